Source: an optimization exercise on an open RTL-to-GDS flow (aim: small area and a short achievable clock period). Production flows keep margins and buffers that such runs may drop. Where RTL was checked, it was by simulation tests only, not by an equivalence proof against the original. Order is by start time. A run may have started before the one above it ended, and the first run may already hold edits. The series may have gaps, and a smaller design here may also do less where the tests do not look. Only the layout flow was run in runs 6, 7, 12, 13, 16 to 18, 23, 25 to 28, 30, 31, 33, 45 and 46; the RTL was not checked for function there.

File: design/flow/run.sh
#!/bin/bash
# synth_recipe.tcl (not shown) runs the flow's synth.tcl, then flattens the netlist and writes it again
# the make line also repeats each setting of config.mk as NAME=value (left out here)
make -C /OpenROAD-flow-scripts/flow DESIGN_CONFIG=/design/flow/config.mk WORK_HOME=/design/flow/orfs CLKGATE_MAP_FILE= SYNTH_SCRIPT=/design/flow/synth_recipe.tcl finish
File: design/flow/constraint.sdc
create_clock -name core_clock -period 15.0 [get_ports {clk}]
set_input_delay 3.0000 -clock core_clock [delete_from_list [all_inputs] [get_ports {clk}]]
set_output_delay 3.0000 -clock core_clock [all_outputs]
set_load 0.01 [all_outputs]
File: design/flow/design.v
module lab2_pipe (
    input clk,
    input rst,
    input start,
    input [31:0] x,
    output reg rdy,
    output reg [31:0] y
);
reg [31:0] pow2, pow3, pow4, pow5, temp_pow2;
reg [31:0] x1, x2, x3, x4;
reg rdy1, rdy2;
always @(posedge clk) begin
    if (rst) begin
        y    <= 0;
        rdy  <= 1;
        pow2 <= 0;
        pow3 <= 0;
        pow4 <= 0;
        pow5 <= 0;
        x1   <= 0;
        x2   <= 0;
        x3   <= 0;
        x4   <= 0;
        rdy1 <= 0;
        rdy2 <= 0;
        temp_pow2 <= 0;
    end else begin
        if (start) begin
            rdy  <= 0;
            rdy1 <= 1;
        end
        rdy2 <= rdy1;
        rdy  <= rdy2;
        x1   <= x;
        x2   <= x1;
        x3   <= x2;
        x4   <= x3;
        pow2      <= x * x;
        pow3      <= pow2 * x1;  
        pow4      <= pow3 * x2;  
        pow5      <= pow4 * x3;  
        temp_pow2  = x4 * x4;    
        y         <= pow5 + temp_pow2;  
    end
end
endmodule
File: design/flow/config.mk
export PLATFORM = sky130hd
export DESIGN_NAME = lab2_pipe
export DESIGN_NICKNAME = lab2_pipe
export VERILOG_FILES = /design/flow/design.v
export SDC_FILE = /design/flow/constraint.sdc
export NUM_CORES = 4
export LEC_CHECK = 0
export CAP_MARGIN = 20
export CORE_MARGIN = 2
export CORE_UTILIZATION = 40
export PLACE_DENSITY = 0.6
export SLEW_MARGIN = 20
==> reports/qor.yml, run 1 <==
die_area_um2: 207000
htreeDepth: 2
avgRoutedWirePerCell_um: 18.4
rsz0062_at_grt: "false"
route.final.wire_length_mm: 207
hp-class: "register to register"
post-place-ws_ns: 3.28
antenna_left: 0
avgViaCountPerCell: 4.91
sequential_cell_area_um2: 5700
netlist-cell-type-count: 68
clkTransAtPathRegs_ns: 0.06
initial_utilization: 0.402
area_growth_syn_to_fin_pct: 6.04
global_route.overflow_total: 0
postCtsSetupBuffers: 0
syn-mean-instance-area_um2: 9.34
multi_input_comb_area_um2: 66200
min_period_ns: 11.13
ys_ff_latch: 284
largest_net_degree_at_the_start_of_global_routing: 152
timing_hold_violations_final: 0
setup_violations: 0
synth_edf_count: 0
max-clock-path-buffers: 3
synthArstFlopShare: 0
timing.reg2reg.worst_path_depth: 27
final_critical_path_setup_slack_ns: 3.87
worstReg2RegStart: "x4[7]$_SDFF_PP0_"
dr_total_vias: 55347
reg2reg_slack_ns: 6.46
maxClockFrequency_ghz: 0.0899
cts-hold-fix-buffers: 0
std_cell_rows: 165
detail_route.drc_violations: 0
share_of_the_yosys_chip_area_belonging_to_registers: 0.0699
synthesis.area_um2: 81300
critical_path.startpoint: "x[6]"
globalRouteTotalUtil: 0.212
endpoint_kind: "register"
post_route_cells_drive_above_1_share: 0.0236
grt_pass1_wl_mm: 346
critPathRequiredTime_ns: 15.57
number_of_antenna_violations_at_the_first_check_in_global_routing: 7
io_pins: 68
filler_cell_count: 19855
port_buffers: 66
clock_buffer_count_from_cts: 42
slew_viol_final: 0
run_status: "finished clean"
clkSinkCount: 284
worst_setup_path_category: "primary input to register"
critical_path.startpoint_type: "primary input"
design.core.area_um2: 202000
final.setup.tns_ns: 0
clk_root_buffer_cell: "sky130_fd_sc_hd__clkbuf_16"
synth_warnings: 1
detail_route.iter0.violations: 2507
worst_skew_pair.late_latency_ns: 0.67
critical_path_peak_fanout: 22
max_cap_viol_count: 0
finalInstanceArea_um2: 86200
postSynthCellCount: 8706
final.setup_skew_ns: 0.0584
dpl_wire_length_mm: 167
dominantRegCellSynth: "sky130_fd_sc_hd__dfxtp_1"
gpl.final_weighted_congestion: 0.873
tritoncts: "yes"
die_x_extent_um: 455
tightestPinTransition_ns: 1.17
cts.repair.resized: 0
drt-pass1-iter-count: 5
cp.arrival_ns: 11.70
postPlaceCellArea_um2: 84700
chipHeight_um: 455
ratio_of_final_minimum_period_to_clock_period: 0.742
worst_r2r_endpoint: "y[31]$_SDFF_PP0_"
finish.net_count: 11199
worstSetupEndpoint: "pow2[30]$_SDFF_PP0_"
relSlewSlack: 0.216
first_global_vias: 63010
-- metal layers --
| metal | up-vias | GRT usage | share of wire |
|---|---|---|---|
| li1 | 24723 | - | - |
| met4 | 0 | 0.0512 | 0.027 |
| met3 | 277 | 0.0233 | 0.045 |
| met2 | 1208 | 0.377 | 0.50 |
| met5 | - | 0 | 0 |
| met1 | 29139 | 0.277 | 0.42 |
-- cell families (layout without fill, tap and decap cells) --
logic type               Yosys count  after routing  synth area share
adder cells (fa/ha/maj)         2610           2610             0.584
AND/OR/NAND/NOR                 2541           2541             0.160
buffers and inverters           2533           2398             0.117
AO/OA/AOI/OAI                    377            377            0.0306
XOR/XNOR                         354            354            0.0381
flip-flops                       284            284            0.0699
multiplexers                       5              5          0.000662
other                              2             23         0.0000924
-- worst min path at each step --
stage,startpoint,endpoint,slack [ns],depth (start not counted)
floorplan,rdy2$_SDFF_PP0_,rdy$_SDFF_PP1_,0.39,1
global placement,rdy2$_SDFF_PP0_,rdy$_SDFF_PP1_,0.39,1
detailed placement,rdy2$_SDFF_PP0_,rdy$_SDFF_PP1_,0.40,1
CTS,rdy2$_SDFF_PP0_,rdy$_SDFF_PP1_,0.42,1
global route,rdy2$_SDFF_PP0_,rdy$_SDFF_PP1_,0.45,1
finish,rdy2$_SDFF_PP0_,rdy$_SDFF_PP1_,0.42,1
-- through the flow --
step	util	instances	hold WS, ns
final	0.427	11264	0.417
after global routing	0.427	11258	0.450
after CTS	0.426	11257	0.422
after detailed placement	0.419	11181	0.404
after global placement	0.419	11181	0.393
after floorplan	-	8721	0.389
-- area by class of cell --
class | instances | share of cell area
multi-input cells | 5904 | 0.767
flip-flops and latches | 284 | 0.0661
diodes | 6 | 0.000174
clock inverters | 19 | 0.00274
clock buffers | 57 | 0.0140
inverters | 2151 | 0.0936
well taps | 2672 | 0.0388
repair buffers | 171 | 0.0171
-- cell usage after synthesis, types with 4 or more instances --
cell                        instances  share of area
sky130_fd_sc_hd__dfxtp_1          284          0.070
sky130_fd_sc_hd__a221oi_1           4        0.00043
sky130_fd_sc_hd__nor2_1           203         0.0094
sky130_fd_sc_hd__clkbuf_1         375          0.017
sky130_fd_sc_hd__ha_1             638          0.098
sky130_fd_sc_hd__o2111ai_1          4        0.00043
sky130_fd_sc_hd__o21a_1            19         0.0018
sky130_fd_sc_hd__a31oi_1           14         0.0011
sky130_fd_sc_hd__inv_1           2151          0.099
sky130_fd_sc_hd__a211oi_1          21         0.0019
sky130_fd_sc_hd__o211ai_1           9        0.00083
sky130_fd_sc_hd__nor3_1            29         0.0018
sky130_fd_sc_hd__nand2_1          944          0.044
sky130_fd_sc_hd__a41oi_1            5        0.00054
sky130_fd_sc_hd__o21ai_1           18         0.0011
sky130_fd_sc_hd__nand2b_1          15         0.0012
sky130_fd_sc_hd__a2111oi_0          4        0.00043
sky130_fd_sc_hd__xnor2_1          243          0.026
sky130_fd_sc_hd__nor2b_1          159          0.012
sky130_fd_sc_hd__o22ai_1            7        0.00054
sky130_fd_sc_hd__a221o_1            4        0.00049
sky130_fd_sc_hd__fa_1            1972           0.49
sky130_fd_sc_hd__xor2_1           111          0.012
sky130_fd_sc_hd__buf_1              6        0.00028
sky130_fd_sc_hd__or2_2              6        0.00046
sky130_fd_sc_hd__a21oi_1          109         0.0067
sky130_fd_sc_hd__o21ai_0           35         0.0022
sky130_fd_sc_hd__a31o_2             4        0.00043
sky130_fd_sc_hd__o31ai_1            8        0.00074
sky130_fd_sc_hd__nor4_1             5        0.00038
sky130_fd_sc_hd__nand3_1           26         0.0016
sky130_fd_sc_hd__o311a_1            4        0.00049
sky130_fd_sc_hd__and2_1          1105          0.085
sky130_fd_sc_hd__a211o_1            5        0.00054
sky130_fd_sc_hd__nand4_1           10        0.00077
sky130_fd_sc_hd__o21bai_1          20         0.0018
sky130_fd_sc_hd__and3_1            19         0.0015
sky130_fd_sc_hd__or3_1              6        0.00046
sky130_fd_sc_hd__a21o_1            60         0.0055
-- worst max-delay path, cell delays in order --
cell	delay, ns
sky130_fd_sc_hd__clkdlybuf4s50_1	1.24
sky130_fd_sc_hd__inv_1	0.41
sky130_fd_sc_hd__nor2_1	0.37
sky130_fd_sc_hd__fa_1	0.51
sky130_fd_sc_hd__fa_1	0.50
sky130_fd_sc_hd__fa_1	0.52
sky130_fd_sc_hd__inv_1	0.05
sky130_fd_sc_hd__fa_1	0.48
sky130_fd_sc_hd__inv_1	0.05
sky130_fd_sc_hd__fa_1	0.48
sky130_fd_sc_hd__fa_1	0.57
sky130_fd_sc_hd__fa_1	0.43
sky130_fd_sc_hd__fa_1	0.46
sky130_fd_sc_hd__ha_1	0.35
sky130_fd_sc_hd__and3_1	0.19
sky130_fd_sc_hd__a221o_1	0.36
sky130_fd_sc_hd__a21o_1	0.23
sky130_fd_sc_hd__o311a_1	0.41
sky130_fd_sc_hd__a311o_1	0.44
sky130_fd_sc_hd__o311a_1	0.33
sky130_fd_sc_hd__o21a_1	0.17
sky130_fd_sc_hd__nor3_1	0.14
-- sequential cells by signal (all words and copies together) (netlist names) --
name  flops
y        31
rdy2      1
pow4     32
x4       30
x1       31
rdy       1
pow5     32
rdy1      1
pow2     31
pow3     32
x3       31
x2       31
-- cells in the final DEF (no fill, tap or decap), drive strengths merged, types with 8 or more instances in the layout --
cell type,count
a211oi,21
a21o,60
a21oi,110
a31oi,14
and2,1105
and3,19
buf,106
clkbuf,57
clkdlybuf4s50,65
clkinv,9
conb,17
dfxtp,284
fa,1972
ha,638
inv,2155
nand2,944
nand2b,15
nand3,26
nand4,10
nor2,203
nor2b,159
nor3,29
o211ai,9
o21a,19
o21ai,53
o21bai,20
o31ai,8
xnor2,243
xor2,111
Power of run 1 is not shown: the default activity estimate is doubtful for this run.
## Run 2: large edit since run 1, in outline
design/flow/design.v: 46 -> 2450 lines; modules unchanged: 0
  lab2_pipe: edited, 46 -> 2450 lines, shown in part
==> module lab2_pipe, changes in run 2, first 72 of 2476 lines <==
@@ -6,6 +6,4 @@
     output reg rdy,
-    output reg [31:0] y
+    output [31:0] y
 );
-reg [31:0] pow2, pow3, pow4, pow5, temp_pow2;
-reg [31:0] x1, x2, x3, x4;
 reg rdy1, rdy2;
@@ -13,34 +11,2440 @@
     if (rst) begin
-        y    <= 0;
-        rdy  <= 1;
-        pow2 <= 0;
-        pow3 <= 0;
-        pow4 <= 0;
-        pow5 <= 0;
-        x1   <= 0;
-        x2   <= 0;
-        x3   <= 0;
-        x4   <= 0;
-        rdy1 <= 0;
-        rdy2 <= 0;
-        temp_pow2 <= 0;
+        rdy1 <= 1'b0;
+        rdy2 <= 1'b0;
+        rdy  <= 1'b1;
     end else begin
-        if (start) begin
-            rdy  <= 0;
-            rdy1 <= 1;
-        end
+        if (start) rdy1 <= 1'b1;
         rdy2 <= rdy1;
         rdy  <= rdy2;
-        x1   <= x;
-        x2   <= x1;
-        x3   <= x2;
-        x4   <= x3;
-        pow2      <= x * x;
-        pow3      <= pow2 * x1;  
-        pow4      <= pow3 * x2;  
-        pow5      <= pow4 * x3;  
-        temp_pow2  = x4 * x4;    
-        y         <= pow5 + temp_pow2;  
     end
 end
+reg [3:0] v;
+always @(posedge clk) v <= rst ? 4'b0 : {v[2:0], 1'b1};
+reg [31:0] r1_x;
+reg [30:0] r2_x2;
+reg [31:0] r2_x;
+reg [28:0] r3_x4;
+reg [31:0] r3_x;
+reg [30:0] r3_x2;
+reg [61:0] r4_cs;
+wire p1 = r1_x[1] & ~r1_x[0];
+wire p2 = r1_x[1] & r1_x[0];
+wire p3 = r1_x[2] & ~r1_x[1];
+wire p4 = r1_x[2] & r1_x[1];
+wire p5 = r1_x[3] & ~r1_x[2];
+wire p6 = r1_x[3] & r1_x[2];
+wire p7 = r1_x[4] & ~r1_x[3];
+wire p8 = r1_x[4] & r1_x[3];
+wire p9 = r1_x[5] & ~r1_x[4];
+wire p10 = r1_x[5] & r1_x[4];
+wire p11 = r1_x[6] & ~r1_x[5];
+wire p12 = r1_x[6] & r1_x[5];
+wire p13 = r1_x[7] & ~r1_x[6];
+wire p14 = r1_x[7] & r1_x[6];
+wire p15 = r1_x[8] & ~r1_x[7];
+wire p16 = r1_x[8] & r1_x[7];
+wire p17 = r1_x[9] & ~r1_x[8];
==> reports/qor.yml, run 2 <==
commonest_cells_after_routing_fill_and_taps_aside: "sky130_fd_sc_hd__fa_1 (665), sky130_fd_sc_hd__inv_1 (557), sky130_fd_sc_hd__and2_1 (505)"
clock_buffer_count_from_cts: 36  # -14%
syn-mean-instance-area_um2: 9.78  # +4.7%
endpoint_kind: "register"
synth.top_cells.by_area: "sky130_fd_sc_hd__fa_1 (42%), sky130_fd_sc_hd__dfxtp_1 (18%), sky130_fd_sc_hd__and2_1 (9.9%), sky130_fd_sc_hd__inv_1 (6.5%), sky130_fd_sc_hd__ha_1 (5.4%)"
synthesis.area_um2: 32000  # -61%
cts-hold-fix-buffers: 0  # unchanged
synth_most_common_cell: "sky130_fd_sc_hd__fa_1"
design.core.area_um2: 79000  # -61%
rsz0062_at_grt: "false"
ys_ff_latch: 283  # -0.35%
dr_total_vias: 21257  # -62%
tightestPinTransition_ns: 0.974  # -0.200 ns
setup_violations: 0  # unchanged
port_buffers: 66  # unchanged
slew_viol_final: 0  # unchanged
hp-class: "register to register"
largest_register: "r4_cs"
min_period_ns: 5.71  # -5.42 ns
synth_edf_count: 0  # unchanged
synthDominantAreaCellType: "sky130_fd_sc_hd__fa_1"
dominantRegCellSynth: "sky130_fd_sc_hd__dfxtp_1"
clkTransAtPathRegs_ns: 0.06  # about the same
std_cell_rows: 103  # -38%
clkSinkCount: 283  # -0.35%
largest_register_ffs: 61
dpl_wire_length_mm: 60.8  # -64%
die_x_extent_um: 287  # -37%
postSynthCellCount: 3269  # -62%
largest_net_degree_at_the_start_of_global_routing: 61  # -60%
top_regs: "r4_cs (61), r1_x (32), r2_x (32)"
detail_route.iter0.violations: 1148  # -54%
postCtsSetupBuffers: 0  # unchanged
globalRouteTotalUtil: 0.210  # -0.00266
io_pins: 68  # unchanged
route.final.wire_length_mm: 82.3  # -60%
critical_path.startpoint_type: "register"
first_global_vias: 23340  # -63%
ratio_of_final_minimum_period_to_clock_period: 0.381  # -0.361
detail_route.drc_violations: 0  # unchanged
relSlewSlack: 0.350  # +0.134
number_of_antenna_violations_at_the_first_check_in_global_routing: 4  # -3
global_route.overflow_total: 0  # unchanged
synth_top_cell_area_share: 0.416  # -0.0692
drt-pass1-iter-count: 5  # unchanged
finish.net_count: 4106  # -63%
timing_hold_violations_final: 0  # unchanged
worst_skew_pair.late_latency_ns: 0.55  # -0.12 ns
layout.cells.most_common: "sky130_fd_sc_hd__fa_1"
antenna_left: 0  # unchanged
synth_warnings: 1  # unchanged
synthArstFlopShare: 0  # unchanged
final.setup.tns_ns: 0  # unchanged
share_of_the_yosys_chip_area_belonging_to_registers: 0.177  # +0.107
post_route_cells_drive_above_1_share: 0.0346  # +0.0110
cp.arrival_ns: 6.12  # -5.58 ns
die_area_um2: 82200  # -60%
chipHeight_um: 287  # -37%
gpl.final_weighted_congestion: 0.883  # +1.1%
area_growth_syn_to_fin_pct: 9.05
netlist-cell-type-count: 62  # -8.8%
htreeDepth: 2  # unchanged
run_status: "finished clean"
grt_pass1_wl_mm: 133  # -62%
critPathRequiredTime_ns: 15.41  # -0.16 ns
worst_setup_path_category: "register to register"
maxClockFrequency_ghz: 0.175  # +95%
initial_utilization: 0.405  # +0.00245
tritoncts: "yes"
max_cap_viol_count: 0  # unchanged
cts.repair.resized: 0  # unchanged
max-clock-path-buffers: 3  # unchanged
avgViaCountPerCell: 4.89  # -0.43%
avgRoutedWirePerCell_um: 18.9  # +3.1%
critical_path_peak_fanout: 23  # +4.5%
synth.top_cells.by_count: "sky130_fd_sc_hd__fa_1 (665), sky130_fd_sc_hd__inv_1 (557), sky130_fd_sc_hd__and2_1 (505)"
clk_root_buffer_cell: "sky130_fd_sc_hd__clkbuf_16"
final.setup_skew_ns: 0.0257  # -0.0326 ns
run 2: final timing paths:
check,from,end,slack (ns),depth (start not counted)
setup / recovery,r3_x[6]$_DFF_P_,r4_cs[61]$_DFF_P_,9.29,16
hold / removal,r2_x[18]$_DFF_P_,r3_x[18]$_DFF_P_,0.33,0
setup reg to reg,r3_x[6]$_DFF_P_,r4_cs[61]$_DFF_P_,9.29,16
hold reg to reg,r2_x[18]$_DFF_P_,r3_x[18]$_DFF_P_,0.33,0
run 2: layout make-up:
class | instances | area (um^2)
timing repair buffer | 107 | 968
clock buffer | 49 | 1030
antenna | 1 | 2.50
tap | 1050 | 1310
sequential | 283 | 5670
inverter | 557 | 2090
fill | 7608 | 44100
clock inverter | 14 | 123
multi-input combinational | 2284 | 23700
run 2: routing by layer:
metal / vias up / wire length [um] / GRT usage
li1: 9645 / - / -
met1: 10919 / 36200 / 0.280
met2: 569 / 39900 / 0.359
met3: 124 / 4200 / 0.0296
met4: 0 / 1990 / 0.0530
met5: - / 0 / 0
run 2: cells by family after synthesis:
kind of cell / synth area share
buffers and inverters: 0.0826
other: 0.000117
DFF: 0.177
and+or+nand+nor: 0.175
AOI/OAI and AO/OA: 0.0451
xor gates and xnor gates: 0.0501
adders and majority gates: 0.470
run 2: per-stage QoR:
step           cells  utilization  worst slack, ns  hold WS [ns]  cell area, um^2
3_3_place_gp    4281        0.427             9.39         0.311            33700
2_1_floorplan   3269            -             9.81         0.310            32000
4_1_cts         4344        0.441             9.31         0.324            34900
6_report        4345        0.441             9.29         0.325            34900
3_5_place_dp    4281        0.427             9.36         0.312            33700
5_1_grt         4344        0.441             9.02         0.334            34900
run 2: worst max-delay path: stages, from the launching register on:
cell and delay (ns):
sky130_fd_sc_hd__dfxtp_1 0.93, sky130_fd_sc_hd__nand2_1 0.18, sky130_fd_sc_hd__fa_1 0.54, sky130_fd_sc_hd__fa_1 0.44, sky130_fd_sc_hd__fa_1 0.47, sky130_fd_sc_hd__fa_1 0.46, sky130_fd_sc_hd__fa_1 0.44, sky130_fd_sc_hd__fa_1 0.46
sky130_fd_sc_hd__fa_1 0.49, sky130_fd_sc_hd__inv_1 0.04, sky130_fd_sc_hd__ha_1 0.18, sky130_fd_sc_hd__xor2_1 0.15, sky130_fd_sc_hd__xnor2_1 0.20, sky130_fd_sc_hd__xnor2_1 0.11, sky130_fd_sc_hd__xnor2_1 0.23, sky130_fd_sc_hd__xnor2_1 0.16
sky130_fd_sc_hd__xnor2_1 0.09
Power of run 2 is left out: the tool's default activity adds up to more than one toggle a clock period on the data nets, which glitch-free logic cannot reach.
--- run 3: outline of the changes from run 2 ---
design/flow/design.v: 2450 -> 2558 lines; modules unchanged: 0
  lab2_pipe: edited, 2450 -> 2548 lines, shown in part
  lab2_fa: new, 4 lines
  lab2_x3: new, 3 lines
  lab2_nor: new, 3 lines
==> module lab2_pipe as of run 3, first 65 of 2548 lines <==
module lab2_pipe (
    input clk,
    input rst,
    input start,
    input [31:0] x,
    output reg rdy,
    output [31:0] y
);
reg rdy1, rdy2;
always @(posedge clk) begin
    if (rst) begin
        rdy1 <= 1'b0;
        rdy2 <= 1'b0;
        rdy  <= 1'b1;
    end else begin
        if (start) rdy1 <= 1'b1;
        rdy2 <= rdy1;
        rdy  <= rdy2;
    end
end
reg [3:0] v;
always @(posedge clk) v <= rst ? 4'b0 : {v[2:0], 1'b1};
reg [31:0] r1_x;
reg [30:0] r2_x2;
reg [31:0] r2_x;
reg [28:0] r3_x4;
reg [31:0] r3_x;
reg [30:0] r3_x2;
reg [61:0] r4_cs;
wire p1 = ~(r1_x[1] & ~r1_x[0]);
wire p2 = ~(r1_x[1] & r1_x[0]);
wire p3 = ~(r1_x[2] & ~r1_x[1]);
wire p4 = ~(r1_x[2] & r1_x[1]);
wire p5 = ~(r1_x[3] & ~r1_x[2]);
wire p6 = ~(r1_x[3] & r1_x[2]);
wire p7 = ~(r1_x[4] & ~r1_x[3]);
wire p8 = ~(r1_x[4] & r1_x[3]);
wire p9 = ~(r1_x[5] & ~r1_x[4]);
wire p10 = ~(r1_x[5] & r1_x[4]);
wire p11 = ~(r1_x[6] & ~r1_x[5]);
wire p12 = ~(r1_x[6] & r1_x[5]);
wire p13 = ~(r1_x[7] & ~r1_x[6]);
wire p14 = ~(r1_x[7] & r1_x[6]);
wire p15 = ~(r1_x[8] & ~r1_x[7]);
wire p16 = ~(r1_x[8] & r1_x[7]);
wire p17 = ~(r1_x[9] & ~r1_x[8]);
wire p18 = ~(r1_x[9] & r1_x[8]);
wire p19 = ~(r1_x[10] & ~r1_x[9]);
wire p20 = ~(r1_x[10] & r1_x[9]);
wire p21 = ~(r1_x[11] & ~r1_x[10]);
wire p22 = ~(r1_x[11] & r1_x[10]);
wire p23 = ~(r1_x[12] & ~r1_x[11]);
wire p24 = ~(r1_x[12] & r1_x[11]);
wire p25 = ~(r1_x[13] & ~r1_x[12]);
wire p26 = ~(r1_x[13] & r1_x[12]);
wire p27 = ~(r1_x[14] & ~r1_x[13]);
wire p28 = ~(r1_x[14] & r1_x[13]);
wire p29 = ~(r1_x[15] & ~r1_x[14]);
wire p30 = ~(r1_x[15] & r1_x[14]);
wire p31 = ~(r1_x[0] & r1_x[2]);
wire p32 = ~(r1_x[0] & r1_x[3]);
wire p33 = ~(r1_x[0] & r1_x[4]);
wire p34 = ~(r1_x[0] & r1_x[5]);
wire p35 = ~(r1_x[0] & r1_x[6]);
wire p36 = ~(r1_x[0] & r1_x[7]);
==> module lab2_fa as of run 3 <==
module lab2_fa (input a, input b, input c, output s, output co);
assign s = a ^ b ^ c;
assign co = (a & b) | (c & (a ^ b));
endmodule
==> module lab2_x3 as of run 3 <==
module lab2_x3 (input a, input b, input c, output y);
assign y = a ^ b ^ c;
endmodule
==> module lab2_nor as of run 3 <==
module lab2_nor (input a, input b, output y);
assign y = ~(a | b);
endmodule
--- a/design/flow/config.mk
+++ b/design/flow/config.mk
@@ -12 +12,2 @@
 export SLEW_MARGIN = 20
+export SYNTH_HIERARCHICAL = 1
==> reports/qor.yml, run 3 <==
run_status: "finished clean"
route.final.wire_length_mm: 77.7  # -5.6%
min_period_ns: 5.53  # -0.183 ns
synthDominantAreaCellType: "sky130_fd_sc_hd__fa_1"
reg2reg_slack_ns: 9.47  # +0.18 ns
critical_path.startpoint_type: "register"
clkTransAtPathRegs_ns: 0.06  # about the same
cp_cell_sequence: "nand2_1, fa_1, fa_1, fa_1, fa_1, fa_1, inv_1, ha_1, a21oi_1, o21ai_0, a221o_1, a31oi_1, o21ai_1, nor4bb_1, nor3_1"
final_critical_path_setup_slack_ns: 9.47  # +0.183 ns
worstReg2RegStart: "r1_x[11]$_DFF_P_"
std_cell_rows: 100  # -2.9%
largest_net_degree_at_the_start_of_global_routing: 61  # unchanged
ys_ff_latch: 285  # +0.71%
endpoint_kind: "register"
dr_total_vias: 20620  # -3.0%
layout.cells.most_common: "sky130_fd_sc_hd__nand2_1"
synthArstFlopShare: 0  # unchanged
clkSinkCount: 285  # +0.71%
cts-hold-fix-buffers: 0  # unchanged
finalNonFillerCells: 3893  # -10%
htreeDepth: 2  # unchanged
largest_register_ffs: 62  # +1.6%
tritoncts: "yes"
max_cap_viol_count: 0  # unchanged
grt_pass1_wl_mm: 126  # -4.9%
commonest_cells_after_routing_fill_and_taps_aside: "sky130_fd_sc_hd__nand2_1 (922), sky130_fd_sc_hd__fa_1 (665), sky130_fd_sc_hd__dfxtp_1 (284)"
largest_register: "r4_cs"
worstHoldEndpoint: "r3_x[1]$_DFF_P_"
worstHoldStart: "r2_x[1]$_DFF_P_"
yosys.area_share.xor_xnor: 0.0754  # +0.0252
synthesis.area_um2: 29900  # -6.5%
worst_skew_pair.late_latency_ns: 0.55  # about the same
crit_slowest_cell: "sky130_fd_sc_hd__dfxtp_1"
cts.repair.resized: 0  # unchanged
place.detailed.instances: 3831  # -11%
share_of_the_yosys_chip_area_belonging_to_registers: 0.191  # +0.0136
filler_cell_count: 7065  # -7.1%
port_buffers: 66  # unchanged
synth.top_cells.by_area: "sky130_fd_sc_hd__fa_1 (45%), sky130_fd_sc_hd__dfxtp_1 (19%), sky130_fd_sc_hd__nand2_1 (12%), sky130_fd_sc_hd__xor3_1 (4.4%), sky130_fd_sc_hd__ha_1 (4.0%)"
gpl.final_weighted_congestion: 0.842  # -4.6%
clk_root_buffer_cell: "sky130_fd_sc_hd__clkbuf_16"
syn-mean-instance-area_um2: 10.2  # +4.4%
critPathMaxStageDelay_ns: 1.01  # +0.08 ns
maxClockFrequency_ghz: 0.181  # +3.3%
cpLargestDelayFamily: "adder cells"
sequential_cell_area_um2: 5710  # +0.71%
tightestPinTransition_ns: 1.16  # +0.189 ns
synth_most_common_cell: "sky130_fd_sc_hd__nand2_1"
synth.top_cells.by_count: "sky130_fd_sc_hd__nand2_1 (922), sky130_fd_sc_hd__fa_1 (665), sky130_fd_sc_hd__dfxtp_1 (285)"
chipHeight_um: 277  # -3.2%
postCtsSetupBuffers: 0  # unchanged
drt-pass1-iter-count: 6  # +1
clock_buffer_count_from_cts: 35  # -2.8%
max-clock-path-buffers: 3  # unchanged
critPathRequiredTime_ns: 15.42  # about the same
cp.arrival_ns: 5.94  # -0.18 ns
netlist-cell-type-count: 68  # +9.7%
area_growth_syn_to_fin_pct: 9.12  # about the same
final.setup_skew_ns: 0.0249  # -0.000784 ns
first_global_vias: 23013  # -1.4%
setup_violations: 0  # unchanged
final.setup.tns_ns: 0  # unchanged
postSynthCellCount: 2929  # -10%
avgRoutedWirePerCell_um: 20.0  # +5.4%
design.core.area_um2: 74200  # -6.1%
slew_viol_final: 0  # unchanged
worstHoldPathCells: 0  # unchanged
die_area_um2: 77000  # -6.4%
timing_hold_violations_final: 0  # unchanged
initial_utilization: 0.403  # -0.00169
worst_r2r_endpoint: "r2_x2[30]$_DFF_P_"
yosys.area_share.adder: 0.485  # +0.0150
finalCoreUtilization: 0.440  # -0.00156
dpl_wire_length_mm: 56.7  # -6.8%
worst_setup_path_category: "register to register"
detail_route.iter0.violations: 1432  # +25%
timing.reg2reg.worst_path_depth: 15  # -1
multi_input_comb_area_um2: 22900  # -3.1%
synth_simple_gate_area_share: 0.154  # -0.0211
synth_warnings: 7  # +6
synth_top_family_by_area: "adder cells"
synth_edf_count: 0  # unchanged
number_of_antenna_violations_at_the_first_check_in_global_routing: 0  # -4
rsz0062_at_grt: "false"
dominantRegCellSynth: "sky130_fd_sc_hd__dfxtp_1"
post_route_cells_drive_above_1_share: 0.0424  # +0.00780
critical_path.most_common_cell: "sky130_fd_sc_hd__fa_1"
hp-class: "register to register"
global_route.overflow_total: 0  # unchanged
antenna_left: 0  # unchanged
critical_path_buf_inv_count: 1  # unchanged
globalRouteTotalUtil: 0.209  # -0.000251
synth_mux_area_frac: 0.00100  # +0.00100
synth_compound_area_frac: 0.0515  # +0.00643
io_pins: 68  # unchanged
finish.net_count: 3694  # -10%
diodes: 0  # -1
critical_path_peak_fanout: 22  # -4.3%
detail_route.drc_violations: 0  # unchanged
relSlewSlack: 0.224  # -0.126
post-place-ws_ns: 9.47  # +0.104 ns
avgViaCountPerCell: 5.30  # +8.3%
die_x_extent_um: 277  # -3.2%
synth_top_cell_area_share: 0.445  # +0.0288
ratio_of_final_minimum_period_to_clock_period: 0.368  # -0.0122
[run 3: how the worst max path moves through the flow]
stage,startpoint,end,slack (ns),cells after the start
final,r1_x[11]$_DFF_P_,r2_x2[30]$_DFF_P_,9.47,15
after floorplan,r1_x[1]$_DFF_P_,r2_x2[30]$_DFF_P_,10.02,17
after global placement,r1_x[11]$_DFF_P_,r2_x2[30]$_DFF_P_,9.59,15
after global routing,r1_x[11]$_DFF_P_,r2_x2[30]$_DFF_P_,9.08,15
after detailed placement,r1_x[11]$_DFF_P_,r2_x2[30]$_DFF_P_,9.47,15
after CTS,r1_x[11]$_DFF_P_,r2_x2[30]$_DFF_P_,9.47,15
[run 3: final cells by class]
| class | count | share of cell area |
|---|---|---|
| Clock buffer | 44 | 0.0294 |
| Sequential cell | 285 | 0.175 |
| Tap cell | 969 | 0.0372 |
| Inverter | 155 | 0.0178 |
| Clock inverter | 18 | 0.00667 |
| Multi-Input combinational cell | 2308 | 0.703 |
| Timing Repair Buffer | 114 | 0.0313 |
[run 3: per-module statistics from Yosys (local to each module, per instance)]
module	area (um^2)	cells	flip-flops and latches
lab2_x3	23.8	1	0
lab2_fa	20.0	1	0
lab2_pipe	15100	2168	285
lab2_nor	3.75	1	0
[run 3: metrics by stage]
stage                     cell area, um^2  hold slack, ns
after detailed placement            31500           0.312
after global routing                32600           0.330
final                               32600           0.323
after CTS                           32600           0.320
after global placement              31500           0.310
after floorplan                     29900           0.310
[run 3: kinds of logic (layout without fill, tap and decap cells)]
family / after synthesis / after routing
simple gates: 1149 / 1149
fa+ha+maj: 760 / 760
buf+inv: 336 / 331
flops: 285 / 285
compound gates: 232 / 232
xor+xnor: 163 / 163
mux: 3 / 3
other cells: 1 / 1
[run 3: metal layers]
layer | wire [um] | part of all wire | track usage
met1 | 31700 | 0.41 | 0.271
met2 | 37500 | 0.48 | 0.358
met3 | 5720 | 0.074 | 0.0305
met4 | 2810 | 0.036 | 0.0747
met5 | 0 | 0 | 0
Power of run 3 is left out for the same reason.
==> inputs of run 4 (changes only) <==
--- a/design/flow/config.mk
+++ b/design/flow/config.mk
@@ -7,3 +7,3 @@
 export LEC_CHECK = 0
-export CAP_MARGIN = 20
+export CAP_MARGIN = 50
 export CORE_MARGIN = 2
@@ -11,3 +11,3 @@
 export PLACE_DENSITY = 0.6
-export SLEW_MARGIN = 20
+export SLEW_MARGIN = 75
 export SYNTH_HIERARCHICAL = 1
==> reports/qor.yml, run 4 <==
dpl_wire_length_mm: 56.8  # +0.15%
critical_path_peak_fanout: 18  # -18%
maxClockFrequency_ghz: 0.195  # +7.5%
critical_path.startpoint_type: "register"
layout.cells.most_common: "sky130_fd_sc_hd__nand2_1"
synth_warnings: 7  # unchanged
place.detailed.instances: 3835  # +0.10%
finish.net_count: 3701  # +0.19%
timing.reg2reg.worst_path_depth: 15  # unchanged
port_buffers: 66  # unchanged
synthesis.area_um2: 29900  # unchanged
multi_input_comb_area_um2: 23000  # +0.51%
detail_route.drc_violations: 0  # unchanged
cp.arrival_ns: 5.55  # -0.39 ns
ratio_of_final_minimum_period_to_clock_period: 0.343  # -0.0256
dr_total_vias: 20677  # +0.28%
worstHoldPathCells: 0  # unchanged
setup_violations: 0  # unchanged
postCtsSetupBuffers: 0  # unchanged
io_pins: 68  # unchanged
postSynthCellCount: 2929  # unchanged
area_growth_syn_to_fin_pct: 10.5
synth.top_cells.by_count: "sky130_fd_sc_hd__nand2_1 (922), sky130_fd_sc_hd__fa_1 (665), sky130_fd_sc_hd__dfxtp_1 (285)"
worst_skew_pair.late_latency_ns: 0.54  # about the same
synthArstFlopShare: 0  # unchanged
synthDominantAreaCellType: "sky130_fd_sc_hd__fa_1"
netlist-cell-type-count: 68  # unchanged
clkTransAtPathRegs_ns: 0.06  # about the same
rsz0062_at_grt: "false"
die_area_um2: 77000  # unchanged
run_status: "finished clean"
finalInstanceArea_um2: 33100  # +1.3%
max-clock-path-buffers: 3  # unchanged
grt_pass1_wl_mm: 126  # -0.35%
route.final.wire_length_mm: 77.7  # about the same
ys_ff_latch: 285  # unchanged
std_cell_rows: 100  # unchanged
avgRoutedWirePerCell_um: 19.9  # -0.27%
clk_root_buffer_cell: "sky130_fd_sc_hd__clkbuf_16"
timing_hold_violations_final: 0  # unchanged
first_global_vias: 23042  # +0.13%
sequential_cell_area_um2: 5830  # +2.1%
initial_utilization: 0.403  # unchanged
synth_edf_count: 0  # unchanged
dominantRegCellSynth: "sky130_fd_sc_hd__dfxtp_1"
endpoint_kind: "register"
globalRouteTotalUtil: 0.208  # -0.00112
avgViaCountPerCell: 5.30  # about the same
worst_setup_path_category: "register to register"
die_x_extent_um: 277  # unchanged
clkSinkCount: 285  # unchanged
drt-pass1-iter-count: 5  # -1
commonest_cells_after_routing_fill_and_taps_aside: "sky130_fd_sc_hd__nand2_1 (921), sky130_fd_sc_hd__fa_1 (665), sky130_fd_sc_hd__dfxtp_1 (238)"
post_route_cells_drive_above_1_share: 0.0668  # +0.0244
slew_viol_final: 0  # unchanged
global_route.overflow_total: 0  # unchanged
chipHeight_um: 277  # unchanged
antenna_left: 0  # unchanged
filler_cell_count: 7003  # -0.88%
detail_route.iter0.violations: 1624  # +13%
design.core.area_um2: 74200  # unchanged
max_cap_viol_count: 0  # unchanged
cts-hold-fix-buffers: 0  # unchanged
hp-class: "register to register"
final.setup_skew_ns: 0.0268  # +0.00186 ns
syn-mean-instance-area_um2: 10.2  # unchanged
gpl.final_weighted_congestion: 0.842  # unchanged
min_period_ns: 5.14  # -0.384 ns
finalNonFillerCells: 3902  # +0.23%
tritoncts: "yes"
finalCoreUtilization: 0.445  # +0.00565
htreeDepth: 2  # unchanged
cts.repair.resized: 0  # unchanged
largest_register_ffs: 62  # unchanged
synth_top_cell_area_share: 0.445  # unchanged
diodes: 0  # unchanged
largest_register: "r4_cs"
number_of_antenna_violations_at_the_first_check_in_global_routing: 0  # unchanged
clock_buffer_count_from_cts: 36  # +2.9%
synth_most_common_cell: "sky130_fd_sc_hd__nand2_1"
synth.top_cells.by_area: "sky130_fd_sc_hd__fa_1 (45%), sky130_fd_sc_hd__dfxtp_1 (19%), sky130_fd_sc_hd__nand2_1 (12%), sky130_fd_sc_hd__xor3_1 (4.4%), sky130_fd_sc_hd__ha_1 (4.0%)"
share_of_the_yosys_chip_area_belonging_to_registers: 0.191  # unchanged
postPlaceCellArea_um2: 31800  # +1.0%
critPathRequiredTime_ns: 15.41  # about the same
largest_net_degree_at_the_start_of_global_routing: 35  # -43%
final.setup.tns_ns: 0  # unchanged
-- run 4: cell counts after synthesis --
Identical to the previous run, type by type.
-- run 4: per-module statistics from Yosys (local to each module, per instance) --
module / cells / cell area [um^2]
lab2_fa: 1 / 20.0
lab2_nor: 1 / 3.75
lab2_pipe: 2168 / 15100
lab2_x3: 1 / 23.8
-- run 4: cell type report --
class	count	share of cell area
Sequential cell	285	0.176
Inverter	155	0.0178
Tap cell	969	0.0367
Clock inverter	18	0.00553
Clock buffer	47	0.0310
Timing Repair Buffer	120	0.0354
Multi-Input combinational cell	2308	0.697
-- run 4: per-stage QoR --
stage	setup WS, ns	hold slack [ns]
global route	9.59	0.324
global placement	9.59	0.310
floorplan	10.02	0.310
finish	9.86	0.319
CTS	9.83	0.321
detailed placement	9.85	0.312
-- run 4: kinds of logic (layout without fill, tap and decap cells) --
kind of cell | Yosys count | in the layout | synth area share
simple gates | 1149 | 1149 | 0.154
xor+xnor | 163 | 163 | 0.0754
compound gates | 232 | 232 | 0.0515
mux | 3 | 3 | 0.00100
fa+ha+maj | 760 | 760 | 0.485
flops | 285 | 285 | 0.191
other cells | 1 | 1 | 0.000125
buf+inv | 336 | 340 | 0.0424
-- run 4: worst paths after layout --
kind	endpoint	slack [ns]	startpoint
setup / recovery	r2_x2[27]$_DFF_P_	9.86	r1_x[4]$_DFF_P_
hold / removal	r3_x[17]$_DFF_P_	0.32	r2_x[17]$_DFF_P_
setup reg to reg	r2_x2[27]$_DFF_P_	9.86	r1_x[4]$_DFF_P_
hold reg to reg	r3_x[17]$_DFF_P_	0.32	r2_x[17]$_DFF_P_
-- run 4: layer usage --
| metal | GRT usage | part of all wire |
|---|---|---|
| met5 | 0 | 0 |
| met1 | 0.270 | 0.41 |
| met2 | 0.356 | 0.48 |
| met3 | 0.0304 | 0.070 |
| met4 | 0.0727 | 0.035 |
-- run 4: worst max-delay path, cell delays in order (launching register included) --
cell	delay, ns
sky130_fd_sc_hd__dfxtp_2	0.47
sky130_fd_sc_hd__buf_4	0.29
sky130_fd_sc_hd__nand2_1	0.10
sky130_fd_sc_hd__fa_1	0.47
sky130_fd_sc_hd__fa_1	0.40
sky130_fd_sc_hd__fa_1	0.46
sky130_fd_sc_hd__fa_1	0.43
sky130_fd_sc_hd__fa_1	0.49
sky130_fd_sc_hd__inv_1	0.04
sky130_fd_sc_hd__ha_1	0.37
sky130_fd_sc_hd__or2_2	0.30
sky130_fd_sc_hd__a21oi_1	0.30
sky130_fd_sc_hd__o32ai_4	0.14
sky130_fd_sc_hd__a221oi_4	0.32
sky130_fd_sc_hd__nor4b_1	0.09
sky130_fd_sc_hd__a311o_1	0.32
Power of run 4 is left out for the same reason.
==> inputs of run 5 (changes only) <==
--- a/design/flow/config.mk
+++ b/design/flow/config.mk
@@ -7,3 +7,3 @@
 export LEC_CHECK = 0
-export CAP_MARGIN = 50
+export CAP_MARGIN = 20
 export CORE_MARGIN = 2
@@ -11,3 +11,3 @@
 export PLACE_DENSITY = 0.6
-export SLEW_MARGIN = 75
+export SLEW_MARGIN = 90
 export SYNTH_HIERARCHICAL = 1
==> reports/qor.yml, run 5 <==
run_status: "finished clean"
share_of_the_yosys_chip_area_belonging_to_registers: 0.191  # unchanged
final.setup.tns_ns: 0  # unchanged
clock_buffer_count_from_cts: 37  # +2.8%
global_route.overflow_total: 0  # unchanged
yosys.area_share.adder: 0.485  # unchanged
dominantRegCellSynth: "sky130_fd_sc_hd__dfxtp_1"
maxClockFrequency_ghz: 0.0694  # -64%
io_pins: 68  # unchanged
cpLargestDelayFamily: "buffers and inverters"
ys_ff_latch: 285  # unchanged
worst_setup_path_category: "register to register"
avgRoutedWirePerCell_um: 23.0  # +16%
timing_hold_violations_final: 0  # unchanged
critical_path_buf_inv_count: 32  # +30
largest_net_degree_at_the_start_of_global_routing: 21  # -40%
min_period_ns: 14.41  # +9.27 ns
finish.net_count: 4343  # +17%
globalRouteTotalUtil: 0.245  # +0.0367
antenna_left: 0  # unchanged
critPathRequiredTime_ns: 15.45  # +0.04 ns
layout.cells.most_common: "sky130_fd_sc_hd__nand2_1"
initial_utilization: 0.403  # unchanged
die_area_um2: 77000  # unchanged
synth_most_common_cell: "sky130_fd_sc_hd__nand2_1"
postSynthCellCount: 2929  # unchanged
grt_pass1_wl_mm: 148  # +18%
design.core.area_um2: 74200  # unchanged
synthArstFlopShare: 0  # unchanged
synth.top_cells.by_count: "sky130_fd_sc_hd__nand2_1 (922), sky130_fd_sc_hd__fa_1 (665), sky130_fd_sc_hd__dfxtp_1 (285)"
critical_path.startpoint_type: "register"
die_x_extent_um: 277  # unchanged
cts-hold-fix-buffers: 0  # unchanged
synth_simple_gate_area_share: 0.154  # unchanged
dr_total_vias: 24998  # +21%
avgViaCountPerCell: 5.50  # +3.8%
std_cell_rows: 100  # unchanged
clkTransAtPathRegs_ns: 0.06  # about the same
synth_top_cell_area_share: 0.445  # unchanged
area_growth_syn_to_fin_pct: 52.8
hp-class: "register to register"
cp.arrival_ns: 14.86  # +9.31 ns
synth_edf_count: 0  # unchanged
critical_path.most_common_cell: "sky130_fd_sc_hd__clkdlybuf4s50_1"
endpoint_kind: "register"
dpl_wire_length_mm: 77.0  # +36%
htreeDepth: 2  # unchanged
netlist-cell-type-count: 68  # unchanged
drt-pass1-iter-count: 5  # unchanged
critical_path_peak_fanout: 3  # -15
synth_mux_area_frac: 0.00100  # unchanged
route.final.wire_length_mm: 105  # +35%
number_of_antenna_violations_at_the_first_check_in_global_routing: 2  # +2
worst_skew_pair.late_latency_ns: 0.56  # +0.02 ns
clk_root_buffer_cell: "sky130_fd_sc_hd__clkbuf_16"
setup_violations: 0  # unchanged
synthDominantAreaCellType: "sky130_fd_sc_hd__fa_1"
detail_route.drc_violations: 0  # unchanged
yosys.area_share.xor_xnor: 0.0754  # unchanged
tritoncts: "yes"
syn-mean-instance-area_um2: 10.2  # unchanged
largest_register: "r4_cs"
final.setup_skew_ns: 0.0174  # -0.00939 ns
crit_slowest_cell: "sky130_fd_sc_hd__clkdlybuf4s50_1"
first_global_vias: 27061  # +17%
commonest_cells_after_routing_fill_and_taps_aside: "sky130_fd_sc_hd__nand2_1 (587), sky130_fd_sc_hd__fa_1 (553), sky130_fd_sc_hd__clkdlybuf4s50_1 (306)"
synth_compound_area_frac: 0.0515  # unchanged
synthesis.area_um2: 29900  # unchanged
critPathMaxStageDelay_ns: 0.52  # +0.03 ns
ratio_of_final_minimum_period_to_clock_period: 0.960  # +0.618
detail_route.iter0.violations: 1903  # +17%
largest_register_ffs: 62  # unchanged
rsz0062_at_grt: "false"
port_buffers: 66  # unchanged
synth_warnings: 7  # unchanged
max_cap_viol_count: 0  # unchanged
max-clock-path-buffers: 3  # unchanged
clkSinkCount: 285  # unchanged
synth_top_family_by_area: "adder cells"
gpl.final_weighted_congestion: 0.842  # unchanged
chipHeight_um: 277  # unchanged
slew_viol_final: 0  # unchanged
synth.top_cells.by_area: "sky130_fd_sc_hd__fa_1 (45%), sky130_fd_sc_hd__dfxtp_1 (19%), sky130_fd_sc_hd__nand2_1 (12%), sky130_fd_sc_hd__xor3_1 (4.4%), sky130_fd_sc_hd__ha_1 (4.0%)"
post_route_cells_drive_above_1_share: 0.413  # +0.346
==> run 5: cell count changes in the layout (fill, tap and decap cells not counted), moves of 72 or more <==
| cell | previous run | this run |
|---|---|---|
| sky130_fd_sc_hd__buf_4 | 31 | 150 |
| sky130_fd_sc_hd__clkdlybuf4s50_1 | 66 | 306 |
| sky130_fd_sc_hd__fa_1 | 665 | 553 |
| sky130_fd_sc_hd__fa_2 | 0 | 74 |
| sky130_fd_sc_hd__ha_1 | 95 | 11 |
| sky130_fd_sc_hd__nand2_1 | 921 | 587 |
| sky130_fd_sc_hd__nand2_2 | 0 | 126 |
| sky130_fd_sc_hd__nand2_4 | 1 | 209 |
| sky130_fd_sc_hd__nor2_1 | 110 | 38 |
==> run 5: logic make-up after synthesis <==
| kind of cell | count (synthesis) |
|---|---|
| AND/OR/NAND/NOR | 1149 |
| adder cells (fa/ha/maj) | 760 |
| buffers and inverters | 336 |
| flip-flops | 285 |
| AO/OA/AOI/OAI | 232 |
| XOR/XNOR | 163 |
| multiplexers | 3 |
| other | 1 |
==> run 5: final timing paths <==
check,start,to,slack [ns],cells after the start
min reg2reg,r2_x[17]$_DFF_P_,r3_x[17]$_DFF_P_,0.32,0
min,r2_x[17]$_DFF_P_,r3_x[17]$_DFF_P_,0.32,0
max,r4_cs[27]$_DFF_P_,y_r[31]$_SDFF_PP0_,0.59,41
max reg2reg,r4_cs[27]$_DFF_P_,y_r[31]$_SDFF_PP0_,0.59,41
==> run 5: stage by stage <==
| step | hold slack [ns] | setup slack (ns) | instances | utilization | area [um^2] |
|---|---|---|---|---|---|
| floorplan | 0.310 | 10.02 | 2929 | - | 29900 |
| global placement | 0.310 | 9.59 | 3831 | 0.424 | 31500 |
| global route | 0.321 | 0.167 | 4542 | 0.616 | 45700 |
| CTS | 0.323 | 0.00867 | 4433 | 0.576 | 42800 |
| detailed placement | 0.312 | -15.03 | 4438 | 0.569 | 42200 |
| finish | 0.319 | 0.594 | 4544 | 0.616 | 45700 |
==> run 5: per-layer routing <==
| layer | global-route usage | up-vias | wire length [um] |
|---|---|---|---|
| met5 | 0 | - | 0 |
| met4 | 0.0928 | 0 | 5860 |
| met3 | 0.0420 | 450 | 6950 |
| met2 | 0.438 | 1320 | 53500 |
| met1 | 0.294 | 12903 | 38200 |
| li1 | - | 10325 | - |
==> run 5: area by class of cell <==
cell class              instances  area (um^2)
inverters                     155          619
repair buffers                761         7200
flip-flops and latches        285         5950
clock inverters                20          243
well taps                     969         1210
clock buffers                  44          962
diodes                          2         5.00
multi-input cells            2308        29500
fillers                      5165        28500
==> run 5: repair_timing <==
action | in CTS | in global routing
buffers inserted | 5 | 12
endpoints found under the setup margin | 21 | 30
resized for setup | 22 | 23
pin swaps | 4 | 11
endpoints found under the hold margin | 0 | 0
==> run 5: modules after synthesis, one instance, submodules excluded <==
module | times used | cells inside | cell area (um^2)
lab2_pipe | 1 | 2168 | 15100
lab2_x3 | 55 | 1 | 23.8
lab2_fa | 664 | 1 | 20.0
lab2_nor | 42 | 1 | 3.75
Power of run 5 is left out for the same reason.
## Run 6: large edit since run 5, in outline
design/flow/design.v: 2558 -> 2687 lines; modules unchanged: 3
  lab2_pipe: edited, 2548 -> 2671 lines, shown in part
  lab2_x2: new, 3 lines
  lab2_bsel: new, 3 lines
==> module lab2_pipe, changes in run 6, first 47 of 3462 lines <==
@@ -28,3 +28,3 @@
 reg [30:0] r3_x2;
-reg [61:0] r4_cs;
+reg [62:0] r4_cs;
 wire p1 = ~(r1_x[1] & ~r1_x[0]);
@@ -662,566 +662,567 @@
 wire s451;
-lab2_x3 u451 (.a(p30), .b(p59), .c(p86), .y(s451));
+lab2_x2 u451 (.a(p30), .b(p59), .y(s451));
 wire s452;
-lab2_x3 u452 (.a(p111), .b(p134), .c(p155), .y(s452));
+lab2_x2 u452 (.a(p86), .b(p111), .y(s452));
 wire s453;
-lab2_x3 u453 (.a(p174), .b(p191), .c(p206), .y(s453));
+lab2_x2 u453 (.a(p134), .b(p155), .y(s453));
 wire s454;
-lab2_x3 u454 (.a(p219), .b(p230), .c(p239), .y(s454));
+lab2_x2 u454 (.a(p174), .b(p191), .y(s454));
 wire s455;
-lab2_x3 u455 (.a(p246), .b(p251), .c(p254), .y(s455));
+lab2_x2 u455 (.a(p206), .b(p219), .y(s455));
 wire s456;
-lab2_x3 u456 (.a(p255), .b(c438), .c(c439), .y(s456));
+lab2_x2 u456 (.a(p230), .b(p239), .y(s456));
 wire s457;
-lab2_x3 u457 (.a(c440), .b(c441), .c(c442), .y(s457));
+lab2_x2 u457 (.a(p246), .b(p251), .y(s457));
 wire s458;
-lab2_x3 u458 (.a(s451), .b(s452), .c(s453), .y(s458));
+lab2_x2 u458 (.a(p254), .b(p255), .y(s458));
 wire s459;
-lab2_x3 u459 (.a(s454), .b(s455), .c(c443), .y(s459));
+lab2_x2 u459 (.a(s451), .b(s452), .y(s459));
 wire s460;
-lab2_x3 u460 (.a(c444), .b(c445), .c(s456), .y(s460));
+lab2_x2 u460 (.a(s453), .b(s454), .y(s460));
 wire s461;
-lab2_x3 u461 (.a(s457), .b(s458), .c(c446), .y(s461));
+lab2_x2 u461 (.a(s455), .b(s456), .y(s461));
 wire s462;
-lab2_x3 u462 (.a(s459), .b(c447), .c(s460), .y(s462));
+lab2_x2 u462 (.a(s457), .b(s458), .y(s462));
 wire s463;
-lab2_x3 u463 (.a(c448), .b(s461), .c(s462), .y(s463));
+lab2_x2 u463 (.a(c438), .b(c439), .y(s463));
 wire s464;
-lab2_x3 u464 (.a(c449), .b(s463), .c(c450), .y(s464));
==> module lab2_x2 as of run 6 <==
module lab2_x2 (input a, input b, output y);
assign y = a ^ b;
endmodule
==> module lab2_bsel as of run 6 <==
module lab2_bsel (input one, input two, input neg, input m0, input m1, output y);
assign y = ~(((one & m0) | (two & m1)) ^ neg);
endmodule
--- a/design/flow/config.mk
+++ b/design/flow/config.mk
@@ -11,3 +11,3 @@
 export PLACE_DENSITY = 0.6
-export SLEW_MARGIN = 90
+export SLEW_MARGIN = 82
 export SYNTH_HIERARCHICAL = 1
==> reports/qor.yml, run 6 <==
worstReg2RegStart: "r2_x2[6]$_DFF_P_"
synthesis.area_um2: 29400  # -1.6%
drt-pass1-iter-count: 5  # unchanged
final.setup.tns_ns: 0  # unchanged
ys_ff_latch: 286  # +0.35%
initial_utilization: 0.404  # +0.000799
worst_setup_path_category: "register to register"
std_cell_rows: 99  # -1.0%
detail_route.iter0.violations: 1260  # -34%
timing.reg2reg.worst_path_depth: 22  # -46%
dpl_wire_length_mm: 57.3  # -26%
area_growth_syn_to_fin_pct: 14.2
port_buffers: 66  # unchanged
min_period_ns: 6.38  # -8.02 ns
share_of_the_yosys_chip_area_belonging_to_registers: 0.195  # +0.00386
synthDominantAreaCellType: "sky130_fd_sc_hd__fa_1"
synth_warnings: 7  # unchanged
worst_skew_pair.late_latency_ns: 0.57  # about the same
route.final.wire_length_mm: 77.8  # -26%
crit_slowest_cell: "sky130_fd_sc_hd__clkdlybuf4s50_1"
dominantRegCellSynth: "sky130_fd_sc_hd__dfxtp_1"
die_area_um2: 75700  # -1.6%
ratio_of_final_minimum_period_to_clock_period: 0.425  # -0.535
cts.repair.resized: 0  # -100%
maxClockFrequency_ghz: 0.157  # +130%
setup_violations: 0  # unchanged
use_met3: 0.0395  # -0.00258
finish.net_count: 3743  # -14%
post_route_cells_drive_above_1_share: 0.0982  # -0.315
clkSinkCount: 286  # +0.35%
critical_path_peak_fanout: 24  # +21
synthArstFlopShare: 0  # unchanged
worst_r2r_endpoint: "r3_x4[25]$_DFF_P_"
die_x_extent_um: 275  # -0.81%
netlist-cell-type-count: 70  # +2.9%
clock_buffer_count_from_cts: 36  # -2.7%
busiest_layer: "met2"
chipHeight_um: 275  # -0.81%
synth.top_cells.by_count: "sky130_fd_sc_hd__nand2_1 (920), sky130_fd_sc_hd__fa_1 (665), sky130_fd_sc_hd__dfxtp_1 (286)"
globalRouteTotalUtil: 0.214  # -0.0312
worstHoldPathCells: 0  # unchanged
gpl.final_weighted_congestion: 0.850  # +0.94%
avgViaCountPerCell: 5.24  # -4.8%
postCtsSetupBuffers: 0  # -5
global_route.overflow_total: 0  # unchanged
run_status: "finished clean"
clkTransAtPathRegs_ns: 0.06  # about the same
critical_path.most_common_cell: "sky130_fd_sc_hd__fa_1"
cts-hold-fix-buffers: 0  # unchanged
antenna_left: 0  # unchanged
critical_path_buf_inv_count: 7  # -78%
layout.cells.most_common: "sky130_fd_sc_hd__nand2_1"
tritoncts: "yes"
rsz0062_at_grt: "false"
hp-class: "register to register"
max_cap_viol_count: 0  # unchanged
io_pins: 68  # unchanged
syn-mean-instance-area_um2: 9.99  # -2.1%
detail_route.drc_violations: 0  # unchanged
number_of_antenna_violations_at_the_first_check_in_global_routing: 1  # -1
grtUsageMet2: 0.362  # -0.0764
timing_hold_violations_final: 0  # unchanged
first_global_vias: 22776  # -16%
filler_cell_count: 6814  # +32%
cp_cell_sequence: "buf_6, nand2_1, fa_1, fa_1, fa_1, fa_1, inv_1, ha_1, nand3_1, nand2b_1, o221ai_2, nor4_2, clkdlybuf4s50_1, clkdlybuf4s50_1, o22ai_2, nor4_4, buf_1, o41ai_4, clkdlybuf4s50_1, buf_1, a31oi_1, xnor2_1"
finalInstanceArea_um2: 33600  # -26%
dr_total_vias: 20649  # -17%
multi_input_comb_area_um2: 23100  # -22%
critPathRequiredTime_ns: 15.45  # about the same
worstHoldEndpoint: "r4_cs[5]$_DFF_P_"
cp.arrival_ns: 6.83  # -8.03 ns
postSynthCellCount: 2943  # +0.48%
postPlaceCellArea_um2: 32000  # -24%
sequential_cell_area_um2: 5900  # -0.90%
synth_edf_count: 0  # unchanged
largest_register: "r4_cs"
largest_register_ffs: 63  # +1.6%
reg2reg_slack_ns: 8.62  # +8.02 ns
holdWs_ns: 0.318  # -0.000968 ns
grt_pass1_wl_mm: 125  # -15%
max-clock-path-buffers: 3  # unchanged
design.core.area_um2: 72800  # -1.8%
critPathMaxStageDelay_ns: 0.56  # +0.04 ns
htreeDepth: 2  # unchanged
synth_most_common_cell: "sky130_fd_sc_hd__nand2_1"
grtUsageMet1: 0.272  # -0.0228
final.setup_skew_ns: 0.0370  # +0.0196 ns
synth.top_cells.by_area: "sky130_fd_sc_hd__fa_1 (45%), sky130_fd_sc_hd__dfxtp_1 (19%), sky130_fd_sc_hd__nand2_1 (12%), sky130_fd_sc_hd__xor2_1 (5.6%), sky130_fd_sc_hd__ha_1 (3.6%)"
critical_path.startpoint_type: "register"
cpLargestDelayFamily: "adder cells"
slew_viol_final: 0  # unchanged
commonest_cells_after_routing_fill_and_taps_aside: "sky130_fd_sc_hd__nand2_1 (920), sky130_fd_sc_hd__fa_1 (665), sky130_fd_sc_hd__dfxtp_1 (229)"
endpoint_kind: "register"
synth_top_cell_area_share: 0.453  # +0.00742
clk_root_buffer_cell: "sky130_fd_sc_hd__clkbuf_16"
largest_net_degree_at_the_start_of_global_routing: 33  # +57%
worstHoldStart: "r3_x2[2]$_DFF_P_"
avgRoutedWirePerCell_um: 19.7  # -14%
## run 6: cell count changes in the layout (fill, tap and decap cells not counted), moves of 62 or more
| cell | change |
|---|---|
| sky130_fd_sc_hd__clkdlybuf4s50_1 | -232 |
| sky130_fd_sc_hd__xor2_1 | +152 |
| sky130_fd_sc_hd__ha_1 | +62 |
| sky130_fd_sc_hd__nand2_4 | -209 |
| sky130_fd_sc_hd__nor2_1 | +71 |
| sky130_fd_sc_hd__ha_4 | -68 |
| sky130_fd_sc_hd__nand2_2 | -126 |
| sky130_fd_sc_hd__nand2_1 | +333 |
| sky130_fd_sc_hd__fa_2 | -74 |
| sky130_fd_sc_hd__buf_4 | -148 |
| sky130_fd_sc_hd__fa_1 | +112 |
## run 6: worst max-delay path by stage
| stage | from | endpoint | slack, ns | depth (start not counted) |
|---|---|---|---|---|
| 6_report | r2_x2[6]$_DFF_P_ | r3_x4[25]$_DFF_P_ | 8.62 | 22 |
| 5_1_grt | r2_x2[1]$_DFF_P_ | r3_x4[25]$_DFF_P_ | 8.25 | 22 |
| 4_1_cts | r2_x2[6]$_DFF_P_ | r3_x4[27]$_DFF_P_ | 8.61 | 22 |
| 3_5_place_dp | r2_x2[6]$_DFF_P_ | r3_x4[25]$_DFF_P_ | 8.65 | 22 |
| 3_3_place_gp | r1_x[12]$_DFF_P_ | r2_x2[30]$_DFF_P_ | 9.27 | 17 |
| 2_1_floorplan | r1_x[1]$_DFF_P_ | r2_x2[30]$_DFF_P_ | 9.58 | 20 |
## run 6: cell families (layout without fill, tap and decap cells)
group | Yosys count | in the layout | synth area share
xor gates and xnor gates | 232 | 232 | 0.0691
buffers and inverters | 313 | 354 | 0.0404
AOI/OAI and AO/OA | 222 | 222 | 0.0523
other | 1 | 2 | 0.000127
adders and majority gates | 750 | 750 | 0.489
muxes | 1 | 1 | 0.000340
and+or+nand+nor | 1138 | 1138 | 0.154
DFF | 286 | 286 | 0.195
## run 6: Yosys stat by module (local to each module, per instance)
module	flops+latches	cell area (um^2)	copies in the design	cells inside
lab2_fa	0	20.0	664	1
lab2_nor	0	3.75	52	1
lab2_pipe	286	15000	1	2120
lab2_x2	0	8.76	107	1
## run 6: layer usage
metal,share of wire,vias up,wire (um)
li1,-,9077,-
met1,0.40,10561,31300
met2,0.49,818,37900
met3,0.074,193,5730
met4,0.038,0,2970
met5,0,-,0
## run 6: worst register-to-register path: cells and delay by family, from the launching register on
kind                       cells  cell delay [ns]
DFF                            1             0.33
and+or+nand+nor                5             0.68
adders and majority gates      5             2.27
buffers and inverters          7             2.05
AOI/OAI and AO/OA              4             0.81
xor gates and xnor gates       1             0.14
## run 6: cell type report
| type | instances | area share |
|---|---|---|
| antenna | 1 | 0.0000745 |
| clock buffer | 49 | 0.0292 |
| clock inverter | 15 | 0.00588 |
| inverter | 131 | 0.0148 |
| multi-input combinational | 2344 | 0.688 |
| sequential | 286 | 0.176 |
| tap | 959 | 0.0357 |
| timing repair buffer | 159 | 0.0511 |
## run 6: per-stage QoR
step / util / setup slack [ns] / instances
final: 0.461 / 8.62 / 3944
after global routing: 0.461 / 8.25 / 3943
after CTS: 0.456 / 8.61 / 3928
after detailed placement: 0.440 / 8.65 / 3864
after global placement: 0.425 / 9.27 / 3833
after floorplan: - / 9.58 / 2943
Power of run 6 is left out for the same reason.
==> inputs of run 7 (changes only) <==
--- a/design/flow/config.mk
+++ b/design/flow/config.mk
@@ -11,3 +11,3 @@
 export PLACE_DENSITY = 0.6
-export SLEW_MARGIN = 82
+export SLEW_MARGIN = 75
 export SYNTH_HIERARCHICAL = 1
==> reports/qor.yml, run 7 <==
finish.net_count: 3704  # -1.0%
hp-class: "register to register"
max_cap_viol_count: 0  # unchanged
slew_viol_final: 0  # unchanged
postSynthCellCount: 2943  # unchanged
area_growth_syn_to_fin_pct: 10.6
drt-pass1-iter-count: 5  # unchanged
ratio_of_final_minimum_period_to_clock_period: 0.360  # -0.0654
largest_net_degree_at_the_start_of_global_routing: 33  # unchanged
postCtsSetupBuffers: 0  # unchanged
cp_cell_sequence: "buf_4, nand2b_1, fa_1, fa_1, fa_1, fa_1, fa_1, fa_1, inv_1, ha_1, and3_1, nor2b_1, a2111oi_2, o21ai_0, o21ai_1, o31ai_1, a21o_1, a21oi_1, xnor2_1"
final.setup.tns_ns: 0  # unchanged
clkSinkCount: 286  # unchanged
critical_path.startpoint: "r1_x[10]$_DFF_P_"
crit_slowest_cell: "sky130_fd_sc_hd__fa_1"
clk_root_buffer_cell: "sky130_fd_sc_hd__clkbuf_16"
io_pins: 68  # unchanged
htreeDepth: 2  # unchanged
syn-mean-instance-area_um2: 9.99  # unchanged
critPathRequiredTime_ns: 15.47  # +0.02 ns
critical_path.most_common_cell: "sky130_fd_sc_hd__fa_1"
post_route_cells_drive_above_1_share: 0.0655  # -0.0327
tritoncts: "yes"
min_period_ns: 5.40  # -0.981 ns
cts-hold-fix-buffers: 0  # unchanged
port_buffers: 66  # unchanged
share_of_the_yosys_chip_area_belonging_to_registers: 0.195  # unchanged
design.core.area_um2: 72800  # unchanged
synth_most_common_cell: "sky130_fd_sc_hd__nand2_1"
critPathMaxStageDelay_ns: 0.49  # -0.07 ns
run_status: "finished clean"
detail_route.drc_violations: 0  # unchanged
avgViaCountPerCell: 5.25  # +0.30%
antenna_left: 0  # unchanged
worstReg2RegStart: "r1_x[10]$_DFF_P_"
first_global_vias: 22625  # -0.66%
critical_path_peak_fanout: 23  # -4.2%
initial_utilization: 0.404  # unchanged
grt_pass1_wl_mm: 124  # -0.67%
std_cell_rows: 99  # unchanged
final.setup_skew_ns: 0.0301  # -0.00693 ns
dr_total_vias: 20501  # -0.72%
worst_skew_pair.late_latency_ns: 0.56  # about the same
maxClockFrequency_ghz: 0.185  # +18%
setup_violations: 0  # unchanged
avgRoutedWirePerCell_um: 19.7  # -0.28%
globalRouteTotalUtil: 0.213  # -0.00123
dominantRegCellSynth: "sky130_fd_sc_hd__dfxtp_1"
chipHeight_um: 275  # unchanged
cts.repair.resized: 0  # unchanged
gpl.final_weighted_congestion: 0.850  # unchanged
layout.cells.most_common: "sky130_fd_sc_hd__nand2_1"
diodes: 0  # -1
die_x_extent_um: 275  # unchanged
ys_ff_latch: 286  # unchanged
synth_edf_count: 0  # unchanged
detail_route.iter0.violations: 1461  # +16%
worst_setup_path_category: "register to register"
cp.arrival_ns: 5.88  # -0.95 ns
dpl_wire_length_mm: 56.5  # -1.4%
route.final.wire_length_mm: 76.8  # -1.3%
clkTransAtPathRegs_ns: 0.06  # about the same
rsz0062_at_grt: "false"
commonest_cells_after_routing_fill_and_taps_aside: "sky130_fd_sc_hd__nand2_1 (920), sky130_fd_sc_hd__fa_1 (665), sky130_fd_sc_hd__dfxtp_1 (237)"
endpoint_kind: "register"
worstHoldStart: "r2_x[16]$_DFF_P_"
timing_hold_violations_final: 0  # unchanged
global_route.overflow_total: 0  # unchanged
synth.top_cells.by_area: "sky130_fd_sc_hd__fa_1 (45%), sky130_fd_sc_hd__dfxtp_1 (19%), sky130_fd_sc_hd__nand2_1 (12%), sky130_fd_sc_hd__xor2_1 (5.6%), sky130_fd_sc_hd__ha_1 (3.6%)"
synthDominantAreaCellType: "sky130_fd_sc_hd__fa_1"
synth_top_cell_area_share: 0.453  # unchanged
max-clock-path-buffers: 3  # unchanged
critical_path.startpoint_type: "register"
synthArstFlopShare: 0  # unchanged
synthesis.area_um2: 29400  # unchanged
netlist-cell-type-count: 70  # unchanged
number_of_antenna_violations_at_the_first_check_in_global_routing: 0  # -1
largest_register: "r4_cs"
synth.top_cells.by_count: "sky130_fd_sc_hd__nand2_1 (920), sky130_fd_sc_hd__fa_1 (665), sky130_fd_sc_hd__dfxtp_1 (286)"
synth_warnings: 7  # unchanged
largest_register_ffs: 63  # unchanged
die_area_um2: 75700  # unchanged
clock_buffer_count_from_cts: 34  # -5.6%
cpLargestDelayFamily: "adder cells"
filler_cell_count: 6911  # +1.4%
critical_path_buf_inv_count: 2  # -5
[run 7: metal layers]
metal | vias to the layer above | GRT usage | share of wire
met5 | - | 0 | 0
met4 | 0 | 0.0869 | 0.039
met3 | 204 | 0.0361 | 0.070
met2 | 823 | 0.357 | 0.48
met1 | 10475 | 0.273 | 0.41
li1 | 8999 | - | -
[run 7: layout make-up]
class	instances	area, um^2	share of cell area
sequential	286	5850	0.180
clock buffer	47	941	0.0289
timing repair buffer	122	1200	0.0371
clock inverter	15	184	0.00566
inverter	131	497	0.0153
tap	959	1200	0.0369
multi-input combinational	2344	22600	0.696
[run 7: metrics by stage]
step	setup WS (ns)	area, um^2	utilization	hold slack, ns	cells
6_report	9.60	32500	0.446	0.318	3904
5_1_grt	9.29	32500	0.446	0.317	3904
4_1_cts	9.58	32400	0.445	0.317	3901
3_5_place_dp	9.60	31300	0.430	0.312	3839
3_3_place_gp	9.27	30900	0.425	0.311	3833
2_1_floorplan	9.58	29400	-	0.310	2943
[run 7: logic make-up (layout without fill, tap and decap cells)]
family          count (synthesis)  in the layout  share of synthesized area
xor+xnor                      232            232                     0.0691
compound gates                222            222                     0.0523
other cells                     1              1                   0.000127
buf+inv                       313            315                     0.0404
flops                         286            286                      0.195
mux                             1              1                   0.000340
fa+ha+maj                     750            750                      0.489
simple gates                 1138           1138                      0.154
[run 7: path summary, 6_finish.rpt]
kind                                          end  slack (ns)  depth (start not counted)
worst max-delay path            r2_x2[30]$_DFF_P_        9.60                         19
worst min-delay path             r3_x[16]$_DFF_P_        0.32                          0
worst max register to register  r2_x2[30]$_DFF_P_        9.60                         19
worst min register to register   r3_x[16]$_DFF_P_        0.32                          0
[run 7: per-module statistics from Yosys (local to each module, per instance)]
| module | cells inside | copies in the design | flip-flops and latches |
|---|---|---|---|
| lab2_nor | 1 | 52 | 0 |
| lab2_pipe | 2120 | 1 | 286 |
| lab2_x2 | 1 | 107 | 0 |
| lab2_fa | 1 | 664 | 0 |
Power of run 7 is left out for the same reason.
==> inputs of run 8 (changes only) <==
==> design/flow/design.v: back to that of run 3 <==
==> reports/qor.yml, run 8 <==
run_status: "finished clean"
drt-pass1-iter-count: 5  # unchanged
synthesis.area_um2: 29900  # +1.7%
clk_root_buffer_cell: "sky130_fd_sc_hd__clkbuf_16"
cts-hold-fix-buffers: 0  # unchanged
synth_simple_gate_area_share: 0.154  # -0.000481
number_of_antenna_violations_at_the_first_check_in_global_routing: 0  # unchanged
critical_path_peak_fanout: 18  # -22%
die_x_extent_um: 277  # +0.82%
timing_hold_violations_final: 0  # unchanged
globalRouteTotalUtil: 0.208  # -0.00433
worst_setup_path_category: "register to register"
chipHeight_um: 277  # +0.82%
dominantRegCellSynth: "sky130_fd_sc_hd__dfxtp_1"
htreeDepth: 2  # unchanged
largest_register_ffs: 62  # -1.6%
hp-class: "register to register"
ys_ff_latch: 285  # -0.35%
io_pins: 68  # unchanged
detail_route.drc_violations: 0  # unchanged
slew_viol_final: 0  # unchanged
tritoncts: "yes"
layout.cells.most_common: "sky130_fd_sc_hd__nand2_1"
final_critical_path_setup_slack_ns: 9.86  # +0.260 ns
cp_cell_sequence: "buf_4, nand2_1, fa_1, fa_1, fa_1, fa_1, fa_1, inv_1, ha_1, or2_2, a21oi_1, o32ai_4, a221oi_4, nor4b_1, a311o_1"
max_cap_viol_count: 0  # unchanged
synth_mux_area_frac: 0.00100  # +0.000664
share_of_the_yosys_chip_area_belonging_to_registers: 0.191  # -0.00386
route.final.wire_length_mm: 77.7  # +1.1%
critical_path_buf_inv_count: 2  # unchanged
largest_net_degree_at_the_start_of_global_routing: 35  # +6.1%
first_global_vias: 23042  # +1.8%
synth_most_common_cell: "sky130_fd_sc_hd__nand2_1"
post_route_cells_drive_above_1_share: 0.0668  # +0.00129
avgViaCountPerCell: 5.30  # +0.91%
design.core.area_um2: 74200  # +1.9%
dr_total_vias: 20677  # +0.86%
synth_warnings: 7  # unchanged
critPathRequiredTime_ns: 15.41  # -0.06 ns
clkSinkCount: 285  # -0.35%
diodes: 0  # unchanged
finish.net_count: 3701  # -0.081%
grt_pass1_wl_mm: 126  # +1.3%
synth.top_cells.by_area: "sky130_fd_sc_hd__fa_1 (45%), sky130_fd_sc_hd__dfxtp_1 (19%), sky130_fd_sc_hd__nand2_1 (12%), sky130_fd_sc_hd__xor3_1 (4.4%), sky130_fd_sc_hd__ha_1 (4.0%)"
finalInstanceArea_um2: 33100  # +1.6%
cp.arrival_ns: 5.55  # -0.33 ns
antenna_left: 0  # unchanged
final.setup_skew_ns: 0.0268  # -0.00329 ns
synthArstFlopShare: 0  # unchanged
netlist-cell-type-count: 68  # -2.9%
postPlaceCellArea_um2: 31800  # +1.5%
detail_route.iter0.violations: 1624  # +11%
crit_slowest_cell: "sky130_fd_sc_hd__fa_1"
clkTransAtPathRegs_ns: 0.06  # about the same
largest_register: "r4_cs"
rsz0062_at_grt: "false"
initial_utilization: 0.403  # -0.000799
finalCoreUtilization: 0.445  # -0.00104
port_buffers: 66  # unchanged
cts.repair.resized: 0  # unchanged
commonest_cells_after_routing_fill_and_taps_aside: "sky130_fd_sc_hd__nand2_1 (921), sky130_fd_sc_hd__fa_1 (665), sky130_fd_sc_hd__dfxtp_1 (238)"
syn-mean-instance-area_um2: 10.2  # +2.2%
die_area_um2: 77000  # +1.6%
post-place-ws_ns: 9.85  # +0.251 ns
area_growth_syn_to_fin_pct: 10.5  # about the same
critPathMaxStageDelay_ns: 0.49  # about the same
std_cell_rows: 100  # +1.0%
max-clock-path-buffers: 3  # unchanged
yosys.area_share.adder: 0.485  # -0.00383
yosys.area_share.xor_xnor: 0.0754  # +0.00627
endpoint_kind: "register"
dpl_wire_length_mm: 56.8  # +0.47%
worst_skew_pair.late_latency_ns: 0.54  # -0.02 ns
postSynthCellCount: 2929  # -0.48%
synth_edf_count: 0  # unchanged
synth.top_cells.by_count: "sky130_fd_sc_hd__nand2_1 (922), sky130_fd_sc_hd__fa_1 (665), sky130_fd_sc_hd__dfxtp_1 (285)"
synth_top_cell_area_share: 0.445  # -0.00742
cpLargestDelayFamily: "adder cells"
setup_violations: 0  # unchanged
synth_compound_area_frac: 0.0515  # -0.000774
synthDominantAreaCellType: "sky130_fd_sc_hd__fa_1"
avgRoutedWirePerCell_um: 19.9  # +1.2%
critical_path.startpoint_type: "register"
critical_path.most_common_cell: "sky130_fd_sc_hd__fa_1"
clock_buffer_count_from_cts: 36  # +5.9%
global_route.overflow_total: 0  # unchanged
postCtsSetupBuffers: 0  # unchanged
min_period_ns: 5.14  # -0.260 ns
maxClockFrequency_ghz: 0.195  # +5.1%
gpl.final_weighted_congestion: 0.842  # -0.93%
synth_top_family_by_area: "adder cells"
final.setup.tns_ns: 0  # unchanged
ratio_of_final_minimum_period_to_clock_period: 0.343  # -0.0173
-- run 8: kinds of logic (layout without fill, tap and decap cells) --
logic type,after synthesis,count (layout)
fa+ha+maj,760,760
flops,285,285
other cells,1,1
xor+xnor,163,163
simple gates,1149,1149
compound gates,232,232
mux,3,3
buf+inv,336,340
-- run 8: worst paths after layout --
| check | slack (ns) | cells after the start | endpoint | from |
|---|---|---|---|---|
| setup / recovery | 9.86 | 15 | r2_x2[27]$_DFF_P_ | r1_x[4]$_DFF_P_ |
| hold / removal | 0.32 | 0 | r3_x[17]$_DFF_P_ | r2_x[17]$_DFF_P_ |
| setup reg to reg | 9.86 | 15 | r2_x2[27]$_DFF_P_ | r1_x[4]$_DFF_P_ |
| hold reg to reg | 0.32 | 0 | r3_x[17]$_DFF_P_ | r2_x[17]$_DFF_P_ |
-- run 8: through the flow --
step	instances	hold WS (ns)
2_1_floorplan	2929	0.310
3_3_place_gp	3831	0.310
3_5_place_dp	3835	0.312
4_1_cts	3900	0.321
5_1_grt	3902	0.324
6_report	3902	0.319
-- run 8: layout make-up --
type	count	area, um^2
sequential	285	5830
inverter	155	587
multi-input combinational	2308	23000
tap	969	1210
fill	7003	41100
clock inverter	18	183
clock buffer	47	1020
timing repair buffer	120	1170
-- run 8: per-module statistics from Yosys, one instance, submodules excluded --
| module | times used | cell area (um^2) |
|---|---|---|
| lab2_fa | 664 | 20.0 |
| lab2_nor | 42 | 3.75 |
| lab2_pipe | 1 | 15100 |
| lab2_x3 | 55 | 23.8 |
-- run 8: per-layer routing --
layer / up-vias / global-route usage / part of all wire
met2: 848 / 0.356 / 0.48
met4: 0 / 0.0727 / 0.035
li1: 9036 / - / -
met5: - / 0 / 0
met3: 190 / 0.0304 / 0.070
met1: 10603 / 0.270 / 0.41
Power of run 8 is left out for the same reason.
==> run 9: too many edits to list; what changed since run 8 <==
design/flow/design.v: 2558 -> 2762 lines; modules unchanged: 3
  lab2_pipe: edited, 2548 -> 2746 lines, shown in part
  lab2_x2: new, 3 lines
  lab2_bsel: new, 3 lines
==> module lab2_pipe, changes in run 9, first 55 of 3580 lines <==
@@ -23,8 +23,10 @@
 reg [31:0] r1_x;
-reg [30:0] r2_x2;
 reg [31:0] r2_x;
-reg [28:0] r3_x4;
+reg [21:0] r2_x2l;
+reg [19:0] r2_x2h;
 reg [31:0] r3_x;
 reg [30:0] r3_x2;
-reg [61:0] r4_cs;
+reg [21:0] r3_x4l;
+reg [15:0] r3_x4h;
+reg [76:0] r4_cs;
 wire p1 = ~(r1_x[1] & ~r1_x[0]);
@@ -662,1882 +664,2078 @@
 wire s451;
-lab2_x3 u451 (.a(p30), .b(p59), .c(p86), .y(s451));
+lab2_x2 u451 (.a(p30), .b(p59), .y(s451));
 wire s452;
-lab2_x3 u452 (.a(p111), .b(p134), .c(p155), .y(s452));
+lab2_x2 u452 (.a(p86), .b(p111), .y(s452));
 wire s453;
-lab2_x3 u453 (.a(p174), .b(p191), .c(p206), .y(s453));
+lab2_x2 u453 (.a(p134), .b(p155), .y(s453));
 wire s454;
-lab2_x3 u454 (.a(p219), .b(p230), .c(p239), .y(s454));
+lab2_x2 u454 (.a(p174), .b(p191), .y(s454));
 wire s455;
-lab2_x3 u455 (.a(p246), .b(p251), .c(p254), .y(s455));
+lab2_x2 u455 (.a(p206), .b(p219), .y(s455));
 wire s456;
-lab2_x3 u456 (.a(p255), .b(c438), .c(c439), .y(s456));
+lab2_x2 u456 (.a(p230), .b(p239), .y(s456));
 wire s457;
-lab2_x3 u457 (.a(c440), .b(c441), .c(c442), .y(s457));
+lab2_x2 u457 (.a(p246), .b(p251), .y(s457));
 wire s458;
-lab2_x3 u458 (.a(s451), .b(s452), .c(s453), .y(s458));
+lab2_x2 u458 (.a(p254), .b(p255), .y(s458));
 wire s459;
-lab2_x3 u459 (.a(s454), .b(s455), .c(c443), .y(s459));
+lab2_x2 u459 (.a(s451), .b(s452), .y(s459));
 wire s460;
-lab2_x3 u460 (.a(c444), .b(c445), .c(s456), .y(s460));
+lab2_x2 u460 (.a(s453), .b(s454), .y(s460));
 wire s461;
-lab2_x3 u461 (.a(s457), .b(s458), .c(c446), .y(s461));
+lab2_x2 u461 (.a(s455), .b(s456), .y(s461));
 wire s462;
-lab2_x3 u462 (.a(s459), .b(c447), .c(s460), .y(s462));
+lab2_x2 u462 (.a(s457), .b(s458), .y(s462));
 wire s463;
-lab2_x3 u463 (.a(c448), .b(s461), .c(s462), .y(s463));
+lab2_x2 u463 (.a(c438), .b(c439), .y(s463));
 wire s464;
==> module lab2_x2 as of run 9 <==
module lab2_x2 (input a, input b, output y);
assign y = a ^ b;
endmodule
==> module lab2_bsel as of run 9 <==
module lab2_bsel (input one, input two, input neg, input m0, input m1, output y);
assign y = ~(((one & m0) | (two & m1)) ^ neg);
endmodule
--- a/design/flow/config.mk
+++ b/design/flow/config.mk
@@ -11,3 +11,3 @@
 export PLACE_DENSITY = 0.6
-export SLEW_MARGIN = 75
+export SLEW_MARGIN = 20
 export SYNTH_HIERARCHICAL = 1
==> reports/qor.yml, run 9 <==
worst_skew_pair.late_latency_ns: 0.58  # +0.04 ns
critPathRequiredTime_ns: 15.51  # +0.10 ns
top_regs: "r4_cs (77), r1_x (32)"
port_buffers: 66  # unchanged
initial_utilization: 0.404  # +0.000550
final.setup.tns_ns: 0  # unchanged
max_cap_viol_count: 0  # unchanged
syn-mean-instance-area_um2: 10.2  # -0.51%
antenna_left: 0  # unchanged
htreeDepth: 2  # unchanged
area_growth_syn_to_fin_pct: 9.36
dpl_wire_length_mm: 55.5  # -2.3%
run_status: "finished clean"
die_x_extent_um: 278  # +0.15%
dominantRegCellSynth: "sky130_fd_sc_hd__dfxtp_1"
synthArstFlopShare: 0  # unchanged
synth.top_cells.by_area: "sky130_fd_sc_hd__fa_1 (45%), sky130_fd_sc_hd__dfxtp_1 (21%), sky130_fd_sc_hd__nand2_1 (11%), sky130_fd_sc_hd__xor2_1 (4.8%), sky130_fd_sc_hd__ha_1 (3.5%)"
chipHeight_um: 278  # +0.15%
clkSinkCount: 320  # +12%
diodes: 0  # unchanged
highest_layer_used_for_signal_routing: "met4"
hp-class: "register to register"
postSynthCellCount: 2953  # +0.82%
max-clock-path-buffers: 3  # unchanged
cts.repair.resized: 0  # unchanged
wl_met2_mm: 37.4  # -0.29%
tightestPinTransition_ns: 1.20
synth_top_cell_area_share: 0.446  # +0.00131
met1_length_mm: 31.9  # -0.24%
post_route_cells_drive_above_1_share: 0.0451  # -0.0218
commonest_cells_after_routing_fill_and_taps_aside: "sky130_fd_sc_hd__nand2_1 (907), sky130_fd_sc_hd__fa_1 (669), sky130_fd_sc_hd__dfxtp_1 (318)"
grt_pass1_wl_mm: 125  # -0.71%
synth_most_common_cell: "sky130_fd_sc_hd__nand2_1"
largest_register: "r4_cs"
holdWs_ns: 0.310  # -0.00962 ns
netlist-cell-type-count: 64  # -5.9%
worst_setup_path_category: "register to register"
clk_root_buffer_cell: "sky130_fd_sc_hd__clkbuf_16"
share_of_the_yosys_chip_area_belonging_to_registers: 0.214  # +0.0228
finalInstanceArea_um2: 32800  # -0.75%
filler_cell_count: 7157  # +2.2%
dr_wl_met3_mm: 6.30  # +15%
reg2reg_slack_ns: 10.24  # +0.38 ns
slew_viol_final: 0  # unchanged
drt-pass1-iter-count: 5  # unchanged
std_cell_rows: 100  # unchanged
multi_input_comb_area_um2: 22500  # -2.5%
clkTransAtPathRegs_ns: 0.07  # about the same
largest_net_degree_at_the_start_of_global_routing: 61  # +74%
synthesis.area_um2: 30000  # +0.31%
synth_edf_count: 0  # unchanged
final.setup_skew_ns: 0.0334  # +0.00665 ns
critical_path.startpoint_type: "register"
rsz0062_at_grt: "false"
sequential_cell_area_um2: 6410  # +10%
io_pins: 68  # unchanged
critical_path_peak_fanout: 23  # +5
dr_total_vias: 20603  # -0.36%
ratio_of_final_minimum_period_to_clock_period: 0.317  # -0.0256
avgViaCountPerCell: 5.25  # -0.84%
finish.net_count: 3710  # +0.24%
avgRoutedWirePerCell_um: 19.8  # -0.63%
postCtsSetupBuffers: 0  # unchanged
number_of_antenna_violations_at_the_first_check_in_global_routing: 0  # unchanged
design.core.area_um2: 74300  # +0.17%
cts-hold-fix-buffers: 0  # unchanged
tritoncts: "yes"
clock_buffer_count_from_cts: 38  # +5.6%
layout.cells.most_common: "sky130_fd_sc_hd__nand2_1"
relSlewSlack: 0.197
global_route.overflow_total: 0  # unchanged
largest_register_ffs: 77  # +24%
timing_hold_violations_final: 0  # unchanged
synth_warnings: 7  # unchanged
die_area_um2: 77200  # +0.30%
endpoint_kind: "register"
setup_violations: 0  # unchanged
route.final.wire_length_mm: 77.6  # -0.15%
first_global_vias: 22597  # -1.9%
globalRouteTotalUtil: 0.208  # -0.000272
min_period_ns: 4.76  # -0.385 ns
maxClockFrequency_ghz: 0.210  # +8.1%
detail_route.iter0.violations: 1563  # -3.8%
gpl.final_weighted_congestion: 0.869  # +3.1%
cp.arrival_ns: 5.27  # -0.28 ns
synthDominantAreaCellType: "sky130_fd_sc_hd__fa_1"
detail_route.drc_violations: 0  # unchanged
ys_ff_latch: 320  # +12%
synth.top_cells.by_count: "sky130_fd_sc_hd__nand2_1 (907), sky130_fd_sc_hd__fa_1 (669), sky130_fd_sc_hd__dfxtp_1 (320)"
postPlaceCellArea_um2: 31500  # -0.87%
==> run 9: worst paths after layout <==
check / end / cells after the start / startpoint
max reg2reg: r3_x4l[21]$_DFF_P_ / 13 / r2_x2l[7]$_DFF_P_
min reg2reg: r3_x[2]$_DFF_P_ / 0 / r2_x[2]$_DFF_P_
min: r3_x[2]$_DFF_P_ / 0 / r2_x[2]$_DFF_P_
max: r3_x4l[21]$_DFF_P_ / 13 / r2_x2l[7]$_DFF_P_
==> run 9: cells by family (layout without fill, tap and decap cells) <==
logic type,after synthesis,after routing,synth area share
compound gates,205,205,0.0446
xor+xnor,228,228,0.0666
fa+ha+maj,752,752,0.481
buf+inv,294,293,0.0373
flops,320,320,0.214
mux,3,3,0.00100
other cells,1,1,0.000125
simple gates,1150,1150,0.156
==> run 9: area by class of cell <==
cell class,instances,share of cell area
clock buffer,47,0.0312
clock inverter,22,0.00843
inverter,116,0.0133
multi-input combinational,2339,0.685
sequential,320,0.195
tap,969,0.0370
timing repair buffer,108,0.0298
==> run 9: routing by layer <==
metal  up-vias  GRT usage
met2       896      0.352
met3       160     0.0404
met4         0     0.0607
li1       8988          -
met5         -          0
met1     10559      0.271
==> run 9: Yosys stat by module (local to each module, per instance) <==
| module | copies in the design | cells | flops+latches | area [um^2] |
|---|---|---|---|---|
| lab2_x2 | 107 | 1 | 0 | 8.76 |
| lab2_fa | 664 | 1 | 0 | 20.0 |
| lab2_pipe | 1 | 2130 | 320 | 15600 |
| lab2_nor | 52 | 1 | 0 | 3.75 |
==> run 9: through the flow <==
step | std cells | util | setup WS [ns]
6_report | 3921 | 0.441 | 10.24
5_1_grt | 3921 | 0.441 | 10.03
4_1_cts | 3921 | 0.441 | 10.30
3_5_place_dp | 3852 | 0.424 | 9.70
3_3_place_gp | 3852 | 0.424 | 9.70
2_1_floorplan | 2953 | - | 10.81
==> run 9: critical path: stages (launching register included) <==
cell                       delay (ns)
sky130_fd_sc_hd__dfxtp_1         1.09
sky130_fd_sc_hd__nand2_1         0.20
sky130_fd_sc_hd__fa_1            0.46
sky130_fd_sc_hd__fa_1            0.41
sky130_fd_sc_hd__fa_1            0.41
sky130_fd_sc_hd__fa_1            0.47
sky130_fd_sc_hd__ha_1            0.35
sky130_fd_sc_hd__a41oi_1         0.17
sky130_fd_sc_hd__o21ai_0         0.14
sky130_fd_sc_hd__a21o_1          0.22
sky130_fd_sc_hd__nor3_1          0.22
sky130_fd_sc_hd__a21boi_0        0.23
sky130_fd_sc_hd__o21bai_1        0.12
sky130_fd_sc_hd__a31oi_1         0.18
Power of run 9 is left out for the same reason.
==> inputs of run 10 (changes only) <==
--- a/design/flow/config.mk
+++ b/design/flow/config.mk
@@ -11,3 +11,3 @@
 export PLACE_DENSITY = 0.6
-export SLEW_MARGIN = 20
+export SLEW_MARGIN = 75
 export SYNTH_HIERARCHICAL = 1
==> reports/qor.yml, run 10 <==
detail_route.drc_violations: 0  # unchanged
clkSinkCount: 320  # unchanged
synthDominantAreaCellType: "sky130_fd_sc_hd__fa_1"
worst_skew_pair.late_latency_ns: 0.58  # about the same
grtUsageMet1: 0.278  # +0.00673
timing_hold_violations_final: 0  # unchanged
final.setup_skew_ns: 0.0420  # +0.00854 ns
setup_violations: 0  # unchanged
maxClockFrequency_ghz: 0.225  # +6.8%
hp-class: "register to register"
detail_route.iter0.violations: 1567  # +0.26%
syn-mean-instance-area_um2: 10.2  # unchanged
clock_buffer_count_from_cts: 39  # +2.6%
cpLargestDelayFamily: "buffers and inverters"
critPathMaxStageDelay_ns: 0.55  # -0.54 ns
run_status: "finished clean"
post_route_cells_drive_above_1_share: 0.0747  # +0.0297
finalNonFillerCells: 3927  # +0.15%
worstSetupEndpoint: "y[4]"
critical_path.startpoint_type: "register"
diodes: 0  # unchanged
synth.top_cells.by_area: "sky130_fd_sc_hd__fa_1 (45%), sky130_fd_sc_hd__dfxtp_1 (21%), sky130_fd_sc_hd__nand2_1 (11%), sky130_fd_sc_hd__xor2_1 (4.8%), sky130_fd_sc_hd__ha_1 (3.5%)"
largest_register_ffs: 77  # unchanged
first_global_vias: 22693  # +0.42%
top_regs: "r4_cs (77), r1_x (32)"
worstReg2RegStart: "r2_x2l[21]$_DFF_P_"
cts.repair.resized: 0  # unchanged
synth_edf_count: 0  # unchanged
synthArstFlopShare: 0  # unchanged
largest_net_degree_at_the_start_of_global_routing: 37  # -39%
yosys.area_share.adder: 0.481  # unchanged
drt-pass1-iter-count: 7  # +2
crit_slowest_cell: "sky130_fd_sc_hd__clkdlybuf4s50_1"
slew_viol_final: 0  # unchanged
place.detailed.instances: 3858  # +0.16%
avgRoutedWirePerCell_um: 19.8  # +0.32%
yosys.area_share.xor_xnor: 0.0666  # unchanged
chipHeight_um: 278  # unchanged
critPathRequiredTime_ns: 12.00  # -3.51 ns
finalCoreUtilization: 0.449  # +0.00729
postCtsSetupBuffers: 0  # unchanged
dr_total_vias: 20602  # -0.0049%
max-clock-path-buffers: 3  # unchanged
largest_register: "r4_cs"
dominantRegCellSynth: "sky130_fd_sc_hd__dfxtp_1"
synth_most_common_cell: "sky130_fd_sc_hd__nand2_1"
design.core.area_um2: 74300  # unchanged
worst_setup_path_category: "register to output pin"
port_buffers: 66  # unchanged
cp_cell_sequence: "clkdlybuf4s50_1"
avgViaCountPerCell: 5.25  # -0.16%
filler_cell_count: 7049  # -1.5%
critical_path_buf_inv_count: 1  # +1
number_of_antenna_violations_at_the_first_check_in_global_routing: 1  # +1
cp.arrival_ns: 1.45  # -3.82 ns
std_cell_rows: 100  # unchanged
critical_path.startpoint: "y_r[4]$_SDFF_PP0_"
netlist-cell-type-count: 64  # unchanged
worst_r2r_endpoint: "r3_x4h[13]$_DFF_P_"
ratio_of_final_minimum_period_to_clock_period: 0.297  # -0.0202
tritoncts: "yes"
synth.top_cells.by_count: "sky130_fd_sc_hd__nand2_1 (907), sky130_fd_sc_hd__fa_1 (669), sky130_fd_sc_hd__dfxtp_1 (320)"
synth_simple_gate_area_share: 0.156  # unchanged
global_route.overflow_total: 0  # unchanged
max_cap_viol_count: 0  # unchanged
clkTransAtPathRegs_ns: 0.07  # about the same
antenna_left: 0  # unchanged
area_growth_syn_to_fin_pct: 11.2
final.setup.tns_ns: 0  # unchanged
gpl.final_weighted_congestion: 0.869  # unchanged
synthesis.area_um2: 30000  # unchanged
critical_path_peak_fanout: 1  # -96%
ys_ff_latch: 320  # unchanged
synth_warnings: 7  # unchanged
die_x_extent_um: 278  # unchanged
share_of_the_yosys_chip_area_belonging_to_registers: 0.214  # unchanged
min_period_ns: 4.45  # -0.302 ns
dpl_wire_length_mm: 55.8  # +0.71%
htreeDepth: 2  # unchanged
synth_mux_area_frac: 0.00100  # unchanged
clk_root_buffer_cell: "sky130_fd_sc_hd__clkbuf_16"
use_met3: 0.0355  # -0.00497
reg2reg_slack_ns: 10.61  # +0.37 ns
io_pins: 68  # unchanged
cts-hold-fix-buffers: 0  # unchanged
crit_cells: 1  # -12
finish.net_count: 3718  # +0.22%
grtUsageMet2: 0.353  # +0.000769
endpoint_kind: "output pin"
globalRouteTotalUtil: 0.209  # +0.00123
postSynthCellCount: 2953  # unchanged
synth_top_family_by_area: "adder cells"
route.final.wire_length_mm: 77.9  # +0.47%
grt_pass1_wl_mm: 126  # +0.94%
timing.reg2reg.worst_path_depth: 14  # +1
initial_utilization: 0.404  # unchanged
synth_compound_area_frac: 0.0446  # unchanged
rsz0062_at_grt: "false"
die_area_um2: 77200  # unchanged
busiest_layer: "met2"
synth_top_cell_area_share: 0.446  # unchanged
layout.cells.most_common: "sky130_fd_sc_hd__nand2_1"
commonest_cells_after_routing_fill_and_taps_aside: "sky130_fd_sc_hd__nand2_1 (906), sky130_fd_sc_hd__fa_1 (665), sky130_fd_sc_hd__dfxtp_1 (270)"
-- run 10: cell counts after synthesis --
No cell type changed its count.
-- run 10: cell type report --
cell class	count	area [um^2]	share of cell area
multi-input combinational	2339	22700	0.680
sequential	320	6550	0.196
clock buffer	55	1210	0.0364
tap	969	1210	0.0364
timing repair buffer	115	1150	0.0346
inverter	116	438	0.0131
clock inverter	13	113	0.00338
-- run 10: worst min-delay path by stage --
stage	from	endpoint	slack (ns)	depth (start not counted)
floorplan	r1_x[31]$_DFF_P_	r2_x[31]$_DFF_P_	0.31	0
global placement	r2_x[9]$_DFF_P_	r3_x[9]$_DFF_P_	0.31	0
finish	r2_x[29]$_DFF_P_	r3_x[29]$_DFF_P_	0.32	0
CTS	r2_x[22]$_DFF_P_	r3_x[22]$_DFF_P_	0.32	0
detailed placement	r2_x[16]$_DFF_P_	r3_x[16]$_DFF_P_	0.31	0
global route	r2_x[16]$_DFF_P_	r3_x[16]$_DFF_P_	0.33	0
-- run 10: kinds of logic after synthesis --
family | Yosys count
XOR/XNOR | 228
flip-flops | 320
AND/OR/NAND/NOR | 1150
other | 1
AO/OA/AOI/OAI | 205
adder cells (fa/ha/maj) | 752
buffers and inverters | 294
multiplexers | 3
-- run 10: Yosys stat by module, one instance, submodules excluded --
module / cells inside / copies in the design / cell area [um^2] / flops+latches
lab2_nor: 1 / 52 / 3.75 / 0
lab2_pipe: 2130 / 1 / 15600 / 320
lab2_fa: 1 / 664 / 20.0 / 0
lab2_x2: 1 / 107 / 8.76 / 0
-- run 10: layer usage --
layer / up-vias / share of wire
li1: 8994 / -
met1: 10566 / 0.41
met2: 904 / 0.48
met3: 138 / 0.081
met4: 0 / 0.023
met5: - / 0
-- run 10: per-stage QoR --
step	worst slack (ns)	area, um^2	hold slack (ns)
5_1_grt	10.33	33300	0.326
2_1_floorplan	10.81	30000	0.310
3_5_place_dp	10.21	31900	0.312
3_3_place_gp	9.70	31500	0.310
6_report	10.55	33300	0.324
4_1_cts	10.49	33200	0.323
Power of run 10 is left out for the same reason.
==> inputs of run 11 (changes only) <==
--- a/design/flow/config.mk
+++ b/design/flow/config.mk
@@ -10,2 +10,4 @@
 export CORE_UTILIZATION = 40
+export CTS_CLUSTER_DIAMETER = 80
+export CTS_CLUSTER_SIZE = 22
 export PLACE_DENSITY = 0.6
==> reports/qor.yml, run 11 <==
run_status: "finished clean"
grt_pass1_wl_mm: 125  # -1.0%
final.setup.tns_ns: 0  # unchanged
clk_root_buffer_cell: "sky130_fd_sc_hd__clkbuf_16"
cts.repair.resized: 0  # unchanged
detail_route.drc_violations: 0  # unchanged
dpl_wire_length_mm: 55.8  # unchanged
htreeDepth: 1  # -1
worst_skew_pair.late_latency_ns: 0.59  # about the same
cp_cell_sequence: "clkdlybuf4s50_1"
postSynthCellCount: 2953  # unchanged
final_critical_path_setup_slack_ns: 10.51  # -0.0410 ns
synthArstFlopShare: 0  # unchanged
synth_most_common_cell: "sky130_fd_sc_hd__nand2_1"
postCtsSetupBuffers: 0  # unchanged
max_cap_viol_count: 0  # unchanged
port_buffers: 66  # unchanged
commonest_cells_after_routing_fill_and_taps_aside: "sky130_fd_sc_hd__nand2_1 (906), sky130_fd_sc_hd__fa_1 (665), sky130_fd_sc_hd__dfxtp_1 (270)"
drt-pass1-iter-count: 5  # -2
share_of_the_yosys_chip_area_belonging_to_registers: 0.214  # unchanged
post_route_cells_drive_above_1_share: 0.0668  # -0.00786
initial_utilization: 0.404  # unchanged
setup_violations: 0  # unchanged
synth_top_cell_area_share: 0.446  # unchanged
layout.cells.most_common: "sky130_fd_sc_hd__nand2_1"
detail_route.iter0.violations: 1506  # -3.9%
largest_register_ffs: 77  # unchanged
finish.net_count: 3703  # -0.40%
synthDominantAreaCellType: "sky130_fd_sc_hd__fa_1"
clkSinkCount: 320  # unchanged
synth_warnings: 7  # unchanged
holdWs_ns: 0.324  # +0.000389 ns
die_area_um2: 77200  # unchanged
critPathRequiredTime_ns: 12.00  # about the same
avgRoutedWirePerCell_um: 19.7  # -0.57%
largest_register: "r4_cs"
max-clock-path-buffers: 3  # unchanged
timing_hold_violations_final: 0  # unchanged
gpl.final_weighted_congestion: 0.869  # unchanged
cts-hold-fix-buffers: 0  # unchanged
ys_ff_latch: 320  # unchanged
largest_net_degree_at_the_start_of_global_routing: 37  # unchanged
cpLargestDelayFamily: "buffers and inverters"
netlist-cell-type-count: 64  # unchanged
critical_path_buf_inv_count: 1  # unchanged
rsz0062_at_grt: "false"
first_global_vias: 22401  # -1.3%
synth_edf_count: 0  # unchanged
critical_path_peak_fanout: 1  # unchanged
route.final.wire_length_mm: 77.0  # -1.2%
final.setup_skew_ns: 0.0559  # +0.0140 ns
cp.arrival_ns: 1.49  # +0.04 ns
diodes: 0  # unchanged
maxClockFrequency_ghz: 0.222  # -0.91%
ratio_of_final_minimum_period_to_clock_period: 0.300  # +0.00273
hp-class: "register to register"
slew_viol_final: 0  # unchanged
critPathMaxStageDelay_ns: 0.55  # about the same
design.core.area_um2: 74300  # unchanged
io_pins: 68  # unchanged
synth.top_cells.by_count: "sky130_fd_sc_hd__nand2_1 (907), sky130_fd_sc_hd__fa_1 (669), sky130_fd_sc_hd__dfxtp_1 (320)"
avgViaCountPerCell: 5.25  # about the same
top_regs: "r4_cs (77), r1_x (32)"
endpoint_kind: "output pin"
dominantRegCellSynth: "sky130_fd_sc_hd__dfxtp_1"
worst_setup_path_category: "register to output pin"
antenna_left: 0  # unchanged
synth.top_cells.by_area: "sky130_fd_sc_hd__fa_1 (45%), sky130_fd_sc_hd__dfxtp_1 (21%), sky130_fd_sc_hd__nand2_1 (11%), sky130_fd_sc_hd__xor2_1 (4.8%), sky130_fd_sc_hd__ha_1 (3.5%)"
globalRouteTotalUtil: 0.206  # -0.00304
synthesis.area_um2: 30000  # unchanged
die_x_extent_um: 278  # unchanged
dr_total_vias: 20473  # -0.63%
global_route.overflow_total: 0  # unchanged
min_period_ns: 4.49  # +0.0410 ns
critical_path.startpoint_type: "register"
area_growth_syn_to_fin_pct: 9.49
crit_slowest_cell: "sky130_fd_sc_hd__clkdlybuf4s50_1"
chipHeight_um: 278  # unchanged
post-place-ws_ns: 10.21  # unchanged
number_of_antenna_violations_at_the_first_check_in_global_routing: 1  # unchanged
clock_buffer_count_from_cts: 24  # -38%
std_cell_rows: 100  # unchanged
tritoncts: "yes"
syn-mean-instance-area_um2: 10.2  # unchanged
clkTransAtPathRegs_ns: 0.08  # about the same
## run 11: final timing paths
check / start / endpoint / slack, ns / cells past startpoint
max: y_r[4]$_SDFF_PP0_ / y[4] / 10.51 / 1
min: r3_x2[1]$_DFF_P_ / r4_cs[3]$_DFF_P_ / 0.32 / 0
max reg2reg: r2_x2l[21]$_DFF_P_ / r3_x4h[13]$_DFF_P_ / 10.61 / 14
min reg2reg: r3_x2[1]$_DFF_P_ / r4_cs[3]$_DFF_P_ / 0.32 / 0
## run 11: logic make-up after synthesis
| logic type | share of synthesized area |
|---|---|
| AOI/OAI and AO/OA | 0.0446 |
| other | 0.000125 |
| buffers and inverters | 0.0373 |
| adders and majority gates | 0.481 |
| DFF | 0.214 |
| muxes | 0.00100 |
| and+or+nand+nor | 0.156 |
| xor gates and xnor gates | 0.0666 |
## run 11: area by class of cell
type / instances / area [um^2]
clock inverters: 14 / 185
inverters: 116 / 438
multi-input cells: 2339 / 22700
fillers: 7096 / 41500
flip-flops and latches: 320 / 6550
well taps: 969 / 1210
clock buffers: 28 / 637
repair buffers: 115 / 1150
## run 11: per-layer routing
layer / part of all wire / GRT usage / vias up
met3: 0.075 / 0.0302 / 129
met5: 0 / 0 / -
met2: 0.48 / 0.354 / 875
met1: 0.42 / 0.276 / 10520
li1: - / - / 8949
met4: 0.023 / 0.0480 / 0
## run 11: metrics by stage
step,std cells,instance area [um^2],util
2_1_floorplan,2953,30000,-
4_1_cts,3900,32700,0.441
6_report,3901,32800,0.442
3_5_place_dp,3858,31900,0.429
5_1_grt,3901,32800,0.442
3_3_place_gp,3852,31500,0.424
## run 11: Yosys stat by module, one instance, submodules excluded
module	copies in the design	cell area, um^2	cells	flip-flops and latches
lab2_pipe	1	15600	2130	320
lab2_nor	52	3.75	1	0
lab2_fa	664	20.0	1	0
lab2_x2	107	8.76	1	0
Power of run 11 is left out for the same reason.
--- run 12: outline of the changes from run 11 ---
design/flow/design.v: 2762 -> 2761 lines; modules unchanged: 5
  lab2_pipe: edited, 2746 -> 2745 lines, shown in part
==> module lab2_pipe as of run 12, first 66 of 2745 lines <==
module lab2_pipe (
    input clk,
    input rst,
    input start,
    input [31:0] x,
    output reg rdy,
    output [31:0] y
);
reg rdy1, rdy2;
always @(posedge clk) begin
    if (rst) begin
        rdy1 <= 1'b0;
        rdy2 <= 1'b0;
        rdy  <= 1'b1;
    end else begin
        if (start) rdy1 <= 1'b1;
        rdy2 <= rdy1;
        rdy  <= rdy2;
    end
end
reg [3:0] v;
always @(posedge clk) v <= rst ? 4'b0 : {v[2:0], 1'b1};
reg [31:0] r1_x;
reg [31:0] r2_x;
reg [21:0] r2_x2l;
reg [19:0] r2_x2h;
reg [31:0] r3_x;
reg [30:0] r3_x2;
reg [19:0] r3_x4l;
reg [19:0] r3_x4h;
reg [78:0] r4_cs;
wire p1 = ~(r1_x[1] & ~r1_x[0]);
wire p2 = ~(r1_x[1] & r1_x[0]);
wire p3 = ~(r1_x[2] & ~r1_x[1]);
wire p4 = ~(r1_x[2] & r1_x[1]);
wire p5 = ~(r1_x[3] & ~r1_x[2]);
wire p6 = ~(r1_x[3] & r1_x[2]);
wire p7 = ~(r1_x[4] & ~r1_x[3]);
wire p8 = ~(r1_x[4] & r1_x[3]);
wire p9 = ~(r1_x[5] & ~r1_x[4]);
wire p10 = ~(r1_x[5] & r1_x[4]);
wire p11 = ~(r1_x[6] & ~r1_x[5]);
wire p12 = ~(r1_x[6] & r1_x[5]);
wire p13 = ~(r1_x[7] & ~r1_x[6]);
wire p14 = ~(r1_x[7] & r1_x[6]);
wire p15 = ~(r1_x[8] & ~r1_x[7]);
wire p16 = ~(r1_x[8] & r1_x[7]);
wire p17 = ~(r1_x[9] & ~r1_x[8]);
wire p18 = ~(r1_x[9] & r1_x[8]);
wire p19 = ~(r1_x[10] & ~r1_x[9]);
wire p20 = ~(r1_x[10] & r1_x[9]);
wire p21 = ~(r1_x[11] & ~r1_x[10]);
wire p22 = ~(r1_x[11] & r1_x[10]);
wire p23 = ~(r1_x[12] & ~r1_x[11]);
wire p24 = ~(r1_x[12] & r1_x[11]);
wire p25 = ~(r1_x[13] & ~r1_x[12]);
wire p26 = ~(r1_x[13] & r1_x[12]);
wire p27 = ~(r1_x[14] & ~r1_x[13]);
wire p28 = ~(r1_x[14] & r1_x[13]);
wire p29 = ~(r1_x[15] & ~r1_x[14]);
wire p30 = ~(r1_x[15] & r1_x[14]);
wire p31 = ~(r1_x[0] & r1_x[2]);
wire p32 = ~(r1_x[0] & r1_x[3]);
wire p33 = ~(r1_x[0] & r1_x[4]);
wire p34 = ~(r1_x[0] & r1_x[5]);
wire p35 = ~(r1_x[0] & r1_x[6]);
removed: design/flow/run.sh
==> design/flow/flow/run.sh (new file) <==
#!/bin/bash
set -euo pipefail
export BUFFER_PORTS_ARGS="-buffer_cell sky130_fd_sc_hd__buf_2"
bash standard.sh > standard_flow.log 2>&1
==> design/flow/standard.sh (new file) <==
#!/bin/bash
# synth_recipe.tcl (not shown) runs the flow's synth.tcl, then flattens the netlist and writes it again
# the make line also repeats each setting of config.mk as NAME=value (left out here)
make -C /OpenROAD-flow-scripts/flow DESIGN_CONFIG=/design/flow/config.mk WORK_HOME=/design/flow/orfs CLKGATE_MAP_FILE= SYNTH_SCRIPT=/design/flow/synth_recipe.tcl "${@:-finish}"
==> reports/qor.yml, run 12 <==
std_cell_rows: 100  # unchanged
diodes: 0  # unchanged
port_buffers: 66  # unchanged
post-place-ws_ns: 10.49  # +0.275 ns
cp_cell_sequence: "buf_4, nand2_1, fa_1, fa_1, fa_1, fa_1, fa_1, ha_1, inv_1, or3_1, o21ai_0, o21ai_0, o2bb2ai_1"
globalRouteTotalUtil: 0.203  # -0.00310
synthDominantAreaCellType: "sky130_fd_sc_hd__fa_1"
rsz0062_at_grt: "false"
hp-class: "register to register"
maxClockFrequency_ghz: 0.225  # +0.99%
max_cap_viol_count: 0  # unchanged
synth_warnings: 7  # unchanged
synth_top_cell_area_share: 0.446  # -0.000874
die_x_extent_um: 278  # about the same
ratio_of_final_minimum_period_to_clock_period: 0.297  # -0.00294
largest_net_degree_at_the_start_of_global_routing: 37  # unchanged
dr_total_vias: 20360  # -0.55%
chipHeight_um: 278  # about the same
area_growth_syn_to_fin_pct: 9.31
filler_cell_count: 7017  # -1.1%
synthArstFlopShare: 0  # unchanged
critical_path.startpoint_type: "register"
critical_path.most_common_cell: "sky130_fd_sc_hd__fa_1"
synth.top_cells.by_count: "sky130_fd_sc_hd__nand2_1 (910), sky130_fd_sc_hd__fa_1 (669), sky130_fd_sc_hd__dfxtp_1 (324)"
clkTransAtPathRegs_ns: 0.09  # about the same
htreeDepth: 1  # unchanged
commonest_cells_after_routing_fill_and_taps_aside: "sky130_fd_sc_hd__nand2_1 (910), sky130_fd_sc_hd__fa_1 (665), sky130_fd_sc_hd__dfxtp_1 (268)"
worst_setup_path_category: "register to register"
reg2reg_slack_ns: 10.55  # -0.06 ns
detail_route.iter0.violations: 1231  # -18%
setup_violations: 0  # unchanged
layout.cells.most_common: "sky130_fd_sc_hd__nand2_1"
endpoint_kind: "register"
postCtsSetupBuffers: 0  # unchanged
gpl.final_weighted_congestion: 0.840  # -3.3%
syn-mean-instance-area_um2: 10.1  # -0.14%
crit_slowest_cell: "sky130_fd_sc_hd__fa_1"
cts.repair.resized: 0  # unchanged
synthesis.area_um2: 30100  # +0.20%
top_regs: "r4_cs (79), r1_x (32)"
antenna_left: 0  # unchanged
critPathRequiredTime_ns: 15.49  # +3.49 ns
avgRoutedWirePerCell_um: 19.6  # -0.83%
drt-pass1-iter-count: 5  # unchanged
min_period_ns: 4.45  # -0.0441 ns
tritoncts: "yes"
netlist-cell-type-count: 63  # -1.6%
design.core.area_um2: 74400  # +0.17%
avgViaCountPerCell: 5.18  # -1.3%
cp.arrival_ns: 4.94  # +3.45 ns
clkSinkCount: 324  # +1.3%
ys_ff_latch: 324  # +1.3%
largest_register: "r4_cs"
synth_edf_count: 0  # unchanged
io_pins: 68  # unchanged
clk_root_buffer_cell: "sky130_fd_sc_hd__clkbuf_16"
postSynthCellCount: 2963  # +0.34%
share_of_the_yosys_chip_area_belonging_to_registers: 0.216  # +0.00225
finish.net_count: 3725  # +0.59%
dpl_wire_length_mm: 56.4  # +0.98%
critPathMaxStageDelay_ns: 0.52  # -0.03 ns
die_area_um2: 77300  # +0.19%
synth.top_cells.by_area: "sky130_fd_sc_hd__fa_1 (45%), sky130_fd_sc_hd__dfxtp_1 (22%), sky130_fd_sc_hd__nand2_1 (11%), sky130_fd_sc_hd__xor2_1 (4.7%), sky130_fd_sc_hd__ha_1 (3.5%)"
dominantRegCellSynth: "sky130_fd_sc_hd__dfxtp_1"
synth_most_common_cell: "sky130_fd_sc_hd__nand2_1"
final_critical_path_setup_slack_ns: 10.55  # +0.0441 ns
clock_buffer_count_from_cts: 28  # +17%
run_status: "finished clean"
detail_route.drc_violations: 0  # unchanged
max-clock-path-buffers: 3  # unchanged
timing_hold_violations_final: 0  # unchanged
critical_path_peak_fanout: 26  # +25
final.setup_skew_ns: 0.0208  # -0.0351 ns
first_global_vias: 21644  # -3.4%
final.setup.tns_ns: 0  # unchanged
largest_register_ffs: 79  # +2.6%
cts-hold-fix-buffers: 0  # unchanged
route.final.wire_length_mm: 76.9  # -0.12%
worst_skew_pair.late_latency_ns: 0.61  # +0.02 ns
slew_viol_final: 0  # unchanged
number_of_antenna_violations_at_the_first_check_in_global_routing: 2  # +1
global_route.overflow_total: 0  # unchanged
initial_utilization: 0.404  # about the same
post_route_cells_drive_above_1_share: 0.0905  # +0.0237
grt_pass1_wl_mm: 122  # -2.0%
[run 12: cell types whose count changed after synthesis, sizes merged, moves of 5 or more]
| cell | previous run | this run |
|---|---|---|
| a31oi | 9 | 4 |
| nor2 | 103 | 108 |
| o211ai | 4 | 12 |
| xnor2 | 64 | 58 |
[run 12: cells by family after synthesis]
group	count (synthesis)	synth area share
simple gates	1155	0.155
fa+ha+maj	752	0.480
flops	324	0.216
buf+inv	295	0.0371
xor+xnor	220	0.0641
compound gates	210	0.0454
mux	6	0.00200
other cells	1	0.000125
[run 12: path summary, 6_finish.rpt]
path | from | endpoint | cells after the start
max | r1_x[7]$_DFF_P_ | r2_x2l[21]$_DFF_P_ | 13
min | r2_x[18]$_DFF_P_ | r3_x[18]$_DFF_P_ | 0
max reg2reg | r1_x[7]$_DFF_P_ | r2_x2l[21]$_DFF_P_ | 13
min reg2reg | r2_x[18]$_DFF_P_ | r3_x[18]$_DFF_P_ | 0
[run 12: stage by stage]
stage	area (um^2)	std cells	hold slack (ns)	utilization
2_1_floorplan	30100	2963	0.310	-
3_3_place_gp	31200	3864	0.310	0.420
3_5_place_dp	31700	3875	0.312	0.426
4_1_cts	32700	3927	0.330	0.440
5_1_grt	32900	3929	0.335	0.441
6_report	32900	3929	0.330	0.441
[run 12: layer usage]
| metal | share of wire | vias up | global-route usage | wire length (um) |
|---|---|---|---|---|
| met4 | 0.033 | 4 | 0.0657 | 2550 |
| li1 | - | 9022 | - | - |
| met2 | 0.48 | 772 | 0.338 | 37200 |
| met1 | 0.41 | 10407 | 0.266 | 31300 |
| met3 | 0.077 | 155 | 0.0408 | 5880 |
| met5 | 0.00035 | - | 0 | 27 |
[run 12: final cells by class]
type	instances	area (um^2)	area share
clock inverter	17	255	0.00777
clock buffer	35	768	0.0234
inverter	119	449	0.0137
sequential	324	6650	0.202
timing repair buffer	121	870	0.0265
multi-input combinational	2344	22700	0.689
tap	969	1210	0.0369
[run 12: per-module statistics from Yosys, one instance, submodules excluded]
| module | flops+latches | area, um^2 |
|---|---|---|
| lab2_fa | 0 | 20.0 |
| lab2_x2 | 0 | 8.76 |
| lab2_nor | 0 | 3.75 |
| lab2_pipe | 324 | 15600 |
[run 12: critical path: cells and delay by family (launching register included)]
family,cells,cell delay [ns]
adder cells (fa/ha/maj),6,2.56
AO/OA/AOI/OAI,3,0.55
AND/OR/NAND/NOR,2,0.54
buffers and inverters,2,0.39
flip-flops,1,0.31
Power of run 12 is left out for the same reason.
--- run 13: outline of the changes from run 12 ---
design/flow/design.v: 2761 -> 2758 lines; modules unchanged: 5
  lab2_pipe: edited, 2745 -> 2742 lines, shown in part
==> module lab2_pipe as of run 13, first 66 of 2742 lines <==
module lab2_pipe (
    input clk,
    input rst,
    input start,
    input [31:0] x,
    output reg rdy,
    output [31:0] y
);
reg rdy1, rdy2;
always @(posedge clk) begin
    if (rst) begin
        rdy1 <= 1'b0;
        rdy2 <= 1'b0;
        rdy  <= 1'b1;
    end else begin
        if (start) rdy1 <= 1'b1;
        rdy2 <= rdy1;
        rdy  <= rdy2;
    end
end
reg [3:0] v;
always @(posedge clk) v <= rst ? 4'b0 : {v[2:0], 1'b1};
reg [31:0] r1_x;
reg [31:0] r2_x;
reg [21:0] r2_x2l;
reg [19:0] r2_x2h;
reg [31:0] r3_x;
reg [30:0] r3_x2;
reg [18:0] r3_x4l;
reg [21:0] r3_x4h;
reg [85:0] r4_cs;
wire p1 = ~(r1_x[1] & ~r1_x[0]);
wire p2 = ~(r1_x[1] & r1_x[0]);
wire p3 = ~(r1_x[2] & ~r1_x[1]);
wire p4 = ~(r1_x[2] & r1_x[1]);
wire p5 = ~(r1_x[3] & ~r1_x[2]);
wire p6 = ~(r1_x[3] & r1_x[2]);
wire p7 = ~(r1_x[4] & ~r1_x[3]);
wire p8 = ~(r1_x[4] & r1_x[3]);
wire p9 = ~(r1_x[5] & ~r1_x[4]);
wire p10 = ~(r1_x[5] & r1_x[4]);
wire p11 = ~(r1_x[6] & ~r1_x[5]);
wire p12 = ~(r1_x[6] & r1_x[5]);
wire p13 = ~(r1_x[7] & ~r1_x[6]);
wire p14 = ~(r1_x[7] & r1_x[6]);
wire p15 = ~(r1_x[8] & ~r1_x[7]);
wire p16 = ~(r1_x[8] & r1_x[7]);
wire p17 = ~(r1_x[9] & ~r1_x[8]);
wire p18 = ~(r1_x[9] & r1_x[8]);
wire p19 = ~(r1_x[10] & ~r1_x[9]);
wire p20 = ~(r1_x[10] & r1_x[9]);
wire p21 = ~(r1_x[11] & ~r1_x[10]);
wire p22 = ~(r1_x[11] & r1_x[10]);
wire p23 = ~(r1_x[12] & ~r1_x[11]);
wire p24 = ~(r1_x[12] & r1_x[11]);
wire p25 = ~(r1_x[13] & ~r1_x[12]);
wire p26 = ~(r1_x[13] & r1_x[12]);
wire p27 = ~(r1_x[14] & ~r1_x[13]);
wire p28 = ~(r1_x[14] & r1_x[13]);
wire p29 = ~(r1_x[15] & ~r1_x[14]);
wire p30 = ~(r1_x[15] & r1_x[14]);
wire p31 = ~(r1_x[0] & r1_x[2]);
wire p32 = ~(r1_x[0] & r1_x[3]);
wire p33 = ~(r1_x[0] & r1_x[4]);
wire p34 = ~(r1_x[0] & r1_x[5]);
wire p35 = ~(r1_x[0] & r1_x[6]);
==> reports/qor.yml, run 13 <==
run_status: "finished clean"
layout.cells.most_common: "sky130_fd_sc_hd__nand2_1"
timing_hold_violations_final: 0  # unchanged
sequential_cell_area_um2: 6840  # +2.8%
cts-hold-fix-buffers: 0  # unchanged
dr_total_vias: 20942  # +2.9%
port_buffers: 66  # unchanged
detail_route.drc_violations: 0  # unchanged
htreeDepth: 1  # unchanged
syn-mean-instance-area_um2: 10.1  # -0.12%
postCtsSetupBuffers: 0  # unchanged
slew_viol_final: 0  # unchanged
clock_buffer_count_from_cts: 29  # +3.6%
setup_violations: 0  # unchanged
dominantRegCellSynth: "sky130_fd_sc_hd__dfxtp_1"
synth.top_cells.by_count: "sky130_fd_sc_hd__nand2_1 (905), sky130_fd_sc_hd__fa_1 (669), sky130_fd_sc_hd__dfxtp_1 (332)"
synth_edf_count: 0  # unchanged
ys_ff_latch: 332  # +2.5%
share_of_the_yosys_chip_area_belonging_to_registers: 0.218  # +0.00213
synth_most_common_cell: "sky130_fd_sc_hd__nand2_1"
maxClockFrequency_ghz: 0.225  # +0.25%
largest_net_degree_at_the_start_of_global_routing: 42  # +14%
clk_root_buffer_cell: "sky130_fd_sc_hd__clkbuf_16"
globalRouteTotalUtil: 0.205  # +0.00184
final.setup.tns_ns: 0  # unchanged
critPathRequiredTime_ns: 15.48  # about the same
die_area_um2: 78500  # +1.4%
ratio_of_final_minimum_period_to_clock_period: 0.296  # -0.000753
tritoncts: "yes"
clkTransAtPathRegs_ns: 0.09  # about the same
hp-class: "register to register"
multi_input_comb_area_um2: 22900  # +1.2%
synthesis.area_um2: 30500  # +1.5%
endpoint_kind: "register"
std_cell_rows: 101  # +1.0%
chipHeight_um: 280  # +0.72%
post_route_cells_drive_above_1_share: 0.0917  # +0.00119
finish.net_count: 3762  # +0.99%
synthDominantAreaCellType: "sky130_fd_sc_hd__fa_1"
synth_top_cell_area_share: 0.439  # -0.00644
synth.top_cells.by_area: "sky130_fd_sc_hd__fa_1 (44%), sky130_fd_sc_hd__dfxtp_1 (22%), sky130_fd_sc_hd__nand2_1 (11%), sky130_fd_sc_hd__xor2_1 (4.5%), sky130_fd_sc_hd__ha_1 (3.4%)"
avgViaCountPerCell: 5.27  # +1.6%
avgRoutedWirePerCell_um: 19.7  # +0.65%
cp.arrival_ns: 4.92  # -0.02 ns
clkSinkCount: 332  # +2.5%
first_global_vias: 22375  # +3.4%
grt_pass1_wl_mm: 125  # +2.2%
number_of_antenna_violations_at_the_first_check_in_global_routing: 1  # -1
die_x_extent_um: 280  # +0.72%
synth_warnings: 7  # unchanged
commonest_cells_after_routing_fill_and_taps_aside: "sky130_fd_sc_hd__nand2_1 (904), sky130_fd_sc_hd__fa_1 (665), sky130_fd_sc_hd__dfxtp_1 (272)"
drt-pass1-iter-count: 5  # unchanged
initial_utilization: 0.403  # -0.000848
largest_register_ffs: 86  # +8.9%
antenna_left: 0  # unchanged
postSynthCellCount: 3010  # +1.6%
dpl_wire_length_mm: 57.6  # +2.2%
max-clock-path-buffers: 3  # unchanged
largest_register: "r4_cs"
critical_path.startpoint_type: "register"
global_route.overflow_total: 0  # unchanged
max_cap_viol_count: 0  # unchanged
diodes: 0  # unchanged
worst_setup_path_category: "register to register"
cts.repair.resized: 0  # unchanged
final.setup_skew_ns: 0.0405  # +0.0197 ns
critical_path_peak_fanout: 3  # -88%
design.core.area_um2: 75700  # +1.7%
synthArstFlopShare: 0  # unchanged
min_period_ns: 4.44  # -0.0113 ns
route.final.wire_length_mm: 78.3  # +1.9%
filler_cell_count: 7182  # +2.4%
worst_skew_pair.late_latency_ns: 0.62  # about the same
netlist-cell-type-count: 63  # unchanged
area_growth_syn_to_fin_pct: 9.10
io_pins: 68  # unchanged
reg2reg_slack_ns: 10.56  # about the same
gpl.final_weighted_congestion: 0.856  # +1.9%
detail_route.iter0.violations: 1405  # +14%
rsz0062_at_grt: "false"
top_regs: "r4_cs (86), r1_x (32)"
run 13: logic make-up (layout without fill, tap and decap cells):
family,Yosys count,count (layout),share of synthesized area
adder cells (fa/ha/maj),752,752,0.473
AO/OA/AOI/OAI,211,211,0.0452
XOR/XNOR,219,219,0.0629
flip-flops,332,332,0.218
other,1,1,0.000123
AND/OR/NAND/NOR,1193,1193,0.162
buffers and inverters,295,283,0.0364
multiplexers,7,7,0.00230
run 13: layer usage:
metal	track usage	vias up	share of wire
li1	-	9178	-
met1	0.266	10774	0.40
met2	0.351	836	0.49
met3	0.0304	154	0.071
met4	0.0679	0	0.035
met5	0	-	0
run 13: path summary, 6_finish.rpt:
kind              cells after the start                  to                from
setup / recovery                     14  r3_x4h[19]$_DFF_P_  r2_x2l[21]$_DFF_P_
hold / removal                        0    r3_x[19]$_DFF_P_    r2_x[19]$_DFF_P_
setup reg to reg                     14  r3_x4h[19]$_DFF_P_  r2_x2l[21]$_DFF_P_
hold reg to reg                       0    r3_x[19]$_DFF_P_    r2_x[19]$_DFF_P_
run 13: layout make-up:
class | instances | area share
Multi-Input combinational cell | 2383 | 0.689
Clock inverter | 22 | 0.00997
Clock buffer | 32 | 0.0228
Tap cell | 978 | 0.0368
Inverter | 118 | 0.0134
Timing Repair Buffer | 111 | 0.0229
Sequential cell | 332 | 0.205
run 13: metrics by stage:
stage	hold slack [ns]	utilization	setup slack (ns)	instance area (um^2)	cells
global route	0.331	0.440	10.33	33300	3976
CTS	0.321	0.438	10.54	33100	3972
detailed placement	0.312	0.423	10.55	32000	3918
finish	0.313	0.440	10.56	33300	3976
global placement	0.311	0.418	10.10	31600	3911
floorplan	0.310	-	10.63	30500	3010
run 13: worst max-delay path: stages (launching register included):
cell and delay, ns:
sky130_fd_sc_hd__dfxtp_1 0.40, sky130_fd_sc_hd__inv_1 0.09, sky130_fd_sc_hd__fa_2 0.41, sky130_fd_sc_hd__fa_2 0.36, sky130_fd_sc_hd__nor2b_1 0.13, sky130_fd_sc_hd__o21ai_0 0.12
sky130_fd_sc_hd__a21boi_1 0.29, sky130_fd_sc_hd__o21ai_0 0.15, sky130_fd_sc_hd__nor2b_1 0.17, sky130_fd_sc_hd__xnor2_2 0.26, sky130_fd_sc_hd__nand2_1 0.12, sky130_fd_sc_hd__fa_1 0.48
sky130_fd_sc_hd__fa_1 0.45, sky130_fd_sc_hd__fa_1 0.51, sky130_fd_sc_hd__fa_1 0.40
run 13: per-module statistics from Yosys (local to each module, per instance):
module     flops+latches  area, um^2
lab2_fa                0        20.0
lab2_nor               0        3.75
lab2_x2                0        8.76
lab2_pipe            332       16100
Power of run 13 is left out for the same reason.
==> inputs of run 14 (changes only) <==
==> design/flow/design.v: back to that of run 9 <==
--- a/design/flow/config.mk
+++ b/design/flow/config.mk
@@ -10,4 +10,2 @@
 export CORE_UTILIZATION = 40
-export CTS_CLUSTER_DIAMETER = 80
-export CTS_CLUSTER_SIZE = 22
 export PLACE_DENSITY = 0.6
==> reports/qor.yml, run 14 <==
place.detailed.instances: 3855  # -1.6%
maxClockFrequency_ghz: 0.233  # +3.6%
postSynthCellCount: 2953  # -1.9%
antenna_left: 0  # unchanged
first_global_vias: 22113  # -1.2%
io_pins: 68  # unchanged
synth_top_cell_area_share: 0.446  # +0.00731
critical_path.startpoint_type: "register"
worstReg2RegStart: "r2_x2l[5]$_DFF_P_"
largest_register: "r4_cs"
ys_ff_latch: 320  # -3.6%
run_status: "finished clean"
global_route.overflow_total: 0  # unchanged
initial_utilization: 0.404  # +0.000737
use_met3: 0.0399  # +0.00953
largest_register_ffs: 77  # -10%
dominantRegCellSynth: "sky130_fd_sc_hd__dfxtp_1"
std_cell_rows: 100  # -0.99%
route.final.wire_length_mm: 77.8  # -0.63%
netlist-cell-type-count: 64  # +1.6%
cpLargestDelayFamily: "adder cells"
worstHoldPathCells: 0  # unchanged
drt-pass1-iter-count: 6  # +1
crit_slowest_cell: "sky130_fd_sc_hd__fa_1"
cts.repair.resized: 0  # unchanged
critical_path_peak_fanout: 25  # +22
port_buffers: 66  # unchanged
diodes: 0  # unchanged
area_growth_syn_to_fin_pct: 10.1
endpoint_kind: "register"
dr_total_vias: 20441  # -2.4%
finalNonFillerCells: 3927  # -1.2%
commonest_cells_after_routing_fill_and_taps_aside: "sky130_fd_sc_hd__nand2_1 (906), sky130_fd_sc_hd__fa_1 (665), sky130_fd_sc_hd__dfxtp_1 (265)"
slew_viol_final: 0  # unchanged
post_route_cells_drive_above_1_share: 0.0963  # +0.00462
cts-hold-fix-buffers: 0  # unchanged
synth_edf_count: 0  # unchanged
number_of_antenna_violations_at_the_first_check_in_global_routing: 1  # unchanged
synth_most_common_cell: "sky130_fd_sc_hd__nand2_1"
worstHoldStart: "r2_x[14]$_DFF_P_"
timing.reg2reg.worst_path_depth: 15  # +1
synth_warnings: 7  # unchanged
hp-class: "register to register"
cp.arrival_ns: 4.78  # -0.14 ns
cp_cell_sequence: "buf_6, inv_1, nand2_1, fa_1, fa_1, fa_1, fa_1, ha_1, a41oi_1, o21ai_0, a21o_1, nor3_1, o21ai_2, a221oi_2, xor2_1"
crit_cells: 15  # +1
htreeDepth: 2  # +1
detail_route.iter0.violations: 1487  # +5.8%
grtUsageMet2: 0.346  # -0.00514
critPathMaxStageDelay_ns: 0.50  # about the same
worst_skew_pair.late_latency_ns: 0.58  # -0.04 ns
setup_violations: 0  # unchanged
final.setup_skew_ns: 0.0386  # -0.00190 ns
finalInstanceArea_um2: 33000  # -0.71%
tritoncts: "yes"
worstHoldEndpoint: "r3_x[14]$_DFF_P_"
synth.top_cells.by_count: "sky130_fd_sc_hd__nand2_1 (907), sky130_fd_sc_hd__fa_1 (669), sky130_fd_sc_hd__dfxtp_1 (320)"
grt_pass1_wl_mm: 125  # about the same
avgRoutedWirePerCell_um: 19.8  # +0.61%
rsz0062_at_grt: "false"
gpl.final_weighted_congestion: 0.840  # -1.9%
die_area_um2: 77200  # -1.6%
largest_net_degree_at_the_start_of_global_routing: 49  # +17%
max_cap_viol_count: 0  # unchanged
max-clock-path-buffers: 3  # unchanged
ratio_of_final_minimum_period_to_clock_period: 0.286  # -0.0104
clock_buffer_count_from_cts: 40  # +38%
synthDominantAreaCellType: "sky130_fd_sc_hd__fa_1"
postPlaceCellArea_um2: 31500  # -1.6%
finalCoreUtilization: 0.444  # +0.00495
share_of_the_yosys_chip_area_belonging_to_registers: 0.214  # -0.00438
postCtsSetupBuffers: 0  # unchanged
chipHeight_um: 278  # -0.81%
layout.cells.most_common: "sky130_fd_sc_hd__nand2_1"
min_period_ns: 4.28  # -0.155 ns
avgViaCountPerCell: 5.21  # -1.2%
critPathRequiredTime_ns: 15.50  # +0.02 ns
dpl_wire_length_mm: 55.8  # -3.2%
worst_setup_path_category: "register to register"
detail_route.drc_violations: 0  # unchanged
grtUsageMet1: 0.276  # +0.00983
busiest_layer: "met2"
design.core.area_um2: 74300  # -1.8%
finish.net_count: 3717  # -1.2%
worst_r2r_endpoint: "r3_x4l[20]$_DFF_P_"
critical_path.most_common_cell: "sky130_fd_sc_hd__fa_1"
synthArstFlopShare: 0  # unchanged
syn-mean-instance-area_um2: 10.2  # +0.26%
top_regs: "r4_cs (77), r1_x (32)"
critical_path_buf_inv_count: 2  # +1
clk_root_buffer_cell: "sky130_fd_sc_hd__clkbuf_16"
die_x_extent_um: 278  # -0.81%
timing_hold_violations_final: 0  # unchanged
clkTransAtPathRegs_ns: 0.06  # -0.03 ns
globalRouteTotalUtil: 0.208  # +0.00317
reg2reg_slack_ns: 10.72  # +0.16 ns
final.setup.tns_ns: 0  # unchanged
filler_cell_count: 7015  # -2.3%
synth.top_cells.by_area: "sky130_fd_sc_hd__fa_1 (45%), sky130_fd_sc_hd__dfxtp_1 (21%), sky130_fd_sc_hd__nand2_1 (11%), sky130_fd_sc_hd__xor2_1 (4.8%), sky130_fd_sc_hd__ha_1 (3.5%)"
synthesis.area_um2: 30000  # -1.6%
clkSinkCount: 320  # -3.6%
## run 14: changes by cell type after synthesis, moves of 5 or more
cell and delta:
sky130_fd_sc_hd__nor3_1 -6, sky130_fd_sc_hd__nor2b_1 -10, sky130_fd_sc_hd__nor2_1 -11, sky130_fd_sc_hd__xor2_1 +7, sky130_fd_sc_hd__dfxtp_1 -12, sky130_fd_sc_hd__a211oi_1 +5
sky130_fd_sc_hd__nand2b_1 -10
## run 14: cell families after synthesis
logic type | count (synthesis) | synth area share
flops | 320 | 0.214
xor+xnor | 228 | 0.0666
mux | 3 | 0.00100
simple gates | 1150 | 0.156
fa+ha+maj | 752 | 0.481
compound gates | 205 | 0.0446
buf+inv | 294 | 0.0373
other cells | 1 | 0.000125
## run 14: worst max-delay path by stage
stage	startpoint	endpoint	slack [ns]
2_1_floorplan	r2_x2l[12]$_DFF_P_	r3_x4l[20]$_DFF_P_	10.81
3_3_place_gp	rst	y_r[26]$_SDFF_PP0_	10.22
3_5_place_dp	r2_x2l[5]$_DFF_P_	r3_x4l[20]$_DFF_P_	10.67
4_1_cts	r2_x2l[5]$_DFF_P_	r3_x4l[20]$_DFF_P_	10.64
5_1_grt	r2_x2l[5]$_DFF_P_	r3_x4l[21]$_DFF_P_	10.43
6_report	r2_x2l[5]$_DFF_P_	r3_x4l[20]$_DFF_P_	10.72
## run 14: routing by layer
layer / vias up / wire length [um]
met4: 0 / 2420
met1: 10445 / 32800
met2: 833 / 36800
met5: - / 0
met3: 172 / 5730
li1: 8991 / -
## run 14: final cells by class
class	count	area (um^2)	share of cell area
clock buffers	51	1140	0.0347
clock inverters	19	268	0.00811
inverters	116	440	0.0133
multi-input cells	2339	22600	0.685
flip-flops and latches	320	6570	0.199
well taps	969	1210	0.0367
repair buffers	113	786	0.0238
## run 14: Yosys stat by module, one instance, submodules excluded
module     cells  flip-flops and latches  area (um^2)
lab2_fa        1                       0         20.0
lab2_x2        1                       0         8.76
lab2_pipe   2130                     320        15600
lab2_nor       1                       0         3.75
## run 14: metrics by stage
| stage | hold WS [ns] | worst slack, ns |
|---|---|---|
| after floorplan | 0.310 | 10.81 |
| after global placement | 0.310 | 10.22 |
| after detailed placement | 0.312 | 10.67 |
| after CTS | 0.320 | 10.64 |
| after global routing | 0.329 | 10.43 |
| final | 0.320 | 10.72 |
Power of run 14 is left out for the same reason.
==> inputs of run 15 (changes only) <==
--- a/design/flow/config.mk
+++ b/design/flow/config.mk
@@ -9,4 +9,6 @@
 export CORE_MARGIN = 2
-export CORE_UTILIZATION = 40
-export PLACE_DENSITY = 0.6
+export CORE_UTILIZATION = 60
+export CTS_CLUSTER_DIAMETER = 80
+export CTS_CLUSTER_SIZE = 22
+export PLACE_DENSITY = 0.75
 export SLEW_MARGIN = 75
==> reports/qor.yml, run 15 <==
grtUsageMet1: 0.373  # +0.0971
clk_root_buffer_cell: "sky130_fd_sc_hd__clkbuf_16"
dr_total_vias: 21420  # +4.8%
area_growth_syn_to_fin_pct: 6.95
run_status: "finished clean"
timing_hold_violations_final: 0  # unchanged
busiest_layer: "met2"
std_cell_rows: 81  # -19%
clkTransAtPathRegs_ns: 0.09  # +0.03 ns
top_regs: "r4_cs (77), r1_x (32)"
rsz0062_at_grt: "false"
detail_route.drc_violations: 0  # unchanged
avgViaCountPerCell: 5.98  # +15%
worstReg2RegStart: "r2_x2l[0]$_DFF_P_"
hp-class: "register to register"
critical_path.startpoint_type: "register"
postSynthCellCount: 2953  # unchanged
timing.reg2reg.worst_path_depth: 14  # -1
share_of_the_yosys_chip_area_belonging_to_registers: 0.214  # unchanged
clkSinkCount: 320  # unchanged
max_cap_viol_count: 0  # unchanged
number_of_antenna_violations_at_the_first_check_in_global_routing: 0  # -1
cp_cell_sequence: "buf_4, nand2_1, fa_1, fa_1, fa_1, fa_1, ha_1, a41oi_1, o21ai_0, a21o_1, nor3_1, o21ai_2, a221oi_2, xor2_1"
commonest_cells_after_routing_fill_and_taps_aside: "sky130_fd_sc_hd__nand2_1 (906), sky130_fd_sc_hd__fa_1 (665), sky130_fd_sc_hd__dfxtp_1 (255)"
cts-hold-fix-buffers: 0  # unchanged
maxClockFrequency_ghz: 0.225  # -3.5%
worstHoldPathCells: 0  # unchanged
diodes: 0  # unchanged
synthArstFlopShare: 0  # unchanged
design.core.area_um2: 49200  # -34%
largest_register: "r4_cs"
postCtsSetupBuffers: 0  # unchanged
synth.top_cells.by_area: "sky130_fd_sc_hd__fa_1 (45%), sky130_fd_sc_hd__dfxtp_1 (21%), sky130_fd_sc_hd__nand2_1 (11%), sky130_fd_sc_hd__xor2_1 (4.8%), sky130_fd_sc_hd__ha_1 (3.5%)"
gpl.final_weighted_congestion: 0.916  # +9.0%
synth_simple_gate_area_share: 0.156  # unchanged
initial_utilization: 0.610  # +0.207
layout.cells.most_common: "sky130_fd_sc_hd__nand2_1"
largest_register_ffs: 77  # unchanged
detail_route.iter0.violations: 2030  # +37%
critPathRequiredTime_ns: 15.50  # about the same
port_buffers: 66  # unchanged
grt_pass1_wl_mm: 122  # -2.6%
max-clock-path-buffers: 3  # unchanged
setup_violations: 0  # unchanged
first_global_vias: 23423  # +5.9%
final_critical_path_setup_slack_ns: 10.56  # -0.156 ns
synth_mux_area_frac: 0.00100  # unchanged
dpl_wire_length_mm: 55.8  # about the same
post_route_cells_drive_above_1_share: 0.0885  # -0.00784
filler_cell_count: 3711  # -47%
slew_viol_final: 0  # unchanged
critical_path.most_common_cell: "sky130_fd_sc_hd__fa_1"
synth_top_cell_area_share: 0.446  # unchanged
route.final.wire_length_mm: 75.7  # -2.7%
synth_top_family_by_area: "adder cells"
synth_warnings: 7  # unchanged
cp.arrival_ns: 4.94  # +0.16 ns
htreeDepth: 1  # -1
ys_ff_latch: 320  # unchanged
chipHeight_um: 228  # -18%
final.setup.tns_ns: 0  # unchanged
io_pins: 68  # unchanged
avgRoutedWirePerCell_um: 21.2  # +6.8%
syn-mean-instance-area_um2: 10.2  # unchanged
critPathMaxStageDelay_ns: 0.47  # -0.03 ns
global_route.overflow_total: 0  # unchanged
clock_buffer_count_from_cts: 25  # -38%
use_met3: 0.0604  # +0.0205
netlist-cell-type-count: 64  # unchanged
finish.net_count: 3688  # -0.78%
synth_compound_area_frac: 0.0446  # unchanged
tritoncts: "yes"
antenna_left: 0  # unchanged
synth.top_cells.by_count: "sky130_fd_sc_hd__nand2_1 (907), sky130_fd_sc_hd__fa_1 (669), sky130_fd_sc_hd__dfxtp_1 (320)"
worst_r2r_endpoint: "r3_x4l[20]$_DFF_P_"
worst_skew_pair.late_latency_ns: 0.58  # about the same
synth_most_common_cell: "sky130_fd_sc_hd__nand2_1"
dominantRegCellSynth: "sky130_fd_sc_hd__dfxtp_1"
yosys.area_share.xor_xnor: 0.0666  # unchanged
yosys.area_share.adder: 0.481  # unchanged
post-place-ws_ns: 10.51  # -0.157 ns
worstHoldEndpoint: "r3_x[19]$_DFF_P_"
largest_net_degree_at_the_start_of_global_routing: 38  # -22%
grtUsageMet2: 0.520  # +0.174
synthesis.area_um2: 30000  # unchanged
globalRouteTotalUtil: 0.306  # +0.0981
crit_slowest_cell: "sky130_fd_sc_hd__fa_1"
drt-pass1-iter-count: 6  # unchanged
synthDominantAreaCellType: "sky130_fd_sc_hd__fa_1"
cts.repair.resized: 0  # unchanged
critical_path_peak_fanout: 27  # +8.0%
endpoint_kind: "register"
worst_setup_path_category: "register to register"
die_area_um2: 51800  # -33%
ratio_of_final_minimum_period_to_clock_period: 0.296  # +0.0104
min_period_ns: 4.44  # +0.156 ns
reg2reg_slack_ns: 10.56  # -0.16 ns
final.setup_skew_ns: 0.0383  # -0.000342 ns
die_x_extent_um: 228  # -18%
synth_edf_count: 0  # unchanged
worstHoldStart: "r2_x[19]$_DFF_P_"
run 15: cell counts after synthesis:
No cell type changed its count.
run 15: worst max path at each step:
stage / from / slack, ns / depth (start not counted) / endpoint
floorplan: r2_x2l[12]$_DFF_P_ / 10.81 / 15 / r3_x4l[20]$_DFF_P_
global placement: rst / 10.31 / 7 / y_r[26]$_SDFF_PP0_
detailed placement: r2_x2l[21]$_DFF_P_ / 10.51 / 14 / r3_x4h[13]$_DFF_P_
CTS: r2_x2l[21]$_DFF_P_ / 10.50 / 14 / r3_x4h[13]$_DFF_P_
global route: r2_x2l[0]$_DFF_P_ / 10.38 / 14 / r3_x4l[20]$_DFF_P_
finish: r2_x2l[0]$_DFF_P_ / 10.56 / 14 / r3_x4l[20]$_DFF_P_
run 15: cell families (layout without fill, tap and decap cells):
logic type,Yosys count,in the layout
XOR/XNOR,228,228
AND/OR/NAND/NOR,1150,1150
buffers and inverters,294,256
AO/OA/AOI/OAI,205,205
adder cells (fa/ha/maj),752,752
multiplexers,3,3
other,1,1
flip-flops,320,320
run 15: final cells by class:
class | count | area, um^2 | share of cell area
multi-input cells | 2339 | 22700 | 0.707
clock buffers | 27 | 633 | 0.0197
well taps | 664 | 831 | 0.0259
clock inverters | 14 | 200 | 0.00624
inverters | 116 | 438 | 0.0137
flip-flops and latches | 320 | 6600 | 0.206
repair buffers | 99 | 698 | 0.0218
run 15: Yosys stat by module (local to each module, per instance):
module / area, um^2 / times used / cells
lab2_pipe: 15600 / 1 / 2130
lab2_x2: 8.76 / 107 / 1
lab2_nor: 3.75 / 52 / 1
lab2_fa: 20.0 / 664 / 1
run 15: layer usage:
metal / routed length (um) / share of wire
met5: 0 / 0
met2: 36800 / 0.49
met3: 7870 / 0.10
met4: 4520 / 0.060
met1: 26600 / 0.35
run 15: per-stage QoR:
step                      instances  hold slack [ns]  instance area, um^2  utilization
after floorplan                2953            0.310                30000            -
after global placement         3528            0.311                30600        0.623
after detailed placement       3535            0.312                31100        0.632
after CTS                      3576            0.327                31900        0.649
after global routing           3579            0.335                32100        0.653
final                          3579            0.324                32100        0.653
run 15: worst max-delay path: cells and delay by family, from the launching register on:
family,cells,cell delay [ns]
fa+ha+maj,5,2.15
simple gates,2,0.40
compound gates,5,1.01
buf+inv,1,0.31
flops,1,0.31
xor+xnor,1,0.19
Power of run 15 is left out for the same reason.
==> run 16: too many edits to list; what changed since run 15 <==
design/flow/design.v: 2762 -> 2755 lines; modules unchanged: 5
  lab2_pipe: edited, 2746 -> 2739 lines, shown in part
==> module lab2_pipe, changes in run 16, first 42 of 3556 lines <==
@@ -24,9 +24,9 @@
 reg [31:0] r2_x;
-reg [21:0] r2_x2l;
-reg [19:0] r2_x2h;
+reg [18:0] r2_x2l;
+reg [25:0] r2_x2h;
 reg [31:0] r3_x;
 reg [30:0] r3_x2;
-reg [21:0] r3_x4l;
-reg [15:0] r3_x4h;
-reg [76:0] r4_cs;
+reg [17:0] r3_x4l;
+reg [23:0] r3_x4h;
+reg [94:0] r4_cs;
 wire p1 = ~(r1_x[1] & ~r1_x[0]);
@@ -732,1546 +732,1555 @@
 wire i492 = ~c311;
-wire i493 = ~s326;
-wire i494 = ~c327;
-wire i495 = ~s344;
-wire [22:0] x2_lo = ~({1'b1, i495, i494, i493, i492, s309, i490, i489, i488, c279, i486, i485, i484, s265, i482, s259, i480, p60, p3, p2, p1, 1'b1, i478} + {1'b1, c335, s335, c318, s318, i491, s303, c290, s290, i487, s279, c270, s270, i483, s263, i481, s258, i479, p32, p31, 1'b1, 1'b1, 1'b1} + 1'b1);
-wire [9:0] x2_hi = {r2_x2h[18], r2_x2h[16], r2_x2h[14], r2_x2h[12], ~r2_x2h[10], r2_x2h[8], r2_x2h[6], r2_x2h[4], ~r2_x2h[2], r2_x2h[0]} + {~r2_x2h[19], ~r2_x2h[17], ~r2_x2h[15], ~r2_x2h[13], r2_x2h[11], ~r2_x2h[9], ~r2_x2h[7], ~r2_x2h[5], r2_x2h[3], ~r2_x2h[1]} + r2_x2l[21];
-wire p496 = ~(r2_x2l[2] & r2_x2l[1]);
-wire p497 = ~(r2_x2l[2] & ~r2_x2l[1]);
-wire p498 = ~(r2_x2l[3] & ~r2_x2l[2]);
-wire p499 = ~(r2_x2l[3] & r2_x2l[2]);
-wire p500 = ~(r2_x2l[4] & ~r2_x2l[3]);
-wire p501 = ~(r2_x2l[4] & r2_x2l[3]);
-wire p502 = ~(r2_x2l[5] & ~r2_x2l[4]);
-wire p503 = ~(r2_x2l[5] & r2_x2l[4]);
-wire p504 = ~(r2_x2l[6] & ~r2_x2l[5]);
-wire p505 = ~(r2_x2l[6] & r2_x2l[5]);
-wire p506 = ~(r2_x2l[7] & ~r2_x2l[6]);
-wire p507 = ~(r2_x2l[7] & r2_x2l[6]);
-wire p508 = ~(r2_x2l[8] & ~r2_x2l[7]);
-wire p509 = ~(r2_x2l[8] & r2_x2l[7]);
-wire p510 = ~(r2_x2l[9] & ~r2_x2l[8]);
-wire p511 = ~(r2_x2l[9] & r2_x2l[8]);
-wire p512 = ~(r2_x2l[10] & ~r2_x2l[9]);
-wire p513 = ~(r2_x2l[10] & r2_x2l[9]);
-wire p514 = ~(r2_x2l[11] & ~r2_x2l[10]);
-wire p515 = ~(r2_x2l[11] & r2_x2l[10]);
--- a/design/flow/config.mk
+++ b/design/flow/config.mk
@@ -9,6 +9,6 @@
 export CORE_MARGIN = 2
-export CORE_UTILIZATION = 60
+export CORE_UTILIZATION = 40
 export CTS_CLUSTER_DIAMETER = 80
 export CTS_CLUSTER_SIZE = 22
-export PLACE_DENSITY = 0.75
+export PLACE_DENSITY = 0.6
 export SLEW_MARGIN = 75
==> reports/qor.yml, run 16 <==
run_status: "finished clean"
max_cap_viol_count: 0  # unchanged
synth.top_cells.by_count: "sky130_fd_sc_hd__nand2_1 (879), sky130_fd_sc_hd__fa_1 (669), sky130_fd_sc_hd__dfxtp_1 (345)"
hp-class: "register to register"
postSynthCellCount: 3016  # +2.1%
cp.arrival_ns: 5.11  # +0.17 ns
std_cell_rows: 101  # +25%
die_area_um2: 79200  # +53%
layout.cells.most_common: "sky130_fd_sc_hd__nand2_1"
postCtsSetupBuffers: 0  # unchanged
critical_path_peak_fanout: 6  # -78%
first_global_vias: 22635  # -3.4%
gpl.final_weighted_congestion: 0.835  # -8.9%
syn-mean-instance-area_um2: 10.2  # +0.50%
synth.top_cells.by_area: "sky130_fd_sc_hd__fa_1 (43%), sky130_fd_sc_hd__dfxtp_1 (22%), sky130_fd_sc_hd__nand2_1 (11%), sky130_fd_sc_hd__xor2_1 (4.6%), sky130_fd_sc_hd__ha_1 (3.4%)"
critical_path.startpoint_type: "register"
top_regs: "r4_cs (95), r1_x (32)"
globalRouteTotalUtil: 0.202  # -0.105
ys_ff_latch: 345  # +7.8%
antenna_left: 0  # unchanged
avgRoutedWirePerCell_um: 19.3  # -9.0%
synthArstFlopShare: 0  # unchanged
area_growth_syn_to_fin_pct: 9.42
chipHeight_um: 281  # +24%
clock_buffer_count_from_cts: 27  # +8.0%
clk_root_buffer_cell: "sky130_fd_sc_hd__clkbuf_16"
tritoncts: "yes"
cts-hold-fix-buffers: 0  # unchanged
rsz0062_at_grt: "false"
cts.repair.resized: 0  # unchanged
share_of_the_yosys_chip_area_belonging_to_registers: 0.224  # +0.0108
setup_violations: 0  # unchanged
maxClockFrequency_ghz: 0.214  # -4.9%
slew_viol_final: 0  # unchanged
largest_register_ffs: 95  # +23%
diodes: 0  # unchanged
synthDominantAreaCellType: "sky130_fd_sc_hd__fa_1"
synthesis.area_um2: 30800  # +2.6%
detail_route.drc_violations: 0  # unchanged
largest_register: "r4_cs"
htreeDepth: 1  # unchanged
synth_top_cell_area_share: 0.435  # -0.0115
synth_compound_area_frac: 0.0484  # +0.00381
timing_hold_violations_final: 0  # unchanged
synth_top_family_by_area: "adder cells"
avgViaCountPerCell: 5.17  # -14%
synth_mux_area_frac: 0.00236  # +0.00136
ratio_of_final_minimum_period_to_clock_period: 0.311  # +0.0152
final.setup_skew_ns: 0.0473  # +0.00899 ns
clkTransAtPathRegs_ns: 0.08  # about the same
port_buffers: 66  # unchanged
synth_warnings: 7  # unchanged
detail_route.iter0.violations: 1509  # -26%
dpl_wire_length_mm: 58.1  # +4.2%
clkSinkCount: 345  # +7.8%
design.core.area_um2: 76100  # +55%
worst_skew_pair.late_latency_ns: 0.60  # +0.02 ns
finalCoreUtilization: 0.443  # -0.210
largest_net_degree_at_the_start_of_global_routing: 33  # -13%
global_route.overflow_total: 0  # unchanged
drt-pass1-iter-count: 5  # -1
yosys.area_share.xor_xnor: 0.0614  # -0.00513
max-clock-path-buffers: 3  # unchanged
yosys.area_share.adder: 0.469  # -0.0120
netlist-cell-type-count: 70  # +9.4%
min_period_ns: 4.67  # +0.228 ns
route.final.wire_length_mm: 77.7  # +2.7%
number_of_antenna_violations_at_the_first_check_in_global_routing: 0  # unchanged
synth_edf_count: 0  # unchanged
filler_cell_count: 7275  # +96%
finish.net_count: 3777  # +2.4%
grt_pass1_wl_mm: 124  # +2.2%
synth_most_common_cell: "sky130_fd_sc_hd__nand2_1"
io_pins: 68  # unchanged
worst_setup_path_category: "register to register"
commonest_cells_after_routing_fill_and_taps_aside: "sky130_fd_sc_hd__nand2_1 (878), sky130_fd_sc_hd__fa_1 (665), sky130_fd_sc_hd__dfxtp_1 (302)"
endpoint_kind: "register"
synth_simple_gate_area_share: 0.157  # +0.00143
post_route_cells_drive_above_1_share: 0.0938  # +0.00524
dr_total_vias: 20893  # -2.5%
die_x_extent_um: 281  # +24%
dominantRegCellSynth: "sky130_fd_sc_hd__dfxtp_1"
final.setup.tns_ns: 0  # unchanged
critPathRequiredTime_ns: 15.44  # -0.06 ns
initial_utilization: 0.405  # -0.206
run 16: changes by cell type after synthesis, sizes merged, moves of 5 or more:
| cell | previous run | this run |
|---|---|---|
| nand2 | 908 | 879 |
| dfxtp | 320 | 345 |
| a21oi | 71 | 52 |
| nand3 | 6 | 22 |
| o21a | 7 | 23 |
| nand2b | 58 | 69 |
| nor2 | 103 | 112 |
| xnor2 | 64 | 56 |
| a21o | 24 | 30 |
| nor2b | 16 | 21 |
| o21ai | 46 | 41 |
run 16: modules after synthesis (local to each module, per instance):
module | copies in the design | cells inside
lab2_fa | 664 | 1
lab2_pipe | 1 | 2193
lab2_x2 | 107 | 1
lab2_nor | 52 | 1
run 16: worst paths after layout:
check	start	endpoint	slack, ns	cells past startpoint
worst max register to register	r2_x2l[18]$_DFF_P_	r3_x4h[21]$_DFF_P_	10.33	15
worst min-delay path	r2_x[1]$_DFF_P_	r3_x[1]$_DFF_P_	0.33	0
worst max-delay path	r2_x2l[18]$_DFF_P_	r3_x4h[21]$_DFF_P_	10.33	15
worst min register to register	r2_x[1]$_DFF_P_	r3_x[1]$_DFF_P_	0.33	0
run 16: cell type report:
type / count / area (um^2) / share of cell area
Sequential cell: 345 / 7010 / 0.208
Clock buffer: 30 / 687 / 0.0204
Inverter: 118 / 443 / 0.0131
Multi-Input combinational cell: 2370 / 23100 / 0.686
Timing Repair Buffer: 127 / 895 / 0.0266
Clock inverter: 18 / 256 / 0.00761
Tap cell: 1030 / 1290 / 0.0383
run 16: cell families after synthesis:
group,Yosys count
xor+xnor,216
mux,7
compound gates,221
simple gates,1172
flops,345
other cells,1
fa+ha+maj,753
buf+inv,301
run 16: worst max-delay path, stage by stage, from the launching register on:
cell and delay (ns):
sky130_fd_sc_hd__dfxtp_1 0.32, sky130_fd_sc_hd__inv_1 0.05, sky130_fd_sc_hd__fa_2 0.40, sky130_fd_sc_hd__fa_2 0.38, sky130_fd_sc_hd__nor2b_1 0.11, sky130_fd_sc_hd__o21ai_0 0.12
sky130_fd_sc_hd__a21boi_2 0.27, sky130_fd_sc_hd__o21a_1 0.14, sky130_fd_sc_hd__nor2_1 0.06, sky130_fd_sc_hd__xnor2_2 0.30, sky130_fd_sc_hd__nand2_1 0.14, sky130_fd_sc_hd__fa_1 0.44
sky130_fd_sc_hd__fa_1 0.51, sky130_fd_sc_hd__fa_1 0.43, sky130_fd_sc_hd__fa_1 0.40, sky130_fd_sc_hd__fa_1 0.46
run 16: stage by stage:
stage,worst slack (ns),hold slack (ns),area [um^2],std cells
after floorplan,10.49,0.310,30800,3016
after global placement,10.18,0.311,32100,3976
after detailed placement,10.25,0.312,32600,3989
after CTS,10.23,0.329,33600,4037
after global routing,10.08,0.337,33700,4038
final,10.33,0.326,33700,4038
run 16: layer usage:
| metal | vias to the layer above | part of all wire | wire length, um | global-route usage |
|---|---|---|---|---|
| met2 | 848 | 0.48 | 37600 | 0.343 |
| met5 | - | 0 | 0 | 0 |
| met3 | 132 | 0.072 | 5590 | 0.0376 |
| li1 | 9231 | - | - | - |
| met1 | 10682 | 0.42 | 32600 | 0.264 |
| met4 | 0 | 0.025 | 1960 | 0.0541 |
Power of run 16 is left out for the same reason.
## Run 17: large edit since run 16, in outline
design/flow/design.v: 2755 -> 2756 lines; modules unchanged: 5
  lab2_pipe: edited, 2739 -> 2740 lines, shown in part
==> module lab2_pipe, changes in run 17, first 39 of 3509 lines <==
@@ -24,9 +24,9 @@
 reg [31:0] r2_x;
-reg [18:0] r2_x2l;
-reg [25:0] r2_x2h;
+reg [19:0] r2_x2l;
+reg [23:0] r2_x2h;
 reg [31:0] r3_x;
 reg [30:0] r3_x2;
-reg [17:0] r3_x4l;
-reg [23:0] r3_x4h;
-reg [94:0] r4_cs;
+reg [18:0] r3_x4l;
+reg [21:0] r3_x4h;
+reg [85:0] r4_cs;
 wire p1 = ~(r1_x[1] & ~r1_x[0]);
@@ -732,590 +732,589 @@
 wire i492 = ~c311;
-wire [19:0] x2_lo = ~({1'b1, i492, s309, i490, i489, i488, c279, i486, i485, i484, s265, i482, s259, i480, p60, p3, p2, p1, 1'b1, i478} + {1'b1, s318, i491, s303, c290, s290, i487, s279, c270, s270, i483, s263, i481, s258, i479, p32, p31, 1'b1, 1'b1, 1'b1} + 1'b1);
-wire [12:0] x2_hi = {r2_x2h[24], r2_x2h[22], r2_x2h[20], r2_x2h[18], ~r2_x2h[16], r2_x2h[14], r2_x2h[12], r2_x2h[10], ~r2_x2h[8], r2_x2h[6], r2_x2h[4], r2_x2h[2], r2_x2h[0]} + {~r2_x2h[25], ~r2_x2h[23], ~r2_x2h[21], ~r2_x2h[19], r2_x2h[17], ~r2_x2h[15], ~r2_x2h[13], ~r2_x2h[11], r2_x2h[9], ~r2_x2h[7], ~r2_x2h[5], ~r2_x2h[3], ~r2_x2h[1]} + r2_x2l[18];
-wire p493 = ~(r2_x2l[2] & r2_x2l[1]);
-wire p494 = ~(r2_x2l[2] & ~r2_x2l[1]);
-wire p495 = ~(r2_x2l[3] & ~r2_x2l[2]);
-wire p496 = ~(r2_x2l[3] & r2_x2l[2]);
-wire p497 = ~(r2_x2l[4] & ~r2_x2l[3]);
-wire p498 = ~(r2_x2l[4] & r2_x2l[3]);
-wire p499 = ~(r2_x2l[5] & ~r2_x2l[4]);
-wire p500 = ~(r2_x2l[5] & r2_x2l[4]);
-wire p501 = ~(r2_x2l[6] & ~r2_x2l[5]);
-wire p502 = ~(r2_x2l[6] & r2_x2l[5]);
-wire p503 = ~(r2_x2l[7] & ~r2_x2l[6]);
-wire p504 = ~(r2_x2l[7] & r2_x2l[6]);
-wire p505 = ~(r2_x2l[8] & ~r2_x2l[7]);
-wire p506 = ~(r2_x2l[8] & r2_x2l[7]);
-wire p507 = ~(r2_x2l[9] & ~r2_x2l[8]);
-wire p508 = ~(r2_x2l[9] & r2_x2l[8]);
-wire p509 = ~(r2_x2l[10] & ~r2_x2l[9]);
-wire p510 = ~(r2_x2l[10] & r2_x2l[9]);
-wire p511 = ~(r2_x2l[11] & ~r2_x2l[10]);
-wire p512 = ~(r2_x2l[11] & r2_x2l[10]);
==> reports/qor.yml, run 17 <==
synth_edf_count: 0  # unchanged
std_cell_rows: 100  # -0.99%
chipHeight_um: 279  # -1.0%
rsz0062_at_grt: "false"
drt-pass1-iter-count: 8  # +3
diodes: 0  # unchanged
max-clock-path-buffers: 3  # unchanged
layout.cells.most_common: "sky130_fd_sc_hd__nand2_1"
die_x_extent_um: 279  # -1.0%
clkSinkCount: 334  # -3.2%
syn-mean-instance-area_um2: 10.2  # -0.30%
synthArstFlopShare: 0  # unchanged
route.final.wire_length_mm: 77.2  # -0.76%
clkTransAtPathRegs_ns: 0.08  # about the same
dpl_wire_length_mm: 56.5  # -2.8%
synthDominantAreaCellType: "sky130_fd_sc_hd__fa_1"
max_cap_viol_count: 0  # unchanged
tritoncts: "yes"
post_route_cells_drive_above_1_share: 0.0896  # -0.00419
htreeDepth: 1  # unchanged
clock_buffer_count_from_cts: 27  # unchanged
first_global_vias: 22150  # -2.1%
globalRouteTotalUtil: 0.203  # +0.00154
timing_hold_violations_final: 0  # unchanged
gpl.final_weighted_congestion: 0.864  # +3.5%
setup_violations: 0  # unchanged
design.core.area_um2: 74600  # -2.0%
dominantRegCellSynth: "sky130_fd_sc_hd__dfxtp_1"
netlist-cell-type-count: 57  # -19%
synth.top_cells.by_count: "sky130_fd_sc_hd__nand2_1 (898), sky130_fd_sc_hd__fa_1 (669), sky130_fd_sc_hd__dfxtp_1 (334)"
critPathRequiredTime_ns: 15.45  # about the same
io_pins: 68  # unchanged
final.setup.tns_ns: 0  # unchanged
detail_route.iter0.violations: 1375  # -8.9%
worst_setup_path_category: "register to register"
share_of_the_yosys_chip_area_belonging_to_registers: 0.222  # -0.00254
top_regs: "r4_cs (86), r1_x (32)"
final.setup_skew_ns: 0.0467  # -0.000533 ns
cts-hold-fix-buffers: 0  # unchanged
synth_top_cell_area_share: 0.444  # +0.00924
filler_cell_count: 7097  # -2.4%
ratio_of_final_minimum_period_to_clock_period: 0.301  # -0.0105
clk_root_buffer_cell: "sky130_fd_sc_hd__clkbuf_16"
port_buffers: 66  # unchanged
critical_path_peak_fanout: 3  # -3
avgViaCountPerCell: 5.21  # +0.66%
largest_register: "r4_cs"
cp.arrival_ns: 4.96  # -0.15 ns
area_growth_syn_to_fin_pct: 8.78
largest_net_degree_at_the_start_of_global_routing: 33  # unchanged
grt_pass1_wl_mm: 123  # -1.0%
ys_ff_latch: 334  # -3.2%
hp-class: "register to register"
largest_register_ffs: 86  # -9.5%
timing.reg2reg.worst_path_depth: 14  # -1
maxClockFrequency_ghz: 0.222  # +3.5%
commonest_cells_after_routing_fill_and_taps_aside: "sky130_fd_sc_hd__nand2_1 (897), sky130_fd_sc_hd__fa_1 (665), sky130_fd_sc_hd__dfxtp_1 (288)"
run_status: "finished clean"
postSynthCellCount: 2962  # -1.8%
cts.repair.resized: 0  # unchanged
die_area_um2: 77600  # -2.1%
endpoint_kind: "register"
antenna_left: 0  # unchanged
worst_skew_pair.late_latency_ns: 0.59  # about the same
dr_total_vias: 20457  # -2.1%
worstHoldPathCells: 0  # unchanged
synth.top_cells.by_area: "sky130_fd_sc_hd__fa_1 (44%), sky130_fd_sc_hd__dfxtp_1 (22%), sky130_fd_sc_hd__nand2_1 (11%), sky130_fd_sc_hd__xor2_1 (5.0%), sky130_fd_sc_hd__ha_1 (3.4%)"
synth_most_common_cell: "sky130_fd_sc_hd__nand2_1"
synthesis.area_um2: 30100  # -2.1%
number_of_antenna_violations_at_the_first_check_in_global_routing: 2  # +2
finish.net_count: 3727  # -1.3%
initial_utilization: 0.404  # -0.000428
synth_warnings: 7  # unchanged
global_route.overflow_total: 0  # unchanged
critical_path.startpoint_type: "register"
avgRoutedWirePerCell_um: 19.6  # +2.0%
postCtsSetupBuffers: 0  # unchanged
detail_route.drc_violations: 0  # unchanged
min_period_ns: 4.51  # -0.158 ns
slew_viol_final: 0  # unchanged
-- run 17: cell count changes after synthesis, sizes merged, moves of 7 or more --
cell    delta
nor2       +8
buf        -7
and2       -7
o21a       -7
nand2     +19
a21oi      +7
a21o      -10
xor2      +13
nand3      -9
nand2b     -8
dfxtp     -11
nor3       +9
-- run 17: path summary, 6_finish.rpt --
check	start	to	slack, ns
min reg2reg	r2_x[14]$_DFF_P_	r3_x[14]$_DFF_P_	0.33
min	r2_x[14]$_DFF_P_	r3_x[14]$_DFF_P_	0.33
max	r2_x2l[19]$_DFF_P_	r3_x4h[19]$_DFF_P_	10.49
max reg2reg	r2_x2l[19]$_DFF_P_	r3_x4h[19]$_DFF_P_	10.49
-- run 17: area by class of cell --
class / instances / area (um^2) / area share
tap: 969 / 1210 / 0.0370
inverter: 121 / 457 / 0.0139
clock buffer: 31 / 691 / 0.0211
multi-input combinational: 2337 / 22600 / 0.689
clock inverter: 17 / 225 / 0.00687
timing repair buffer: 119 / 787 / 0.0240
sequential: 334 / 6820 / 0.208
-- run 17: worst max-delay path: stages (launching register included) --
cell and delay [ns]:
sky130_fd_sc_hd__dfxtp_1 0.31, sky130_fd_sc_hd__inv_1 0.05, sky130_fd_sc_hd__fa_2 0.41, sky130_fd_sc_hd__fa_2 0.39, sky130_fd_sc_hd__nor2b_1 0.12, sky130_fd_sc_hd__o21ai_0 0.11
sky130_fd_sc_hd__a21boi_1 0.28, sky130_fd_sc_hd__o21ai_0 0.16, sky130_fd_sc_hd__a21oi_1 0.33, sky130_fd_sc_hd__xor2_2 0.28, sky130_fd_sc_hd__nand2_1 0.12, sky130_fd_sc_hd__fa_1 0.53
sky130_fd_sc_hd__fa_1 0.43, sky130_fd_sc_hd__fa_1 0.41, sky130_fd_sc_hd__fa_1 0.45
-- run 17: through the flow --
step	cell area [um^2]	utilization	hold WS, ns	instances	setup WS (ns)
after global placement	31400	0.421	0.311	3869	10.44
after global routing	32800	0.440	0.323	3928	10.25
after detailed placement	31800	0.426	0.312	3878	10.52
after CTS	32700	0.439	0.330	3926	10.49
after floorplan	30100	-	0.310	2962	10.79
final	32800	0.440	0.329	3928	10.49
-- run 17: per-module statistics from Yosys, one instance, submodules excluded --
module	area, um^2	times used	flip-flops and latches	cells
lab2_nor	3.75	52	0	1
lab2_x2	8.76	107	0	1
lab2_pipe	15700	1	334	2139
lab2_fa	20.0	664	0	1
-- run 17: logic make-up (layout without fill, tap and decap cells) --
family	Yosys count	after routing	synth area share
adder cells (fa/ha/maj)	752	752	0.479
AND/OR/NAND/NOR	1169	1169	0.157
buffers and inverters	291	288	0.0364
other	1	1	0.000124
flip-flops	334	334	0.222
multiplexers	2	2	0.000664
AO/OA/AOI/OAI	189	189	0.0404
XOR/XNOR	224	224	0.0651
-- run 17: per-layer routing --
layer  GRT usage  share of wire  vias to the layer above  wire length, um
met3      0.0292          0.071                      152             5490
met4      0.0576          0.032                        0             2480
li1            -              -                     8991                -
met2       0.347           0.48                      809            37200
met1       0.270           0.41                    10505            31900
met5           0              0                        -                0
Power of run 17 is left out for the same reason.
--- run 18: outline of the changes from run 17 ---
design/flow/design.v: 2756 -> 2784 lines; modules unchanged: 5
  lab2_pipe: edited, 2740 -> 2768 lines, shown in part
==> module lab2_pipe, changes in run 18, first 43 of 3923 lines <==
@@ -25,3 +25,3 @@
 reg [19:0] r2_x2l;
-reg [23:0] r2_x2h;
+reg [27:0] r2_x2h;
 reg [31:0] r3_x;
@@ -29,4 +29,4 @@
 reg [18:0] r3_x4l;
-reg [21:0] r3_x4h;
-reg [85:0] r4_cs;
+reg [31:0] r3_x4h;
+reg [87:0] r4_cs;
 wire p1 = ~(r1_x[1] & ~r1_x[0]);
@@ -515,2067 +515,2047 @@
 wire s375, c375;
-lab2_fa u375 (.a(c362), .b(s374), .c(c363), .s(s375), .co(c375));
+lab2_fa u375 (.a(p24), .b(p53), .c(p80), .s(s375), .co(c375));
 wire s376, c376;
-lab2_fa u376 (.a(p24), .b(p53), .c(p80), .s(s376), .co(c376));
+lab2_fa u376 (.a(p105), .b(p128), .c(p149), .s(s376), .co(c376));
 wire s377, c377;
-lab2_fa u377 (.a(p105), .b(p128), .c(p149), .s(s377), .co(c377));
+lab2_fa u377 (.a(p168), .b(p185), .c(p200), .s(s377), .co(c377));
 wire s378, c378;
-lab2_fa u378 (.a(p168), .b(p185), .c(p200), .s(s378), .co(c378));
+lab2_fa u378 (.a(p213), .b(p224), .c(p233), .s(s378), .co(c378));
 wire s379, c379;
-lab2_fa u379 (.a(p213), .b(p224), .c(p233), .s(s379), .co(c379));
+lab2_fa u379 (.a(p240), .b(c366), .c(c367), .s(s379), .co(c379));
 wire s380, c380;
-lab2_fa u380 (.a(p240), .b(c366), .c(c367), .s(s380), .co(c380));
+lab2_fa u380 (.a(c368), .b(c369), .c(s375), .s(s380), .co(c380));
 wire s381, c381;
-lab2_fa u381 (.a(c368), .b(c369), .c(s376), .s(s381), .co(c381));
+lab2_fa u381 (.a(s376), .b(s377), .c(s378), .s(s381), .co(c381));
 wire s382, c382;
-lab2_fa u382 (.a(s377), .b(s378), .c(s379), .s(s382), .co(c382));
+lab2_fa u382 (.a(c370), .b(c371), .c(s379), .s(s382), .co(c382));
 wire s383, c383;
-lab2_fa u383 (.a(c370), .b(c371), .c(s380), .s(s383), .co(c383));
+lab2_fa u383 (.a(s380), .b(s381), .c(c372), .s(s383), .co(c383));
 wire s384, c384;
-lab2_fa u384 (.a(s381), .b(s382), .c(c372), .s(s384), .co(c384));
+lab2_fa u384 (.a(c373), .b(s382), .c(s383), .s(s384), .co(c384));
==> reports/qor.yml, run 18 <==
critPathMaxStageDelay_ns: 0.52  # about the same
filler_cell_count: 7185  # +1.2%
max-clock-path-buffers: 3  # unchanged
min_period_ns: 4.18  # -0.335 ns
hp-class: "register to register"
setup_violations: 0  # unchanged
critical_path.startpoint_type: "register"
dr_total_vias: 20831  # +1.8%
layout.cells.most_common: "sky130_fd_sc_hd__nand2_1"
synthesis.area_um2: 30900  # +2.3%
chipHeight_um: 282  # +1.1%
clkSinkCount: 350  # +4.8%
finalCoreUtilization: 0.441  # +0.00167
clkTransAtPathRegs_ns: 0.08  # about the same
synth_warnings: 7  # unchanged
critical_path_peak_fanout: 26  # +23
worst_setup_path_category: "register to register"
maxClockFrequency_ghz: 0.239  # +8.0%
io_pins: 68  # unchanged
largest_register_ffs: 88  # +2.3%
synth.top_cells.by_count: "sky130_fd_sc_hd__nand2_1 (901), sky130_fd_sc_hd__fa_1 (668), sky130_fd_sc_hd__dfxtp_1 (350)"
first_global_vias: 23197  # +4.7%
avgRoutedWirePerCell_um: 19.5  # -0.70%
final.setup.tns_ns: 0  # unchanged
worst_skew_pair.late_latency_ns: 0.61  # +0.02 ns
commonest_cells_after_routing_fill_and_taps_aside: "sky130_fd_sc_hd__nand2_1 (900), sky130_fd_sc_hd__fa_1 (664), sky130_fd_sc_hd__dfxtp_1 (301)"
route.final.wire_length_mm: 78.8  # +2.2%
timing_hold_violations_final: 0  # unchanged
multi_input_comb_area_um2: 22900  # +1.5%
design.core.area_um2: 76200  # +2.2%
share_of_the_yosys_chip_area_belonging_to_registers: 0.227  # +0.00532
cts.repair.resized: 0  # unchanged
post-place-ws_ns: 10.76  # +0.246 ns
globalRouteTotalUtil: 0.208  # +0.00491
avgViaCountPerCell: 5.15  # -1.0%
gpl.final_weighted_congestion: 0.845  # -2.2%
synth_most_common_cell: "sky130_fd_sc_hd__nand2_1"
slew_viol_final: 0  # unchanged
rsz0062_at_grt: "false"
post_route_cells_drive_above_1_share: 0.0917  # +0.00211
detail_route.iter0.violations: 1369  # -0.44%
initial_utilization: 0.405  # +0.000594
largest_register: "r4_cs"
endpoint_kind: "register"
area_growth_syn_to_fin_pct: 9.03
netlist-cell-type-count: 71  # +25%
critical_path.most_common_cell: "sky130_fd_sc_hd__fa_1"
clk_root_buffer_cell: "sky130_fd_sc_hd__clkbuf_16"
tritoncts: "yes"
critPathRequiredTime_ns: 15.45  # about the same
postCtsSetupBuffers: 0  # unchanged
detail_route.drc_violations: 0  # unchanged
number_of_antenna_violations_at_the_first_check_in_global_routing: 1  # -1
synthDominantAreaCellType: "sky130_fd_sc_hd__fa_1"
postSynthCellCount: 3017  # +1.9%
dominantRegCellSynth: "sky130_fd_sc_hd__dfxtp_1"
cts-hold-fix-buffers: 0  # unchanged
synth.top_cells.by_area: "sky130_fd_sc_hd__fa_1 (43%), sky130_fd_sc_hd__dfxtp_1 (23%), sky130_fd_sc_hd__nand2_1 (11%), sky130_fd_sc_hd__xor2_1 (4.8%), sky130_fd_sc_hd__ha_1 (3.4%)"
synth_edf_count: 0  # unchanged
antenna_left: 0  # unchanged
sequential_cell_area_um2: 7150  # +4.9%
worstReg2RegStart: "r1_x[7]$_DFF_P_"
run_status: "finished clean"
top_regs: "r4_cs (88), r1_x (32), r3_x4h (32)"
critical_path.startpoint: "r1_x[7]$_DFF_P_"
drt-pass1-iter-count: 5  # -3
std_cell_rows: 101  # +1.0%
grt_pass1_wl_mm: 128  # +3.7%
die_x_extent_um: 282  # +1.1%
max_cap_viol_count: 0  # unchanged
finish.net_count: 3777  # +1.3%
synthArstFlopShare: 0  # unchanged
final.setup_skew_ns: 0.0518  # +0.00507 ns
synth_top_cell_area_share: 0.433  # -0.0108
largest_net_degree_at_the_start_of_global_routing: 33  # unchanged
global_route.overflow_total: 0  # unchanged
syn-mean-instance-area_um2: 10.2  # +0.47%
port_buffers: 66  # unchanged
crit_slowest_cell: "sky130_fd_sc_hd__or4_1"
clock_buffer_count_from_cts: 27  # unchanged
ys_ff_latch: 350  # +4.8%
cp.arrival_ns: 4.63  # -0.33 ns
final_critical_path_setup_slack_ns: 10.82  # +0.335 ns
cp_cell_sequence: "buf_4, nand2_1, fa_1, fa_1, fa_1, fa_1, fa_1, ha_1, inv_1, or4_1, and4_1"
dpl_wire_length_mm: 58.0  # +2.6%
ratio_of_final_minimum_period_to_clock_period: 0.278  # -0.0223
worstHoldStart: "r2_x[30]$_DFF_P_"
die_area_um2: 79400  # +2.3%
htreeDepth: 1  # unchanged
## run 18: changes by cell type in the layout (fill, tap and decap cells not counted), sizes merged, moves of 5 or more
| cell | before | now |
|---|---|---|
| a21o | 20 | 31 |
| a21oi | 59 | 66 |
| and2 | 4 | 9 |
| dfxtp | 334 | 350 |
| nand2b | 61 | 53 |
| nor2 | 120 | 111 |
| nor3 | 24 | 14 |
| or4 | 1 | 7 |
| xnor2 | 51 | 60 |
## run 18: worst paths after layout
path	depth (start not counted)	end	slack, ns
max	11	r2_x2l[17]$_DFF_P_	10.82
min	0	r3_x[30]$_DFF_P_	0.33
max reg2reg	11	r2_x2l[17]$_DFF_P_	10.82
min reg2reg	0	r3_x[30]$_DFF_P_	0.33
## run 18: layout make-up
class / count / share of cell area
clock buffer: 32 / 0.0219
tap: 1030 / 0.0383
clock inverter: 18 / 0.00625
timing repair buffer: 122 / 0.0260
antenna: 1 / 0.0000744
inverter: 115 / 0.0129
multi-input combinational: 2374 / 0.682
sequential: 350 / 0.212
## run 18: metrics by stage
step	cells	instance area (um^2)	hold slack, ns
floorplan	3017	30900	0.310
global placement	3979	32100	0.310
detailed placement	3991	32600	0.312
CTS	4041	33600	0.329
global route	4041	33600	0.332
finish	4042	33600	0.329
## run 18: worst max-delay path: cells and delay by family, from the launching register on
kind | cells | cell delay (ns)
adders and majority gates | 6 | 2.50
and+or+nand+nor | 3 | 0.83
buffers and inverters | 2 | 0.43
DFF | 1 | 0.31
## run 18: per-module statistics from Yosys (local to each module, per instance)
module / cells / times used / flops+latches / area, um^2
lab2_fa: 1 / 663 / 0 / 20.0
lab2_nor: 1 / 56 / 0 / 3.75
lab2_x2: 1 / 108 / 0 / 8.76
lab2_pipe: 2190 / 1 / 350 / 16400
## run 18: cell families after synthesis
group | share of synthesized area
simple gates | 0.156
fa+ha+maj | 0.467
flops | 0.227
buf+inv | 0.0365
xor+xnor | 0.0653
compound gates | 0.0468
mux | 0.000649
other cells | 0.000122
## run 18: routing by layer
metal  part of all wire  track usage  wire length [um]
met5                  0            0                 0
met3              0.070       0.0338              5530
met1               0.41        0.270             32500
met4              0.034       0.0693              2710
met2               0.48        0.355             38100
Power of run 18 is left out for the same reason.
==> inputs of run 19 (changes only) <==
==> design/flow/design.v: back to that of run 9 <==
--- a/design/flow/config.mk
+++ b/design/flow/config.mk
@@ -10,4 +10,4 @@
 export CORE_UTILIZATION = 40
-export CTS_CLUSTER_DIAMETER = 80
-export CTS_CLUSTER_SIZE = 22
+export CTS_CLUSTER_DIAMETER = 60
+export CTS_CLUSTER_SIZE = 30
 export PLACE_DENSITY = 0.6
==> reports/qor.yml, run 19 <==
setup_violations: 0  # unchanged
synth_top_family_by_area: "adder cells"
run_status: "finished clean"
min_period_ns: 4.30  # +0.120 ns
dpl_wire_length_mm: 55.8  # -3.8%
max-clock-path-buffers: 3  # unchanged
clkTransAtPathRegs_ns: 0.10  # +0.02 ns
largest_register: "r4_cs"
port_buffers: 66  # unchanged
yosys.area_share.adder: 0.481  # +0.0136
final.setup.tns_ns: 0  # unchanged
cts.repair.resized: 0  # unchanged
postSynthCellCount: 2953  # -2.1%
ratio_of_final_minimum_period_to_clock_period: 0.286  # +0.00802
post_route_cells_drive_above_1_share: 0.0946  # +0.00291
largest_register_ffs: 77  # -13%
final.setup_skew_ns: 0.0210  # -0.0308 ns
worst_skew_pair.late_latency_ns: 0.58  # -0.03 ns
synthDominantAreaCellType: "sky130_fd_sc_hd__fa_1"
netlist-cell-type-count: 64  # -9.9%
htreeDepth: 2  # +1
synthesis.area_um2: 30000  # -2.8%
chipHeight_um: 278  # -1.4%
layout.cells.most_common: "sky130_fd_sc_hd__nand2_1"
synth_compound_area_frac: 0.0446  # -0.00217
timing_hold_violations_final: 0  # unchanged
largest_net_degree_at_the_start_of_global_routing: 49  # +48%
design.core.area_um2: 74300  # -2.5%
worst_setup_path_category: "register to register"
dr_total_vias: 20425  # -1.9%
die_area_um2: 77200  # -2.7%
top_regs: "r4_cs (77), r1_x (32)"
syn-mean-instance-area_um2: 10.2  # -0.67%
slew_viol_final: 0  # unchanged
multi_input_comb_area_um2: 22600  # -1.5%
first_global_vias: 22126  # -4.6%
route.final.wire_length_mm: 77.8  # -1.4%
cp.arrival_ns: 4.75  # +0.12 ns
synth_simple_gate_area_share: 0.156  # -0.000338
avgRoutedWirePerCell_um: 19.8  # +1.7%
filler_cell_count: 7037  # -2.1%
die_x_extent_um: 278  # -1.4%
synth_top_cell_area_share: 0.446  # +0.0131
rsz0062_at_grt: "false"
endpoint_kind: "register"
std_cell_rows: 100  # -0.99%
gpl.final_weighted_congestion: 0.840  # -0.60%
synth_most_common_cell: "sky130_fd_sc_hd__nand2_1"
critical_path_peak_fanout: 3  # -88%
io_pins: 68  # unchanged
synth_edf_count: 0  # unchanged
synthArstFlopShare: 0  # unchanged
clock_buffer_count_from_cts: 34  # +26%
detail_route.iter0.violations: 1549  # +13%
antenna_left: 0  # unchanged
area_growth_syn_to_fin_pct: 9.57
number_of_antenna_violations_at_the_first_check_in_global_routing: 1  # unchanged
synth.top_cells.by_count: "sky130_fd_sc_hd__nand2_1 (907), sky130_fd_sc_hd__fa_1 (669), sky130_fd_sc_hd__dfxtp_1 (320)"
cts-hold-fix-buffers: 0  # unchanged
diodes: 0  # -1
ys_ff_latch: 320  # -8.6%
dominantRegCellSynth: "sky130_fd_sc_hd__dfxtp_1"
critical_path.startpoint_type: "register"
clk_root_buffer_cell: "sky130_fd_sc_hd__clkbuf_16"
postCtsSetupBuffers: 0  # unchanged
yosys.area_share.xor_xnor: 0.0666  # +0.00128
avgViaCountPerCell: 5.21  # +1.1%
global_route.overflow_total: 0  # unchanged
critPathRequiredTime_ns: 15.46  # about the same
drt-pass1-iter-count: 6  # +1
commonest_cells_after_routing_fill_and_taps_aside: "sky130_fd_sc_hd__nand2_1 (906), sky130_fd_sc_hd__fa_1 (665), sky130_fd_sc_hd__dfxtp_1 (265)"
synth_mux_area_frac: 0.00100  # +0.000352
grt_pass1_wl_mm: 125  # -2.2%
clkSinkCount: 320  # -8.6%
maxClockFrequency_ghz: 0.233  # -2.8%
tritoncts: "yes"
share_of_the_yosys_chip_area_belonging_to_registers: 0.214  # -0.0135
initial_utilization: 0.404  # -0.00129
finish.net_count: 3711  # -1.7%
detail_route.drc_violations: 0  # unchanged
max_cap_viol_count: 0  # unchanged
synth_warnings: 7  # unchanged
globalRouteTotalUtil: 0.208  # about the same
synth.top_cells.by_area: "sky130_fd_sc_hd__fa_1 (45%), sky130_fd_sc_hd__dfxtp_1 (21%), sky130_fd_sc_hd__nand2_1 (11%), sky130_fd_sc_hd__xor2_1 (4.8%), sky130_fd_sc_hd__ha_1 (3.5%)"
hp-class: "register to register"
sequential_cell_area_um2: 6570  # -8.1%
run 19: stage by stage:
step | area (um^2) | utilization | worst slack, ns | hold WS [ns] | instances
after floorplan | 30000 | - | 10.81 | 0.310 | 2953
after global placement | 31200 | 0.419 | 10.22 | 0.310 | 3850
after detailed placement | 31500 | 0.424 | 10.67 | 0.312 | 3855
after CTS | 32800 | 0.441 | 10.63 | 0.307 | 3917
after global routing | 32900 | 0.442 | 10.39 | 0.309 | 3919
final | 32900 | 0.442 | 10.70 | 0.303 | 3919
run 19: Yosys stat by module (local to each module, per instance):
module	cells	cell area (um^2)
lab2_fa	1	20.0
lab2_nor	1	3.75
lab2_pipe	2130	15600
lab2_x2	1	8.76
run 19: worst paths after layout:
kind                      startpoint                  to  slack (ns)  cells after the start
hold / removal      r2_x[14]$_DFF_P_    r3_x[14]$_DFF_P_        0.30                      0
setup reg to reg  r2_x2l[21]$_DFF_P_  r3_x4h[13]$_DFF_P_       10.70                     14
setup / recovery  r2_x2l[21]$_DFF_P_  r3_x4h[13]$_DFF_P_       10.70                     14
hold reg to reg     r2_x[14]$_DFF_P_    r3_x[14]$_DFF_P_        0.30                      0
run 19: worst max-delay path, cell delays in order, from the launching register on:
cell and delay (ns):
sky130_fd_sc_hd__dfxtp_1 0.33, sky130_fd_sc_hd__inv_1 0.06, sky130_fd_sc_hd__fa_2 0.41, sky130_fd_sc_hd__fa_2 0.36
sky130_fd_sc_hd__nor2b_1 0.10, sky130_fd_sc_hd__o21ai_0 0.10, sky130_fd_sc_hd__a21boi_1 0.30, sky130_fd_sc_hd__o21ai_0 0.16
sky130_fd_sc_hd__nor2b_1 0.18, sky130_fd_sc_hd__xnor2_2 0.22, sky130_fd_sc_hd__nand2_1 0.12, sky130_fd_sc_hd__fa_1 0.47
sky130_fd_sc_hd__fa_1 0.44, sky130_fd_sc_hd__fa_1 0.52, sky130_fd_sc_hd__fa_1 0.41
run 19: cells by family after synthesis:
| logic type | Yosys count |
|---|---|
| DFF | 320 |
| buffers and inverters | 294 |
| and+or+nand+nor | 1150 |
| xor gates and xnor gates | 228 |
| AOI/OAI and AO/OA | 205 |
| adders and majority gates | 752 |
| muxes | 3 |
| other | 1 |
run 19: area by class of cell:
type / count / share of cell area
Multi-Input combinational cell: 2339 / 0.688
Sequential cell: 320 / 0.200
Tap cell: 969 / 0.0369
Clock buffer: 39 / 0.0280
Timing Repair Buffer: 113 / 0.0239
Inverter: 116 / 0.0134
Clock inverter: 23 / 0.00994
run 19: layer usage:
layer	track usage	share of wire	up-vias
met5	0	0	-
met4	0.0640	0.029	0
met3	0.0379	0.074	158
met2	0.344	0.47	867
met1	0.279	0.42	10417
li1	-	-	8983
Power of run 19 is left out for the same reason.
==> inputs of run 20 (changes only) <==
--- a/design/flow/config.mk
+++ b/design/flow/config.mk
@@ -10,4 +10,4 @@
 export CORE_UTILIZATION = 40
-export CTS_CLUSTER_DIAMETER = 60
-export CTS_CLUSTER_SIZE = 30
+export CTS_CLUSTER_DIAMETER = 80
+export CTS_CLUSTER_SIZE = 22
 export PLACE_DENSITY = 0.6
==> reports/qor.yml, run 20 <==
cts.repair.resized: 0  # unchanged
tritoncts: "yes"
global_route.overflow_total: 0  # unchanged
slew_viol_final: 0  # unchanged
timing.reg2reg.worst_path_depth: 14  # unchanged
max_cap_viol_count: 0  # unchanged
largest_register_ffs: 77  # unchanged
gpl.final_weighted_congestion: 0.840  # unchanged
post_route_cells_drive_above_1_share: 0.0915  # -0.00311
cts-hold-fix-buffers: 0  # unchanged
netlist-cell-type-count: 64  # unchanged
finish.net_count: 3706  # -0.13%
timing_hold_violations_final: 0  # unchanged
largest_net_degree_at_the_start_of_global_routing: 49  # unchanged
endpoint_kind: "register"
top_regs: "r4_cs (77), r1_x (32)"
critical_path.startpoint_type: "register"
ys_ff_latch: 320  # unchanged
synthesis.area_um2: 30000  # unchanged
design.core.area_um2: 74300  # unchanged
critical_path_peak_fanout: 3  # unchanged
avgViaCountPerCell: 5.22  # +0.14%
antenna_left: 0  # unchanged
route.final.wire_length_mm: 77.5  # -0.33%
ratio_of_final_minimum_period_to_clock_period: 0.285  # -0.00175
share_of_the_yosys_chip_area_belonging_to_registers: 0.214  # unchanged
reg2reg_slack_ns: 10.73  # +0.03 ns
largest_register: "r4_cs"
drt-pass1-iter-count: 5  # -1
finalCoreUtilization: 0.439  # -0.00290
dpl_wire_length_mm: 55.8  # unchanged
synth_top_cell_area_share: 0.446  # unchanged
dr_total_vias: 20407  # -0.088%
holdWs_ns: 0.328  # +0.0249 ns
synthDominantAreaCellType: "sky130_fd_sc_hd__fa_1"
commonest_cells_after_routing_fill_and_taps_aside: "sky130_fd_sc_hd__nand2_1 (906), sky130_fd_sc_hd__fa_1 (665), sky130_fd_sc_hd__dfxtp_1 (265)"
syn-mean-instance-area_um2: 10.2  # unchanged
synth.top_cells.by_area: "sky130_fd_sc_hd__fa_1 (45%), sky130_fd_sc_hd__dfxtp_1 (21%), sky130_fd_sc_hd__nand2_1 (11%), sky130_fd_sc_hd__xor2_1 (4.8%), sky130_fd_sc_hd__ha_1 (3.5%)"
clkSinkCount: 320  # unchanged
min_period_ns: 4.27  # -0.0263 ns
synth_most_common_cell: "sky130_fd_sc_hd__nand2_1"
post-place-ws_ns: 10.67  # unchanged
io_pins: 68  # unchanged
number_of_antenna_violations_at_the_first_check_in_global_routing: 2  # +1
first_global_vias: 21950  # -0.80%
maxClockFrequency_ghz: 0.234  # +0.61%
max-clock-path-buffers: 3  # unchanged
synth_warnings: 7  # unchanged
hp-class: "register to register"
clkTransAtPathRegs_ns: 0.09  # about the same
die_area_um2: 77200  # unchanged
synth.top_cells.by_count: "sky130_fd_sc_hd__nand2_1 (907), sky130_fd_sc_hd__fa_1 (669), sky130_fd_sc_hd__dfxtp_1 (320)"
detail_route.iter0.violations: 1509  # -2.6%
postSynthCellCount: 2953  # unchanged
run_status: "finished clean"
final.setup.tns_ns: 0  # unchanged
cp.arrival_ns: 4.74  # about the same
final.setup_skew_ns: 0.0495  # +0.0285 ns
postCtsSetupBuffers: 0  # unchanged
globalRouteTotalUtil: 0.206  # -0.00208
die_x_extent_um: 278  # unchanged
diodes: 0  # unchanged
synthArstFlopShare: 0  # unchanged
initial_utilization: 0.404  # unchanged
dominantRegCellSynth: "sky130_fd_sc_hd__dfxtp_1"
worst_setup_path_category: "register to register"
grt_pass1_wl_mm: 124  # -0.51%
clk_root_buffer_cell: "sky130_fd_sc_hd__clkbuf_16"
setup_violations: 0  # unchanged
rsz0062_at_grt: "false"
synth_edf_count: 0  # unchanged
port_buffers: 66  # unchanged
htreeDepth: 1  # -1
detail_route.drc_violations: 0  # unchanged
area_growth_syn_to_fin_pct: 8.86
std_cell_rows: 100  # unchanged
layout.cells.most_common: "sky130_fd_sc_hd__nand2_1"
avgRoutedWirePerCell_um: 19.8  # -0.10%
chipHeight_um: 278  # unchanged
final_critical_path_setup_slack_ns: 10.73  # +0.0263 ns
critPathRequiredTime_ns: 15.47  # about the same
worst_skew_pair.late_latency_ns: 0.62  # +0.04 ns
clock_buffer_count_from_cts: 28  # -18%
worstHoldPathCells: 0  # unchanged
## run 20: logic make-up (layout without fill, tap and decap cells)
logic type,Yosys count,count (layout),share of synthesized area
compound gates,205,205,0.0446
xor+xnor,228,228,0.0666
mux,3,3,0.00100
buf+inv,294,282,0.0373
fa+ha+maj,752,752,0.481
other cells,1,1,0.000125
simple gates,1150,1150,0.156
flops,320,320,0.214
## run 20: final timing paths
check	start	endpoint
setup / recovery	r2_x2l[21]$_DFF_P_	r3_x4h[13]$_DFF_P_
hold / removal	r2_x[14]$_DFF_P_	r3_x[14]$_DFF_P_
setup reg to reg	r2_x2l[21]$_DFF_P_	r3_x4h[13]$_DFF_P_
hold reg to reg	r2_x[14]$_DFF_P_	r3_x[14]$_DFF_P_
## run 20: area by class of cell
| type | instances | area, um^2 |
|---|---|---|
| fillers | 7067 | 41700 |
| multi-input cells | 2339 | 22600 |
| flip-flops and latches | 320 | 6570 |
| well taps | 969 | 1210 |
| repair buffers | 114 | 793 |
| clock buffers | 32 | 747 |
| inverters | 116 | 440 |
| clock inverters | 20 | 280 |
## run 20: worst max-delay path, stage by stage (launching register included)
cell	delay, ns
sky130_fd_sc_hd__dfxtp_1	0.33
sky130_fd_sc_hd__inv_1	0.06
sky130_fd_sc_hd__fa_2	0.41
sky130_fd_sc_hd__fa_2	0.36
sky130_fd_sc_hd__nor2b_1	0.10
sky130_fd_sc_hd__o21ai_0	0.10
sky130_fd_sc_hd__a21boi_1	0.30
sky130_fd_sc_hd__o21ai_0	0.16
sky130_fd_sc_hd__nor2b_1	0.18
sky130_fd_sc_hd__xnor2_2	0.22
sky130_fd_sc_hd__nand2_1	0.11
sky130_fd_sc_hd__fa_1	0.47
sky130_fd_sc_hd__fa_1	0.44
sky130_fd_sc_hd__fa_1	0.51
sky130_fd_sc_hd__fa_1	0.41
## run 20: modules after synthesis, one instance, submodules excluded
module	copies in the design	cells	cell area (um^2)
lab2_nor	52	1	3.75
lab2_pipe	1	2130	15600
lab2_fa	664	1	20.0
lab2_x2	107	1	8.76
## run 20: stage by stage
stage                     area [um^2]  instances
after floorplan                 30000       2953
after global placement          31200       3850
after detailed placement        31500       3855
after CTS                       32600       3907
after global routing            32700       3910
final                           32700       3910
## run 20: per-layer routing
metal / track usage / wire, um
met1: 0.278 / 32800
met2: 0.343 / 36900
met3: 0.0333 / 5470
met4: 0.0578 / 2280
met5: 0 / 0
Power of run 20 is left out for the same reason.
==> inputs of run 21 (changes only) <==
--- a/design/flow/config.mk
+++ b/design/flow/config.mk
@@ -13,3 +13,3 @@
 export PLACE_DENSITY = 0.6
-export SLEW_MARGIN = 75
+export SLEW_MARGIN = 65
 export SYNTH_HIERARCHICAL = 1
==> reports/qor.yml, run 21 <==
post_route_cells_drive_above_1_share: 0.0825  # -0.00896
place.detailed.instances: 3851  # -0.10%
maxClockFrequency_ghz: 0.229  # -2.1%
reg2reg_slack_ns: 10.64  # -0.09 ns
design.core.area_um2: 74300  # unchanged
rsz0062_at_grt: "false"
synth_top_cell_area_share: 0.446  # unchanged
synth.top_cells.by_count: "sky130_fd_sc_hd__nand2_1 (907), sky130_fd_sc_hd__fa_1 (669), sky130_fd_sc_hd__dfxtp_1 (320)"
detail_route.iter0.violations: 1360  # -9.9%
gpl.final_weighted_congestion: 0.840  # unchanged
die_x_extent_um: 278  # unchanged
tightestPinTransition_ns: 0.559
min_period_ns: 4.36  # +0.0927 ns
dominantRegCellSynth: "sky130_fd_sc_hd__dfxtp_1"
finalNonFillerCells: 3902  # -0.20%
critical_path_peak_fanout: 3  # unchanged
drt-pass1-iter-count: 6  # +1
synthesis.area_um2: 30000  # unchanged
relSlewSlack: 0.627
postSynthCellCount: 2953  # unchanged
slew_viol_final: 0  # unchanged
synth_edf_count: 0  # unchanged
clk_root_buffer_cell: "sky130_fd_sc_hd__clkbuf_16"
sequential_cell_area_um2: 6510  # -0.88%
cts-hold-fix-buffers: 0  # unchanged
synth.top_cells.by_area: "sky130_fd_sc_hd__fa_1 (45%), sky130_fd_sc_hd__dfxtp_1 (21%), sky130_fd_sc_hd__nand2_1 (11%), sky130_fd_sc_hd__xor2_1 (4.8%), sky130_fd_sc_hd__ha_1 (3.5%)"
timing_hold_violations_final: 0  # unchanged
top_regs: "r4_cs (77), r1_x (32)"
dpl_wire_length_mm: 55.6  # -0.39%
critical_path.startpoint_type: "register"
io_pins: 68  # unchanged
ratio_of_final_minimum_period_to_clock_period: 0.291  # +0.00618
worst_skew_pair.late_latency_ns: 0.62  # about the same
route.final.wire_length_mm: 77.3  # -0.31%
dr_total_vias: 20235  # -0.84%
synth_top_family_by_area: "adder cells"
detail_route.drc_violations: 0  # unchanged
largest_register: "r4_cs"
worst_r2r_endpoint: "r3_x4h[13]$_DFF_P_"
max_cap_viol_count: 0  # unchanged
run_status: "finished clean"
commonest_cells_after_routing_fill_and_taps_aside: "sky130_fd_sc_hd__nand2_1 (906), sky130_fd_sc_hd__fa_1 (666), sky130_fd_sc_hd__dfxtp_1 (271)"
worst_setup_path_category: "register to register"
tritoncts: "yes"
synthDominantAreaCellType: "sky130_fd_sc_hd__fa_1"
number_of_antenna_violations_at_the_first_check_in_global_routing: 0  # -2
critical_path.startpoint: "r2_x2l[21]$_DFF_P_"
setup_violations: 0  # unchanged
postCtsSetupBuffers: 0  # unchanged
clkTransAtPathRegs_ns: 0.09  # about the same
cp.arrival_ns: 4.83  # +0.09 ns
syn-mean-instance-area_um2: 10.2  # unchanged
layout.cells.most_common: "sky130_fd_sc_hd__nand2_1"
synth_mux_area_frac: 0.00100  # unchanged
port_buffers: 66  # unchanged
avgRoutedWirePerCell_um: 19.8  # -0.11%
yosys.area_share.xor_xnor: 0.0666  # unchanged
finish.net_count: 3699  # -0.19%
grt_pass1_wl_mm: 124  # -0.26%
globalRouteTotalUtil: 0.206  # about the same
global_route.overflow_total: 0  # unchanged
chipHeight_um: 278  # unchanged
final.setup_skew_ns: 0.0514  # +0.00189 ns
final.setup.tns_ns: 0  # unchanged
worstReg2RegStart: "r2_x2l[21]$_DFF_P_"
max-clock-path-buffers: 3  # unchanged
timing.reg2reg.worst_path_depth: 14  # unchanged
netlist-cell-type-count: 64  # unchanged
holdWs_ns: 0.327  # -0.000838 ns
synth_compound_area_frac: 0.0446  # unchanged
postPlaceCellArea_um2: 31300  # -0.75%
area_growth_syn_to_fin_pct: 7.95
largest_register_ffs: 77  # unchanged
avgViaCountPerCell: 5.19  # -0.64%
antenna_left: 0  # unchanged
critPathRequiredTime_ns: 15.47  # about the same
die_area_um2: 77200  # unchanged
initial_utilization: 0.404  # unchanged
share_of_the_yosys_chip_area_belonging_to_registers: 0.214  # unchanged
clkSinkCount: 320  # unchanged
filler_cell_count: 7064  # -0.042%
worstSetupEndpoint: "r3_x4h[13]$_DFF_P_"
synth_most_common_cell: "sky130_fd_sc_hd__nand2_1"
synthArstFlopShare: 0  # unchanged
first_global_vias: 22050  # +0.46%
htreeDepth: 1  # unchanged
finalInstanceArea_um2: 32400  # -0.83%
yosys.area_share.adder: 0.481  # unchanged
ys_ff_latch: 320  # unchanged
synth_warnings: 7  # unchanged
largest_net_degree_at_the_start_of_global_routing: 49  # unchanged
endpoint_kind: "register"
clock_buffer_count_from_cts: 28  # unchanged
std_cell_rows: 100  # unchanged
multi_input_comb_area_um2: 22500  # -0.38%
diodes: 0  # unchanged
cts.repair.resized: 0  # unchanged
hp-class: "register to register"
synth_simple_gate_area_share: 0.156  # unchanged
[run 21: cell counts after synthesis]
Identical to the previous run, type by type.
[run 21: cell type report]
| cell class | instances | area share |
|---|---|---|
| Tap cell | 969 | 0.0374 |
| Multi-Input combinational cell | 2339 | 0.696 |
| Timing Repair Buffer | 107 | 0.0197 |
| Inverter | 116 | 0.0135 |
| Sequential cell | 320 | 0.201 |
| Clock inverter | 18 | 0.00842 |
| Clock buffer | 33 | 0.0242 |
[run 21: critical path: stages (launching register included)]
cell and delay [ns]:
sky130_fd_sc_hd__dfxtp_1 0.32, sky130_fd_sc_hd__inv_1 0.06, sky130_fd_sc_hd__fa_2 0.40, sky130_fd_sc_hd__fa_2 0.36
sky130_fd_sc_hd__nor2b_1 0.11, sky130_fd_sc_hd__o21ai_0 0.10, sky130_fd_sc_hd__a21boi_0 0.30, sky130_fd_sc_hd__o21ai_0 0.15
sky130_fd_sc_hd__nor2b_1 0.16, sky130_fd_sc_hd__xnor2_1 0.33, sky130_fd_sc_hd__nand2_1 0.12, sky130_fd_sc_hd__fa_1 0.47
sky130_fd_sc_hd__fa_1 0.44, sky130_fd_sc_hd__fa_1 0.51, sky130_fd_sc_hd__fa_1 0.40
[run 21: metal layers]
metal / vias to the layer above / global-route usage / share of wire / wire length, um
met2: 846 / 0.347 / 0.48 / 37100
li1: 8959 / - / - / -
met3: 148 / 0.0380 / 0.078 / 6010
met5: - / 0 / 0 / 0
met4: 0 / 0.0571 / 0.028 / 2190
met1: 10282 / 0.273 / 0.41 / 32000
[run 21: cells by family after synthesis]
family | count (synthesis)
adders and majority gates | 752
buffers and inverters | 294
and+or+nand+nor | 1150
DFF | 320
xor gates and xnor gates | 228
AOI/OAI and AO/OA | 205
muxes | 3
other | 1
[run 21: through the flow]
step | utilization | setup WS, ns
after floorplan | - | 10.81
after global placement | 0.419 | 10.22
after detailed placement | 0.421 | 10.59
after CTS | 0.435 | 10.58
after global routing | 0.436 | 10.29
final | 0.436 | 10.64
[run 21: worst min-delay path by stage]
stage | from | endpoint | slack (ns) | cells past startpoint
CTS | r2_x[28]$_DFF_P_ | r3_x[28]$_DFF_P_ | 0.32 | 0
global placement | r2_x[13]$_DFF_P_ | r3_x[13]$_DFF_P_ | 0.31 | 0
finish | r2_x[28]$_DFF_P_ | r3_x[28]$_DFF_P_ | 0.33 | 0
floorplan | r1_x[31]$_DFF_P_ | r2_x[31]$_DFF_P_ | 0.31 | 0
detailed placement | r2_x[11]$_DFF_P_ | r3_x[11]$_DFF_P_ | 0.31 | 0
global route | r2_x[24]$_DFF_P_ | r3_x[24]$_DFF_P_ | 0.33 | 0
[run 21: modules after synthesis (local to each module, per instance)]
module     area, um^2  cells  flip-flops and latches  copies in the design
lab2_fa          20.0      1                       0                   664
lab2_nor         3.75      1                       0                    52
lab2_pipe       15600   2130                     320                     1
lab2_x2          8.76      1                       0                   107
Power of run 21 is left out for the same reason.
==> inputs of run 22 (changes only) <==
--- a/design/flow/config.mk
+++ b/design/flow/config.mk
@@ -13,3 +13,3 @@
 export PLACE_DENSITY = 0.6
-export SLEW_MARGIN = 65
+export SLEW_MARGIN = 80
 export SYNTH_HIERARCHICAL = 1
==> reports/qor.yml, run 22 <==
run_status: "finished clean"
largest_net_degree_at_the_start_of_global_routing: 33  # -33%
clkSinkCount: 320  # unchanged
die_area_um2: 77200  # unchanged
die_x_extent_um: 278  # unchanged
synth.top_cells.by_count: "sky130_fd_sc_hd__nand2_1 (907), sky130_fd_sc_hd__fa_1 (669), sky130_fd_sc_hd__dfxtp_1 (320)"
worstReg2RegStart: "r2_x2l[21]$_DFF_P_"
number_of_antenna_violations_at_the_first_check_in_global_routing: 0  # unchanged
grt_pass1_wl_mm: 125  # +0.72%
dominantRegCellSynth: "sky130_fd_sc_hd__dfxtp_1"
ratio_of_final_minimum_period_to_clock_period: 0.291  # +0.000467
post_route_cells_drive_above_1_share: 0.109  # +0.0267
htreeDepth: 1  # unchanged
clkTransAtPathRegs_ns: 0.09  # about the same
cp_cell_sequence: "inv_1, fa_4, fa_4, nor2b_1, o21ai_1, a21boi_2, o21ai_0, nor2b_1, xnor2_2, nand2_1, fa_1, fa_1, fa_1, fa_1"
finish.net_count: 3731  # +0.87%
chipHeight_um: 278  # unchanged
worst_skew_pair.late_latency_ns: 0.60  # -0.02 ns
cts-hold-fix-buffers: 0  # unchanged
tritoncts: "yes"
worst_setup_path_category: "register to register"
postSynthCellCount: 2953  # unchanged
filler_cell_count: 7040  # -0.34%
syn-mean-instance-area_um2: 10.2  # unchanged
critPathRequiredTime_ns: 15.48  # about the same
max-clock-path-buffers: 3  # unchanged
clock_buffer_count_from_cts: 29  # +3.6%
postPlaceCellArea_um2: 32100  # +2.4%
rsz0062_at_grt: "false"
share_of_the_yosys_chip_area_belonging_to_registers: 0.214  # unchanged
initial_utilization: 0.404  # unchanged
top_regs: "r4_cs (77), r1_x (32)"
slew_viol_final: 0  # unchanged
antenna_left: 0  # unchanged
hp-class: "register to register"
globalRouteTotalUtil: 0.207  # +0.000445
gpl.final_weighted_congestion: 0.840  # unchanged
cts.repair.resized: 0  # unchanged
dpl_wire_length_mm: 56.8  # +2.2%
port_buffers: 66  # unchanged
synth_edf_count: 0  # unchanged
critPathMaxStageDelay_ns: 0.51  # about the same
critical_path_peak_fanout: 3  # unchanged
synth_warnings: 7  # unchanged
global_route.overflow_total: 0  # unchanged
critical_path_buf_inv_count: 1  # unchanged
cp.arrival_ns: 4.85  # +0.02 ns
endpoint_kind: "register"
postCtsSetupBuffers: 0  # unchanged
io_pins: 68  # unchanged
setup_violations: 0  # unchanged
route.final.wire_length_mm: 77.7  # +0.54%
timing_hold_violations_final: 0  # unchanged
synth.top_cells.by_area: "sky130_fd_sc_hd__fa_1 (45%), sky130_fd_sc_hd__dfxtp_1 (21%), sky130_fd_sc_hd__nand2_1 (11%), sky130_fd_sc_hd__xor2_1 (4.8%), sky130_fd_sc_hd__ha_1 (3.5%)"
worstHoldStart: "r2_x[3]$_DFF_P_"
drt-pass1-iter-count: 5  # -1
min_period_ns: 4.37  # +0.00700 ns
avgRoutedWirePerCell_um: 19.7  # -0.30%
detail_route.drc_violations: 0  # unchanged
critical_path.startpoint_type: "register"
largest_register: "r4_cs"
synth_most_common_cell: "sky130_fd_sc_hd__nand2_1"
max_cap_viol_count: 0  # unchanged
detail_route.iter0.violations: 1285  # -5.5%
maxClockFrequency_ghz: 0.229  # -0.16%
first_global_vias: 22140  # +0.41%
critical_path.startpoint: "r2_x2l[21]$_DFF_P_"
ys_ff_latch: 320  # unchanged
diodes: 0  # unchanged
synthDominantAreaCellType: "sky130_fd_sc_hd__fa_1"
clk_root_buffer_cell: "sky130_fd_sc_hd__clkbuf_16"
layout.cells.most_common: "sky130_fd_sc_hd__nand2_1"
finalInstanceArea_um2: 33400  # +3.1%
dr_total_vias: 20464  # +1.1%
area_growth_syn_to_fin_pct: 11.2
cpLargestDelayFamily: "adder cells"
netlist-cell-type-count: 64  # unchanged
commonest_cells_after_routing_fill_and_taps_aside: "sky130_fd_sc_hd__nand2_1 (905), sky130_fd_sc_hd__fa_1 (665), sky130_fd_sc_hd__dfxtp_1 (259)"
avgViaCountPerCell: 5.20  # +0.28%
crit_slowest_cell: "sky130_fd_sc_hd__fa_4"
synth_top_cell_area_share: 0.446  # unchanged
critical_path.most_common_cell: "sky130_fd_sc_hd__fa_1"
std_cell_rows: 100  # unchanged
final.setup_skew_ns: 0.0216  # -0.0299 ns
largest_register_ffs: 77  # unchanged
synthesis.area_um2: 30000  # unchanged
design.core.area_um2: 74300  # unchanged
final.setup.tns_ns: 0  # unchanged
synthArstFlopShare: 0  # unchanged
==> run 22: worst paths after layout <==
kind,cells after the start,to,slack [ns]
hold reg to reg,0,r3_x[3]$_DFF_P_,0.32
hold / removal,0,r3_x[3]$_DFF_P_,0.32
setup / recovery,14,r3_x4h[13]$_DFF_P_,10.63
setup reg to reg,14,r3_x4h[13]$_DFF_P_,10.63
==> run 22: routing by layer <==
layer / track usage / part of all wire / wire [um]
met5: 0.00313 / 0.00040 / 31
met1: 0.275 / 0.42 / 32500
met3: 0.0359 / 0.073 / 5670
met4: 0.0534 / 0.028 / 2170
met2: 0.349 / 0.48 / 37300
==> run 22: cells by family after synthesis <==
family / share of synthesized area
flops: 0.214
buf+inv: 0.0373
compound gates: 0.0446
simple gates: 0.156
xor+xnor: 0.0666
fa+ha+maj: 0.481
other cells: 0.000125
mux: 0.00100
==> run 22: through the flow <==
stage | instances | worst slack, ns | hold WS, ns | util
floorplan | 2953 | 10.81 | 0.310 | -
global placement | 3850 | 10.22 | 0.310 | 0.419
detailed placement | 3873 | 10.52 | 0.312 | 0.431
CTS | 3926 | 10.48 | 0.327 | 0.446
global route | 3935 | 10.40 | 0.328 | 0.449
finish | 3935 | 10.63 | 0.323 | 0.449
==> run 22: per-module statistics from Yosys (local to each module, per instance) <==
module | times used | cells inside | area (um^2) | flops+latches
lab2_fa | 664 | 1 | 20.0 | 0
lab2_nor | 52 | 1 | 3.75 | 0
lab2_pipe | 1 | 2130 | 15600 | 320
lab2_x2 | 107 | 1 | 8.76 | 0
==> run 22: layout make-up <==
class	instances	area [um^2]	area share
inverters	116	440	0.0132
repair buffers	138	1180	0.0355
well taps	969	1210	0.0363
flip-flops and latches	320	6600	0.198
clock inverters	20	297	0.00889
multi-input cells	2339	22900	0.686
clock buffers	33	762	0.0228
Power of run 22 is left out for the same reason.
==> run 23: too many edits to list; what changed since run 22 <==
design/flow/design.v: 2762 -> 2757 lines; modules unchanged: 5
  lab2_pipe: edited, 2746 -> 2741 lines, shown in part
==> module lab2_pipe, changes in run 23, first 41 of 3512 lines <==
@@ -24,9 +24,9 @@
 reg [31:0] r2_x;
-reg [21:0] r2_x2l;
-reg [19:0] r2_x2h;
+reg [20:0] r2_x2l;
+reg [21:0] r2_x2h;
 reg [31:0] r3_x;
 reg [30:0] r3_x2;
-reg [21:0] r3_x4l;
-reg [15:0] r3_x4h;
-reg [76:0] r4_cs;
+reg [18:0] r3_x4l;
+reg [21:0] r3_x4h;
+reg [85:0] r4_cs;
 wire p1 = ~(r1_x[1] & ~r1_x[0]);
@@ -734,591 +734,592 @@
 wire i494 = ~c327;
-wire i495 = ~s344;
-wire [22:0] x2_lo = ~({1'b1, i495, i494, i493, i492, s309, i490, i489, i488, c279, i486, i485, i484, s265, i482, s259, i480, p60, p3, p2, p1, 1'b1, i478} + {1'b1, c335, s335, c318, s318, i491, s303, c290, s290, i487, s279, c270, s270, i483, s263, i481, s258, i479, p32, p31, 1'b1, 1'b1, 1'b1} + 1'b1);
-wire [9:0] x2_hi = {r2_x2h[18], r2_x2h[16], r2_x2h[14], r2_x2h[12], ~r2_x2h[10], r2_x2h[8], r2_x2h[6], r2_x2h[4], ~r2_x2h[2], r2_x2h[0]} + {~r2_x2h[19], ~r2_x2h[17], ~r2_x2h[15], ~r2_x2h[13], r2_x2h[11], ~r2_x2h[9], ~r2_x2h[7], ~r2_x2h[5], r2_x2h[3], ~r2_x2h[1]} + r2_x2l[21];
-wire p496 = ~(r2_x2l[2] & r2_x2l[1]);
-wire p497 = ~(r2_x2l[2] & ~r2_x2l[1]);
-wire p498 = ~(r2_x2l[3] & ~r2_x2l[2]);
-wire p499 = ~(r2_x2l[3] & r2_x2l[2]);
-wire p500 = ~(r2_x2l[4] & ~r2_x2l[3]);
-wire p501 = ~(r2_x2l[4] & r2_x2l[3]);
-wire p502 = ~(r2_x2l[5] & ~r2_x2l[4]);
-wire p503 = ~(r2_x2l[5] & r2_x2l[4]);
-wire p504 = ~(r2_x2l[6] & ~r2_x2l[5]);
-wire p505 = ~(r2_x2l[6] & r2_x2l[5]);
-wire p506 = ~(r2_x2l[7] & ~r2_x2l[6]);
-wire p507 = ~(r2_x2l[7] & r2_x2l[6]);
-wire p508 = ~(r2_x2l[8] & ~r2_x2l[7]);
-wire p509 = ~(r2_x2l[8] & r2_x2l[7]);
-wire p510 = ~(r2_x2l[9] & ~r2_x2l[8]);
-wire p511 = ~(r2_x2l[9] & r2_x2l[8]);
-wire p512 = ~(r2_x2l[10] & ~r2_x2l[9]);
-wire p513 = ~(r2_x2l[10] & r2_x2l[9]);
-wire p514 = ~(r2_x2l[11] & ~r2_x2l[10]);
-wire p515 = ~(r2_x2l[11] & r2_x2l[10]);
-wire p516 = ~(r2_x2l[12] & ~r2_x2l[11]);
--- a/design/flow/config.mk
+++ b/design/flow/config.mk
@@ -13,3 +13,3 @@
 export PLACE_DENSITY = 0.6
-export SLEW_MARGIN = 80
+export SLEW_MARGIN = 75
 export SYNTH_HIERARCHICAL = 1
==> reports/qor.yml, run 23 <==
largest_register_ffs: 86  # +12%
worst_setup_path_category: "register to register"
postPlaceCellArea_um2: 31900  # -0.43%
largest_register: "r4_cs"
final.setup.tns_ns: 0  # unchanged
ys_ff_latch: 333  # +4.1%
holdWs_ns: 0.326  # +0.00251 ns
syn-mean-instance-area_um2: 10.1  # -0.18%
chipHeight_um: 279  # +0.56%
busiest_layer: "met2"
grtUsageMet2: 0.357  # +0.00745
number_of_antenna_violations_at_the_first_check_in_global_routing: 2  # +2
first_global_vias: 22729  # +2.7%
detail_route.iter0.violations: 1571  # +22%
maxClockFrequency_ghz: 0.227  # -0.72%
synth.top_cells.by_count: "sky130_fd_sc_hd__nand2_1 (903), sky130_fd_sc_hd__fa_1 (669), sky130_fd_sc_hd__dfxtp_1 (333)"
die_x_extent_um: 279  # +0.56%
hp-class: "register to register"
share_of_the_yosys_chip_area_belonging_to_registers: 0.220  # +0.00616
io_pins: 68  # unchanged
min_period_ns: 4.40  # +0.0316 ns
avgRoutedWirePerCell_um: 19.9  # +1.1%
global_route.overflow_total: 0  # unchanged
rsz0062_at_grt: "false"
std_cell_rows: 100  # unchanged
setup_violations: 0  # unchanged
postCtsSetupBuffers: 0  # unchanged
tritoncts: "yes"
drt-pass1-iter-count: 5  # unchanged
worstHoldEndpoint: "r3_x[4]$_DFF_P_"
postSynthCellCount: 2992  # +1.3%
dpl_wire_length_mm: 57.6  # +1.4%
finalInstanceArea_um2: 33000  # -1.2%
largest_net_degree_at_the_start_of_global_routing: 33  # unchanged
diodes: 0  # unchanged
synthDominantAreaCellType: "sky130_fd_sc_hd__fa_1"
ratio_of_final_minimum_period_to_clock_period: 0.293  # +0.00211
top_regs: "r4_cs (86), r1_x (32)"
synth_top_cell_area_share: 0.441  # -0.00505
finish.net_count: 3751  # +0.54%
reg2reg_slack_ns: 10.60  # -0.03 ns
dr_total_vias: 20546  # +0.40%
clock_buffer_count_from_cts: 27  # -6.9%
dominantRegCellSynth: "sky130_fd_sc_hd__dfxtp_1"
critical_path_peak_fanout: 4  # +1
timing_hold_violations_final: 0  # unchanged
synth.top_cells.by_area: "sky130_fd_sc_hd__fa_1 (44%), sky130_fd_sc_hd__dfxtp_1 (22%), sky130_fd_sc_hd__nand2_1 (11%), sky130_fd_sc_hd__xor2_1 (4.8%), sky130_fd_sc_hd__ha_1 (3.4%)"
worstHoldPathCells: 0  # unchanged
synth_most_common_cell: "sky130_fd_sc_hd__nand2_1"
port_buffers: 66  # unchanged
commonest_cells_after_routing_fill_and_taps_aside: "sky130_fd_sc_hd__nand2_1 (903), sky130_fd_sc_hd__fa_1 (665), sky130_fd_sc_hd__dfxtp_1 (292)"
worstReg2RegStart: "r2_x2l[20]$_DFF_P_"
design.core.area_um2: 74800  # +0.67%
run_status: "finished clean"
cts.repair.resized: 0  # unchanged
max-clock-path-buffers: 3  # unchanged
cts-hold-fix-buffers: 0  # unchanged
max_cap_viol_count: 0  # unchanged
avgViaCountPerCell: 5.20  # about the same
netlist-cell-type-count: 64  # unchanged
final.setup_skew_ns: 0.0311  # +0.00955 ns
antenna_left: 0  # unchanged
critPathRequiredTime_ns: 15.49  # about the same
worst_skew_pair.late_latency_ns: 0.60  # about the same
slew_viol_final: 0  # unchanged
post_route_cells_drive_above_1_share: 0.0868  # -0.0224
synthesis.area_um2: 30300  # +1.1%
cp.arrival_ns: 4.89  # +0.04 ns
synthArstFlopShare: 0  # unchanged
grtUsageMet1: 0.270  # -0.00514
critical_path.startpoint_type: "register"
synth_edf_count: 0  # unchanged
clkSinkCount: 333  # +4.1%
htreeDepth: 1  # unchanged
layout.cells.most_common: "sky130_fd_sc_hd__nand2_1"
gpl.final_weighted_congestion: 0.845  # +0.54%
area_growth_syn_to_fin_pct: 8.66
worst_r2r_endpoint: "r3_x4h[19]$_DFF_P_"
synth_warnings: 7  # unchanged
detail_route.drc_violations: 0  # unchanged
worstHoldStart: "r2_x[4]$_DFF_P_"
timing.reg2reg.worst_path_depth: 14  # unchanged
grt_pass1_wl_mm: 126  # +1.0%
globalRouteTotalUtil: 0.207  # +0.000730
initial_utilization: 0.405  # +0.00188
die_area_um2: 78100  # +1.1%
clk_root_buffer_cell: "sky130_fd_sc_hd__clkbuf_16"
clkTransAtPathRegs_ns: 0.09  # about the same
use_met3: 0.0293  # -0.00661
endpoint_kind: "register"
route.final.wire_length_mm: 78.9  # +1.5%
-- run 23: worst max-delay path, stage by stage (launching register included) --
cell,delay (ns)
sky130_fd_sc_hd__dfxtp_1,0.32
sky130_fd_sc_hd__inv_1,0.06
sky130_fd_sc_hd__fa_2,0.41
sky130_fd_sc_hd__fa_2,0.37
sky130_fd_sc_hd__nor2b_1,0.11
sky130_fd_sc_hd__o21ai_0,0.10
sky130_fd_sc_hd__a21boi_1,0.32
sky130_fd_sc_hd__o21ai_0,0.16
sky130_fd_sc_hd__nand2_1,0.14
sky130_fd_sc_hd__xor2_2,0.28
sky130_fd_sc_hd__nand2_1,0.12
sky130_fd_sc_hd__fa_1,0.52
sky130_fd_sc_hd__fa_1,0.45
sky130_fd_sc_hd__fa_1,0.55
sky130_fd_sc_hd__fa_1,0.41
-- run 23: final cells by class --
class	count	area, um^2
fill	7131	41900
timing repair buffer	123	853
tap	969	1210
inverter	124	468
clock buffer	31	701
clock inverter	18	234
sequential	333	6780
multi-input combinational	2355	22700
-- run 23: logic make-up (layout without fill, tap and decap cells) --
family                     count (synthesis)  in the layout  synth area share
DFF                                      333            333             0.220
buffers and inverters                    304            296            0.0379
and+or+nand+nor                         1163           1163             0.155
xor gates and xnor gates                 223            223            0.0644
muxes                                      3              3          0.000990
adders and majority gates                752            752             0.476
AOI/OAI and AO/OA                        213            213            0.0462
other                                      1              1          0.000124
-- run 23: routing by layer --
layer | wire length [um] | part of all wire | vias to the layer above
li1 | - | - | 9090
met1 | 33000 | 0.42 | 10537
met2 | 38300 | 0.49 | 747
met3 | 4810 | 0.061 | 172
met4 | 2730 | 0.035 | 0
met5 | 0 | 0 | -
-- run 23: worst max-delay path by stage --
stage                       startpoint            endpoint  cells past startpoint
finish              r2_x2l[20]$_DFF_P_  r3_x4h[19]$_DFF_P_                     14
global route        r2_x2l[20]$_DFF_P_  r3_x4h[19]$_DFF_P_                     14
CTS                 r2_x2l[20]$_DFF_P_  r3_x4h[19]$_DFF_P_                     14
detailed placement  r2_x2l[20]$_DFF_P_  r3_x4h[19]$_DFF_P_                     14
global placement       r1_x[9]$_DFF_P_  r2_x2l[18]$_DFF_P_                     13
floorplan            r2_x2l[4]$_DFF_P_  r3_x4l[15]$_DFF_P_                     13
-- run 23: Yosys stat by module, one instance, submodules excluded --
module,area (um^2),times used,flip-flops and latches
lab2_x2,8.76,107,0
lab2_pipe,15900,1,333
lab2_nor,3.75,52,0
lab2_fa,20.0,664,0
-- run 23: through the flow --
| step | setup slack (ns) | std cells | util |
|---|---|---|---|
| floorplan | 10.83 | 2992 | - |
| global placement | 10.57 | 3897 | 0.422 |
| detailed placement | 10.61 | 3903 | 0.427 |
| CTS | 10.61 | 3952 | 0.439 |
| global route | 10.40 | 3953 | 0.441 |
| finish | 10.60 | 3953 | 0.441 |
Power of run 23 is left out for the same reason.
--- run 24: outline of the changes from run 23 ---
design/flow/design.v: 2757 -> 2756 lines; modules unchanged: 5
  lab2_pipe: edited, 2741 -> 2740 lines, shown in part
==> module lab2_pipe, changes in run 24, first 40 of 3534 lines <==
@@ -24,9 +24,9 @@
 reg [31:0] r2_x;
-reg [20:0] r2_x2l;
-reg [21:0] r2_x2h;
+reg [19:0] r2_x2l;
+reg [23:0] r2_x2h;
 reg [31:0] r3_x;
 reg [30:0] r3_x2;
-reg [18:0] r3_x4l;
-reg [21:0] r3_x4h;
-reg [85:0] r4_cs;
+reg [17:0] r3_x4l;
+reg [30:0] r3_x4h;
+reg [94:0] r4_cs;
 wire p1 = ~(r1_x[1] & ~r1_x[0]);
@@ -733,1994 +733,1993 @@
 wire i493 = ~s326;
-wire i494 = ~c327;
-wire [21:0] x2_lo = ~({1'b1, i494, i493, i492, s309, i490, i489, i488, c279, i486, i485, i484, s265, i482, s259, i480, p60, p3, p2, p1, 1'b1, i478} + {1'b1, s335, c318, s318, i491, s303, c290, s290, i487, s279, c270, s270, i483, s263, i481, s258, i479, p32, p31, 1'b1, 1'b1, 1'b1} + 1'b1);
-wire [10:0] x2_hi = {r2_x2h[20], r2_x2h[18], r2_x2h[16], r2_x2h[14], ~r2_x2h[12], r2_x2h[10], r2_x2h[8], r2_x2h[6], ~r2_x2h[4], r2_x2h[2], r2_x2h[0]} + {~r2_x2h[21], ~r2_x2h[19], ~r2_x2h[17], ~r2_x2h[15], r2_x2h[13], ~r2_x2h[11], ~r2_x2h[9], ~r2_x2h[7], r2_x2h[5], ~r2_x2h[3], ~r2_x2h[1]} + {r2_x2l[20]};
-wire p495 = ~(r2_x2l[2] & r2_x2l[1]);
-wire p496 = ~(r2_x2l[2] & ~r2_x2l[1]);
-wire p497 = ~(r2_x2l[3] & ~r2_x2l[2]);
-wire p498 = ~(r2_x2l[3] & r2_x2l[2]);
-wire p499 = ~(r2_x2l[4] & ~r2_x2l[3]);
-wire p500 = ~(r2_x2l[4] & r2_x2l[3]);
-wire p501 = ~(r2_x2l[5] & ~r2_x2l[4]);
-wire p502 = ~(r2_x2l[5] & r2_x2l[4]);
-wire p503 = ~(r2_x2l[6] & ~r2_x2l[5]);
-wire p504 = ~(r2_x2l[6] & r2_x2l[5]);
-wire p505 = ~(r2_x2l[7] & ~r2_x2l[6]);
-wire p506 = ~(r2_x2l[7] & r2_x2l[6]);
-wire p507 = ~(r2_x2l[8] & ~r2_x2l[7]);
-wire p508 = ~(r2_x2l[8] & r2_x2l[7]);
-wire p509 = ~(r2_x2l[9] & ~r2_x2l[8]);
-wire p510 = ~(r2_x2l[9] & r2_x2l[8]);
-wire p511 = ~(r2_x2l[10] & ~r2_x2l[9]);
-wire p512 = ~(r2_x2l[10] & r2_x2l[9]);
-wire p513 = ~(r2_x2l[11] & ~r2_x2l[10]);
-wire p514 = ~(r2_x2l[11] & r2_x2l[10]);
==> reports/qor.yml, run 24 <==
run_status: "finished clean"
timing_hold_violations_final: 0  # unchanged
drt-pass1-iter-count: 5  # unchanged
critical_path_peak_fanout: 1  # -3
std_cell_rows: 101  # +1.0%
share_of_the_yosys_chip_area_belonging_to_registers: 0.228  # +0.00867
final.setup_skew_ns: 0.0410  # +0.00986 ns
max-clock-path-buffers: 3  # unchanged
maxClockFrequency_ghz: 0.244  # +7.2%
synth.top_cells.by_area: "sky130_fd_sc_hd__fa_1 (44%), sky130_fd_sc_hd__dfxtp_1 (23%), sky130_fd_sc_hd__nand2_1 (11%), sky130_fd_sc_hd__xor2_1 (4.6%), sky130_fd_sc_hd__ha_1 (3.4%)"
finish.net_count: 3785  # +0.91%
cts.repair.resized: 0  # unchanged
design.core.area_um2: 76100  # +1.7%
tritoncts: "yes"
synth_top_family_by_area: "adder cells"
detail_route.iter0.violations: 1552  # -1.2%
postSynthCellCount: 3016  # +0.80%
worstSetupEndpoint: "y[1]"
cpLargestDelayFamily: "flip-flops"
io_pins: 68  # unchanged
final.setup.tns_ns: 0  # unchanged
worst_skew_pair.late_latency_ns: 0.61  # about the same
critPathMaxStageDelay_ns: 0.31  # -0.24 ns
die_x_extent_um: 281  # +0.69%
dr_total_vias: 20971  # +2.1%
slew_viol_final: 0  # unchanged
synth_edf_count: 0  # unchanged
synth_simple_gate_area_share: 0.155  # -0.000477
htreeDepth: 1  # unchanged
critical_path_buf_inv_count: 1  # unchanged
syn-mean-instance-area_um2: 10.2  # +0.60%
synth_top_cell_area_share: 0.435  # -0.00610
top_regs: "r4_cs (95), r1_x (32)"
route.final.wire_length_mm: 78.6  # -0.27%
worst_r2r_endpoint: "r3_x4l[16]$_DFF_P_"
commonest_cells_after_routing_fill_and_taps_aside: "sky130_fd_sc_hd__nand2_1 (891), sky130_fd_sc_hd__fa_1 (665), sky130_fd_sc_hd__dfxtp_1 (308)"
clkTransAtPathRegs_ns: 0.09  # about the same
synth_compound_area_frac: 0.0468  # +0.000622
chipHeight_um: 281  # +0.69%
cp.arrival_ns: 1.11  # -3.78 ns
area_growth_syn_to_fin_pct: 9.66
critical_path.startpoint_type: "register"
reg2reg_slack_ns: 10.98  # +0.38 ns
clock_buffer_count_from_cts: 30  # +11%
worst_setup_path_category: "register to output pin"
cts-hold-fix-buffers: 0  # unchanged
dominantRegCellSynth: "sky130_fd_sc_hd__dfxtp_1"
post_route_cells_drive_above_1_share: 0.0908  # +0.00396
synthDominantAreaCellType: "sky130_fd_sc_hd__fa_1"
synth_most_common_cell: "sky130_fd_sc_hd__nand2_1"
critical_path.startpoint: "y_r[1]$_SDFF_PP0_"
hp-class: "register to register"
synthArstFlopShare: 0  # unchanged
first_global_vias: 22861  # +0.58%
final_critical_path_setup_slack_ns: 10.89  # +0.296 ns
avgRoutedWirePerCell_um: 19.4  # -2.6%
setup_violations: 0  # unchanged
crit_slowest_cell: "sky130_fd_sc_hd__dfxtp_1"
netlist-cell-type-count: 66  # +3.1%
timing.reg2reg.worst_path_depth: 13  # -1
grt_pass1_wl_mm: 127  # +0.85%
initial_utilization: 0.404  # -0.00109
max_cap_viol_count: 0  # unchanged
yosys.area_share.adder: 0.469  # -0.00617
dpl_wire_length_mm: 58.0  # +0.71%
worstReg2RegStart: "r2_x2l[4]$_DFF_P_"
yosys.area_share.xor_xnor: 0.0635  # -0.000890
min_period_ns: 4.11  # -0.296 ns
critPathRequiredTime_ns: 12.00  # -3.49 ns
number_of_antenna_violations_at_the_first_check_in_global_routing: 1  # -1
rsz0062_at_grt: "false"
largest_register: "r4_cs"
clkSinkCount: 351  # +5.4%
ratio_of_final_minimum_period_to_clock_period: 0.274  # -0.0197
synth_warnings: 7  # unchanged
die_area_um2: 79100  # +1.4%
diodes: 0  # unchanged
largest_net_degree_at_the_start_of_global_routing: 35  # +6.1%
endpoint_kind: "output pin"
ys_ff_latch: 351  # +5.4%
crit_cells: 1  # -13
clk_root_buffer_cell: "sky130_fd_sc_hd__clkbuf_16"
synth_mux_area_frac: 0.00102  # +0.0000270
synth.top_cells.by_count: "sky130_fd_sc_hd__nand2_1 (892), sky130_fd_sc_hd__fa_1 (669), sky130_fd_sc_hd__dfxtp_1 (351)"
cp_cell_sequence: "buf_2"
gpl.final_weighted_congestion: 0.855  # +1.3%
globalRouteTotalUtil: 0.207  # -0.000745
synthesis.area_um2: 30800  # +1.4%
avgViaCountPerCell: 5.18  # -0.35%
port_buffers: 66  # unchanged
post-place-ws_ns: 10.95  # +0.338 ns
layout.cells.most_common: "sky130_fd_sc_hd__nand2_1"
filler_cell_count: 7267  # +1.9%
detail_route.drc_violations: 0  # unchanged
antenna_left: 0  # unchanged
global_route.overflow_total: 0  # unchanged
largest_register_ffs: 95  # +10%
postCtsSetupBuffers: 0  # unchanged
-- run 24: cell count changes after synthesis, sizes merged, moves of 9 or more --
cell,previous run,this run
a21oi,65,83
dfxtp,333,351
a21o,33,20
nand2b,58,71
o21a,18,6
nand2,903,892
inv,124,115
-- run 24: worst reg2reg max path: cells and delay by family (launching register included) --
kind	cells	cell delay, ns
AO/OA/AOI/OAI	3	0.71
flip-flops	1	0.31
AND/OR/NAND/NOR	3	0.32
buffers and inverters	1	0.32
adder cells (fa/ha/maj)	5	2.13
XOR/XNOR	1	0.13
-- run 24: kinds of logic after synthesis --
logic type,after synthesis
mux,3
xor+xnor,223
buf+inv,293
fa+ha+maj,753
simple gates,1166
flops,351
other cells,1
compound gates,226
-- run 24: area by class of cell --
| type | instances | area (um^2) | area share |
|---|---|---|---|
| clock buffer | 33 | 783 | 0.0232 |
| timing repair buffer | 127 | 840 | 0.0249 |
| multi-input combinational | 2372 | 22900 | 0.680 |
| clock inverter | 21 | 312 | 0.00923 |
| inverter | 115 | 434 | 0.0129 |
| tap | 1030 | 1290 | 0.0382 |
| sequential | 351 | 7150 | 0.212 |
-- run 24: Yosys stat by module (local to each module, per instance) --
module / flops+latches / cells
lab2_fa: 0 / 1
lab2_pipe: 351 / 2193
lab2_nor: 0 / 1
lab2_x2: 0 / 1
-- run 24: routing by layer --
layer | wire length (um) | up-vias | track usage
met5 | 0 | - | 0
met4 | 2840 | 0 | 0.0700
met3 | 4990 | 162 | 0.0280
met2 | 38200 | 793 | 0.354
met1 | 32600 | 10771 | 0.271
li1 | - | 9245 | -
-- run 24: per-stage QoR --
step	std cells	utilization	hold WS, ns	instance area, um^2
final	4049	0.443	0.318	33700
after global routing	4049	0.443	0.320	33700
after CTS	4049	0.442	0.317	33700
after detailed placement	3995	0.428	0.312	32600
after global placement	3978	0.421	0.310	32000
after floorplan	3016	-	0.310	30800
-- run 24: how the worst min path moves through the flow --
stage / from / endpoint / slack, ns / cells past startpoint
after floorplan: r1_x[31]$_DFF_P_ / r2_x[31]$_DFF_P_ / 0.31 / 0
after global placement: r2_x[9]$_DFF_P_ / r3_x[9]$_DFF_P_ / 0.31 / 0
after detailed placement: r2_x[20]$_DFF_P_ / r3_x[20]$_DFF_P_ / 0.31 / 0
after CTS: r2_x[8]$_DFF_P_ / r3_x[8]$_DFF_P_ / 0.32 / 0
after global routing: r2_x[8]$_DFF_P_ / r3_x[8]$_DFF_P_ / 0.32 / 0
final: r2_x[8]$_DFF_P_ / r3_x[8]$_DFF_P_ / 0.32 / 0
Power of run 24 is left out for the same reason.
## Run 25: large edit since run 24, in outline
design/flow/design.v: 2756 -> 2755 lines; modules unchanged: 5
  lab2_pipe: edited, 2740 -> 2739 lines, shown in part
==> module lab2_pipe, changes in run 25, first 40 of 1511 lines <==
@@ -29,4 +29,4 @@
 reg [17:0] r3_x4l;
-reg [30:0] r3_x4h;
-reg [94:0] r4_cs;
+reg [27:0] r3_x4h;
+reg [86:0] r4_cs;
 wire p1 = ~(r1_x[1] & ~r1_x[0]);
@@ -1188,163 +1188,163 @@
 wire s837, c837;
-lab2_fa u837 (.a(p515), .b(p664), .c(p677), .s(s837), .co(c837));
+lab2_fa u837 (.a(s835), .b(c825), .c(s836), .s(s837), .co(c837));
 wire s838, c838;
-lab2_fa u838 (.a(p688), .b(p697), .c(p704), .s(s838), .co(c838));
+lab2_fa u838 (.a(p515), .b(p664), .c(p677), .s(s838), .co(c838));
 wire s839, c839;
-lab2_fa u839 (.a(p709), .b(c828), .c(c829), .s(s839), .co(c839));
+lab2_fa u839 (.a(p688), .b(p697), .c(p704), .s(s839), .co(c839));
 wire s840, c840;
-lab2_fa u840 (.a(p649), .b(s837), .c(s838), .s(s840), .co(c840));
+lab2_fa u840 (.a(p709), .b(c828), .c(c829), .s(s840), .co(c840));
 wire s841, c841;
-lab2_fa u841 (.a(p632), .b(c830), .c(p592), .s(s841), .co(c841));
+lab2_fa u841 (.a(p649), .b(s838), .c(s839), .s(s841), .co(c841));
 wire s842, c842;
-lab2_fa u842 (.a(p613), .b(c831), .c(s839), .s(s842), .co(c842));
+lab2_fa u842 (.a(p632), .b(c830), .c(p592), .s(s842), .co(c842));
 wire s843, c843;
-lab2_fa u843 (.a(s840), .b(p544), .c(p569), .s(s843), .co(c843));
+lab2_fa u843 (.a(p613), .b(c831), .c(s840), .s(s843), .co(c843));
 wire s844, c844;
-lab2_fa u844 (.a(c832), .b(c833), .c(s841), .s(s844), .co(c844));
+lab2_fa u844 (.a(s841), .b(p544), .c(p569), .s(s844), .co(c844));
 wire s845, c845;
-lab2_fa u845 (.a(s842), .b(s843), .c(c834), .s(s845), .co(c845));
+lab2_fa u845 (.a(c832), .b(c833), .c(s842), .s(s845), .co(c845));
 wire s846, c846;
-lab2_fa u846 (.a(c835), .b(s844), .c(s845), .s(s846), .co(c846));
+lab2_fa u846 (.a(s843), .b(s844), .c(c834), .s(s846), .co(c846));
 wire s847, c847;
-lab2_fa u847 (.a(p516), .b(p678), .c(p689), .s(s847), .co(c847));
==> reports/qor.yml, run 25 <==
synth_most_common_cell: "sky130_fd_sc_hd__nand2_1"
synth.top_cells.by_area: "sky130_fd_sc_hd__fa_1 (44%), sky130_fd_sc_hd__dfxtp_1 (22%), sky130_fd_sc_hd__nand2_1 (11%), sky130_fd_sc_hd__xor2_1 (4.8%), sky130_fd_sc_hd__ha_1 (3.4%)"
dominantRegCellSynth: "sky130_fd_sc_hd__dfxtp_1"
die_area_um2: 78200  # -1.2%
netlist-cell-type-count: 61  # -7.6%
port_buffers: 66  # unchanged
filler_cell_count: 7141  # -1.7%
drt-pass1-iter-count: 5  # unchanged
layout.cells.most_common: "sky130_fd_sc_hd__nand2_1"
largest_register_ffs: 87  # -8.4%
initial_utilization: 0.402  # -0.00238
min_period_ns: 4.25  # +0.140 ns
final.setup.tns_ns: 0  # unchanged
area_growth_syn_to_fin_pct: 9.12
io_pins: 68  # unchanged
post_route_cells_drive_above_1_share: 0.0909  # +0.000151
detail_route.drc_violations: 0  # unchanged
share_of_the_yosys_chip_area_belonging_to_registers: 0.224  # -0.00436
timing_hold_violations_final: 0  # unchanged
post-place-ws_ns: 10.77  # -0.179 ns
synthesis.area_um2: 30400  # -1.2%
gpl.final_weighted_congestion: 0.845  # -1.2%
endpoint_kind: "register"
detail_route.iter0.violations: 1568  # +1.0%
dr_total_vias: 20440  # -2.5%
worst_skew_pair.late_latency_ns: 0.59  # -0.02 ns
slew_viol_final: 0  # unchanged
ys_ff_latch: 340  # -3.1%
wl_met2_mm: 37.3  # -2.2%
met1_length_mm: 32.1  # -1.8%
max-clock-path-buffers: 3  # unchanged
finish.net_count: 3749  # -0.95%
critical_path_peak_fanout: 4  # +3
reg2reg_slack_ns: 10.75  # -0.23 ns
global_route.overflow_total: 0  # unchanged
tritoncts: "yes"
synth_edf_count: 0  # unchanged
synthDominantAreaCellType: "sky130_fd_sc_hd__fa_1"
worst_setup_path_category: "register to register"
hp-class: "register to register"
sequential_cell_area_um2: 6920  # -3.3%
htreeDepth: 1  # unchanged
synth_top_cell_area_share: 0.441  # +0.00550
globalRouteTotalUtil: 0.202  # -0.00502
cp.arrival_ns: 4.72  # +3.61 ns
synth.top_cells.by_count: "sky130_fd_sc_hd__nand2_1 (898), sky130_fd_sc_hd__fa_1 (669), sky130_fd_sc_hd__dfxtp_1 (340)"
die_x_extent_um: 280  # -0.62%
number_of_antenna_violations_at_the_first_check_in_global_routing: 3  # +2
multi_input_comb_area_um2: 22700  # -1.1%
synth_warnings: 7  # unchanged
final_critical_path_setup_slack_ns: 10.75  # -0.140 ns
largest_register: "r4_cs"
cts.repair.resized: 0  # unchanged
dpl_wire_length_mm: 56.5  # -2.6%
worstReg2RegStart: "r3_x4l[17]$_DFF_P_"
cts-hold-fix-buffers: 0  # unchanged
clkTransAtPathRegs_ns: 0.09  # about the same
rsz0062_at_grt: "false"
postSynthCellCount: 2976  # -1.3%
critPathMaxStageDelay_ns: 0.54  # +0.23 ns
critical_path.startpoint_type: "register"
highest_layer_used_for_signal_routing: "met5"
critical_path.startpoint: "r3_x4l[17]$_DFF_P_"
dr_wl_met3_mm: 4.95  # -0.82%
cp_cell_sequence: "inv_1, fa_4, fa_4, nor2b_1, o21ai_0, a21boi_1, o21ai_1, a21o_1, nand2_1, xor2_2, nand2_1, fa_1, fa_1, fa_1"
setup_violations: 0  # unchanged
std_cell_rows: 101  # unchanged
chipHeight_um: 280  # -0.62%
run_status: "finished clean"
first_global_vias: 22322  # -2.4%
critPathRequiredTime_ns: 15.47  # +3.47 ns
ratio_of_final_minimum_period_to_clock_period: 0.283  # +0.00934
antenna_left: 0  # unchanged
grt_pass1_wl_mm: 124  # -3.0%
avgRoutedWirePerCell_um: 19.3  # -0.47%
clock_buffer_count_from_cts: 27  # -10%
synthArstFlopShare: 0  # unchanged
route.final.wire_length_mm: 76.6  # -2.6%
avgViaCountPerCell: 5.16  # -0.37%
max_cap_viol_count: 0  # unchanged
worstHoldStart: "r2_x[20]$_DFF_P_"
clk_root_buffer_cell: "sky130_fd_sc_hd__clkbuf_16"
postCtsSetupBuffers: 0  # unchanged
critical_path.most_common_cell: "sky130_fd_sc_hd__fa_1"
final.setup_skew_ns: 0.0346  # -0.00639 ns
maxClockFrequency_ghz: 0.236  # -3.3%
syn-mean-instance-area_um2: 10.2  # about the same
top_regs: "r4_cs (87), r1_x (32)"
largest_net_degree_at_the_start_of_global_routing: 39  # +11%
crit_slowest_cell: "sky130_fd_sc_hd__fa_4"
design.core.area_um2: 75600  # -0.66%
commonest_cells_after_routing_fill_and_taps_aside: "sky130_fd_sc_hd__nand2_1 (897), sky130_fd_sc_hd__fa_1 (665), sky130_fd_sc_hd__dfxtp_1 (300)"
clkSinkCount: 340  # -3.1%
==> run 25: cell types whose count changed after synthesis, sizes merged, moves of 4 or more <==
| cell | previous run | this run |
|---|---|---|
| a21oi | 83 | 71 |
| clkbuf | 157 | 152 |
| dfxtp | 351 | 340 |
| inv | 115 | 134 |
| nand2 | 892 | 898 |
| nand4 | 7 | 3 |
| nor2 | 115 | 100 |
| o211ai | 12 | 4 |
| o21a | 6 | 11 |
| o21ai | 50 | 43 |
| or3 | 7 | 14 |
| xnor2 | 61 | 52 |
| xor2 | 162 | 166 |
==> run 25: cells by family (layout without fill, tap and decap cells) <==
kind of cell               Yosys count  in the layout  share of synthesized area
AOI/OAI and AO/OA                  200            200                     0.0428
xor gates and xnor gates           218            218                     0.0628
adders and majority gates          752            752                      0.475
buffers and inverters              307            312                     0.0386
DFF                                340            340                      0.224
muxes                                5              5                    0.00165
other                                1              3                   0.000123
and+or+nand+nor                   1153           1153                      0.155
==> run 25: path summary, 6_finish.rpt <==
kind / to / depth (start not counted)
worst max-delay path: r4_cs[83]$_DFF_P_ / 14
worst min register to register: r3_x[20]$_DFF_P_ / 0
worst max register to register: r4_cs[83]$_DFF_P_ / 14
worst min-delay path: r3_x[20]$_DFF_P_ / 0
==> run 25: final cells by class <==
type,count,share of cell area
Antenna cell,2,0.000151
Clock buffer,31,0.0215
Clock inverter,17,0.00668
Inverter,134,0.0152
Multi-Input combinational cell,2329,0.684
Sequential cell,340,0.209
Tap cell,978,0.0369
Timing Repair Buffer,130,0.0269
==> run 25: layer usage <==
metal,vias up,track usage
met2,778,0.343
met4,2,0.0595
met5,-,0
met1,10476,0.271
li1,9052,-
met3,132,0.0250
==> run 25: stage by stage <==
stage	area (um^2)	hold slack, ns	util	std cells
after floorplan	30400	0.310	-	2976
after global placement	31600	0.311	0.419	3896
after detailed placement	32100	0.312	0.425	3909
after CTS	33000	0.330	0.437	3957
after global routing	33100	0.332	0.439	3959
final	33200	0.328	0.439	3961
==> run 25: per-module statistics from Yosys (local to each module, per instance) <==
| module | flip-flops and latches | cell area, um^2 |
|---|---|---|
| lab2_fa | 0 | 20.0 |
| lab2_x2 | 0 | 8.76 |
| lab2_nor | 0 | 3.75 |
| lab2_pipe | 340 | 16000 |
==> run 25: worst max-delay path: cells and delay by family, from the launching register on <==
family | cells | cell delay (ns)
adders and majority gates | 5 | 2.36
AOI/OAI and AO/OA | 4 | 0.75
and+or+nand+nor | 3 | 0.35
xor gates and xnor gates | 1 | 0.34
DFF | 1 | 0.31
buffers and inverters | 1 | 0.05
Power of run 25 is left out for the same reason.
## Run 26: large edit since run 25, in outline
design/flow/design.v: 2755 -> 2744 lines; modules unchanged: 5
  lab2_pipe: edited, 2739 -> 2725 lines, shown in part
  lab2_or: new, 3 lines
==> module lab2_pipe, changes in run 26, first 51 of 4183 lines <==
@@ -29,4 +29,4 @@
 reg [17:0] r3_x4l;
-reg [27:0] r3_x4h;
-reg [86:0] r4_cs;
+reg [30:0] r3_x4h;
+reg [94:0] r4_cs;
 wire p1 = ~(r1_x[1] & ~r1_x[0]);
@@ -287,1523 +287,1523 @@
 wire s256 = p4 ^ p33;
-wire c257;
-lab2_nor u257 (.a(p4), .b(p33), .y(c257));
-wire s258, c258;
-lab2_fa u258 (.a(p5), .b(p34), .c(p61), .s(s258), .co(c258));
+wire s257 = ~(p4 ^ p33);
+wire c258;
+lab2_or u258 (.a(p4), .b(p33), .y(c258));
 wire s259, c259;
-lab2_fa u259 (.a(p6), .b(p35), .c(p62), .s(s259), .co(c259));
-wire s260 = p87 ^ c258;
-wire c261;
-lab2_nor u261 (.a(p87), .b(c258), .y(c261));
-wire s262, c262;
-lab2_fa u262 (.a(p7), .b(p36), .c(p63), .s(s262), .co(c262));
-wire s263, c263;
-lab2_fa u263 (.a(p88), .b(c259), .c(s262), .s(s263), .co(c263));
+lab2_fa u259 (.a(p5), .b(p34), .c(p61), .s(s259), .co(c259));
+wire s260, c260;
+lab2_fa u260 (.a(p6), .b(p35), .c(p62), .s(s260), .co(c260));
+wire s261 = p87 ^ c259;
+wire s262 = ~(p87 ^ c259);
+wire c263;
+lab2_or u263 (.a(p87), .b(c259), .y(c263));
 wire s264, c264;
-lab2_fa u264 (.a(p8), .b(p37), .c(p64), .s(s264), .co(c264));
+lab2_fa u264 (.a(p7), .b(p36), .c(p63), .s(s264), .co(c264));
 wire s265, c265;
-lab2_fa u265 (.a(p89), .b(p112), .c(c262), .s(s265), .co(c265));
-wire s266 = s264 ^ c263;
-wire c267;
-lab2_nor u267 (.a(s264), .b(c263), .y(c267));
-wire s268, c268;
-lab2_fa u268 (.a(p9), .b(p38), .c(p65), .s(s268), .co(c268));
-wire s269, c269;
-lab2_fa u269 (.a(p90), .b(p113), .c(c264), .s(s269), .co(c269));
-wire s270, c270;
-lab2_fa u270 (.a(s268), .b(c265), .c(s269), .s(s270), .co(c270));
+lab2_fa u265 (.a(p88), .b(c260), .c(s264), .s(s265), .co(c265));
+wire s266, c266;
+lab2_fa u266 (.a(p8), .b(p37), .c(p64), .s(s266), .co(c266));
+wire s267, c267;
+lab2_fa u267 (.a(p89), .b(p112), .c(c264), .s(s267), .co(c267));
==> module lab2_or as of run 26 <==
module lab2_or (input a, input b, output y);
assign y = a | b;
endmodule
==> reports/qor.yml, run 26 <==
grt_pass1_wl_mm: 123  # -0.68%
final.setup.tns_ns: 0  # unchanged
top_regs: "r4_cs (95), r1_x (32)"
synthDominantAreaCellType: "sky130_fd_sc_hd__fa_1"
number_of_antenna_violations_at_the_first_check_in_global_routing: 0  # -3
synthesis.area_um2: 30400  # +0.16%
clock_buffer_count_from_cts: 28  # +3.7%
globalRouteTotalUtil: 0.201  # -0.000788
initial_utilization: 0.403  # +0.000662
hp-class: "register to register"
port_buffers: 66  # unchanged
dr_total_vias: 20135  # -1.5%
endpoint_kind: "register"
postSynthCellCount: 2920  # -1.9%
largest_net_degree_at_the_start_of_global_routing: 36  # -7.7%
htreeDepth: 1  # unchanged
commonest_cells_after_routing_fill_and_taps_aside: "sky130_fd_sc_hd__nand2_1 (900), sky130_fd_sc_hd__fa_1 (665), sky130_fd_sc_hd__dfxtp_1 (304)"
detail_route.iter0.violations: 1439  # -8.2%
min_period_ns: 4.22  # -0.0231 ns
synth_warnings: 7  # unchanged
finalCoreUtilization: 0.441  # +0.00252
holdWs_ns: 0.328  # +0.0000300 ns
maxClockFrequency_ghz: 0.237  # +0.55%
area_growth_syn_to_fin_pct: 9.56
timing_hold_violations_final: 0  # unchanged
clkSinkCount: 351  # +3.2%
synth_most_common_cell: "sky130_fd_sc_hd__nand2_1"
first_global_vias: 22067  # -1.1%
drt-pass1-iter-count: 7  # +2
design.core.area_um2: 75600  # unchanged
slew_viol_final: 0  # unchanged
std_cell_rows: 101  # unchanged
largest_register_ffs: 95  # +9.2%
dominantRegCellSynth: "sky130_fd_sc_hd__dfxtp_1"
synth_top_cell_area_share: 0.440  # -0.000725
synth.top_cells.by_count: "sky130_fd_sc_hd__nand2_1 (901), sky130_fd_sc_hd__fa_1 (669), sky130_fd_sc_hd__dfxtp_1 (351)"
max_cap_viol_count: 0  # unchanged
clk_root_buffer_cell: "sky130_fd_sc_hd__clkbuf_16"
diodes: 0  # -2
final.setup_skew_ns: 0.0300  # -0.00461 ns
avgViaCountPerCell: 5.18  # +0.31%
rsz0062_at_grt: "false"
largest_register: "r4_cs"
ys_ff_latch: 351  # +3.2%
max-clock-path-buffers: 3  # unchanged
post_route_cells_drive_above_1_share: 0.0917  # +0.000780
ratio_of_final_minimum_period_to_clock_period: 0.282  # -0.00154
place.detailed.instances: 3837  # -1.8%
setup_violations: 0  # unchanged
critical_path_peak_fanout: 5  # +1
dpl_wire_length_mm: 56.3  # -0.37%
synth_edf_count: 0  # unchanged
critical_path.startpoint_type: "register"
tritoncts: "yes"
die_x_extent_um: 280  # about the same
synthArstFlopShare: 0  # unchanged
cp.arrival_ns: 4.70  # -0.02 ns
share_of_the_yosys_chip_area_belonging_to_registers: 0.231  # +0.00687
synth.top_cells.by_area: "sky130_fd_sc_hd__fa_1 (44%), sky130_fd_sc_hd__dfxtp_1 (23%), sky130_fd_sc_hd__nand2_1 (11%), sky130_fd_sc_hd__xor2_1 (4.1%), sky130_fd_sc_hd__ha_1 (3.4%)"
avgRoutedWirePerCell_um: 19.5  # +0.72%
cts.repair.resized: 0  # unchanged
chipHeight_um: 280  # about the same
layout.cells.most_common: "sky130_fd_sc_hd__nand2_1"
run_status: "finished clean"
netlist-cell-type-count: 59  # -3.3%
postCtsSetupBuffers: 0  # unchanged
clkTransAtPathRegs_ns: 0.08  # about the same
die_area_um2: 78300  # +0.16%
finish.net_count: 3678  # -1.9%
antenna_left: 0  # unchanged
syn-mean-instance-area_um2: 10.4  # +2.1%
critPathRequiredTime_ns: 15.48  # about the same
route.final.wire_length_mm: 75.7  # -1.1%
detail_route.drc_violations: 0  # unchanged
worst_setup_path_category: "register to register"
finalNonFillerCells: 3890  # -1.8%
io_pins: 68  # unchanged
gpl.final_weighted_congestion: 0.829  # -1.9%
worst_skew_pair.late_latency_ns: 0.61  # +0.02 ns
cts-hold-fix-buffers: 0  # unchanged
global_route.overflow_total: 0  # unchanged
[run 26: changes by cell type in the layout (fill, tap and decap cells not counted), moves of 8 or more]
cell	previous run	this run
sky130_fd_sc_hd__or2_1	1	52
sky130_fd_sc_hd__nor2_1	97	71
sky130_fd_sc_hd__dfxtp_4	24	32
sky130_fd_sc_hd__buf_4	35	27
sky130_fd_sc_hd__xor2_1	161	132
sky130_fd_sc_hd__inv_1	133	46
sky130_fd_sc_hd__o21ai_1	15	6
sky130_fd_sc_hd__xnor2_1	45	83
sky130_fd_sc_hd__nand2b_1	69	60
[run 26: through the flow]
step	cell area (um^2)	worst slack, ns
after floorplan	30400	10.87
after global placement	31600	10.44
after detailed placement	32200	10.78
after CTS	33200	10.79
after global routing	33300	10.59
final	33300	10.78
[run 26: per-layer routing]
metal  track usage  routed length [um]  vias up
li1              -                   -     8953
met1         0.260               31700    10336
met2         0.351               37100      720
met3        0.0288                4800      126
met4        0.0566                2080        0
met5             0                   0        -
[run 26: logic make-up after synthesis]
| family | synth area share |
|---|---|
| mux | 0.000658 |
| buf+inv | 0.0279 |
| other cells | 0.000123 |
| flops | 0.231 |
| xor+xnor | 0.0665 |
| fa+ha+maj | 0.474 |
| simple gates | 0.160 |
| compound gates | 0.0393 |
[run 26: worst paths after layout]
path | start | to | slack [ns] | cells past startpoint
max | r2_x2l[19]$_DFF_P_ | r3_x4h[17]$_DFF_P_ | 10.78 | 13
max reg2reg | r2_x2l[19]$_DFF_P_ | r3_x4h[17]$_DFF_P_ | 10.78 | 13
min | r2_x[15]$_DFF_P_ | r3_x[15]$_DFF_P_ | 0.33 | 0
min reg2reg | r2_x[15]$_DFF_P_ | r3_x[15]$_DFF_P_ | 0.33 | 0
[run 26: final cells by class]
cell class | count | area (um^2)
Timing Repair Buffer | 119 | 813
Sequential cell | 351 | 7170
Clock inverter | 17 | 260
Multi-Input combinational cell | 2344 | 22900
Clock buffer | 34 | 754
Tap cell | 978 | 1220
Fill cell | 7169 | 42200
Inverter | 47 | 176
[run 26: modules after synthesis, one instance, submodules excluded]
module,copies in the design,cells inside,flops+latches,cell area (um^2)
lab2_fa,664,1,0,20.0
lab2_or,52,1,0,6.26
lab2_x2,107,1,0,8.76
lab2_pipe,1,2097,351,15900
[run 26: worst max-delay path, cell delays in order (launching register included)]
cell and delay (ns):
sky130_fd_sc_hd__dfxtp_1 0.35, sky130_fd_sc_hd__inv_1 0.07, sky130_fd_sc_hd__fa_4 0.52, sky130_fd_sc_hd__fa_2 0.37, sky130_fd_sc_hd__a21o_1 0.18, sky130_fd_sc_hd__a21oi_2 0.25, sky130_fd_sc_hd__nor2b_1 0.09, sky130_fd_sc_hd__o21a_1 0.24
sky130_fd_sc_hd__nor2_1 0.20, sky130_fd_sc_hd__xor2_2 0.31, sky130_fd_sc_hd__nand2_1 0.13, sky130_fd_sc_hd__fa_1 0.49, sky130_fd_sc_hd__fa_1 0.53, sky130_fd_sc_hd__fa_1 0.40
Power of run 26 is left out for the same reason.
==> inputs of run 27 (changes only) <==
--- a/design/flow/design.v
+++ b/design/flow/design.v
@@ -731,5 +731,7 @@
 wire i491 = ~r1_x[0];
-wire [20:0] x2_lo = ~({1'b1, s334, c318, s315, c303, s302, c290, c283, c279, s278, c270, s267, c263, s260, c258, p60, p3, p2, p1, 1'b1, i491} + {1'b1, c325, s325, s317, s309, c295, s295, s289, s283, c273, s273, s269, s265, s262, s259, s257, p32, p31, 1'b1, 1'b1, 1'b1} + 1'b1);
+wire [21:0] x2_lo_c = {{1'b1, s334, c318, s315, c303, s302, c290, c283, c279, s278, c270, s267, c263, s260, c258, p60, p3, p2, p1, 1'b1, i491}, 1'b1} + {{1'b1, c325, s325, s317, s309, c295, s295, s289, s283, c273, s273, s269, s265, s262, s259, s257, p32, p31, 1'b1, 1'b1, 1'b1}, 1'b1};
+wire [20:0] x2_lo = ~x2_lo_c[21:1];
 wire i492 = ~r2_x2h[22];
-wire [11:0] x2_hi = ~({i492, r2_x2h[20], r2_x2h[18], r2_x2h[16], r2_x2h[14], r2_x2h[12], r2_x2h[10], r2_x2h[8], r2_x2h[6], r2_x2h[4], r2_x2h[2], r2_x2h[0]} + {r2_x2h[23], r2_x2h[21], r2_x2h[19], r2_x2h[17], r2_x2h[15], r2_x2h[13], r2_x2h[11], r2_x2h[9], r2_x2h[7], r2_x2h[5], r2_x2h[3], r2_x2h[1]} + {~r2_x2l[19]});
+wire [12:0] x2_hi_c = {{i492, r2_x2h[20], r2_x2h[18], r2_x2h[16], r2_x2h[14], r2_x2h[12], r2_x2h[10], r2_x2h[8], r2_x2h[6], r2_x2h[4], r2_x2h[2], r2_x2h[0]}, 1'b1} + {{r2_x2h[23], r2_x2h[21], r2_x2h[19], r2_x2h[17], r2_x2h[15], r2_x2h[13], r2_x2h[11], r2_x2h[9], r2_x2h[7], r2_x2h[5], r2_x2h[3], r2_x2h[1]}, {~r2_x2l[19]}};
+wire [11:0] x2_hi = ~x2_hi_c[12:1];
 wire p493 = ~(r2_x2l[2] & r2_x2l[1]);
@@ -1323,3 +1325,4 @@
 wire i909 = ~r2_x2l[0];
-wire [20:0] x4_lo = ~({1'b1, s776, c764, s763, c751, c744, c740, s739, c731, s728, c724, s721, c719, p548, p493, p521, r2_x2l[1], p519, 1'b1, 1'b1, i909} + {1'b1, s778, s770, c756, s756, s750, s744, c734, s734, s730, s726, s723, s720, s718, p522, 1'b1, p520, 1'b1, 1'b1, 1'b1, 1'b1} + 1'b1);
+wire [21:0] x4_lo_c = {{1'b1, s776, c764, s763, c751, c744, c740, s739, c731, s728, c724, s721, c719, p548, p493, p521, r2_x2l[1], p519, 1'b1, 1'b1, i909}, 1'b1} + {{1'b1, s778, s770, c756, s756, s750, s744, c734, s734, s730, s726, s723, s720, s718, p522, 1'b1, p520, 1'b1, 1'b1, 1'b1, 1'b1}, 1'b1};
+wire [20:0] x4_lo = ~x4_lo_c[21:1];
 wire s910, c910;
@@ -1347,3 +1350,4 @@
 wire i923 = ~s922;
-wire [11:0] x4_hi = ~({i923, c918, s915, c913, s912, r3_x4h[15], r3_x4h[10], r3_x4h[8], r3_x4h[6], r3_x4h[4], r3_x4h[2], r3_x4h[0]} + {c920, s920, s917, s914, c910, s910, r3_x4h[11], r3_x4h[9], r3_x4h[7], r3_x4h[5], r3_x4h[3], r3_x4h[1]} + {~r3_x4l[17]});
+wire [12:0] x4_hi_c = {{i923, c918, s915, c913, s912, r3_x4h[15], r3_x4h[10], r3_x4h[8], r3_x4h[6], r3_x4h[4], r3_x4h[2], r3_x4h[0]}, 1'b1} + {{c920, s920, s917, s914, c910, s910, r3_x4h[11], r3_x4h[9], r3_x4h[7], r3_x4h[5], r3_x4h[3], r3_x4h[1]}, {~r3_x4l[17]}};
+wire [11:0] x4_hi = ~x4_hi_c[12:1];
 wire p924 = ~(r3_x4l[0] & r3_x[0]);
@@ -2708,3 +2712,4 @@
 wire i1850 = ~s1848;
-wire [31:0] y_s = ~({i1850, c1835, c1829, s1826, c1817, c1812, c1807, c1802, s1799, s1796, c1792, s1791, c1787, s1784, c1780, c1777, r4_cs[31], r4_cs[27], r4_cs[25], r4_cs[23], r4_cs[21], r4_cs[19], r4_cs[17], r4_cs[15], r4_cs[13], r4_cs[11], r4_cs[9], r4_cs[7], r4_cs[5], i1849, r4_cs[2], r4_cs[0]} + {c1842, s1841, s1834, s1828, s1822, s1816, s1811, s1806, s1801, c1793, s1793, c1788, s1788, s1786, s1782, s1779, s1776, r4_cs[28], r4_cs[26], r4_cs[24], r4_cs[22], r4_cs[20], r4_cs[18], r4_cs[16], r4_cs[14], r4_cs[12], r4_cs[10], r4_cs[8], r4_cs[6], r4_cs[4], 1'b1, r4_cs[1]} + 1'b1);
+wire [32:0] y_s_c = {{i1850, c1835, c1829, s1826, c1817, c1812, c1807, c1802, s1799, s1796, c1792, s1791, c1787, s1784, c1780, c1777, r4_cs[31], r4_cs[27], r4_cs[25], r4_cs[23], r4_cs[21], r4_cs[19], r4_cs[17], r4_cs[15], r4_cs[13], r4_cs[11], r4_cs[9], r4_cs[7], r4_cs[5], i1849, r4_cs[2], r4_cs[0]}, 1'b1} + {{c1842, s1841, s1834, s1828, s1822, s1816, s1811, s1806, s1801, c1793, s1793, c1788, s1788, s1786, s1782, s1779, s1776, r4_cs[28], r4_cs[26], r4_cs[24], r4_cs[22], r4_cs[20], r4_cs[18], r4_cs[16], r4_cs[14], r4_cs[12], r4_cs[10], r4_cs[8], r4_cs[6], r4_cs[4], 1'b1, r4_cs[1]}, 1'b1};
+wire [31:0] y_s = ~y_s_c[32:1];
 always @(posedge clk) begin
--- a/design/flow/config.mk
+++ b/design/flow/config.mk
@@ -10,4 +10,5 @@
 export CORE_UTILIZATION = 40
-export CTS_CLUSTER_DIAMETER = 80
-export CTS_CLUSTER_SIZE = 22
+export CTS_BUF_LIST = sky130_fd_sc_hd__clkbuf_8
+export CTS_CLUSTER_DIAMETER = 60
+export CTS_CLUSTER_SIZE = 16
 export PLACE_DENSITY = 0.6
==> reports/qor.yml, run 27 <==
run_status: "finished clean"
synth_edf_count: 0  # unchanged
tritoncts: "yes"
largest_net_degree_at_the_start_of_global_routing: 33  # -8.3%
min_period_ns: 4.16  # -0.0605 ns
first_global_vias: 22715  # +2.9%
cp_cell_sequence: "buf_2"
critical_path.startpoint_type: "register"
crit_slowest_cell: "sky130_fd_sc_hd__dfxtp_1"
postSynthCellCount: 2971  # +1.7%
largest_register: "r4_cs"
clock_buffer_count_from_cts: 39  # +39%
cp.arrival_ns: 1.16  # -3.54 ns
dominantRegCellSynth: "sky130_fd_sc_hd__dfxtp_1"
filler_cell_count: 7256  # +1.2%
initial_utilization: 0.404  # +0.00160
sequential_cell_area_um2: 7160  # -0.10%
finalInstanceArea_um2: 33700  # +1.0%
detail_route.iter0.violations: 1330  # -7.6%
worstReg2RegStart: "r2_x2l[6]$_DFF_P_"
cpLargestDelayFamily: "flip-flops"
design.core.area_um2: 76100  # +0.67%
htreeDepth: 2  # +1
top_regs: "r4_cs (95), r1_x (32)"
drt-pass1-iter-count: 6  # -1
chipHeight_um: 281  # +0.53%
slew_viol_final: 0  # unchanged
std_cell_rows: 101  # unchanged
clkTransAtPathRegs_ns: 0.10  # +0.02 ns
grt_pass1_wl_mm: 127  # +3.2%
worst_skew_pair.late_latency_ns: 0.67  # +0.06 ns
die_area_um2: 79100  # +1.1%
worst_setup_path_category: "register to output pin"
share_of_the_yosys_chip_area_belonging_to_registers: 0.228  # -0.00244
maxClockFrequency_ghz: 0.240  # +1.5%
ratio_of_final_minimum_period_to_clock_period: 0.277  # -0.00403
antenna_left: 0  # unchanged
final.setup.tns_ns: 0  # unchanged
avgViaCountPerCell: 5.19  # +0.27%
hp-class: "register to register"
max-clock-path-buffers: 3  # unchanged
number_of_antenna_violations_at_the_first_check_in_global_routing: 2  # +2
multi_input_comb_area_um2: 23200  # +1.2%
synth_most_common_cell: "sky130_fd_sc_hd__nand2_1"
finish.net_count: 3741  # +1.7%
port_buffers: 66  # unchanged
gpl.final_weighted_congestion: 0.831  # +0.18%
syn-mean-instance-area_um2: 10.4  # -0.67%
dpl_wire_length_mm: 58.1  # +3.3%
reg2reg_slack_ns: 10.90  # +0.12 ns
avgRoutedWirePerCell_um: 19.6  # +0.51%
endpoint_kind: "output pin"
ys_ff_latch: 351  # unchanged
synthesis.area_um2: 30800  # +1.1%
critPathRequiredTime_ns: 12.00  # -3.48 ns
commonest_cells_after_routing_fill_and_taps_aside: "sky130_fd_sc_hd__nand2_1 (922), sky130_fd_sc_hd__fa_1 (665), sky130_fd_sc_hd__dfxtp_1 (304)"
globalRouteTotalUtil: 0.207  # +0.00651
postPlaceCellArea_um2: 32600  # +1.3%
synthArstFlopShare: 0  # unchanged
critPathMaxStageDelay_ns: 0.38  # -0.15 ns
worst_r2r_endpoint: "r3_x4l[17]$_DFF_P_"
timing_hold_violations_final: 0  # unchanged
cts.repair.resized: 0  # unchanged
layout.cells.most_common: "sky130_fd_sc_hd__nand2_1"
synth.top_cells.by_area: "sky130_fd_sc_hd__fa_1 (43%), sky130_fd_sc_hd__dfxtp_1 (23%), sky130_fd_sc_hd__nand2_1 (11%), sky130_fd_sc_hd__xor2_1 (3.8%), sky130_fd_sc_hd__ha_1 (3.5%)"
netlist-cell-type-count: 75  # +27%
postCtsSetupBuffers: 0  # unchanged
area_growth_syn_to_fin_pct: 9.51  # about the same
timing.reg2reg.worst_path_depth: 13  # unchanged
global_route.overflow_total: 0  # unchanged
cts-hold-fix-buffers: 0  # unchanged
detail_route.drc_violations: 0  # unchanged
max_cap_viol_count: 0  # unchanged
critical_path_buf_inv_count: 1  # unchanged
critical_path_peak_fanout: 1  # -4
synthDominantAreaCellType: "sky130_fd_sc_hd__fa_1"
die_x_extent_um: 281  # +0.53%
synth_top_cell_area_share: 0.434  # -0.00596
clk_root_buffer_cell: "sky130_fd_sc_hd__clkbuf_8"
io_pins: 68  # unchanged
post_route_cells_drive_above_1_share: 0.104  # +0.0126
clkSinkCount: 351  # unchanged
largest_register_ffs: 95  # unchanged
synth_warnings: 7  # unchanged
worstHoldStart: "r2_x[13]$_DFF_P_"
dr_total_vias: 20833  # +3.5%
holdWs_ns: 0.323  # -0.00499 ns
rsz0062_at_grt: "false"
worstHoldEndpoint: "r3_x[13]$_DFF_P_"
route.final.wire_length_mm: 78.5  # +3.7%
worstHoldPathCells: 0  # unchanged
synth.top_cells.by_count: "sky130_fd_sc_hd__nand2_1 (923), sky130_fd_sc_hd__fa_1 (667), sky130_fd_sc_hd__dfxtp_1 (351)"
final.setup_skew_ns: 0.0483  # +0.0183 ns
setup_violations: 0  # unchanged
run 27: cell types whose count changed after synthesis, sizes merged, moves of 9 or more:
cell	previous run	this run
xor2	142	133
inv	47	57
nand2	901	924
nand3	10	21
nand2b	60	39
run 27: layer usage:
layer / track usage / vias up / wire, um
li1: - / 9177 / -
met1: 0.270 / 10767 / 32600
met2: 0.350 / 739 / 38100
met3: 0.0303 / 150 / 4980
met4: 0.0777 / 0 / 2940
met5: 0 / - / 0
run 27: kinds of logic after synthesis:
| group | Yosys count | synth area share |
|---|---|---|
| xor+xnor | 226 | 0.0644 |
| fa+ha+maj | 752 | 0.469 |
| compound gates | 223 | 0.0500 |
| buf+inv | 241 | 0.0299 |
| flops | 351 | 0.228 |
| other cells | 1 | 0.000122 |
| simple gates | 1176 | 0.158 |
| mux | 1 | 0.000325 |
run 27: worst max path at each step:
| stage | start | end | slack (ns) | cells after the start |
|---|---|---|---|---|
| after floorplan | r1_x[2]$_DFF_P_ | r2_x2l[17]$_DFF_P_ | 11.06 | 13 |
| after global placement | rst | y_r[30]$_SDFF_PP0_ | 10.56 | 6 |
| after detailed placement | rst | y_r[30]$_SDFF_PP0_ | 10.69 | 6 |
| after CTS | y_r[28]$_SDFF_PP0_ | y[28] | 10.78 | 1 |
| after global routing | r2_x2l[6]$_DFF_P_ | r3_x4l[17]$_DFF_P_ | 10.70 | 13 |
| final | y_r[28]$_SDFF_PP0_ | y[28] | 10.84 | 1 |
run 27: modules after synthesis (local to each module, per instance):
module	area, um^2	cells inside
lab2_fa	20.0	1
lab2_or	6.26	1
lab2_pipe	16200	2148
lab2_x2	8.76	1
run 27: layout make-up:
cell class                 instances  area share
sequential                       351       0.213
clock buffer                      40      0.0163
tap                             1030      0.0383
inverter                          58     0.00661
antenna                            1   0.0000743
timing repair buffer             125      0.0260
clock inverter                    30      0.0106
multi-input combinational       2379       0.690
run 27: stage by stage:
step / util / std cells / setup slack (ns)
2_1_floorplan: - / 2971 / 11.06
5_1_grt: 0.443 / 4014 / 10.70
6_report: 0.443 / 4014 / 10.84
3_3_place_gp: 0.421 / 3929 / 10.56
4_1_cts: 0.441 / 4009 / 10.78
3_5_place_dp: 0.429 / 3939 / 10.69
Power of run 27 is left out for the same reason.
## Run 28: large edit since run 27, in outline
design/flow/design.v: 2749 -> 2761 lines; modules unchanged: 5
  lab2_pipe: edited, 2730 -> 2745 lines, shown in part
  removed: lab2_or
==> module lab2_pipe, changes in run 28, first 49 of 4181 lines <==
@@ -287,1527 +287,1527 @@
 wire s256 = p4 ^ p33;
-wire s257 = ~(p4 ^ p33);
-wire c258;
-lab2_or u258 (.a(p4), .b(p33), .y(c258));
+wire c257;
+lab2_nor u257 (.a(p4), .b(p33), .y(c257));
+wire s258, c258;
+lab2_fa u258 (.a(p5), .b(p34), .c(p61), .s(s258), .co(c258));
 wire s259, c259;
-lab2_fa u259 (.a(p5), .b(p34), .c(p61), .s(s259), .co(c259));
-wire s260, c260;
-lab2_fa u260 (.a(p6), .b(p35), .c(p62), .s(s260), .co(c260));
-wire s261 = p87 ^ c259;
-wire s262 = ~(p87 ^ c259);
-wire c263;
-lab2_or u263 (.a(p87), .b(c259), .y(c263));
+lab2_fa u259 (.a(p6), .b(p35), .c(p62), .s(s259), .co(c259));
+wire s260 = p87 ^ c258;
+wire c261;
+lab2_nor u261 (.a(p87), .b(c258), .y(c261));
+wire s262, c262;
+lab2_fa u262 (.a(p7), .b(p36), .c(p63), .s(s262), .co(c262));
+wire s263, c263;
+lab2_fa u263 (.a(p88), .b(c259), .c(s262), .s(s263), .co(c263));
 wire s264, c264;
-lab2_fa u264 (.a(p7), .b(p36), .c(p63), .s(s264), .co(c264));
+lab2_fa u264 (.a(p8), .b(p37), .c(p64), .s(s264), .co(c264));
 wire s265, c265;
-lab2_fa u265 (.a(p88), .b(c260), .c(s264), .s(s265), .co(c265));
-wire s266, c266;
-lab2_fa u266 (.a(p8), .b(p37), .c(p64), .s(s266), .co(c266));
-wire s267, c267;
-lab2_fa u267 (.a(p89), .b(p112), .c(c264), .s(s267), .co(c267));
-wire s268 = s266 ^ c265;
-wire s269 = ~(s266 ^ c265);
-wire c270;
-lab2_or u270 (.a(s266), .b(c265), .y(c270));
+lab2_fa u265 (.a(p89), .b(p112), .c(c262), .s(s265), .co(c265));
+wire s266 = s264 ^ c263;
+wire c267;
+lab2_nor u267 (.a(s264), .b(c263), .y(c267));
+wire s268, c268;
+lab2_fa u268 (.a(p9), .b(p38), .c(p65), .s(s268), .co(c268));
+wire s269, c269;
+lab2_fa u269 (.a(p90), .b(p113), .c(c264), .s(s269), .co(c269));
+wire s270, c270;
+lab2_fa u270 (.a(s268), .b(c265), .c(s269), .s(s270), .co(c270));
 wire s271, c271;
==> reports/qor.yml, run 28 <==
gpl.final_weighted_congestion: 0.840  # +1.1%
ys_ff_latch: 351  # unchanged
final.setup_skew_ns: 0.0894  # +0.0411 ns
crit_slowest_cell: "sky130_fd_sc_hd__dfxtp_1"
share_of_the_yosys_chip_area_belonging_to_registers: 0.231  # +0.00230
highest_layer_used_for_signal_routing: "met4"
postSynthCellCount: 2946  # -0.84%
critPathRequiredTime_ns: 12.00  # about the same
synthesis.area_um2: 30400  # -1.0%
final.setup.tns_ns: 0  # unchanged
wl_met2_mm: 36.8  # -3.3%
dr_wl_met3_mm: 5.21  # +4.5%
layout.cells.most_common: "sky130_fd_sc_hd__nand2_1"
timing_hold_violations_final: 0  # unchanged
globalRouteTotalUtil: 0.201  # -0.00672
critPathMaxStageDelay_ns: 0.34  # -0.04 ns
worstHoldPathCells: 0  # unchanged
htreeDepth: 2  # unchanged
timing.reg2reg.worst_path_depth: 13  # unchanged
clock_buffer_count_from_cts: 41  # +5.1%
slew_viol_final: 0  # unchanged
endpoint_kind: "output pin"
tritoncts: "yes"
chipHeight_um: 280  # -0.49%
cts-hold-fix-buffers: 0  # unchanged
clk_root_buffer_cell: "sky130_fd_sc_hd__clkbuf_8"
detail_route.iter0.violations: 1065  # -20%
max-clock-path-buffers: 3  # unchanged
std_cell_rows: 101  # unchanged
critical_path.startpoint_type: "register"
finish.net_count: 3742  # +0.027%
synth_edf_count: 0  # unchanged
critical_path.startpoint: "y_r[6]$_SDFF_PP0_"
largest_register_ffs: 95  # unchanged
dpl_wire_length_mm: 55.5  # -4.5%
initial_utilization: 0.402  # -0.00202
top_regs: "r4_cs (95), r1_x (32)"
synth_most_common_cell: "sky130_fd_sc_hd__nand2_1"
design.core.area_um2: 75700  # -0.50%
min_period_ns: 4.15  # -0.0145 ns
run_status: "finished clean"
crit_cells: 1  # unchanged
number_of_antenna_violations_at_the_first_check_in_global_routing: 1  # -1
global_route.overflow_total: 0  # unchanged
clkSinkCount: 351  # unchanged
synth_warnings: 7  # unchanged
cts.repair.resized: 0  # unchanged
drt-pass1-iter-count: 7  # +1
io_pins: 68  # unchanged
synth.top_cells.by_count: "sky130_fd_sc_hd__nand2_1 (923), sky130_fd_sc_hd__fa_1 (667), sky130_fd_sc_hd__dfxtp_1 (351)"
clkTransAtPathRegs_ns: 0.10  # about the same
setup_violations: 0  # unchanged
avgRoutedWirePerCell_um: 19.0  # -3.1%
cp_cell_sequence: "buf_2"
hp-class: "register to register"
commonest_cells_after_routing_fill_and_taps_aside: "sky130_fd_sc_hd__nand2_1 (922), sky130_fd_sc_hd__fa_1 (665), sky130_fd_sc_hd__dfxtp_1 (308)"
worst_skew_pair.late_latency_ns: 0.68  # about the same
filler_cell_count: 7179  # -1.1%
largest_net_degree_at_the_start_of_global_routing: 36  # +9.1%
worstReg2RegStart: "r1_x[6]$_DFF_P_"
die_x_extent_um: 280  # -0.49%
syn-mean-instance-area_um2: 10.3  # -0.16%
worstHoldStart: "r2_x[18]$_DFF_P_"
detail_route.drc_violations: 0  # unchanged
met1_length_mm: 31.4  # -3.5%
max_cap_viol_count: 0  # unchanged
synth.top_cells.by_area: "sky130_fd_sc_hd__fa_1 (44%), sky130_fd_sc_hd__dfxtp_1 (23%), sky130_fd_sc_hd__nand2_1 (11%), sky130_fd_sc_hd__xor2_1 (4.7%), sky130_fd_sc_hd__ha_1 (3.5%)"
synthDominantAreaCellType: "sky130_fd_sc_hd__fa_1"
rsz0062_at_grt: "false"
cpLargestDelayFamily: "flip-flops"
critical_path_buf_inv_count: 1  # unchanged
die_area_um2: 78300  # -0.98%
netlist-cell-type-count: 70  # -6.7%
critical_path_peak_fanout: 1  # unchanged
maxClockFrequency_ghz: 0.241  # +0.35%
largest_register: "r4_cs"
port_buffers: 66  # unchanged
area_growth_syn_to_fin_pct: 9.28
postCtsSetupBuffers: 0  # unchanged
route.final.wire_length_mm: 75.1  # -4.4%
cp.arrival_ns: 1.15  # about the same
grt_pass1_wl_mm: 122  # -3.2%
synth_top_cell_area_share: 0.439  # +0.00437
final_critical_path_setup_slack_ns: 10.85  # +0.0145 ns
post-place-ws_ns: 10.84  # +0.147 ns
post_route_cells_drive_above_1_share: 0.0999  # -0.00439
finalCoreUtilization: 0.440  # -0.00314
ratio_of_final_minimum_period_to_clock_period: 0.277  # -0.000967
avgViaCountPerCell: 5.12  # -1.3%
first_global_vias: 22242  # -2.1%
dominantRegCellSynth: "sky130_fd_sc_hd__dfxtp_1"
synthArstFlopShare: 0  # unchanged
antenna_left: 0  # unchanged
worst_setup_path_category: "register to output pin"
dr_total_vias: 20304  # -2.5%
[run 28: cell count changes after synthesis, moves of 20 or more]
cell	previous run	this run
sky130_fd_sc_hd__nor2_1	70	106
sky130_fd_sc_hd__xor2_1	133	163
sky130_fd_sc_hd__or2_1	53	2
sky130_fd_sc_hd__inv_1	57	118
sky130_fd_sc_hd__xnor2_1	93	70
sky130_fd_sc_hd__o21ai_0	34	14
[run 28: layout make-up]
cell class	count	area, um^2	area share
multi-input combinational	2303	22600	0.678
clock inverter	31	365	0.0110
tap	978	1220	0.0368
timing repair buffer	138	932	0.0280
inverter	119	447	0.0134
antenna	1	2.50	0.0000752
sequential	351	7150	0.215
clock buffer	42	578	0.0174
[run 28: logic make-up (layout without fill, tap and decap cells)]
logic type                 count (synthesis)  after routing  share of synthesized area
and+or+nand+nor                         1121           1121                      0.146
adders and majority gates                753            753                      0.474
DFF                                      351            351                      0.231
buffers and inverters                    292            330                     0.0362
xor gates and xnor gates                 233            233                     0.0670
AOI/OAI and AO/OA                        195            195                     0.0456
other                                      1              2                   0.000123
[run 28: metal layers]
| metal | GRT usage | vias up |
|---|---|---|
| li1 | - | 9036 |
| met5 | 0 | - |
| met1 | 0.266 | 10485 |
| met4 | 0.0522 | 0 |
| met2 | 0.341 | 679 |
| met3 | 0.0344 | 104 |
[run 28: per-module statistics from Yosys, one instance, submodules excluded]
| module | cells inside | flops+latches | area (um^2) |
|---|---|---|---|
| lab2_nor | 1 | 0 | 3.75 |
| lab2_x2 | 1 | 0 | 8.76 |
| lab2_fa | 1 | 0 | 20.0 |
| lab2_pipe | 2123 | 351 | 16000 |
[run 28: stage by stage]
step           instances  instance area [um^2]  hold WS, ns
2_1_floorplan       2946                 30400        0.310
3_3_place_gp        3870                 31800        0.311
3_5_place_dp        3889                 32200        0.312
4_1_cts             3962                 33200        0.321
5_1_grt             3963                 33300        0.325
6_report            3963                 33300        0.312
[run 28: final timing paths]
check	to	slack [ns]
max	y[6]	10.85
min	r3_x[18]$_DFF_P_	0.31
max reg2reg	r2_x2l[19]$_DFF_P_	10.91
min reg2reg	r3_x[18]$_DFF_P_	0.31
Power of run 28 is left out for the same reason.
==> inputs of run 29 (changes only) <==
==> design/flow/design.v: back to that of run 24 <==
==> reports/qor.yml, run 29 <==
gpl.final_weighted_congestion: 0.855  # +1.9%
critical_path_peak_fanout: 1  # unchanged
timing.reg2reg.worst_path_depth: 12  # -1
htreeDepth: 2  # unchanged
syn-mean-instance-area_um2: 10.2  # -1.3%
drt-pass1-iter-count: 5  # -2
synthesis.area_um2: 30800  # +1.0%
run_status: "finished clean"
area_growth_syn_to_fin_pct: 8.85
clkSinkCount: 351  # unchanged
filler_cell_count: 7323  # +2.0%
critical_path_buf_inv_count: 1  # unchanged
die_x_extent_um: 281  # +0.51%
detail_route.drc_violations: 0  # unchanged
postSynthCellCount: 3016  # +2.4%
worstHoldPathCells: 0  # unchanged
final.setup_skew_ns: 0.0632  # -0.0262 ns
tritoncts: "yes"
initial_utilization: 0.404  # +0.00214
synth.top_cells.by_area: "sky130_fd_sc_hd__fa_1 (44%), sky130_fd_sc_hd__dfxtp_1 (23%), sky130_fd_sc_hd__nand2_1 (11%), sky130_fd_sc_hd__xor2_1 (4.6%), sky130_fd_sc_hd__ha_1 (3.4%)"
top_regs: "r4_cs (95), r1_x (32)"
cp_cell_sequence: "buf_2"
largest_net_degree_at_the_start_of_global_routing: 35  # -2.8%
worst_skew_pair.late_latency_ns: 0.65  # -0.03 ns
critPathMaxStageDelay_ns: 0.35  # about the same
timing_hold_violations_final: 0  # unchanged
largest_register_ffs: 95  # unchanged
synth_edf_count: 0  # unchanged
clk_root_buffer_cell: "sky130_fd_sc_hd__clkbuf_8"
postCtsSetupBuffers: 0  # unchanged
chipHeight_um: 281  # +0.51%
std_cell_rows: 101  # unchanged
share_of_the_yosys_chip_area_belonging_to_registers: 0.228  # -0.00237
critical_path.startpoint_type: "register"
ys_ff_latch: 351  # unchanged
setup_violations: 0  # unchanged
synth_most_common_cell: "sky130_fd_sc_hd__nand2_1"
crit_slowest_cell: "sky130_fd_sc_hd__dfxtp_1"
min_period_ns: 4.12  # -0.0244 ns
critPathRequiredTime_ns: 12.00  # about the same
post_route_cells_drive_above_1_share: 0.0944  # -0.00551
avgViaCountPerCell: 5.19  # +1.2%
globalRouteTotalUtil: 0.207  # +0.00672
crit_cells: 1  # unchanged
finish.net_count: 3793  # +1.4%
synthArstFlopShare: 0  # unchanged
first_global_vias: 22899  # +3.0%
design.core.area_um2: 76100  # +0.50%
maxClockFrequency_ghz: 0.243  # +0.59%
cts-hold-fix-buffers: 0  # unchanged
global_route.overflow_total: 0  # unchanged
avgRoutedWirePerCell_um: 19.3  # +2.1%
hp-class: "register to register"
cp.arrival_ns: 1.12  # -0.03 ns
number_of_antenna_violations_at_the_first_check_in_global_routing: 2  # +1
slew_viol_final: 0  # unchanged
largest_register: "r4_cs"
clkTransAtPathRegs_ns: 0.10  # about the same
dr_total_vias: 21069  # +3.8%
cpLargestDelayFamily: "flip-flops"
max_cap_viol_count: 0  # unchanged
endpoint_kind: "output pin"
synth_top_cell_area_share: 0.435  # -0.00319
finalCoreUtilization: 0.440  # +0.000605
io_pins: 68  # unchanged
synth_warnings: 7  # unchanged
synth.top_cells.by_count: "sky130_fd_sc_hd__nand2_1 (892), sky130_fd_sc_hd__fa_1 (669), sky130_fd_sc_hd__dfxtp_1 (351)"
rsz0062_at_grt: "false"
grt_pass1_wl_mm: 127  # +3.8%
worst_setup_path_category: "register to output pin"
dpl_wire_length_mm: 58.0  # +4.4%
layout.cells.most_common: "sky130_fd_sc_hd__nand2_1"
route.final.wire_length_mm: 78.6  # +4.6%
netlist-cell-type-count: 66  # -5.7%
die_area_um2: 79100  # +1.0%
clock_buffer_count_from_cts: 38  # -7.3%
ratio_of_final_minimum_period_to_clock_period: 0.275  # -0.00163
port_buffers: 66  # unchanged
max-clock-path-buffers: 3  # unchanged
dominantRegCellSynth: "sky130_fd_sc_hd__dfxtp_1"
detail_route.iter0.violations: 1471  # +38%
antenna_left: 0  # unchanged
commonest_cells_after_routing_fill_and_taps_aside: "sky130_fd_sc_hd__nand2_1 (891), sky130_fd_sc_hd__fa_1 (665), sky130_fd_sc_hd__dfxtp_1 (307)"
final.setup.tns_ns: 0  # unchanged
synthDominantAreaCellType: "sky130_fd_sc_hd__fa_1"
cts.repair.resized: 0  # unchanged
run 29: worst paths after layout:
kind	from	to	slack, ns
setup / recovery	y_r[2]$_SDFF_PP0_	y[2]	10.88
setup reg to reg	r1_x[2]$_DFF_P_	r2_x2l[18]$_DFF_P_	10.98
hold reg to reg	r2_x[17]$_DFF_P_	r3_x[17]$_DFF_P_	0.29
hold / removal	r2_x[17]$_DFF_P_	r3_x[17]$_DFF_P_	0.29
run 29: modules after synthesis, one instance, submodules excluded:
module / flops+latches / cells inside
lab2_fa: 0 / 1
lab2_nor: 0 / 1
lab2_pipe: 351 / 2193
lab2_x2: 0 / 1
run 29: layout make-up:
cell class,instances,area (um^2),share of cell area
Antenna cell,1,2.50,0.0000747
Clock buffer,40,551,0.0164
Clock inverter,26,289,0.00863
Inverter,115,434,0.0130
Multi-Input combinational cell,2372,22900,0.685
Sequential cell,351,7160,0.214
Tap cell,1030,1290,0.0385
Timing Repair Buffer,127,840,0.0251
run 29: metal layers:
layer	routed length [um]	GRT usage
met3	5140	0.0304
met1	32400	0.269
met2	38200	0.351
met5	0	0
met4	2850	0.0798
run 29: logic make-up after synthesis:
group / share of synthesized area
compound gates: 0.0468
xor+xnor: 0.0635
fa+ha+maj: 0.469
buf+inv: 0.0361
flops: 0.228
mux: 0.00102
other cells: 0.000122
simple gates: 0.155
run 29: metrics by stage:
stage                     hold WS (ns)  area [um^2]  instances  setup slack [ns]
final                            0.293        33500       4062             10.88
after global routing             0.301        33500       4062             10.75
after CTS                        0.280        33400       4061             10.78
after detailed placement         0.312        32600       3995             10.95
after global placement           0.310        32000       3978             10.44
after floorplan                  0.310        30800       3016             10.86
Power of run 29 is left out for the same reason.
==> inputs of run 30 (changes only) <==
==> design/flow/design.v: back to that of run 28 <==
--- a/design/flow/config.mk
+++ b/design/flow/config.mk
@@ -10,5 +10,4 @@
 export CORE_UTILIZATION = 40
-export CTS_BUF_LIST = sky130_fd_sc_hd__clkbuf_8
-export CTS_CLUSTER_DIAMETER = 60
-export CTS_CLUSTER_SIZE = 16
+export CTS_CLUSTER_DIAMETER = 50
+export CTS_CLUSTER_SIZE = 40
 export PLACE_DENSITY = 0.6
==> reports/qor.yml, run 30 <==
run_status: "finished clean"
io_pins: 68  # unchanged
critical_path.most_common_cell: "sky130_fd_sc_hd__fa_1"
die_x_extent_um: 280  # -0.51%
synthesis.area_um2: 30400  # -1.0%
critical_path.startpoint_type: "register"
largest_register_ffs: 95  # unchanged
endpoint_kind: "register"
dpl_wire_length_mm: 55.5  # -4.3%
postCtsSetupBuffers: 0  # unchanged
detail_route.drc_violations: 0  # unchanged
worst_setup_path_category: "register to register"
timing_hold_violations_final: 0  # unchanged
syn-mean-instance-area_um2: 10.3  # +1.3%
clk_root_buffer_cell: "sky130_fd_sc_hd__clkbuf_16"
holdWs_ns: 0.304  # +0.0104 ns
initial_utilization: 0.402  # -0.00214
cts-hold-fix-buffers: 0  # unchanged
layout.cells.most_common: "sky130_fd_sc_hd__nand2_1"
chipHeight_um: 280  # -0.51%
critPathRequiredTime_ns: 15.53  # +3.53 ns
synth_edf_count: 0  # unchanged
worst_skew_pair.late_latency_ns: 0.60  # -0.05 ns
globalRouteTotalUtil: 0.201  # -0.00594
largest_net_degree_at_the_start_of_global_routing: 36  # +2.9%
detail_route.iter0.violations: 1109  # -25%
finalCoreUtilization: 0.449  # +0.00901
dominantRegCellSynth: "sky130_fd_sc_hd__dfxtp_1"
setup_violations: 0  # unchanged
die_area_um2: 78300  # -1.0%
max_cap_viol_count: 0  # unchanged
synthDominantAreaCellType: "sky130_fd_sc_hd__fa_1"
synth_most_common_cell: "sky130_fd_sc_hd__nand2_1"
grt_pass1_wl_mm: 123  # -3.4%
number_of_antenna_violations_at_the_first_check_in_global_routing: 0  # -2
critPathMaxStageDelay_ns: 0.52  # +0.17 ns
synth.top_cells.by_count: "sky130_fd_sc_hd__nand2_1 (923), sky130_fd_sc_hd__fa_1 (667), sky130_fd_sc_hd__dfxtp_1 (351)"
crit_slowest_cell: "sky130_fd_sc_hd__fa_1"
netlist-cell-type-count: 70  # +6.1%
first_global_vias: 22281  # -2.7%
port_buffers: 66  # unchanged
final.setup.tns_ns: 0  # unchanged
std_cell_rows: 101  # unchanged
max-clock-path-buffers: 3  # unchanged
clkTransAtPathRegs_ns: 0.07  # -0.03 ns
commonest_cells_after_routing_fill_and_taps_aside: "sky130_fd_sc_hd__nand2_1 (922), sky130_fd_sc_hd__fa_1 (665), sky130_fd_sc_hd__dfxtp_1 (308)"
clkSinkCount: 351  # unchanged
hp-class: "register to register"
postSynthCellCount: 2946  # -2.3%
synth_top_cell_area_share: 0.439  # +0.00319
maxClockFrequency_ghz: 0.244  # +0.66%
min_period_ns: 4.10  # -0.0272 ns
antenna_left: 0  # unchanged
diodes: 0  # -1
ys_ff_latch: 351  # unchanged
rsz0062_at_grt: "false"
htreeDepth: 2  # unchanged
ratio_of_final_minimum_period_to_clock_period: 0.273  # -0.00181
synthArstFlopShare: 0  # unchanged
gpl.final_weighted_congestion: 0.840  # -1.8%
drt-pass1-iter-count: 5  # unchanged
share_of_the_yosys_chip_area_belonging_to_registers: 0.231  # +0.00237
finish.net_count: 3748  # -1.2%
avgViaCountPerCell: 5.12  # -1.4%
critical_path_peak_fanout: 27  # +26
largest_register: "r4_cs"
top_regs: "r4_cs (95), r1_x (32)"
design.core.area_um2: 75700  # -0.50%
cts.repair.resized: 0  # unchanged
cp.arrival_ns: 4.62  # +3.50 ns
dr_total_vias: 20338  # -3.5%
synth_warnings: 7  # unchanged
clock_buffer_count_from_cts: 46  # +21%
synth.top_cells.by_area: "sky130_fd_sc_hd__fa_1 (44%), sky130_fd_sc_hd__dfxtp_1 (23%), sky130_fd_sc_hd__nand2_1 (11%), sky130_fd_sc_hd__xor2_1 (4.7%), sky130_fd_sc_hd__ha_1 (3.5%)"
avgRoutedWirePerCell_um: 18.9  # -2.1%
final.setup_skew_ns: 0.0339  # -0.0293 ns
tritoncts: "yes"
route.final.wire_length_mm: 75.3  # -4.2%
global_route.overflow_total: 0  # unchanged
area_growth_syn_to_fin_pct: 11.7
post_route_cells_drive_above_1_share: 0.105  # +0.0104
slew_viol_final: 0  # unchanged
cp_cell_sequence: "buf_4, nand2b_1, fa_1, fa_1, fa_1, fa_1, ha_1, nor3_1, o211ai_1, a31oi_1, o21bai_1, a2111o_1, o21ai_1"
[run 30: per-stage QoR]
| step | setup WS [ns] | area [um^2] | std cells |
|---|---|---|---|
| detailed placement | 10.84 | 32200 | 3889 |
| CTS | 10.87 | 33900 | 3974 |
| finish | 10.90 | 34000 | 3975 |
| global route | 10.61 | 34000 | 3975 |
| floorplan | 10.93 | 30400 | 2946 |
| global placement | 10.33 | 31800 | 3870 |
[run 30: modules after synthesis (local to each module, per instance)]
module | copies in the design | flops+latches | cells | area [um^2]
lab2_nor | 52 | 0 | 1 | 3.75
lab2_pipe | 1 | 351 | 2123 | 16000
lab2_fa | 664 | 0 | 1 | 20.0
lab2_x2 | 107 | 0 | 1 | 8.76
[run 30: cell families after synthesis]
family / count (synthesis) / synth area share
xor gates and xnor gates: 233 / 0.0670
buffers and inverters: 292 / 0.0362
DFF: 351 / 0.231
and+or+nand+nor: 1121 / 0.146
other: 1 / 0.000123
AOI/OAI and AO/OA: 195 / 0.0456
adders and majority gates: 753 / 0.474
[run 30: critical path: cells and delay by family (launching register included)]
family | cells | cell delay (ns)
adders and majority gates | 5 | 2.05
AOI/OAI and AO/OA | 5 | 1.01
and+or+nand+nor | 2 | 0.34
buffers and inverters | 1 | 0.31
DFF | 1 | 0.30
[run 30: cell type report]
class                   instances  area, um^2
well taps                     978        1220
multi-input cells            2303       22600
clock buffers                  53        1250
fillers                      7090       41700
inverters                     119         447
repair buffers                139         940
clock inverters                32         419
flip-flops and latches        351        7150
[run 30: final timing paths]
path                                       start            endpoint  slack (ns)  cells past startpoint
worst max-delay path             r1_x[6]$_DFF_P_  r2_x2l[19]$_DFF_P_       10.90                     13
worst min-delay path            r2_x[17]$_DFF_P_    r3_x[17]$_DFF_P_        0.30                      0
worst max register to register   r1_x[6]$_DFF_P_  r2_x2l[19]$_DFF_P_       10.90                     13
worst min register to register  r2_x[17]$_DFF_P_    r3_x[17]$_DFF_P_        0.30                      0
[run 30: layer usage]
metal	global-route usage	up-vias	share of wire
met5	0	-	0
met4	0.0521	0	0.022
met3	0.0375	114	0.072
met2	0.343	710	0.49
met1	0.265	10442	0.41
li1	-	9072	-
Power of run 30 is left out for the same reason.
==> run 31: too many edits to list; what changed since run 30 <==
design/flow/design.v: 2761 -> 2730 lines; modules unchanged: 5
  lab2_pipe: edited, 2745 -> 2714 lines, shown in part
==> module lab2_pipe, changes in run 31, first 43 of 4238 lines <==
@@ -286,1835 +286,1848 @@
 wire p255 = ~(r1_x[14] & r1_x[16]);
-wire s256 = p4 ^ p33;
-wire c257;
-lab2_nor u257 (.a(p4), .b(p33), .y(c257));
+wire s256, c256;
+lab2_fa u256 (.a(p4), .b(p33), .c(p60), .s(s256), .co(c256));
+wire s257, c257;
+lab2_fa u257 (.a(p5), .b(p34), .c(p61), .s(s257), .co(c257));
 wire s258, c258;
-lab2_fa u258 (.a(p5), .b(p34), .c(p61), .s(s258), .co(c258));
+lab2_fa u258 (.a(p6), .b(p35), .c(p62), .s(s258), .co(c258));
 wire s259, c259;
-lab2_fa u259 (.a(p6), .b(p35), .c(p62), .s(s259), .co(c259));
-wire s260 = p87 ^ c258;
-wire c261;
-lab2_nor u261 (.a(p87), .b(c258), .y(c261));
+lab2_fa u259 (.a(p87), .b(c257), .c(s258), .s(s259), .co(c259));
+wire s260, c260;
+lab2_fa u260 (.a(p7), .b(p36), .c(p63), .s(s260), .co(c260));
+wire s261, c261;
+lab2_fa u261 (.a(p88), .b(c258), .c(s260), .s(s261), .co(c261));
 wire s262, c262;
-lab2_fa u262 (.a(p7), .b(p36), .c(p63), .s(s262), .co(c262));
+lab2_fa u262 (.a(p8), .b(p37), .c(p64), .s(s262), .co(c262));
 wire s263, c263;
-lab2_fa u263 (.a(p88), .b(c259), .c(s262), .s(s263), .co(c263));
+lab2_fa u263 (.a(p89), .b(p112), .c(c260), .s(s263), .co(c263));
 wire s264, c264;
-lab2_fa u264 (.a(p8), .b(p37), .c(p64), .s(s264), .co(c264));
+lab2_fa u264 (.a(s262), .b(c261), .c(s263), .s(s264), .co(c264));
 wire s265, c265;
-lab2_fa u265 (.a(p89), .b(p112), .c(c262), .s(s265), .co(c265));
-wire s266 = s264 ^ c263;
-wire c267;
-lab2_nor u267 (.a(s264), .b(c263), .y(c267));
+lab2_fa u265 (.a(p9), .b(p38), .c(p65), .s(s265), .co(c265));
+wire s266, c266;
+lab2_fa u266 (.a(p90), .b(p113), .c(c262), .s(s266), .co(c266));
+wire s267, c267;
+lab2_fa u267 (.a(s265), .b(c263), .c(s266), .s(s267), .co(c267));
 wire s268, c268;
-lab2_fa u268 (.a(p9), .b(p38), .c(p65), .s(s268), .co(c268));
--- a/design/flow/config.mk
+++ b/design/flow/config.mk
@@ -10,4 +10,5 @@
 export CORE_UTILIZATION = 40
-export CTS_CLUSTER_DIAMETER = 50
-export CTS_CLUSTER_SIZE = 40
+export CTS_BUF_LIST = sky130_fd_sc_hd__clkbuf_8
+export CTS_CLUSTER_DIAMETER = 60
+export CTS_CLUSTER_SIZE = 16
 export PLACE_DENSITY = 0.6
==> reports/qor.yml, run 31 <==
share_of_the_yosys_chip_area_belonging_to_registers: 0.232  # +0.00111
busiest_layer: "met2"
min_period_ns: 4.30  # +0.208 ns
critical_path.startpoint_type: "register"
synthesis.area_um2: 30300  # -0.48%
design.core.area_um2: 74700  # -1.3%
postSynthCellCount: 2933  # -0.44%
grtUsageMet1: 0.260  # -0.00460
setup_violations: 0  # unchanged
cts.repair.resized: 0  # unchanged
htreeDepth: 2  # unchanged
clkTransAtPathRegs_ns: 0.09  # +0.02 ns
critPathMaxStageDelay_ns: 0.53  # about the same
finalNonFillerCells: 3912  # -1.6%
grtUsageMet2: 0.349  # +0.00589
clkSinkCount: 351  # unchanged
top_regs: "r4_cs (95), r1_x (32)"
finalInstanceArea_um2: 32900  # -3.1%
post-place-ws_ns: 10.71  # -0.132 ns
largest_register: "r4_cs"
final.setup.tns_ns: 0  # unchanged
maxClockFrequency_ghz: 0.232  # -4.8%
area_growth_syn_to_fin_pct: 8.70
synthArstFlopShare: 0  # unchanged
detail_route.iter0.violations: 1403  # +27%
synth_warnings: 7  # unchanged
port_buffers: 66  # unchanged
detail_route.drc_violations: 0  # unchanged
place.detailed.instances: 3845  # -1.1%
worst_setup_path_category: "register to register"
finish.net_count: 3702  # -1.2%
rsz0062_at_grt: "false"
worstReg2RegStart: "r3_x4l[17]$_DFF_P_"
synth.top_cells.by_area: "sky130_fd_sc_hd__fa_1 (45%), sky130_fd_sc_hd__dfxtp_1 (23%), sky130_fd_sc_hd__nand2_1 (11%), sky130_fd_sc_hd__xor2_1 (4.5%), sky130_fd_sc_hd__ha_1 (3.1%)"
final_critical_path_setup_slack_ns: 10.70  # -0.208 ns
worstHoldStart: "r2_x[20]$_DFF_P_"
worstHoldPathCells: 0  # unchanged
final.setup_skew_ns: 0.0467  # +0.0128 ns
critPathRequiredTime_ns: 15.51  # -0.02 ns
run_status: "finished clean"
tritoncts: "yes"
clock_buffer_count_from_cts: 37  # -20%
max_cap_viol_count: 0  # unchanged
synth_most_common_cell: "sky130_fd_sc_hd__nand2_1"
critical_path.most_common_cell: "sky130_fd_sc_hd__fa_1"
die_area_um2: 78000  # -0.47%
netlist-cell-type-count: 57  # -19%
hp-class: "register to register"
timing.reg2reg.worst_path_depth: 14  # +1
dpl_wire_length_mm: 56.5  # +1.9%
cp.arrival_ns: 4.81  # +0.19 ns
worstHoldEndpoint: "r3_x[20]$_DFF_P_"
use_met3: 0.0359  # -0.00163
critical_path_buf_inv_count: 2  # +1
antenna_left: 0  # unchanged
synth_top_cell_area_share: 0.448  # +0.00939
crit_slowest_cell: "sky130_fd_sc_hd__fa_4"
postCtsSetupBuffers: 0  # unchanged
synth.top_cells.by_count: "sky130_fd_sc_hd__nand2_1 (891), sky130_fd_sc_hd__fa_1 (678), sky130_fd_sc_hd__dfxtp_1 (351)"
reg2reg_slack_ns: 10.70  # -0.21 ns
filler_cell_count: 7072  # -0.25%
avgRoutedWirePerCell_um: 19.6  # +3.5%
io_pins: 68  # unchanged
gpl.final_weighted_congestion: 0.850  # +1.3%
number_of_antenna_violations_at_the_first_check_in_global_routing: 4  # +4
drt-pass1-iter-count: 6  # +1
dominantRegCellSynth: "sky130_fd_sc_hd__dfxtp_1"
commonest_cells_after_routing_fill_and_taps_aside: "sky130_fd_sc_hd__nand2_1 (890), sky130_fd_sc_hd__fa_1 (674), sky130_fd_sc_hd__dfxtp_1 (304)"
cpLargestDelayFamily: "adder cells"
timing_hold_violations_final: 0  # unchanged
cts-hold-fix-buffers: 0  # unchanged
slew_viol_final: 0  # unchanged
die_x_extent_um: 279  # -0.24%
worst_r2r_endpoint: "r4_cs[84]$_DFF_P_"
dr_total_vias: 20411  # +0.36%
grt_pass1_wl_mm: 124  # +0.66%
synth_edf_count: 0  # unchanged
ys_ff_latch: 351  # unchanged
max-clock-path-buffers: 3  # unchanged
synthDominantAreaCellType: "sky130_fd_sc_hd__fa_1"
critical_path_peak_fanout: 5  # -81%
globalRouteTotalUtil: 0.204  # +0.00266
cp_cell_sequence: "inv_1, fa_4, fa_4, nor2b_1, o21ai_1, a21boi_1, o21ai_1, nor2b_1, xnor2_2, clkdlybuf4s15_2, nand2_1, fa_1, fa_1, fa_1"
ratio_of_final_minimum_period_to_clock_period: 0.287  # +0.0139
avgViaCountPerCell: 5.22  # +2.0%
clk_root_buffer_cell: "sky130_fd_sc_hd__clkbuf_8"
std_cell_rows: 100  # -0.99%
worst_skew_pair.late_latency_ns: 0.67  # +0.07 ns
largest_net_degree_at_the_start_of_global_routing: 42  # +17%
global_route.overflow_total: 0  # unchanged
first_global_vias: 22242  # -0.18%
route.final.wire_length_mm: 76.7  # +1.8%
syn-mean-instance-area_um2: 10.3  # about the same
layout.cells.most_common: "sky130_fd_sc_hd__nand2_1"
largest_register_ffs: 95  # unchanged
initial_utilization: 0.406  # +0.00342
postPlaceCellArea_um2: 32000  # -0.62%
chipHeight_um: 279  # -0.24%
endpoint_kind: "register"
post_route_cells_drive_above_1_share: 0.0965  # -0.00824
## run 31: how the worst max path moves through the flow
stage | startpoint | cells after the start | slack (ns) | end
finish | r3_x4l[17]$_DFF_P_ | 14 | 10.70 | r4_cs[84]$_DFF_P_
global placement | r1_x[6]$_DFF_P_ | 11 | 10.51 | r2_x2l[18]$_DFF_P_
detailed placement | r3_x4l[17]$_DFF_P_ | 14 | 10.71 | r4_cs[84]$_DFF_P_
CTS | r3_x4l[17]$_DFF_P_ | 14 | 10.65 | r4_cs[84]$_DFF_P_
global route | r3_x4l[17]$_DFF_P_ | 14 | 10.50 | r4_cs[84]$_DFF_P_
floorplan | r1_x[2]$_DFF_P_ | 13 | 11.00 | r2_x2l[18]$_DFF_P_
## run 31: per-stage QoR
| stage | hold WS (ns) | utilization |
|---|---|---|
| after floorplan | 0.310 | - |
| after global routing | 0.338 | 0.441 |
| after CTS | 0.331 | 0.440 |
| after global placement | 0.311 | 0.422 |
| after detailed placement | 0.312 | 0.429 |
| final | 0.331 | 0.441 |
## run 31: final cells by class
cell class              count  area, um^2  area share
diodes                      1        2.50   0.0000760
clock buffers              42         578      0.0175
clock inverters            24         253     0.00767
inverters                 109         414      0.0126
multi-input cells        2297       22500       0.683
flip-flops and latches    351        7170       0.218
well taps                 969        1210      0.0368
repair buffers            119         808      0.0245
## run 31: layer usage
layer	up-vias	part of all wire
met4	2	0.037
met5	-	0.00017
met1	10559	0.41
met3	168	0.069
li1	8884	-
met2	798	0.49
## run 31: Yosys stat by module (local to each module, per instance)
module | times used | cell area (um^2) | cells inside | flops+latches
lab2_nor | 43 | 3.75 | 1 | 0
lab2_x2 | 107 | 8.76 | 1 | 0
lab2_pipe | 1 | 15700 | 2110 | 351
lab2_fa | 673 | 20.0 | 1 | 0
## run 31: kinds of logic after synthesis
family	synth area share
mux	0.000661
buf+inv	0.0354
simple gates	0.155
flops	0.232
xor+xnor	0.0630
compound gates	0.0356
other cells	0.000124
fa+ha+maj	0.478
## run 31: worst register-to-register path: stages (launching register included)
cell	delay (ns)
sky130_fd_sc_hd__dfxtp_1	0.31
sky130_fd_sc_hd__inv_1	0.05
sky130_fd_sc_hd__fa_4	0.53
sky130_fd_sc_hd__fa_4	0.50
sky130_fd_sc_hd__nor2b_1	0.13
sky130_fd_sc_hd__o21ai_1	0.10
sky130_fd_sc_hd__a21boi_1	0.29
sky130_fd_sc_hd__o21ai_1	0.12
sky130_fd_sc_hd__nor2b_1	0.17
sky130_fd_sc_hd__xnor2_2	0.22
sky130_fd_sc_hd__clkdlybuf4s15_2	0.30
sky130_fd_sc_hd__nand2_1	0.08
sky130_fd_sc_hd__fa_1	0.39
sky130_fd_sc_hd__fa_1	0.53
sky130_fd_sc_hd__fa_1	0.43
Power of run 31 is left out for the same reason.
## Run 32: large edit since run 31, in outline
design/flow/design.v: 2730 -> 2707 lines; modules unchanged: 5
  lab2_pipe: edited, 2714 -> 2691 lines, shown in part
==> module lab2_pipe, changes in run 32, first 40 of 4099 lines <==
@@ -316,1972 +316,1984 @@
 lab2_fa u270 (.a(c265), .b(s268), .c(s269), .s(s270), .co(c270));
-wire s271 = c266 ^ s270;
-wire c272;
-lab2_nor u272 (.a(c266), .b(s270), .y(c272));
+wire s271, c271;
+lab2_fa u271 (.a(c266), .b(s270), .c(c267), .s(s271), .co(c271));
+wire s272, c272;
+lab2_fa u272 (.a(p11), .b(p40), .c(p67), .s(s272), .co(c272));
 wire s273, c273;
-lab2_fa u273 (.a(p11), .b(p40), .c(p67), .s(s273), .co(c273));
+lab2_fa u273 (.a(p92), .b(p115), .c(p136), .s(s273), .co(c273));
 wire s274, c274;
-lab2_fa u274 (.a(p92), .b(p115), .c(p136), .s(s274), .co(c274));
+lab2_fa u274 (.a(c268), .b(c269), .c(s272), .s(s274), .co(c274));
 wire s275, c275;
-lab2_fa u275 (.a(c268), .b(c269), .c(s273), .s(s275), .co(c275));
+lab2_fa u275 (.a(s273), .b(c270), .c(s274), .s(s275), .co(c275));
 wire s276, c276;
-lab2_fa u276 (.a(s274), .b(c270), .c(s275), .s(s276), .co(c276));
+lab2_fa u276 (.a(p12), .b(p41), .c(p68), .s(s276), .co(c276));
 wire s277, c277;
-lab2_fa u277 (.a(p12), .b(p41), .c(p68), .s(s277), .co(c277));
+lab2_fa u277 (.a(p93), .b(p116), .c(p137), .s(s277), .co(c277));
 wire s278, c278;
-lab2_fa u278 (.a(p93), .b(p116), .c(p137), .s(s278), .co(c278));
+lab2_fa u278 (.a(p156), .b(c272), .c(c273), .s(s278), .co(c278));
 wire s279, c279;
-lab2_fa u279 (.a(p156), .b(c273), .c(c274), .s(s279), .co(c279));
+lab2_fa u279 (.a(s276), .b(s277), .c(c274), .s(s279), .co(c279));
 wire s280, c280;
-lab2_fa u280 (.a(s277), .b(s278), .c(c275), .s(s280), .co(c280));
-wire s281 = s279 ^ s280;
-wire c282;
-lab2_nor u282 (.a(s279), .b(s280), .y(c282));
+lab2_fa u280 (.a(s278), .b(s279), .c(c275), .s(s280), .co(c280));
+wire s281, c281;
+lab2_fa u281 (.a(p13), .b(p42), .c(p69), .s(s281), .co(c281));
+wire s282, c282;
+lab2_fa u282 (.a(p94), .b(p117), .c(p138), .s(s282), .co(c282));
==> reports/qor.yml, run 32 <==
critPathRequiredTime_ns: 12.00  # -3.51 ns
min_period_ns: 4.10  # -0.203 ns
ys_ff_latch: 351  # unchanged
cp_cell_sequence: "buf_2"
gpl.final_weighted_congestion: 0.853  # +0.35%
postSynthCellCount: 2919  # -0.48%
first_global_vias: 22575  # +1.5%
crit_slowest_cell: "sky130_fd_sc_hd__dfxtp_1"
synth_warnings: 7  # unchanged
critical_path_buf_inv_count: 1  # -1
clkTransAtPathRegs_ns: 0.10  # about the same
avgViaCountPerCell: 5.24  # +0.48%
route.final.wire_length_mm: 77.7  # +1.4%
timing_hold_violations_final: 0  # unchanged
synth_top_cell_area_share: 0.452  # +0.00367
max_cap_viol_count: 0  # unchanged
setup_violations: 0  # unchanged
maxClockFrequency_ghz: 0.244  # +5.0%
endpoint_kind: "output pin"
rsz0062_at_grt: "false"
global_route.overflow_total: 0  # unchanged
cpLargestDelayFamily: "flip-flops"
avgRoutedWirePerCell_um: 19.9  # +1.5%
netlist-cell-type-count: 71  # +25%
critical_path_peak_fanout: 1  # -4
largest_net_degree_at_the_start_of_global_routing: 35  # -17%
worst_skew_pair.late_latency_ns: 0.63  # -0.04 ns
chipHeight_um: 280  # +0.25%
drt-pass1-iter-count: 5  # -1
htreeDepth: 2  # unchanged
finish.net_count: 3690  # -0.32%
slew_viol_final: 0  # unchanged
syn-mean-instance-area_um2: 10.4  # +0.99%
postCtsSetupBuffers: 0  # unchanged
layout.cells.most_common: "sky130_fd_sc_hd__nand2_1"
critPathMaxStageDelay_ns: 0.34  # -0.19 ns
detail_route.drc_violations: 0  # unchanged
synth.top_cells.by_area: "sky130_fd_sc_hd__fa_1 (45%), sky130_fd_sc_hd__dfxtp_1 (23%), sky130_fd_sc_hd__nand2_1 (11%), sky130_fd_sc_hd__xor2_1 (4.2%), sky130_fd_sc_hd__ha_1 (2.7%)"
final.setup.tns_ns: 0  # unchanged
max-clock-path-buffers: 3  # unchanged
crit_cells: 1  # -13
cts-hold-fix-buffers: 0  # unchanged
clk_root_buffer_cell: "sky130_fd_sc_hd__clkbuf_8"
die_x_extent_um: 280  # +0.25%
grt_pass1_wl_mm: 125  # +1.0%
clock_buffer_count_from_cts: 35  # -5.4%
top_regs: "r4_cs (95), r1_x (32)"
antenna_left: 0  # unchanged
timing.reg2reg.worst_path_depth: 12  # -2
clkSinkCount: 351  # unchanged
finalNonFillerCells: 3907  # -0.13%
filler_cell_count: 7155  # +1.2%
dominantRegCellSynth: "sky130_fd_sc_hd__dfxtp_1"
ratio_of_final_minimum_period_to_clock_period: 0.273  # -0.0135
synth_edf_count: 0  # unchanged
port_buffers: 66  # unchanged
synth.top_cells.by_count: "sky130_fd_sc_hd__nand2_1 (873), sky130_fd_sc_hd__fa_1 (687), sky130_fd_sc_hd__dfxtp_1 (351)"
io_pins: 68  # unchanged
post_route_cells_drive_above_1_share: 0.101  # +0.00422
globalRouteTotalUtil: 0.206  # +0.00151
largest_register: "r4_cs"
dr_total_vias: 20482  # +0.35%
design.core.area_um2: 75700  # +1.3%
die_area_um2: 78400  # +0.49%
run_status: "finished clean"
hp-class: "register to register"
commonest_cells_after_routing_fill_and_taps_aside: "sky130_fd_sc_hd__nand2_1 (873), sky130_fd_sc_hd__fa_1 (681), sky130_fd_sc_hd__dfxtp_1 (301)"
dpl_wire_length_mm: 57.3  # +1.3%
synthDominantAreaCellType: "sky130_fd_sc_hd__fa_1"
final.setup_skew_ns: 0.0466  # -0.0000945 ns
worst_setup_path_category: "register to output pin"
number_of_antenna_violations_at_the_first_check_in_global_routing: 1  # -3
worstHoldPathCells: 0  # unchanged
holdWs_ns: 0.320  # -0.0110 ns
synthArstFlopShare: 0  # unchanged
area_growth_syn_to_fin_pct: 8.45
initial_utilization: 0.402  # -0.00334
synthesis.area_um2: 30500  # +0.50%
largest_register_ffs: 95  # unchanged
cts.repair.resized: 0  # unchanged
place.detailed.instances: 3844  # -0.026%
critical_path.startpoint_type: "register"
cp.arrival_ns: 1.10  # -3.71 ns
synth_most_common_cell: "sky130_fd_sc_hd__nand2_1"
std_cell_rows: 101  # +1.0%
share_of_the_yosys_chip_area_belonging_to_registers: 0.231  # -0.00116
tritoncts: "yes"
detail_route.iter0.violations: 1291  # -8.0%
## run 32: changes by cell type in the layout (fill, tap and decap cells not counted), moves of 6 or more
cell | previous run | this run
sky130_fd_sc_hd__xor2_1 | 152 | 143
sky130_fd_sc_hd__nand2_1 | 890 | 873
sky130_fd_sc_hd__ha_1 | 74 | 64
sky130_fd_sc_hd__nand3b_1 | 2 | 8
sky130_fd_sc_hd__inv_1 | 111 | 105
sky130_fd_sc_hd__fa_1 | 674 | 681
sky130_fd_sc_hd__xnor2_1 | 50 | 40
sky130_fd_sc_hd__a21oi_1 | 55 | 46
sky130_fd_sc_hd__nor3_1 | 13 | 19
sky130_fd_sc_hd__o21ai_1 | 18 | 8
sky130_fd_sc_hd__nand3_1 | 14 | 7
sky130_fd_sc_hd__a211oi_1 | 2 | 8
sky130_fd_sc_hd__o21a_1 | 10 | 16
## run 32: area by class of cell
type	count	area, um^2	share of cell area
Antenna cell	1	2.50	0.0000758
Clock buffer	38	523	0.0158
Clock inverter	24	224	0.00678
Inverter	100	378	0.0114
Multi-Input combinational cell	2293	22700	0.687
Sequential cell	351	7170	0.217
Tap cell	978	1220	0.0370
Timing Repair Buffer	122	811	0.0245
## run 32: path summary, 6_finish.rpt
check                    start            endpoint  slack (ns)
max          y_r[8]$_SDFF_PP0_                y[8]       10.90
min           r2_x[16]$_DFF_P_    r3_x[16]$_DFF_P_        0.32
max reg2reg  r4_cs[42]$_DFF_P_  y_r[31]$_SDFF_PP0_       11.02
min reg2reg   r2_x[16]$_DFF_P_    r3_x[16]$_DFF_P_        0.32
## run 32: metrics by stage
stage                     instance area, um^2  setup WS (ns)   util
after CTS                               32900          10.80  0.435
after detailed placement                32200          10.83  0.425
after global placement                  31600          10.64  0.418
after global routing                    33000          10.83  0.436
after floorplan                         30500          11.06      -
final                                   33000          10.90  0.436
## run 32: kinds of logic (layout without fill, tap and decap cells)
family | after synthesis | count (layout) | synth area share
AO/OA/AOI/OAI | 185 | 185 | 0.0407
XOR/XNOR | 196 | 196 | 0.0564
adder cells (fa/ha/maj) | 752 | 752 | 0.478
buffers and inverters | 275 | 284 | 0.0347
flip-flops | 351 | 351 | 0.231
multiplexers | 2 | 2 | 0.000657
other | 1 | 2 | 0.000123
AND/OR/NAND/NOR | 1157 | 1157 | 0.158
## run 32: per-module statistics from Yosys (local to each module, per instance)
module,cells inside,flops+latches
lab2_nor,1,0
lab2_x2,1,0
lab2_pipe,2096,351
lab2_fa,1,0
## run 32: per-layer routing
metal	part of all wire	wire length, um	up-vias	track usage
met5	0	0	-	0
met4	0.034	2630	0	0.0724
met3	0.070	5460	161	0.0359
met2	0.49	37800	811	0.350
met1	0.41	31800	10577	0.264
li1	-	-	8933	-
Power of run 32 is left out for the same reason.
==> run 33: too many edits to list; what changed since run 32 <==
design/flow/design.v: 2707 -> 2704 lines; modules unchanged: 5
  lab2_pipe: edited, 2691 -> 2688 lines, shown in part
==> module lab2_pipe, changes in run 33, first 38 of 1845 lines <==
@@ -356,965 +356,965 @@
 lab2_fa u290 (.a(c283), .b(s288), .c(s289), .s(s290), .co(c290));
-wire s291 = c284 ^ s290;
-wire c292;
-lab2_nor u292 (.a(c284), .b(s290), .y(c292));
+wire s291, c291;
+lab2_fa u291 (.a(c284), .b(s290), .c(c285), .s(s291), .co(c291));
+wire s292, c292;
+lab2_fa u292 (.a(p15), .b(p44), .c(p71), .s(s292), .co(c292));
 wire s293, c293;
-lab2_fa u293 (.a(p15), .b(p44), .c(p71), .s(s293), .co(c293));
+lab2_fa u293 (.a(p96), .b(p119), .c(p140), .s(s293), .co(c293));
 wire s294, c294;
-lab2_fa u294 (.a(p96), .b(p119), .c(p140), .s(s294), .co(c294));
+lab2_fa u294 (.a(p159), .b(p176), .c(c286), .s(s294), .co(c294));
 wire s295, c295;
-lab2_fa u295 (.a(p159), .b(p176), .c(c286), .s(s295), .co(c295));
+lab2_fa u295 (.a(c287), .b(s292), .c(s293), .s(s295), .co(c295));
 wire s296, c296;
-lab2_fa u296 (.a(c287), .b(s293), .c(s294), .s(s296), .co(c296));
+lab2_fa u296 (.a(c288), .b(c289), .c(s294), .s(s296), .co(c296));
 wire s297, c297;
-lab2_fa u297 (.a(c288), .b(c289), .c(s295), .s(s297), .co(c297));
+lab2_fa u297 (.a(s295), .b(c290), .c(s296), .s(s297), .co(c297));
 wire s298, c298;
-lab2_fa u298 (.a(s296), .b(c290), .c(s297), .s(s298), .co(c298));
+lab2_fa u298 (.a(p16), .b(p45), .c(p72), .s(s298), .co(c298));
 wire s299, c299;
-lab2_fa u299 (.a(p16), .b(p45), .c(p72), .s(s299), .co(c299));
+lab2_fa u299 (.a(p97), .b(p120), .c(p141), .s(s299), .co(c299));
 wire s300, c300;
-lab2_fa u300 (.a(p97), .b(p120), .c(p141), .s(s300), .co(c300));
+lab2_fa u300 (.a(p160), .b(p177), .c(p192), .s(s300), .co(c300));
 wire s301, c301;
-lab2_fa u301 (.a(p160), .b(p177), .c(p192), .s(s301), .co(c301));
+lab2_fa u301 (.a(c292), .b(c293), .c(s298), .s(s301), .co(c301));
 wire s302, c302;
-lab2_fa u302 (.a(c293), .b(c294), .c(s299), .s(s302), .co(c302));
==> reports/qor.yml, run 33 <==
synth.top_cells.by_area: "sky130_fd_sc_hd__fa_1 (45%), sky130_fd_sc_hd__dfxtp_1 (23%), sky130_fd_sc_hd__nand2_1 (11%), sky130_fd_sc_hd__xor2_1 (4.1%), sky130_fd_sc_hd__ha_1 (2.4%)"
critical_path_peak_fanout: 20  # +19
worst_skew_pair.late_latency_ns: 0.65  # +0.02 ns
synth_top_cell_area_share: 0.452  # about the same
largest_register_ffs: 95  # unchanged
sequential_cell_area_um2: 7160  # -0.24%
finalCoreUtilization: 0.440  # +0.00351
cp.arrival_ns: 4.95  # +3.85 ns
timing.reg2reg.worst_path_depth: 13  # +1
endpoint_kind: "register"
grt_pass1_wl_mm: 128  # +2.5%
highest_layer_used_for_signal_routing: "met4"
slew_viol_final: 0  # unchanged
htreeDepth: 2  # unchanged
worstHoldEndpoint: "r4_cs[5]$_DFF_P_"
layout.cells.most_common: "sky130_fd_sc_hd__nand2_1"
worst_r2r_endpoint: "r2_x2l[16]$_DFF_P_"
setup_violations: 0  # unchanged
gpl.final_weighted_congestion: 0.871  # +2.1%
share_of_the_yosys_chip_area_belonging_to_registers: 0.229  # -0.00149
std_cell_rows: 101  # unchanged
port_buffers: 66  # unchanged
critical_path.startpoint_type: "register"
synth_edf_count: 0  # unchanged
detail_route.iter0.violations: 1392  # +7.8%
cts.repair.resized: 0  # unchanged
largest_net_degree_at_the_start_of_global_routing: 51  # +46%
run_status: "finished clean"
dominantRegCellSynth: "sky130_fd_sc_hd__dfxtp_1"
multi_input_comb_area_um2: 22900  # +1.1%
dr_total_vias: 20863  # +1.9%
top_regs: "r4_cs (95), r1_x (32)"
filler_cell_count: 7201  # +0.64%
hp-class: "register to register"
route.final.wire_length_mm: 80.2  # +3.2%
max_cap_viol_count: 0  # unchanged
antenna_left: 0  # unchanged
synthDominantAreaCellType: "sky130_fd_sc_hd__fa_1"
synth_warnings: 7  # unchanged
synth.top_cells.by_count: "sky130_fd_sc_hd__nand2_1 (922), sky130_fd_sc_hd__fa_1 (692), sky130_fd_sc_hd__dfxtp_1 (351)"
dpl_wire_length_mm: 59.2  # +3.3%
syn-mean-instance-area_um2: 10.4  # -0.44%
cts-hold-fix-buffers: 0  # unchanged
detail_route.drc_violations: 0  # unchanged
clkTransAtPathRegs_ns: 0.10  # about the same
netlist-cell-type-count: 68  # -4.2%
final.setup_skew_ns: 0.0328  # -0.0138 ns
globalRouteTotalUtil: 0.211  # +0.00559
max-clock-path-buffers: 3  # unchanged
synth_most_common_cell: "sky130_fd_sc_hd__nand2_1"
area_growth_syn_to_fin_pct: 8.98
postCtsSetupBuffers: 0  # unchanged
global_route.overflow_total: 0  # unchanged
synthesis.area_um2: 30700  # +0.65%
largest_register: "r4_cs"
worstHoldPathCells: 0  # unchanged
tritoncts: "yes"
clock_buffer_count_from_cts: 38  # +8.6%
worstReg2RegStart: "r1_x[0]$_DFF_P_"
design.core.area_um2: 75900  # +0.33%
critPathRequiredTime_ns: 15.56  # +3.56 ns
post_route_cells_drive_above_1_share: 0.103  # +0.00225
wl_met2_mm: 39.4  # +4.2%
worstHoldStart: "r3_x2[2]$_DFF_P_"
die_area_um2: 78900  # +0.64%
postPlaceCellArea_um2: 32500  # +0.84%
min_period_ns: 4.39  # +0.292 ns
initial_utilization: 0.404  # +0.00126
synthArstFlopShare: 0  # unchanged
chipHeight_um: 281  # +0.32%
die_x_extent_um: 281  # +0.32%
commonest_cells_after_routing_fill_and_taps_aside: "sky130_fd_sc_hd__nand2_1 (920), sky130_fd_sc_hd__fa_1 (685), sky130_fd_sc_hd__dfxtp_1 (305)"
avgViaCountPerCell: 5.23  # -0.31%
rsz0062_at_grt: "false"
io_pins: 68  # unchanged
clkSinkCount: 351  # unchanged
finalInstanceArea_um2: 33400  # +1.1%
final.setup.tns_ns: 0  # unchanged
ys_ff_latch: 351  # unchanged
drt-pass1-iter-count: 5  # unchanged
clk_root_buffer_cell: "sky130_fd_sc_hd__clkbuf_8"
first_global_vias: 22849  # +1.2%
postSynthCellCount: 2951  # +1.1%
met1_length_mm: 32.5  # +2.3%
worst_setup_path_category: "register to register"
avgRoutedWirePerCell_um: 20.1  # +1.0%
number_of_antenna_violations_at_the_first_check_in_global_routing: 1  # unchanged
reg2reg_slack_ns: 10.61  # -0.41 ns
maxClockFrequency_ghz: 0.228  # -6.7%
ratio_of_final_minimum_period_to_clock_period: 0.293  # +0.0195
dr_wl_met3_mm: 5.24  # -4.1%
timing_hold_violations_final: 0  # unchanged
finish.net_count: 3720  # +0.81%
[run 33: cell types whose count changed after synthesis, moves of 6 or more]
| cell | change |
|---|---|
| sky130_fd_sc_hd__o21ai_1 | -9 |
| sky130_fd_sc_hd__inv_1 | -14 |
| sky130_fd_sc_hd__nor2_1 | -16 |
| sky130_fd_sc_hd__a2111oi_0 | +6 |
| sky130_fd_sc_hd__nand2b_1 | -8 |
| sky130_fd_sc_hd__xnor2_1 | -17 |
| sky130_fd_sc_hd__mux2_2 | +11 |
| sky130_fd_sc_hd__nand2_1 | +49 |
| sky130_fd_sc_hd__nand3_1 | +6 |
| sky130_fd_sc_hd__or2_2 | +6 |
| sky130_fd_sc_hd__o21ai_0 | +17 |
| sky130_fd_sc_hd__clkbuf_1 | +12 |
| sky130_fd_sc_hd__nand3b_1 | -7 |
[run 33: cells by family (layout without fill, tap and decap cells)]
| logic type | after synthesis | in the layout | synth area share |
|---|---|---|---|
| adder cells (fa/ha/maj) | 752 | 752 | 0.476 |
| AND/OR/NAND/NOR | 1174 | 1174 | 0.158 |
| multiplexers | 17 | 17 | 0.00600 |
| AO/OA/AOI/OAI | 210 | 210 | 0.0465 |
| buffers and inverters | 268 | 278 | 0.0333 |
| other | 1 | 2 | 0.000122 |
| XOR/XNOR | 178 | 178 | 0.0509 |
| flip-flops | 351 | 351 | 0.229 |
[run 33: routing by layer]
metal  vias up  GRT usage
met5         -          0
li1       9074          -
met2       807      0.362
met1     10789      0.271
met4         0     0.0821
met3       193     0.0288
[run 33: modules after synthesis (local to each module, per instance)]
module / times used / area (um^2)
lab2_pipe: 1 / 15900
lab2_nor: 29 / 3.75
lab2_x2: 107 / 8.76
lab2_fa: 687 / 20.0
[run 33: worst max path at each step]
stage / startpoint / endpoint / slack, ns
6_report: r1_x[0]$_DFF_P_ / r2_x2l[16]$_DFF_P_ / 10.61
5_1_grt: r1_x[0]$_DFF_P_ / r2_x2l[16]$_DFF_P_ / 10.41
4_1_cts: r1_x[4]$_DFF_P_ / r2_x2l[16]$_DFF_P_ / 10.45
3_5_place_dp: r1_x[4]$_DFF_P_ / r2_x2l[16]$_DFF_P_ / 10.49
3_3_place_gp: r1_x[11]$_DFF_P_ / r2_x2l[18]$_DFF_P_ / 10.53
2_1_floorplan: r1_x[4]$_DFF_P_ / r2_x2l[18]$_DFF_P_ / 10.71
[run 33: per-stage QoR]
stage / instances / hold WS [ns] / setup WS, ns
finish: 3992 / 0.324 / 10.61
global route: 3992 / 0.328 / 10.41
detailed placement: 3923 / 0.312 / 10.49
global placement: 3907 / 0.312 / 10.53
CTS: 3991 / 0.320 / 10.45
floorplan: 2951 / 0.310 / 10.71
[run 33: area by class of cell]
cell class / count / area share
antenna: 1 / 0.0000749
sequential: 351 / 0.214
tap: 1030 / 0.0386
clock buffer: 42 / 0.0173
multi-input combinational: 2332 / 0.686
clock inverter: 26 / 0.00753
inverter: 85 / 0.00955
timing repair buffer: 125 / 0.0262
[run 33: worst max-delay path, stage by stage (launching register included)]
cell	delay [ns]
sky130_fd_sc_hd__dfxtp_1	0.32
sky130_fd_sc_hd__buf_4	0.23
sky130_fd_sc_hd__buf_16	0.18
sky130_fd_sc_hd__nand2_1	0.08
sky130_fd_sc_hd__fa_1	0.42
sky130_fd_sc_hd__fa_1	0.45
sky130_fd_sc_hd__fa_1	0.39
sky130_fd_sc_hd__fa_1	0.51
sky130_fd_sc_hd__or2_2	0.37
sky130_fd_sc_hd__a2111oi_4	0.34
sky130_fd_sc_hd__clkdlybuf4s50_1	0.56
sky130_fd_sc_hd__o21ai_1	0.12
sky130_fd_sc_hd__a31oi_1	0.22
sky130_fd_sc_hd__xnor2_1	0.14
Power of run 33 is left out for the same reason.
==> inputs of run 34 (changes only) <==
==> design/flow/design.v: back to that of run 32 <==
--- a/design/flow/config.mk
+++ b/design/flow/config.mk
@@ -13,3 +13,3 @@
 export CTS_CLUSTER_SIZE = 16
-export PLACE_DENSITY = 0.6
+export PLACE_DENSITY = 0.7
 export SLEW_MARGIN = 75
==> reports/qor.yml, run 34 <==
run_status: "finished clean"
synth_most_common_cell: "sky130_fd_sc_hd__nand2_1"
critical_path_peak_fanout: 1  # -95%
timing_hold_violations_final: 0  # unchanged
post-place-ws_ns: 11.02  # +0.529 ns
layout.cells.most_common: "sky130_fd_sc_hd__nand2_1"
die_x_extent_um: 280  # -0.32%
reg2reg_slack_ns: 11.06  # +0.45 ns
die_area_um2: 78400  # -0.64%
maxClockFrequency_ghz: 0.241  # +5.8%
finalCoreUtilization: 0.438  # -0.00220
synth_warnings: 7  # unchanged
route.final.wire_length_mm: 75.9  # -5.4%
commonest_cells_after_routing_fill_and_taps_aside: "sky130_fd_sc_hd__nand2_1 (872), sky130_fd_sc_hd__fa_1 (682), sky130_fd_sc_hd__dfxtp_1 (298)"
timing.reg2reg.worst_path_depth: 12  # -1
crit_slowest_cell: "sky130_fd_sc_hd__dfxtp_1"
ys_ff_latch: 351  # unchanged
drt-pass1-iter-count: 5  # unchanged
worst_setup_path_category: "register to output pin"
worst_skew_pair.late_latency_ns: 0.64  # about the same
postSynthCellCount: 2919  # -1.1%
clkSinkCount: 351  # unchanged
share_of_the_yosys_chip_area_belonging_to_registers: 0.231  # +0.00149
post_route_cells_drive_above_1_share: 0.101  # -0.00181
multi_input_comb_area_um2: 22700  # -1.0%
first_global_vias: 22776  # -0.32%
critical_path_buf_inv_count: 1  # -2
antenna_left: 0  # unchanged
worstHoldStart: "r2_x[19]$_DFF_P_"
worstReg2RegStart: "r4_cs[42]$_DFF_P_"
postCtsSetupBuffers: 0  # unchanged
finish.net_count: 3688  # -0.86%
dr_total_vias: 20773  # -0.43%
endpoint_kind: "output pin"
dominantRegCellSynth: "sky130_fd_sc_hd__dfxtp_1"
clkTransAtPathRegs_ns: 0.10  # about the same
critPathRequiredTime_ns: 12.00  # -3.56 ns
cpLargestDelayFamily: "flip-flops"
avgRoutedWirePerCell_um: 19.4  # -3.3%
area_growth_syn_to_fin_pct: 8.77
chipHeight_um: 280  # -0.32%
design.core.area_um2: 75700  # -0.33%
largest_net_degree_at_the_start_of_global_routing: 33  # -35%
slew_viol_final: 0  # unchanged
synth_edf_count: 0  # unchanged
std_cell_rows: 101  # unchanged
synthArstFlopShare: 0  # unchanged
largest_register_ffs: 95  # unchanged
tritoncts: "yes"
min_period_ns: 4.15  # -0.242 ns
detail_route.drc_violations: 0  # unchanged
critPathMaxStageDelay_ns: 0.37  # -0.19 ns
largest_register: "r4_cs"
htreeDepth: 2  # unchanged
detail_route.iter0.violations: 1782  # +28%
global_route.overflow_total: 0  # unchanged
filler_cell_count: 7017  # -2.6%
sequential_cell_area_um2: 7180  # +0.33%
netlist-cell-type-count: 71  # +4.4%
ratio_of_final_minimum_period_to_clock_period: 0.277  # -0.0161
worstHoldEndpoint: "r3_x[19]$_DFF_P_"
clock_buffer_count_from_cts: 37  # -2.6%
globalRouteTotalUtil: 0.199  # -0.0120
synthDominantAreaCellType: "sky130_fd_sc_hd__fa_1"
synth.top_cells.by_count: "sky130_fd_sc_hd__nand2_1 (873), sky130_fd_sc_hd__fa_1 (687), sky130_fd_sc_hd__dfxtp_1 (351)"
worstHoldPathCells: 0  # unchanged
port_buffers: 66  # unchanged
top_regs: "r4_cs (95), r1_x (32)"
syn-mean-instance-area_um2: 10.4  # +0.44%
max-clock-path-buffers: 3  # unchanged
gpl.final_weighted_congestion: 0.884  # +1.6%
final_critical_path_setup_slack_ns: 10.85  # +0.242 ns
grt_pass1_wl_mm: 122  # -4.6%
final.setup_skew_ns: 0.0487  # +0.0159 ns
synth.top_cells.by_area: "sky130_fd_sc_hd__fa_1 (45%), sky130_fd_sc_hd__dfxtp_1 (23%), sky130_fd_sc_hd__nand2_1 (11%), sky130_fd_sc_hd__xor2_1 (4.2%), sky130_fd_sc_hd__ha_1 (2.7%)"
synth_top_cell_area_share: 0.452  # about the same
dpl_wire_length_mm: 55.7  # -5.8%
critical_path.startpoint_type: "register"
synthesis.area_um2: 30500  # -0.64%
initial_utilization: 0.402  # -0.00126
max_cap_viol_count: 0  # unchanged
setup_violations: 0  # unchanged
number_of_antenna_violations_at_the_first_check_in_global_routing: 2  # +1
final.setup.tns_ns: 0  # unchanged
cp_cell_sequence: "buf_2"
hp-class: "register to register"
clk_root_buffer_cell: "sky130_fd_sc_hd__clkbuf_8"
io_pins: 68  # unchanged
worst_r2r_endpoint: "y_r[31]$_SDFF_PP0_"
avgViaCountPerCell: 5.32  # +1.8%
cts.repair.resized: 0  # unchanged
cp.arrival_ns: 1.15  # -3.80 ns
cts-hold-fix-buffers: 0  # unchanged
rsz0062_at_grt: "false"
==> run 34: cell count changes in the layout (fill, tap and decap cells not counted), moves of 10 or more <==
| cell | previous run | this run |
|---|---|---|
| sky130_fd_sc_hd__inv_1 | 89 | 104 |
| sky130_fd_sc_hd__mux2_2 | 11 | 0 |
| sky130_fd_sc_hd__o21ai_0 | 33 | 23 |
| sky130_fd_sc_hd__nand2_1 | 920 | 872 |
| sky130_fd_sc_hd__nor2_1 | 90 | 105 |
==> run 34: worst max path at each step <==
stage,from,to,cells past startpoint
finish,y_r[6]$_SDFF_PP0_,y[6],1
global route,y_r[6]$_SDFF_PP0_,y[6],1
CTS,y_r[6]$_SDFF_PP0_,y[6],1
detailed placement,rst,y_r[24]$_SDFF_PP0_,5
global placement,rst,y_r[24]$_SDFF_PP0_,5
floorplan,r1_x[2]$_DFF_P_,r2_x2l[18]$_DFF_P_,13
==> run 34: final cells by class <==
class	instances	area share
repair buffers	118	0.0239
clock inverters	24	0.00940
flip-flops and latches	351	0.217
multi-input cells	2293	0.685
clock buffers	39	0.0162
inverters	100	0.0114
diodes	2	0.000151
well taps	978	0.0369
==> run 34: Yosys stat by module, one instance, submodules excluded <==
| module | cell area [um^2] | cells inside | copies in the design | flip-flops and latches |
|---|---|---|---|---|
| lab2_nor | 3.75 | 1 | 34 | 0 |
| lab2_fa | 20.0 | 1 | 682 | 0 |
| lab2_x2 | 8.76 | 1 | 107 | 0 |
| lab2_pipe | 15700 | 2096 | 1 | 351 |
==> run 34: per-layer routing <==
metal / up-vias / share of wire / track usage
li1: 8935 / - / -
met1: 10623 / 0.39 / 0.253
met2: 1010 / 0.48 / 0.334
met3: 201 / 0.087 / 0.0405
met4: 4 / 0.036 / 0.0797
met5: - / 0.00036 / 0
==> run 34: kinds of logic after synthesis <==
group                      after synthesis  synth area share
and+or+nand+nor                       1157             0.158
xor gates and xnor gates               196            0.0564
muxes                                    2          0.000657
DFF                                    351             0.231
AOI/OAI and AO/OA                      185            0.0407
buffers and inverters                  275            0.0347
adders and majority gates              752             0.478
other                                    1          0.000123
==> run 34: stage by stage <==
step | instance area [um^2] | hold WS, ns | instances
after floorplan | 30500 | 0.310 | 2919
after global placement | 31600 | 0.311 | 3825
after detailed placement | 32100 | 0.312 | 3837
after CTS | 33000 | 0.333 | 3900
after global routing | 33100 | 0.333 | 3904
final | 33100 | 0.324 | 3905
Power of run 34 is left out for the same reason.
==> inputs of run 35 (changes only) <==
--- a/design/flow/config.mk
+++ b/design/flow/config.mk
@@ -13,3 +13,4 @@
 export CTS_CLUSTER_SIZE = 16
-export PLACE_DENSITY = 0.7
+export GPL_ROUTABILITY_DRIVEN = 0
+export PLACE_DENSITY = 0.6
 export SLEW_MARGIN = 75
==> reports/qor.yml, run 35 <==
run_status: "finished clean"
htreeDepth: 2  # unchanged
die_x_extent_um: 280  # unchanged
first_global_vias: 22575  # -0.88%
dominantRegCellSynth: "sky130_fd_sc_hd__dfxtp_1"
worst_skew_pair.late_latency_ns: 0.63  # about the same
top_regs: "r4_cs (95), r1_x (32)"
die_area_um2: 78400  # unchanged
timing.reg2reg.worst_path_depth: 12  # unchanged
number_of_antenna_violations_at_the_first_check_in_global_routing: 1  # -1
hp-class: "register to register"
postCtsSetupBuffers: 0  # unchanged
synthesis.area_um2: 30500  # unchanged
crit_slowest_cell: "sky130_fd_sc_hd__dfxtp_1"
grt_pass1_wl_mm: 125  # +2.2%
endpoint_kind: "output pin"
final.setup.tns_ns: 0  # unchanged
route.final.wire_length_mm: 77.7  # +2.4%
rsz0062_at_grt: "false"
maxClockFrequency_ghz: 0.244  # +1.2%
drt-pass1-iter-count: 5  # unchanged
chipHeight_um: 280  # unchanged
worst_setup_path_category: "register to output pin"
synth_warnings: 7  # unchanged
highest_layer_used_for_signal_routing: "met4"
area_growth_syn_to_fin_pct: 8.45
reg2reg_slack_ns: 11.02  # -0.04 ns
dpl_wire_length_mm: 57.3  # +2.8%
worstHoldPathCells: 0  # unchanged
largest_register_ffs: 95  # unchanged
worst_r2r_endpoint: "y_r[31]$_SDFF_PP0_"
critical_path.startpoint: "y_r[8]$_SDFF_PP0_"
met1_length_mm: 31.8  # +6.2%
crit_cells: 1  # unchanged
largest_net_degree_at_the_start_of_global_routing: 35  # +6.1%
tritoncts: "yes"
timing_hold_violations_final: 0  # unchanged
final.setup_skew_ns: 0.0466  # -0.00216 ns
critical_path.startpoint_type: "register"
critical_path_buf_inv_count: 1  # unchanged
cpLargestDelayFamily: "flip-flops"
share_of_the_yosys_chip_area_belonging_to_registers: 0.231  # unchanged
post-place-ws_ns: 10.83  # -0.194 ns
cts.repair.resized: 0  # unchanged
io_pins: 68  # unchanged
critPathRequiredTime_ns: 12.00  # about the same
synth.top_cells.by_area: "sky130_fd_sc_hd__fa_1 (45%), sky130_fd_sc_hd__dfxtp_1 (23%), sky130_fd_sc_hd__nand2_1 (11%), sky130_fd_sc_hd__xor2_1 (4.2%), sky130_fd_sc_hd__ha_1 (2.7%)"
worstReg2RegStart: "r4_cs[42]$_DFF_P_"
clock_buffer_count_from_cts: 35  # -5.4%
detail_route.iter0.violations: 1291  # -28%
cp.arrival_ns: 1.10  # -0.05 ns
antenna_left: 0  # unchanged
design.core.area_um2: 75700  # unchanged
max_cap_viol_count: 0  # unchanged
min_period_ns: 4.10  # -0.0500 ns
postSynthCellCount: 2919  # unchanged
clkSinkCount: 351  # unchanged
initial_utilization: 0.402  # unchanged
clk_root_buffer_cell: "sky130_fd_sc_hd__clkbuf_8"
max-clock-path-buffers: 3  # unchanged
dr_total_vias: 20482  # -1.4%
ys_ff_latch: 351  # unchanged
critical_path_peak_fanout: 1  # unchanged
synth.top_cells.by_count: "sky130_fd_sc_hd__nand2_1 (873), sky130_fd_sc_hd__fa_1 (687), sky130_fd_sc_hd__dfxtp_1 (351)"
layout.cells.most_common: "sky130_fd_sc_hd__nand2_1"
finish.net_count: 3690  # +0.054%
worstHoldStart: "r2_x[16]$_DFF_P_"
cp_cell_sequence: "buf_2"
std_cell_rows: 101  # unchanged
largest_register: "r4_cs"
ratio_of_final_minimum_period_to_clock_period: 0.273  # -0.00333
syn-mean-instance-area_um2: 10.4  # unchanged
avgRoutedWirePerCell_um: 19.9  # +2.3%
finalInstanceArea_um2: 33000  # -0.30%
worstHoldEndpoint: "r3_x[16]$_DFF_P_"
synth_edf_count: 0  # unchanged
postPlaceCellArea_um2: 32200  # +0.21%
critPathMaxStageDelay_ns: 0.34  # -0.03 ns
cts-hold-fix-buffers: 0  # unchanged
port_buffers: 66  # unchanged
setup_violations: 0  # unchanged
clkTransAtPathRegs_ns: 0.10  # about the same
final_critical_path_setup_slack_ns: 10.90  # +0.0500 ns
synthDominantAreaCellType: "sky130_fd_sc_hd__fa_1"
avgViaCountPerCell: 5.24  # -1.5%
slew_viol_final: 0  # unchanged
wl_met2_mm: 37.8  # +3.4%
post_route_cells_drive_above_1_share: 0.101  # -0.000445
synthArstFlopShare: 0  # unchanged
detail_route.drc_violations: 0  # unchanged
commonest_cells_after_routing_fill_and_taps_aside: "sky130_fd_sc_hd__nand2_1 (873), sky130_fd_sc_hd__fa_1 (681), sky130_fd_sc_hd__dfxtp_1 (301)"
globalRouteTotalUtil: 0.206  # +0.00636
synth_most_common_cell: "sky130_fd_sc_hd__nand2_1"
netlist-cell-type-count: 71  # unchanged
synth_top_cell_area_share: 0.452  # unchanged
global_route.overflow_total: 0  # unchanged
dr_wl_met3_mm: 5.46  # -17%
## run 35: cell count changes in the layout (fill, tap and decap cells not counted), moves of 2 or more
cell,change
sky130_fd_sc_hd__buf_2,+5
sky130_fd_sc_hd__clkdlybuf4s18_2,-2
sky130_fd_sc_hd__bufinv_16,-3
sky130_fd_sc_hd__fa_4,+2
sky130_fd_sc_hd__clkinvlp_4,+4
sky130_fd_sc_hd__o21ai_1,-2
sky130_fd_sc_hd__dfxtp_2,-2
sky130_fd_sc_hd__o21ai_2,+3
sky130_fd_sc_hd__dfxtp_1,+3
sky130_fd_sc_hd__buf_6,+4
## run 35: routing by layer
| metal | global-route usage | vias up |
|---|---|---|
| li1 | - | 8933 |
| met1 | 0.264 | 10577 |
| met2 | 0.350 | 811 |
| met3 | 0.0359 | 161 |
| met4 | 0.0724 | 0 |
| met5 | 0 | - |
## run 35: final cells by class
type                    count  area, um^2
diodes                      1        2.50
clock buffers              38         523
clock inverters            24         224
fillers                  7155       42700
inverters                 100         378
multi-input cells        2293       22700
flip-flops and latches    351        7170
well taps                 978        1220
repair buffers            122         811
## run 35: how the worst max path moves through the flow
stage                     slack (ns)            endpoint
after CTS                      10.80                y[8]
final                          10.90                y[8]
after global placement         10.64  r2_x2l[18]$_DFF_P_
after floorplan                11.06  r2_x2l[18]$_DFF_P_
after detailed placement       10.83  y_r[29]$_SDFF_PP0_
after global routing           10.83  r3_x4h[17]$_DFF_P_
## run 35: Yosys stat by module, one instance, submodules excluded
module     times used  cell area [um^2]  flops+latches  cells
lab2_pipe           1             15700            351   2096
lab2_nor           34              3.75              0      1
lab2_x2           107              8.76              0      1
lab2_fa           682              20.0              0      1
## run 35: cells by family after synthesis
logic type               count (synthesis)  synth area share
AND/OR/NAND/NOR                       1157             0.158
multiplexers                             2          0.000657
adder cells (fa/ha/maj)                752             0.478
XOR/XNOR                               196            0.0564
flip-flops                             351             0.231
AO/OA/AOI/OAI                          185            0.0407
other                                    1          0.000123
buffers and inverters                  275            0.0347
## run 35: through the flow
stage                      util  std cells  hold slack, ns
after floorplan               -       2919           0.310
after global placement    0.418       3828           0.310
after detailed placement  0.425       3844           0.312
after CTS                 0.435       3906           0.317
after global routing      0.436       3907           0.328
final                     0.436       3907           0.320
Power of run 35 is left out for the same reason.
==> inputs of run 36 (changes only) <==
--- a/design/flow/config.mk
+++ b/design/flow/config.mk
@@ -10,6 +10,4 @@
 export CORE_UTILIZATION = 40
-export CTS_BUF_LIST = sky130_fd_sc_hd__clkbuf_8
 export CTS_CLUSTER_DIAMETER = 60
-export CTS_CLUSTER_SIZE = 16
-export GPL_ROUTABILITY_DRIVEN = 0
+export CTS_CLUSTER_SIZE = 30
 export PLACE_DENSITY = 0.6
==> reports/qor.yml, run 36 <==
run_status: "finished clean"
final.setup_skew_ns: 0.0317  # -0.0148 ns
avgViaCountPerCell: 5.22  # -0.39%
worstReg2RegStart: "r4_cs[42]$_DFF_P_"
clkSinkCount: 351  # unchanged
rsz0062_at_grt: "false"
synth_top_cell_area_share: 0.452  # unchanged
synth_warnings: 7  # unchanged
max-clock-path-buffers: 3  # unchanged
critical_path.startpoint_type: "register"
grtUsageMet1: 0.265  # +0.00103
largest_net_degree_at_the_start_of_global_routing: 35  # unchanged
synth.top_cells.by_area: "sky130_fd_sc_hd__fa_1 (45%), sky130_fd_sc_hd__dfxtp_1 (23%), sky130_fd_sc_hd__nand2_1 (11%), sky130_fd_sc_hd__xor2_1 (4.2%), sky130_fd_sc_hd__ha_1 (2.7%)"
synthArstFlopShare: 0  # unchanged
critPathRequiredTime_ns: 12.00  # about the same
synth.top_cells.by_count: "sky130_fd_sc_hd__nand2_1 (873), sky130_fd_sc_hd__fa_1 (687), sky130_fd_sc_hd__dfxtp_1 (351)"
slew_viol_final: 0  # unchanged
cpLargestDelayFamily: "flip-flops"
antenna_left: 0  # unchanged
netlist-cell-type-count: 71  # unchanged
commonest_cells_after_routing_fill_and_taps_aside: "sky130_fd_sc_hd__nand2_1 (873), sky130_fd_sc_hd__fa_1 (681), sky130_fd_sc_hd__dfxtp_1 (301)"
hp-class: "register to register"
dpl_wire_length_mm: 57.3  # unchanged
first_global_vias: 22529  # -0.20%
htreeDepth: 2  # unchanged
area_growth_syn_to_fin_pct: 10.0
clk_root_buffer_cell: "sky130_fd_sc_hd__clkbuf_16"
reg2reg_slack_ns: 11.02  # about the same
worstHoldStart: "r2_x[18]$_DFF_P_"
initial_utilization: 0.402  # unchanged
cts-hold-fix-buffers: 0  # unchanged
route.final.wire_length_mm: 77.8  # about the same
die_area_um2: 78400  # unchanged
critical_path_buf_inv_count: 1  # unchanged
cp.arrival_ns: 1.02  # -0.08 ns
layout.cells.most_common: "sky130_fd_sc_hd__nand2_1"
min_period_ns: 4.02  # -0.0785 ns
synth_most_common_cell: "sky130_fd_sc_hd__nand2_1"
timing.reg2reg.worst_path_depth: 12  # unchanged
postSynthCellCount: 2919  # unchanged
final.setup.tns_ns: 0  # unchanged
synth_edf_count: 0  # unchanged
place.detailed.instances: 3844  # unchanged
critical_path_peak_fanout: 1  # unchanged
critical_path.startpoint: "y_r[8]$_SDFF_PP0_"
number_of_antenna_violations_at_the_first_check_in_global_routing: 0  # -1
ys_ff_latch: 351  # unchanged
use_met3: 0.0351  # -0.000834
ratio_of_final_minimum_period_to_clock_period: 0.268  # -0.00523
crit_slowest_cell: "sky130_fd_sc_hd__dfxtp_1"
design.core.area_um2: 75700  # unchanged
largest_register_ffs: 95  # unchanged
diodes: 0  # -1
finish.net_count: 3689  # -0.027%
timing_hold_violations_final: 0  # unchanged
port_buffers: 66  # unchanged
syn-mean-instance-area_um2: 10.4  # unchanged
clkTransAtPathRegs_ns: 0.08  # -0.02 ns
worst_r2r_endpoint: "y_r[31]$_SDFF_PP0_"
worstHoldEndpoint: "r3_x[18]$_DFF_P_"
share_of_the_yosys_chip_area_belonging_to_registers: 0.231  # unchanged
avgRoutedWirePerCell_um: 19.9  # +0.14%
cts.repair.resized: 0  # unchanged
grt_pass1_wl_mm: 125  # +0.14%
endpoint_kind: "output pin"
tritoncts: "yes"
setup_violations: 0  # unchanged
dr_total_vias: 20387  # -0.46%
cp_cell_sequence: "buf_2"
std_cell_rows: 101  # unchanged
maxClockFrequency_ghz: 0.249  # +2.0%
detail_route.iter0.violations: 1357  # +5.1%
post_route_cells_drive_above_1_share: 0.101  # +0.000411
busiest_layer: "met2"
drt-pass1-iter-count: 5  # unchanged
global_route.overflow_total: 0  # unchanged
detail_route.drc_violations: 0  # unchanged
synthDominantAreaCellType: "sky130_fd_sc_hd__fa_1"
max_cap_viol_count: 0  # unchanged
worst_setup_path_category: "register to output pin"
die_x_extent_um: 280  # unchanged
globalRouteTotalUtil: 0.206  # about the same
critPathMaxStageDelay_ns: 0.33  # about the same
postCtsSetupBuffers: 0  # unchanged
worst_skew_pair.late_latency_ns: 0.57  # -0.06 ns
dominantRegCellSynth: "sky130_fd_sc_hd__dfxtp_1"
chipHeight_um: 280  # unchanged
grtUsageMet2: 0.351  # +0.00108
largest_register: "r4_cs"
io_pins: 68  # unchanged
synthesis.area_um2: 30500  # unchanged
top_regs: "r4_cs (95), r1_x (32)"
gpl.final_weighted_congestion: 0.853
finalNonFillerCells: 3904  # -0.077%
worstHoldPathCells: 0  # unchanged
clock_buffer_count_from_cts: 34  # -2.9%
## run 36: area by class of cell
type                    count  area, um^2
clock buffers              40         915
flip-flops and latches    351        7170
inverters                 100         378
multi-input cells        2293       22700
clock inverters            20         322
repair buffers            122         811
fillers                  7106       42200
well taps                 978        1220
## run 36: metrics by stage
stage	utilization	setup WS (ns)	hold slack, ns	instance area, um^2
global placement	0.418	10.64	0.310	31600
detailed placement	0.425	10.83	0.312	32200
floorplan	-	11.06	0.310	30500
global route	0.443	10.83	0.335	33500
CTS	0.442	10.91	0.329	33400
finish	0.443	10.98	0.329	33500
## run 36: cell families (layout without fill, tap and decap cells)
kind of cell	Yosys count	count (layout)	synth area share
flip-flops	351	351	0.231
AND/OR/NAND/NOR	1157	1157	0.158
XOR/XNOR	196	196	0.0564
buffers and inverters	275	282	0.0347
multiplexers	2	2	0.000657
adder cells (fa/ha/maj)	752	752	0.478
other	1	1	0.000123
AO/OA/AOI/OAI	185	185	0.0407
## run 36: how the worst max path moves through the flow
| stage | to | depth (start not counted) |
|---|---|---|
| floorplan | r2_x2l[18]$_DFF_P_ | 13 |
| global placement | r2_x2l[18]$_DFF_P_ | 11 |
| detailed placement | y_r[29]$_SDFF_PP0_ | 6 |
| CTS | y[8] | 1 |
| global route | r3_x4h[17]$_DFF_P_ | 13 |
| finish | y[8] | 1 |
## run 36: worst reg2reg max path, delay by kind of cell (launching register included)
family                   cells  cell delay (ns)
flip-flops                   1             0.33
adder cells (fa/ha/maj)      5             2.10
AO/OA/AOI/OAI                2             0.33
AND/OR/NAND/NOR              4             0.96
XOR/XNOR                     1             0.15
## run 36: per-module statistics from Yosys, one instance, submodules excluded
module | copies in the design | cells
lab2_fa | 682 | 1
lab2_x2 | 107 | 1
lab2_pipe | 1 | 2096
lab2_nor | 34 | 1
## run 36: metal layers
metal | wire, um | vias to the layer above
met2 | 37900 | 756
met1 | 32100 | 10539
li1 | - | 8933
met4 | 2570 | 0
met5 | 0 | -
met3 | 5230 | 159
Power of run 36 is left out for the same reason.
==> inputs of run 37 (changes only) <==
--- a/design/flow/config.mk
+++ b/design/flow/config.mk
@@ -10,5 +10,5 @@
 export CORE_UTILIZATION = 40
-export CTS_CLUSTER_DIAMETER = 60
-export CTS_CLUSTER_SIZE = 30
-export PLACE_DENSITY = 0.6
+export CTS_CLUSTER_DIAMETER = 80
+export CTS_CLUSTER_SIZE = 22
+export PLACE_DENSITY = 0.7
 export SLEW_MARGIN = 75
==> reports/qor.yml, run 37 <==
setup_violations: 0  # unchanged
worstReg2RegStart: "r4_cs[42]$_DFF_P_"
cpLargestDelayFamily: "flip-flops"
crit_cells: 1  # unchanged
max-clock-path-buffers: 3  # unchanged
htreeDepth: 1  # -1
sequential_cell_area_um2: 7180  # about the same
largest_register_ffs: 95  # unchanged
final.setup_skew_ns: 0.0312  # -0.000532 ns
max_cap_viol_count: 0  # unchanged
clk_root_buffer_cell: "sky130_fd_sc_hd__clkbuf_16"
area_growth_syn_to_fin_pct: 8.64
diodes: 0  # unchanged
endpoint_kind: "output pin"
synthArstFlopShare: 0  # unchanged
largest_net_degree_at_the_start_of_global_routing: 33  # -5.7%
largest_register: "r4_cs"
syn-mean-instance-area_um2: 10.4  # unchanged
worstHoldPathCells: 0  # unchanged
critical_path.startpoint_type: "register"
cts.repair.resized: 0  # unchanged
cp.arrival_ns: 1.09  # +0.07 ns
synth_warnings: 7  # unchanged
antenna_left: 0  # unchanged
port_buffers: 66  # unchanged
global_route.overflow_total: 0  # unchanged
critical_path.startpoint: "y_r[4]$_SDFF_PP0_"
critPathRequiredTime_ns: 12.00  # about the same
ys_ff_latch: 351  # unchanged
globalRouteTotalUtil: 0.198  # -0.00822
slew_viol_final: 0  # unchanged
cp_cell_sequence: "buf_2"
finalNonFillerCells: 3878  # -0.67%
rsz0062_at_grt: "false"
final.setup.tns_ns: 0  # unchanged
dominantRegCellSynth: "sky130_fd_sc_hd__dfxtp_1"
synth.top_cells.by_area: "sky130_fd_sc_hd__fa_1 (45%), sky130_fd_sc_hd__dfxtp_1 (23%), sky130_fd_sc_hd__nand2_1 (11%), sky130_fd_sc_hd__xor2_1 (4.2%), sky130_fd_sc_hd__ha_1 (2.7%)"
avgRoutedWirePerCell_um: 19.5  # -2.3%
dpl_wire_length_mm: 55.7  # -2.7%
detail_route.iter0.violations: 1800  # +33%
cts-hold-fix-buffers: 0  # unchanged
synthDominantAreaCellType: "sky130_fd_sc_hd__fa_1"
worst_setup_path_category: "register to output pin"
layout.cells.most_common: "sky130_fd_sc_hd__nand2_1"
chipHeight_um: 280  # unchanged
worstHoldStart: "r2_x[9]$_DFF_P_"
synth_most_common_cell: "sky130_fd_sc_hd__nand2_1"
critPathMaxStageDelay_ns: 0.37  # +0.04 ns
synthesis.area_um2: 30500  # unchanged
hp-class: "register to register"
min_period_ns: 4.09  # +0.0694 ns
timing.reg2reg.worst_path_depth: 12  # unchanged
gpl.final_weighted_congestion: 0.884  # +3.6%
worst_skew_pair.late_latency_ns: 0.58  # about the same
dr_total_vias: 20721  # +1.6%
synth_top_cell_area_share: 0.452  # unchanged
commonest_cells_after_routing_fill_and_taps_aside: "sky130_fd_sc_hd__nand2_1 (872), sky130_fd_sc_hd__fa_1 (682), sky130_fd_sc_hd__dfxtp_1 (298)"
synth.top_cells.by_count: "sky130_fd_sc_hd__nand2_1 (873), sky130_fd_sc_hd__fa_1 (687), sky130_fd_sc_hd__dfxtp_1 (351)"
critical_path_buf_inv_count: 1  # unchanged
top_regs: "r4_cs (95), r1_x (32)"
std_cell_rows: 101  # unchanged
initial_utilization: 0.402  # unchanged
share_of_the_yosys_chip_area_belonging_to_registers: 0.231  # unchanged
maxClockFrequency_ghz: 0.244  # -1.7%
die_x_extent_um: 280  # unchanged
clkSinkCount: 351  # unchanged
drt-pass1-iter-count: 7  # +2
avgViaCountPerCell: 5.34  # +2.3%
filler_cell_count: 7008  # -1.4%
netlist-cell-type-count: 71  # unchanged
clock_buffer_count_from_cts: 24  # -29%
design.core.area_um2: 75700  # unchanged
place.detailed.instances: 3837  # -0.18%
first_global_vias: 22661  # +0.59%
detail_route.drc_violations: 0  # unchanged
number_of_antenna_violations_at_the_first_check_in_global_routing: 0  # unchanged
clkTransAtPathRegs_ns: 0.09  # about the same
run_status: "finished clean"
synth_edf_count: 0  # unchanged
crit_slowest_cell: "sky130_fd_sc_hd__dfxtp_1"
multi_input_comb_area_um2: 22700  # about the same
io_pins: 68  # unchanged
finish.net_count: 3673  # -0.43%
postCtsSetupBuffers: 0  # unchanged
timing_hold_violations_final: 0  # unchanged
critical_path_peak_fanout: 1  # unchanged
ratio_of_final_minimum_period_to_clock_period: 0.273  # +0.00463
tritoncts: "yes"
postSynthCellCount: 2919  # unchanged
route.final.wire_length_mm: 75.5  # -3.0%
post_route_cells_drive_above_1_share: 0.0945  # -0.00668
die_area_um2: 78400  # unchanged
grt_pass1_wl_mm: 122  # -2.6%
## run 37: cell counts after synthesis
No cell type changed its count.
## run 37: cells by family after synthesis
logic type                 synth area share
xor gates and xnor gates             0.0564
and+or+nand+nor                       0.158
adders and majority gates             0.478
muxes                              0.000657
other                              0.000123
buffers and inverters                0.0347
DFF                                   0.231
AOI/OAI and AO/OA                    0.0407
## run 37: worst paths after layout
| check | end | slack (ns) |
|---|---|---|
| max | y[4] | 10.91 |
| min | r3_x[9]$_DFF_P_ | 0.32 |
| max reg2reg | y_r[31]$_SDFF_PP0_ | 11.08 |
| min reg2reg | r3_x[9]$_DFF_P_ | 0.32 |
## run 37: layout make-up
class / instances / share of cell area
well taps: 978 / 0.0370
flip-flops and latches: 351 / 0.217
inverters: 100 / 0.0114
clock buffers: 31 / 0.0211
repair buffers: 116 / 0.0232
clock inverters: 9 / 0.00378
multi-input cells: 2293 / 0.686
## run 37: per-module statistics from Yosys, one instance, submodules excluded
| module | times used | flops+latches | cells |
|---|---|---|---|
| lab2_pipe | 1 | 351 | 2096 |
| lab2_fa | 682 | 0 | 1 |
| lab2_x2 | 107 | 0 | 1 |
| lab2_nor | 34 | 0 | 1 |
## run 37: layer usage
layer / up-vias / track usage / part of all wire
li1: 8897 / - / -
met1: 10624 / 0.252 / 0.40
met2: 1001 / 0.336 / 0.48
met3: 199 / 0.0368 / 0.081
met4: 0 / 0.0705 / 0.037
met5: - / 0 / 0
## run 37: stage by stage
stage          setup slack [ns]  hold WS (ns)   util  area [um^2]
3_5_place_dp              11.02         0.312  0.424        32100
5_1_grt                   10.85         0.334  0.437        33100
2_1_floorplan             11.06         0.310      -        30500
3_3_place_gp              10.62         0.311  0.418        31600
6_report                  10.91         0.325  0.437        33100
4_1_cts                   10.84         0.327  0.435        32900
Power of run 37 is left out for the same reason.
==> inputs of run 38 (changes only) <==
--- a/design/flow/config.mk
+++ b/design/flow/config.mk
@@ -13,3 +13,3 @@
 export PLACE_DENSITY = 0.7
-export SLEW_MARGIN = 75
+export SLEW_MARGIN = 70
 export SYNTH_HIERARCHICAL = 1
==> reports/qor.yml, run 38 <==
run_status: "finished clean"
layout.cells.most_common: "sky130_fd_sc_hd__nand2_1"
critical_path_buf_inv_count: 1  # unchanged
worst_r2r_endpoint: "r2_x2l[19]$_DFF_P_"
number_of_antenna_violations_at_the_first_check_in_global_routing: 1  # +1
synth_most_common_cell: "sky130_fd_sc_hd__nand2_1"
timing_hold_violations_final: 0  # unchanged
synth.top_cells.by_area: "sky130_fd_sc_hd__fa_1 (45%), sky130_fd_sc_hd__dfxtp_1 (23%), sky130_fd_sc_hd__nand2_1 (11%), sky130_fd_sc_hd__xor2_1 (4.2%), sky130_fd_sc_hd__ha_1 (2.7%)"
io_pins: 68  # unchanged
detail_route.iter0.violations: 1868  # +3.8%
endpoint_kind: "output pin"
reg2reg_slack_ns: 10.95  # -0.13 ns
cts.repair.resized: 0  # unchanged
clock_buffer_count_from_cts: 24  # unchanged
std_cell_rows: 101  # unchanged
synth_edf_count: 0  # unchanged
htreeDepth: 1  # unchanged
worst_skew_pair.late_latency_ns: 0.60  # +0.02 ns
hp-class: "register to register"
detail_route.drc_violations: 0  # unchanged
slew_viol_final: 0  # unchanged
synthDominantAreaCellType: "sky130_fd_sc_hd__fa_1"
share_of_the_yosys_chip_area_belonging_to_registers: 0.231  # unchanged
max-clock-path-buffers: 3  # unchanged
relSlewSlack: 0.671
critPathMaxStageDelay_ns: 0.36  # about the same
worstSetupEndpoint: "y[2]"
crit_slowest_cell: "sky130_fd_sc_hd__dfxtp_1"
dpl_wire_length_mm: 55.6  # -0.24%
rsz0062_at_grt: "false"
route.final.wire_length_mm: 75.7  # +0.25%
postSynthCellCount: 2919  # unchanged
synth_warnings: 7  # unchanged
avgRoutedWirePerCell_um: 19.5  # +0.43%
largest_net_degree_at_the_start_of_global_routing: 61  # +85%
syn-mean-instance-area_um2: 10.4  # unchanged
clk_root_buffer_cell: "sky130_fd_sc_hd__clkbuf_16"
tritoncts: "yes"
cts-hold-fix-buffers: 0  # unchanged
synth_top_cell_area_share: 0.452  # unchanged
holdWs_ns: 0.329  # +0.00443 ns
cp.arrival_ns: 1.10  # about the same
globalRouteTotalUtil: 0.199  # +0.00159
clkSinkCount: 351  # unchanged
final.setup_skew_ns: 0.0452  # +0.0140 ns
critical_path.startpoint: "y_r[2]$_SDFF_PP0_"
critical_path_peak_fanout: 1  # unchanged
maxClockFrequency_ghz: 0.244  # about the same
critPathRequiredTime_ns: 12.00  # about the same
avgViaCountPerCell: 5.34  # about the same
synthesis.area_um2: 30500  # unchanged
drt-pass1-iter-count: 6  # -1
grt_pass1_wl_mm: 123  # +0.78%
dominantRegCellSynth: "sky130_fd_sc_hd__dfxtp_1"
die_x_extent_um: 280  # unchanged
finish.net_count: 3667  # -0.16%
diodes: 0  # unchanged
worst_setup_path_category: "register to output pin"
synth.top_cells.by_count: "sky130_fd_sc_hd__nand2_1 (873), sky130_fd_sc_hd__fa_1 (687), sky130_fd_sc_hd__dfxtp_1 (351)"
clkTransAtPathRegs_ns: 0.09  # about the same
postCtsSetupBuffers: 0  # unchanged
tightestPinTransition_ns: 0.490
initial_utilization: 0.402  # unchanged
worstReg2RegStart: "r1_x[4]$_DFF_P_"
netlist-cell-type-count: 71  # unchanged
top_regs: "r4_cs (95), r1_x (32)"
max_cap_viol_count: 0  # unchanged
dr_total_vias: 20682  # -0.19%
design.core.area_um2: 75700  # unchanged
post_route_cells_drive_above_1_share: 0.0847  # -0.00980
cpLargestDelayFamily: "flip-flops"
largest_register: "r4_cs"
first_global_vias: 22648  # -0.057%
min_period_ns: 4.10  # +0.00290 ns
final.setup.tns_ns: 0  # unchanged
global_route.overflow_total: 0  # unchanged
commonest_cells_after_routing_fill_and_taps_aside: "sky130_fd_sc_hd__nand2_1 (872), sky130_fd_sc_hd__fa_1 (683), sky130_fd_sc_hd__dfxtp_1 (302)"
port_buffers: 66  # unchanged
ys_ff_latch: 351  # unchanged
post-place-ws_ns: 10.96  # -0.0642 ns
gpl.final_weighted_congestion: 0.884  # unchanged
area_growth_syn_to_fin_pct: 7.70
ratio_of_final_minimum_period_to_clock_period: 0.273  # about the same
largest_register_ffs: 95  # unchanged
die_area_um2: 78400  # unchanged
final_critical_path_setup_slack_ns: 10.90  # -0.00290 ns
chipHeight_um: 280  # unchanged
cp_cell_sequence: "buf_2"
critical_path.startpoint_type: "register"
crit_cells: 1  # unchanged
setup_violations: 0  # unchanged
synthArstFlopShare: 0  # unchanged
filler_cell_count: 7060  # +0.74%
timing.reg2reg.worst_path_depth: 13  # +1
antenna_left: 0  # unchanged
## run 38: layout make-up
cell class	count	area, um^2	area share
clock buffers	30	664	0.0203
multi-input cells	2293	22600	0.689
clock inverters	9	128	0.00389
flip-flops and latches	351	7150	0.218
repair buffers	110	673	0.0205
inverters	100	378	0.0115
well taps	978	1220	0.0373
## run 38: worst min-delay path by stage
stage / startpoint / end / depth (start not counted)
global placement: r2_x[19]$_DFF_P_ / r3_x[19]$_DFF_P_ / 0
finish: r2_x[19]$_DFF_P_ / r3_x[19]$_DFF_P_ / 0
CTS: r2_x[19]$_DFF_P_ / r3_x[19]$_DFF_P_ / 0
detailed placement: r2_x[16]$_DFF_P_ / r3_x[16]$_DFF_P_ / 0
floorplan: r1_x[31]$_DFF_P_ / r2_x[31]$_DFF_P_ / 0
global route: r2_x[14]$_DFF_P_ / r3_x[14]$_DFF_P_ / 0
## run 38: kinds of logic after synthesis
group,count (synthesis),synth area share
and+or+nand+nor,1157,0.158
adders and majority gates,752,0.478
DFF,351,0.231
buffers and inverters,275,0.0347
xor gates and xnor gates,196,0.0564
AOI/OAI and AO/OA,185,0.0407
muxes,2,0.000657
other,1,0.000123
## run 38: per-stage QoR
stage | util | area [um^2] | instances
final | 0.433 | 32800 | 3871
after CTS | 0.432 | 32700 | 3870
after global placement | 0.418 | 31600 | 3825
after floorplan | - | 30500 | 2919
after global routing | 0.433 | 32800 | 3871
after detailed placement | 0.422 | 31900 | 3831
## run 38: layer usage
layer  vias up  GRT usage  routed length, um
met1     10579      0.259              29800
met2      1007      0.339              36600
met3       213     0.0304               6340
met4         0     0.0672               2970
li1       8883          -                  -
met5         -          0                  0
## run 38: per-module statistics from Yosys, one instance, submodules excluded
| module | area [um^2] | copies in the design |
|---|---|---|
| lab2_x2 | 8.76 | 107 |
| lab2_nor | 3.75 | 34 |
| lab2_pipe | 15700 | 1 |
| lab2_fa | 20.0 | 682 |
Power of run 38 is left out for the same reason.
==> inputs of run 39 (changes only) <==
--- a/design/flow/config.mk
+++ b/design/flow/config.mk
@@ -13,3 +13,3 @@
 export PLACE_DENSITY = 0.7
-export SLEW_MARGIN = 70
+export SLEW_MARGIN = 60
 export SYNTH_HIERARCHICAL = 1
==> reports/qor.yml, run 39 <==
max-clock-path-buffers: 3  # unchanged
endpoint_kind: "register"
slew_viol_final: 0  # unchanged
synth_simple_gate_area_share: 0.158  # unchanged
commonest_cells_after_routing_fill_and_taps_aside: "sky130_fd_sc_hd__nand2_1 (872), sky130_fd_sc_hd__fa_1 (684), sky130_fd_sc_hd__dfxtp_1 (312)"
chipHeight_um: 280  # unchanged
htreeDepth: 1  # unchanged
tightestPinTransition_ns: 0.615  # +0.126 ns
use_met3: 0.0324  # +0.00200
antenna_left: 0  # unchanged
dr_total_vias: 20668  # -0.068%
ratio_of_final_minimum_period_to_clock_period: 0.282  # +0.00868
critical_path.startpoint_type: "register"
layout.cells.most_common: "sky130_fd_sc_hd__nand2_1"
grt_pass1_wl_mm: 122  # -0.43%
synthDominantAreaCellType: "sky130_fd_sc_hd__fa_1"
filler_cell_count: 7049  # -0.16%
final.setup_skew_ns: 0.0362  # -0.00904 ns
clock_buffer_count_from_cts: 25  # +4.2%
post_route_cells_drive_above_1_share: 0.0786  # -0.00611
dpl_wire_length_mm: 55.4  # -0.35%
min_period_ns: 4.23  # +0.130 ns
synthArstFlopShare: 0  # unchanged
synth_compound_area_frac: 0.0407  # unchanged
initial_utilization: 0.402  # unchanged
rsz0062_at_grt: "false"
cts-hold-fix-buffers: 0  # unchanged
design.core.area_um2: 75700  # unchanged
clkSinkCount: 351  # unchanged
avgRoutedWirePerCell_um: 19.5  # -0.20%
largest_register: "r4_cs"
maxClockFrequency_ghz: 0.237  # -3.1%
first_global_vias: 22566  # -0.36%
timing_hold_violations_final: 0  # unchanged
worst_skew_pair.late_latency_ns: 0.59  # about the same
setup_violations: 0  # unchanged
largest_net_degree_at_the_start_of_global_routing: 61  # unchanged
detail_route.iter0.violations: 1686  # -9.7%
top_regs: "r4_cs (95), r1_x (32)"
postSynthCellCount: 2919  # unchanged
cts.repair.resized: 0  # unchanged
io_pins: 68  # unchanged
worst_setup_path_category: "register to register"
synth_top_cell_area_share: 0.452  # unchanged
die_x_extent_um: 280  # unchanged
busiest_layer: "met2"
ys_ff_latch: 351  # unchanged
detail_route.drc_violations: 0  # unchanged
synth_top_family_by_area: "adder cells"
area_growth_syn_to_fin_pct: 7.11
clk_root_buffer_cell: "sky130_fd_sc_hd__clkbuf_16"
dominantRegCellSynth: "sky130_fd_sc_hd__dfxtp_1"
sequential_cell_area_um2: 7080  # -0.95%
cp.arrival_ns: 4.73  # +3.63 ns
finish.net_count: 3663  # -0.11%
relSlewSlack: 0.590  # -0.0814
syn-mean-instance-area_um2: 10.4  # unchanged
multi_input_comb_area_um2: 22500  # -0.41%
gpl.final_weighted_congestion: 0.884  # unchanged
synth_edf_count: 0  # unchanged
critical_path_peak_fanout: 26  # +25
synth.top_cells.by_count: "sky130_fd_sc_hd__nand2_1 (873), sky130_fd_sc_hd__fa_1 (687), sky130_fd_sc_hd__dfxtp_1 (351)"
netlist-cell-type-count: 71  # unchanged
max_cap_viol_count: 0  # unchanged
run_status: "finished clean"
grtUsageMet2: 0.338  # -0.00108
synth_most_common_cell: "sky130_fd_sc_hd__nand2_1"
critPathRequiredTime_ns: 15.50  # +3.50 ns
synth_warnings: 7  # unchanged
largest_register_ffs: 95  # unchanged
yosys.area_share.adder: 0.478  # unchanged
globalRouteTotalUtil: 0.198  # -0.00104
yosys.area_share.xor_xnor: 0.0564  # unchanged
hp-class: "register to register"
route.final.wire_length_mm: 75.4  # -0.30%
postCtsSetupBuffers: 0  # unchanged
drt-pass1-iter-count: 5  # -1
diodes: 0  # unchanged
number_of_antenna_violations_at_the_first_check_in_global_routing: 0  # -1
die_area_um2: 78400  # unchanged
clkTransAtPathRegs_ns: 0.10  # about the same
synthesis.area_um2: 30500  # unchanged
global_route.overflow_total: 0  # unchanged
grtUsageMet1: 0.257  # -0.00231
share_of_the_yosys_chip_area_belonging_to_registers: 0.231  # unchanged
synth.top_cells.by_area: "sky130_fd_sc_hd__fa_1 (45%), sky130_fd_sc_hd__dfxtp_1 (23%), sky130_fd_sc_hd__nand2_1 (11%), sky130_fd_sc_hd__xor2_1 (4.2%), sky130_fd_sc_hd__ha_1 (2.7%)"
std_cell_rows: 101  # unchanged
avgViaCountPerCell: 5.34  # about the same
synth_mux_area_frac: 0.000657  # unchanged
tritoncts: "yes"
final.setup.tns_ns: 0  # unchanged
port_buffers: 66  # unchanged
[run 39: cell types whose count changed in the layout (fill, tap and decap cells not counted), sizes merged]
cell           delta
buf               -6
clkinv            +3
clkbuf            -1
clkdlybuf4s15     +1
inv               -1
[run 39: per-module statistics from Yosys (local to each module, per instance)]
module,cells,copies in the design
lab2_pipe,2096,1
lab2_fa,1,682
lab2_x2,1,107
lab2_nor,1,34
[run 39: cell type report]
cell class | instances | share of cell area
Sequential cell | 351 | 0.217
Multi-Input combinational cell | 2293 | 0.690
Inverter | 100 | 0.0115
Timing Repair Buffer | 105 | 0.0193
Clock inverter | 11 | 0.00487
Tap cell | 978 | 0.0375
Clock buffer | 29 | 0.0203
[run 39: critical path: stages, from the launching register on]
cell and delay (ns):
sky130_fd_sc_hd__dfxtp_1 0.56, sky130_fd_sc_hd__clkinv_2 0.51, sky130_fd_sc_hd__nand2_1 0.21, sky130_fd_sc_hd__fa_1 0.46
sky130_fd_sc_hd__fa_1 0.45, sky130_fd_sc_hd__fa_1 0.54, sky130_fd_sc_hd__fa_1 0.41, sky130_fd_sc_hd__ha_1 0.34
sky130_fd_sc_hd__and3_1 0.16, sky130_fd_sc_hd__a221oi_1 0.31, sky130_fd_sc_hd__xor2_1 0.18
[run 39: routing by layer]
layer | part of all wire | vias to the layer above | wire length, um
met5 | 0 | - | 0
met4 | 0.035 | 0 | 2650
met3 | 0.080 | 177 | 6070
met2 | 0.48 | 976 | 36600
met1 | 0.40 | 10638 | 30100
li1 | - | 8877 | -
[run 39: metrics by stage]
step,hold WS [ns],setup WS (ns),std cells,utilization,cell area (um^2)
2_1_floorplan,0.310,11.06,2919,-,30500
3_3_place_gp,0.311,10.62,3825,0.418,31600
3_5_place_dp,0.312,10.90,3827,0.420,31800
4_1_cts,0.332,10.86,3867,0.431,32600
5_1_grt,0.335,10.62,3867,0.431,32600
6_report,0.331,10.77,3867,0.431,32600
[run 39: cells by family (layout without fill, tap and decap cells)]
group	Yosys count	count (layout)
and+or+nand+nor	1157	1157
adders and majority gates	752	752
DFF	351	351
buffers and inverters	275	245
xor gates and xnor gates	196	196
AOI/OAI and AO/OA	185	185
muxes	2	2
other	1	1
[run 39: worst paths after layout]
path | from | end | slack [ns] | cells after the start
setup reg to reg | r2_x2l[1]$_DFF_P_ | r3_x4l[16]$_DFF_P_ | 10.77 | 10
setup / recovery | r2_x2l[1]$_DFF_P_ | r3_x4l[16]$_DFF_P_ | 10.77 | 10
hold / removal | r2_x[16]$_DFF_P_ | r3_x[16]$_DFF_P_ | 0.33 | 0
hold reg to reg | r2_x[16]$_DFF_P_ | r3_x[16]$_DFF_P_ | 0.33 | 0
Power of run 39 is left out for the same reason.
==> inputs of run 40 (changes only) <==
--- a/design/flow/config.mk
+++ b/design/flow/config.mk
@@ -9,3 +9,3 @@
 export CORE_MARGIN = 2
-export CORE_UTILIZATION = 40
+export CORE_UTILIZATION = 55
 export CTS_CLUSTER_DIAMETER = 80
@@ -13,3 +13,3 @@
 export PLACE_DENSITY = 0.7
-export SLEW_MARGIN = 60
+export SLEW_MARGIN = 75
 export SYNTH_HIERARCHICAL = 1
==> reports/qor.yml, run 40 <==
max-clock-path-buffers: 3  # unchanged
rsz0062_at_grt: "false"
port_buffers: 66  # unchanged
diodes: 0  # unchanged
layout.cells.most_common: "sky130_fd_sc_hd__nand2_1"
top_regs: "r4_cs (95), r1_x (32)"
dpl_wire_length_mm: 58.2  # +5.1%
clk_root_buffer_cell: "sky130_fd_sc_hd__clkbuf_16"
clock_buffer_count_from_cts: 25  # unchanged
netlist-cell-type-count: 71  # unchanged
largest_register_ffs: 95  # unchanged
worstHoldStart: "r2_x[11]$_DFF_P_"
gpl.final_weighted_congestion: 0.906  # +2.5%
synthesis.area_um2: 30500  # unchanged
postSynthCellCount: 2919  # unchanged
endpoint_kind: "output pin"
slew_viol_final: 0  # unchanged
min_period_ns: 4.04  # -0.185 ns
synth.top_cells.by_count: "sky130_fd_sc_hd__nand2_1 (873), sky130_fd_sc_hd__fa_1 (687), sky130_fd_sc_hd__dfxtp_1 (351)"
maxClockFrequency_ghz: 0.248  # +4.6%
crit_slowest_cell: "sky130_fd_sc_hd__dfxtp_1"
cp_cell_sequence: "buf_2"
finish.net_count: 3684  # +0.57%
die_x_extent_um: 239  # -15%
post-place-ws_ns: 10.84  # -0.0569 ns
largest_register: "r4_cs"
cts.repair.resized: 0  # unchanged
design.core.area_um2: 54900  # -28%
cp.arrival_ns: 1.04  # -3.69 ns
final.setup_skew_ns: 0.0448  # +0.00864 ns
number_of_antenna_violations_at_the_first_check_in_global_routing: 0  # unchanged
worst_setup_path_category: "register to output pin"
first_global_vias: 23857  # +5.7%
clkSinkCount: 351  # unchanged
max_cap_viol_count: 0  # unchanged
critical_path_peak_fanout: 1  # -96%
critPathMaxStageDelay_ns: 0.32  # -0.24 ns
initial_utilization: 0.555  # +0.153
synth_top_cell_area_share: 0.452  # unchanged
detail_route.drc_violations: 0  # unchanged
detail_route.iter0.violations: 1663  # -1.4%
io_pins: 68  # unchanged
worst_skew_pair.late_latency_ns: 0.60  # about the same
synth_edf_count: 0  # unchanged
htreeDepth: 1  # unchanged
die_area_um2: 57300  # -27%
synth.top_cells.by_area: "sky130_fd_sc_hd__fa_1 (45%), sky130_fd_sc_hd__dfxtp_1 (23%), sky130_fd_sc_hd__nand2_1 (11%), sky130_fd_sc_hd__xor2_1 (4.2%), sky130_fd_sc_hd__ha_1 (2.7%)"
run_status: "finished clean"
route.final.wire_length_mm: 79.3  # +5.1%
setup_violations: 0  # unchanged
post_route_cells_drive_above_1_share: 0.0964  # +0.0179
critPathRequiredTime_ns: 12.00  # -3.50 ns
ys_ff_latch: 351  # unchanged
synth_warnings: 7  # unchanged
commonest_cells_after_routing_fill_and_taps_aside: "sky130_fd_sc_hd__nand2_1 (873), sky130_fd_sc_hd__fa_1 (682), sky130_fd_sc_hd__dfxtp_1 (299)"
postCtsSetupBuffers: 0  # unchanged
synthDominantAreaCellType: "sky130_fd_sc_hd__fa_1"
cts-hold-fix-buffers: 0  # unchanged
final_critical_path_setup_slack_ns: 10.96  # +0.185 ns
share_of_the_yosys_chip_area_belonging_to_registers: 0.231  # unchanged
hp-class: "register to register"
synthArstFlopShare: 0  # unchanged
timing_hold_violations_final: 0  # unchanged
largest_net_degree_at_the_start_of_global_routing: 33  # -46%
cpLargestDelayFamily: "flip-flops"
chipHeight_um: 239  # -15%
area_growth_syn_to_fin_pct: 7.75
drt-pass1-iter-count: 7  # +2
antenna_left: 0  # unchanged
tritoncts: "yes"
grt_pass1_wl_mm: 127  # +4.0%
worstReg2RegStart: "r2_x2l[1]$_DFF_P_"
clkTransAtPathRegs_ns: 0.09  # about the same
ratio_of_final_minimum_period_to_clock_period: 0.269  # -0.0124
critical_path_buf_inv_count: 1  # unchanged
global_route.overflow_total: 0  # unchanged
dr_total_vias: 21264  # +2.9%
critical_path.startpoint: "y_r[27]$_SDFF_PP0_"
std_cell_rows: 86  # -15%
avgRoutedWirePerCell_um: 21.9  # +12%
final.setup.tns_ns: 0  # unchanged
syn-mean-instance-area_um2: 10.4  # unchanged
globalRouteTotalUtil: 0.288  # +0.0895
dominantRegCellSynth: "sky130_fd_sc_hd__dfxtp_1"
critical_path.startpoint_type: "register"
synth_most_common_cell: "sky130_fd_sc_hd__nand2_1"
avgViaCountPerCell: 5.88  # +10%
[run 40: cell types whose count changed in the layout (fill, tap and decap cells not counted), sizes merged]
| cell | previous run | this run |
|---|---|---|
| buf | 104 | 124 |
| bufinv | 0 | 1 |
| clkbuf | 29 | 30 |
| clkdlybuf4s15 | 1 | 2 |
| clkinv | 6 | 1 |
| clkinvlp | 0 | 5 |
| inv | 105 | 107 |
[run 40: through the flow]
| stage | utilization | area (um^2) | instances | hold slack [ns] |
|---|---|---|---|---|
| floorplan | - | 30500 | 2919 | 0.310 |
| global placement | 0.570 | 31300 | 3552 | 0.311 |
| detailed placement | 0.580 | 31800 | 3572 | 0.312 |
| CTS | 0.595 | 32700 | 3616 | 0.323 |
| global route | 0.598 | 32800 | 3618 | 0.331 |
| finish | 0.598 | 32800 | 3618 | 0.324 |
[run 40: per-layer routing]
metal	global-route usage	up-vias	routed length, um	part of all wire
met4	0.160	0	4660	0.059
met5	0	-	0	0
met1	0.355	10781	29000	0.37
met2	0.487	1219	38600	0.49
met3	0.0437	333	7040	0.089
li1	-	8931	-	-
[run 40: layout make-up]
cell class	count	area (um^2)
fill	4454	22100
timing repair buffer	126	842
clock buffer	30	644
sequential	351	7190
clock inverter	14	186
inverter	100	378
multi-input combinational	2293	22700
tap	704	881
[run 40: path summary, 6_finish.rpt]
kind,to,slack [ns],depth (start not counted)
max,y[27],10.96,1
min,r3_x[11]$_DFF_P_,0.32,0
max reg2reg,r3_x4l[17]$_DFF_P_,11.07,12
min reg2reg,r3_x[11]$_DFF_P_,0.32,0
[run 40: cell families (layout without fill, tap and decap cells)]
logic type      after synthesis  count (layout)  share of synthesized area
compound gates              185             185                     0.0407
xor+xnor                    196             196                     0.0564
fa+ha+maj                   752             752                      0.478
buf+inv                     275             270                     0.0347
flops                       351             351                      0.231
mux                           2               2                   0.000657
other cells                   1               1                   0.000123
simple gates               1157            1157                      0.158
[run 40: Yosys stat by module (local to each module, per instance)]
module | flops+latches | cell area (um^2) | times used
lab2_fa | 0 | 20.0 | 682
lab2_x2 | 0 | 8.76 | 107
lab2_nor | 0 | 3.75 | 34
lab2_pipe | 351 | 15700 | 1
Power of run 40 is left out for the same reason.
==> inputs of run 41 (changes only) <==
--- a/design/flow/config.mk
+++ b/design/flow/config.mk
@@ -9,6 +9,6 @@
 export CORE_MARGIN = 2
-export CORE_UTILIZATION = 55
+export CORE_UTILIZATION = 60
 export CTS_CLUSTER_DIAMETER = 80
 export CTS_CLUSTER_SIZE = 22
-export PLACE_DENSITY = 0.7
+export PLACE_DENSITY = 0.75
 export SLEW_MARGIN = 75
==> reports/qor.yml, run 41 <==
dpl_wire_length_mm: 57.7  # -0.90%
area_growth_syn_to_fin_pct: 7.58
dominantRegCellSynth: "sky130_fd_sc_hd__dfxtp_1"
endpoint_kind: "output pin"
critical_path.startpoint: "y_r[24]$_SDFF_PP0_"
synth.top_cells.by_count: "sky130_fd_sc_hd__nand2_1 (873), sky130_fd_sc_hd__fa_1 (687), sky130_fd_sc_hd__dfxtp_1 (351)"
worst_skew_pair.late_latency_ns: 0.57  # -0.03 ns
avgViaCountPerCell: 5.94  # +1.1%
ys_ff_latch: 351  # unchanged
clkSinkCount: 351  # unchanged
std_cell_rows: 82  # -4.7%
ratio_of_final_minimum_period_to_clock_period: 0.267  # -0.00238
postPlaceCellArea_um2: 31800  # unchanged
crit_slowest_cell: "sky130_fd_sc_hd__dfxtp_1"
run_status: "finished clean"
rsz0062_at_grt: "false"
synth_top_cell_area_share: 0.452  # unchanged
drt-pass1-iter-count: 5  # -2
min_period_ns: 4.00  # -0.0357 ns
crit_cells: 1  # unchanged
netlist-cell-type-count: 71  # unchanged
route.final.wire_length_mm: 78.5  # -1.0%
synthArstFlopShare: 0  # unchanged
hp-class: "register to register"
cts-hold-fix-buffers: 0  # unchanged
maxClockFrequency_ghz: 0.250  # +0.89%
finalInstanceArea_um2: 32800  # -0.16%
timing_hold_violations_final: 0  # unchanged
syn-mean-instance-area_um2: 10.4  # unchanged
critical_path.startpoint_type: "register"
synthDominantAreaCellType: "sky130_fd_sc_hd__fa_1"
cts.repair.resized: 0  # unchanged
commonest_cells_after_routing_fill_and_taps_aside: "sky130_fd_sc_hd__nand2_1 (873), sky130_fd_sc_hd__fa_1 (682), sky130_fd_sc_hd__dfxtp_1 (293)"
cp.arrival_ns: 1.00  # -0.04 ns
globalRouteTotalUtil: 0.310  # +0.0229
port_buffers: 66  # unchanged
io_pins: 68  # unchanged
number_of_antenna_violations_at_the_first_check_in_global_routing: 2  # +2
cpLargestDelayFamily: "flip-flops"
finish.net_count: 3677  # -0.19%
reg2reg_slack_ns: 11.06  # about the same
filler_cell_count: 3794  # -15%
die_area_um2: 52600  # -8.2%
timing.reg2reg.worst_path_depth: 12  # unchanged
worstReg2RegStart: "r4_cs[42]$_DFF_P_"
layout.cells.most_common: "sky130_fd_sc_hd__nand2_1"
avgRoutedWirePerCell_um: 21.9  # about the same
synthesis.area_um2: 30500  # unchanged
largest_register: "r4_cs"
worstSetupEndpoint: "y[24]"
die_x_extent_um: 229  # -4.2%
worst_setup_path_category: "register to output pin"
cp_cell_sequence: "buf_2"
clkTransAtPathRegs_ns: 0.08  # about the same
grt_pass1_wl_mm: 127  # about the same
largest_net_degree_at_the_start_of_global_routing: 33  # unchanged
tritoncts: "yes"
top_regs: "r4_cs (95), r1_x (32)"
final.setup.tns_ns: 0  # unchanged
detail_route.iter0.violations: 1769  # +6.4%
synth_warnings: 7  # unchanged
first_global_vias: 24148  # +1.2%
post_route_cells_drive_above_1_share: 0.0980  # +0.00157
detail_route.drc_violations: 0  # unchanged
critPathRequiredTime_ns: 12.00  # about the same
synth_most_common_cell: "sky130_fd_sc_hd__nand2_1"
largest_register_ffs: 95  # unchanged
chipHeight_um: 229  # -4.2%
gpl.final_weighted_congestion: 0.881  # -2.8%
global_route.overflow_total: 0  # unchanged
postSynthCellCount: 2919  # unchanged
design.core.area_um2: 50200  # -8.6%
postCtsSetupBuffers: 0  # unchanged
final.setup_skew_ns: 0.0369  # -0.00794 ns
setup_violations: 0  # unchanged
critical_path_peak_fanout: 1  # unchanged
clk_root_buffer_cell: "sky130_fd_sc_hd__clkbuf_16"
htreeDepth: 1  # unchanged
slew_viol_final: 0  # unchanged
clock_buffer_count_from_cts: 24  # -4.0%
synth_edf_count: 0  # unchanged
worst_r2r_endpoint: "y_r[31]$_SDFF_PP0_"
dr_total_vias: 21268  # +0.019%
max-clock-path-buffers: 3  # unchanged
max_cap_viol_count: 0  # unchanged
synth.top_cells.by_area: "sky130_fd_sc_hd__fa_1 (45%), sky130_fd_sc_hd__dfxtp_1 (23%), sky130_fd_sc_hd__nand2_1 (11%), sky130_fd_sc_hd__xor2_1 (4.2%), sky130_fd_sc_hd__ha_1 (2.7%)"
antenna_left: 0  # unchanged
critPathMaxStageDelay_ns: 0.32  # about the same
critical_path_buf_inv_count: 1  # unchanged
share_of_the_yosys_chip_area_belonging_to_registers: 0.231  # unchanged
initial_utilization: 0.607  # +0.0521
## run 41: cell counts after synthesis
No cell type changed its count.
## run 41: worst min-delay path by stage
stage	startpoint	cells after the start	end	slack [ns]
floorplan	r1_x[31]$_DFF_P_	0	r2_x[31]$_DFF_P_	0.31
global placement	r2_x[21]$_DFF_P_	0	r3_x[21]$_DFF_P_	0.31
detailed placement	r2_x[13]$_DFF_P_	0	r3_x[13]$_DFF_P_	0.31
CTS	r2_x[13]$_DFF_P_	0	r3_x[13]$_DFF_P_	0.33
global route	r2_x[17]$_DFF_P_	0	r3_x[17]$_DFF_P_	0.32
finish	r2_x[20]$_DFF_P_	0	r3_x[20]$_DFF_P_	0.33
## run 41: cell type report
cell class	instances	area [um^2]	area share
flip-flops and latches	351	7200	0.220
diodes	1	2.50	0.0000764
well taps	672	841	0.0257
clock inverters	14	154	0.00470
multi-input cells	2293	22700	0.693
inverters	100	378	0.0115
clock buffers	30	664	0.0203
repair buffers	120	826	0.0252
## run 41: metal layers
layer | vias to the layer above | routed length, um | track usage
met5 | - | 0 | 0
met4 | 0 | 4640 | 0.166
met3 | 329 | 7370 | 0.0672
met2 | 1287 | 38300 | 0.526
met1 | 10743 | 28100 | 0.372
li1 | 8909 | - | -
## run 41: Yosys stat by module (local to each module, per instance)
| module | cells | flip-flops and latches | copies in the design |
|---|---|---|---|
| lab2_pipe | 2096 | 351 | 1 |
| lab2_fa | 1 | 0 | 682 |
| lab2_x2 | 1 | 0 | 107 |
| lab2_nor | 1 | 0 | 34 |
## run 41: cell families after synthesis
family,synth area share
xor gates and xnor gates,0.0564
adders and majority gates,0.478
muxes,0.000657
DFF,0.231
buffers and inverters,0.0347
and+or+nand+nor,0.158
AOI/OAI and AO/OA,0.0407
other,0.000123
## run 41: per-stage QoR
step / hold WS (ns) / cells / setup WS, ns / utilization
after global routing: 0.322 / 3580 / 10.86 / 0.653
after floorplan: 0.310 / 2919 / 11.06 / -
after global placement: 0.310 / 3513 / 10.44 / 0.621
final: 0.329 / 3581 / 11.00 / 0.653
after CTS: 0.329 / 3578 / 10.96 / 0.651
after detailed placement: 0.312 / 3534 / 10.93 / 0.634
Power of run 41 is left out for the same reason.
==> inputs of run 42 (changes only) <==
--- a/design/flow/config.mk
+++ b/design/flow/config.mk
@@ -9,6 +9,6 @@
 export CORE_MARGIN = 2
-export CORE_UTILIZATION = 60
+export CORE_UTILIZATION = 70
 export CTS_CLUSTER_DIAMETER = 80
 export CTS_CLUSTER_SIZE = 22
-export PLACE_DENSITY = 0.75
+export PLACE_DENSITY = 0.8
 export SLEW_MARGIN = 75
==> reports/qor.yml, run 42 <==
synth.top_cells.by_count: "sky130_fd_sc_hd__nand2_1 (873), sky130_fd_sc_hd__fa_1 (687), sky130_fd_sc_hd__dfxtp_1 (351)"
worst_skew_pair.late_latency_ns: 0.58  # about the same
finish.net_count: 3689  # +0.33%
run_status: "finished clean"
worstReg2RegStart: "r3_x4l[17]$_DFF_P_"
filler_cell_count: 2795  # -26%
postCtsSetupBuffers: 0  # unchanged
cp_cell_sequence: "inv_1, fa_4, fa_4, nor2b_1, o21ai_0, a21oi_1, nor2_1, xnor2_2, buf_2, buf_2, nand2_1, fa_1, fa_1, fa_1"
number_of_antenna_violations_at_the_first_check_in_global_routing: 0  # -2
dominantRegCellSynth: "sky130_fd_sc_hd__dfxtp_1"
yosys.area_share.adder: 0.478  # unchanged
ratio_of_final_minimum_period_to_clock_period: 0.282  # +0.0146
tritoncts: "yes"
crit_cells: 14  # +13
endpoint_kind: "register"
gpl.final_weighted_congestion: 0.944  # +7.2%
worstSetupEndpoint: "r4_cs[68]$_DFF_P_"
synth.top_cells.by_area: "sky130_fd_sc_hd__fa_1 (45%), sky130_fd_sc_hd__dfxtp_1 (23%), sky130_fd_sc_hd__nand2_1 (11%), sky130_fd_sc_hd__xor2_1 (4.2%), sky130_fd_sc_hd__ha_1 (2.7%)"
avgRoutedWirePerCell_um: 22.9  # +4.5%
critPathMaxStageDelay_ns: 0.55  # +0.23 ns
first_global_vias: 23898  # -1.0%
min_period_ns: 4.22  # +0.219 ns
yosys.area_share.xor_xnor: 0.0564  # unchanged
io_pins: 68  # unchanged
chipHeight_um: 213  # -7.3%
final.setup.tns_ns: 0  # unchanged
cts.repair.resized: 0  # unchanged
global_route.overflow_total: 0  # unchanged
cts-hold-fix-buffers: 0  # unchanged
syn-mean-instance-area_um2: 10.4  # unchanged
largest_net_degree_at_the_start_of_global_routing: 34  # +3.0%
synth_mux_area_frac: 0.000657  # unchanged
commonest_cells_after_routing_fill_and_taps_aside: "sky130_fd_sc_hd__nand2_1 (872), sky130_fd_sc_hd__fa_1 (681), sky130_fd_sc_hd__dfxtp_1 (301)"
max-clock-path-buffers: 3  # unchanged
detail_route.iter0.violations: 2267  # +28%
maxClockFrequency_ghz: 0.237  # -5.2%
dr_total_vias: 21698  # +2.0%
dpl_wire_length_mm: 58.3  # +1.1%
area_growth_syn_to_fin_pct: 7.48  # about the same
htreeDepth: 1  # unchanged
synth_top_cell_area_share: 0.452  # unchanged
synth_compound_area_frac: 0.0407  # unchanged
largest_register: "r4_cs"
cp.arrival_ns: 4.68  # +3.68 ns
netlist-cell-type-count: 71  # unchanged
hp-class: "register to register"
clock_buffer_count_from_cts: 25  # +4.2%
setup_violations: 0  # unchanged
route.final.wire_length_mm: 80.2  # +2.2%
port_buffers: 66  # unchanged
slew_viol_final: 0  # unchanged
diodes: 0  # -1
cpLargestDelayFamily: "adder cells"
holdWs_ns: 0.324  # -0.00489 ns
finalCoreUtilization: 0.762  # +0.109
synth_most_common_cell: "sky130_fd_sc_hd__nand2_1"
synth_warnings: 7  # unchanged
finalInstanceArea_um2: 32700  # about the same
synth_edf_count: 0  # unchanged
critical_path.startpoint: "r3_x4l[17]$_DFF_P_"
std_cell_rows: 76  # -7.3%
layout.cells.most_common: "sky130_fd_sc_hd__nand2_1"
top_regs: "r4_cs (95), r1_x (32)"
avgViaCountPerCell: 6.19  # +4.3%
worst_r2r_endpoint: "r4_cs[68]$_DFF_P_"
critical_path.most_common_cell: "sky130_fd_sc_hd__fa_1"
share_of_the_yosys_chip_area_belonging_to_registers: 0.231  # unchanged
critical_path_buf_inv_count: 3  # +2
largest_register_ffs: 95  # unchanged
clkTransAtPathRegs_ns: 0.08  # about the same
design.core.area_um2: 43000  # -14%
synthArstFlopShare: 0  # unchanged
final.setup_skew_ns: 0.0198  # -0.0170 ns
clkSinkCount: 351  # unchanged
synth_simple_gate_area_share: 0.158  # unchanged
globalRouteTotalUtil: 0.375  # +0.0641
crit_slowest_cell: "sky130_fd_sc_hd__fa_4"
drt-pass1-iter-count: 6  # +1
critical_path.startpoint_type: "register"
post_route_cells_drive_above_1_share: 0.0987  # +0.000692
synthDominantAreaCellType: "sky130_fd_sc_hd__fa_1"
initial_utilization: 0.709  # +0.102
detail_route.drc_violations: 0  # unchanged
max_cap_viol_count: 0  # unchanged
ys_ff_latch: 351  # unchanged
worst_setup_path_category: "register to register"
timing.reg2reg.worst_path_depth: 14  # +2
die_x_extent_um: 213  # -7.3%
grt_pass1_wl_mm: 128  # +0.49%
timing_hold_violations_final: 0  # unchanged
critPathRequiredTime_ns: 15.45  # +3.45 ns
reg2reg_slack_ns: 10.78  # -0.28 ns
synth_top_family_by_area: "adder cells"
postSynthCellCount: 2919  # unchanged
die_area_um2: 45200  # -14%
synthesis.area_um2: 30500  # unchanged
postPlaceCellArea_um2: 31700  # -0.26%
antenna_left: 0  # unchanged
rsz0062_at_grt: "false"
clk_root_buffer_cell: "sky130_fd_sc_hd__clkbuf_16"
critical_path_peak_fanout: 4  # +3
run 42: cell counts after synthesis:
Identical to the previous run, type by type.
run 42: per-stage QoR:
stage	std cells	setup slack [ns]
after floorplan	2919	11.06
after global placement	3434	10.40
after detailed placement	3458	10.89
after CTS	3501	10.78
after global routing	3503	10.61
final	3503	10.78
run 42: cell type report:
cell class	instances	area (um^2)	share of cell area
tap	585	732	0.0224
clock buffer	28	647	0.0198
sequential	351	7170	0.219
inverter	100	378	0.0115
clock inverter	15	179	0.00547
timing repair buffer	131	873	0.0267
multi-input combinational	2293	22800	0.695
run 42: worst min path at each step:
| stage | cells after the start | endpoint | start |
|---|---|---|---|
| detailed placement | 0 | r3_x[15]$_DFF_P_ | r2_x[15]$_DFF_P_ |
| CTS | 0 | r3_x[15]$_DFF_P_ | r2_x[15]$_DFF_P_ |
| finish | 0 | r3_x[15]$_DFF_P_ | r2_x[15]$_DFF_P_ |
| floorplan | 0 | r2_x[31]$_DFF_P_ | r1_x[31]$_DFF_P_ |
| global placement | 0 | r3_x[15]$_DFF_P_ | r2_x[15]$_DFF_P_ |
| global route | 0 | r3_x[8]$_DFF_P_ | r2_x[8]$_DFF_P_ |
run 42: kinds of logic (layout without fill, tap and decap cells):
logic type / after synthesis / count (layout)
adders and majority gates: 752 / 752
buffers and inverters: 275 / 274
xor gates and xnor gates: 196 / 196
and+or+nand+nor: 1157 / 1157
DFF: 351 / 351
AOI/OAI and AO/OA: 185 / 185
other: 1 / 1
muxes: 2 / 2
run 42: Yosys stat by module (local to each module, per instance):
module,times used,flops+latches,cells inside,cell area (um^2)
lab2_pipe,1,351,2096,15700
lab2_fa,682,0,1,20.0
lab2_x2,107,0,1,8.76
lab2_nor,34,0,1,3.75
run 42: worst reg2reg max path: cells and delay by family, from the launching register on:
family,cells,cell delay (ns)
and+or+nand+nor,3,0.33
AOI/OAI and AO/OA,2,0.37
buffers and inverters,3,0.50
xor gates and xnor gates,1,0.15
adders and majority gates,5,2.45
DFF,1,0.31
run 42: per-layer routing:
metal,wire [um],GRT usage,share of wire,up-vias
met3,9330,0.104,0.12,375
met5,0,0,0,-
met4,4890,0.196,0.061,0
li1,-,-,-,8942
met1,27800,0.455,0.35,10869
met2,38200,0.616,0.48,1512
Power of run 42 is left out for the same reason.
==> inputs of run 43 (changes only) <==
--- a/design/flow/config.mk
+++ b/design/flow/config.mk
@@ -9,7 +9,7 @@
 export CORE_MARGIN = 2
-export CORE_UTILIZATION = 70
+export CORE_UTILIZATION = 60
 export CTS_CLUSTER_DIAMETER = 80
 export CTS_CLUSTER_SIZE = 22
-export PLACE_DENSITY = 0.8
-export SLEW_MARGIN = 75
+export PLACE_DENSITY = 0.75
+export SLEW_MARGIN = 70
 export SYNTH_HIERARCHICAL = 1
==> reports/qor.yml, run 43 <==
first_global_vias: 23857  # -0.17%
post_route_cells_drive_above_1_share: 0.0884  # -0.0103
area_growth_syn_to_fin_pct: 6.62
layout.cells.most_common: "sky130_fd_sc_hd__nand2_1"
port_buffers: 66  # unchanged
ratio_of_final_minimum_period_to_clock_period: 0.274  # -0.00737
clkTransAtPathRegs_ns: 0.08  # about the same
gpl.final_weighted_congestion: 0.881  # -6.7%
slew_viol_final: 0  # unchanged
dominantRegCellSynth: "sky130_fd_sc_hd__dfxtp_1"
critical_path.startpoint_type: "register"
detail_route.drc_violations: 0  # unchanged
globalRouteTotalUtil: 0.312  # -0.0624
timing_hold_violations_final: 0  # unchanged
dpl_wire_length_mm: 57.2  # -1.9%
die_x_extent_um: 229  # +7.9%
dr_total_vias: 21183  # -2.4%
min_period_ns: 4.11  # -0.111 ns
max-clock-path-buffers: 3  # unchanged
share_of_the_yosys_chip_area_belonging_to_registers: 0.231  # unchanged
synth_top_cell_area_share: 0.452  # unchanged
avgViaCountPerCell: 5.94  # -4.1%
clock_buffer_count_from_cts: 25  # unchanged
final.setup.tns_ns: 0  # unchanged
largest_register: "r4_cs"
setup_violations: 0  # unchanged
maxClockFrequency_ghz: 0.243  # +2.7%
critical_path_buf_inv_count: 1  # -2
endpoint_kind: "register"
critPathRequiredTime_ns: 15.43  # -0.02 ns
largest_register_ffs: 95  # unchanged
run_status: "finished clean"
detail_route.iter0.violations: 1917  # -15%
global_route.overflow_total: 0  # unchanged
cts-hold-fix-buffers: 0  # unchanged
postCtsSetupBuffers: 0  # unchanged
critical_path.most_common_cell: "sky130_fd_sc_hd__fa_1"
max_cap_viol_count: 0  # unchanged
syn-mean-instance-area_um2: 10.4  # unchanged
synth_most_common_cell: "sky130_fd_sc_hd__nand2_1"
synthArstFlopShare: 0  # unchanged
critPathMaxStageDelay_ns: 0.47  # -0.08 ns
number_of_antenna_violations_at_the_first_check_in_global_routing: 1  # +1
netlist-cell-type-count: 71  # unchanged
design.core.area_um2: 50200  # +17%
cp_cell_sequence: "buf_4, nand2_1, fa_1, fa_1, fa_1, fa_1, ha_1, nor2_1, a21oi_1, and2_1, o211ai_1, o21ai_1, o31ai_1"
synth.top_cells.by_area: "sky130_fd_sc_hd__fa_1 (45%), sky130_fd_sc_hd__dfxtp_1 (23%), sky130_fd_sc_hd__nand2_1 (11%), sky130_fd_sc_hd__xor2_1 (4.2%), sky130_fd_sc_hd__ha_1 (2.7%)"
synthesis.area_um2: 30500  # unchanged
top_regs: "r4_cs (95), r1_x (32)"
antenna_left: 0  # unchanged
cpLargestDelayFamily: "adder cells"
cp.arrival_ns: 4.54  # -0.14 ns
clk_root_buffer_cell: "sky130_fd_sc_hd__clkbuf_16"
worst_skew_pair.late_latency_ns: 0.58  # about the same
io_pins: 68  # unchanged
postSynthCellCount: 2919  # unchanged
die_area_um2: 52600  # +16%
synth.top_cells.by_count: "sky130_fd_sc_hd__nand2_1 (873), sky130_fd_sc_hd__fa_1 (687), sky130_fd_sc_hd__dfxtp_1 (351)"
avgRoutedWirePerCell_um: 22.0  # -3.8%
hp-class: "register to register"
std_cell_rows: 82  # +7.9%
commonest_cells_after_routing_fill_and_taps_aside: "sky130_fd_sc_hd__nand2_1 (873), sky130_fd_sc_hd__fa_1 (683), sky130_fd_sc_hd__dfxtp_1 (296)"
cts.repair.resized: 0  # unchanged
final.setup_skew_ns: 0.0213  # +0.00144 ns
drt-pass1-iter-count: 6  # unchanged
route.final.wire_length_mm: 78.6  # -2.0%
initial_utilization: 0.607  # -0.102
diodes: 0  # unchanged
worst_setup_path_category: "register to register"
crit_slowest_cell: "sky130_fd_sc_hd__fa_1"
synth_warnings: 7  # unchanged
tritoncts: "yes"
grt_pass1_wl_mm: 127  # -0.35%
synth_edf_count: 0  # unchanged
rsz0062_at_grt: "false"
synthDominantAreaCellType: "sky130_fd_sc_hd__fa_1"
finish.net_count: 3665  # -0.65%
ys_ff_latch: 351  # unchanged
htreeDepth: 1  # unchanged
largest_net_degree_at_the_start_of_global_routing: 61  # +79%
clkSinkCount: 351  # unchanged
critical_path_peak_fanout: 29  # +25
chipHeight_um: 229  # +7.9%
[run 43: metal layers]
layer | share of wire | global-route usage | wire length (um)
met4 | 0.058 | 0.158 | 4550
met5 | 0 | 0 | 0
met3 | 0.10 | 0.0671 | 7840
met2 | 0.49 | 0.528 | 38400
met1 | 0.35 | 0.379 | 27800
[run 43: cells by family after synthesis]
family                     after synthesis  share of synthesized area
adders and majority gates              752                      0.478
and+or+nand+nor                       1157                      0.158
muxes                                    2                   0.000657
buffers and inverters                  275                     0.0347
other                                    1                   0.000123
AOI/OAI and AO/OA                      185                     0.0407
DFF                                    351                      0.231
xor gates and xnor gates               196                     0.0564
[run 43: final cells by class]
| class | instances | area [um^2] |
|---|---|---|
| Clock buffer | 29 | 641 |
| Fill cell | 3822 | 17700 |
| Multi-Input combinational cell | 2293 | 22600 |
| Sequential cell | 351 | 7180 |
| Tap cell | 672 | 841 |
| Inverter | 100 | 378 |
| Clock inverter | 15 | 188 |
| Timing Repair Buffer | 107 | 637 |
[run 43: worst register-to-register path, delay by kind of cell, from the launching register on]
kind / cells / cell delay, ns
flops: 1 / 0.32
simple gates: 3 / 0.47
fa+ha+maj: 5 / 2.13
buf+inv: 1 / 0.36
compound gates: 4 / 0.72
[run 43: path summary, 6_finish.rpt]
path,from,to,slack [ns],depth (start not counted)
min reg2reg,r2_x[27]$_DFF_P_,r3_x[27]$_DFF_P_,0.33,0
min,r2_x[27]$_DFF_P_,r3_x[27]$_DFF_P_,0.33,0
max,r1_x[4]$_DFF_P_,r2_x2l[19]$_DFF_P_,10.89,13
max reg2reg,r1_x[4]$_DFF_P_,r2_x2l[19]$_DFF_P_,10.89,13
[run 43: per-module statistics from Yosys (local to each module, per instance)]
module	flops+latches	cells inside	copies in the design	cell area (um^2)
lab2_fa	0	1	682	20.0
lab2_x2	0	1	107	8.76
lab2_pipe	351	2096	1	15700
lab2_nor	0	1	34	3.75
[run 43: through the flow]
step           hold slack [ns]  area, um^2   util  setup slack, ns  instances
2_1_floorplan            0.310       30500      -            11.06       2919
3_3_place_gp             0.310       31200  0.621            10.44       3513
3_5_place_dp             0.312       31500  0.629            10.94       3522
4_1_cts                  0.329       32400  0.645            10.89       3566
5_1_grt                  0.331       32500  0.647            10.75       3567
6_report                 0.328       32500  0.647            10.89       3567
Power of run 43 is left out for the same reason.
==> inputs of run 44 (changes only) <==
--- a/design/flow/config.mk
+++ b/design/flow/config.mk
@@ -12,4 +12,4 @@
 export CTS_CLUSTER_SIZE = 22
-export PLACE_DENSITY = 0.75
-export SLEW_MARGIN = 70
+export PLACE_DENSITY = 0.7
+export SLEW_MARGIN = 75
 export SYNTH_HIERARCHICAL = 1
==> reports/qor.yml, run 44 <==
run_status: "finished clean"
std_cell_rows: 82  # unchanged
share_of_the_yosys_chip_area_belonging_to_registers: 0.231  # unchanged
netlist-cell-type-count: 71  # unchanged
design.core.area_um2: 50200  # unchanged
worstHoldPathCells: 0  # unchanged
hp-class: "register to register"
ratio_of_final_minimum_period_to_clock_period: 0.269  # -0.00495
layout.cells.most_common: "sky130_fd_sc_hd__nand2_1"
largest_net_degree_at_the_start_of_global_routing: 33  # -46%
largest_register_ffs: 95  # unchanged
max_cap_viol_count: 0  # unchanged
synth.top_cells.by_area: "sky130_fd_sc_hd__fa_1 (45%), sky130_fd_sc_hd__dfxtp_1 (23%), sky130_fd_sc_hd__nand2_1 (11%), sky130_fd_sc_hd__xor2_1 (4.2%), sky130_fd_sc_hd__ha_1 (2.7%)"
globalRouteTotalUtil: 0.312  # about the same
critical_path_peak_fanout: 1  # -97%
postCtsSetupBuffers: 0  # unchanged
clock_buffer_count_from_cts: 27  # +8.0%
critPathRequiredTime_ns: 12.00  # -3.43 ns
first_global_vias: 23577  # -1.2%
cts.repair.resized: 0  # unchanged
busiest_layer: "met2"
avgRoutedWirePerCell_um: 22.0  # -0.40%
grtUsageMet2: 0.527  # -0.00180
die_x_extent_um: 229  # unchanged
htreeDepth: 1  # unchanged
max-clock-path-buffers: 3  # unchanged
synth.top_cells.by_count: "sky130_fd_sc_hd__nand2_1 (873), sky130_fd_sc_hd__fa_1 (687), sky130_fd_sc_hd__dfxtp_1 (351)"
detail_route.drc_violations: 0  # unchanged
final.setup_skew_ns: 0.0202  # -0.00103 ns
dr_total_vias: 21154  # -0.14%
synthArstFlopShare: 0  # unchanged
synth_warnings: 7  # unchanged
ys_ff_latch: 351  # unchanged
synthDominantAreaCellType: "sky130_fd_sc_hd__fa_1"
dpl_wire_length_mm: 57.7  # +0.82%
cpLargestDelayFamily: "flip-flops"
largest_register: "r4_cs"
critical_path.startpoint_type: "register"
crit_cells: 1  # -12
finish.net_count: 3685  # +0.55%
worst_skew_pair.late_latency_ns: 0.58  # about the same
initial_utilization: 0.607  # unchanged
cp.arrival_ns: 1.04  # -3.50 ns
drt-pass1-iter-count: 6  # unchanged
maxClockFrequency_ghz: 0.248  # +1.8%
timing.reg2reg.worst_path_depth: 13  # unchanged
final.setup.tns_ns: 0  # unchanged
postSynthCellCount: 2919  # unchanged
post_route_cells_drive_above_1_share: 0.0953  # +0.00688
top_regs: "r4_cs (95), r1_x (32)"
number_of_antenna_violations_at_the_first_check_in_global_routing: 0  # -1
rsz0062_at_grt: "false"
avgViaCountPerCell: 5.89  # -0.75%
endpoint_kind: "output pin"
reg2reg_slack_ns: 10.98  # +0.09 ns
crit_slowest_cell: "sky130_fd_sc_hd__dfxtp_1"
port_buffers: 66  # unchanged
route.final.wire_length_mm: 78.8  # +0.21%
clkTransAtPathRegs_ns: 0.08  # about the same
critical_path_buf_inv_count: 1  # unchanged
worst_setup_path_category: "register to output pin"
synth_top_cell_area_share: 0.452  # unchanged
area_growth_syn_to_fin_pct: 7.83
grtUsageMet1: 0.395  # +0.0153
clkSinkCount: 351  # unchanged
die_area_um2: 52600  # unchanged
timing_hold_violations_final: 0  # unchanged
synth_most_common_cell: "sky130_fd_sc_hd__nand2_1"
gpl.final_weighted_congestion: 0.867  # -1.6%
finalInstanceArea_um2: 32800  # +1.1%
dominantRegCellSynth: "sky130_fd_sc_hd__dfxtp_1"
cp_cell_sequence: "buf_2"
commonest_cells_after_routing_fill_and_taps_aside: "sky130_fd_sc_hd__nand2_1 (873), sky130_fd_sc_hd__fa_1 (682), sky130_fd_sc_hd__dfxtp_1 (299)"
tritoncts: "yes"
grt_pass1_wl_mm: 127  # -0.20%
clk_root_buffer_cell: "sky130_fd_sc_hd__clkbuf_16"
detail_route.iter0.violations: 1855  # -3.2%
syn-mean-instance-area_um2: 10.4  # unchanged
filler_cell_count: 3845  # +0.60%
use_met3: 0.0611  # -0.00598
chipHeight_um: 229  # unchanged
io_pins: 68  # unchanged
synthesis.area_um2: 30500  # unchanged
critPathMaxStageDelay_ns: 0.33  # -0.14 ns
setup_violations: 0  # unchanged
global_route.overflow_total: 0  # unchanged
cts-hold-fix-buffers: 0  # unchanged
antenna_left: 0  # unchanged
diodes: 0  # unchanged
synth_edf_count: 0  # unchanged
min_period_ns: 4.04  # -0.0742 ns
postPlaceCellArea_um2: 31800  # +0.83%
slew_viol_final: 0  # unchanged
## run 44: final timing paths
path | start | end
setup / recovery | y_r[17]$_SDFF_PP0_ | y[17]
hold / removal | r2_x[13]$_DFF_P_ | r3_x[13]$_DFF_P_
setup reg to reg | r1_x[4]$_DFF_P_ | r2_x2l[19]$_DFF_P_
hold reg to reg | r2_x[13]$_DFF_P_ | r3_x[13]$_DFF_P_
## run 44: modules after synthesis (local to each module, per instance)
module     copies in the design  cells inside  flip-flops and latches  cell area, um^2
lab2_nor                     34             1                       0             3.75
lab2_fa                     682             1                       0             20.0
lab2_pipe                     1          2096                     351            15700
lab2_x2                     107             1                       0             8.76
## run 44: cell type report
cell class                      count  area [um^2]  area share
Clock buffer                       32          716      0.0218
Tap cell                          672          841      0.0256
Clock inverter                     16          228     0.00693
Inverter                          100          378      0.0115
Multi-Input combinational cell   2293        22700       0.690
Timing Repair Buffer              125          841      0.0256
Sequential cell                   351         7180       0.219
## run 44: per-layer routing
layer,wire length (um),share of wire
met1,29300,0.37
met2,38200,0.49
met3,7390,0.094
met4,3880,0.049
met5,0,0
## run 44: kinds of logic (layout without fill, tap and decap cells)
| logic type | Yosys count | in the layout | synth area share |
|---|---|---|---|
| mux | 2 | 2 | 0.000657 |
| other cells | 1 | 1 | 0.000123 |
| simple gates | 1157 | 1157 | 0.158 |
| fa+ha+maj | 752 | 752 | 0.478 |
| buf+inv | 275 | 273 | 0.0347 |
| flops | 351 | 351 | 0.231 |
| compound gates | 185 | 185 | 0.0407 |
| xor+xnor | 196 | 196 | 0.0564 |
## run 44: through the flow
| stage | std cells | utilization | worst slack (ns) | hold WS (ns) |
|---|---|---|---|---|
| 2_1_floorplan | 2919 | - | 11.06 | 0.310 |
| 3_3_place_gp | 3521 | 0.623 | 10.39 | 0.310 |
| 3_5_place_dp | 3540 | 0.634 | 10.95 | 0.312 |
| 4_1_cts | 3588 | 0.653 | 10.93 | 0.328 |
| 5_1_grt | 3589 | 0.655 | 10.79 | 0.334 |
| 6_report | 3589 | 0.655 | 10.96 | 0.328 |
Power of run 44 is left out for the same reason.
==> inputs of run 45 (changes only) <==
==> design/flow/design.v: back to that of run 31 <==
--- a/design/flow/config.mk
+++ b/design/flow/config.mk
@@ -12,3 +12,3 @@
 export CTS_CLUSTER_SIZE = 22
-export PLACE_DENSITY = 0.7
+export PLACE_DENSITY = 0.75
 export SLEW_MARGIN = 75
==> reports/qor.yml, run 45 <==
clkSinkCount: 351  # unchanged
slew_viol_final: 0  # unchanged
holdWs_ns: 0.330  # +0.00127 ns
min_period_ns: 4.29  # +0.248 ns
dpl_wire_length_mm: 57.0  # -1.3%
worstSetupEndpoint: "r4_cs[94]$_DFF_P_"
final.setup.tns_ns: 0  # unchanged
design.core.area_um2: 50000  # -0.41%
worst_r2r_endpoint: "r4_cs[94]$_DFF_P_"
initial_utilization: 0.606  # about the same
critical_path_peak_fanout: 4  # +3
postCtsSetupBuffers: 0  # unchanged
ratio_of_final_minimum_period_to_clock_period: 0.286  # +0.0166
die_area_um2: 52300  # -0.49%
htreeDepth: 1  # unchanged
avgViaCountPerCell: 5.86  # -0.60%
area_growth_syn_to_fin_pct: 7.88  # about the same
std_cell_rows: 82  # unchanged
largest_register_ffs: 95  # unchanged
max-clock-path-buffers: 3  # unchanged
setup_violations: 0  # unchanged
clk_root_buffer_cell: "sky130_fd_sc_hd__clkbuf_16"
maxClockFrequency_ghz: 0.233  # -5.8%
detail_route.drc_violations: 0  # unchanged
number_of_antenna_violations_at_the_first_check_in_global_routing: 1  # +1
chipHeight_um: 229  # -0.25%
cts.repair.resized: 0  # unchanged
worst_setup_path_category: "register to register"
final.setup_skew_ns: 0.0168  # -0.00339 ns
synthDominantAreaCellType: "sky130_fd_sc_hd__fa_1"
synthArstFlopShare: 0  # unchanged
synth_top_cell_area_share: 0.448  # -0.00367
synth_most_common_cell: "sky130_fd_sc_hd__nand2_1"
final_critical_path_setup_slack_ns: 10.71  # -0.248 ns
cp.arrival_ns: 4.73  # +3.69 ns
timing.reg2reg.worst_path_depth: 16  # +3
first_global_vias: 23224  # -1.5%
finalCoreUtilization: 0.654  # about the same
largest_net_degree_at_the_start_of_global_routing: 37  # +12%
gpl.final_weighted_congestion: 0.902  # +4.1%
diodes: 0  # unchanged
synth_edf_count: 0  # unchanged
finish.net_count: 3689  # +0.11%
synthesis.area_um2: 30300  # -0.50%
share_of_the_yosys_chip_area_belonging_to_registers: 0.232  # +0.00116
worstReg2RegStart: "r3_x4l[17]$_DFF_P_"
ys_ff_latch: 351  # unchanged
dominantRegCellSynth: "sky130_fd_sc_hd__dfxtp_1"
drt-pass1-iter-count: 5  # -1
synth.top_cells.by_area: "sky130_fd_sc_hd__fa_1 (45%), sky130_fd_sc_hd__dfxtp_1 (23%), sky130_fd_sc_hd__nand2_1 (11%), sky130_fd_sc_hd__xor2_1 (4.5%), sky130_fd_sc_hd__ha_1 (3.1%)"
detail_route.iter0.violations: 1680  # -9.4%
top_regs: "r4_cs (95), r1_x (32)"
synth_warnings: 7  # unchanged
timing_hold_violations_final: 0  # unchanged
io_pins: 68  # unchanged
global_route.overflow_total: 0  # unchanged
post-place-ws_ns: 10.83  # -0.112 ns
critical_path.startpoint: "r3_x4l[17]$_DFF_P_"
syn-mean-instance-area_um2: 10.3  # -0.98%
rsz0062_at_grt: "false"
dr_total_vias: 21044  # -0.52%
synth.top_cells.by_count: "sky130_fd_sc_hd__nand2_1 (891), sky130_fd_sc_hd__fa_1 (678), sky130_fd_sc_hd__dfxtp_1 (351)"
critical_path.startpoint_type: "register"
port_buffers: 66  # unchanged
largest_register: "r4_cs"
antenna_left: 0  # unchanged
globalRouteTotalUtil: 0.303  # -0.00922
netlist-cell-type-count: 57  # -20%
worst_skew_pair.late_latency_ns: 0.57  # about the same
avgRoutedWirePerCell_um: 21.5  # -2.2%
layout.cells.most_common: "sky130_fd_sc_hd__nand2_1"
postSynthCellCount: 2933  # +0.48%
route.final.wire_length_mm: 77.1  # -2.1%
cts-hold-fix-buffers: 0  # unchanged
hp-class: "register to register"
critPathRequiredTime_ns: 15.44  # +3.44 ns
commonest_cells_after_routing_fill_and_taps_aside: "sky130_fd_sc_hd__nand2_1 (890), sky130_fd_sc_hd__fa_1 (673), sky130_fd_sc_hd__dfxtp_1 (298)"
die_x_extent_um: 229  # -0.25%
run_status: "finished clean"
clock_buffer_count_from_cts: 25  # -7.4%
max_cap_viol_count: 0  # unchanged
tritoncts: "yes"
endpoint_kind: "register"
grt_pass1_wl_mm: 123  # -3.0%
post_route_cells_drive_above_1_share: 0.0928  # -0.00250
clkTransAtPathRegs_ns: 0.09  # about the same
reg2reg_slack_ns: 10.71  # -0.27 ns
run 45: critical path, cell delays in order (launching register included):
cell                              delay, ns
sky130_fd_sc_hd__dfxtp_1               0.31
sky130_fd_sc_hd__inv_1                 0.05
sky130_fd_sc_hd__fa_4                  0.51
sky130_fd_sc_hd__fa_2                  0.37
sky130_fd_sc_hd__nor2b_1               0.11
sky130_fd_sc_hd__o21ai_1               0.10
sky130_fd_sc_hd__a21boi_1              0.31
sky130_fd_sc_hd__o21ai_1               0.14
sky130_fd_sc_hd__nor2b_1               0.17
sky130_fd_sc_hd__xnor2_2               0.11
sky130_fd_sc_hd__clkdlybuf4s18_2       0.32
sky130_fd_sc_hd__buf_2                 0.20
sky130_fd_sc_hd__nand2_1               0.08
sky130_fd_sc_hd__fa_1                  0.40
sky130_fd_sc_hd__fa_1                  0.39
sky130_fd_sc_hd__fa_1                  0.39
sky130_fd_sc_hd__xor2_1                0.17
run 45: metrics by stage:
step	instance area [um^2]	std cells
after floorplan	30300	2933
after global placement	31100	3527
after detailed placement	31700	3544
after CTS	32600	3589
after global routing	32700	3592
final	32700	3592
run 45: per-module statistics from Yosys (local to each module, per instance):
module | flip-flops and latches | times used | area, um^2 | cells inside
lab2_x2 | 0 | 107 | 8.76 | 1
lab2_pipe | 351 | 1 | 15700 | 2110
lab2_nor | 0 | 43 | 3.75 | 1
lab2_fa | 0 | 673 | 20.0 | 1
run 45: cells by family after synthesis:
logic type               after synthesis  synth area share
multiplexers                           2          0.000661
adder cells (fa/ha/maj)              752             0.478
buffers and inverters                285            0.0354
other                                  1          0.000124
AO/OA/AOI/OAI                        173            0.0356
XOR/XNOR                             218            0.0630
flip-flops                           351             0.232
AND/OR/NAND/NOR                     1151             0.155
run 45: metal layers:
metal	vias up	global-route usage	wire length, um
li1	8874	-	-
met1	10557	0.368	27800
met2	1299	0.516	37400
met3	314	0.0649	7550
met4	0	0.149	4360
met5	-	0	0
run 45: layout make-up:
class	instances	area [um^2]
Clock buffer	29	641
Sequential cell	351	7190
Inverter	109	412
Multi-Input combinational cell	2297	22500
Tap cell	672	841
Timing Repair Buffer	118	817
Clock inverter	16	265
Fill cell	3775	17300
run 45: worst min path at each step:
stage / slack (ns) / endpoint / depth (start not counted) / start
after floorplan: 0.31 / r2_x[31]$_DFF_P_ / 0 / r1_x[31]$_DFF_P_
after global placement: 0.31 / r3_x[17]$_DFF_P_ / 0 / r2_x[17]$_DFF_P_
after detailed placement: 0.31 / r3_x[10]$_DFF_P_ / 0 / r2_x[10]$_DFF_P_
after CTS: 0.33 / r3_x[19]$_DFF_P_ / 0 / r2_x[19]$_DFF_P_
after global routing: 0.32 / r3_x[12]$_DFF_P_ / 0 / r2_x[12]$_DFF_P_
final: 0.33 / r3_x[11]$_DFF_P_ / 0 / r2_x[11]$_DFF_P_
Power of run 45 is left out for the same reason.
==> inputs of run 46 (changes only) <==
==> design/flow/design.v: back to that of run 28 <==
==> reports/qor.yml, run 46 <==
ratio_of_final_minimum_period_to_clock_period: 0.273  # -0.0129
max_cap_viol_count: 0  # unchanged
worst_r2r_endpoint: "r3_x4h[30]$_DFF_P_"
number_of_antenna_violations_at_the_first_check_in_global_routing: 0  # -1
netlist-cell-type-count: 70  # +23%
final.setup.tns_ns: 0  # unchanged
min_period_ns: 4.09  # -0.193 ns
rsz0062_at_grt: "false"
synthDominantAreaCellType: "sky130_fd_sc_hd__fa_1"
syn-mean-instance-area_um2: 10.3  # about the same
dr_wl_met3_mm: 6.75  # -11%
detail_route.drc_violations: 0  # unchanged
clk_root_buffer_cell: "sky130_fd_sc_hd__clkbuf_16"
dr_total_vias: 21199  # +0.74%
globalRouteTotalUtil: 0.295  # -0.00817
clkTransAtPathRegs_ns: 0.08  # about the same
synth_most_common_cell: "sky130_fd_sc_hd__nand2_1"
commonest_cells_after_routing_fill_and_taps_aside: "sky130_fd_sc_hd__nand2_1 (922), sky130_fd_sc_hd__fa_1 (665), sky130_fd_sc_hd__dfxtp_1 (302)"
global_route.overflow_total: 0  # unchanged
finish.net_count: 3722  # +0.89%
slew_viol_final: 0  # unchanged
endpoint_kind: "register"
layout.cells.most_common: "sky130_fd_sc_hd__nand2_1"
first_global_vias: 23573  # +1.5%
synth_edf_count: 0  # unchanged
cts-hold-fix-buffers: 0  # unchanged
area_growth_syn_to_fin_pct: 7.59
detail_route.iter0.violations: 1557  # -7.3%
critical_path_peak_fanout: 3  # -1
largest_register: "r4_cs"
setup_violations: 0  # unchanged
worstReg2RegStart: "r2_x2l[19]$_DFF_P_"
avgRoutedWirePerCell_um: 20.7  # -3.8%
maxClockFrequency_ghz: 0.244  # +4.7%
drt-pass1-iter-count: 5  # unchanged
worst_skew_pair.late_latency_ns: 0.57  # about the same
chipHeight_um: 229  # +0.24%
synthArstFlopShare: 0  # unchanged
critPathRequiredTime_ns: 15.44  # about the same
critical_path.startpoint: "r2_x2l[19]$_DFF_P_"
top_regs: "r4_cs (95), r1_x (32)"
die_area_um2: 52600  # +0.48%
port_buffers: 66  # unchanged
largest_net_degree_at_the_start_of_global_routing: 35  # -5.4%
ys_ff_latch: 351  # unchanged
postCtsSetupBuffers: 0  # unchanged
avgViaCountPerCell: 5.85  # about the same
met1_length_mm: 26.9  # -3.2%
diodes: 0  # unchanged
clock_buffer_count_from_cts: 25  # unchanged
timing_hold_violations_final: 0  # unchanged
route.final.wire_length_mm: 74.8  # -3.0%
run_status: "finished clean"
synthesis.area_um2: 30400  # +0.48%
dominantRegCellSynth: "sky130_fd_sc_hd__dfxtp_1"
htreeDepth: 1  # unchanged
highest_layer_used_for_signal_routing: "met4"
initial_utilization: 0.607  # about the same
wl_met2_mm: 36.8  # -1.7%
final.setup_skew_ns: 0.0240  # +0.00715 ns
clkSinkCount: 351  # unchanged
postSynthCellCount: 2946  # +0.44%
synth.top_cells.by_count: "sky130_fd_sc_hd__nand2_1 (923), sky130_fd_sc_hd__fa_1 (667), sky130_fd_sc_hd__dfxtp_1 (351)"
worstHoldPathCells: 0  # unchanged
post_route_cells_drive_above_1_share: 0.0922  # -0.000574
synth.top_cells.by_area: "sky130_fd_sc_hd__fa_1 (44%), sky130_fd_sc_hd__dfxtp_1 (23%), sky130_fd_sc_hd__nand2_1 (11%), sky130_fd_sc_hd__xor2_1 (4.7%), sky130_fd_sc_hd__ha_1 (3.5%)"
io_pins: 68  # unchanged
std_cell_rows: 82  # unchanged
timing.reg2reg.worst_path_depth: 14  # -2
cp.arrival_ns: 4.54  # -0.19 ns
synth_warnings: 7  # unchanged
reg2reg_slack_ns: 10.91  # +0.19 ns
cts.repair.resized: 0  # unchanged
synth_top_cell_area_share: 0.439  # -0.00939
antenna_left: 0  # unchanged
worstHoldEndpoint: "r3_x[13]$_DFF_P_"
design.core.area_um2: 50200  # +0.41%
worstHoldStart: "r2_x[13]$_DFF_P_"
dpl_wire_length_mm: 55.4  # -2.8%
filler_cell_count: 3741  # -0.90%
critical_path.startpoint_type: "register"
grt_pass1_wl_mm: 121  # -1.6%
worst_setup_path_category: "register to register"
hp-class: "register to register"
share_of_the_yosys_chip_area_belonging_to_registers: 0.231  # -0.00111
die_x_extent_um: 229  # +0.24%
max-clock-path-buffers: 3  # unchanged
tritoncts: "yes"
gpl.final_weighted_congestion: 0.900  # -0.21%
largest_register_ffs: 95  # unchanged
## run 46: critical path, stage by stage, from the launching register on
cell and delay [ns]:
sky130_fd_sc_hd__dfxtp_1 0.40, sky130_fd_sc_hd__fa_4 0.58, sky130_fd_sc_hd__a21o_1 0.20, sky130_fd_sc_hd__a21oi_1 0.28, sky130_fd_sc_hd__o21bai_1 0.17, sky130_fd_sc_hd__a21oi_2 0.28
sky130_fd_sc_hd__o21bai_1 0.10, sky130_fd_sc_hd__a21oi_1 0.23, sky130_fd_sc_hd__xnor2_2 0.17, sky130_fd_sc_hd__buf_2 0.23, sky130_fd_sc_hd__nand2_1 0.10, sky130_fd_sc_hd__fa_1 0.50
sky130_fd_sc_hd__fa_1 0.39, sky130_fd_sc_hd__xor2_1 0.16, sky130_fd_sc_hd__xor2_1 0.17
## run 46: cell families (layout without fill, tap and decap cells)
logic type,count (synthesis),after routing,synth area share
flops,351,351,0.231
other cells,1,1,0.000123
buf+inv,292,295,0.0362
xor+xnor,233,233,0.0670
fa+ha+maj,753,753,0.474
compound gates,195,195,0.0456
simple gates,1121,1121,0.146
## run 46: final cells by class
type                            instances  area (um^2)  area share
Sequential cell                       351         7170       0.219
Multi-Input combinational cell       2303        22600       0.689
Timing Repair Buffer                  134          918      0.0280
Tap cell                              672          841      0.0257
Clock buffer                           28          637      0.0194
Inverter                              119          447      0.0136
Clock inverter                         14          169     0.00516
## run 46: routing by layer
| layer | vias to the layer above | track usage |
|---|---|---|
| li1 | 8996 | - |
| met1 | 10728 | 0.355 |
| met2 | 1208 | 0.500 |
| met3 | 267 | 0.0560 |
| met4 | 0 | 0.166 |
| met5 | - | 0 |
## run 46: worst max-delay path by stage
stage	slack [ns]	end	cells past startpoint
floorplan	10.93	r2_x2l[19]$_DFF_P_	14
global placement	10.42	y_r[24]$_SDFF_PP0_	5
detailed placement	10.80	y_r[24]$_SDFF_PP0_	5
CTS	10.85	r2_x2l[19]$_DFF_P_	13
global route	10.75	r2_x2l[19]$_DFF_P_	13
finish	10.91	r3_x4h[30]$_DFF_P_	14
## run 46: through the flow
step | hold WS [ns] | setup WS, ns | instances | area (um^2) | utilization
5_1_grt | 0.336 | 10.75 | 3621 | 32800 | 0.653
2_1_floorplan | 0.310 | 10.93 | 2946 | 30400 | -
6_report | 0.329 | 10.91 | 3621 | 32800 | 0.653
4_1_cts | 0.330 | 10.85 | 3614 | 32600 | 0.650
3_5_place_dp | 0.312 | 10.80 | 3572 | 31800 | 0.634
3_3_place_gp | 0.312 | 10.42 | 3552 | 31300 | 0.623
## run 46: per-module statistics from Yosys, one instance, submodules excluded
module     cells inside  copies in the design
lab2_fa               1                   664
lab2_nor              1                    52
lab2_pipe          2123                     1
lab2_x2               1                   107
Power of run 46 is left out for the same reason.

[re-timing with driven ports]
No port has a modelled driver above. Below, the same layouts with a new extraction and two added sets of constraints.
Step 1 assumes that a clkbuf_16 drives the clock port and a buf_2 every other input.
Step 2 times the ports against the registers' clock, not the clock port: input delays grow and output delays shrink by t, the midpoint of the rising clock arrivals with the driver on.
Three values: ideal, step 1, step 2; two values: the first two.
run	t, ns	setup WS [ns]	clock arrival spread, ns	worst data-port slew with drivers (ns)
run 1	0.715	3.872 / 3.923 / 3.208	0.062 / 0.062	0.06
run 2	0.603	9.292 / 9.292 / 9.292	0.026 / 0.027	0.05
run 3	0.602	9.475 / 9.475 / 9.475	0.026 / 0.026	0.04
run 4	0.595	9.859 / 9.859 / 9.859	0.033 / 0.033	0.04
run 5	0.624	0.594 / 0.594 / 0.594	0.024 / 0.024	0.04
run 6	0.619	8.619 / 8.619 / 8.619	0.037 / 0.037	0.05
run 7	0.611	9.599 / 9.599 / 9.599	0.035 / 0.035	0.05
run 8	0.595	9.859 / 9.859 / 9.859	0.033 / 0.033	0.04
run 9	0.627	10.244 / 10.244 / 9.722	0.034 / 0.034	0.04
run 10	0.615	10.546 / 10.484 / 10.263	0.045 / 0.045	0.04
run 11	0.627	10.505 / 10.445 / 10.241	0.058 / 0.058	0.04
run 12	0.664	10.549 / 10.549 / 10.549	0.023 / 0.024	0.04
run 13	0.665	10.561 / 10.561 / 10.561	0.043 / 0.043	0.04
run 14	0.623	10.716 / 10.716 / 10.716	0.040 / 0.039	0.03
run 15	0.617	10.560 / 10.560 / 10.560	0.038 / 0.039	0.04
run 16	0.643	10.331 / 10.331 / 10.331	0.047 / 0.047	0.03
run 17	0.635	10.489 / 10.489 / 10.489	0.047 / 0.047	0.04
run 18	0.647	10.824 / 10.824 / 10.817	0.052 / 0.052	0.05
run 19	0.629	10.703 / 10.703 / 10.703	0.022 / 0.022	0.03
run 20	0.660	10.729 / 10.729 / 10.729	0.058 / 0.058	0.03
run 21	0.655	10.637 / 10.637 / 10.637	0.057 / 0.057	0.03
run 22	0.656	10.630 / 10.630 / 10.630	0.022 / 0.022	0.03
run 23	0.658	10.598 / 10.598 / 10.598	0.036 / 0.036	0.04
run 24	0.659	10.894 / 10.831 / 10.981	0.048 / 0.048	0.03
run 25	0.639	10.754 / 10.754 / 10.754	0.037 / 0.036	0.04
run 26	0.655	10.777 / 10.777 / 10.777	0.038 / 0.037	0.04
run 27	0.706	10.838 / 10.773 / 10.680	0.050 / 0.051	0.04
run 28	0.696	10.852 / 10.791 / 10.889	0.090 / 0.089	0.05
run 29	0.674	10.877 / 10.818 / 10.971	0.063 / 0.064	0.03
run 30	0.653	10.904 / 10.872 / 10.853	0.034 / 0.034	0.05
run 31	0.704	10.695 / 10.695 / 10.695	0.047 / 0.047	0.04
run 32	0.672	10.899 / 10.837 / 10.858	0.046 / 0.047	0.03
run 33	0.693	10.606 / 10.606 / 10.606	0.032 / 0.033	0.04
run 34	0.676	10.849 / 10.788 / 11.011	0.052 / 0.051	0.04
run 35	0.672	10.899 / 10.837 / 10.858	0.046 / 0.047	0.03
run 36	0.629	10.977 / 10.904 / 10.832	0.031 / 0.031	0.03
run 37	0.631	10.908 / 10.841 / 11.039	0.035 / 0.034	0.04
run 38	0.643	10.905 / 10.835 / 10.951	0.049 / 0.049	0.04
run 39	0.644	10.775 / 10.775 / 10.775	0.036 / 0.036	0.04
run 40	0.631	10.960 / 10.906 / 10.852	0.046 / 0.045	0.04
run 41	0.603	10.996 / 10.944 / 10.902	0.037 / 0.038	0.04
run 42	0.630	10.776 / 10.776 / 10.776	0.022 / 0.022	0.05
run 43	0.620	10.887 / 10.887 / 10.887	0.023 / 0.022	0.04
run 44	0.633	10.961 / 10.900 / 10.941	0.027 / 0.027	0.04
run 45	0.611	10.713 / 10.713 / 10.713	0.017 / 0.017	0.03
run 46	0.619	10.906 / 10.906 / 10.825	0.025 / 0.024	0.03
After both steps every run listed still meets setup and hold. The setup slack of run 1, which loses most, moves by +0.051 ns with the drivers and by -0.664 ns with both steps.
